From an optimization exercise on the open Yosys and OpenROAD flow, aimed at small area and a short achievable clock period; shortcuts taken in it are not production practice.
Where RTL was checked, it was by simulation tests only, not by an equivalence proof against the original.
Runs are listed by start time; runs that overlapped did not see each other's results, and the first one shown may already differ from the original design.
Not every run is shown, and edits may drop behaviour that the tests do not exercise.
No functional check of the RTL was part of runs 2 to 4 and 16.
In runs 9, 10 and 12 to 18 the design's own scripts or RTL, not TritonCTS, make the clock network.
No driver is modelled on the clock port, so clock power and skew are understated where the tree is cut down; a real chip needs a root buffer or a tree.
Power is estimated from default activity; no workload was simulated.

==> flow/design.v <==
module Multiplier_Reg(
    input logic clk,
    input logic rst,  
    input logic [65:0]phase_result_in,
    input logic [31:0]multiplicand_in,
    input logic done_in,
    output logic [65:0]phase_result_out,
    output logic [31:0]multiplicand_out,
    output logic done_out
);
    always_ff @(posedge clk , negedge rst)
    begin
        if(~rst)
        begin
            phase_result_out <= 66'd0;
            multiplicand_out <= 32'd0;
            done_out <= 1'b0;
        end
        else
        begin
            phase_result_out <= phase_result_in;
            multiplicand_out <= multiplicand_in;
            done_out <= done_in;
        end
    end
endmodule
module Multiplier_32bit(
    input logic clk,
    input logic rst,
    input logic [31:0] in0,  
    input logic [31:0] in1,  
    output logic done,
    output logic [63:0] result
);
    genvar i;
    logic [32:0]Holder[31:0];
    logic [32:0]Holder_wire[31:0];
    logic [31:0]add_en;
    logic [31:0]sub_en;
    logic [32:0]Q[31:0];
    logic [65:0]phase_in[31:0];           
    logic [65:0]phase_result_wire[31:0];
    logic [65:0]phase_result[31:0];
    logic [32:0]mcand[31:0];              
    logic [65:0]phase_wire_1, phase_wire_2, phase_wire_3;
    logic [31:0]in0_1, in0_2, in0_3;
    logic done_1, done_2;
    generate
        for(i=0 ; i<32 ; i=i+1)
        begin : step
            if(i == 0) begin : first
                assign phase_in[i] = {33'd0, in1, 1'b0};
                assign mcand[i] = {in0[31], in0};
            end
            else if(i == 8) begin : r1
                assign phase_in[i] = phase_wire_1;
                assign mcand[i] = {in0_1[31], in0_1};
            end
            else if(i == 16) begin : r2
                assign phase_in[i] = phase_wire_2;
                assign mcand[i] = {in0_2[31], in0_2};
            end
            else if(i == 24) begin : r3
                assign phase_in[i] = phase_wire_3;
                assign mcand[i] = {in0_3[31], in0_3};
            end
            else begin : mid
                assign phase_in[i] = phase_result[i-1];
                assign mcand[i] = mcand[i-1];
            end
            always_comb begin
            Q[i] = phase_in[i][32:0];          
            Holder[i] = phase_in[i][65:33];    
            case({Q[i][1], Q[i][0]})
                2'b00: begin sub_en[i] = 0; add_en[i] = 0; end
                2'b01: begin sub_en[i] = 0; add_en[i]  = 1; end
                2'b10: begin sub_en[i] = 1; add_en[i]  = 0; end
                default: begin sub_en[i] = 0; add_en[i]  = 0; end
            endcase
            if(add_en[i]) begin
                Holder_wire[i] = Holder[i] + mcand[i];
            end
            else if(sub_en[i]) begin
                Holder_wire[i] = Holder[i] - mcand[i];
            end
            else begin
                Holder_wire[i] = Holder[i];
            end
            phase_result_wire[i] = {Holder_wire[i], Q[i]};
            phase_result[i] = {phase_result_wire[i][65] , phase_result_wire[i][65:1]};
            end
        end
    endgenerate
    Multiplier_Reg Reg_1(
                .clk(clk),
                .rst(rst),
                .phase_result_in(phase_result[7]),
                .multiplicand_in(in0),
                .done_in(1'b1),
                .phase_result_out(phase_wire_1),
                .multiplicand_out(in0_1),
                .done_out(done_1)
            );
    Multiplier_Reg Reg_2(
                .clk(clk),
                .rst(rst),
                .phase_result_in(phase_result[15]),
                .multiplicand_in(in0_1),
                .done_in(done_1),
                .phase_result_out(phase_wire_2),
                .multiplicand_out(in0_2),
                .done_out(done_2)
            );
    Multiplier_Reg Reg_3(
                .clk(clk),
                .rst(rst),
                .phase_result_in(phase_result[23]),
                .multiplicand_in(in0_2),
                .done_in(done_2),
                .phase_result_out(phase_wire_3),
                .multiplicand_out(in0_3),
                .done_out(done)
            );
    assign result = phase_result[31][64:1];  
endmodule
==> flow/run.sh <==
#!/bin/bash
# synth_recipe.tcl (not shown) runs the flow's synth.tcl, then flattens the netlist and writes it again
# the make line also repeats each setting of config.mk as NAME=value (left out here)
make -C /OpenROAD-flow-scripts/flow DESIGN_CONFIG=/design/flow/config.mk WORK_HOME=/design/flow/orfs CLKGATE_MAP_FILE= SYNTH_SCRIPT=/design/flow/synth_recipe.tcl finish
==> flow/config.mk <==
export PLATFORM = sky130hd
export DESIGN_NAME = Multiplier_32bit
export DESIGN_NICKNAME = Multiplier_32bit
export VERILOG_FILES = /design/flow/design.v
export SDC_FILE = /design/flow/constraint.sdc
export NUM_CORES = 4
export LEC_CHECK = 0
export CAP_MARGIN = 20
export CORE_MARGIN = 2
export CORE_UTILIZATION = 40
export PLACE_DENSITY = 0.6
export SLEW_MARGIN = 20
==> flow/constraint.sdc <==
create_clock -name core_clock -period 28.0 [get_ports {clk}]
set_input_delay 5.6000 -clock core_clock [delete_from_list [all_inputs] [get_ports {clk}]]
set_output_delay 5.6000 -clock core_clock [all_outputs]
set_load 0.01 [all_outputs]
==> results of run 1 <==
[final cells by class]
type	instances	share of cell area [%]
Antenna cell	33	0.0606
Clock buffer	48	0.857
Clock inverter	31	0.246
Inverter	1286	3.55
Multi-Input combinational cell	16466	82.6
Sequential cell	294	5.42
Tap cell	4305	3.96
Timing Repair Buffer	556	3.29
[per-layer routing]
layer	wire length, microns	part of all wire (%)
met1	253000	41
met2	257000	41
met3	64400	10
met4	46000	7.4
met5	138	0.022
[path summary, 6_finish.rpt]
kind | start | endpoint | slack (ns) | depth (start not counted)
setup / recovery | Reg_3.multiplicand_out[12] | result[63] | 1.04 | 75
hold / removal | Reg_2.done_out | Reg_3.done_out | 0.34 | 0
setup reg to reg | Reg_1.multiplicand_out[7] | Reg_2.phase_result_out[63] | 5.65 | 76
hold reg to reg | Reg_2.done_out | Reg_3.done_out | 0.34 | 0
max in group asynchronous | rst | Reg_1.phase_result_out[1] | 20.66 | 4
min in group asynchronous | rst | Reg_1.phase_result_out[27] | 4.83 | 1
[worst max-delay path: cells and delay by family, from the launching register on]
| kind | cells | cell delay [ns] |
|---|---|---|
| flops | 1 | 0.80 |
| compound gates | 49 | 12.43 |
| simple gates | 13 | 2.61 |
| fa+ha+maj | 8 | 3.19 |
| buf+inv | 5 | 1.54 |
[cells by family after synthesis]
family / Yosys count
AOI/OAI and AO/OA: 7910
xor gates and xnor gates: 422
adders and majority gates: 2046
buffers and inverters: 2392
DFF: 294
muxes: 115
other: 1
and+or+nand+nor: 5972
[through the flow]
stage / util (%) / std cells / TNS (ns) / hold WS (ns) / instance area [sq um]
final: 42.5 / 23019 / 0 / 0.344 / 136000
after floorplan: - / 19152 / 0 / 0.331 / 129000
after detailed placement: 41.9 / 22904 / 0 / 0.336 / 134000
after global routing: 42.5 / 23006 / -0.00418 / 0.344 / 136000
after global placement: 41.9 / 22903 / 0 / 0.332 / 134000
after CTS: 42.4 / 22983 / 0 / 0.348 / 136000
[flip-flops by register name, indices dropped and copies added, names as in the netlist]
signal,cells
Reg_1.phase_result_out,65
Reg_3.multiplicand_out,32
Reg_1.multiplicand_out,32
Reg_2.phase_result_out,65
Reg_3.phase_result_out,65
Reg_1.done_out,1
Reg_2.done_out,1
Reg_2.multiplicand_out,32
Reg_3.done_out,1
[layout by cell type (no fill, tap or decap), drive strengths merged, types with 233 or more instances in the layout]
cell type | Yosys | layout
buf | 132 | 435
a21o | 457 | 457
o22ai | 295 | 295
nand2 | 1292 | 1292
inv | 1276 | 1282
o211ai | 233 | 233
xnor2 | 334 | 334
a211oi | 263 | 263
a31oi | 249 | 249
o21bai | 430 | 430
nor2 | 2158 | 2158
dfrtp | 294 | 294
nor3 | 617 | 617
nand3 | 362 | 362
a21oi | 2151 | 2151
o21ai | 1333 | 1333
nand2b | 280 | 280
ha | 1983 | 1983
[what timing repair did]
action / CTS / global route
endpoints found under the setup margin: 4 / 8
setup buffers: 0 / 3
gates resized for setup: 4 / 27
==> metrics.cfg, run 1 <==
[status]
run_status=finished clean

[floorplan]
fp.dieW_microns=571
die-area_sq_um=326000
die_h_microns=571
row_count=208
initial_core_util_pct=40.2
core_area_sq_um=321000
ios=131

[global_route]
grt_pass1_wl_microns=907000
grtUsageMet3_pct=7.08
grtUsageMet2_pct=54.1
grt.met1_usage_pct=46.9
grt_max_degree=78
top_usage_layer=met2
grt_usage_pct=36.0
antenna_found_initial=33
grt_pass1_vias=139005
gr-total-overflow=0

[clock_network]
cts.path.max_buffers=3
cts.sinks=294
numCtsBuffers=43
root_buffer=clkbuf_16
cts_tree=built
htreeDepth=2
clock_latency_ns=0.72
cts_hold_buf=0
clkTransAtPathRegs_ns=0.06

[yosys]
yosysTopAreaCellShare_pct=19.3
yosysTopAreaCell=ha_1
synth_top_family_by_area=compound AO/OA/AOI/OAI gates
synth_commonest_cells=2,158 x nor2_1, 2,146 x a21oi_1, 1,983 x ha_1
postSynthCellCount=19152
syn_avg_cell_area_sq_um=6.72
synth_compound_area_share_pct=41.5
synth_cell_types=119
synth_nets=21263
syn_area_sq_um=129000
synthAdderAreaFrac_pct=20.2
synth-edff-count=0
ys_seq_area_share_pct=5.72
synth-async-reset-ratio_pct=100
ys_ff_latch=294
synth_xor_area_share_pct=2.87
yosysMostFrequentCell=nor2_1
synth-simple-area-share_pct=21.7
synthMuxAreaShare_pct=0.960
ys_top_cells_by_area=ha_1 19%, a21oi_1 8.3%, nor2_1 6.3%
yosys_most_used_dff=dfrtp_1
synth_warnings=16

[final_layout]
syn_to_final_growth_pct=5.78
n_fill_cell=33990
multiInputGateArea_sq_um=113000
drive_above_1_share_pct=5.04
nNetsFinal=20758
register_area_sq_um=7380

[critical_path]
slowest_stage=dfrtp_1
required_ns=22.40
end_kind=output port
cp.arrival_ns=21.36
crit_fanout=9
crit_top_cell=a21oi_1
slowest_delay_ns=0.80
start_kind=flip-flop
crit_type=reg -> out

[drt]
wl_per_cell_microns=27.0
viasPerCell=6.70
ant_nets=0
drcViolationCount=0
vias=154293
routed_wl_microns=621000
drt-pass1-iter-count=8
first_iter_violations=19947

[timing]
final-hold-violation-count=0
fin_crit_sh_pct=96.3
skew_ns=0.0478
final_max_slew_viol_count=0
setup_viol=0
fin_crit_ns=26.96
layout_setup_ws_ns=1.04
max_clock_freq_ghz=0.0371
worstMarginPinSlew_ns=1.23
slew_headroom_pct=17.8

[placed_design]
hpwl_microns=478000
routabilityCongestion=1.04
place_ws_ns=0.370
io_buffers=130

[worst_hold_path]
hold_class=reg -> reg

[job]
max_cap_violations=0

Power of run 1 is not shown: the default activity estimate is doubtful for this run.
==> run 2: changes to the inputs <==
==> flow/design.v (replaced) <==
module FullAdd(
    input  logic a,
    input  logic b,
    input  logic ci,
    output logic s,
    output logic co
);
    assign s  = a ^ b ^ ci;
    assign co = (a & b) | (a & ci) | (b & ci);
endmodule
module HalfAdd(
    input  logic a,
    input  logic b,
    output logic s,
    output logic co
);
    assign s  = a ^ b;
    assign co = a & b;
endmodule
module Multiplier_32bit(
    input  logic        clk,
    input  logic        rst,
    input  logic [31:0] in0,   
    input  logic [31:0] in1,   
    output logic        done,
    output logic [63:0] result
);
    logic [31:0] a_q, b_q;
    logic [2:0]  done_q;
    always_ff @(posedge clk) begin
        a_q <= in0;
        b_q <= in1;
    end
    always_ff @(posedge clk, negedge rst) begin
        if (~rst) done_q <= 3'b000;
        else      done_q <= {done_q[1:0], 1'b1};
    end
    assign done = done_q[2];
    logic [15:0] one, two, neg;
    logic [32:0] bx;
    assign bx = {b_q, 1'b0};
    genvar gi;
    generate
        for (gi = 0; gi < 16; gi = gi + 1) begin : enc
            assign one[gi] = bx[2*gi+1] ^ bx[2*gi];
            assign two[gi] = (bx[2*gi+2] ^ bx[2*gi+1]) & ~(bx[2*gi+1] ^ bx[2*gi]);
            assign neg[gi] = bx[2*gi+2];
        end
    endgenerate
    logic [33:0] ax;
    assign ax = {a_q[31], a_q, 1'b0};
    logic [32:0] pp0;
    assign pp0 = ((ax[33:1] & {33{one[0]}}) | (ax[32:0] & {33{two[0]}})) ^ {33{neg[0]}};
    logic [32:0] pp1;
    assign pp1 = ((ax[33:1] & {33{one[1]}}) | (ax[32:0] & {33{two[1]}})) ^ {33{neg[1]}};
    logic [32:0] pp2;
    assign pp2 = ((ax[33:1] & {33{one[2]}}) | (ax[32:0] & {33{two[2]}})) ^ {33{neg[2]}};
    logic [32:0] pp3;
    assign pp3 = ((ax[33:1] & {33{one[3]}}) | (ax[32:0] & {33{two[3]}})) ^ {33{neg[3]}};
    logic [32:0] pp4;
    assign pp4 = ((ax[33:1] & {33{one[4]}}) | (ax[32:0] & {33{two[4]}})) ^ {33{neg[4]}};
    logic [32:0] pp5;
    assign pp5 = ((ax[33:1] & {33{one[5]}}) | (ax[32:0] & {33{two[5]}})) ^ {33{neg[5]}};
    logic [32:0] pp6;
    assign pp6 = ((ax[33:1] & {33{one[6]}}) | (ax[32:0] & {33{two[6]}})) ^ {33{neg[6]}};
    logic [32:0] pp7;
    assign pp7 = ((ax[33:1] & {33{one[7]}}) | (ax[32:0] & {33{two[7]}})) ^ {33{neg[7]}};
    logic [32:0] pp8;
    assign pp8 = ((ax[33:1] & {33{one[8]}}) | (ax[32:0] & {33{two[8]}})) ^ {33{neg[8]}};
    logic [32:0] pp9;
    assign pp9 = ((ax[33:1] & {33{one[9]}}) | (ax[32:0] & {33{two[9]}})) ^ {33{neg[9]}};
    logic [32:0] pp10;
    assign pp10 = ((ax[33:1] & {33{one[10]}}) | (ax[32:0] & {33{two[10]}})) ^ {33{neg[10]}};
    logic [32:0] pp11;
    assign pp11 = ((ax[33:1] & {33{one[11]}}) | (ax[32:0] & {33{two[11]}})) ^ {33{neg[11]}};
    logic [32:0] pp12;
    assign pp12 = ((ax[33:1] & {33{one[12]}}) | (ax[32:0] & {33{two[12]}})) ^ {33{neg[12]}};
    logic [32:0] pp13;
    assign pp13 = ((ax[33:1] & {33{one[13]}}) | (ax[32:0] & {33{two[13]}})) ^ {33{neg[13]}};
    logic [32:0] pp14;
    assign pp14 = ((ax[33:1] & {33{one[14]}}) | (ax[32:0] & {33{two[14]}})) ^ {33{neg[14]}};
    logic [32:0] pp15;
    assign pp15 = ((ax[33:1] & {33{one[15]}}) | (ax[32:0] & {33{two[15]}})) ^ {33{neg[15]}};
    logic n1;
    logic n2;
    logic n3;
    logic n4;
    logic n5;
    logic n6;
    logic n7;
    logic n8;
    logic n9;
    logic n10;
    logic n11;
    logic n12;
    logic n13;
    logic n14;
    logic n15;
    logic n16;
    logic s17;
    logic c18;
    logic s19;
    logic c20;
    logic s21;
    logic c22;
    logic s23;
    logic c24;
    logic s25;
    logic c26;
    logic s27;
    logic c28;
    logic s29;
    logic c30;
    logic s31;
    logic c32;
    logic s33;
    logic c34;
    logic s35;
    logic c36;
    logic s37;
    logic c38;
    logic s39;
    logic c40;
    logic s41;
    logic c42;
    logic s43;
    logic c44;
    logic s45;
    logic c46;
    logic s47;
    logic c48;
    logic s49;
    logic c50;
    logic s51;
    logic c52;
    logic s53;
    logic c54;
    logic s55;
    logic c56;
    logic s57;
    logic c58;
    logic s59;
    logic c60;
    logic s61;
    logic c62;
    logic s63;
    logic c64;
    logic s65;
    logic c66;
    logic s67;
    logic c68;
    logic s69;
    logic c70;
    logic s71;
    logic c72;
    logic s73;
    logic c74;
    logic s75;
    logic c76;
    logic s77;
    logic c78;
    logic s79;
    logic c80;
    logic s81;
    logic c82;
    logic s83;
    logic c84;
    logic s85;
    logic c86;
    logic s87;
    logic c88;
    logic s89;
    logic c90;
    logic s91;
    logic c92;
    logic s93;
    logic c94;
    logic s95;
    logic c96;
    logic n97;
    logic s98;
    logic c99;
    logic s100;
    logic c101;
    logic s102;
    logic c103;
    logic s104;
    logic c105;
    logic s106;
    logic c107;
    logic s108;
    logic c109;
    logic s110;
    logic c111;
    logic s112;
    logic c113;
    logic s114;
    logic c115;
    logic s116;
    logic c117;
    logic s118;
    logic c119;
    logic s120;
    logic c121;
    logic s122;
    logic c123;
    logic s124;
    logic c125;
    logic s126;
    logic c127;
    logic s128;
    logic c129;
    logic s130;
    logic c131;
    logic s132;
    logic c133;
    logic s134;
    logic c135;
    logic s136;
    logic c137;
    logic s138;
    logic c139;
    logic s140;
    logic c141;
    logic s142;
    logic c143;
    logic s144;
    logic c145;
    logic s146;
    logic c147;
    logic s148;
    logic c149;
    logic s150;
    logic c151;
    logic s152;
    logic c153;
    logic s154;
    logic c155;
    logic s156;
    logic c157;
    logic s158;
    logic c159;
    logic s160;
    logic c161;
    logic s162;
    logic c163;
    logic s164;
    logic c165;
    logic s166;
    logic c167;
    logic s168;
    logic c169;
    logic s170;
    logic c171;
    logic s172;
    logic c173;
    logic s174;
    logic c175;
    logic s176;
    logic c177;
    logic s178;
    logic c179;
    logic s180;
    logic c181;
    logic s182;
    logic c183;
    logic s184;
    logic c185;
    logic s186;
    logic c187;
    logic s188;
    logic c189;
    logic s190;
    logic c191;
    logic s192;
    logic c193;
    logic s194;
    logic c195;
    logic s196;
    logic c197;
    logic s198;
    logic c199;
    logic s200;
    logic c201;
    logic s202;
    logic c203;
    logic s204;
    logic c205;
    logic s206;
    logic c207;
    logic s208;
    logic c209;
    logic s210;
    logic c211;
    logic s212;
    logic c213;
    logic s214;
    logic c215;
    logic s216;
    logic c217;
    logic s218;
    logic c219;
    logic s220;
    logic c221;
    logic s222;
    logic c223;
    logic s224;
    logic c225;
    logic s226;
    logic c227;
    logic s228;
    logic c229;
    logic s230;
    logic c231;
    logic s232;
    logic c233;
    logic s234;
    logic c235;
    logic s236;
    logic c237;
    logic s238;
    logic c239;
    logic s240;
    logic c241;
    logic s242;
    logic c243;
    logic s244;
    logic c245;
    logic s246;
    logic c247;
    logic s248;
    logic c249;
    logic s250;
    logic c251;
    logic s252;
    logic c253;
    logic s254;
    logic c255;
    logic s256;
    logic c257;
    logic s258;
    logic c259;
    logic s260;
    logic c261;
    logic s262;
    logic c263;
    logic s264;
    logic c265;
    logic s266;
    logic c267;
    logic s268;
    logic c269;
    logic s270;
    logic c271;
    logic s272;
    logic c273;
    logic s274;
    logic c275;
    logic s276;
    logic c277;
    logic s278;
    logic c279;
    logic s280;
    logic c281;
    logic s282;
    logic c283;
    logic s284;
    logic c285;
    logic s286;
    logic c287;
    logic s288;
    logic c289;
    logic s290;
    logic c291;
    logic s292;
    logic c293;
    logic s294;
    logic c295;
    logic s296;
    logic c297;
    logic s298;
    logic c299;
    logic s300;
    logic c301;
    logic s302;
    logic c303;
    logic n304;
    logic s305;
    logic c306;
    logic s307;
    logic c308;
    logic s309;
    logic c310;
    logic s311;
    logic c312;
    logic s313;
    logic c314;
    logic s315;
    logic c316;
    logic s317;
    logic c318;
    logic s319;
    logic c320;
    logic s321;
    logic c322;
    logic s323;
    logic c324;
    logic s325;
    logic c326;
    logic s327;
    logic c328;
    logic s329;
    logic c330;
    logic s331;
    logic c332;
    logic s333;
    logic c334;
    logic s335;
    logic c336;
    logic s337;
    logic c338;
    logic s339;
    logic c340;
    logic s341;
    logic c342;
    logic s343;
    logic c344;
    logic s345;
    logic c346;
    logic s347;
    logic c348;
    logic s349;
    logic c350;
    logic s351;
    logic c352;
    logic s353;
    logic c354;
    logic s355;
    logic c356;
    logic s357;
    logic c358;
    logic s359;
    logic c360;
    logic s361;
    logic c362;
    logic s363;
    logic c364;
    logic s365;
    logic c366;
    logic s367;
    logic c368;
    logic s369;
    logic c370;
    logic s371;
    logic c372;
    logic s373;
    logic c374;
    logic s375;
    logic c376;
    logic s377;
    logic c378;
    logic s379;
    logic c380;
    logic s381;
    logic c382;
    logic s383;
    logic c384;
    logic s385;
    logic c386;
    logic s387;
    logic c388;
    logic s389;
    logic c390;
    logic s391;
    logic c392;
    logic s393;
    logic c394;
    logic s395;
    logic c396;
    logic s397;
    logic c398;
    logic s399;
    logic c400;
    logic s401;
    logic c402;
    logic s403;
    logic c404;
    logic s405;
    logic c406;
    logic s407;
    logic c408;
    logic s409;
    logic c410;
    logic s411;
    logic c412;
    logic s413;
    logic c414;
    logic s415;
    logic c416;
    logic s417;
    logic c418;
    logic s419;
    logic c420;
    logic s421;
    logic c422;
    logic s423;
    logic c424;
    logic s425;
    logic c426;
    logic s427;
    logic c428;
    logic s429;
    logic c430;
    logic s431;
    logic c432;
    logic s433;
    logic c434;
    logic s435;
    logic c436;
    logic s437;
    logic c438;
    logic s439;
    logic c440;
    logic s441;
    logic c442;
    logic s443;
    logic c444;
    logic s445;
    logic c446;
    logic s447;
    logic c448;
    logic s449;
    logic c450;
    logic s451;
    logic c452;
    logic s453;
    logic c454;
    logic s455;
    logic c456;
    logic s457;
    logic c458;
    logic s459;
    logic c460;
    logic s461;
    logic c462;
    logic s463;
    logic c464;
    logic s465;
    logic c466;
    logic s467;
    logic c468;
    logic s469;
    logic c470;
    logic s471;
    logic c472;
    logic s473;
    logic c474;
    logic s475;
    logic c476;
    logic s477;
    logic c478;
    logic s479;
    logic c480;
    logic s481;
    logic c482;
    logic s483;
    logic c484;
    logic s485;
    logic c486;
    logic s487;
    logic c488;
    logic s489;
    logic c490;
    logic s491;
    logic c492;
    logic s493;
    logic c494;
    logic s495;
    logic c496;
    logic s497;
    logic c498;
    logic s499;
    logic c500;
    logic s501;
    logic c502;
    logic s503;
    logic c504;
    logic s505;
    logic c506;
    logic s507;
    logic c508;
    logic s509;
    logic c510;
    logic s511;
    logic c512;
    logic s513;
    logic c514;
    logic s515;
    logic c516;
    logic s517;
    logic c518;
    logic s519;
    logic c520;
    logic s521;
    logic c522;
    logic s523;
    logic c524;
    logic s525;
    logic c526;
    logic s527;
    logic c528;
    logic s529;
    logic c530;
    logic s531;
    logic c532;
    logic s533;
    logic c534;
    logic s535;
    logic c536;
    logic s537;
    logic c538;
    logic s539;
    logic c540;
    logic s541;
    logic c542;
    logic n543;
    logic s544;
    logic c545;
    logic s546;
    logic c547;
    logic s548;
    logic c549;
    logic s550;
    logic c551;
    logic s552;
    logic c553;
    logic s554;
    logic c555;
    logic s556;
    logic c557;
    logic s558;
    logic c559;
    logic s560;
    logic c561;
    logic s562;
    logic c563;
    logic s564;
    logic c565;
    logic s566;
    logic c567;
    logic s568;
    logic c569;
    logic s570;
    logic c571;
    logic s572;
    logic c573;
    logic s574;
    logic c575;
    logic s576;
    logic c577;
    logic s578;
    logic c579;
    logic s580;
    logic c581;
    logic s582;
    logic c583;
    logic s584;
    logic c585;
    logic s586;
    logic c587;
    logic s588;
    logic c589;
    logic s590;
    logic c591;
    logic s592;
    logic c593;
    logic s594;
    logic c595;
    logic s596;
    logic c597;
    logic s598;
    logic c599;
    logic s600;
    logic c601;
    logic s602;
    logic c603;
    logic s604;
    logic c605;
    logic s606;
    logic c607;
    logic s608;
    logic c609;
    logic s610;
    logic c611;
    logic s612;
    logic c613;
    logic s614;
    logic c615;
    logic s616;
    logic c617;
    logic s618;
    logic c619;
    logic s620;
    logic c621;
    logic s622;
    logic c623;
    logic s624;
    logic c625;
    logic s626;
    logic c627;
    logic s628;
    logic c629;
    logic s630;
    logic c631;
    logic s632;
    logic c633;
    logic s634;
    logic c635;
    logic s636;
    logic c637;
    logic s638;
    logic c639;
    logic s640;
    logic c641;
    logic s642;
    logic c643;
    logic s644;
    logic c645;
    logic s646;
    logic c647;
    logic s648;
    logic c649;
    logic s650;
    logic c651;
    logic s652;
    logic c653;
    logic s654;
    logic c655;
    logic s656;
    logic c657;
    logic s658;
    logic c659;
    logic s660;
    logic c661;
    logic s662;
    logic c663;
    logic s664;
    logic c665;
    logic s666;
    logic c667;
    logic s668;
    logic c669;
    logic s670;
    logic c671;
    logic s672;
    logic c673;
    logic s674;
    logic c675;
    logic s676;
    logic c677;
    logic s678;
    logic c679;
    logic s680;
    logic c681;
    logic s682;
    logic c683;
    logic s684;
    logic c685;
    logic s686;
    logic c687;
    logic s688;
    logic c689;
    logic s690;
    logic c691;
    logic s692;
    logic c693;
    logic s694;
    logic c695;
    logic s696;
    logic c697;
    logic s698;
    logic c699;
    logic s700;
    logic c701;
    logic s702;
    logic c703;
    logic s704;
    logic c705;
    logic s706;
    logic c707;
    logic s708;
    logic c709;
    logic s710;
    logic c711;
    logic s712;
    logic c713;
    logic s714;
    logic c715;
    logic s716;
    logic c717;
    logic s718;
    logic c719;
    logic s720;
    logic c721;
    logic s722;
    logic c723;
    logic s724;
    logic c725;
    logic s726;
    logic c727;
    logic s728;
    logic c729;
    logic s730;
    logic c731;
    logic s732;
    logic c733;
    logic s734;
    logic c735;
    logic s736;
    logic c737;
    logic s738;
    logic c739;
    logic s740;
    logic c741;
    logic n742;
    logic s743;
    logic c744;
    logic s745;
    logic c746;
    logic s747;
    logic c748;
    logic s749;
    logic c750;
    logic s751;
    logic c752;
    logic s753;
    logic c754;
    logic s755;
    logic c756;
    logic s757;
    logic c758;
    logic s759;
    logic c760;
    logic s761;
    logic c762;
    logic s763;
    logic c764;
    logic s765;
    logic c766;
    logic s767;
    logic c768;
    logic s769;
    logic c770;
    logic s771;
    logic c772;
    logic s773;
    logic c774;
    logic s775;
    logic c776;
    logic s777;
    logic c778;
    logic s779;
    logic c780;
    logic s781;
    logic c782;
    logic s783;
    logic c784;
    logic s785;
    logic c786;
    logic s787;
    logic c788;
    logic s789;
    logic c790;
    logic s791;
    logic c792;
    logic s793;
    logic c794;
    logic s795;
    logic c796;
    logic s797;
    logic c798;
    logic s799;
    logic c800;
    logic s801;
    logic c802;
    logic s803;
    logic c804;
    logic s805;
    logic c806;
    logic s807;
    logic c808;
    logic s809;
    logic c810;
    logic s811;
    logic c812;
    logic s813;
    logic c814;
    logic s815;
    logic c816;
    logic s817;
    logic c818;
    logic s819;
    logic c820;
    logic s821;
    logic c822;
    logic s823;
    logic c824;
    logic s825;
    logic c826;
    logic s827;
    logic c828;
    logic s829;
    logic c830;
    logic s831;
    logic c832;
    logic s833;
    logic c834;
    logic s835;
    logic c836;
    logic s837;
    logic c838;
    logic s839;
    logic c840;
    logic s841;
    logic c842;
    logic s843;
    logic c844;
    logic s845;
    logic c846;
    logic s847;
    logic c848;
    logic s849;
    logic c850;
    logic s851;
    logic c852;
    logic n853;
    logic s854;
    logic c855;
    logic s856;
    logic c857;
    logic s858;
    logic c859;
    logic s860;
    logic c861;
    logic s862;
    logic c863;
    logic s864;
    logic c865;
    logic s866;
    logic c867;
    logic s868;
    logic c869;
    logic s870;
    logic c871;
    logic s872;
    logic c873;
    logic s874;
    logic c875;
    logic s876;
    logic c877;
    logic s878;
    logic c879;
    logic s880;
    logic c881;
    logic s882;
    logic c883;
    logic s884;
    logic c885;
    logic s886;
    logic c887;
    logic s888;
    logic c889;
    logic s890;
    logic c891;
    logic s892;
    logic c893;
    logic s894;
    logic c895;
    logic s896;
    logic c897;
    logic s898;
    logic c899;
    logic s900;
    logic c901;
    logic s902;
    logic c903;
    logic s904;
    logic c905;
    logic s906;
    logic c907;
    logic s908;
    logic c909;
    logic s910;
    logic c911;
    logic s912;
    logic c913;
    logic s914;
    logic c915;
    logic s916;
    logic c917;
    logic s918;
    logic c919;
    logic s920;
    logic c921;
    logic s922;
    logic c923;
    logic s924;
    logic c925;
    logic s926;
    logic c927;
    logic s928;
    logic c929;
    logic s930;
    logic c931;
    logic s932;
    logic c933;
    logic s934;
    logic c935;
    logic s936;
    logic c937;
    logic s938;
    logic c939;
    logic s940;
    logic c941;
    logic s942;
    logic c943;
    logic s944;
    logic c945;
    logic s946;
    logic c947;
    logic s948;
    logic c949;
    logic s950;
    logic c951;
    logic s952;
    logic c953;
    logic s954;
    logic c955;
    logic s956;
    logic c957;
    logic s958;
    logic c959;
    logic s960;
    logic c961;
    logic s962;
    logic c963;
    logic s964;
    logic c965;
    logic s966;
    logic c967;
    logic s968;
    logic c969;
    logic s970;
    logic c971;
    logic n972;
    assign n1 = ~pp0[32];
    assign n2 = ~pp1[32];
    assign n3 = ~pp2[32];
    assign n4 = ~pp3[32];
    assign n5 = ~pp4[32];
    assign n6 = ~pp5[32];
    assign n7 = ~pp6[32];
    assign n8 = ~pp7[32];
    assign n9 = ~pp8[32];
    assign n10 = ~pp9[32];
    assign n11 = ~pp10[32];
    assign n12 = ~pp11[32];
    assign n13 = ~pp12[32];
    assign n14 = ~pp13[32];
    assign n15 = ~pp14[32];
    assign n16 = ~pp15[32];
    HalfAdd u_s17 (.a(pp0[24]), .b(pp1[22]), .s(s17), .co(c18));
    HalfAdd u_s19 (.a(pp0[25]), .b(pp1[23]), .s(s19), .co(c20));
    FullAdd u_s21 (.a(pp0[26]), .b(pp1[24]), .ci(pp2[22]), .s(s21), .co(c22));
    HalfAdd u_s23 (.a(pp3[20]), .b(pp4[18]), .s(s23), .co(c24));
    FullAdd u_s25 (.a(pp0[27]), .b(pp1[25]), .ci(pp2[23]), .s(s25), .co(c26));
    HalfAdd u_s27 (.a(pp3[21]), .b(pp4[19]), .s(s27), .co(c28));
    FullAdd u_s29 (.a(pp0[28]), .b(pp1[26]), .ci(pp2[24]), .s(s29), .co(c30));
    FullAdd u_s31 (.a(pp3[22]), .b(pp4[20]), .ci(pp5[18]), .s(s31), .co(c32));
    HalfAdd u_s33 (.a(pp6[16]), .b(pp7[14]), .s(s33), .co(c34));
    FullAdd u_s35 (.a(pp0[29]), .b(pp1[27]), .ci(pp2[25]), .s(s35), .co(c36));
    FullAdd u_s37 (.a(pp3[23]), .b(pp4[21]), .ci(pp5[19]), .s(s37), .co(c38));
    HalfAdd u_s39 (.a(pp6[17]), .b(pp7[15]), .s(s39), .co(c40));
    FullAdd u_s41 (.a(pp0[30]), .b(pp1[28]), .ci(pp2[26]), .s(s41), .co(c42));
    FullAdd u_s43 (.a(pp3[24]), .b(pp4[22]), .ci(pp5[20]), .s(s43), .co(c44));
    FullAdd u_s45 (.a(pp6[18]), .b(pp7[16]), .ci(pp8[14]), .s(s45), .co(c46));
    HalfAdd u_s47 (.a(pp9[12]), .b(pp10[10]), .s(s47), .co(c48));
    FullAdd u_s49 (.a(pp0[31]), .b(pp1[29]), .ci(pp2[27]), .s(s49), .co(c50));
    FullAdd u_s51 (.a(pp3[25]), .b(pp4[23]), .ci(pp5[21]), .s(s51), .co(c52));
    FullAdd u_s53 (.a(pp6[19]), .b(pp7[17]), .ci(pp8[15]), .s(s53), .co(c54));
    HalfAdd u_s55 (.a(pp9[13]), .b(pp10[11]), .s(s55), .co(c56));
    FullAdd u_s57 (.a(pp0[32]), .b(pp1[30]), .ci(pp2[28]), .s(s57), .co(c58));
    FullAdd u_s59 (.a(pp3[26]), .b(pp4[24]), .ci(pp5[22]), .s(s59), .co(c60));
    FullAdd u_s61 (.a(pp6[20]), .b(pp7[18]), .ci(pp8[16]), .s(s61), .co(c62));
    HalfAdd u_s63 (.a(pp9[14]), .b(pp10[12]), .s(s63), .co(c64));
    FullAdd u_s65 (.a(pp0[32]), .b(pp1[31]), .ci(pp2[29]), .s(s65), .co(c66));
    FullAdd u_s67 (.a(pp3[27]), .b(pp4[25]), .ci(pp5[23]), .s(s67), .co(c68));
    FullAdd u_s69 (.a(pp6[21]), .b(pp7[19]), .ci(pp8[17]), .s(s69), .co(c70));
    HalfAdd u_s71 (.a(pp9[15]), .b(pp10[13]), .s(s71), .co(c72));
    FullAdd u_s73 (.a(n1), .b(n2), .ci(pp2[30]), .s(s73), .co(c74));
    FullAdd u_s75 (.a(pp3[28]), .b(pp4[26]), .ci(pp5[24]), .s(s75), .co(c76));
    FullAdd u_s77 (.a(pp6[22]), .b(pp7[20]), .ci(pp8[18]), .s(s77), .co(c78));
    HalfAdd u_s79 (.a(pp9[16]), .b(pp10[14]), .s(s79), .co(c80));
    assign s81 = ~(pp2[31] ^ pp3[29]);
    assign c82 = pp2[31] | pp3[29];
    FullAdd u_s83 (.a(pp4[27]), .b(pp5[25]), .ci(pp6[23]), .s(s83), .co(c84));
    FullAdd u_s85 (.a(pp7[21]), .b(pp8[19]), .ci(pp9[17]), .s(s85), .co(c86));
    FullAdd u_s87 (.a(n3), .b(pp3[30]), .ci(pp4[28]), .s(s87), .co(c88));
    FullAdd u_s89 (.a(pp5[26]), .b(pp6[24]), .ci(pp7[22]), .s(s89), .co(c90));
    assign s91 = ~(pp3[31] ^ pp4[29]);
    assign c92 = pp3[31] | pp4[29];
    HalfAdd u_s93 (.a(pp5[27]), .b(pp6[25]), .s(s93), .co(c94));
    FullAdd u_s95 (.a(n4), .b(pp4[30]), .ci(pp5[28]), .s(s95), .co(c96));
    assign n97 = ~pp4[31];
    HalfAdd u_s98 (.a(pp0[16]), .b(pp1[14]), .s(s98), .co(c99));
    HalfAdd u_s100 (.a(pp0[17]), .b(pp1[15]), .s(s100), .co(c101));
    FullAdd u_s102 (.a(pp0[18]), .b(pp1[16]), .ci(pp2[14]), .s(s102), .co(c103));
    HalfAdd u_s104 (.a(pp3[12]), .b(pp4[10]), .s(s104), .co(c105));
    FullAdd u_s106 (.a(pp0[19]), .b(pp1[17]), .ci(pp2[15]), .s(s106), .co(c107));
    HalfAdd u_s108 (.a(pp3[13]), .b(pp4[11]), .s(s108), .co(c109));
    FullAdd u_s110 (.a(pp0[20]), .b(pp1[18]), .ci(pp2[16]), .s(s110), .co(c111));
    FullAdd u_s112 (.a(pp3[14]), .b(pp4[12]), .ci(pp5[10]), .s(s112), .co(c113));
    HalfAdd u_s114 (.a(pp6[8]), .b(pp7[6]), .s(s114), .co(c115));
    FullAdd u_s116 (.a(pp0[21]), .b(pp1[19]), .ci(pp2[17]), .s(s116), .co(c117));
    FullAdd u_s118 (.a(pp3[15]), .b(pp4[13]), .ci(pp5[11]), .s(s118), .co(c119));
    HalfAdd u_s120 (.a(pp6[9]), .b(pp7[7]), .s(s120), .co(c121));
    FullAdd u_s122 (.a(pp0[22]), .b(pp1[20]), .ci(pp2[18]), .s(s122), .co(c123));
    FullAdd u_s124 (.a(pp3[16]), .b(pp4[14]), .ci(pp5[12]), .s(s124), .co(c125));
    FullAdd u_s126 (.a(pp6[10]), .b(pp7[8]), .ci(pp8[6]), .s(s126), .co(c127));
    HalfAdd u_s128 (.a(pp9[4]), .b(pp10[2]), .s(s128), .co(c129));
    FullAdd u_s130 (.a(pp0[23]), .b(pp1[21]), .ci(pp2[19]), .s(s130), .co(c131));
    FullAdd u_s132 (.a(pp3[17]), .b(pp4[15]), .ci(pp5[13]), .s(s132), .co(c133));
    FullAdd u_s134 (.a(pp6[11]), .b(pp7[9]), .ci(pp8[7]), .s(s134), .co(c135));
    HalfAdd u_s136 (.a(pp9[5]), .b(pp10[3]), .s(s136), .co(c137));
    FullAdd u_s138 (.a(s17), .b(pp2[20]), .ci(pp3[18]), .s(s138), .co(c139));
    FullAdd u_s140 (.a(pp4[16]), .b(pp5[14]), .ci(pp6[12]), .s(s140), .co(c141));
    FullAdd u_s142 (.a(pp7[10]), .b(pp8[8]), .ci(pp9[6]), .s(s142), .co(c143));
    FullAdd u_s144 (.a(pp10[4]), .b(pp11[2]), .ci(pp12[0]), .s(s144), .co(c145));
    FullAdd u_s146 (.a(s19), .b(pp2[21]), .ci(pp3[19]), .s(s146), .co(c147));
    FullAdd u_s148 (.a(pp4[17]), .b(pp5[15]), .ci(pp6[13]), .s(s148), .co(c149));
    FullAdd u_s150 (.a(pp7[11]), .b(pp8[9]), .ci(pp9[7]), .s(s150), .co(c151));
    FullAdd u_s152 (.a(pp10[5]), .b(pp11[3]), .ci(pp12[1]), .s(s152), .co(c153));
    FullAdd u_s154 (.a(s21), .b(s23), .ci(pp5[16]), .s(s154), .co(c155));
    FullAdd u_s156 (.a(pp6[14]), .b(pp7[12]), .ci(pp8[10]), .s(s156), .co(c157));
    FullAdd u_s158 (.a(pp9[8]), .b(pp10[6]), .ci(pp11[4]), .s(s158), .co(c159));
    FullAdd u_s160 (.a(pp12[2]), .b(pp13[0]), .ci(neg[13]), .s(s160), .co(c161));
    FullAdd u_s162 (.a(s25), .b(s27), .ci(pp5[17]), .s(s162), .co(c163));
    FullAdd u_s164 (.a(pp6[15]), .b(pp7[13]), .ci(pp8[11]), .s(s164), .co(c165));
    FullAdd u_s166 (.a(pp9[9]), .b(pp10[7]), .ci(pp11[5]), .s(s166), .co(c167));
    FullAdd u_s168 (.a(pp12[3]), .b(pp13[1]), .ci(c22), .s(s168), .co(c169));
    FullAdd u_s170 (.a(s29), .b(s31), .ci(s33), .s(s170), .co(c171));
    FullAdd u_s172 (.a(pp8[12]), .b(pp9[10]), .ci(pp10[8]), .s(s172), .co(c173));
    FullAdd u_s174 (.a(pp11[6]), .b(pp12[4]), .ci(pp13[2]), .s(s174), .co(c175));
    FullAdd u_s176 (.a(pp14[0]), .b(neg[14]), .ci(c26), .s(s176), .co(c177));
    FullAdd u_s178 (.a(s35), .b(s37), .ci(s39), .s(s178), .co(c179));
    FullAdd u_s180 (.a(pp8[13]), .b(pp9[11]), .ci(pp10[9]), .s(s180), .co(c181));
    FullAdd u_s182 (.a(pp11[7]), .b(pp12[5]), .ci(pp13[3]), .s(s182), .co(c183));
    FullAdd u_s184 (.a(pp14[1]), .b(c30), .ci(c32), .s(s184), .co(c185));
    FullAdd u_s186 (.a(s41), .b(s43), .ci(s45), .s(s186), .co(c187));
    FullAdd u_s188 (.a(s47), .b(pp11[8]), .ci(pp12[6]), .s(s188), .co(c189));
    FullAdd u_s190 (.a(pp13[4]), .b(pp14[2]), .ci(pp15[0]), .s(s190), .co(c191));
    FullAdd u_s192 (.a(neg[15]), .b(c36), .ci(c38), .s(s192), .co(c193));
    FullAdd u_s194 (.a(s49), .b(s51), .ci(s53), .s(s194), .co(c195));
    FullAdd u_s196 (.a(s55), .b(pp11[9]), .ci(pp12[7]), .s(s196), .co(c197));
    FullAdd u_s198 (.a(pp13[5]), .b(pp14[3]), .ci(pp15[1]), .s(s198), .co(c199));
    FullAdd u_s200 (.a(c42), .b(c44), .ci(c46), .s(s200), .co(c201));
    FullAdd u_s202 (.a(s57), .b(s59), .ci(s61), .s(s202), .co(c203));
    FullAdd u_s204 (.a(s63), .b(pp11[10]), .ci(pp12[8]), .s(s204), .co(c205));
    FullAdd u_s206 (.a(pp13[6]), .b(pp14[4]), .ci(pp15[2]), .s(s206), .co(c207));
    FullAdd u_s208 (.a(c50), .b(c52), .ci(c54), .s(s208), .co(c209));
    FullAdd u_s210 (.a(s65), .b(s67), .ci(s69), .s(s210), .co(c211));
    FullAdd u_s212 (.a(s71), .b(pp11[11]), .ci(pp12[9]), .s(s212), .co(c213));
    FullAdd u_s214 (.a(pp13[7]), .b(pp14[5]), .ci(pp15[3]), .s(s214), .co(c215));
    FullAdd u_s216 (.a(c58), .b(c60), .ci(c62), .s(s216), .co(c217));
    FullAdd u_s218 (.a(s73), .b(s75), .ci(s77), .s(s218), .co(c219));
    FullAdd u_s220 (.a(s79), .b(pp11[12]), .ci(pp12[10]), .s(s220), .co(c221));
    FullAdd u_s222 (.a(pp13[8]), .b(pp14[6]), .ci(pp15[4]), .s(s222), .co(c223));
    FullAdd u_s224 (.a(c66), .b(c68), .ci(c70), .s(s224), .co(c225));
    FullAdd u_s226 (.a(s81), .b(s83), .ci(s85), .s(s226), .co(c227));
    FullAdd u_s228 (.a(pp10[15]), .b(pp11[13]), .ci(pp12[11]), .s(s228), .co(c229));
    FullAdd u_s230 (.a(pp13[9]), .b(pp14[7]), .ci(pp15[5]), .s(s230), .co(c231));
    FullAdd u_s232 (.a(c74), .b(c76), .ci(c78), .s(s232), .co(c233));
    FullAdd u_s234 (.a(s87), .b(s89), .ci(pp8[20]), .s(s234), .co(c235));
    FullAdd u_s236 (.a(pp9[18]), .b(pp10[16]), .ci(pp11[14]), .s(s236), .co(c237));
    FullAdd u_s238 (.a(pp12[12]), .b(pp13[10]), .ci(pp14[8]), .s(s238), .co(c239));
    FullAdd u_s240 (.a(pp15[6]), .b(c82), .ci(c84), .s(s240), .co(c241));
    FullAdd u_s242 (.a(s91), .b(s93), .ci(pp7[23]), .s(s242), .co(c243));
    FullAdd u_s244 (.a(pp8[21]), .b(pp9[19]), .ci(pp10[17]), .s(s244), .co(c245));
    FullAdd u_s246 (.a(pp11[15]), .b(pp12[13]), .ci(pp13[11]), .s(s246), .co(c247));
    FullAdd u_s248 (.a(pp14[9]), .b(pp15[7]), .ci(c88), .s(s248), .co(c249));
    FullAdd u_s250 (.a(s95), .b(pp6[26]), .ci(pp7[24]), .s(s250), .co(c251));
    FullAdd u_s252 (.a(pp8[22]), .b(pp9[20]), .ci(pp10[18]), .s(s252), .co(c253));
    FullAdd u_s254 (.a(pp11[16]), .b(pp12[14]), .ci(pp13[12]), .s(s254), .co(c255));
    FullAdd u_s256 (.a(pp14[10]), .b(pp15[8]), .ci(c92), .s(s256), .co(c257));
    FullAdd u_s258 (.a(n97), .b(pp5[29]), .ci(pp6[27]), .s(s258), .co(c259));
    FullAdd u_s260 (.a(pp7[25]), .b(pp8[23]), .ci(pp9[21]), .s(s260), .co(c261));
    FullAdd u_s262 (.a(pp10[19]), .b(pp11[17]), .ci(pp12[15]), .s(s262), .co(c263));
    FullAdd u_s264 (.a(pp13[13]), .b(pp14[11]), .ci(pp15[9]), .s(s264), .co(c265));
    FullAdd u_s266 (.a(n5), .b(pp5[30]), .ci(pp6[28]), .s(s266), .co(c267));
    FullAdd u_s268 (.a(pp7[26]), .b(pp8[24]), .ci(pp9[22]), .s(s268), .co(c269));
    FullAdd u_s270 (.a(pp10[20]), .b(pp11[18]), .ci(pp12[16]), .s(s270), .co(c271));
    FullAdd u_s272 (.a(pp13[14]), .b(pp14[12]), .ci(pp15[10]), .s(s272), .co(c273));
    assign s274 = ~(pp5[31] ^ pp6[29]);
    assign c275 = pp5[31] | pp6[29];
    FullAdd u_s276 (.a(pp7[27]), .b(pp8[25]), .ci(pp9[23]), .s(s276), .co(c277));
    FullAdd u_s278 (.a(pp10[21]), .b(pp11[19]), .ci(pp12[17]), .s(s278), .co(c279));
    HalfAdd u_s280 (.a(pp13[15]), .b(pp14[13]), .s(s280), .co(c281));
    FullAdd u_s282 (.a(n6), .b(pp6[30]), .ci(pp7[28]), .s(s282), .co(c283));
    FullAdd u_s284 (.a(pp8[26]), .b(pp9[24]), .ci(pp10[22]), .s(s284), .co(c285));
    FullAdd u_s286 (.a(pp11[20]), .b(pp12[18]), .ci(pp13[16]), .s(s286), .co(c287));
    assign s288 = ~(pp6[31] ^ pp7[29]);
    assign c289 = pp6[31] | pp7[29];
    FullAdd u_s290 (.a(pp8[27]), .b(pp9[25]), .ci(pp10[23]), .s(s290), .co(c291));
    HalfAdd u_s292 (.a(pp11[21]), .b(pp12[19]), .s(s292), .co(c293));
    FullAdd u_s294 (.a(n7), .b(pp7[30]), .ci(pp8[28]), .s(s294), .co(c295));
    FullAdd u_s296 (.a(pp9[26]), .b(pp10[24]), .ci(pp11[22]), .s(s296), .co(c297));
    assign s298 = ~(pp7[31] ^ pp8[29]);
    assign c299 = pp7[31] | pp8[29];
    HalfAdd u_s300 (.a(pp9[27]), .b(pp10[25]), .s(s300), .co(c301));
    FullAdd u_s302 (.a(n8), .b(pp8[30]), .ci(pp9[28]), .s(s302), .co(c303));
    assign n304 = ~pp8[31];
    HalfAdd u_s305 (.a(pp0[10]), .b(pp1[8]), .s(s305), .co(c306));
    HalfAdd u_s307 (.a(pp0[11]), .b(pp1[9]), .s(s307), .co(c308));
    FullAdd u_s309 (.a(pp0[12]), .b(pp1[10]), .ci(pp2[8]), .s(s309), .co(c310));
    HalfAdd u_s311 (.a(pp3[6]), .b(pp4[4]), .s(s311), .co(c312));
    FullAdd u_s313 (.a(pp0[13]), .b(pp1[11]), .ci(pp2[9]), .s(s313), .co(c314));
    HalfAdd u_s315 (.a(pp3[7]), .b(pp4[5]), .s(s315), .co(c316));
    FullAdd u_s317 (.a(pp0[14]), .b(pp1[12]), .ci(pp2[10]), .s(s317), .co(c318));
    FullAdd u_s319 (.a(pp3[8]), .b(pp4[6]), .ci(pp5[4]), .s(s319), .co(c320));
    HalfAdd u_s321 (.a(pp6[2]), .b(pp7[0]), .s(s321), .co(c322));
    FullAdd u_s323 (.a(pp0[15]), .b(pp1[13]), .ci(pp2[11]), .s(s323), .co(c324));
    FullAdd u_s325 (.a(pp3[9]), .b(pp4[7]), .ci(pp5[5]), .s(s325), .co(c326));
    HalfAdd u_s327 (.a(pp6[3]), .b(pp7[1]), .s(s327), .co(c328));
    FullAdd u_s329 (.a(s98), .b(pp2[12]), .ci(pp3[10]), .s(s329), .co(c330));
    FullAdd u_s331 (.a(pp4[8]), .b(pp5[6]), .ci(pp6[4]), .s(s331), .co(c332));
    FullAdd u_s333 (.a(pp7[2]), .b(pp8[0]), .ci(neg[8]), .s(s333), .co(c334));
    FullAdd u_s335 (.a(s100), .b(pp2[13]), .ci(pp3[11]), .s(s335), .co(c336));
    FullAdd u_s337 (.a(pp4[9]), .b(pp5[7]), .ci(pp6[5]), .s(s337), .co(c338));
    FullAdd u_s339 (.a(pp7[3]), .b(pp8[1]), .ci(c99), .s(s339), .co(c340));
    FullAdd u_s341 (.a(s102), .b(s104), .ci(pp5[8]), .s(s341), .co(c342));
    FullAdd u_s343 (.a(pp6[6]), .b(pp7[4]), .ci(pp8[2]), .s(s343), .co(c344));
    FullAdd u_s345 (.a(pp9[0]), .b(neg[9]), .ci(c101), .s(s345), .co(c346));
    FullAdd u_s347 (.a(s106), .b(s108), .ci(pp5[9]), .s(s347), .co(c348));
    FullAdd u_s349 (.a(pp6[7]), .b(pp7[5]), .ci(pp8[3]), .s(s349), .co(c350));
    FullAdd u_s351 (.a(pp9[1]), .b(c103), .ci(c105), .s(s351), .co(c352));
    FullAdd u_s353 (.a(s110), .b(s112), .ci(s114), .s(s353), .co(c354));
    FullAdd u_s355 (.a(pp8[4]), .b(pp9[2]), .ci(pp10[0]), .s(s355), .co(c356));
    FullAdd u_s357 (.a(neg[10]), .b(c107), .ci(c109), .s(s357), .co(c358));
    FullAdd u_s359 (.a(s116), .b(s118), .ci(s120), .s(s359), .co(c360));
    FullAdd u_s361 (.a(pp8[5]), .b(pp9[3]), .ci(pp10[1]), .s(s361), .co(c362));
    FullAdd u_s363 (.a(c111), .b(c113), .ci(c115), .s(s363), .co(c364));
    FullAdd u_s365 (.a(s122), .b(s124), .ci(s126), .s(s365), .co(c366));
    FullAdd u_s367 (.a(s128), .b(pp11[0]), .ci(neg[11]), .s(s367), .co(c368));
    FullAdd u_s369 (.a(c117), .b(c119), .ci(c121), .s(s369), .co(c370));
    FullAdd u_s371 (.a(s130), .b(s132), .ci(s134), .s(s371), .co(c372));
    FullAdd u_s373 (.a(s136), .b(pp11[1]), .ci(c123), .s(s373), .co(c374));
    FullAdd u_s375 (.a(c125), .b(c127), .ci(c129), .s(s375), .co(c376));
    FullAdd u_s377 (.a(s138), .b(s140), .ci(s142), .s(s377), .co(c378));
    FullAdd u_s379 (.a(s144), .b(neg[12]), .ci(c131), .s(s379), .co(c380));
    FullAdd u_s381 (.a(c133), .b(c135), .ci(c137), .s(s381), .co(c382));
    FullAdd u_s383 (.a(s146), .b(s148), .ci(s150), .s(s383), .co(c384));
    FullAdd u_s385 (.a(s152), .b(c18), .ci(c139), .s(s385), .co(c386));
    FullAdd u_s387 (.a(c141), .b(c143), .ci(c145), .s(s387), .co(c388));
    FullAdd u_s389 (.a(s154), .b(s156), .ci(s158), .s(s389), .co(c390));
    FullAdd u_s391 (.a(s160), .b(c20), .ci(c147), .s(s391), .co(c392));
    FullAdd u_s393 (.a(c149), .b(c151), .ci(c153), .s(s393), .co(c394));
    FullAdd u_s395 (.a(s162), .b(s164), .ci(s166), .s(s395), .co(c396));
    FullAdd u_s397 (.a(s168), .b(c24), .ci(c155), .s(s397), .co(c398));
    FullAdd u_s399 (.a(c157), .b(c159), .ci(c161), .s(s399), .co(c400));
    FullAdd u_s401 (.a(s170), .b(s172), .ci(s174), .s(s401), .co(c402));
    FullAdd u_s403 (.a(s176), .b(c28), .ci(c163), .s(s403), .co(c404));
    FullAdd u_s405 (.a(c165), .b(c167), .ci(c169), .s(s405), .co(c406));
    FullAdd u_s407 (.a(s178), .b(s180), .ci(s182), .s(s407), .co(c408));
    FullAdd u_s409 (.a(s184), .b(c34), .ci(c171), .s(s409), .co(c410));
    FullAdd u_s411 (.a(c173), .b(c175), .ci(c177), .s(s411), .co(c412));
    FullAdd u_s413 (.a(s186), .b(s188), .ci(s190), .s(s413), .co(c414));
    FullAdd u_s415 (.a(s192), .b(c40), .ci(c179), .s(s415), .co(c416));
    FullAdd u_s417 (.a(c181), .b(c183), .ci(c185), .s(s417), .co(c418));
    FullAdd u_s419 (.a(s194), .b(s196), .ci(s198), .s(s419), .co(c420));
    FullAdd u_s421 (.a(s200), .b(c48), .ci(c187), .s(s421), .co(c422));
    FullAdd u_s423 (.a(c189), .b(c191), .ci(c193), .s(s423), .co(c424));
    FullAdd u_s425 (.a(s202), .b(s204), .ci(s206), .s(s425), .co(c426));
    FullAdd u_s427 (.a(s208), .b(c56), .ci(c195), .s(s427), .co(c428));
    FullAdd u_s429 (.a(c197), .b(c199), .ci(c201), .s(s429), .co(c430));
    FullAdd u_s431 (.a(s210), .b(s212), .ci(s214), .s(s431), .co(c432));
    FullAdd u_s433 (.a(s216), .b(c64), .ci(c203), .s(s433), .co(c434));
    FullAdd u_s435 (.a(c205), .b(c207), .ci(c209), .s(s435), .co(c436));
    FullAdd u_s437 (.a(s218), .b(s220), .ci(s222), .s(s437), .co(c438));
    FullAdd u_s439 (.a(s224), .b(c72), .ci(c211), .s(s439), .co(c440));
    FullAdd u_s441 (.a(c213), .b(c215), .ci(c217), .s(s441), .co(c442));
    FullAdd u_s443 (.a(s226), .b(s228), .ci(s230), .s(s443), .co(c444));
    FullAdd u_s445 (.a(s232), .b(c80), .ci(c219), .s(s445), .co(c446));
    FullAdd u_s447 (.a(c221), .b(c223), .ci(c225), .s(s447), .co(c448));
    FullAdd u_s449 (.a(s234), .b(s236), .ci(s238), .s(s449), .co(c450));
    FullAdd u_s451 (.a(s240), .b(c86), .ci(c227), .s(s451), .co(c452));
    FullAdd u_s453 (.a(c229), .b(c231), .ci(c233), .s(s453), .co(c454));
    FullAdd u_s455 (.a(s242), .b(s244), .ci(s246), .s(s455), .co(c456));
    FullAdd u_s457 (.a(s248), .b(c90), .ci(c235), .s(s457), .co(c458));
    FullAdd u_s459 (.a(c237), .b(c239), .ci(c241), .s(s459), .co(c460));
    FullAdd u_s461 (.a(s250), .b(s252), .ci(s254), .s(s461), .co(c462));
    FullAdd u_s463 (.a(s256), .b(c94), .ci(c243), .s(s463), .co(c464));
    FullAdd u_s465 (.a(c245), .b(c247), .ci(c249), .s(s465), .co(c466));
    FullAdd u_s467 (.a(s258), .b(s260), .ci(s262), .s(s467), .co(c468));
    FullAdd u_s469 (.a(s264), .b(c96), .ci(c251), .s(s469), .co(c470));
    FullAdd u_s471 (.a(c253), .b(c255), .ci(c257), .s(s471), .co(c472));
    FullAdd u_s473 (.a(s266), .b(s268), .ci(s270), .s(s473), .co(c474));
    FullAdd u_s475 (.a(s272), .b(pp4[31]), .ci(c259), .s(s475), .co(c476));
    FullAdd u_s477 (.a(c261), .b(c263), .ci(c265), .s(s477), .co(c478));
    FullAdd u_s479 (.a(s274), .b(s276), .ci(s278), .s(s479), .co(c480));
    FullAdd u_s481 (.a(s280), .b(pp15[11]), .ci(c267), .s(s481), .co(c482));
    FullAdd u_s483 (.a(c269), .b(c271), .ci(c273), .s(s483), .co(c484));
    FullAdd u_s485 (.a(s282), .b(s284), .ci(s286), .s(s485), .co(c486));
    FullAdd u_s487 (.a(pp14[14]), .b(pp15[12]), .ci(c275), .s(s487), .co(c488));
    FullAdd u_s489 (.a(c277), .b(c279), .ci(c281), .s(s489), .co(c490));
    FullAdd u_s491 (.a(s288), .b(s290), .ci(s292), .s(s491), .co(c492));
    FullAdd u_s493 (.a(pp13[17]), .b(pp14[15]), .ci(pp15[13]), .s(s493), .co(c494));
    FullAdd u_s495 (.a(c283), .b(c285), .ci(c287), .s(s495), .co(c496));
    FullAdd u_s497 (.a(s294), .b(s296), .ci(pp12[20]), .s(s497), .co(c498));
    FullAdd u_s499 (.a(pp13[18]), .b(pp14[16]), .ci(pp15[14]), .s(s499), .co(c500));
    FullAdd u_s501 (.a(c289), .b(c291), .ci(c293), .s(s501), .co(c502));
    FullAdd u_s503 (.a(s298), .b(s300), .ci(pp11[23]), .s(s503), .co(c504));
    FullAdd u_s505 (.a(pp12[21]), .b(pp13[19]), .ci(pp14[17]), .s(s505), .co(c506));
    FullAdd u_s507 (.a(pp15[15]), .b(c295), .ci(c297), .s(s507), .co(c508));
    FullAdd u_s509 (.a(s302), .b(pp10[26]), .ci(pp11[24]), .s(s509), .co(c510));
    FullAdd u_s511 (.a(pp12[22]), .b(pp13[20]), .ci(pp14[18]), .s(s511), .co(c512));
    FullAdd u_s513 (.a(pp15[16]), .b(c299), .ci(c301), .s(s513), .co(c514));
    FullAdd u_s515 (.a(n304), .b(pp9[29]), .ci(pp10[27]), .s(s515), .co(c516));
    FullAdd u_s517 (.a(pp11[25]), .b(pp12[23]), .ci(pp13[21]), .s(s517), .co(c518));
    FullAdd u_s519 (.a(pp14[19]), .b(pp15[17]), .ci(c303), .s(s519), .co(c520));
    FullAdd u_s521 (.a(n9), .b(pp9[30]), .ci(pp10[28]), .s(s521), .co(c522));
    FullAdd u_s523 (.a(pp11[26]), .b(pp12[24]), .ci(pp13[22]), .s(s523), .co(c524));
    FullAdd u_s525 (.a(pp14[20]), .b(pp15[18]), .ci(pp8[31]), .s(s525), .co(c526));
    assign s527 = ~(pp9[31] ^ pp10[29]);
    assign c528 = pp9[31] | pp10[29];
    FullAdd u_s529 (.a(pp11[27]), .b(pp12[25]), .ci(pp13[23]), .s(s529), .co(c530));
    HalfAdd u_s531 (.a(pp14[21]), .b(pp15[19]), .s(s531), .co(c532));
    FullAdd u_s533 (.a(n10), .b(pp10[30]), .ci(pp11[28]), .s(s533), .co(c534));
    FullAdd u_s535 (.a(pp12[26]), .b(pp13[24]), .ci(pp14[22]), .s(s535), .co(c536));
    assign s537 = ~(pp10[31] ^ pp11[29]);
    assign c538 = pp10[31] | pp11[29];
    HalfAdd u_s539 (.a(pp12[27]), .b(pp13[25]), .s(s539), .co(c540));
    FullAdd u_s541 (.a(n11), .b(pp11[30]), .ci(pp12[28]), .s(s541), .co(c542));
    assign n543 = ~pp11[31];
    HalfAdd u_s544 (.a(pp0[6]), .b(pp1[4]), .s(s544), .co(c545));
    HalfAdd u_s546 (.a(pp0[7]), .b(pp1[5]), .s(s546), .co(c547));
    FullAdd u_s548 (.a(pp0[8]), .b(pp1[6]), .ci(pp2[4]), .s(s548), .co(c549));
    HalfAdd u_s550 (.a(pp3[2]), .b(pp4[0]), .s(s550), .co(c551));
    FullAdd u_s552 (.a(pp0[9]), .b(pp1[7]), .ci(pp2[5]), .s(s552), .co(c553));
    HalfAdd u_s554 (.a(pp3[3]), .b(pp4[1]), .s(s554), .co(c555));
    FullAdd u_s556 (.a(s305), .b(pp2[6]), .ci(pp3[4]), .s(s556), .co(c557));
    FullAdd u_s558 (.a(pp4[2]), .b(pp5[0]), .ci(neg[5]), .s(s558), .co(c559));
    FullAdd u_s560 (.a(s307), .b(pp2[7]), .ci(pp3[5]), .s(s560), .co(c561));
    FullAdd u_s562 (.a(pp4[3]), .b(pp5[1]), .ci(c306), .s(s562), .co(c563));
    FullAdd u_s564 (.a(s309), .b(s311), .ci(pp5[2]), .s(s564), .co(c565));
    FullAdd u_s566 (.a(pp6[0]), .b(neg[6]), .ci(c308), .s(s566), .co(c567));
    FullAdd u_s568 (.a(s313), .b(s315), .ci(pp5[3]), .s(s568), .co(c569));
    FullAdd u_s570 (.a(pp6[1]), .b(c310), .ci(c312), .s(s570), .co(c571));
    FullAdd u_s572 (.a(s317), .b(s319), .ci(s321), .s(s572), .co(c573));
    FullAdd u_s574 (.a(neg[7]), .b(c314), .ci(c316), .s(s574), .co(c575));
    FullAdd u_s576 (.a(s323), .b(s325), .ci(s327), .s(s576), .co(c577));
    FullAdd u_s578 (.a(c318), .b(c320), .ci(c322), .s(s578), .co(c579));
    FullAdd u_s580 (.a(s329), .b(s331), .ci(s333), .s(s580), .co(c581));
    FullAdd u_s582 (.a(c324), .b(c326), .ci(c328), .s(s582), .co(c583));
    FullAdd u_s584 (.a(s335), .b(s337), .ci(s339), .s(s584), .co(c585));
    FullAdd u_s586 (.a(c330), .b(c332), .ci(c334), .s(s586), .co(c587));
    FullAdd u_s588 (.a(s341), .b(s343), .ci(s345), .s(s588), .co(c589));
    FullAdd u_s590 (.a(c336), .b(c338), .ci(c340), .s(s590), .co(c591));
    FullAdd u_s592 (.a(s347), .b(s349), .ci(s351), .s(s592), .co(c593));
    FullAdd u_s594 (.a(c342), .b(c344), .ci(c346), .s(s594), .co(c595));
    FullAdd u_s596 (.a(s353), .b(s355), .ci(s357), .s(s596), .co(c597));
    FullAdd u_s598 (.a(c348), .b(c350), .ci(c352), .s(s598), .co(c599));
    FullAdd u_s600 (.a(s359), .b(s361), .ci(s363), .s(s600), .co(c601));
    FullAdd u_s602 (.a(c354), .b(c356), .ci(c358), .s(s602), .co(c603));
    FullAdd u_s604 (.a(s365), .b(s367), .ci(s369), .s(s604), .co(c605));
    FullAdd u_s606 (.a(c360), .b(c362), .ci(c364), .s(s606), .co(c607));
    FullAdd u_s608 (.a(s371), .b(s373), .ci(s375), .s(s608), .co(c609));
    FullAdd u_s610 (.a(c366), .b(c368), .ci(c370), .s(s610), .co(c611));
    FullAdd u_s612 (.a(s377), .b(s379), .ci(s381), .s(s612), .co(c613));
    FullAdd u_s614 (.a(c372), .b(c374), .ci(c376), .s(s614), .co(c615));
    FullAdd u_s616 (.a(s383), .b(s385), .ci(s387), .s(s616), .co(c617));
    FullAdd u_s618 (.a(c378), .b(c380), .ci(c382), .s(s618), .co(c619));
    FullAdd u_s620 (.a(s389), .b(s391), .ci(s393), .s(s620), .co(c621));
    FullAdd u_s622 (.a(c384), .b(c386), .ci(c388), .s(s622), .co(c623));
    FullAdd u_s624 (.a(s395), .b(s397), .ci(s399), .s(s624), .co(c625));
    FullAdd u_s626 (.a(c390), .b(c392), .ci(c394), .s(s626), .co(c627));
    FullAdd u_s628 (.a(s401), .b(s403), .ci(s405), .s(s628), .co(c629));
    FullAdd u_s630 (.a(c396), .b(c398), .ci(c400), .s(s630), .co(c631));
    FullAdd u_s632 (.a(s407), .b(s409), .ci(s411), .s(s632), .co(c633));
    FullAdd u_s634 (.a(c402), .b(c404), .ci(c406), .s(s634), .co(c635));
    FullAdd u_s636 (.a(s413), .b(s415), .ci(s417), .s(s636), .co(c637));
    FullAdd u_s638 (.a(c408), .b(c410), .ci(c412), .s(s638), .co(c639));
    FullAdd u_s640 (.a(s419), .b(s421), .ci(s423), .s(s640), .co(c641));
    FullAdd u_s642 (.a(c414), .b(c416), .ci(c418), .s(s642), .co(c643));
    FullAdd u_s644 (.a(s425), .b(s427), .ci(s429), .s(s644), .co(c645));
    FullAdd u_s646 (.a(c420), .b(c422), .ci(c424), .s(s646), .co(c647));
    FullAdd u_s648 (.a(s431), .b(s433), .ci(s435), .s(s648), .co(c649));
    FullAdd u_s650 (.a(c426), .b(c428), .ci(c430), .s(s650), .co(c651));
    FullAdd u_s652 (.a(s437), .b(s439), .ci(s441), .s(s652), .co(c653));
    FullAdd u_s654 (.a(c432), .b(c434), .ci(c436), .s(s654), .co(c655));
    FullAdd u_s656 (.a(s443), .b(s445), .ci(s447), .s(s656), .co(c657));
    FullAdd u_s658 (.a(c438), .b(c440), .ci(c442), .s(s658), .co(c659));
    FullAdd u_s660 (.a(s449), .b(s451), .ci(s453), .s(s660), .co(c661));
    FullAdd u_s662 (.a(c444), .b(c446), .ci(c448), .s(s662), .co(c663));
    FullAdd u_s664 (.a(s455), .b(s457), .ci(s459), .s(s664), .co(c665));
    FullAdd u_s666 (.a(c450), .b(c452), .ci(c454), .s(s666), .co(c667));
    FullAdd u_s668 (.a(s461), .b(s463), .ci(s465), .s(s668), .co(c669));
    FullAdd u_s670 (.a(c456), .b(c458), .ci(c460), .s(s670), .co(c671));
    FullAdd u_s672 (.a(s467), .b(s469), .ci(s471), .s(s672), .co(c673));
    FullAdd u_s674 (.a(c462), .b(c464), .ci(c466), .s(s674), .co(c675));
    FullAdd u_s676 (.a(s473), .b(s475), .ci(s477), .s(s676), .co(c677));
    FullAdd u_s678 (.a(c468), .b(c470), .ci(c472), .s(s678), .co(c679));
    FullAdd u_s680 (.a(s479), .b(s481), .ci(s483), .s(s680), .co(c681));
    FullAdd u_s682 (.a(c474), .b(c476), .ci(c478), .s(s682), .co(c683));
    FullAdd u_s684 (.a(s485), .b(s487), .ci(s489), .s(s684), .co(c685));
    FullAdd u_s686 (.a(c480), .b(c482), .ci(c484), .s(s686), .co(c687));
    FullAdd u_s688 (.a(s491), .b(s493), .ci(s495), .s(s688), .co(c689));
    FullAdd u_s690 (.a(c486), .b(c488), .ci(c490), .s(s690), .co(c691));
    FullAdd u_s692 (.a(s497), .b(s499), .ci(s501), .s(s692), .co(c693));
    FullAdd u_s694 (.a(c492), .b(c494), .ci(c496), .s(s694), .co(c695));
    FullAdd u_s696 (.a(s503), .b(s505), .ci(s507), .s(s696), .co(c697));
    FullAdd u_s698 (.a(c498), .b(c500), .ci(c502), .s(s698), .co(c699));
    FullAdd u_s700 (.a(s509), .b(s511), .ci(s513), .s(s700), .co(c701));
    FullAdd u_s702 (.a(c504), .b(c506), .ci(c508), .s(s702), .co(c703));
    FullAdd u_s704 (.a(s515), .b(s517), .ci(s519), .s(s704), .co(c705));
    FullAdd u_s706 (.a(c510), .b(c512), .ci(c514), .s(s706), .co(c707));
    FullAdd u_s708 (.a(s521), .b(s523), .ci(s525), .s(s708), .co(c709));
    FullAdd u_s710 (.a(c516), .b(c518), .ci(c520), .s(s710), .co(c711));
    FullAdd u_s712 (.a(s527), .b(s529), .ci(s531), .s(s712), .co(c713));
    FullAdd u_s714 (.a(c522), .b(c524), .ci(c526), .s(s714), .co(c715));
    FullAdd u_s716 (.a(s533), .b(s535), .ci(pp15[20]), .s(s716), .co(c717));
    FullAdd u_s718 (.a(c528), .b(c530), .ci(c532), .s(s718), .co(c719));
    FullAdd u_s720 (.a(s537), .b(s539), .ci(pp14[23]), .s(s720), .co(c721));
    FullAdd u_s722 (.a(pp15[21]), .b(c534), .ci(c536), .s(s722), .co(c723));
    FullAdd u_s724 (.a(s541), .b(pp13[26]), .ci(pp14[24]), .s(s724), .co(c725));
    FullAdd u_s726 (.a(pp15[22]), .b(c538), .ci(c540), .s(s726), .co(c727));
    FullAdd u_s728 (.a(n543), .b(pp12[29]), .ci(pp13[27]), .s(s728), .co(c729));
    FullAdd u_s730 (.a(pp14[25]), .b(pp15[23]), .ci(c542), .s(s730), .co(c731));
    FullAdd u_s732 (.a(n12), .b(pp12[30]), .ci(pp13[28]), .s(s732), .co(c733));
    FullAdd u_s734 (.a(pp14[26]), .b(pp15[24]), .ci(pp11[31]), .s(s734), .co(c735));
    assign s736 = ~(pp12[31] ^ pp13[29]);
    assign c737 = pp12[31] | pp13[29];
    HalfAdd u_s738 (.a(pp14[27]), .b(pp15[25]), .s(s738), .co(c739));
    FullAdd u_s740 (.a(n13), .b(pp13[30]), .ci(pp14[28]), .s(s740), .co(c741));
    assign n742 = ~pp13[31];
    HalfAdd u_s743 (.a(pp0[4]), .b(pp1[2]), .s(s743), .co(c744));
    HalfAdd u_s745 (.a(pp0[5]), .b(pp1[3]), .s(s745), .co(c746));
    FullAdd u_s747 (.a(s544), .b(pp2[2]), .ci(pp3[0]), .s(s747), .co(c748));
    FullAdd u_s749 (.a(s546), .b(pp2[3]), .ci(pp3[1]), .s(s749), .co(c750));
    FullAdd u_s751 (.a(s548), .b(s550), .ci(neg[4]), .s(s751), .co(c752));
    FullAdd u_s753 (.a(s552), .b(s554), .ci(c549), .s(s753), .co(c754));
    FullAdd u_s755 (.a(s556), .b(s558), .ci(c553), .s(s755), .co(c756));
    FullAdd u_s757 (.a(s560), .b(s562), .ci(c557), .s(s757), .co(c758));
    FullAdd u_s759 (.a(s564), .b(s566), .ci(c561), .s(s759), .co(c760));
    FullAdd u_s761 (.a(s568), .b(s570), .ci(c565), .s(s761), .co(c762));
    FullAdd u_s763 (.a(s572), .b(s574), .ci(c569), .s(s763), .co(c764));
    FullAdd u_s765 (.a(s576), .b(s578), .ci(c573), .s(s765), .co(c766));
    FullAdd u_s767 (.a(s580), .b(s582), .ci(c577), .s(s767), .co(c768));
    FullAdd u_s769 (.a(s584), .b(s586), .ci(c581), .s(s769), .co(c770));
    FullAdd u_s771 (.a(s588), .b(s590), .ci(c585), .s(s771), .co(c772));
    FullAdd u_s773 (.a(s592), .b(s594), .ci(c589), .s(s773), .co(c774));
    FullAdd u_s775 (.a(s596), .b(s598), .ci(c593), .s(s775), .co(c776));
    FullAdd u_s777 (.a(s600), .b(s602), .ci(c597), .s(s777), .co(c778));
    FullAdd u_s779 (.a(s604), .b(s606), .ci(c601), .s(s779), .co(c780));
    FullAdd u_s781 (.a(s608), .b(s610), .ci(c605), .s(s781), .co(c782));
    FullAdd u_s783 (.a(s612), .b(s614), .ci(c609), .s(s783), .co(c784));
    FullAdd u_s785 (.a(s616), .b(s618), .ci(c613), .s(s785), .co(c786));
    FullAdd u_s787 (.a(s620), .b(s622), .ci(c617), .s(s787), .co(c788));
    FullAdd u_s789 (.a(s624), .b(s626), .ci(c621), .s(s789), .co(c790));
    FullAdd u_s791 (.a(s628), .b(s630), .ci(c625), .s(s791), .co(c792));
    FullAdd u_s793 (.a(s632), .b(s634), .ci(c629), .s(s793), .co(c794));
    FullAdd u_s795 (.a(s636), .b(s638), .ci(c633), .s(s795), .co(c796));
    FullAdd u_s797 (.a(s640), .b(s642), .ci(c637), .s(s797), .co(c798));
    FullAdd u_s799 (.a(s644), .b(s646), .ci(c641), .s(s799), .co(c800));
    FullAdd u_s801 (.a(s648), .b(s650), .ci(c645), .s(s801), .co(c802));
    FullAdd u_s803 (.a(s652), .b(s654), .ci(c649), .s(s803), .co(c804));
    FullAdd u_s805 (.a(s656), .b(s658), .ci(c653), .s(s805), .co(c806));
    FullAdd u_s807 (.a(s660), .b(s662), .ci(c657), .s(s807), .co(c808));
    FullAdd u_s809 (.a(s664), .b(s666), .ci(c661), .s(s809), .co(c810));
    FullAdd u_s811 (.a(s668), .b(s670), .ci(c665), .s(s811), .co(c812));
    FullAdd u_s813 (.a(s672), .b(s674), .ci(c669), .s(s813), .co(c814));
    FullAdd u_s815 (.a(s676), .b(s678), .ci(c673), .s(s815), .co(c816));
    FullAdd u_s817 (.a(s680), .b(s682), .ci(c677), .s(s817), .co(c818));
    FullAdd u_s819 (.a(s684), .b(s686), .ci(c681), .s(s819), .co(c820));
    FullAdd u_s821 (.a(s688), .b(s690), .ci(c685), .s(s821), .co(c822));
    FullAdd u_s823 (.a(s692), .b(s694), .ci(c689), .s(s823), .co(c824));
    FullAdd u_s825 (.a(s696), .b(s698), .ci(c693), .s(s825), .co(c826));
    FullAdd u_s827 (.a(s700), .b(s702), .ci(c697), .s(s827), .co(c828));
    FullAdd u_s829 (.a(s704), .b(s706), .ci(c701), .s(s829), .co(c830));
    FullAdd u_s831 (.a(s708), .b(s710), .ci(c705), .s(s831), .co(c832));
    FullAdd u_s833 (.a(s712), .b(s714), .ci(c709), .s(s833), .co(c834));
    FullAdd u_s835 (.a(s716), .b(s718), .ci(c713), .s(s835), .co(c836));
    FullAdd u_s837 (.a(s720), .b(s722), .ci(c717), .s(s837), .co(c838));
    FullAdd u_s839 (.a(s724), .b(s726), .ci(c721), .s(s839), .co(c840));
    FullAdd u_s841 (.a(s728), .b(s730), .ci(c725), .s(s841), .co(c842));
    FullAdd u_s843 (.a(s732), .b(s734), .ci(c729), .s(s843), .co(c844));
    FullAdd u_s845 (.a(s736), .b(s738), .ci(c733), .s(s845), .co(c846));
    FullAdd u_s847 (.a(s740), .b(pp15[26]), .ci(c737), .s(s847), .co(c848));
    FullAdd u_s849 (.a(n742), .b(pp14[29]), .ci(pp15[27]), .s(s849), .co(c850));
    FullAdd u_s851 (.a(n14), .b(pp14[30]), .ci(pp15[28]), .s(s851), .co(c852));
    assign n853 = ~pp14[31];
    HalfAdd u_s854 (.a(pp0[2]), .b(pp1[0]), .s(s854), .co(c855));
    HalfAdd u_s856 (.a(pp0[3]), .b(pp1[1]), .s(s856), .co(c857));
    FullAdd u_s858 (.a(s743), .b(pp2[0]), .ci(neg[2]), .s(s858), .co(c859));
    FullAdd u_s860 (.a(s745), .b(pp2[1]), .ci(c744), .s(s860), .co(c861));
    FullAdd u_s862 (.a(s747), .b(neg[3]), .ci(c746), .s(s862), .co(c863));
    FullAdd u_s864 (.a(s749), .b(c545), .ci(c748), .s(s864), .co(c865));
    FullAdd u_s866 (.a(s751), .b(c547), .ci(c750), .s(s866), .co(c867));
    FullAdd u_s868 (.a(s753), .b(c551), .ci(c752), .s(s868), .co(c869));
    FullAdd u_s870 (.a(s755), .b(c555), .ci(c754), .s(s870), .co(c871));
    FullAdd u_s872 (.a(s757), .b(c559), .ci(c756), .s(s872), .co(c873));
    FullAdd u_s874 (.a(s759), .b(c563), .ci(c758), .s(s874), .co(c875));
    FullAdd u_s876 (.a(s761), .b(c567), .ci(c760), .s(s876), .co(c877));
    FullAdd u_s878 (.a(s763), .b(c571), .ci(c762), .s(s878), .co(c879));
    FullAdd u_s880 (.a(s765), .b(c575), .ci(c764), .s(s880), .co(c881));
    FullAdd u_s882 (.a(s767), .b(c579), .ci(c766), .s(s882), .co(c883));
    FullAdd u_s884 (.a(s769), .b(c583), .ci(c768), .s(s884), .co(c885));
    FullAdd u_s886 (.a(s771), .b(c587), .ci(c770), .s(s886), .co(c887));
    FullAdd u_s888 (.a(s773), .b(c591), .ci(c772), .s(s888), .co(c889));
    FullAdd u_s890 (.a(s775), .b(c595), .ci(c774), .s(s890), .co(c891));
    FullAdd u_s892 (.a(s777), .b(c599), .ci(c776), .s(s892), .co(c893));
    FullAdd u_s894 (.a(s779), .b(c603), .ci(c778), .s(s894), .co(c895));
    FullAdd u_s896 (.a(s781), .b(c607), .ci(c780), .s(s896), .co(c897));
    FullAdd u_s898 (.a(s783), .b(c611), .ci(c782), .s(s898), .co(c899));
    FullAdd u_s900 (.a(s785), .b(c615), .ci(c784), .s(s900), .co(c901));
    FullAdd u_s902 (.a(s787), .b(c619), .ci(c786), .s(s902), .co(c903));
    FullAdd u_s904 (.a(s789), .b(c623), .ci(c788), .s(s904), .co(c905));
    FullAdd u_s906 (.a(s791), .b(c627), .ci(c790), .s(s906), .co(c907));
    FullAdd u_s908 (.a(s793), .b(c631), .ci(c792), .s(s908), .co(c909));
    FullAdd u_s910 (.a(s795), .b(c635), .ci(c794), .s(s910), .co(c911));
    FullAdd u_s912 (.a(s797), .b(c639), .ci(c796), .s(s912), .co(c913));
    FullAdd u_s914 (.a(s799), .b(c643), .ci(c798), .s(s914), .co(c915));
    FullAdd u_s916 (.a(s801), .b(c647), .ci(c800), .s(s916), .co(c917));
    FullAdd u_s918 (.a(s803), .b(c651), .ci(c802), .s(s918), .co(c919));
    FullAdd u_s920 (.a(s805), .b(c655), .ci(c804), .s(s920), .co(c921));
    FullAdd u_s922 (.a(s807), .b(c659), .ci(c806), .s(s922), .co(c923));
    FullAdd u_s924 (.a(s809), .b(c663), .ci(c808), .s(s924), .co(c925));
    FullAdd u_s926 (.a(s811), .b(c667), .ci(c810), .s(s926), .co(c927));
    FullAdd u_s928 (.a(s813), .b(c671), .ci(c812), .s(s928), .co(c929));
    FullAdd u_s930 (.a(s815), .b(c675), .ci(c814), .s(s930), .co(c931));
    FullAdd u_s932 (.a(s817), .b(c679), .ci(c816), .s(s932), .co(c933));
    FullAdd u_s934 (.a(s819), .b(c683), .ci(c818), .s(s934), .co(c935));
    FullAdd u_s936 (.a(s821), .b(c687), .ci(c820), .s(s936), .co(c937));
    FullAdd u_s938 (.a(s823), .b(c691), .ci(c822), .s(s938), .co(c939));
    FullAdd u_s940 (.a(s825), .b(c695), .ci(c824), .s(s940), .co(c941));
    FullAdd u_s942 (.a(s827), .b(c699), .ci(c826), .s(s942), .co(c943));
    FullAdd u_s944 (.a(s829), .b(c703), .ci(c828), .s(s944), .co(c945));
    FullAdd u_s946 (.a(s831), .b(c707), .ci(c830), .s(s946), .co(c947));
    FullAdd u_s948 (.a(s833), .b(c711), .ci(c832), .s(s948), .co(c949));
    FullAdd u_s950 (.a(s835), .b(c715), .ci(c834), .s(s950), .co(c951));
    FullAdd u_s952 (.a(s837), .b(c719), .ci(c836), .s(s952), .co(c953));
    FullAdd u_s954 (.a(s839), .b(c723), .ci(c838), .s(s954), .co(c955));
    FullAdd u_s956 (.a(s841), .b(c727), .ci(c840), .s(s956), .co(c957));
    FullAdd u_s958 (.a(s843), .b(c731), .ci(c842), .s(s958), .co(c959));
    FullAdd u_s960 (.a(s845), .b(c735), .ci(c844), .s(s960), .co(c961));
    FullAdd u_s962 (.a(s847), .b(c739), .ci(c846), .s(s962), .co(c963));
    FullAdd u_s964 (.a(s849), .b(c741), .ci(c848), .s(s964), .co(c965));
    FullAdd u_s966 (.a(s851), .b(pp13[31]), .ci(c850), .s(s966), .co(c967));
    FullAdd u_s968 (.a(n853), .b(pp15[29]), .ci(c852), .s(s968), .co(c969));
    FullAdd u_s970 (.a(n15), .b(pp15[30]), .ci(pp14[31]), .s(s970), .co(c971));
    assign n972 = ~pp15[31];
    logic [63:0] ra_q, rb_q;
    always_ff @(posedge clk) begin
        ra_q[0] <= pp0[0];
        rb_q[0] <= neg[0];
        ra_q[1] <= pp0[1];
        ra_q[2] <= s854;
        rb_q[2] <= neg[1];
        ra_q[3] <= s856;
        rb_q[3] <= c855;
        ra_q[4] <= s858;
        rb_q[4] <= c857;
        ra_q[5] <= s860;
        rb_q[5] <= c859;
        ra_q[6] <= s862;
        rb_q[6] <= c861;
        ra_q[7] <= s864;
        rb_q[7] <= c863;
        ra_q[8] <= s866;
        rb_q[8] <= c865;
        ra_q[9] <= s868;
        rb_q[9] <= c867;
        ra_q[10] <= s870;
        rb_q[10] <= c869;
        ra_q[11] <= s872;
        rb_q[11] <= c871;
        ra_q[12] <= s874;
        rb_q[12] <= c873;
        ra_q[13] <= s876;
        rb_q[13] <= c875;
        ra_q[14] <= s878;
        rb_q[14] <= c877;
        ra_q[15] <= s880;
        rb_q[15] <= c879;
        ra_q[16] <= s882;
        rb_q[16] <= c881;
        ra_q[17] <= s884;
        rb_q[17] <= c883;
        ra_q[18] <= s886;
        rb_q[18] <= c885;
        ra_q[19] <= s888;
        rb_q[19] <= c887;
        ra_q[20] <= s890;
        rb_q[20] <= c889;
        ra_q[21] <= s892;
        rb_q[21] <= c891;
        ra_q[22] <= s894;
        rb_q[22] <= c893;
        ra_q[23] <= s896;
        rb_q[23] <= c895;
        ra_q[24] <= s898;
        rb_q[24] <= c897;
        ra_q[25] <= s900;
        rb_q[25] <= c899;
        ra_q[26] <= s902;
        rb_q[26] <= c901;
        ra_q[27] <= s904;
        rb_q[27] <= c903;
        ra_q[28] <= s906;
        rb_q[28] <= c905;
        ra_q[29] <= s908;
        rb_q[29] <= c907;
        ra_q[30] <= s910;
        rb_q[30] <= c909;
        ra_q[31] <= s912;
        rb_q[31] <= c911;
        ra_q[32] <= s914;
        rb_q[32] <= c913;
        ra_q[33] <= s916;
        rb_q[33] <= c915;
        ra_q[34] <= s918;
        rb_q[34] <= c917;
        ra_q[35] <= s920;
        rb_q[35] <= c919;
        ra_q[36] <= s922;
        rb_q[36] <= c921;
        ra_q[37] <= s924;
        rb_q[37] <= c923;
        ra_q[38] <= s926;
        rb_q[38] <= c925;
        ra_q[39] <= s928;
        rb_q[39] <= c927;
        ra_q[40] <= s930;
        rb_q[40] <= c929;
        ra_q[41] <= s932;
        rb_q[41] <= c931;
        ra_q[42] <= s934;
        rb_q[42] <= c933;
        ra_q[43] <= s936;
        rb_q[43] <= c935;
        ra_q[44] <= s938;
        rb_q[44] <= c937;
        ra_q[45] <= s940;
        rb_q[45] <= c939;
        ra_q[46] <= s942;
        rb_q[46] <= c941;
        ra_q[47] <= s944;
        rb_q[47] <= c943;
        ra_q[48] <= s946;
        rb_q[48] <= c945;
        ra_q[49] <= s948;
        rb_q[49] <= c947;
        ra_q[50] <= s950;
        rb_q[50] <= c949;
        ra_q[51] <= s952;
        rb_q[51] <= c951;
        ra_q[52] <= s954;
        rb_q[52] <= c953;
        ra_q[53] <= s956;
        rb_q[53] <= c955;
        ra_q[54] <= s958;
        rb_q[54] <= c957;
        ra_q[55] <= s960;
        rb_q[55] <= c959;
        ra_q[56] <= s962;
        rb_q[56] <= c961;
        ra_q[57] <= s964;
        rb_q[57] <= c963;
        ra_q[58] <= s966;
        rb_q[58] <= c965;
        ra_q[59] <= s968;
        rb_q[59] <= c967;
        ra_q[60] <= s970;
        rb_q[60] <= c969;
        ra_q[61] <= n972;
        rb_q[61] <= c971;
        ra_q[62] <= n16;
        rb_q[62] <= pp15[31];
    end
    logic [63:0] xa, xb;
    assign xa = {1'b1, ra_q[62], ra_q[61], ra_q[60], ra_q[59], ra_q[58], ra_q[57], ra_q[56], ra_q[55], ra_q[54], ra_q[53], ra_q[52], ra_q[51], ra_q[50], ra_q[49], ra_q[48], ra_q[47], ra_q[46], ra_q[45], ra_q[44], ra_q[43], ra_q[42], ra_q[41], ra_q[40], ra_q[39], ra_q[38], ra_q[37], ra_q[36], ra_q[35], ra_q[34], ra_q[33], ra_q[32], ra_q[31], ra_q[30], ra_q[29], ra_q[28], ra_q[27], ra_q[26], ra_q[25], ra_q[24], ra_q[23], ra_q[22], ra_q[21], ra_q[20], ra_q[19], ra_q[18], ra_q[17], ra_q[16], ra_q[15], ra_q[14], ra_q[13], ra_q[12], ra_q[11], ra_q[10], ra_q[9], ra_q[8], ra_q[7], ra_q[6], ra_q[5], ra_q[4], ra_q[3], ra_q[2], ra_q[1], ra_q[0]};
    assign xb = {1'b0, rb_q[62], rb_q[61], rb_q[60], rb_q[59], rb_q[58], rb_q[57], rb_q[56], rb_q[55], rb_q[54], rb_q[53], rb_q[52], rb_q[51], rb_q[50], rb_q[49], rb_q[48], rb_q[47], rb_q[46], rb_q[45], rb_q[44], rb_q[43], rb_q[42], rb_q[41], rb_q[40], rb_q[39], rb_q[38], rb_q[37], rb_q[36], rb_q[35], rb_q[34], rb_q[33], rb_q[32], rb_q[31], rb_q[30], rb_q[29], rb_q[28], rb_q[27], rb_q[26], rb_q[25], rb_q[24], rb_q[23], rb_q[22], rb_q[21], rb_q[20], rb_q[19], rb_q[18], rb_q[17], rb_q[16], rb_q[15], rb_q[14], rb_q[13], rb_q[12], rb_q[11], rb_q[10], rb_q[9], rb_q[8], rb_q[7], rb_q[6], rb_q[5], rb_q[4], rb_q[3], rb_q[2], 1'b0, rb_q[0]};
    logic [63:0] sum;
    assign sum = xa + xb;
    logic [63:0] p_q;
    always_ff @(posedge clk) p_q <= sum;
    assign result = p_q;
endmodule
--- a/flow/config.mk
+++ b/flow/config.mk
@@ -7,2 +7,3 @@
 export LEC_CHECK = 0
+export ABC_AREA = 1
 export CAP_MARGIN = 20
@@ -12 +13,2 @@
 export SLEW_MARGIN = 20
+export SYNTH_HIERARCHICAL = 1
==> run 2 against run 1 <==
Against the previous run:
- still clean on timing, DRC and antenna
- core utilization rose by 2.3 points
- worst setup slack improved by 20 ns
- count of clock-buffer cells in the layout fell by 7
- first-iteration DRC count fell by 86%
- register-to-register slack improved by 17 ns
- maximum frequency rose to 3.8 times the previous value
- routed wire length fell by 83%
- critical path depth fell by 74
- sequential cell count fell by 38
- critical endpoint is now result[32]
==> metrics.cfg, run 2 <==
[critical_path]
reg2reg_setup_slack_ns=22.29
crit_chain=clkdlybuf4s50_1
r2r-start=b_q[7]
r2r_cells=11
end_kind=output port
crit_fanout=1
cp.arrival_ns=1.40
start_kind=flip-flop
cp_num_buf_inv=1
worstReg2RegEnd=ra_q[33]
slowest_delay_ns=0.53
crit_type=reg -> out
slowest_stage=clkdlybuf4s50_1
path_delay_family=buffers and inverters
required_ns=22.40

[global_route]
grt_pass1_wl_microns=159000
grt_max_degree=47
gr-total-overflow=0
grt_usage_pct=27.2
antenna_found_initial=8
grt_pass1_vias=26093

[clock_network]
postCtsSetupBuffers=0
htreeDepth=2
cts_hold_buf=0
cts.sinks=256
clock_latency_ns=0.58
numCtsBuffers=34
cts_tree=built
cts-resized-gates=0
cts.path.max_buffers=3
clkTransAtPathRegs_ns=0.07
root_buffer=clkbuf_16

[yosys]
postSynthCellCount=3456
ys_top_cells_by_area=fa_1 29%, dfxtp_1 17%, xor2_1 16%
yosysTopAreaCellShare_pct=28.8
ys_seq_area_share_pct=17.3
yosysTopAreaCell=fa_1
yosysMostFrequentCell=nand2_1
synth_warnings=7
ys_ff_latch=256
synth_commonest_cells=627 x nand2_1, 542 x xor2_1, 495 x o22ai_1
synth_cell_types=34
syn_area_sq_um=29600
synth-async-reset-ratio_pct=1.17
syn_avg_cell_area_sq_um=8.57
synth_nets=4060
synth-edff-count=0
yosys_most_used_dff=dfxtp_1

[drt]
wl_per_cell_microns=23.8
ant_nets=0
drt-pass1-iter-count=6
vias=25522
viasPerCell=5.77
first_iter_violations=2737
drcViolationCount=0
routed_wl_microns=105000

[floorplan]
ios=131
die_h_microns=276
core_area_sq_um=73200
die-area_sq_um=76300
fp.dieW_microns=276
initial_core_util_pct=40.5
row_count=99

[final_layout]
syn_to_final_growth_pct=10.7
largest_register_ffs=64
top_register=p_q
final_common_cell=nand2_1
reg_top3=p_q: 64 flops, ra_q: 63 flops, rb_q: 62 flops
layout_common_cells=614 x nand2_1, 542 x xor2_1, 495 x o22ai_1
n_fill_cell=7173
drive_above_1_share_pct=6.67
post-route-util_pct=44.8
nNetsFinal=4041

[timing]
skew_ns=0.0402
setup_viol=0
slew_headroom_pct=24.4
tns_ns=0
final_max_slew_viol_count=0
worstMarginPinSlew_ns=1.13
max_clock_freq_ghz=0.143
final-hold-violation-count=0
layout_setup_ws_ns=21.00
rsz0062_at_grt=no
fin_crit_ns=7.00
fin_crit_sh_pct=25.0
whs_ns=0.354

[job]
max_cap_violations=0

[worst_hold_path]
worstHoldStart=done_q[1]
whs_path_depth=0
hold_class=reg -> reg
hold_end=done_q[2]

[status]
run_status=finished clean

[placed_design]
hpwl_microns=70000
routabilityCongestion=0.942
io_buffers=130
place_ws_ns=21.56

==> run 2: cell types whose count changed after synthesis, moves of 365 or more <==
cell      before  now
clkbuf_1     973  110
fa_1          62  427
inv_1       1272  375
nor2_1      2158  134
a21o_1       457    0
a21oi_1     2146   59
xor2_1        88  542
nand2_1     1292  627
nor3_1       615   10
o21ai_0     1296    7
o21bai_1     430    5
ha_1        1983  111
==> run 2: through the flow <==
| stage | area (sq um) | instances |
|---|---|---|
| floorplan | 29600 | 3456 |
| global placement | 31700 | 4360 |
| detailed placement | 31700 | 4360 |
| CTS | 32800 | 4420 |
| global route | 32800 | 4421 |
| finish | 32800 | 4422 |
==> run 2: cell type report <==
type                            instances  area (sq um)  share of cell area, %
Multi-Input combinational cell       2554         22100                   67.3
Inverter                              389          1460                   4.45
Clock buffer                           41           918                   2.80
Tap cell                              959          1200                   3.66
Sequential cell                       256          5160                   15.7
Antenna cell                            2          5.00                 0.0153
Timing Repair Buffer                  202          1840                   5.62
Clock inverter                         19           151                  0.462
==> run 2: kinds of logic (layout without fill, tap and decap cells) <==
logic type / Yosys count / count (layout) / share of synthesized area, %
other: 1 / 3 / 0.0127
adders and majority gates: 538 / 538 / 33.5
DFF: 256 / 256 / 17.3
and+or+nand+nor: 876 / 876 / 12.0
AOI/OAI and AO/OA: 597 / 597 / 12.4
buffers and inverters: 646 / 651 / 8.70
xor gates and xnor gates: 542 / 542 / 16.0
==> run 2: per-module statistics from Yosys (local to each module, per instance) <==
| module | cells | times used |
|---|---|---|
| Multiplier_32bit | 2989 | 1 |
| FullAdd | 1 | 427 |
| HalfAdd | 1 | 40 |
==> run 2: how the worst max path moves through the flow <==
stage	startpoint	endpoint	slack, ns	cells past startpoint
3_5_place_dp	done_q[2]	done	21.56	1
4_1_cts	p_q[21]	result[21]	20.96	1
5_1_grt	p_q[31]	result[31]	20.93	1
6_report	p_q[32]	result[32]	21.00	1
2_1_floorplan	done_q[2]	done	22.02	0
3_3_place_gp	done_q[2]	done	21.57	1
==> run 2: layer usage <==
metal  share of wire, %  vias to the layer above  wire length (microns)  track usage (%)
met1                 39                    12241                  40700             34.3
met2                 43                     1757                  44900             40.9
met3                 14                      394                  14500             10.7
li1                   -                    11120                      -                -
met4                4.9                       10                   5120             12.3
met5              0.098                        -                    103            0.500
Power of run 2 is not shown: the default activity estimate is doubtful for this run.
==> run 3: changes to the inputs <==
--- a/flow/design.v
+++ b/flow/design.v
@@ -1692,3 +1692,795 @@
     logic [63:0] sum;
-    assign sum = xa + xb;
+    logic fp1;
+    logic fg2;
+    logic fp3;
+    logic fg4;
+    logic fp5;
+    logic fg6;
+    logic fp7;
+    logic fg8;
+    logic fp9;
+    logic fg10;
+    logic fp11;
+    logic fg12;
+    logic fp13;
+    logic fg14;
+    logic fp15;
+    logic fg16;
+    logic fp17;
+    logic fg18;
+    logic fp19;
+    logic fg20;
+    logic fp21;
+    logic fg22;
+    logic fp23;
+    logic fg24;
+    logic fp25;
+    logic fg26;
+    logic fp27;
+    logic fg28;
+    logic fp29;
+    logic fg30;
+    logic fp31;
+    logic fg32;
+    logic fp33;
+    logic fg34;
+    logic fp35;
+    logic fg36;
+    logic fp37;
+    logic fg38;
+    logic fp39;
+    logic fg40;
+    logic fp41;
+    logic fg42;
+    logic fp43;
+    logic fg44;
+    logic fp45;
+    logic fg46;
+    logic fp47;
+    logic fg48;
+    logic fp49;
+    logic fg50;
+    logic fp51;
+    logic fg52;
+    logic fp53;
+    logic fg54;
+    logic fp55;
+    logic fg56;
+    logic fp57;
+    logic fg58;
+    logic fp59;
+    logic fg60;
+    logic fp61;
+    logic fg62;
+    logic fp63;
+    logic fg64;
+    logic fp65;
+    logic fg66;
+    logic fp67;
+    logic fg68;
+    logic fp69;
+    logic fg70;
+    logic fp71;
+    logic fg72;
+    logic fp73;
+    logic fg74;
+    logic fp75;
+    logic fg76;
+    logic fp77;
+    logic fg78;
+    logic fp79;
+    logic fg80;
+    logic fp81;
+    logic fg82;
+    logic fp83;
+    logic fg84;
+    logic fp85;
+    logic fg86;
+    logic fp87;
+    logic fg88;
+    logic fp89;
+    logic fg90;
+    logic fp91;
+    logic fg92;
+    logic fp93;
+    logic fg94;
+    logic fp95;
+    logic fg96;
+    logic fp97;
+    logic fg98;
+    logic fp99;
+    logic fg100;
+    logic fp101;
+    logic fg102;
+    logic fp103;
+    logic fg104;
+    logic fp105;
+    logic fg106;
+    logic fp107;
+    logic fg108;
+    logic fp109;
+    logic fg110;
+    logic fp111;
+    logic fg112;
+    logic fp113;
+    logic fg114;
+    logic fp115;
+    logic fg116;
+    logic fp117;
+    logic fg118;
+    logic fp119;
+    logic fg120;
+    logic fp121;
+    logic fg122;
+    logic fp123;
+    logic fg124;
+    logic fg125;
+    logic fq126;
+    logic fg127;
+    logic fq128;
+    logic fg129;
+    logic fq130;
+    logic fg131;
+    logic fq132;
+    logic fg133;
+    logic fq134;
+    logic fg135;
+    logic fq136;
+    logic fg137;
+    logic fq138;
+    logic fg139;
+    logic fq140;
+    logic fg141;
+    logic fq142;
+    logic fg143;
+    logic fq144;
+    logic fg145;
+    logic fq146;
+    logic fg147;
+    logic fq148;
+    logic fg149;
+    logic fq150;
+    logic fg151;
+    logic fq152;
+    logic fg153;
+    logic fq154;
+    logic fg155;
+    logic fq156;
+    logic fg157;
+    logic fq158;
+    logic fg159;
+    logic fq160;
+    logic fg161;
+    logic fq162;
+    logic fg163;
+    logic fq164;
+    logic fg165;
+    logic fq166;
+    logic fg167;
+    logic fq168;
+    logic fg169;
+    logic fq170;
+    logic fg171;
+    logic fq172;
+    logic fg173;
+    logic fq174;
+    logic fg175;
+    logic fq176;
+    logic fg177;
+    logic fq178;
+    logic fg179;
+    logic fq180;
+    logic fg181;
+    logic fq182;
+    logic fg183;
+    logic fq184;
+    logic fg185;
+    logic fq186;
+    logic fg187;
+    logic fq188;
+    logic fg189;
+    logic fq190;
+    logic fg191;
+    logic fq192;
+    logic fg193;
+    logic fq194;
+    logic fg195;
+    logic fq196;
+    logic fg197;
+    logic fq198;
+    logic fg199;
+    logic fq200;
+    logic fg201;
+    logic fq202;
+    logic fg203;
+    logic fq204;
+    logic fg205;
+    logic fq206;
+    logic fg207;
+    logic fq208;
+    logic fg209;
+    logic fq210;
+    logic fg211;
+    logic fq212;
+    logic fg213;
+    logic fq214;
+    logic fg215;
+    logic fq216;
+    logic fg217;
+    logic fq218;
+    logic fg219;
+    logic fq220;
+    logic fg221;
+    logic fq222;
+    logic fg223;
+    logic fq224;
+    logic fg225;
+    logic fq226;
+    logic fg227;
+    logic fq228;
+    logic fg229;
+    logic fq230;
+    logic fg231;
+    logic fq232;
+    logic fg233;
+    logic fq234;
+    logic fg235;
+    logic fq236;
+    logic fg237;
+    logic fq238;
+    logic fg239;
+    logic fq240;
+    logic fg241;
+    logic fq242;
+    logic fg243;
+    logic fq244;
+    logic fg245;
+    logic fq246;
+    logic fg247;
+    logic fq248;
+    logic fg249;
+    logic fq250;
+    logic fg251;
+    logic fq252;
+    logic fg253;
+    logic fq254;
+    logic fg255;
+    logic fq256;
+    logic fg257;
+    logic fq258;
+    logic fg259;
+    logic fq260;
+    logic fg261;
+    logic fq262;
+    logic fg263;
+    logic fq264;
+    logic fg265;
+    logic fq266;
+    logic fg267;
+    logic fq268;
+    logic fg269;
+    logic fq270;
+    logic fg271;
+    logic fq272;
+    logic fg273;
+    logic fq274;
+    logic fg275;
+    logic fq276;
+    logic fg277;
+    logic fq278;
+    logic fg279;
+    logic fq280;
+    logic fg281;
+    logic fq282;
+    logic fg283;
+    logic fq284;
+    logic fg285;
+    logic fq286;
+    logic fg287;
+    logic fq288;
+    logic fg289;
+    logic fq290;
+    logic fg291;
+    logic fq292;
+    logic fg293;
+    logic fq294;
+    logic fg295;
+    logic fq296;
+    logic fg297;
+    logic fq298;
+    logic fg299;
+    logic fq300;
+    logic fg301;
+    logic fq302;
+    logic fg303;
+    logic fq304;
+    logic fg305;
+    logic fq306;
+    logic fg307;
+    logic fq308;
+    logic fg309;
+    logic fq310;
+    logic fg311;
+    logic fq312;
+    logic fg313;
+    logic fq314;
+    logic fg315;
+    logic fq316;
+    logic fg317;
+    logic fq318;
+    logic fg319;
+    logic fq320;
+    logic fg321;
+    logic fq322;
+    logic fg323;
+    logic fq324;
+    logic fg325;
+    logic fq326;
+    logic fg327;
+    logic fq328;
+    logic fg329;
+    logic fq330;
+    logic fg331;
+    logic fq332;
+    logic fg333;
+    logic fq334;
+    logic fg335;
+    logic fq336;
+    logic fg337;
+    logic fq338;
+    logic fg339;
+    logic fq340;
+    logic fg341;
+    logic fq342;
+    logic fg343;
+    logic fq344;
+    logic fg345;
+    logic fq346;
+    logic fg347;
+    logic fq348;
+    logic fg349;
+    logic fq350;
+    logic fg351;
+    logic fq352;
+    logic fg353;
+    logic fq354;
+    logic fg355;
+    logic fq356;
+    logic fg357;
+    logic fq358;
+    logic fg359;
+    logic fq360;
+    logic fg361;
+    logic fq362;
+    logic fg363;
+    logic fq364;
+    logic fo365;
+    logic fo366;
+    logic fo367;
+    logic fo368;
+    logic fo369;
+    logic fo370;
+    logic fo371;
+    logic fo372;
+    logic fo373;
+    logic fo374;
+    logic fo375;
+    logic fo376;
+    logic fo377;
+    logic fo378;
+    logic fo379;
+    logic fo380;
+    logic fo381;
+    logic fo382;
+    logic fo383;
+    logic fo384;
+    logic fo385;
+    logic fo386;
+    logic fo387;
+    logic fo388;
+    logic fo389;
+    logic fo390;
+    logic fo391;
+    logic fo392;
+    logic fo393;
+    logic fo394;
+    logic fo395;
+    logic fo396;
+    logic fo397;
+    logic fo398;
+    logic fo399;
+    logic fo400;
+    logic fo401;
+    logic fo402;
+    logic fo403;
+    logic fo404;
+    logic fo405;
+    logic fo406;
+    logic fo407;
+    logic fo408;
+    logic fo409;
+    logic fo410;
+    logic fo411;
+    logic fo412;
+    logic fo413;
+    logic fo414;
+    logic fo415;
+    logic fo416;
+    logic fo417;
+    logic fo418;
+    logic fo419;
+    logic fo420;
+    logic fo421;
+    logic fo422;
+    logic fo423;
+    logic fo424;
+    logic fo425;
+    logic fo426;
+    logic fo427;
+    HalfAdd u_fp1 (.a(ra_q[0]), .b(rb_q[0]), .s(fp1), .co(fg2));
+    HalfAdd u_fp3 (.a(ra_q[2]), .b(rb_q[2]), .s(fp3), .co(fg4));
+    HalfAdd u_fp5 (.a(ra_q[3]), .b(rb_q[3]), .s(fp5), .co(fg6));
+    HalfAdd u_fp7 (.a(ra_q[4]), .b(rb_q[4]), .s(fp7), .co(fg8));
+    HalfAdd u_fp9 (.a(ra_q[5]), .b(rb_q[5]), .s(fp9), .co(fg10));
+    HalfAdd u_fp11 (.a(ra_q[6]), .b(rb_q[6]), .s(fp11), .co(fg12));
+    HalfAdd u_fp13 (.a(ra_q[7]), .b(rb_q[7]), .s(fp13), .co(fg14));
+    HalfAdd u_fp15 (.a(ra_q[8]), .b(rb_q[8]), .s(fp15), .co(fg16));
+    HalfAdd u_fp17 (.a(ra_q[9]), .b(rb_q[9]), .s(fp17), .co(fg18));
+    HalfAdd u_fp19 (.a(ra_q[10]), .b(rb_q[10]), .s(fp19), .co(fg20));
+    HalfAdd u_fp21 (.a(ra_q[11]), .b(rb_q[11]), .s(fp21), .co(fg22));
+    HalfAdd u_fp23 (.a(ra_q[12]), .b(rb_q[12]), .s(fp23), .co(fg24));
+    HalfAdd u_fp25 (.a(ra_q[13]), .b(rb_q[13]), .s(fp25), .co(fg26));
+    HalfAdd u_fp27 (.a(ra_q[14]), .b(rb_q[14]), .s(fp27), .co(fg28));
+    HalfAdd u_fp29 (.a(ra_q[15]), .b(rb_q[15]), .s(fp29), .co(fg30));
+    HalfAdd u_fp31 (.a(ra_q[16]), .b(rb_q[16]), .s(fp31), .co(fg32));
+    HalfAdd u_fp33 (.a(ra_q[17]), .b(rb_q[17]), .s(fp33), .co(fg34));
+    HalfAdd u_fp35 (.a(ra_q[18]), .b(rb_q[18]), .s(fp35), .co(fg36));
+    HalfAdd u_fp37 (.a(ra_q[19]), .b(rb_q[19]), .s(fp37), .co(fg38));
+    HalfAdd u_fp39 (.a(ra_q[20]), .b(rb_q[20]), .s(fp39), .co(fg40));
+    HalfAdd u_fp41 (.a(ra_q[21]), .b(rb_q[21]), .s(fp41), .co(fg42));
+    HalfAdd u_fp43 (.a(ra_q[22]), .b(rb_q[22]), .s(fp43), .co(fg44));
+    HalfAdd u_fp45 (.a(ra_q[23]), .b(rb_q[23]), .s(fp45), .co(fg46));
+    HalfAdd u_fp47 (.a(ra_q[24]), .b(rb_q[24]), .s(fp47), .co(fg48));
+    HalfAdd u_fp49 (.a(ra_q[25]), .b(rb_q[25]), .s(fp49), .co(fg50));
+    HalfAdd u_fp51 (.a(ra_q[26]), .b(rb_q[26]), .s(fp51), .co(fg52));
+    HalfAdd u_fp53 (.a(ra_q[27]), .b(rb_q[27]), .s(fp53), .co(fg54));
+    HalfAdd u_fp55 (.a(ra_q[28]), .b(rb_q[28]), .s(fp55), .co(fg56));
+    HalfAdd u_fp57 (.a(ra_q[29]), .b(rb_q[29]), .s(fp57), .co(fg58));
+    HalfAdd u_fp59 (.a(ra_q[30]), .b(rb_q[30]), .s(fp59), .co(fg60));
+    HalfAdd u_fp61 (.a(ra_q[31]), .b(rb_q[31]), .s(fp61), .co(fg62));
+    HalfAdd u_fp63 (.a(ra_q[32]), .b(rb_q[32]), .s(fp63), .co(fg64));
+    HalfAdd u_fp65 (.a(ra_q[33]), .b(rb_q[33]), .s(fp65), .co(fg66));
+    HalfAdd u_fp67 (.a(ra_q[34]), .b(rb_q[34]), .s(fp67), .co(fg68));
+    HalfAdd u_fp69 (.a(ra_q[35]), .b(rb_q[35]), .s(fp69), .co(fg70));
+    HalfAdd u_fp71 (.a(ra_q[36]), .b(rb_q[36]), .s(fp71), .co(fg72));
+    HalfAdd u_fp73 (.a(ra_q[37]), .b(rb_q[37]), .s(fp73), .co(fg74));
+    HalfAdd u_fp75 (.a(ra_q[38]), .b(rb_q[38]), .s(fp75), .co(fg76));
+    HalfAdd u_fp77 (.a(ra_q[39]), .b(rb_q[39]), .s(fp77), .co(fg78));
+    HalfAdd u_fp79 (.a(ra_q[40]), .b(rb_q[40]), .s(fp79), .co(fg80));
+    HalfAdd u_fp81 (.a(ra_q[41]), .b(rb_q[41]), .s(fp81), .co(fg82));
+    HalfAdd u_fp83 (.a(ra_q[42]), .b(rb_q[42]), .s(fp83), .co(fg84));
+    HalfAdd u_fp85 (.a(ra_q[43]), .b(rb_q[43]), .s(fp85), .co(fg86));
+    HalfAdd u_fp87 (.a(ra_q[44]), .b(rb_q[44]), .s(fp87), .co(fg88));
+    HalfAdd u_fp89 (.a(ra_q[45]), .b(rb_q[45]), .s(fp89), .co(fg90));
+    HalfAdd u_fp91 (.a(ra_q[46]), .b(rb_q[46]), .s(fp91), .co(fg92));
+    HalfAdd u_fp93 (.a(ra_q[47]), .b(rb_q[47]), .s(fp93), .co(fg94));
+    HalfAdd u_fp95 (.a(ra_q[48]), .b(rb_q[48]), .s(fp95), .co(fg96));
+    HalfAdd u_fp97 (.a(ra_q[49]), .b(rb_q[49]), .s(fp97), .co(fg98));
+    HalfAdd u_fp99 (.a(ra_q[50]), .b(rb_q[50]), .s(fp99), .co(fg100));
+    HalfAdd u_fp101 (.a(ra_q[51]), .b(rb_q[51]), .s(fp101), .co(fg102));
+    HalfAdd u_fp103 (.a(ra_q[52]), .b(rb_q[52]), .s(fp103), .co(fg104));
+    HalfAdd u_fp105 (.a(ra_q[53]), .b(rb_q[53]), .s(fp105), .co(fg106));
+    HalfAdd u_fp107 (.a(ra_q[54]), .b(rb_q[54]), .s(fp107), .co(fg108));
+    HalfAdd u_fp109 (.a(ra_q[55]), .b(rb_q[55]), .s(fp109), .co(fg110));
+    HalfAdd u_fp111 (.a(ra_q[56]), .b(rb_q[56]), .s(fp111), .co(fg112));
+    HalfAdd u_fp113 (.a(ra_q[57]), .b(rb_q[57]), .s(fp113), .co(fg114));
+    HalfAdd u_fp115 (.a(ra_q[58]), .b(rb_q[58]), .s(fp115), .co(fg116));
+    HalfAdd u_fp117 (.a(ra_q[59]), .b(rb_q[59]), .s(fp117), .co(fg118));
+    HalfAdd u_fp119 (.a(ra_q[60]), .b(rb_q[60]), .s(fp119), .co(fg120));
+    HalfAdd u_fp121 (.a(ra_q[61]), .b(rb_q[61]), .s(fp121), .co(fg122));
+    HalfAdd u_fp123 (.a(ra_q[62]), .b(rb_q[62]), .s(fp123), .co(fg124));
+    assign fg125 = ra_q[1] & fg2;
+    assign fq126 = ra_q[1] & fp1;
+    assign fg127 = fg6 | (fp5 & fg4);
+    assign fq128 = fp5 & fp3;
+    assign fg129 = fg10 | (fp9 & fg8);
+    assign fq130 = fp9 & fp7;
+    assign fg131 = fg14 | (fp13 & fg12);
+    assign fq132 = fp13 & fp11;
+    assign fg133 = fg18 | (fp17 & fg16);
+    assign fq134 = fp17 & fp15;
+    assign fg135 = fg22 | (fp21 & fg20);
+    assign fq136 = fp21 & fp19;
+    assign fg137 = fg26 | (fp25 & fg24);
+    assign fq138 = fp25 & fp23;
+    assign fg139 = fg30 | (fp29 & fg28);
+    assign fq140 = fp29 & fp27;
+    assign fg141 = fg34 | (fp33 & fg32);
+    assign fq142 = fp33 & fp31;
+    assign fg143 = fg38 | (fp37 & fg36);
+    assign fq144 = fp37 & fp35;
+    assign fg145 = fg42 | (fp41 & fg40);
+    assign fq146 = fp41 & fp39;
+    assign fg147 = fg46 | (fp45 & fg44);
+    assign fq148 = fp45 & fp43;
+    assign fg149 = fg50 | (fp49 & fg48);
+    assign fq150 = fp49 & fp47;
+    assign fg151 = fg54 | (fp53 & fg52);
+    assign fq152 = fp53 & fp51;
+    assign fg153 = fg58 | (fp57 & fg56);
+    assign fq154 = fp57 & fp55;
+    assign fg155 = fg62 | (fp61 & fg60);
+    assign fq156 = fp61 & fp59;
+    assign fg157 = fg66 | (fp65 & fg64);
+    assign fq158 = fp65 & fp63;
+    assign fg159 = fg70 | (fp69 & fg68);
+    assign fq160 = fp69 & fp67;
+    assign fg161 = fg74 | (fp73 & fg72);
+    assign fq162 = fp73 & fp71;
+    assign fg163 = fg78 | (fp77 & fg76);
+    assign fq164 = fp77 & fp75;
+    assign fg165 = fg82 | (fp81 & fg80);
+    assign fq166 = fp81 & fp79;
+    assign fg167 = fg86 | (fp85 & fg84);
+    assign fq168 = fp85 & fp83;
+    assign fg169 = fg90 | (fp89 & fg88);
+    assign fq170 = fp89 & fp87;
+    assign fg171 = fg94 | (fp93 & fg92);
+    assign fq172 = fp93 & fp91;
+    assign fg173 = fg98 | (fp97 & fg96);
+    assign fq174 = fp97 & fp95;
+    assign fg175 = fg102 | (fp101 & fg100);
+    assign fq176 = fp101 & fp99;
+    assign fg177 = fg106 | (fp105 & fg104);
+    assign fq178 = fp105 & fp103;
+    assign fg179 = fg110 | (fp109 & fg108);
+    assign fq180 = fp109 & fp107;
+    assign fg181 = fg114 | (fp113 & fg112);
+    assign fq182 = fp113 & fp111;
+    assign fg183 = fg118 | (fp117 & fg116);
+    assign fq184 = fp117 & fp115;
+    assign fg185 = fg122 | (fp121 & fg120);
+    assign fq186 = fp121 & fp119;
+    assign fg187 = 1'b1 & fg124;
+    assign fq188 = 1'b1 & fp123;
+    assign fg189 = fg127 | (fq128 & fg125);
+    assign fq190 = fq128 & fq126;
+    assign fg191 = fg131 | (fq132 & fg129);
+    assign fq192 = fq132 & fq130;
+    assign fg193 = fg135 | (fq136 & fg133);
+    assign fq194 = fq136 & fq134;
+    assign fg195 = fg139 | (fq140 & fg137);
+    assign fq196 = fq140 & fq138;
+    assign fg197 = fg143 | (fq144 & fg141);
+    assign fq198 = fq144 & fq142;
+    assign fg199 = fg147 | (fq148 & fg145);
+    assign fq200 = fq148 & fq146;
+    assign fg201 = fg151 | (fq152 & fg149);
+    assign fq202 = fq152 & fq150;
+    assign fg203 = fg155 | (fq156 & fg153);
+    assign fq204 = fq156 & fq154;
+    assign fg205 = fg159 | (fq160 & fg157);
+    assign fq206 = fq160 & fq158;
+    assign fg207 = fg163 | (fq164 & fg161);
+    assign fq208 = fq164 & fq162;
+    assign fg209 = fg167 | (fq168 & fg165);
+    assign fq210 = fq168 & fq166;
+    assign fg211 = fg171 | (fq172 & fg169);
+    assign fq212 = fq172 & fq170;
+    assign fg213 = fg175 | (fq176 & fg173);
+    assign fq214 = fq176 & fq174;
+    assign fg215 = fg179 | (fq180 & fg177);
+    assign fq216 = fq180 & fq178;
+    assign fg217 = fg183 | (fq184 & fg181);
+    assign fq218 = fq184 & fq182;
+    assign fg219 = fg187 | (fq188 & fg185);
+    assign fq220 = fq188 & fq186;
+    assign fg221 = fg191 | (fq192 & fg189);
+    assign fq222 = fq192 & fq190;
+    assign fg223 = fg195 | (fq196 & fg193);
+    assign fq224 = fq196 & fq194;
+    assign fg225 = fg199 | (fq200 & fg197);
+    assign fq226 = fq200 & fq198;
+    assign fg227 = fg203 | (fq204 & fg201);
+    assign fq228 = fq204 & fq202;
+    assign fg229 = fg207 | (fq208 & fg205);
+    assign fq230 = fq208 & fq206;
+    assign fg231 = fg211 | (fq212 & fg209);
+    assign fq232 = fq212 & fq210;
+    assign fg233 = fg215 | (fq216 & fg213);
+    assign fq234 = fq216 & fq214;
+    assign fg235 = fg219 | (fq220 & fg217);
+    assign fq236 = fq220 & fq218;
+    assign fg237 = fg223 | (fq224 & fg221);
+    assign fq238 = fq224 & fq222;
+    assign fg239 = fg227 | (fq228 & fg225);
+    assign fq240 = fq228 & fq226;
+    assign fg241 = fg231 | (fq232 & fg229);
+    assign fq242 = fq232 & fq230;
+    assign fg243 = fg235 | (fq236 & fg233);
+    assign fq244 = fq236 & fq234;
+    assign fg245 = fg239 | (fq240 & fg237);
+    assign fq246 = fq240 & fq238;
+    assign fg247 = fg243 | (fq244 & fg241);
+    assign fq248 = fq244 & fq242;
+    assign fg249 = fg247 | (fq248 & fg245);
+    assign fq250 = fq248 & fq246;
+    assign fg251 = fg241 | (fq242 & fg245);
+    assign fq252 = fq242 & fq246;
+    assign fg253 = fg225 | (fq226 & fg237);
+    assign fq254 = fq226 & fq238;
+    assign fg255 = fg229 | (fq230 & fg245);
+    assign fq256 = fq230 & fq246;
+    assign fg257 = fg233 | (fq234 & fg251);
+    assign fq258 = fq234 & fq252;
+    assign fg259 = fg193 | (fq194 & fg221);
+    assign fq260 = fq194 & fq222;
+    assign fg261 = fg197 | (fq198 & fg237);
+    assign fq262 = fq198 & fq238;
+    assign fg263 = fg201 | (fq202 & fg253);
+    assign fq264 = fq202 & fq254;
+    assign fg265 = fg205 | (fq206 & fg245);
+    assign fq266 = fq206 & fq246;
+    assign fg267 = fg209 | (fq210 & fg255);
+    assign fq268 = fq210 & fq256;
+    assign fg269 = fg213 | (fq214 & fg251);
+    assign fq270 = fq214 & fq252;
+    assign fg271 = fg217 | (fq218 & fg257);
+    assign fq272 = fq218 & fq258;
+    assign fg273 = fg129 | (fq130 & fg189);
+    assign fq274 = fq130 & fq190;
+    assign fg275 = fg133 | (fq134 & fg221);
+    assign fq276 = fq134 & fq222;
+    assign fg277 = fg137 | (fq138 & fg259);
+    assign fq278 = fq138 & fq260;
+    assign fg279 = fg141 | (fq142 & fg237);
+    assign fq280 = fq142 & fq238;
+    assign fg281 = fg145 | (fq146 & fg261);
+    assign fq282 = fq146 & fq262;
+    assign fg283 = fg149 | (fq150 & fg253);
+    assign fq284 = fq150 & fq254;
+    assign fg285 = fg153 | (fq154 & fg263);
+    assign fq286 = fq154 & fq264;
+    assign fg287 = fg157 | (fq158 & fg245);
+    assign fq288 = fq158 & fq246;
+    assign fg289 = fg161 | (fq162 & fg265);
+    assign fq290 = fq162 & fq266;
+    assign fg291 = fg165 | (fq166 & fg255);
+    assign fq292 = fq166 & fq256;
+    assign fg293 = fg169 | (fq170 & fg267);
+    assign fq294 = fq170 & fq268;
+    assign fg295 = fg173 | (fq174 & fg251);
+    assign fq296 = fq174 & fq252;
+    assign fg297 = fg177 | (fq178 & fg269);
+    assign fq298 = fq178 & fq270;
+    assign fg299 = fg181 | (fq182 & fg257);
+    assign fq300 = fq182 & fq258;
+    assign fg301 = fg185 | (fq186 & fg271);
+    assign fq302 = fq186 & fq272;
+    assign fg303 = fg4 | (fp3 & fg125);
+    assign fq304 = fp3 & fq126;
+    assign fg305 = fg8 | (fp7 & fg189);
+    assign fq306 = fp7 & fq190;
+    assign fg307 = fg12 | (fp11 & fg273);
+    assign fq308 = fp11 & fq274;
+    assign fg309 = fg16 | (fp15 & fg221);
+    assign fq310 = fp15 & fq222;
+    assign fg311 = fg20 | (fp19 & fg275);
+    assign fq312 = fp19 & fq276;
+    assign fg313 = fg24 | (fp23 & fg259);
+    assign fq314 = fp23 & fq260;
+    assign fg315 = fg28 | (fp27 & fg277);
+    assign fq316 = fp27 & fq278;
+    assign fg317 = fg32 | (fp31 & fg237);
+    assign fq318 = fp31 & fq238;
+    assign fg319 = fg36 | (fp35 & fg279);
+    assign fq320 = fp35 & fq280;
+    assign fg321 = fg40 | (fp39 & fg261);
+    assign fq322 = fp39 & fq262;
+    assign fg323 = fg44 | (fp43 & fg281);
+    assign fq324 = fp43 & fq282;
+    assign fg325 = fg48 | (fp47 & fg253);
+    assign fq326 = fp47 & fq254;
+    assign fg327 = fg52 | (fp51 & fg283);
+    assign fq328 = fp51 & fq284;
+    assign fg329 = fg56 | (fp55 & fg263);
+    assign fq330 = fp55 & fq264;
+    assign fg331 = fg60 | (fp59 & fg285);
+    assign fq332 = fp59 & fq286;
+    assign fg333 = fg64 | (fp63 & fg245);
+    assign fq334 = fp63 & fq246;
+    assign fg335 = fg68 | (fp67 & fg287);
+    assign fq336 = fp67 & fq288;
+    assign fg337 = fg72 | (fp71 & fg265);
+    assign fq338 = fp71 & fq266;
+    assign fg339 = fg76 | (fp75 & fg289);
+    assign fq340 = fp75 & fq290;
+    assign fg341 = fg80 | (fp79 & fg255);
+    assign fq342 = fp79 & fq256;
+    assign fg343 = fg84 | (fp83 & fg291);
+    assign fq344 = fp83 & fq292;
+    assign fg345 = fg88 | (fp87 & fg267);
+    assign fq346 = fp87 & fq268;
+    assign fg347 = fg92 | (fp91 & fg293);
+    assign fq348 = fp91 & fq294;
+    assign fg349 = fg96 | (fp95 & fg251);
+    assign fq350 = fp95 & fq252;
+    assign fg351 = fg100 | (fp99 & fg295);
+    assign fq352 = fp99 & fq296;
+    assign fg353 = fg104 | (fp103 & fg269);
+    assign fq354 = fp103 & fq270;
+    assign fg355 = fg108 | (fp107 & fg297);
+    assign fq356 = fp107 & fq298;
+    assign fg357 = fg112 | (fp111 & fg257);
+    assign fq358 = fp111 & fq258;
+    assign fg359 = fg116 | (fp115 & fg299);
+    assign fq360 = fp115 & fq300;
+    assign fg361 = fg120 | (fp119 & fg271);
+    assign fq362 = fp119 & fq272;
+    assign fg363 = fg124 | (fp123 & fg301);
+    assign fq364 = fp123 & fq302;
+    assign fo365 = ra_q[1] ^ fg2;
+    assign fo366 = fp3 ^ fg125;
+    assign fo367 = fp5 ^ fg303;
+    assign fo368 = fp7 ^ fg189;
+    assign fo369 = fp9 ^ fg305;
+    assign fo370 = fp11 ^ fg273;
+    assign fo371 = fp13 ^ fg307;
+    assign fo372 = fp15 ^ fg221;
+    assign fo373 = fp17 ^ fg309;
+    assign fo374 = fp19 ^ fg275;
+    assign fo375 = fp21 ^ fg311;
+    assign fo376 = fp23 ^ fg259;
+    assign fo377 = fp25 ^ fg313;
+    assign fo378 = fp27 ^ fg277;
+    assign fo379 = fp29 ^ fg315;
+    assign fo380 = fp31 ^ fg237;
+    assign fo381 = fp33 ^ fg317;
+    assign fo382 = fp35 ^ fg279;
+    assign fo383 = fp37 ^ fg319;
+    assign fo384 = fp39 ^ fg261;
+    assign fo385 = fp41 ^ fg321;
+    assign fo386 = fp43 ^ fg281;
+    assign fo387 = fp45 ^ fg323;
+    assign fo388 = fp47 ^ fg253;
+    assign fo389 = fp49 ^ fg325;
+    assign fo390 = fp51 ^ fg283;
+    assign fo391 = fp53 ^ fg327;
+    assign fo392 = fp55 ^ fg263;
+    assign fo393 = fp57 ^ fg329;
+    assign fo394 = fp59 ^ fg285;
+    assign fo395 = fp61 ^ fg331;
+    assign fo396 = fp63 ^ fg245;
+    assign fo397 = fp65 ^ fg333;
+    assign fo398 = fp67 ^ fg287;
+    assign fo399 = fp69 ^ fg335;
+    assign fo400 = fp71 ^ fg265;
+    assign fo401 = fp73 ^ fg337;
+    assign fo402 = fp75 ^ fg289;
+    assign fo403 = fp77 ^ fg339;
+    assign fo404 = fp79 ^ fg255;
+    assign fo405 = fp81 ^ fg341;
+    assign fo406 = fp83 ^ fg291;
+    assign fo407 = fp85 ^ fg343;
+    assign fo408 = fp87 ^ fg267;
+    assign fo409 = fp89 ^ fg345;
+    assign fo410 = fp91 ^ fg293;
+    assign fo411 = fp93 ^ fg347;
+    assign fo412 = fp95 ^ fg251;
+    assign fo413 = fp97 ^ fg349;
+    assign fo414 = fp99 ^ fg295;
+    assign fo415 = fp101 ^ fg351;
+    assign fo416 = fp103 ^ fg269;
+    assign fo417 = fp105 ^ fg353;
+    assign fo418 = fp107 ^ fg297;
+    assign fo419 = fp109 ^ fg355;
+    assign fo420 = fp111 ^ fg257;
+    assign fo421 = fp113 ^ fg357;
+    assign fo422 = fp115 ^ fg299;
+    assign fo423 = fp117 ^ fg359;
+    assign fo424 = fp119 ^ fg271;
+    assign fo425 = fp121 ^ fg361;
+    assign fo426 = fp123 ^ fg301;
+    assign fo427 = 1'b1 ^ fg363;
+    assign sum = {fo427, fo426, fo425, fo424, fo423, fo422, fo421, fo420, fo419, fo418, fo417, fo416, fo415, fo414, fo413, fo412, fo411, fo410, fo409, fo408, fo407, fo406, fo405, fo404, fo403, fo402, fo401, fo400, fo399, fo398, fo397, fo396, fo395, fo394, fo393, fo392, fo391, fo390, fo389, fo388, fo387, fo386, fo385, fo384, fo383, fo382, fo381, fo380, fo379, fo378, fo377, fo376, fo375, fo374, fo373, fo372, fo371, fo370, fo369, fo368, fo367, fo366, fo365, fp1};
     logic [63:0] p_q;
==> run 3 against run 2 <==
Against the previous run:
- still clean on timing, DRC and antenna
- global-route usage fell by 1.7 points
- sequential share of layout area is 1.7 points higher
- cell count fell by 21%
- synthesized cell count down 25%
- count of clock-buffer cells in the layout rose by 1
- maximum frequency down 1.3%
- final area is 9.9% lower
- register-to-register slack lost 0.16 ns
- clock skew down 0.0011 ns
==> metrics.cfg, run 3 <==
[critical_path]
crit_path_end=result[49]
r2r_cells=11
slowest_delay_ns=0.53
crit_start=p_q[49]
cp_num_buf_inv=1
cp.arrival_ns=1.50
path_delay_family=buffers and inverters
required_ns=22.40
crit_chain=clkdlybuf4s50_1
reg2reg_setup_slack_ns=22.13
crit_type=reg -> out
crit_fanout=1
worstReg2RegEnd=ra_q[34]
start_kind=flip-flop
end_kind=output port
slowest_stage=clkdlybuf4s50_1
r2r-start=b_q[11]
crit_cells=1

[global_route]
grt_pass1_wl_microns=133000
antenna_found_initial=0
grt_max_degree=64
grt_usage_pct=25.5
gr-total-overflow=0
grt_pass1_vias=22602

[pwr]
p_total_w=0.00384
ir_drop_v=0.0000896
leakagePower_nw=12.2
power_density_nw_per_um2=130

[yosys]
syn_avg_cell_area_sq_um=10.1
synth-edff-count=0
synth_compound_area_share_pct=14.3
synthAdderAreaFrac_pct=39.1
synthMuxAreaShare_pct=0
ys_ff_latch=256
postSynthCellCount=2609
yosysTopAreaCell=fa_1
synth_cell_types=36
synth_top_family_by_area=adder cells
synth_nets=3244
synth_warnings=7
synth_commonest_cells=482 x xor2_1, 465 x o22ai_1, 427 x fa_1
syn_area_sq_um=26400
ys_top_cells_by_area=fa_1 32%, dfxtp_1 19%, xor2_1 16%
synth_xor_area_share_pct=17.0
yosys_most_used_dff=dfxtp_1
synth-simple-area-share_pct=4.57
synth-async-reset-ratio_pct=1.17
yosysTopAreaCellShare_pct=32.4
ys_seq_area_share_pct=19.5
yosysMostFrequentCell=xor2_1

[floorplan]
core_area_sq_um=65500
die-area_sq_um=68000
row_count=94
die_h_microns=261
ios=131
initial_core_util_pct=40.3
fp.dieW_microns=261

[placed_design]
placed_cell_area_sq_um=28500
io_buffers=130
hpwl_microns=58000
dp_cells=3424
routabilityCongestion=0.885

[clock_network]
cts_tree=built
postCtsSetupBuffers=0
cts_hold_buf=0
cts-resized-gates=0
numCtsBuffers=31
clkTransAtPathRegs_ns=0.06
cts.path.max_buffers=3
root_buffer=clkbuf_16
cts.sinks=256
htreeDepth=1
clock_latency_ns=0.65

[final_layout]
final_common_cell=xor2_1
finalInstanceArea_sq_um=29500
diodes=0
drive_above_1_share_pct=7.60
top_register=p_q
syn_to_final_growth_pct=11.9
layout_common_cells=482 x xor2_1, 465 x o22ai_1, 427 x fa_1
reg_top3=p_q: 64 flops, ra_q: 63 flops, rb_q: 62 flops
fin_cells=3482
nNetsFinal=3228
largest_register_ffs=64

[drt]
drcViolationCount=0
ant_nets=0
vias=21032
first_iter_violations=2353
drt-pass1-iter-count=9
routed_wl_microns=86200
wl_per_cell_microns=24.8
viasPerCell=6.04

[timing]
whs_ns=0.360
final-hold-violation-count=0
fin_crit_sh_pct=25.3
tns_ns=0
fin_crit_ns=7.10
worstMarginPinSlew_ns=1.18
setup_viol=0
rsz0062_at_grt=no
final_max_slew_viol_count=0
slew_headroom_pct=21.2
max_clock_freq_ghz=0.141
skew_ns=0.0390

[worst_hold_path]
hold_class=reg -> reg

[status]
run_status=finished clean

[job]
max_cap_violations=0

==> run 3: cell count changes in the layout (fill, tap and decap cells not counted), sizes merged, moves of 14 or more <==
cell and delta:
xor2 -60, nand3 -37, xnor2 +29, ha +31, inv -270, nor2 -46, nand2 -486, o22ai -30
nor3 -14, o21ai +26
==> run 3: where the power goes <==
group          total, W  leakage [nW]  internal, W  switching [W]
clock          0.000410         0.519     0.000233       0.000177
sequential     0.000639          2.17     0.000595      0.0000444
combinational   0.00279          9.54      0.00128        0.00151
==> run 3: logic make-up (layout without fill, tap and decap cells) <==
group / count (synthesis) / count (layout)
other: 1 / 1
adders and majority gates: 569 / 569
DFF: 256 / 256
buffers and inverters: 371 / 380
and+or+nand+nor: 285 / 285
AOI/OAI and AO/OA: 616 / 616
xor gates and xnor gates: 511 / 511
==> run 3: how the worst min path moves through the flow <==
stage / from / to / slack [ns] / cells after the start
after floorplan: done_q[0] / done_q[1] / 0.33 / 0
after detailed placement: done_q[0] / done_q[1] / 0.34 / 0
after global placement: done_q[0] / done_q[1] / 0.34 / 0
final: done_q[0] / done_q[1] / 0.36 / 0
after global routing: done_q[1] / done_q[2] / 0.38 / 0
after CTS: done_q[0] / done_q[1] / 0.37 / 0
==> run 3: cell type report <==
type	instances	area, sq um
well taps	864	1080
multi-input cells	1982	19900
inverters	111	417
repair buffers	211	1910
clock inverters	16	150
flip-flops and latches	256	5160
fillers	6074	36000
clock buffers	42	887
==> run 3: per-module statistics from Yosys (local to each module, per instance) <==
module            flip-flops and latches  area (sq um)  times used  cells
HalfAdd                                0          12.5         102      1
FullAdd                                0          20.0         427      1
Multiplier_32bit                     256         16600           1   2080
==> run 3: per-stage QoR <==
| step | util [%] | setup WS, ns |
|---|---|---|
| 6_report | 45.1 | 20.90 |
| 5_1_grt | 45.1 | 20.82 |
| 4_1_cts | 45.1 | 20.87 |
| 3_5_place_dp | 43.5 | 21.57 |
| 3_3_place_gp | 43.5 | 21.57 |
| 2_1_floorplan | - | 22.02 |
==> run 3: layer usage <==
layer  GRT usage (%)  routed length, microns
met4            12.5                    4460
met5               0                       0
met2            41.1                   39900
met3            6.18                    9430
met1            31.9                   32400
==> run 4: changes to the inputs <==
==> flow/flow/run.sh (new file) <==
#!/bin/bash
set -euo pipefail
export BUFFER_PORTS_ARGS="-buffer_cell sky130_fd_sc_hd__buf_2"
bash standard.sh > standard_flow.log 2>&1
==> flow/standard.sh (new file) <==
#!/bin/bash
# synth_recipe.tcl (not shown) runs the flow's synth.tcl, then flattens the netlist and writes it again
# the make line also repeats each setting of config.mk as NAME=value (left out here)
make -C /OpenROAD-flow-scripts/flow DESIGN_CONFIG=/design/flow/config.mk WORK_HOME=/design/flow/orfs CLKGATE_MAP_FILE= SYNTH_SCRIPT=/design/flow/synth_recipe.tcl "${@:-finish}"
removed: flow/run.sh
==> run 4 against run 3 <==
Against the previous run:
- first-iteration DRC count is 1.9% higher
- critical path type unchanged
- clock skew shrank 0.014 ns
- register-to-register slack gained 0.07 ns
- synthesized area is the same
- via count shrank 0.72%
- worst hold slack worse by 0.0080 ns
- worst setup slack improved by 0.44 ns
- sequential share of layout area up 0.43 points
- sequential cell count unchanged
- routed wire length fell by 2.2%
- synthesized cell count unchanged
- still clean on timing, DRC and antenna
==> metrics.cfg, run 4 <==
[status]
run_status=finished clean

[clock_network]
clock_latency_ns=0.60
root_buffer=clkbuf_16
cts-resized-gates=0
cts.path.max_buffers=3
numCtsBuffers=29
postCtsSetupBuffers=0
htreeDepth=1
cts_hold_buf=0
cts.sinks=256
clkTransAtPathRegs_ns=0.06
cts_tree=built

[critical_path]
end_kind=output port
crit_type=reg -> out
cp.arrival_ns=1.06
required_ns=22.40
reg2reg_setup_slack_ns=22.20
worstReg2RegEnd=ra_q[38]
crit_chain=buf_2
r2r_cells=11
crit_fanout=1
path_delay_family=flip-flops
cp_num_buf_inv=1
start_kind=flip-flop
slowest_delay_ns=0.35
r2r-start=b_q[11]
slowest_stage=dfrtp_1

[yosys]
syn_area_sq_um=26400
synth_nets=3244
ys_seq_area_share_pct=19.5
yosysMostFrequentCell=xor2_1
synth_commonest_cells=482 x xor2_1, 465 x o22ai_1, 427 x fa_1
synth_cell_types=36
yosys_most_used_dff=dfxtp_1
postSynthCellCount=2609
synth-async-reset-ratio_pct=1.17
yosysTopAreaCell=fa_1
synth-edff-count=0
syn_avg_cell_area_sq_um=10.1
yosysTopAreaCellShare_pct=32.4
ys_ff_latch=256
synth_warnings=7
ys_top_cells_by_area=fa_1 32%, dfxtp_1 19%, xor2_1 16%

[final_layout]
reg_top3=p_q: 64 flops, ra_q: 63 flops, rb_q: 62 flops
largest_register_ffs=64
post-route-util_pct=44.0
drive_above_1_share_pct=12.4
syn_to_final_growth_pct=9.22
layout_common_cells=482 x xor2_1, 465 x o22ai_1, 427 x fa_1
fin_cells=3475
top_register=p_q
nNetsFinal=3224
final_common_cell=xor2_1
diodes=0
n_fill_cell=6179

[timing]
skew_ns=0.0251
fin_crit_ns=6.66
whs_ns=0.352
max_clock_freq_ghz=0.150
fin_crit_sh_pct=23.8
setup_viol=0
final_max_slew_viol_count=0
worstMarginPinSlew_ns=1.13
rsz0062_at_grt=no
final-hold-violation-count=0
layout_setup_ws_ns=21.34
tns_ns=0
slew_headroom_pct=24.2

[global_route]
grt_pass1_wl_microns=130000
gr-total-overflow=0
grt_pass1_vias=22053
grt_max_degree=64
antenna_found_initial=0
grt_usage_pct=24.8

[floorplan]
die_h_microns=261
initial_core_util_pct=40.3
fp.dieW_microns=261
die-area_sq_um=68000
core_area_sq_um=65500
row_count=94
ios=131

[drt]
drt-pass1-iter-count=8
wl_per_cell_microns=24.3
vias=20881
routed_wl_microns=84300
ant_nets=0
viasPerCell=6.01
first_iter_violations=2397
drcViolationCount=0

[pwr]
ir_drop_v=0.000106
power_density_nw_per_um2=129
leakagePower_nw=12.2

[placed_design]
routabilityCongestion=0.903
dp_cells=3422
hpwl_microns=57200
place_ws_ns=21.94
io_buffers=130

[worst_hold_path]
hold_class=reg -> reg
hold_end=done_q[2]
whs_path_depth=0
worstHoldStart=done_q[1]

[job]
max_cap_violations=0

run 4: worst reg2reg max path: stages, from the launching register on:
cell and delay (ns):
dfxtp_2 0.32, buf_4 0.56, inv_1 0.26, o21ai_4 0.89, o22ai_1 0.21, xor2_1 0.28
fa_1 0.48, fa_1 0.56, fa_1 0.58, fa_1 0.53, fa_1 0.52, fa_1 0.48
run 4: logic make-up after synthesis:
kind of cell / count (synthesis) / share of synthesized area (%)
other cells: 1 / 0.0142
simple gates: 285 / 4.57
fa+ha+maj: 569 / 39.1
xor+xnor: 511 / 17.0
compound gates: 616 / 14.3
buf+inv: 371 / 5.54
flops: 256 / 19.5
run 4: metrics by stage:
| stage | total power [W] | cell area, sq um |
|---|---|---|
| after detailed placement | 0.00341 | 27800 |
| after floorplan | 0.00260 | 26400 |
| after CTS | 0.00383 | 28800 |
| final | 0.00372 | 28800 |
| after global routing | 0.00421 | 28800 |
| after global placement | 0.00337 | 27800 |
run 4: worst max path at each step:
stage | start | to | slack, ns | depth (start not counted)
after floorplan | done_q[2] | done | 22.02 | 0
after global placement | done_q[2] | done | 21.93 | 1
after detailed placement | done_q[2] | done | 21.94 | 1
after CTS | done_q[2] | done | 21.28 | 1
after global routing | done_q[2] | done | 21.28 | 1
final | done_q[2] | done | 21.34 | 1
run 4: modules after synthesis, one instance, submodules excluded:
| module | flops+latches | area (sq um) | cells inside |
|---|---|---|---|
| HalfAdd | 0 | 12.5 | 1 |
| FullAdd | 0 | 20.0 | 1 |
| Multiplier_32bit | 256 | 16600 | 2080 |
run 4: area by class of cell:
type	instances	area (sq um)	area share, %
timing repair buffer	209	1240	4.31
tap	864	1080	3.75
clock inverter	17	203	0.703
inverter	111	417	1.45
sequential	256	5160	17.9
multi-input combinational	1982	19900	69.1
clock buffer	36	792	2.75
run 4: where the power goes:
| part | leakage [nW] | total (W) | switching [W] | internal [W] |
|---|---|---|---|---|
| Sequential | 2.17 | 0.000639 | 0.0000444 | 0.000594 |
| Combinational | 9.53 | 0.00269 | 0.00148 | 0.00121 |
| Clock | 0.476 | 0.000392 | 0.000162 | 0.000230 |
| Total | 12.2 | 0.00372 | 0.00169 | 0.00204 |
run 4: per-layer routing:
| layer | vias to the layer above | global-route usage (%) | part of all wire (%) |
|---|---|---|---|
| met4 | 0 | 13.7 | 6.3 |
| met3 | 375 | 6.42 | 11 |
| li1 | 8788 | - | - |
| met2 | 1363 | 39.2 | 45 |
| met5 | - | 0 | 0 |
| met1 | 10355 | 31.0 | 38 |
## Run 5: large edit since run 4, in outline
flow/design.v: 2489 -> 2327 lines; modules unchanged: 2
  Multiplier_32bit: edited, 2470 -> 2308 lines, shown in part
==> module Multiplier_32bit, changes in run 5, first 101 of 3140 lines <==
@@ -9,3 +9,2 @@
     logic [31:0] a_q, b_q;
-    logic [2:0]  done_q;
     always_ff @(posedge clk) begin
@@ -14,2 +13,3 @@
     end
+    logic [2:0] done_q;
     always_ff @(posedge clk, negedge rst) begin
@@ -64,20 +64,20 @@
     assign pp15 = ((ax[33:1] & {33{one[15]}}) | (ax[32:0] & {33{two[15]}})) ^ {33{neg[15]}};
-    logic n1;
-    logic n2;
-    logic n3;
-    logic n4;
-    logic n5;
-    logic n6;
-    logic n7;
-    logic n8;
-    logic n9;
-    logic n10;
-    logic n11;
-    logic n12;
-    logic n13;
-    logic n14;
-    logic n15;
-    logic n16;
-    logic s17;
-    logic c18;
+    logic h1;
+    logic k2;
+    logic h3;
+    logic k4;
+    logic s5;
+    logic c6;
+    logic h7;
+    logic k8;
+    logic s9;
+    logic c10;
+    logic h11;
+    logic k12;
+    logic s13;
+    logic c14;
+    logic s15;
+    logic c16;
+    logic h17;
+    logic k18;
     logic s19;
@@ -86,4 +86,4 @@
     logic c22;
-    logic s23;
-    logic c24;
+    logic h23;
+    logic k24;
     logic s25;
@@ -94,4 +94,4 @@
     logic c30;
-    logic s31;
-    logic c32;
+    logic h31;
+    logic k32;
     logic s33;
@@ -102,6 +102,6 @@
     logic c38;
-    logic s39;
-    logic c40;
-    logic s41;
-    logic c42;
+    logic h39;
+    logic k40;
+    logic x41;
+    logic o42;
     logic s43;
@@ -112,4 +112,4 @@
     logic c48;
-    logic s49;
-    logic c50;
+    logic x49;
+    logic o50;
     logic s51;
@@ -118,4 +118,4 @@
     logic c54;
-    logic s55;
-    logic c56;
+    logic h55;
+    logic k56;
     logic s57;
@@ -126,8 +126,8 @@
     logic c62;
-    logic s63;
-    logic c64;
+    logic x63;
+    logic o64;
     logic s65;
     logic c66;
-    logic s67;
-    logic c68;
+    logic h67;
+    logic k68;
     logic s69;
@@ -136,27 +136,27 @@
     logic c72;
--- a/flow/config.mk
+++ b/flow/config.mk
@@ -8,7 +8,8 @@
 export ABC_AREA = 1
-export CAP_MARGIN = 20
+export CAP_MARGIN = 0
 export CORE_MARGIN = 2
 export CORE_UTILIZATION = 40
+export GPL_TIMING_DRIVEN = 0
 export PLACE_DENSITY = 0.6
-export SLEW_MARGIN = 20
+export SLEW_MARGIN = 0
 export SYNTH_HIERARCHICAL = 1
==> run 5 against run 4 <==
Against the previous run:
- synthesized area is essentially flat
- combinational power grew 2%
- core utilization grew 0.43 points
- non-clock buffer count grew 181
- die area is essentially flat
- critical path depth is the same
==> metrics.cfg, run 5 <==
[worst_hold_path]
hold_class=reg -> reg
hold_end=done_q[1]
worstHoldStart=done_q[0]
whs_path_depth=0

[timing]
whs_ns=0.350
worstMarginPinSlew_ns=1.31
rsz0062_at_grt=no
skew_ns=0.0422
fin_crit_sh_pct=23.8
fin_crit_ns=6.67
final-hold-violation-count=0
max_clock_freq_ghz=0.150
setup_viol=0
final_max_slew_viol_count=0
tns_ns=0
slew_headroom_pct=11.9

[final_layout]
layout_common_cells=482 x xor2_1, 465 x o22ai_1, 425 x fa_1
reg_top3=p_q: 64 flops, ra_q: 63 flops, rb_q: 62 flops
nNetsFinal=3408
final_common_cell=xor2_1
drive_above_1_share_pct=9.48
largest_register_ffs=64
top_register=p_q
syn_to_final_growth_pct=10.3

[yosys]
synth_cell_types=36
synth_top_family_by_area=adder cells
postSynthCellCount=2615
synth_nets=3249
ys_top_cells_by_area=fa_1 32%, dfxtp_1 19%, xor2_1 16%
synth-edff-count=0
synthMuxAreaShare_pct=0
synth-simple-area-share_pct=4.62
synth_compound_area_share_pct=14.3
syn_avg_cell_area_sq_um=10.1
synth_warnings=7
ys_seq_area_share_pct=19.5
syn_area_sq_um=26400
yosys_most_used_dff=dfxtp_1
synth-async-reset-ratio_pct=1.17
yosysMostFrequentCell=xor2_1
synth_commonest_cells=482 x xor2_1, 465 x o22ai_1, 425 x fa_1
yosysTopAreaCell=fa_1
synth_xor_area_share_pct=17.0
synthAdderAreaFrac_pct=39.0
yosysTopAreaCellShare_pct=32.2
ys_ff_latch=256

[pwr]
power_density_nw_per_um2=129
p_int_w=0.00205
clock_power_share_pct=10.5
p_sw_w=0.00172
p_seq_share_pct=16.9
switching_share_pct=45.5
ir_drop_v=0.000108
leakagePower_nw=12.2
pwr-share-comb_pct=72.6

[placed_design]
io_buffers=130
hpwl_microns=88900
routabilityCongestion=1.03

[drt]
viasPerCell=5.96
drcViolationCount=0
first_iter_violations=2399
wl_per_cell_microns=30.4
drt-pass1-iter-count=8
ant_nets=0
routed_wl_microns=111000
vias=21814

[global_route]
grt_pass1_wl_microns=159000
antenna_found_initial=3
grt_usage_pct=33.0
gr-total-overflow=0
grt_pass1_vias=22724
grt_max_degree=15

[clock_network]
root_buffer=clkbuf_16
cts.sinks=256
postCtsSetupBuffers=0
clkTransAtPathRegs_ns=0.06
clock_latency_ns=0.61
cts-resized-gates=0
cts.path.max_buffers=3
cts_hold_buf=0
htreeDepth=1
numCtsBuffers=27
cts_tree=built

[critical_path]
end_kind=output port
cp_num_buf_inv=1
worstReg2RegEnd=ra_q[36]
path_delay_family=flip-flops
crit_fanout=1
required_ns=22.40
slowest_stage=dfxtp_1
r2r_cells=12
start_kind=flip-flop
crit_type=reg -> out
reg2reg_setup_slack_ns=21.83
crit_chain=buf_2
cp.arrival_ns=1.07
r2r-start=b_q[11]
slowest_delay_ns=0.31

[job]
max_cap_violations=0

[floorplan]
fp.dieW_microns=261
die_h_microns=261
ios=131
die-area_sq_um=68000
core_area_sq_um=65500
row_count=94
initial_core_util_pct=40.3

[status]
run_status=finished clean

==> run 5: cell count changes after synthesis, moves of 2 or more <==
cell / before / now
buf_1: 37 / 33
inv_1: 109 / 115
nand2_1: 140 / 144
o21ai_0: 47 / 49
buf_2: 56 / 59
nand2_2: 6 / 4
fa_1: 427 / 425
==> run 5: worst max-delay path by stage <==
| stage | cells past startpoint | start | endpoint |
|---|---|---|---|
| after floorplan | 0 | done_q[2] | done |
| after detailed placement | 12 | b_q[15] | rb_q[32] |
| after global routing | 1 | p_q[60] | result[60] |
| after global placement | 1 | done_q[2] | done |
| after CTS | 1 | p_q[60] | result[60] |
| final | 1 | p_q[58] | result[58] |
==> run 5: cell type report <==
cell class / count / area [sq um]
timing repair buffer: 130 / 651
clock inverter: 16 / 241
tap: 864 / 1080
sequential: 256 / 5140
clock buffer: 34 / 742
buffer: 260 / 1050
antenna: 1 / 2.50
inverter: 117 / 439
fill: 6339 / 36400
multi-input combinational: 1982 / 19800
==> run 5: power groups by stage <==
| stage | clock network [W] | logic (W) | registers (W) |
|---|---|---|---|
| 6_report | 0.000394 | 0.00274 | 0.000638 |
| 5_1_grt | 0.000420 | 0.00319 | 0.000654 |
| 4_1_cts | 0.000407 | 0.00285 | 0.000641 |
| 3_5_place_dp | 0 | 0.00283 | 0.000646 |
| 3_3_place_gp | 0 | 0.00279 | 0.000644 |
| 2_1_floorplan | 0 | 0.00193 | 0.000661 |
==> run 5: modules after synthesis (local to each module, per instance) <==
module / flip-flops and latches / times used / cell area, sq um
Multiplier_32bit: 256 / 1 / 16600
FullAdd: 0 / 425 / 20.0
HalfAdd: 0 / 101 / 12.5
==> run 5: logic make-up (layout without fill, tap and decap cells) <==
family	count (synthesis)	count (layout)
AO/OA/AOI/OAI	615	615
XOR/XNOR	511	511
adder cells (fa/ha/maj)	568	568
buffers and inverters	377	557
flip-flops	256	256
other	1	2
AND/OR/NAND/NOR	287	287
==> run 5: per-stage QoR <==
stage	power (W)	setup slack (ns)	util (%)	std cells	cell area [sq um]
global route	0.00426	21.29	44.4	3659	29100
floorplan	0.00259	22.02	-	2615	26400
finish	0.00377	21.33	44.4	3660	29100
CTS	0.00389	21.29	44.4	3659	29100
detailed placement	0.00347	21.90	42.9	3609	28100
global placement	0.00343	21.93	42.9	3609	28100
==> run 5: layer usage <==
metal | GRT usage [%] | vias to the layer above | wire (microns)
met5 | 0 | - | 0
met4 | 16.2 | 0 | 6610
met3 | 7.49 | 307 | 9910
met2 | 52.0 | 1335 | 50000
met1 | 42.7 | 11002 | 44800
li1 | - | 9170 | -
==> run 6: changes to the inputs <==
--- a/flow/config.mk
+++ b/flow/config.mk
@@ -8,8 +8,9 @@
 export ABC_AREA = 1
-export CAP_MARGIN = 0
+export CAP_MARGIN = 20
 export CORE_MARGIN = 2
-export CORE_UTILIZATION = 40
-export GPL_TIMING_DRIVEN = 0
-export PLACE_DENSITY = 0.6
-export SLEW_MARGIN = 0
+export CORE_UTILIZATION = 60
+export CTS_CLUSTER_DIAMETER = 60
+export CTS_CLUSTER_SIZE = 30
+export PLACE_DENSITY = 0.75
+export SLEW_MARGIN = 20
 export SYNTH_HIERARCHICAL = 1
==> run 6 against run 5 <==
Against the previous run:
- via count decreased by 1.9%
- clock power decreased by 9.6%
- combinational power about the same
- cell count decreased by 13%
- largest power group unchanged
- synthesized area unchanged
- synthesized cell count unchanged
- count of clock-buffer cells in the layout decreased by 12
- first-iteration DRC count increased by 19%
- sequential power about the same
- routed wire length decreased by 29%
==> metrics.cfg, run 6 <==
[status]
run_status=finished clean

[critical_path]
path_delay_family=flip-flops
slowest_delay_ns=0.34
r2r-start=b_q[15]
crit_type=reg -> out
crit_fanout=1
required_ns=22.40
start_kind=flip-flop
slowest_stage=dfxtp_1
crit_chain=buf_2
crit_start=p_q[63]
end_kind=output port
cp_num_buf_inv=1
cp.arrival_ns=1.05

[final_layout]
syn_to_final_growth_pct=7.42
largest_register_ffs=64
fin_cells=3183
diodes=0
drive_above_1_share_pct=11.7
final_common_cell=xor2_1
layout_common_cells=482 x xor2_1, 465 x o22ai_1, 425 x fa_1
top_register=p_q
nNetsFinal=3216
reg_top3=p_q: 64 flops, ra_q: 63 flops, rb_q: 62 flops
n_fill_cell=3336
post-route-util_pct=65.5

[floorplan]
fp.dieW_microns=214
ios=131
die-area_sq_um=45700
core_area_sq_um=43300
initial_core_util_pct=61.0
row_count=76
die_h_microns=214

[timing]
setup_viol=0
slew_headroom_pct=21.2
rsz0062_at_grt=no
fin_crit_ns=6.65
final-hold-violation-count=0
skew_ns=0.0480
worstMarginPinSlew_ns=1.18
max_clock_freq_ghz=0.150
whs_ns=0.355
final_max_slew_viol_count=0
fin_crit_sh_pct=23.8
tns_ns=0

[yosys]
synth_warnings=7
yosysTopAreaCell=fa_1
synth_cell_types=36
synth_compound_area_share_pct=14.3
synth-simple-area-share_pct=4.62
yosysMostFrequentCell=xor2_1
syn_area_sq_um=26400
yosys_most_used_dff=dfxtp_1
ys_seq_area_share_pct=19.5
postSynthCellCount=2615
synth_xor_area_share_pct=17.0
synth-async-reset-ratio_pct=1.17
synthMuxAreaShare_pct=0
syn_avg_cell_area_sq_um=10.1
yosysTopAreaCellShare_pct=32.2
ys_ff_latch=256
synth_commonest_cells=482 x xor2_1, 465 x o22ai_1, 425 x fa_1
ys_top_cells_by_area=fa_1 32%, dfxtp_1 19%, xor2_1 16%
synth_top_family_by_area=adder cells
synth-edff-count=0
synth_nets=3249
synthAdderAreaFrac_pct=39.0

[clock_network]
numCtsBuffers=22
clkTransAtPathRegs_ns=0.10
cts.path.max_buffers=3
cts-resized-gates=0
postCtsSetupBuffers=0
root_buffer=clkbuf_16
cts_tree=built
htreeDepth=1
clock_latency_ns=0.59
cts_hold_buf=0
cts.sinks=256

[placed_design]
routabilityCongestion=0.984
hpwl_microns=53200
dp_cells=3143
io_buffers=130

[drt]
drcViolationCount=0
first_iter_violations=2863
routed_wl_microns=79100
drt-pass1-iter-count=6
vias=21408
ant_nets=0
viasPerCell=6.73
wl_per_cell_microns=24.9

[pwr]
power_density_nw_per_um2=131
leakagePower_nw=12.1
ir_drop_v=0.0000948

[global_route]
grt_pass1_vias=22680
grt_usage_pct=35.7
grt_max_degree=65
gr-total-overflow=0
antenna_found_initial=1
grt_pass1_wl_microns=124000

[worst_hold_path]
hold_class=reg -> reg
worstHoldStart=done_q[1]

[job]
max_cap_violations=0

==> run 6: logic make-up (layout without fill, tap and decap cells) <==
family,count (synthesis),count (layout)
AO/OA/AOI/OAI,615,615
XOR/XNOR,511,511
adder cells (fa/ha/maj),568,568
buffers and inverters,377,360
flip-flops,256,256
other,1,1
AND/OR/NAND/NOR,287,287
==> run 6: per-stage QoR <==
step	cell area (sq um)	power, W	worst slack, ns
floorplan	26400	0.00259	22.02
global placement	27400	0.00324	21.94
detailed placement	27400	0.00337	21.94
CTS	28300	0.00375	21.33
global route	28300	0.00414	21.31
finish	28300	0.00370	21.35
==> run 6: worst register-to-register path: cells and delay by family, from the launching register on <==
| kind | cells | cell delay, ns |
|---|---|---|
| XOR/XNOR | 1 | 0.22 |
| flip-flops | 1 | 0.32 |
| adder cells (fa/ha/maj) | 6 | 3.13 |
| AO/OA/AOI/OAI | 2 | 1.12 |
| buffers and inverters | 2 | 0.90 |
==> run 6: layer usage <==
| layer | up-vias | wire (microns) | track usage (%) |
|---|---|---|---|
| li1 | 8762 | - | - |
| met1 | 10198 | 27700 | 44.8 |
| met2 | 1921 | 34400 | 53.8 |
| met3 | 527 | 12000 | 12.6 |
| met4 | 0 | 5080 | 20.6 |
| met5 | - | 0 | 0 |
==> run 6: layout make-up <==
cell class	count	area (sq um)	share of cell area (%)
Multi-Input combinational cell	1982	19900	70.1
Inverter	117	439	1.55
Clock buffer	22	551	1.94
Timing Repair Buffer	203	1220	4.30
Sequential cell	256	5160	18.2
Tap cell	585	732	2.58
Clock inverter	18	367	1.29
==> run 6: worst paths after layout <==
kind | to | slack [ns] | cells after the start
setup / recovery | result[63] | 21.35 | 1
hold / removal | done_q[2] | 0.35 | 0
setup reg to reg | ra_q[34] | 22.17 | 11
hold reg to reg | done_q[2] | 0.35 | 0
max in group asynchronous | done_q[1] | 23.06 | 1
min in group asynchronous | done_q[0] | 4.82 | 1
==> run 6: modules after synthesis (local to each module, per instance) <==
module            cells inside  area [sq um]  times used
FullAdd                      1          20.0         425
HalfAdd                      1          12.5         101
Multiplier_32bit          2089         16600           1
==> run 6: where the power goes <==
group	internal, W	total [W]	switching, W
Clock	0.000170	0.000356	0.000187
Combinational	0.00122	0.00271	0.00149
Sequential	0.000593	0.000638	0.0000448
Total	0.00198	0.00370	0.00172
==> run 7: changes to the inputs <==
--- a/flow/config.mk
+++ b/flow/config.mk
@@ -11,4 +11,4 @@
 export CORE_UTILIZATION = 60
-export CTS_CLUSTER_DIAMETER = 60
-export CTS_CLUSTER_SIZE = 30
+export CTS_CLUSTER_DIAMETER = 80
+export CTS_CLUSTER_SIZE = 25
 export PLACE_DENSITY = 0.75
==> run 7 against run 6 <==
Against the previous run:
- still clean
- count of clock-buffer cells in the layout fell by 4
- register-to-register slack got worse by 0.02 ns
- via count barely moved
- largest power group unchanged
==> metrics.cfg, run 7 <==
[yosys]
synth_xor_area_share_pct=17.0
synth_commonest_cells=482 x xor2_1, 465 x o22ai_1, 425 x fa_1
synthMuxAreaShare_pct=0
syn_avg_cell_area_sq_um=10.1
yosysTopAreaCell=fa_1
synth_warnings=7
synth_compound_area_share_pct=14.3
synth_top_family_by_area=adder cells
postSynthCellCount=2615
ys_seq_area_share_pct=19.5
yosys_most_used_dff=dfxtp_1
synth-async-reset-ratio_pct=1.17
synth-edff-count=0
synth_nets=3249
ys_ff_latch=256
synth_cell_types=36
yosysTopAreaCellShare_pct=32.2
synth-simple-area-share_pct=4.62
syn_area_sq_um=26400
synthAdderAreaFrac_pct=39.0
ys_top_cells_by_area=fa_1 32%, dfxtp_1 19%, xor2_1 16%
yosysMostFrequentCell=xor2_1

[timing]
slew_headroom_pct=21.6
final_max_slew_viol_count=0
rsz0062_at_grt=no
fin_crit_sh_pct=23.7
worstMarginPinSlew_ns=1.17
setup_viol=0
tns_ns=0
max_clock_freq_ghz=0.151
skew_ns=0.0421
fin_crit_ns=6.64
final-hold-violation-count=0

[global_route]
grt_usage_pct=35.9
grt_max_degree=65
grtUsageMet3_pct=11.7
antenna_found_initial=1
grt.met1_usage_pct=45.2
grtUsageMet2_pct=54.0
grt_pass1_wl_microns=125000
top_usage_layer=met2
grt_pass1_vias=22800
gr-total-overflow=0

[final_layout]
largest_register_ffs=64
multiInputGateArea_sq_um=19900
top_register=p_q
diodes=0
layout_common_cells=482 x xor2_1, 465 x o22ai_1, 425 x fa_1
n_fill_cell=3360
drive_above_1_share_pct=11.4
final_common_cell=xor2_1
syn_to_final_growth_pct=6.43
finalInstanceArea_sq_um=28100
reg_top3=p_q: 64 flops, ra_q: 63 flops, rb_q: 62 flops
register_area_sq_um=5160
nNetsFinal=3212

[clock_network]
root_buffer=clkbuf_16
clkTransAtPathRegs_ns=0.09
clock_latency_ns=0.58
postCtsSetupBuffers=0
cts-resized-gates=0
htreeDepth=1
numCtsBuffers=18
cts_hold_buf=0
cts_tree=built
cts.path.max_buffers=3
cts.sinks=256

[critical_path]
path_delay_family=flip-flops
worstReg2RegEnd=ra_q[34]
start_kind=flip-flop
cp.arrival_ns=1.04
crit_path_end=result[63]
crit_cells=1
crit_type=reg -> out
r2r_cells=11
crit_fanout=1
required_ns=22.40
cp_num_buf_inv=1
slowest_delay_ns=0.34
r2r-start=b_q[15]
end_kind=output port
reg2reg_setup_slack_ns=22.15
crit_chain=buf_2
slowest_stage=dfxtp_1
crit_start=p_q[63]

[floorplan]
ios=131
initial_core_util_pct=61.0
die_h_microns=214
row_count=76
fp.dieW_microns=214
core_area_sq_um=43300
die-area_sq_um=45700

[placed_design]
io_buffers=130
placed_cell_area_sq_um=27400
hpwl_microns=53200
routabilityCongestion=0.984

[job]
max_cap_violations=0

[pwr]
switching_share_pct=46.4
pwr-share-comb_pct=74.5
p_total_w=0.00364
power_density_nw_per_um2=130
leakagePower_nw=12.0
p_int_w=0.00195
p_sw_w=0.00169
p_seq_share_pct=17.5
clock_power_share_pct=8.0
ir_drop_v=0.0000869

[drt]
viasPerCell=6.75
wl_per_cell_microns=25.1
routed_wl_microns=79600
drt-pass1-iter-count=8
ant_nets=0
first_iter_violations=2942
vias=21425
drcViolationCount=0

[status]
run_status=finished clean

[worst_hold_path]
hold_class=reg -> reg

## run 7: cell counts after synthesis
No cell type changed its count.
## run 7: power groups by stage
stage | clock network, W | registers (W) | logic (W)
3_5_place_dp | 0 | 0.000646 | 0.00272
6_report | 0.000292 | 0.000638 | 0.00271
4_1_cts | 0.000300 | 0.000639 | 0.00274
2_1_floorplan | 0 | 0.000661 | 0.00193
3_3_place_gp | 0 | 0.000642 | 0.00259
5_1_grt | 0.000312 | 0.000653 | 0.00311
## run 7: final cells by class
type	instances	area share, %
inverters	117	1.56
flip-flops and latches	256	18.4
repair buffers	203	4.34
clock buffers	18	1.60
well taps	585	2.61
multi-input cells	1982	70.8
clock inverters	11	0.735
## run 7: logic make-up (layout without fill, tap and decap cells)
kind of cell               after synthesis  in the layout
buffers and inverters                  377            349
DFF                                    256            256
and+or+nand+nor                        287            287
xor gates and xnor gates               511            511
other                                    1              1
adders and majority gates              568            568
AOI/OAI and AO/OA                      615            615
## run 7: modules after synthesis, one instance, submodules excluded
module,cells,flops+latches
Multiplier_32bit,2089,256
FullAdd,1,0
HalfAdd,1,0
## run 7: worst min path at each step
stage	from	endpoint	slack, ns	cells past startpoint
floorplan	b_q[3]	rb_q[2]	0.33	0
global placement	done_q[0]	done_q[1]	0.34	0
detailed placement	done_q[0]	done_q[1]	0.34	0
CTS	done_q[0]	done_q[1]	0.36	0
global route	done_q[0]	done_q[1]	0.36	0
finish	done_q[0]	done_q[1]	0.35	0
## run 7: per-stage QoR
stage / hold WS, ns / setup slack, ns / util (%) / cells
6_report: 0.352 / 21.36 / 64.9 / 3172
5_1_grt: 0.363 / 21.33 / 64.9 / 3172
4_1_cts: 0.356 / 21.34 / 64.9 / 3172
3_5_place_dp: 0.336 / 21.94 / 63.4 / 3143
3_3_place_gp: 0.339 / 21.94 / 63.3 / 3142
2_1_floorplan: 0.326 / 22.02 / - / 2615
## run 7: per-layer routing
layer	up-vias	share of wire, %
met5	-	0.074
met4	4	6.4
met3	521	15
met2	1917	44
met1	10233	35
li1	8750	-
==> run 8: changes to the inputs <==
--- a/flow/config.mk
+++ b/flow/config.mk
@@ -10,6 +10,6 @@
 export CORE_MARGIN = 2
-export CORE_UTILIZATION = 60
+export CORE_UTILIZATION = 55
 export CTS_CLUSTER_DIAMETER = 80
-export CTS_CLUSTER_SIZE = 25
-export PLACE_DENSITY = 0.75
+export CTS_CLUSTER_SIZE = 30
+export PLACE_DENSITY = 0.65
 export SLEW_MARGIN = 20
==> run 8 against run 7 <==
Against the previous run:
- clock power increased by 2%
- worst hold slack is essentially flat
- maximum frequency down 0.12%
- global-route usage fell by 2.6 points
- total power shrank 0.85%
- largest power group unchanged
- highest routed layer unchanged
==> metrics.cfg, run 8 <==
[critical_path]
crit_fanout=1
crit_type=reg -> out
cp.arrival_ns=1.05
start_kind=flip-flop
end_kind=output port
cp_num_buf_inv=1
required_ns=22.40
slowest_delay_ns=0.36
slowest_stage=dfrtp_1
crit_chain=buf_2
path_delay_family=flip-flops

[pwr]
pwr-share-comb_pct=74.0
leakagePower_nw=12.0
p_int_w=0.00194
ir_drop_v=0.0000768
switching_share_pct=46.4
p_seq_share_pct=17.7
p_sw_w=0.00167
power_density_nw_per_um2=128
clock_power_share_pct=8.3

[placed_design]
routabilityCongestion=0.943
place_ws_ns=21.93
placed_cell_area_sq_um=27500
io_buffers=130
hpwl_microns=54300

[final_layout]
n_fill_cell=3949
final_common_cell=xor2_1
drive_above_1_share_pct=11.4
largest_register_ffs=64
top_register=p_q
finalInstanceArea_sq_um=28200
reg_top3=p_q: 64 flops, ra_q: 63 flops, rb_q: 62 flops
register_area_sq_um=5160
layout_common_cells=482 x xor2_1, 465 x o22ai_1, 425 x fa_1
multiInputGateArea_sq_um=19900
syn_to_final_growth_pct=6.80
nNetsFinal=3212

[clock_network]
clkTransAtPathRegs_ns=0.08
cts_tree=built
htreeDepth=1
cts.path.max_buffers=3
cts-resized-gates=0
clock_latency_ns=0.58
root_buffer=clkbuf_16
cts.sinks=256
numCtsBuffers=18
postCtsSetupBuffers=0
cts_hold_buf=0

[drt]
drcViolationCount=0
wl_per_cell_microns=25.4
first_iter_violations=2682
vias=20976
viasPerCell=6.54
drt-pass1-iter-count=6
routed_wl_microns=81400
ant_nets=0

[timing]
final-hold-violation-count=0
setup_viol=0
worstMarginPinSlew_ns=1.12
fin_crit_ns=6.65
whs_ns=0.352
tns_ns=0
max_clock_freq_ghz=0.150
slew_headroom_pct=24.9
rsz0062_at_grt=no
fin_crit_sh_pct=23.7
skew_ns=0.0343
layout_setup_ws_ns=21.35
final_max_slew_viol_count=0

[yosys]
synth-async-reset-ratio_pct=1.17
yosys_most_used_dff=dfxtp_1
synth_warnings=7
synth_cell_types=36
syn_area_sq_um=26400
yosysTopAreaCellShare_pct=32.2
ys_top_cells_by_area=fa_1 32%, dfxtp_1 19%, xor2_1 16%
ys_ff_latch=256
ys_seq_area_share_pct=19.5
syn_avg_cell_area_sq_um=10.1
yosysMostFrequentCell=xor2_1
synth_nets=3249
synth_commonest_cells=482 x xor2_1, 465 x o22ai_1, 425 x fa_1
yosysTopAreaCell=fa_1
synth-edff-count=0
postSynthCellCount=2615

[floorplan]
die-area_sq_um=49700
initial_core_util_pct=55.5
die_h_microns=223
fp.dieW_microns=223
ios=131
core_area_sq_um=47500
row_count=80

[global_route]
gr-total-overflow=0
grt_pass1_vias=22485
grt_pass1_wl_microns=128000
grt_usage_pct=33.2
grt_max_degree=65
antenna_found_initial=2

[job]
max_cap_violations=0

[status]
run_status=finished clean

[worst_hold_path]
hold_class=reg -> reg

[run 8: cell counts after synthesis]
No cell type changed its count.
[run 8: final timing paths]
kind	startpoint	end	slack (ns)	depth (start not counted)
worst max-delay path	done_q[2]	done	21.35	1
worst min-delay path	done_q[0]	done_q[1]	0.35	0
worst max register to register	b_q[9]	ra_q[36]	21.97	12
worst min register to register	done_q[0]	done_q[1]	0.35	0
max in group asynchronous	rst	done_q[1]	23.07	1
min in group asynchronous	rst	done_q[2]	4.82	1
[run 8: layout make-up]
class | instances | share of cell area, %
multi-input combinational | 1982 | 70.6
sequential | 256 | 18.3
timing repair buffer | 203 | 4.32
tap | 615 | 2.73
clock buffer | 18 | 1.60
inverter | 117 | 1.56
clock inverter | 14 | 0.861
antenna | 1 | 0.00888
[run 8: Yosys stat by module (local to each module, per instance)]
module            copies in the design  flip-flops and latches  cells inside  area, sq um
HalfAdd                            101                       0             1         12.5
FullAdd                            425                       0             1         20.0
Multiplier_32bit                     1                     256          2089        16600
[run 8: kinds of logic (layout without fill, tap and decap cells)]
kind of cell    Yosys count  after routing  synth area share (%)
flops                   256            256                  19.5
simple gates            287            287                  4.62
other cells               1              2                0.0142
xor+xnor                511            511                  17.0
buf+inv                 377            352                  5.64
compound gates          615            615                  14.3
fa+ha+maj               568            568                  39.0
[run 8: per-stage QoR]
step	utilization (%)	power [W]	instances
after floorplan	-	0.00259	2615
after global placement	57.8	0.00327	3172
after detailed placement	57.8	0.00335	3172
after CTS	59.2	0.00368	3204
after global routing	59.3	0.00411	3205
final	59.3	0.00361	3206
[run 8: power groups by stage]
| stage | Clock [W] | Sequential [W] | Combinational, W |
|---|---|---|---|
| CTS | 0.000309 | 0.000640 | 0.00273 |
| global placement | 0 | 0.000643 | 0.00263 |
| detailed placement | 0 | 0.000646 | 0.00270 |
| global route | 0.000324 | 0.000652 | 0.00314 |
| finish | 0.000299 | 0.000639 | 0.00267 |
| floorplan | 0 | 0.000661 | 0.00193 |
[run 8: worst reg2reg max path, delay by kind of cell, from the launching register on]
kind                     cells  cell delay, ns
buffers and inverters        3            1.25
adder cells (fa/ha/maj)      6            3.13
flip-flops                   1            0.33
XOR/XNOR                     1            0.20
AO/OA/AOI/OAI                2            1.00
[run 8: routing by layer]
metal  GRT usage [%]  part of all wire (%)
met4            16.8                   5.5
met1            42.4                    38
met2            51.3                    44
met3            10.2                    12
met5               0                 0.016
==> run 9: changes to the inputs <==
==> flow/flow/run.sh (replaced) <==
#!/bin/bash
# The standard layout with two changes:
#  - the port buffers are plain buf_2 cells (BUFFER_PORTS_ARGS);
#  - after CTS, flow/clock_tree.tcl (ORFS's POST_CTS_TCL hook) replaces the
#    clock tree with a shallow two-level tree of clkbuf_16 cells.
# ORFS writes each step's log under orfs/logs; make's own output goes to
# standard_flow.log here.
set -euo pipefail
export BUFFER_PORTS_ARGS="-buffer_cell sky130_fd_sc_hd__buf_2"
export POST_CTS_TCL="$PWD/flow/clock_tree.tcl"
bash standard.sh > standard_flow.log 2>&1
==> flow/flow/clock_tree.tcl (new file) <==

proc ct_cluster {pts NX NY} {
  set n [llength $pts]
  set byx [lsort -real -index 1 $pts]
  set groups {}
  for {set cx 0} {$cx < $NX} {incr cx} {
    set a [expr {int(round(double($cx)*$n/$NX))}]
    set b [expr {int(round(double($cx+1)*$n/$NX))-1}]
    set col [lsort -real -index 2 [lrange $byx $a $b]]
    set m [llength $col]
    for {set cy 0} {$cy < $NY} {incr cy} {
      set a2 [expr {int(round(double($cy)*$m/$NY))}]
      set b2 [expr {int(round(double($cy+1)*$m/$NY))-1}]
      set g [lrange $col $a2 $b2]
      if {[llength $g]} { lappend groups $g }
    }
  }
  return $groups
}

proc ct_centroid {g} {
  set sx 0.0; set sy 0.0
  foreach p $g { set sx [expr {$sx + [lindex $p 1]}]; set sy [expr {$sy + [lindex $p 2]}] }
  return [list [expr {$sx/[llength $g]}] [expr {$sy/[llength $g]}]]
}

proc ct_rebuild {NX NY MX MY leafcell rootcell} {
  set block [ord::get_db_block]
  set db [ord::get_db]
  set dbu [$block getDbUnitsPerMicron]
  set clknet [$block findNet clk]

  # collect the clock tree cells and the flip-flop clock pins below the port
  set tree_insts {}
  set tree_nets {}
  set sinks {}
  set todo [list $clknet]
  while {[llength $todo]} {
    set net [lindex $todo 0]
    set todo [lrange $todo 1 end]
    foreach it [$net getITerms] {
      if {![$it isInputSignal]} continue
      set inst [$it getInst]
      set master [$inst getMaster]
      if {[$master isSequential]} {
        lappend sinks $it
      } else {
        lappend tree_insts $inst
        foreach ot [$inst getITerms] {
          if {[$ot isOutputSignal] && [$ot getNet] ne "NULL"} {
            lappend tree_nets [$ot getNet]
            lappend todo [$ot getNet]
          }
        }
      }
    }
  }
  puts "clock tree: removing [llength $tree_insts] cells, [llength $tree_nets] nets; [llength $sinks] flip-flops"
  foreach it $sinks { $it disconnect }
  foreach inst $tree_insts { odb::dbInst_destroy $inst }
  foreach net $tree_nets { odb::dbNet_destroy $net }

  set pts {}
  foreach it $sinks {
    set b [[$it getInst] getBBox]
    lappend pts [list $it [expr {([$b xMin]+[$b xMax])/2.0/$dbu}] [expr {([$b yMin]+[$b yMax])/2.0/$dbu}]]
  }
  set leaves {}
  set i 0
  foreach g [ct_cluster $pts $NX $NY] {
    lassign [ct_centroid $g] cx cy
    set inst [odb::dbInst_create $block [$db findMaster $leafcell] "clktree_leaf_$i"]
    set net [odb::dbNet_create $block "clktree_leaf_net_$i"]
    $net setSigType CLOCK
    [$inst findITerm X] connect $net
    foreach p $g { [lindex $p 0] connect $net }
    $inst setLocation [expr {int($cx*$dbu)}] [expr {int($cy*$dbu)}]
    $inst setPlacementStatus PLACED
    lappend leaves [list $inst $cx $cy]
    puts "clock leaf $i: [llength $g] flip-flops at [format %.1f $cx] [format %.1f $cy]"
    incr i
  }
  set j 0
  foreach g [ct_cluster $leaves $MX $MY] {
    lassign [ct_centroid $g] cx cy
    set inst [odb::dbInst_create $block [$db findMaster $rootcell] "clktree_root_$j"]
    set net [odb::dbNet_create $block "clktree_root_net_$j"]
    $net setSigType CLOCK
    [$inst findITerm A] connect $clknet
    [$inst findITerm X] connect $net
    foreach p $g { [[lindex $p 0] findITerm A] connect $net }
    $inst setLocation [expr {int($cx*$dbu)}] [expr {int($cy*$dbu)}]
    $inst setPlacementStatus PLACED
    puts "clock root $j: [llength $g] leaves at [format %.1f $cx] [format %.1f $cy]"
    incr j
  }
}

ct_rebuild 4 4 2 2 sky130_fd_sc_hd__clkbuf_16 sky130_fd_sc_hd__clkbuf_16
detailed_placement
check_placement -verbose
estimate_parasitics -placement
report_clock_latency
--- a/flow/config.mk
+++ b/flow/config.mk
@@ -10,6 +10,6 @@
 export CORE_MARGIN = 2
-export CORE_UTILIZATION = 55
+export CORE_UTILIZATION = 60
 export CTS_CLUSTER_DIAMETER = 80
-export CTS_CLUSTER_SIZE = 30
-export PLACE_DENSITY = 0.65
+export CTS_CLUSTER_SIZE = 25
+export PLACE_DENSITY = 0.75
 export SLEW_MARGIN = 20
==> run 9 against run 8 <==
Against the previous run:
- critical path depth did not move
- total power fell by 0.25%
- sequential power barely moved
- clock power fell by 17%
- final area fell by 0.91%
- die area fell by 8.2%
- via count rose by 2.8%
- sequential cell count did not move
- core utilization rose by 5.3 points
- global-route usage rose by 2.9 points
- largest cell class unchanged
==> metrics.cfg, run 9 <==
[status]
run_status=finished clean

[floorplan]
core_area_sq_um=43300
row_count=76
die_h_microns=214
die-area_sq_um=45700
ios=131
initial_core_util_pct=61.0
fp.dieW_microns=214

[critical_path]
slowest_delay_ns=0.35
slowest_stage=dfrtp_1
crit_start=done_q[2]
crit_chain=buf_2
cp_num_buf_inv=1
crit_type=reg -> out
crit_fanout=1
reg2reg_setup_slack_ns=22.14
worstReg2RegEnd=ra_q[30]
crit_path_end=done
start_kind=flip-flop
crit_cells=1
cp.arrival_ns=0.80
path_delay_family=flip-flops
required_ns=22.40
r2r-start=b_q[13]
r2r_cells=11
end_kind=output port

[clock_network]
clkTransAtPathRegs_ns=0.07
cts.sinks=256
clock_latency_ns=0.35

[timing]
fin_crit_sh_pct=22.8
final_max_slew_viol_count=0
rsz0062_at_grt=no
layout_setup_ws_ns=21.60
fin_crit_ns=6.40
slew_headroom_pct=21.4
final-hold-violation-count=0
skew_ns=0.0590
max_clock_freq_ghz=0.156
setup_viol=0
worstMarginPinSlew_ns=1.17
tns_ns=0

[yosys]
ys_seq_area_share_pct=19.5
ys_ff_latch=256
synth_nets=3249
synth_cell_types=36
synth_commonest_cells=482 x xor2_1, 465 x o22ai_1, 425 x fa_1
synth-async-reset-ratio_pct=1.17
ys_top_cells_by_area=fa_1 32%, dfxtp_1 19%, xor2_1 16%
syn_avg_cell_area_sq_um=10.1
postSynthCellCount=2615
yosys_most_used_dff=dfxtp_1
syn_area_sq_um=26400
synth-edff-count=0
yosysTopAreaCellShare_pct=32.2
yosysMostFrequentCell=xor2_1
synth_warnings=7
yosysTopAreaCell=fa_1

[placed_design]
routabilityCongestion=0.984
io_buffers=130
place_ws_ns=21.94
hpwl_microns=53200

[global_route]
grt_usage_pct=36.2
grt_max_degree=65
grtUsageMet3_pct=12.6
grt_pass1_wl_microns=125000
top_usage_layer=met2
gr-total-overflow=0
grt.met1_usage_pct=44.9
grt_pass1_vias=22910
antenna_found_initial=1
grtUsageMet2_pct=54.3

[final_layout]
register_area_sq_um=5160
multiInputGateArea_sq_um=19900
nNetsFinal=3214
diodes=0
largest_register_ffs=64
final_common_cell=xor2_1
reg_top3=p_q: 64 flops, ra_q: 63 flops, rb_q: 62 flops
drive_above_1_share_pct=11.1
layout_common_cells=482 x xor2_1, 465 x o22ai_1, 425 x fa_1
syn_to_final_growth_pct=5.84
n_fill_cell=3361
top_register=p_q

[drt]
viasPerCell=6.82
first_iter_violations=3036
drcViolationCount=0
wl_per_cell_microns=25.3
drt-pass1-iter-count=9
vias=21560
routed_wl_microns=79900
ant_nets=0

[pwr]
power_density_nw_per_um2=129
leakagePower_nw=11.9
ir_drop_v=0.0000849

[worst_hold_path]
hold_class=reg -> reg

[job]
max_cap_violations=0

run 9: cell counts after synthesis:
Identical to the previous run, type by type.
run 9: cells by family after synthesis:
logic type,share of synthesized area (%)
AND/OR/NAND/NOR,4.62
adder cells (fa/ha/maj),39.0
XOR/XNOR,17.0
buffers and inverters,5.64
flip-flops,19.5
other,0.0142
AO/OA/AOI/OAI,14.3
run 9: per-layer routing:
metal,wire [microns],vias up
li1,-,8748
met1,28000,10289
met2,34800,1975
met3,11600,548
met4,5480,0
met5,0,-
run 9: how the worst min path moves through the flow:
stage                   start         to  depth (start not counted)
floorplan              b_q[3]    rb_q[2]                          0
global placement    done_q[0]  done_q[1]                          0
detailed placement  done_q[0]  done_q[1]                          0
global route        done_q[0]  done_q[1]                          0
finish              done_q[0]  done_q[1]                          0
run 9: per-stage QoR:
stage          cell area [sq um]  utilization [%]  cells  hold slack, ns  power [W]
2_1_floorplan              26400                -   2615           0.326    0.00259
3_3_place_gp               27400             63.3   3142           0.339    0.00324
3_5_place_dp               27400             63.4   3143           0.336    0.00337
5_1_grt                    27900             64.5   3163           0.360    0.00403
6_report                   27900             64.5   3163           0.349    0.00360
run 9: power breakdown:
part           internal [W]  total, W  switching (W)  leakage, nW
combinational       0.00122   0.00271        0.00149         9.52
sequential         0.000593  0.000638      0.0000450         2.17
clock              0.000127  0.000249       0.000121        0.246
run 9: per-module statistics from Yosys (local to each module, per instance):
module	copies in the design	cells	flip-flops and latches	cell area, sq um
Multiplier_32bit	1	2089	256	16600
FullAdd	425	1	0	20.0
HalfAdd	101	1	0	12.5
run 9: final cells by class:
type / count / area share (%)
Sequential cell: 256 / 18.5
Buffer: 20 / 1.79
Inverter: 117 / 1.57
Tap cell: 585 / 2.62
Timing Repair Buffer: 203 / 4.36
Multi-Input combinational cell: 1982 / 71.2
==> run 10: changes to the inputs <==
--- a/flow/flow/run.sh
+++ b/flow/flow/run.sh
@@ -4,3 +4,3 @@
 #  - after CTS, flow/clock_tree.tcl (ORFS's POST_CTS_TCL hook) replaces the
-#    clock tree with a shallow two-level tree of clkbuf_16 cells.
+#    clock tree with a shallow two-level tree of inv_16 cells.
 # ORFS writes each step's log under orfs/logs; make's own output goes to
--- a/flow/flow/clock_tree.tcl
+++ b/flow/flow/clock_tree.tcl
@@ -24,2 +24,9 @@
   return [list [expr {$sx/[llength $g]}] [expr {$sy/[llength $g]}]]
+}
+
+proc ct_out {inst} {
+  set m [$inst getMaster]
+  foreach mt [$m getMTerms] {
+    if {[$mt getIoType] eq "OUTPUT"} { return [$mt getName] }
+  }
 }
@@ -74,3 +81,3 @@
     $net setSigType CLOCK
-    [$inst findITerm X] connect $net
+    [$inst findITerm [ct_out $inst]] connect $net
     foreach p $g { [lindex $p 0] connect $net }
@@ -89,3 +96,3 @@
     [$inst findITerm A] connect $clknet
-    [$inst findITerm X] connect $net
+    [$inst findITerm [ct_out $inst]] connect $net
     foreach p $g { [[lindex $p 0] findITerm A] connect $net }
@@ -98,3 +105,3 @@
 
-ct_rebuild 4 4 2 2 sky130_fd_sc_hd__clkbuf_16 sky130_fd_sc_hd__clkbuf_16
+ct_rebuild 3 4 2 2 sky130_fd_sc_hd__inv_16 sky130_fd_sc_hd__inv_16
 detailed_placement
==> run 10 against run 9 <==
Against the previous run:
- sequential cell count unchanged
- still clean on timing, DRC and antenna
- clock power down 25%
- critical endpoint unchanged
- synthesized cell count unchanged
- worst setup slack better by 0.18 ns
- sequential share of layout area up 0.12 points
- die area unchanged
==> metrics.cfg, run 10 <==
[status]
run_status=finished clean

[drt]
wl_per_cell_microns=25.2
ant_nets=0
viasPerCell=6.79
vias=21452
drt-pass1-iter-count=6
dr.max_layer_used=met5
wl_met1_microns=27900
met3_length_microns=11700
routed_wl_microns=79500
drcViolationCount=0
dr_wl_met2_microns=34900
first_iter_violations=3120

[critical_path]
end_kind=output port
crit_type=reg -> out
slowest_delay_ns=0.35
path_delay_family=flip-flops
slowest_stage=dfrtp_1
crit_fanout=1
cp_num_buf_inv=1
start_kind=flip-flop
crit_chain=buf_2
required_ns=22.40
cp.arrival_ns=0.62

[timing]
final_max_slew_viol_count=0
fin_crit_sh_pct=22.2
skew_ns=0.0260
rsz0062_at_grt=no
layout_setup_ws_ns=21.78
fin_crit_ns=6.22
setup_viol=0
tns_ns=0
final-hold-violation-count=0
max_clock_freq_ghz=0.161
slew_headroom_pct=21.7
worstMarginPinSlew_ns=1.17

[yosys]
postSynthCellCount=2615
yosys_most_used_dff=dfxtp_1
synth_commonest_cells=482 x xor2_1, 465 x o22ai_1, 425 x fa_1
synth_warnings=7
syn_avg_cell_area_sq_um=10.1
syn_area_sq_um=26400
synth_cell_types=36
ys_seq_area_share_pct=19.5
yosysMostFrequentCell=xor2_1
synth-async-reset-ratio_pct=1.17
synth-edff-count=0
ys_ff_latch=256
ys_top_cells_by_area=fa_1 32%, dfxtp_1 19%, xor2_1 16%
yosysTopAreaCellShare_pct=32.2
synth_nets=3249
yosysTopAreaCell=fa_1

[final_layout]
finalInstanceArea_sq_um=27700
nNetsFinal=3210
top_register=p_q
syn_to_final_growth_pct=5.15
drive_above_1_share_pct=10.9
reg_top3=p_q: 64 flops, ra_q: 63 flops, rb_q: 62 flops
n_fill_cell=3392
diodes=0
largest_register_ffs=64
final_common_cell=xor2_1
post-route-util_pct=64.1
layout_common_cells=482 x xor2_1, 465 x o22ai_1, 425 x fa_1

[clock_network]
clock_latency_ns=0.15
cts.sinks=256
clkTransAtPathRegs_ns=0.07

[placed_design]
place_ws_ns=21.94
placed_cell_area_sq_um=27400
hpwl_microns=53200
io_buffers=130
routabilityCongestion=0.984

[floorplan]
core_area_sq_um=43300
ios=131
die-area_sq_um=45700
fp.dieW_microns=214
die_h_microns=214
initial_core_util_pct=61.0
row_count=76

[global_route]
grt_pass1_vias=22783
grt_pass1_wl_microns=125000
grt_usage_pct=36.0
antenna_found_initial=1
grt_max_degree=65
gr-total-overflow=0

[pwr]
power_density_nw_per_um2=128
p_total_w=0.00354
leakagePower_nw=11.8
ir_drop_v=0.0000806

[worst_hold_path]
hold_class=reg -> reg

[job]
max_cap_violations=0

==> run 10: cell count changes in the layout (fill, tap and decap cells not counted), sizes merged <==
cell | previous run | this run
clkbuf | 20 | 0
inv | 116 | 132
==> run 10: logic make-up after synthesis <==
group	Yosys count	synth area share, %
compound gates	615	14.3
fa+ha+maj	568	39.0
xor+xnor	511	17.0
buf+inv	377	5.64
simple gates	287	4.62
flops	256	19.5
other cells	1	0.0142
==> run 10: where the power goes <==
group	total (W)	internal [W]	switching [W]
sequential	0.000639	0.000594	0.0000454
combinational	0.00272	0.00122	0.00149
clock	0.000186	0.0000398	0.000146
total	0.00354	0.00186	0.00168
==> run 10: worst paths after layout <==
kind                        endpoint      start  cells past startpoint  slack, ns
max                             done  done_q[2]                      1      21.78
min                        done_q[1]  done_q[0]                      0       0.35
max reg2reg                 ra_q[30]    b_q[15]                     11      22.15
min reg2reg                done_q[1]  done_q[0]                      0       0.35
max in group asynchronous  done_q[0]        rst                      1      22.65
min in group asynchronous  done_q[1]        rst                      1       5.24
==> run 10: per-layer routing <==
layer | global-route usage, % | vias up
met2 | 54.0 | 1929
met3 | 12.4 | 489
met5 | 0.862 | -
li1 | - | 8750
met1 | 44.9 | 10282
met4 | 22.1 | 2
==> run 10: layout make-up <==
cell class                      count  area [sq um]  area share [%]
Inverter                          133           759            2.74
Multi-Input combinational cell   1982         19900            71.6
Sequential cell                   256          5160            18.6
Tap cell                          585           732            2.64
Timing Repair Buffer              203          1220            4.39
==> run 10: stage by stage <==
step / instances / hold WS, ns
detailed placement: 3143 / 0.336
global placement: 3142 / 0.339
finish: 3159 / 0.349
floorplan: 2615 / 0.326
global route: 3159 / 0.361
==> run 10: modules after synthesis (local to each module, per instance) <==
module	copies in the design	cells	area, sq um
FullAdd	425	1	20.0
HalfAdd	101	1	12.5
Multiplier_32bit	1	2089	16600
==> run 11: changes to the inputs <==
--- a/flow/design.v
+++ b/flow/design.v
@@ -19,2 +19,13 @@
 endmodule
+module Sel3(
+    input  logic s1,
+    input  logic s2,
+    input  logic s3,
+    input  logic x1,
+    input  logic x2,
+    input  logic x3,
+    output logic yn
+);
+    assign yn = ~((s1 & x1) | (s2 & x2) | (s3 & x3));
+endmodule
 module Multiplier_32bit(
@@ -1037,2 +1048,20 @@
     logic i954;
+    logic h955;
+    logic k956;
+    logic h957;
+    logic k958;
+    logic s959;
+    logic c960;
+    logic s961;
+    logic c962;
+    logic s963;
+    logic c964;
+    logic s965;
+    logic c966;
+    logic s967;
+    logic c968;
+    logic s969;
+    logic c970;
+    logic s971;
+    logic c972;
     HalfAdd u_h1 (.a(pp0[24]), .b(pp1[22]), .s(h1), .co(k2));
@@ -1527,21 +1556,15 @@
     assign i954 = ~pp15[31];
+    HalfAdd u_h955 (.a(pp0[0]), .b(neg[0]), .s(h955), .co(k956));
+    HalfAdd u_h957 (.a(pp0[1]), .b(k956), .s(h957), .co(k958));
+    FullAdd u_s959 (.a(h836), .b(neg[1]), .ci(k958), .s(s959), .co(c960));
+    FullAdd u_s961 (.a(h838), .b(k837), .ci(c960), .s(s961), .co(c962));
+    FullAdd u_s963 (.a(s840), .b(k839), .ci(c962), .s(s963), .co(c964));
+    FullAdd u_s965 (.a(s842), .b(c841), .ci(c964), .s(s965), .co(c966));
+    FullAdd u_s967 (.a(s844), .b(c843), .ci(c966), .s(s967), .co(c968));
+    FullAdd u_s969 (.a(s846), .b(c845), .ci(c968), .s(s969), .co(c970));
+    FullAdd u_s971 (.a(s848), .b(c847), .ci(c970), .s(s971), .co(c972));
     logic [63:0] ra_q, rb_q;
+    logic [8:0] rl_q;
+    logic [0:0] rc_q;
     always_ff @(posedge clk) begin
-        ra_q[0] <= pp0[0];
-        rb_q[0] <= neg[0];
-        ra_q[1] <= pp0[1];
-        ra_q[2] <= h836;
-        rb_q[2] <= neg[1];
-        ra_q[3] <= h838;
-        rb_q[3] <= k837;
-        ra_q[4] <= s840;
-        rb_q[4] <= k839;
-        ra_q[5] <= s842;
-        rb_q[5] <= c841;
-        ra_q[6] <= s844;
-        rb_q[6] <= c843;
-        ra_q[7] <= s846;
-        rb_q[7] <= c845;
-        ra_q[8] <= s848;
-        rb_q[8] <= c847;
         ra_q[9] <= s850;
@@ -1654,21 +1677,13 @@
         rb_q[62] <= pp15[31];
+        rl_q[0] <= h955;
+        rl_q[1] <= h957;
+        rl_q[2] <= s959;
+        rl_q[3] <= s961;
+        rl_q[4] <= s963;
+        rl_q[5] <= s965;
+        rl_q[6] <= s967;
+        rl_q[7] <= s969;
+        rl_q[8] <= s971;
+        rc_q[0] <= c972;
     end
-    logic fp955;
-    logic fg956;
-    logic fp957;
-    logic fg958;
-    logic fp959;
-    logic fg960;
-    logic fp961;
-    logic fg962;
-    logic fp963;
-    logic fg964;
-    logic fp965;
-    logic fg966;
-    logic fp967;
-    logic fg968;
-    logic fp969;
-    logic fg970;
-    logic fp971;
-    logic fg972;
     logic fp973;
@@ -1779,60 +1794,60 @@
     logic fg1078;
-    logic fg1079;
-    logic fq1080;
+    logic fp1079;
+    logic fg1080;
     logic fg1081;
-    logic fq1082;
-    logic fg1083;
-    logic fq1084;
-    logic fg1085;
-    logic fq1086;
-    logic fg1087;
-    logic fq1088;
-    logic fg1089;
-    logic fq1090;
-    logic fg1091;
-    logic fq1092;
-    logic fg1093;
-    logic fq1094;
-    logic fg1095;
-    logic fq1096;
-    logic fg1097;
-    logic fq1098;
-    logic fg1099;
-    logic fq1100;
-    logic fg1101;
-    logic fq1102;
-    logic fg1103;
-    logic fq1104;
-    logic fg1105;
-    logic fq1106;
-    logic fg1107;
-    logic fq1108;
-    logic fg1109;
-    logic fq1110;
-    logic fg1111;
-    logic fq1112;
-    logic fg1113;
-    logic fq1114;
-    logic fg1115;
-    logic fq1116;
-    logic fg1117;
-    logic fq1118;
-    logic fg1119;
-    logic fq1120;
-    logic fg1121;
-    logic fq1122;
-    logic fg1123;
-    logic fq1124;
-    logic fg1125;
-    logic fq1126;
-    logic fg1127;
-    logic fq1128;
-    logic fg1129;
-    logic fq1130;
-    logic fg1131;
-    logic fq1132;
-    logic fg1133;
-    logic fq1134;
-    logic fg1135;
-    logic fq1136;
+    logic fg1082;
+    logic fq1083;
+    logic fg1084;
+    logic fq1085;
+    logic fg1086;
+    logic fq1087;
+    logic fg1088;
+    logic fq1089;
+    logic fg1090;
+    logic fq1091;
+    logic fg1092;
+    logic fq1093;
+    logic fg1094;
+    logic fq1095;
+    logic fg1096;
+    logic fq1097;
+    logic fg1098;
+    logic fq1099;
+    logic fg1100;
+    logic fq1101;
+    logic fg1102;
+    logic fq1103;
+    logic fg1104;
+    logic fq1105;
+    logic fg1106;
+    logic fq1107;
+    logic fg1108;
+    logic fq1109;
+    logic fg1110;
+    logic fq1111;
+    logic fg1112;
+    logic fq1113;
+    logic fg1114;
+    logic fq1115;
+    logic fg1116;
+    logic fq1117;
+    logic fg1118;
+    logic fq1119;
+    logic fg1120;
+    logic fq1121;
+    logic fg1122;
+    logic fq1123;
+    logic fg1124;
+    logic fq1125;
+    logic fg1126;
+    logic fq1127;
+    logic fg1128;
+    logic fq1129;
+    logic fg1130;
+    logic fq1131;
+    logic fg1132;
+    logic fq1133;
+    logic fg1134;
+    logic fq1135;
+    logic fg1136;
     logic fg1137;
@@ -1864,15 +1879,15 @@
     logic fg1163;
-    logic fq1164;
-    logic fg1165;
-    logic fq1166;
-    logic fg1167;
-    logic fq1168;
-    logic fg1169;
-    logic fq1170;
-    logic fg1171;
-    logic fq1172;
-    logic fg1173;
-    logic fq1174;
-    logic fg1175;
-    logic fq1176;
+    logic fg1164;
+    logic fq1165;
+    logic fg1166;
+    logic fq1167;
+    logic fg1168;
+    logic fq1169;
+    logic fg1170;
+    logic fq1171;
+    logic fg1172;
+    logic fq1173;
+    logic fg1174;
+    logic fq1175;
+    logic fg1176;
     logic fg1177;
@@ -1882,443 +1897,259 @@
     logic fg1181;
-    logic fq1182;
+    logic fg1182;
     logic fg1183;
-    logic fq1184;
+    logic fg1184;
     logic fg1185;
-    logic fq1186;
+    logic fg1186;
     logic fg1187;
-    logic fq1188;
+    logic fg1188;
     logic fg1189;
-    logic fq1190;
+    logic fg1190;
     logic fg1191;
-    logic fq1192;
+    logic fg1192;
     logic fg1193;
-    logic fq1194;
+    logic fg1194;
     logic fg1195;
-    logic fq1196;
+    logic fg1196;
     logic fg1197;
-    logic fq1198;
+    logic fg1198;
     logic fg1199;
-    logic fq1200;
+    logic fg1200;
     logic fg1201;
-    logic fq1202;
+    logic fg1202;
     logic fg1203;
-    logic fq1204;
+    logic fg1204;
     logic fg1205;
-    logic fq1206;
+    logic fg1206;
     logic fg1207;
-    logic fq1208;
+    logic fg1208;
     logic fg1209;
-    logic fq1210;
+    logic fg1210;
     logic fg1211;
-    logic fq1212;
+    logic fg1212;
     logic fg1213;
-    logic fq1214;
+    logic fg1214;
     logic fg1215;
-    logic fq1216;
+    logic fg1216;
     logic fg1217;
-    logic fq1218;
+    logic fg1218;
     logic fg1219;
-    logic fq1220;
+    logic fg1220;
     logic fg1221;
-    logic fq1222;
+    logic fg1222;
     logic fg1223;
-    logic fq1224;
+    logic fg1224;
     logic fg1225;
-    logic fq1226;
+    logic fg1226;
     logic fg1227;
-    logic fq1228;
+    logic fg1228;
     logic fg1229;
-    logic fq1230;
+    logic fg1230;
     logic fg1231;
-    logic fq1232;
-    logic fg1233;
-    logic fq1234;
-    logic fg1235;
-    logic fq1236;
-    logic fg1237;
-    logic fq1238;
-    logic fg1239;
-    logic fq1240;
-    logic fg1241;
-    logic fq1242;
-    logic fg1243;
-    logic fq1244;
-    logic fg1245;
-    logic fq1246;
-    logic fg1247;
-    logic fq1248;
-    logic fg1249;
-    logic fq1250;
-    logic fg1251;
-    logic fq1252;
-    logic fg1253;
-    logic fq1254;
-    logic fg1255;
-    logic fq1256;
-    logic fg1257;
-    logic fq1258;
-    logic fg1259;
-    logic fq1260;
-    logic fg1261;
-    logic fq1262;
-    logic fg1263;
-    logic fq1264;
-    logic fg1265;
-    logic fq1266;
-    logic fg1267;
-    logic fq1268;
-    logic fg1269;
-    logic fq1270;
-    logic fg1271;
-    logic fq1272;
-    logic fg1273;
-    logic fq1274;
-    logic fg1275;
-    logic fq1276;
-    logic fg1277;
-    logic fq1278;
-    logic fg1279;
-    logic fq1280;
-    logic fg1281;
-    logic fq1282;
-    logic fg1283;
-    logic fq1284;
-    logic fg1285;
-    logic fq1286;
-    logic fg1287;
-    logic fq1288;
-    logic fg1289;
-    logic fq1290;
-    logic fg1291;
-    logic fq1292;
-    logic fg1293;
-    logic fq1294;
-    logic fg1295;
-    logic fq1296;
-    logic fg1297;
-    logic fq1298;
-    logic fg1299;
-    logic fq1300;
-    logic fg1301;
-    logic fq1302;
-    logic fg1303;
-    logic fq1304;
-    logic fg1305;
-    logic fq1306;
-    logic fg1307;
-    logic fq1308;
-    logic fg1309;
-    logic fq1310;
-    logic fg1311;
-    logic fq1312;
-    logic fg1313;
-    logic fq1314;
-    logic fg1315;
-    logic fq1316;
-    logic fg1317;
-    logic fq1318;
-    HalfAdd u_fp955 (.a(ra_q[0]), .b(rb_q[0]), .s(fp955), .co(fg956));
-    HalfAdd u_fp957 (.a(ra_q[2]), .b(rb_q[2]), .s(fp957), .co(fg958));
-    HalfAdd u_fp959 (.a(ra_q[3]), .b(rb_q[3]), .s(fp959), .co(fg960));
-    HalfAdd u_fp961 (.a(ra_q[4]), .b(rb_q[4]), .s(fp961), .co(fg962));
-    HalfAdd u_fp963 (.a(ra_q[5]), .b(rb_q[5]), .s(fp963), .co(fg964));
-    HalfAdd u_fp965 (.a(ra_q[6]), .b(rb_q[6]), .s(fp965), .co(fg966));
-    HalfAdd u_fp967 (.a(ra_q[7]), .b(rb_q[7]), .s(fp967), .co(fg968));
-    HalfAdd u_fp969 (.a(ra_q[8]), .b(rb_q[8]), .s(fp969), .co(fg970));
-    HalfAdd u_fp971 (.a(ra_q[9]), .b(rb_q[9]), .s(fp971), .co(fg972));
-    HalfAdd u_fp973 (.a(ra_q[10]), .b(rb_q[10]), .s(fp973), .co(fg974));
-    HalfAdd u_fp975 (.a(ra_q[11]), .b(rb_q[11]), .s(fp975), .co(fg976));
-    HalfAdd u_fp977 (.a(ra_q[12]), .b(rb_q[12]), .s(fp977), .co(fg978));
-    HalfAdd u_fp979 (.a(ra_q[13]), .b(rb_q[13]), .s(fp979), .co(fg980));
-    HalfAdd u_fp981 (.a(ra_q[14]), .b(rb_q[14]), .s(fp981), .co(fg982));
-    HalfAdd u_fp983 (.a(ra_q[15]), .b(rb_q[15]), .s(fp983), .co(fg984));
-    HalfAdd u_fp985 (.a(ra_q[16]), .b(rb_q[16]), .s(fp985), .co(fg986));
-    HalfAdd u_fp987 (.a(ra_q[17]), .b(rb_q[17]), .s(fp987), .co(fg988));
-    HalfAdd u_fp989 (.a(ra_q[18]), .b(rb_q[18]), .s(fp989), .co(fg990));
-    HalfAdd u_fp991 (.a(ra_q[19]), .b(rb_q[19]), .s(fp991), .co(fg992));
-    HalfAdd u_fp993 (.a(ra_q[20]), .b(rb_q[20]), .s(fp993), .co(fg994));
-    HalfAdd u_fp995 (.a(ra_q[21]), .b(rb_q[21]), .s(fp995), .co(fg996));
-    HalfAdd u_fp997 (.a(ra_q[22]), .b(rb_q[22]), .s(fp997), .co(fg998));
-    HalfAdd u_fp999 (.a(ra_q[23]), .b(rb_q[23]), .s(fp999), .co(fg1000));
-    HalfAdd u_fp1001 (.a(ra_q[24]), .b(rb_q[24]), .s(fp1001), .co(fg1002));
-    HalfAdd u_fp1003 (.a(ra_q[25]), .b(rb_q[25]), .s(fp1003), .co(fg1004));
-    HalfAdd u_fp1005 (.a(ra_q[26]), .b(rb_q[26]), .s(fp1005), .co(fg1006));
-    HalfAdd u_fp1007 (.a(ra_q[27]), .b(rb_q[27]), .s(fp1007), .co(fg1008));
-    HalfAdd u_fp1009 (.a(ra_q[28]), .b(rb_q[28]), .s(fp1009), .co(fg1010));
-    HalfAdd u_fp1011 (.a(ra_q[29]), .b(rb_q[29]), .s(fp1011), .co(fg1012));
-    HalfAdd u_fp1013 (.a(ra_q[30]), .b(rb_q[30]), .s(fp1013), .co(fg1014));
-    HalfAdd u_fp1015 (.a(ra_q[31]), .b(rb_q[31]), .s(fp1015), .co(fg1016));
-    HalfAdd u_fp1017 (.a(ra_q[32]), .b(rb_q[32]), .s(fp1017), .co(fg1018));
-    HalfAdd u_fp1019 (.a(ra_q[33]), .b(rb_q[33]), .s(fp1019), .co(fg1020));
-    HalfAdd u_fp1021 (.a(ra_q[34]), .b(rb_q[34]), .s(fp1021), .co(fg1022));
-    HalfAdd u_fp1023 (.a(ra_q[35]), .b(rb_q[35]), .s(fp1023), .co(fg1024));
-    HalfAdd u_fp1025 (.a(ra_q[36]), .b(rb_q[36]), .s(fp1025), .co(fg1026));
-    HalfAdd u_fp1027 (.a(ra_q[37]), .b(rb_q[37]), .s(fp1027), .co(fg1028));
-    HalfAdd u_fp1029 (.a(ra_q[38]), .b(rb_q[38]), .s(fp1029), .co(fg1030));
-    HalfAdd u_fp1031 (.a(ra_q[39]), .b(rb_q[39]), .s(fp1031), .co(fg1032));
-    HalfAdd u_fp1033 (.a(ra_q[40]), .b(rb_q[40]), .s(fp1033), .co(fg1034));
-    HalfAdd u_fp1035 (.a(ra_q[41]), .b(rb_q[41]), .s(fp1035), .co(fg1036));
-    HalfAdd u_fp1037 (.a(ra_q[42]), .b(rb_q[42]), .s(fp1037), .co(fg1038));
-    HalfAdd u_fp1039 (.a(ra_q[43]), .b(rb_q[43]), .s(fp1039), .co(fg1040));
-    HalfAdd u_fp1041 (.a(ra_q[44]), .b(rb_q[44]), .s(fp1041), .co(fg1042));
-    HalfAdd u_fp1043 (.a(ra_q[45]), .b(rb_q[45]), .s(fp1043), .co(fg1044));
-    HalfAdd u_fp1045 (.a(ra_q[46]), .b(rb_q[46]), .s(fp1045), .co(fg1046));
-    HalfAdd u_fp1047 (.a(ra_q[47]), .b(rb_q[47]), .s(fp1047), .co(fg1048));
-    HalfAdd u_fp1049 (.a(ra_q[48]), .b(rb_q[48]), .s(fp1049), .co(fg1050));
-    HalfAdd u_fp1051 (.a(ra_q[49]), .b(rb_q[49]), .s(fp1051), .co(fg1052));
-    HalfAdd u_fp1053 (.a(ra_q[50]), .b(rb_q[50]), .s(fp1053), .co(fg1054));
-    HalfAdd u_fp1055 (.a(ra_q[51]), .b(rb_q[51]), .s(fp1055), .co(fg1056));
-    HalfAdd u_fp1057 (.a(ra_q[52]), .b(rb_q[52]), .s(fp1057), .co(fg1058));
-    HalfAdd u_fp1059 (.a(ra_q[53]), .b(rb_q[53]), .s(fp1059), .co(fg1060));
-    HalfAdd u_fp1061 (.a(ra_q[54]), .b(rb_q[54]), .s(fp1061), .co(fg1062));
-    HalfAdd u_fp1063 (.a(ra_q[55]), .b(rb_q[55]), .s(fp1063), .co(fg1064));
-    HalfAdd u_fp1065 (.a(ra_q[56]), .b(rb_q[56]), .s(fp1065), .co(fg1066));
-    HalfAdd u_fp1067 (.a(ra_q[57]), .b(rb_q[57]), .s(fp1067), .co(fg1068));
-    HalfAdd u_fp1069 (.a(ra_q[58]), .b(rb_q[58]), .s(fp1069), .co(fg1070));
-    HalfAdd u_fp1071 (.a(ra_q[59]), .b(rb_q[59]), .s(fp1071), .co(fg1072));
-    HalfAdd u_fp1073 (.a(ra_q[60]), .b(rb_q[60]), .s(fp1073), .co(fg1074));
-    HalfAdd u_fp1075 (.a(ra_q[61]), .b(rb_q[61]), .s(fp1075), .co(fg1076));
-    HalfAdd u_fp1077 (.a(ra_q[62]), .b(rb_q[62]), .s(fp1077), .co(fg1078));
-    assign fg1079 = ra_q[1] & fg956;
-    assign fq1080 = ra_q[1] & fp955;
-    assign fg1081 = fg960 | (fp959 & fg958);
-    assign fq1082 = fp959 & fp957;
-    assign fg1083 = fg964 | (fp963 & fg962);
-    assign fq1084 = fp963 & fp961;
-    assign fg1085 = fg968 | (fp967 & fg966);
-    assign fq1086 = fp967 & fp965;
-    assign fg1087 = fg972 | (fp971 & fg970);
-    assign fq1088 = fp971 & fp969;
-    assign fg1089 = fg976 | (fp975 & fg974);
-    assign fq1090 = fp975 & fp973;
-    assign fg1091 = fg980 | (fp979 & fg978);
-    assign fq1092 = fp979 & fp977;
-    assign fg1093 = fg984 | (fp983 & fg982);
-    assign fq1094 = fp983 & fp981;
-    assign fg1095 = fg988 | (fp987 & fg986);
-    assign fq1096 = fp987 & fp985;
-    assign fg1097 = fg992 | (fp991 & fg990);
-    assign fq1098 = fp991 & fp989;
-    assign fg1099 = fg996 | (fp995 & fg994);
-    assign fq1100 = fp995 & fp993;
-    assign fg1101 = fg1000 | (fp999 & fg998);
-    assign fq1102 = fp999 & fp997;
-    assign fg1103 = fg1004 | (fp1003 & fg1002);
-    assign fq1104 = fp1003 & fp1001;
-    assign fg1105 = fg1008 | (fp1007 & fg1006);
-    assign fq1106 = fp1007 & fp1005;
-    assign fg1107 = fg1012 | (fp1011 & fg1010);
-    assign fq1108 = fp1011 & fp1009;
-    assign fg1109 = fg1016 | (fp1015 & fg1014);
-    assign fq1110 = fp1015 & fp1013;
-    assign fg1111 = fg1020 | (fp1019 & fg1018);
-    assign fq1112 = fp1019 & fp1017;
-    assign fg1113 = fg1024 | (fp1023 & fg1022);
-    assign fq1114 = fp1023 & fp1021;
-    assign fg1115 = fg1028 | (fp1027 & fg1026);
-    assign fq1116 = fp1027 & fp1025;
-    assign fg1117 = fg1032 | (fp1031 & fg1030);
-    assign fq1118 = fp1031 & fp1029;
-    assign fg1119 = fg1036 | (fp1035 & fg1034);
-    assign fq1120 = fp1035 & fp1033;
-    assign fg1121 = fg1040 | (fp1039 & fg1038);
-    assign fq1122 = fp1039 & fp1037;
-    assign fg1123 = fg1044 | (fp1043 & fg1042);
-    assign fq1124 = fp1043 & fp1041;
-    assign fg1125 = fg1048 | (fp1047 & fg1046);
-    assign fq1126 = fp1047 & fp1045;
-    assign fg1127 = fg1052 | (fp1051 & fg1050);
-    assign fq1128 = fp1051 & fp1049;
-    assign fg1129 = fg1056 | (fp1055 & fg1054);
-    assign fq1130 = fp1055 & fp1053;
-    assign fg1131 = fg1060 | (fp1059 & fg1058);
-    assign fq1132 = fp1059 & fp1057;
-    assign fg1133 = fg1064 | (fp1063 & fg1062);
-    assign fq1134 = fp1063 & fp1061;
-    assign fg1135 = fg1068 | (fp1067 & fg1066);
-    assign fq1136 = fp1067 & fp1065;
-    assign fg1137 = fg1072 | (fp1071 & fg1070);
-    assign fq1138 = fp1071 & fp1069;
-    assign fg1139 = fg1076 | (fp1075 & fg1074);
-    assign fq1140 = fp1075 & fp1073;
-    assign fg1141 = 1'b1 & fg1078;
-    assign fq1142 = 1'b1 & fp1077;
-    assign fg1143 = fg1081 | (fq1082 & fg1079);
-    assign fq1144 = fq1082 & fq1080;
-    assign fg1145 = fg1085 | (fq1086 & fg1083);
-    assign fq1146 = fq1086 & fq1084;
-    assign fg1147 = fg1089 | (fq1090 & fg1087);
-    assign fq1148 = fq1090 & fq1088;
-    assign fg1149 = fg1093 | (fq1094 & fg1091);
-    assign fq1150 = fq1094 & fq1092;
-    assign fg1151 = fg1097 | (fq1098 & fg1095);
-    assign fq1152 = fq1098 & fq1096;
-    assign fg1153 = fg1101 | (fq1102 & fg1099);
-    assign fq1154 = fq1102 & fq1100;
-    assign fg1155 = fg1105 | (fq1106 & fg1103);
-    assign fq1156 = fq1106 & fq1104;
-    assign fg1157 = fg1109 | (fq1110 & fg1107);
-    assign fq1158 = fq1110 & fq1108;
-    assign fg1159 = fg1113 | (fq1114 & fg1111);
-    assign fq1160 = fq1114 & fq1112;
-    assign fg1161 = fg1117 | (fq1118 & fg1115);
-    assign fq1162 = fq1118 & fq1116;
-    assign fg1163 = fg1121 | (fq1122 & fg1119);
-    assign fq1164 = fq1122 & fq1120;
-    assign fg1165 = fg1125 | (fq1126 & fg1123);
-    assign fq1166 = fq1126 & fq1124;
-    assign fg1167 = fg1129 | (fq1130 & fg1127);
-    assign fq1168 = fq1130 & fq1128;
-    assign fg1169 = fg1133 | (fq1134 & fg1131);
-    assign fq1170 = fq1134 & fq1132;
-    assign fg1171 = fg1137 | (fq1138 & fg1135);
-    assign fq1172 = fq1138 & fq1136;
-    assign fg1173 = fg1141 | (fq1142 & fg1139);
-    assign fq1174 = fq1142 & fq1140;
-    assign fg1175 = fg1145 | (fq1146 & fg1143);
-    assign fq1176 = fq1146 & fq1144;
-    assign fg1177 = fg1149 | (fq1150 & fg1147);
-    assign fq1178 = fq1150 & fq1148;
-    assign fg1179 = fg1153 | (fq1154 & fg1151);
-    assign fq1180 = fq1154 & fq1152;
-    assign fg1181 = fg1157 | (fq1158 & fg1155);
-    assign fq1182 = fq1158 & fq1156;
-    assign fg1183 = fg1161 | (fq1162 & fg1159);
-    assign fq1184 = fq1162 & fq1160;
-    assign fg1185 = fg1165 | (fq1166 & fg1163);
-    assign fq1186 = fq1166 & fq1164;
-    assign fg1187 = fg1169 | (fq1170 & fg1167);
-    assign fq1188 = fq1170 & fq1168;
-    assign fg1189 = fg1173 | (fq1174 & fg1171);
-    assign fq1190 = fq1174 & fq1172;
-    assign fg1191 = fg1177 | (fq1178 & fg1175);
-    assign fq1192 = fq1178 & fq1176;
-    assign fg1193 = fg1181 | (fq1182 & fg1179);
-    assign fq1194 = fq1182 & fq1180;
-    assign fg1195 = fg1185 | (fq1186 & fg1183);
-    assign fq1196 = fq1186 & fq1184;
-    assign fg1197 = fg1189 | (fq1190 & fg1187);
-    assign fq1198 = fq1190 & fq1188;
-    assign fg1199 = fg1193 | (fq1194 & fg1191);
-    assign fq1200 = fq1194 & fq1192;
-    assign fg1201 = fg1197 | (fq1198 & fg1195);
-    assign fq1202 = fq1198 & fq1196;
-    assign fg1203 = fg1201 | (fq1202 & fg1199);
-    assign fq1204 = fq1202 & fq1200;
-    assign fg1205 = fg1195 | (fq1196 & fg1199);
-    assign fq1206 = fq1196 & fq1200;
-    assign fg1207 = fg1179 | (fq1180 & fg1191);
-    assign fq1208 = fq1180 & fq1192;
-    assign fg1209 = fg1183 | (fq1184 & fg1199);
-    assign fq1210 = fq1184 & fq1200;
-    assign fg1211 = fg1187 | (fq1188 & fg1205);
-    assign fq1212 = fq1188 & fq1206;
-    assign fg1213 = fg1147 | (fq1148 & fg1175);
-    assign fq1214 = fq1148 & fq1176;
-    assign fg1215 = fg1151 | (fq1152 & fg1191);
-    assign fq1216 = fq1152 & fq1192;
-    assign fg1217 = fg1155 | (fq1156 & fg1207);
-    assign fq1218 = fq1156 & fq1208;
-    assign fg1219 = fg1159 | (fq1160 & fg1199);
-    assign fq1220 = fq1160 & fq1200;
-    assign fg1221 = fg1163 | (fq1164 & fg1209);
-    assign fq1222 = fq1164 & fq1210;
-    assign fg1223 = fg1167 | (fq1168 & fg1205);
-    assign fq1224 = fq1168 & fq1206;
-    assign fg1225 = fg1171 | (fq1172 & fg1211);
-    assign fq1226 = fq1172 & fq1212;
-    assign fg1227 = fg1083 | (fq1084 & fg1143);
-    assign fq1228 = fq1084 & fq1144;
-    assign fg1229 = fg1087 | (fq1088 & fg1175);
-    assign fq1230 = fq1088 & fq1176;
-    assign fg1231 = fg1091 | (fq1092 & fg1213);
-    assign fq1232 = fq1092 & fq1214;
-    assign fg1233 = fg1095 | (fq1096 & fg1191);
-    assign fq1234 = fq1096 & fq1192;
-    assign fg1235 = fg1099 | (fq1100 & fg1215);
-    assign fq1236 = fq1100 & fq1216;
-    assign fg1237 = fg1103 | (fq1104 & fg1207);
-    assign fq1238 = fq1104 & fq1208;
-    assign fg1239 = fg1107 | (fq1108 & fg1217);
-    assign fq1240 = fq1108 & fq1218;
-    assign fg1241 = fg1111 | (fq1112 & fg1199);
-    assign fq1242 = fq1112 & fq1200;
-    assign fg1243 = fg1115 | (fq1116 & fg1219);
-    assign fq1244 = fq1116 & fq1220;
-    assign fg1245 = fg1119 | (fq1120 & fg1209);
-    assign fq1246 = fq1120 & fq1210;
-    assign fg1247 = fg1123 | (fq1124 & fg1221);
-    assign fq1248 = fq1124 & fq1222;
-    assign fg1249 = fg1127 | (fq1128 & fg1205);
-    assign fq1250 = fq1128 & fq1206;
-    assign fg1251 = fg1131 | (fq1132 & fg1223);
-    assign fq1252 = fq1132 & fq1224;
-    assign fg1253 = fg1135 | (fq1136 & fg1211);
-    assign fq1254 = fq1136 & fq1212;
-    assign fg1255 = fg1139 | (fq1140 & fg1225);
-    assign fq1256 = fq1140 & fq1226;
-    assign fg1257 = fg958 | (fp957 & fg1079);
-    assign fq1258 = fp957 & fq1080;
-    assign fg1259 = fg962 | (fp961 & fg1143);
-    assign fq1260 = fp961 & fq1144;
-    assign fg1261 = fg966 | (fp965 & fg1227);
-    assign fq1262 = fp965 & fq1228;
-    assign fg1263 = fg970 | (fp969 & fg1175);
-    assign fq1264 = fp969 & fq1176;
-    assign fg1265 = fg974 | (fp973 & fg1229);
-    assign fq1266 = fp973 & fq1230;
-    assign fg1267 = fg978 | (fp977 & fg1213);
-    assign fq1268 = fp977 & fq1214;
-    assign fg1269 = fg982 | (fp981 & fg1231);
-    assign fq1270 = fp981 & fq1232;
-    assign fg1271 = fg986 | (fp985 & fg1191);
-    assign fq1272 = fp985 & fq1192;
-    assign fg1273 = fg990 | (fp989 & fg1233);
-    assign fq1274 = fp989 & fq1234;
-    assign fg1275 = fg994 | (fp993 & fg1215);
-    assign fq1276 = fp993 & fq1216;
-    assign fg1277 = fg998 | (fp997 & fg1235);
-    assign fq1278 = fp997 & fq1236;
-    assign fg1279 = fg1002 | (fp1001 & fg1207);
-    assign fq1280 = fp1001 & fq1208;
-    assign fg1281 = fg1006 | (fp1005 & fg1237);
-    assign fq1282 = fp1005 & fq1238;
-    assign fg1283 = fg1010 | (fp1009 & fg1217);
-    assign fq1284 = fp1009 & fq1218;
-    assign fg1285 = fg1014 | (fp1013 & fg1239);
-    assign fq1286 = fp1013 & fq1240;
-    assign fg1287 = fg1018 | (fp1017 & fg1199);
-    assign fq1288 = fp1017 & fq1200;
-    assign fg1289 = fg1022 | (fp1021 & fg1241);
-    assign fq1290 = fp1021 & fq1242;
-    assign fg1291 = fg1026 | (fp1025 & fg1219);
-    assign fq1292 = fp1025 & fq1220;
-    assign fg1293 = fg1030 | (fp1029 & fg1243);
-    assign fq1294 = fp1029 & fq1244;
-    assign fg1295 = fg1034 | (fp1033 & fg1209);
-    assign fq1296 = fp1033 & fq1210;
-    assign fg1297 = fg1038 | (fp1037 & fg1245);
-    assign fq1298 = fp1037 & fq1246;
-    assign fg1299 = fg1042 | (fp1041 & fg1221);
-    assign fq1300 = fp1041 & fq1222;
-    assign fg1301 = fg1046 | (fp1045 & fg1247);
-    assign fq1302 = fp1045 & fq1248;
-    assign fg1303 = fg1050 | (fp1049 & fg1205);
-    assign fq1304 = fp1049 & fq1206;
-    assign fg1305 = fg1054 | (fp1053 & fg1249);
-    assign fq1306 = fp1053 & fq1250;
-    assign fg1307 = fg1058 | (fp1057 & fg1223);
-    assign fq1308 = fp1057 & fq1224;
-    assign fg1309 = fg1062 | (fp1061 & fg1251);
-    assign fq1310 = fp1061 & fq1252;
-    assign fg1311 = fg1066 | (fp1065 & fg1211);
-    assign fq1312 = fp1065 & fq1212;
-    assign fg1313 = fg1070 | (fp1069 & fg1253);
-    assign fq1314 = fp1069 & fq1254;
-    assign fg1315 = fg1074 | (fp1073 & fg1225);
-    assign fq1316 = fp1073 & fq1226;
-    assign fg1317 = fg1078 | (fp1077 & fg1255);
-    assign fq1318 = fp1077 & fq1256;
+    HalfAdd u_fp973 (.a(ra_q[9]), .b(rb_q[9]), .s(fp973), .co(fg974));
+    HalfAdd u_fp975 (.a(ra_q[10]), .b(rb_q[10]), .s(fp975), .co(fg976));
+    HalfAdd u_fp977 (.a(ra_q[11]), .b(rb_q[11]), .s(fp977), .co(fg978));
+    HalfAdd u_fp979 (.a(ra_q[12]), .b(rb_q[12]), .s(fp979), .co(fg980));
+    HalfAdd u_fp981 (.a(ra_q[13]), .b(rb_q[13]), .s(fp981), .co(fg982));
+    HalfAdd u_fp983 (.a(ra_q[14]), .b(rb_q[14]), .s(fp983), .co(fg984));
+    HalfAdd u_fp985 (.a(ra_q[15]), .b(rb_q[15]), .s(fp985), .co(fg986));
+    HalfAdd u_fp987 (.a(ra_q[16]), .b(rb_q[16]), .s(fp987), .co(fg988));
+    HalfAdd u_fp989 (.a(ra_q[17]), .b(rb_q[17]), .s(fp989), .co(fg990));
+    HalfAdd u_fp991 (.a(ra_q[18]), .b(rb_q[18]), .s(fp991), .co(fg992));
+    HalfAdd u_fp993 (.a(ra_q[19]), .b(rb_q[19]), .s(fp993), .co(fg994));
+    HalfAdd u_fp995 (.a(ra_q[20]), .b(rb_q[20]), .s(fp995), .co(fg996));
+    HalfAdd u_fp997 (.a(ra_q[21]), .b(rb_q[21]), .s(fp997), .co(fg998));
+    HalfAdd u_fp999 (.a(ra_q[22]), .b(rb_q[22]), .s(fp999), .co(fg1000));
+    HalfAdd u_fp1001 (.a(ra_q[23]), .b(rb_q[23]), .s(fp1001), .co(fg1002));
+    HalfAdd u_fp1003 (.a(ra_q[24]), .b(rb_q[24]), .s(fp1003), .co(fg1004));
+    HalfAdd u_fp1005 (.a(ra_q[25]), .b(rb_q[25]), .s(fp1005), .co(fg1006));
+    HalfAdd u_fp1007 (.a(ra_q[26]), .b(rb_q[26]), .s(fp1007), .co(fg1008));
+    HalfAdd u_fp1009 (.a(ra_q[27]), .b(rb_q[27]), .s(fp1009), .co(fg1010));
+    HalfAdd u_fp1011 (.a(ra_q[28]), .b(rb_q[28]), .s(fp1011), .co(fg1012));
+    HalfAdd u_fp1013 (.a(ra_q[29]), .b(rb_q[29]), .s(fp1013), .co(fg1014));
+    HalfAdd u_fp1015 (.a(ra_q[30]), .b(rb_q[30]), .s(fp1015), .co(fg1016));
+    HalfAdd u_fp1017 (.a(ra_q[31]), .b(rb_q[31]), .s(fp1017), .co(fg1018));
+    HalfAdd u_fp1019 (.a(ra_q[32]), .b(rb_q[32]), .s(fp1019), .co(fg1020));
+    HalfAdd u_fp1021 (.a(ra_q[33]), .b(rb_q[33]), .s(fp1021), .co(fg1022));
+    HalfAdd u_fp1023 (.a(ra_q[34]), .b(rb_q[34]), .s(fp1023), .co(fg1024));
+    HalfAdd u_fp1025 (.a(ra_q[35]), .b(rb_q[35]), .s(fp1025), .co(fg1026));
+    HalfAdd u_fp1027 (.a(ra_q[36]), .b(rb_q[36]), .s(fp1027), .co(fg1028));
+    HalfAdd u_fp1029 (.a(ra_q[37]), .b(rb_q[37]), .s(fp1029), .co(fg1030));
+    HalfAdd u_fp1031 (.a(ra_q[38]), .b(rb_q[38]), .s(fp1031), .co(fg1032));
+    HalfAdd u_fp1033 (.a(ra_q[39]), .b(rb_q[39]), .s(fp1033), .co(fg1034));
+    HalfAdd u_fp1035 (.a(ra_q[40]), .b(rb_q[40]), .s(fp1035), .co(fg1036));
+    HalfAdd u_fp1037 (.a(ra_q[41]), .b(rb_q[41]), .s(fp1037), .co(fg1038));
+    HalfAdd u_fp1039 (.a(ra_q[42]), .b(rb_q[42]), .s(fp1039), .co(fg1040));
+    HalfAdd u_fp1041 (.a(ra_q[43]), .b(rb_q[43]), .s(fp1041), .co(fg1042));
+    HalfAdd u_fp1043 (.a(ra_q[44]), .b(rb_q[44]), .s(fp1043), .co(fg1044));
+    HalfAdd u_fp1045 (.a(ra_q[45]), .b(rb_q[45]), .s(fp1045), .co(fg1046));
+    HalfAdd u_fp1047 (.a(ra_q[46]), .b(rb_q[46]), .s(fp1047), .co(fg1048));
+    HalfAdd u_fp1049 (.a(ra_q[47]), .b(rb_q[47]), .s(fp1049), .co(fg1050));
+    HalfAdd u_fp1051 (.a(ra_q[48]), .b(rb_q[48]), .s(fp1051), .co(fg1052));
+    HalfAdd u_fp1053 (.a(ra_q[49]), .b(rb_q[49]), .s(fp1053), .co(fg1054));
+    HalfAdd u_fp1055 (.a(ra_q[50]), .b(rb_q[50]), .s(fp1055), .co(fg1056));
+    HalfAdd u_fp1057 (.a(ra_q[51]), .b(rb_q[51]), .s(fp1057), .co(fg1058));
+    HalfAdd u_fp1059 (.a(ra_q[52]), .b(rb_q[52]), .s(fp1059), .co(fg1060));
+    HalfAdd u_fp1061 (.a(ra_q[53]), .b(rb_q[53]), .s(fp1061), .co(fg1062));
+    HalfAdd u_fp1063 (.a(ra_q[54]), .b(rb_q[54]), .s(fp1063), .co(fg1064));
+    HalfAdd u_fp1065 (.a(ra_q[55]), .b(rb_q[55]), .s(fp1065), .co(fg1066));
+    HalfAdd u_fp1067 (.a(ra_q[56]), .b(rb_q[56]), .s(fp1067), .co(fg1068));
+    HalfAdd u_fp1069 (.a(ra_q[57]), .b(rb_q[57]), .s(fp1069), .co(fg1070));
+    HalfAdd u_fp1071 (.a(ra_q[58]), .b(rb_q[58]), .s(fp1071), .co(fg1072));
+    HalfAdd u_fp1073 (.a(ra_q[59]), .b(rb_q[59]), .s(fp1073), .co(fg1074));
+    HalfAdd u_fp1075 (.a(ra_q[60]), .b(rb_q[60]), .s(fp1075), .co(fg1076));
+    HalfAdd u_fp1077 (.a(ra_q[61]), .b(rb_q[61]), .s(fp1077), .co(fg1078));
+    HalfAdd u_fp1079 (.a(ra_q[62]), .b(rb_q[62]), .s(fp1079), .co(fg1080));
+    assign fg1081 = fg974 | (fp973 & rc_q[0]);
+    assign fg1082 = fg978 | (fp977 & fg976);
+    assign fq1083 = fp977 & fp975;
+    assign fg1084 = fg982 | (fp981 & fg980);
+    assign fq1085 = fp981 & fp979;
+    assign fg1086 = fg986 | (fp985 & fg984);
+    assign fq1087 = fp985 & fp983;
+    assign fg1088 = fg990 | (fp989 & fg988);
+    assign fq1089 = fp989 & fp987;
+    assign fg1090 = fg994 | (fp993 & fg992);
+    assign fq1091 = fp993 & fp991;
+    assign fg1092 = fg998 | (fp997 & fg996);
+    assign fq1093 = fp997 & fp995;
+    assign fg1094 = fg1002 | (fp1001 & fg1000);
+    assign fq1095 = fp1001 & fp999;
+    assign fg1096 = fg1006 | (fp1005 & fg1004);
+    assign fq1097 = fp1005 & fp1003;
+    assign fg1098 = fg1010 | (fp1009 & fg1008);
+    assign fq1099 = fp1009 & fp1007;
+    assign fg1100 = fg1014 | (fp1013 & fg1012);
+    assign fq1101 = fp1013 & fp1011;
+    assign fg1102 = fg1018 | (fp1017 & fg1016);
+    assign fq1103 = fp1017 & fp1015;
+    assign fg1104 = fg1022 | (fp1021 & fg1020);
+    assign fq1105 = fp1021 & fp1019;
+    assign fg1106 = fg1026 | (fp1025 & fg1024);
+    assign fq1107 = fp1025 & fp1023;
+    assign fg1108 = fg1030 | (fp1029 & fg1028);
+    assign fq1109 = fp1029 & fp1027;
+    assign fg1110 = fg1034 | (fp1033 & fg1032);
+    assign fq1111 = fp1033 & fp1031;
+    assign fg1112 = fg1038 | (fp1037 & fg1036);
+    assign fq1113 = fp1037 & fp1035;
+    assign fg1114 = fg1042 | (fp1041 & fg1040);
+    assign fq1115 = fp1041 & fp1039;
+    assign fg1116 = fg1046 | (fp1045 & fg1044);
+    assign fq1117 = fp1045 & fp1043;
+    assign fg1118 = fg1050 | (fp1049 & fg1048);
+    assign fq1119 = fp1049 & fp1047;
+    assign fg1120 = fg1054 | (fp1053 & fg1052);
+    assign fq1121 = fp1053 & fp1051;
+    assign fg1122 = fg1058 | (fp1057 & fg1056);
+    assign fq1123 = fp1057 & fp1055;
+    assign fg1124 = fg1062 | (fp1061 & fg1060);
+    assign fq1125 = fp1061 & fp1059;
+    assign fg1126 = fg1066 | (fp1065 & fg1064);
+    assign fq1127 = fp1065 & fp1063;
+    assign fg1128 = fg1070 | (fp1069 & fg1068);
+    assign fq1129 = fp1069 & fp1067;
+    assign fg1130 = fg1074 | (fp1073 & fg1072);
+    assign fq1131 = fp1073 & fp1071;
+    assign fg1132 = fg1078 | (fp1077 & fg1076);
+    assign fq1133 = fp1077 & fp1075;
+    assign fg1134 = 1'b1 & fg1080;
+    assign fq1135 = 1'b1 & fp1079;
+    assign fg1136 = fg1082 | (fq1083 & fg1081);
+    assign fg1137 = fg1086 | (fq1087 & fg1084);
+    assign fq1138 = fq1087 & fq1085;
+    assign fg1139 = fg1090 | (fq1091 & fg1088);
+    assign fq1140 = fq1091 & fq1089;
+    assign fg1141 = fg1094 | (fq1095 & fg1092);
+    assign fq1142 = fq1095 & fq1093;
+    assign fg1143 = fg1098 | (fq1099 & fg1096);
+    assign fq1144 = fq1099 & fq1097;
+    assign fg1145 = fg1102 | (fq1103 & fg1100);
+    assign fq1146 = fq1103 & fq1101;
+    assign fg1147 = fg1106 | (fq1107 & fg1104);
+    assign fq1148 = fq1107 & fq1105;
+    assign fg1149 = fg1110 | (fq1111 & fg1108);
+    assign fq1150 = fq1111 & fq1109;
+    assign fg1151 = fg1114 | (fq1115 & fg1112);
+    assign fq1152 = fq1115 & fq1113;
+    assign fg1153 = fg1118 | (fq1119 & fg1116);
+    assign fq1154 = fq1119 & fq1117;
+    assign fg1155 = fg1122 | (fq1123 & fg1120);
+    assign fq1156 = fq1123 & fq1121;
+    assign fg1157 = fg1126 | (fq1127 & fg1124);
+    assign fq1158 = fq1127 & fq1125;
+    assign fg1159 = fg1130 | (fq1131 & fg1128);
+    assign fq1160 = fq1131 & fq1129;
+    assign fg1161 = fg1134 | (fq1135 & fg1132);
+    assign fq1162 = fq1135 & fq1133;
+    assign fg1163 = fg1137 | (fq1138 & fg1136);
+    assign fg1164 = fg1141 | (fq1142 & fg1139);
+    assign fq1165 = fq1142 & fq1140;
+    assign fg1166 = fg1145 | (fq1146 & fg1143);
+    assign fq1167 = fq1146 & fq1144;
+    assign fg1168 = fg1149 | (fq1150 & fg1147);
+    assign fq1169 = fq1150 & fq1148;
+    assign fg1170 = fg1153 | (fq1154 & fg1151);
+    assign fq1171 = fq1154 & fq1152;
+    assign fg1172 = fg1157 | (fq1158 & fg1155);
+    assign fq1173 = fq1158 & fq1156;
+    assign fg1174 = fg1161 | (fq1162 & fg1159);
+    assign fq1175 = fq1162 & fq1160;
+    assign fg1176 = fg1164 | (fq1165 & fg1163);
+    assign fg1177 = fg1168 | (fq1169 & fg1166);
+    assign fq1178 = fq1169 & fq1167;
+    assign fg1179 = fg1172 | (fq1173 & fg1170);
+    assign fq1180 = fq1173 & fq1171;
+    assign fg1181 = fg1177 | (fq1178 & fg1176);
+    assign fg1182 = fg1179 | (fq1180 & fg1181);
+    assign fg1183 = fg1166 | (fq1167 & fg1176);
+    assign fg1184 = fg1170 | (fq1171 & fg1181);
+    assign fg1185 = fg1174 | (fq1175 & fg1182);
+    assign fg1186 = fg1139 | (fq1140 & fg1163);
+    assign fg1187 = fg1143 | (fq1144 & fg1176);
+    assign fg1188 = fg1147 | (fq1148 & fg1183);
+    assign fg1189 = fg1151 | (fq1152 & fg1181);
+    assign fg1190 = fg1155 | (fq1156 & fg1184);
+    assign fg1191 = fg1159 | (fq1160 & fg1182);
+    assign fg1192 = fg1084 | (fq1085 & fg1136);
+    assign fg1193 = fg1088 | (fq1089 & fg1163);
+    assign fg1194 = fg1092 | (fq1093 & fg1186);
+    assign fg1195 = fg1096 | (fq1097 & fg1176);
+    assign fg1196 = fg1100 | (fq1101 & fg1187);
+    assign fg1197 = fg1104 | (fq1105 & fg1183);
+    assign fg1198 = fg1108 | (fq1109 & fg1188);
+    assign fg1199 = fg1112 | (fq1113 & fg1181);
+    assign fg1200 = fg1116 | (fq1117 & fg1189);
+    assign fg1201 = fg1120 | (fq1121 & fg1184);
+    assign fg1202 = fg1124 | (fq1125 & fg1190);
+    assign fg1203 = fg1128 | (fq1129 & fg1182);
+    assign fg1204 = fg1132 | (fq1133 & fg1191);
+    assign fg1205 = fg976 | (fp975 & fg1081);
+    assign fg1206 = fg980 | (fp979 & fg1136);
+    assign fg1207 = fg984 | (fp983 & fg1192);
+    assign fg1208 = fg988 | (fp987 & fg1163);
+    assign fg1209 = fg992 | (fp991 & fg1193);
+    assign fg1210 = fg996 | (fp995 & fg1186);
+    assign fg1211 = fg1000 | (fp999 & fg1194);
+    assign fg1212 = fg1004 | (fp1003 & fg1176);
+    assign fg1213 = fg1008 | (fp1007 & fg1195);
+    assign fg1214 = fg1012 | (fp1011 & fg1187);
+    assign fg1215 = fg1016 | (fp1015 & fg1196);
+    assign fg1216 = fg1020 | (fp1019 & fg1183);
+    assign fg1217 = fg1024 | (fp1023 & fg1197);
+    assign fg1218 = fg1028 | (fp1027 & fg1188);
+    assign fg1219 = fg1032 | (fp1031 & fg1198);
+    assign fg1220 = fg1036 | (fp1035 & fg1181);
+    assign fg1221 = fg1040 | (fp1039 & fg1199);
+    assign fg1222 = fg1044 | (fp1043 & fg1189);
+    assign fg1223 = fg1048 | (fp1047 & fg1200);
+    assign fg1224 = fg1052 | (fp1051 & fg1184);
+    assign fg1225 = fg1056 | (fp1055 & fg1201);
+    assign fg1226 = fg1060 | (fp1059 & fg1190);
+    assign fg1227 = fg1064 | (fp1063 & fg1202);
+    assign fg1228 = fg1068 | (fp1067 & fg1182);
+    assign fg1229 = fg1072 | (fp1071 & fg1203);
+    assign fg1230 = fg1076 | (fp1075 & fg1191);
+    assign fg1231 = fg1080 | (fp1079 & fg1204);
     logic [63:0] sum;
-    assign sum = {(1'b1 ^ fg1317), (fp1077 ^ fg1255), (fp1075 ^ fg1315), (fp1073 ^ fg1225), (fp1071 ^ fg1313), (fp1069 ^ fg1253), (fp1067 ^ fg1311), (fp1065 ^ fg1211), (fp1063 ^ fg1309), (fp1061 ^ fg1251), (fp1059 ^ fg1307), (fp1057 ^ fg1223), (fp1055 ^ fg1305), (fp1053 ^ fg1249), (fp1051 ^ fg1303), (fp1049 ^ fg1205), (fp1047 ^ fg1301), (fp1045 ^ fg1247), (fp1043 ^ fg1299), (fp1041 ^ fg1221), (fp1039 ^ fg1297), (fp1037 ^ fg1245), (fp1035 ^ fg1295), (fp1033 ^ fg1209), (fp1031 ^ fg1293), (fp1029 ^ fg1243), (fp1027 ^ fg1291), (fp1025 ^ fg1219), (fp1023 ^ fg1289), (fp1021 ^ fg1241), (fp1019 ^ fg1287), (fp1017 ^ fg1199), (fp1015 ^ fg1285), (fp1013 ^ fg1239), (fp1011 ^ fg1283), (fp1009 ^ fg1217), (fp1007 ^ fg1281), (fp1005 ^ fg1237), (fp1003 ^ fg1279), (fp1001 ^ fg1207), (fp999 ^ fg1277), (fp997 ^ fg1235), (fp995 ^ fg1275), (fp993 ^ fg1215), (fp991 ^ fg1273), (fp989 ^ fg1233), (fp987 ^ fg1271), (fp985 ^ fg1191), (fp983 ^ fg1269), (fp981 ^ fg1231), (fp979 ^ fg1267), (fp977 ^ fg1213), (fp975 ^ fg1265), (fp973 ^ fg1229), (fp971 ^ fg1263), (fp969 ^ fg1175), (fp967 ^ fg1261), (fp965 ^ fg1227), (fp963 ^ fg1259), (fp961 ^ fg1143), (fp959 ^ fg1257), (fp957 ^ fg1079), (ra_q[1] ^ fg956), fp955};
+    assign sum = {(1'b1 ^ fg1231), (fp1079 ^ fg1204), (fp1077 ^ fg1230), (fp1075 ^ fg1191), (fp1073 ^ fg1229), (fp1071 ^ fg1203), (fp1069 ^ fg1228), (fp1067 ^ fg1182), (fp1065 ^ fg1227), (fp1063 ^ fg1202), (fp1061 ^ fg1226), (fp1059 ^ fg1190), (fp1057 ^ fg1225), (fp1055 ^ fg1201), (fp1053 ^ fg1224), (fp1051 ^ fg1184), (fp1049 ^ fg1223), (fp1047 ^ fg1200), (fp1045 ^ fg1222), (fp1043 ^ fg1189), (fp1041 ^ fg1221), (fp1039 ^ fg1199), (fp1037 ^ fg1220), (fp1035 ^ fg1181), (fp1033 ^ fg1219), (fp1031 ^ fg1198), (fp1029 ^ fg1218), (fp1027 ^ fg1188), (fp1025 ^ fg1217), (fp1023 ^ fg1197), (fp1021 ^ fg1216), (fp1019 ^ fg1183), (fp1017 ^ fg1215), (fp1015 ^ fg1196), (fp1013 ^ fg1214), (fp1011 ^ fg1187), (fp1009 ^ fg1213), (fp1007 ^ fg1195), (fp1005 ^ fg1212), (fp1003 ^ fg1176), (fp1001 ^ fg1211), (fp999 ^ fg1194), (fp997 ^ fg1210), (fp995 ^ fg1186), (fp993 ^ fg1209), (fp991 ^ fg1193), (fp989 ^ fg1208), (fp987 ^ fg1163), (fp985 ^ fg1207), (fp983 ^ fg1192), (fp981 ^ fg1206), (fp979 ^ fg1136), (fp977 ^ fg1205), (fp975 ^ fg1081), (fp973 ^ rc_q[0]), rl_q[8], rl_q[7], rl_q[6], rl_q[5], rl_q[4], rl_q[3], rl_q[2], rl_q[1], rl_q[0]};
     logic [63:0] p_q;
--- a/flow/flow/run.sh
+++ b/flow/flow/run.sh
@@ -4,3 +4,4 @@
 #  - after CTS, flow/clock_tree.tcl (ORFS's POST_CTS_TCL hook) replaces the
-#    clock tree with a shallow two-level tree of inv_16 cells.
+#    clock tree with a shallow two-level tree of inv_16 cells, and makes
+#    the input ports' buffers buf_1.
 # ORFS writes each step's log under orfs/logs; make's own output goes to
--- a/flow/flow/clock_tree.tcl
+++ b/flow/flow/clock_tree.tcl
@@ -106,2 +106,17 @@
 ct_rebuild 3 4 2 2 sky130_fd_sc_hd__inv_16 sky130_fd_sc_hd__inv_16
+
+# The input ports' buffers only feed flip-flops here, so the smallest buffer does.
+set n_in 0
+foreach port [get_ports -filter "direction==input"] {
+  set pname [get_full_name $port]
+  if {$pname eq "clk"} continue
+  foreach pin [get_pins -of_objects [get_nets -of_objects $port] -filter "direction==input"] {
+    set inst [get_cells -of_objects $pin]
+    if {[get_property $inst ref_name] eq "sky130_fd_sc_hd__buf_2"} {
+      replace_cell $inst sky130_fd_sc_hd__buf_1
+      incr n_in
+    }
+  }
+}
+puts "input port buffers made buf_1: $n_in"
 detailed_placement
==> run 11 against run 10 <==
Against the previous run:
- the run now fails in 4_1_cts
- synthesized cell count decreased by 0.99%
- synthesized area down 0.85%
==> metrics.cfg, run 11 <==
[yosys]
synthAdderAreaFrac_pct=39.4
synth-edff-count=0
synth_commonest_cells=482 x xor2_1, 465 x o22ai_1, 432 x fa_1
yosysMostFrequentCell=xor2_1
synth_nets=3220
synth_warnings=7
synth_compound_area_share_pct=14.2
yosysTopAreaCellShare_pct=33.1
ys_ff_latch=249
synth-async-reset-ratio_pct=1.20
yosysTopAreaCell=fa_1
synth_cell_types=36
synthMuxAreaShare_pct=0
synth_xor_area_share_pct=17.0
ys_top_cells_by_area=fa_1 33%, dfxtp_1 19%, xor2_1 16%
synth-simple-area-share_pct=4.27
synth_top_family_by_area=adder cells
ys_seq_area_share_pct=19.1
postSynthCellCount=2589
syn_area_sq_um=26200
yosys_most_used_dff=dfxtp_1
syn_avg_cell_area_sq_um=10.1

[placed_design]
placed_cell_area_sq_um=27100
place_ws_ns=21.92
io_buffers=130
routabilityCongestion=0.971
hpwl_microns=52400

[floorplan]
ios=131
initial_core_util_pct=60.7
die_h_microns=213
fp.dieW_microns=213
row_count=76

[status]
stop_stage=4_1_cts
toolErrorMsg=[ERROR STA-0100] unsupported object type Port.
run_status=stopped before the end

[clock_network]
cts.sinks=249

## run 11: cell types whose count changed after synthesis, sizes merged, moves of 7 or more
cell    before  now
fa         425  432
ha         143  133
inv        116  124
clkbuf     168  122
nor2       103   95
buf         92  138
dfxtp      253  246
## run 11: worst max path at each step
stage / end / cells past startpoint
3_3_place_gp: done / 1
3_5_place_dp: done / 1
2_1_floorplan: done / 0
## run 11: cells by family after synthesis
family	after synthesis
compound gates	607
xor+xnor	507
fa+ha+maj	565
buf+inv	385
flops	249
other cells	1
simple gates	275
## run 11: modules after synthesis (local to each module, per instance)
module	copies in the design	cell area, sq um	flip-flops and latches	cells inside
HalfAdd	95	12.5	0	1
Multiplier_32bit	1	16300	249	2062
FullAdd	432	20.0	0	1
## run 11: per-stage QoR
step | hold WS [ns] | std cells
floorplan | 0.310 | 2589
global placement | 0.313 | 3120
detailed placement | 0.312 | 3120
==> run 12: changes to the inputs <==
--- a/flow/flow/clock_tree.tcl
+++ b/flow/flow/clock_tree.tcl
@@ -109,9 +109,8 @@
 set n_in 0
-foreach port [get_ports -filter "direction==input"] {
-  set pname [get_full_name $port]
-  if {$pname eq "clk"} continue
-  foreach pin [get_pins -of_objects [get_nets -of_objects $port] -filter "direction==input"] {
-    set inst [get_cells -of_objects $pin]
-    if {[get_property $inst ref_name] eq "sky130_fd_sc_hd__buf_2"} {
-      replace_cell $inst sky130_fd_sc_hd__buf_1
+foreach bt [[ord::get_db_block] getBTerms] {
+  if {[$bt getIoType] ne "INPUT" || [$bt getName] eq "clk"} continue
+  foreach it [[$bt getNet] getITerms] {
+    set inst [$it getInst]
+    if {[[$inst getMaster] getName] eq "sky130_fd_sc_hd__buf_2"} {
+      replace_cell [get_cells [$inst getName]] sky130_fd_sc_hd__buf_1
       incr n_in
==> run 12 against run 11 <==
Against the previous run:
- the run now finishes clean
- synthesized area stayed put
- synthesized cell count stayed put
==> metrics.cfg, run 12 <==
[placed_design]
io_buffers=130
hpwl_microns=52400
placed_cell_area_sq_um=27100
routabilityCongestion=0.971
place_ws_ns=21.92

[floorplan]
die-area_sq_um=45300
fp.dieW_microns=213
ios=131
die_h_microns=213
row_count=76
initial_core_util_pct=60.7
core_area_sq_um=43100

[final_layout]
largest_register_ffs=64
nNetsFinal=3184
finalInstanceArea_sq_um=27400
post-route-util_pct=63.6
diodes=0
syn_to_final_growth_pct=4.69
reg_top3=p_q: 64 flops, ra_q: 54 flops, rb_q: 54 flops
final_common_cell=xor2_1
drive_above_1_share_pct=8.35
layout_common_cells=482 x xor2_1, 465 x o22ai_1, 432 x fa_1
top_register=p_q

[timing]
rsz0062_at_grt=no
worstMarginPinSlew_ns=1.15
skew_ns=0.0273
setup_viol=0
final_max_slew_viol_count=0
slew_headroom_pct=23.0
max_clock_freq_ghz=0.160
layout_setup_ws_ns=21.75
fin_crit_sh_pct=22.3
fin_crit_ns=6.25
tns_ns=0
final-hold-violation-count=0

[critical_path]
required_ns=22.40
path_delay_family=flip-flops
crit_fanout=1
cp_num_buf_inv=1
end_kind=output port
slowest_delay_ns=0.36
start_kind=flip-flop
crit_type=reg -> out
slowest_stage=dfrtp_1
crit_chain=buf_2
cp.arrival_ns=0.65

[status]
run_status=finished clean

[clock_network]
clkTransAtPathRegs_ns=0.07
clock_latency_ns=0.16
cts.sinks=249

[drt]
vias=21114
routed_wl_microns=78300
ant_nets=0
viasPerCell=6.73
drcViolationCount=0
drt-pass1-iter-count=8
first_iter_violations=3261
wl_per_cell_microns=25.0

[yosys]
synth-edff-count=0
ys_top_cells_by_area=fa_1 33%, dfxtp_1 19%, xor2_1 16%
ys_ff_latch=249
yosys_most_used_dff=dfxtp_1
syn_avg_cell_area_sq_um=10.1
yosysMostFrequentCell=xor2_1
synth_commonest_cells=482 x xor2_1, 465 x o22ai_1, 432 x fa_1
ys_seq_area_share_pct=19.1
synth-async-reset-ratio_pct=1.20
synth_cell_types=36
yosysTopAreaCell=fa_1
syn_area_sq_um=26200
synth_nets=3220
synth_warnings=7
yosysTopAreaCellShare_pct=33.1
postSynthCellCount=2589

[pwr]
p_int_w=0.00183
p_sw_w=0.00166
clock_power_share_pct=5.3
p_seq_share_pct=18.1
ir_drop_v=0.0000901
pwr-share-comb_pct=76.6
switching_share_pct=47.5
power_density_nw_per_um2=127
leakagePower_nw=11.6

[global_route]
grt_pass1_vias=22134
gr-total-overflow=0
grt_usage_pct=35.5
grt_pass1_wl_microns=123000
grt_max_degree=65
antenna_found_initial=0

[job]
max_cap_violations=0

[worst_hold_path]
hold_class=reg -> reg

-- run 12: cell counts after synthesis --
Identical to the previous run, type by type.
-- run 12: cell type report --
type	count	area [sq um]
multi-input cells	1955	19700
fillers	3475	15700
repair buffers	206	1140
well taps	585	732
flip-flops and latches	249	5020
inverters	141	790
-- run 12: routing by layer --
layer / global-route usage (%) / up-vias / part of all wire [%]
li1: - / 8633 / -
met1: 45.0 / 10213 / 36
met2: 53.1 / 1805 / 43
met3: 13.3 / 463 / 15
met4: 18.8 / 0 / 5.9
met5: 0 / - / 0
-- run 12: worst paths after layout --
| kind | startpoint | end | slack, ns | cells past startpoint |
|---|---|---|---|---|
| setup reg to reg | b_q[7] | ra_q[30] | 22.12 | 12 |
| setup / recovery | done_q[2] | done | 21.75 | 1 |
| min in group asynchronous | rst | done_q[0] | 5.24 | 1 |
| hold reg to reg | rl_q[8] | p_q[8] | 0.33 | 0 |
| max in group asynchronous | rst | done_q[2] | 22.60 | 1 |
| hold / removal | rl_q[8] | p_q[8] | 0.33 | 0 |
-- run 12: cell families after synthesis --
group,after synthesis,share of synthesized area (%)
compound gates,607,14.2
other cells,1,0.0143
fa+ha+maj,565,39.4
xor+xnor,507,17.0
buf+inv,385,6.01
flops,249,19.1
simple gates,275,4.27
-- run 12: modules after synthesis, one instance, submodules excluded --
| module | flip-flops and latches | cells inside | area (sq um) |
|---|---|---|---|
| FullAdd | 0 | 1 | 20.0 |
| Multiplier_32bit | 249 | 2062 | 16300 |
| HalfAdd | 0 | 1 | 12.5 |
-- run 12: through the flow --
stage / power [W] / std cells / hold slack (ns)
6_report: 0.00348 / 3136 / 0.327
2_1_floorplan: 0.00257 / 2589 / 0.310
3_5_place_dp: 0.00330 / 3120 / 0.312
3_3_place_gp: 0.00321 / 3120 / 0.313
5_1_grt: 0.00392 / 3136 / 0.334
-- run 12: power by group through the flow --
stage	logic (W)	registers (W)	clock network [W]
global placement	0.00258	0.000632	0
detailed placement	0.00267	0.000635	0
global route	0.00307	0.000641	0.000205
floorplan	0.00192	0.000649	0
finish	0.00267	0.000629	0.000186
==> run 13: changes to the inputs <==
--- a/flow/config.mk
+++ b/flow/config.mk
@@ -8,3 +8,3 @@
 export ABC_AREA = 1
-export CAP_MARGIN = 20
+export CAP_MARGIN = 0
 export CORE_MARGIN = 2
@@ -14,3 +14,3 @@
 export PLACE_DENSITY = 0.75
-export SLEW_MARGIN = 20
+export SLEW_MARGIN = 0
 export SYNTH_HIERARCHICAL = 1
==> run 13 against run 12 <==
Against the previous run:
- worst hold slack stayed put
- first-iteration DRC count is 0.71% higher
- register-to-register slack hardly changed
- final area hardly changed
- worst setup slack hardly changed
- still clean on timing, DRC and antenna
- routed wire length hardly changed
- cell count stayed put
- synthesized cell count stayed put
- combinational power hardly changed
- clock skew hardly changed
- largest cell class unchanged
==> metrics.cfg, run 13 <==
[timing]
fin_crit_ns=6.25
final-hold-violation-count=0
skew_ns=0.0273
fin_crit_sh_pct=22.3
whs_ns=0.327
slew_headroom_pct=22.8
worstMarginPinSlew_ns=1.15
setup_viol=0
final_max_slew_viol_count=0
max_clock_freq_ghz=0.160
layout_setup_ws_ns=21.75
tns_ns=0
rsz0062_at_grt=no

[final_layout]
n_fill_cell=3476
largest_register_ffs=64
nNetsFinal=3184
final_common_cell=xor2_1
diodes=0
drive_above_1_share_pct=8.35
top_register=p_q
syn_to_final_growth_pct=4.68
layout_common_cells=482 x xor2_1, 465 x o22ai_1, 432 x fa_1
reg_top3=p_q: 64 flops, ra_q: 54 flops, rb_q: 54 flops

[clock_network]
cts.sinks=249
clock_latency_ns=0.16
clkTransAtPathRegs_ns=0.07

[yosys]
synthMuxAreaShare_pct=0
syn_area_sq_um=26200
synth_commonest_cells=482 x xor2_1, 465 x o22ai_1, 432 x fa_1
ys_ff_latch=249
synth-simple-area-share_pct=4.27
synth_nets=3220
synth_xor_area_share_pct=17.0
yosysTopAreaCellShare_pct=33.1
yosysMostFrequentCell=xor2_1
synth-edff-count=0
yosysTopAreaCell=fa_1
synth_cell_types=36
syn_avg_cell_area_sq_um=10.1
synth-async-reset-ratio_pct=1.20
synth_compound_area_share_pct=14.2
synthAdderAreaFrac_pct=39.4
ys_top_cells_by_area=fa_1 33%, dfxtp_1 19%, xor2_1 16%
synth_warnings=7
postSynthCellCount=2589
synth_top_family_by_area=adder cells
ys_seq_area_share_pct=19.1
yosys_most_used_dff=dfxtp_1

[drt]
viasPerCell=6.74
routed_wl_microns=78400
ant_nets=0
first_iter_violations=3284
drt-pass1-iter-count=8
drcViolationCount=0
vias=21145
wl_per_cell_microns=25.0

[global_route]
antenna_found_initial=0
grt_usage_pct=35.5
grt_pass1_vias=22134
gr-total-overflow=0
grt_max_degree=65
grt_pass1_wl_microns=123000

[worst_hold_path]
hold_class=reg -> reg

[floorplan]
fp.dieW_microns=213
row_count=76
ios=131
die-area_sq_um=45300
die_h_microns=213
initial_core_util_pct=60.7
core_area_sq_um=43100

[critical_path]
crit_chain=buf_2
cp.arrival_ns=0.65
crit_type=reg -> out
slowest_delay_ns=0.36
slowest_stage=dfrtp_1
end_kind=output port
path_delay_family=flip-flops
start_kind=flip-flop
cp_num_buf_inv=1
required_ns=22.40
crit_fanout=1

[pwr]
p_total_w=0.00348
power_density_nw_per_um2=127
leakagePower_nw=11.6
ir_drop_v=0.0000902

[placed_design]
hpwl_microns=52400
place_ws_ns=21.92
routabilityCongestion=0.971
io_buffers=130

[job]
max_cap_violations=0

[status]
run_status=finished clean

==> run 13: cell count changes in the layout (fill, tap and decap cells not counted) <==
| cell | change |
|---|---|
| dfxtp_4 | -1 |
| dfxtp_2 | +1 |
==> run 13: final timing paths <==
kind                                start        end  slack [ns]  depth (start not counted)
worst max register to register     b_q[7]   ra_q[30]       22.13                         12
worst min register to register    rl_q[8]     p_q[8]        0.33                          0
max in group asynchronous             rst  done_q[2]       22.60                          1
worst min-delay path              rl_q[8]     p_q[8]        0.33                          0
worst max-delay path            done_q[2]       done       21.75                          1
min in group asynchronous             rst  done_q[0]        5.24                          1
==> run 13: per-module statistics from Yosys (local to each module, per instance) <==
| module | flip-flops and latches | cells |
|---|---|---|
| Multiplier_32bit | 249 | 2062 |
| HalfAdd | 0 | 1 |
| FullAdd | 0 | 1 |
==> run 13: per-stage QoR <==
| step | instances | instance area [sq um] | utilization, % |
|---|---|---|---|
| after floorplan | 2589 | 26200 | - |
| after global placement | 3120 | 27100 | 63.0 |
| after detailed placement | 3120 | 27100 | 63.0 |
| after global routing | 3136 | 27400 | 63.6 |
| final | 3136 | 27400 | 63.6 |
==> run 13: cell families after synthesis <==
kind of cell,Yosys count
xor+xnor,507
simple gates,275
flops,249
other cells,1
buf+inv,385
fa+ha+maj,565
compound gates,607
==> run 13: area by class of cell <==
| class | instances | area (sq um) | share of cell area, % |
|---|---|---|---|
| inverters | 141 | 790 | 2.88 |
| flip-flops and latches | 249 | 5020 | 18.3 |
| multi-input cells | 1955 | 19700 | 72.0 |
| repair buffers | 206 | 1140 | 4.16 |
| well taps | 585 | 732 | 2.67 |
==> run 13: metal layers <==
metal  GRT usage [%]  routed length [microns]
met3            13.3                    12000
met1            45.0                    28100
met4            18.8                     4650
met5               0                        0
met2            53.1                    33700
==> run 13: report_power, final <==
group	internal, W	switching, W	leakage, nW
registers	0.000583	0.0000461	2.11
clock network	0.0000392	0.000146	0.157
logic	0.00121	0.00146	9.29
==> run 14: changes to the inputs <==
--- a/flow/config.mk
+++ b/flow/config.mk
@@ -8,9 +8,9 @@
 export ABC_AREA = 1
-export CAP_MARGIN = 0
+export CAP_MARGIN = 20
 export CORE_MARGIN = 2
-export CORE_UTILIZATION = 60
+export CORE_UTILIZATION = 50
 export CTS_CLUSTER_DIAMETER = 80
 export CTS_CLUSTER_SIZE = 25
-export PLACE_DENSITY = 0.75
-export SLEW_MARGIN = 0
+export PLACE_DENSITY = 0.65
+export SLEW_MARGIN = 20
 export SYNTH_HIERARCHICAL = 1
==> run 14 against run 13 <==
Against the previous run:
- still clean on timing, DRC and antenna
- clock skew shrank 0.0070 ns
- total power grew 0.19%
- global-route usage shrank 5.4 points
- synthesized cell count is the same
- sequential share of layout area shrank 0.079 points
- cell count grew 3.1%
- first-iteration DRC count shrank 25%
- register-to-register slack is essentially flat
- routed wire length grew 2.5%
- sequential cell count is the same
- clock power is essentially flat
- sequential power is essentially flat
- critical path type unchanged
==> metrics.cfg, run 14 <==
[placed_design]
io_buffers=130
placed_cell_area_sq_um=27300
routabilityCongestion=0.930
place_ws_ns=21.94
hpwl_microns=54500

[floorplan]
ios=131
row_count=83
fp.dieW_microns=233
core_area_sq_um=51500
initial_core_util_pct=50.8
die_h_microns=233
die-area_sq_um=54200

[yosys]
synth-simple-area-share_pct=4.27
syn_avg_cell_area_sq_um=10.1
ys_top_cells_by_area=fa_1 33%, dfxtp_1 19%, xor2_1 16%
synth_compound_area_share_pct=14.2
synth-edff-count=0
ys_ff_latch=249
synth_cell_types=36
syn_area_sq_um=26200
synthMuxAreaShare_pct=0
ys_seq_area_share_pct=19.1
yosysMostFrequentCell=xor2_1
yosys_most_used_dff=dfxtp_1
synth_warnings=7
yosysTopAreaCellShare_pct=33.1
synth-async-reset-ratio_pct=1.20
synth_xor_area_share_pct=17.0
synthAdderAreaFrac_pct=39.4
synth_nets=3220
postSynthCellCount=2589
synth_top_family_by_area=adder cells
synth_commonest_cells=482 x xor2_1, 465 x o22ai_1, 432 x fa_1
yosysTopAreaCell=fa_1

[global_route]
grt_pass1_vias=21495
gr-total-overflow=0
grt_usage_pct=30.1
grt_max_degree=65
grt_pass1_wl_microns=125000
antenna_found_initial=0

[critical_path]
r2r-start=b_q[7]
r2r_cells=12
crit_cells=1
crit_start=done_q[2]
crit_path_end=done
worstReg2RegEnd=ra_q[30]
cp_num_buf_inv=1
slowest_stage=dfrtp_1
end_kind=output port
cp.arrival_ns=0.63
slowest_delay_ns=0.35
crit_type=reg -> out
crit_fanout=1
crit_chain=buf_2
start_kind=flip-flop
reg2reg_setup_slack_ns=22.14
path_delay_family=flip-flops
required_ns=22.40

[timing]
layout_setup_ws_ns=21.77
tns_ns=0
skew_ns=0.0203
rsz0062_at_grt=no
final_max_slew_viol_count=0
slew_headroom_pct=25.1
fin_crit_sh_pct=22.2
worstMarginPinSlew_ns=1.12
final-hold-violation-count=0
setup_viol=0
fin_crit_ns=6.23
max_clock_freq_ghz=0.161
whs_ns=0.322

[drt]
ant_nets=0
wl_per_cell_microns=24.9
drcViolationCount=0
first_iter_violations=2477
vias=20689
viasPerCell=6.40
routed_wl_microns=80300
drt-pass1-iter-count=9

[pwr]
ir_drop_v=0.0000650
p_total_w=0.00349
power_density_nw_per_um2=127
leakagePower_nw=11.6

[job]
max_cap_violations=0

[final_layout]
final_common_cell=xor2_1
layout_common_cells=482 x xor2_1, 465 x o22ai_1, 432 x fa_1
nNetsFinal=3185
diodes=0
finalInstanceArea_sq_um=27500
syn_to_final_growth_pct=5.14
top_register=p_q
largest_register_ffs=64
n_fill_cell=4648
reg_top3=p_q: 64 flops, ra_q: 54 flops, rb_q: 54 flops
drive_above_1_share_pct=8.39

[worst_hold_path]
whs_path_depth=0
hold_class=reg -> reg

[clock_network]
cts.sinks=249
clkTransAtPathRegs_ns=0.07
clock_latency_ns=0.14

[status]
run_status=finished clean

[run 14: cell types whose count changed in the layout (fill, tap and decap cells not counted)]
| cell | change |
|---|---|
| o21ai_4 | -1 |
| buf_4 | +1 |
| o21ai_2 | +1 |
[run 14: layout make-up]
class	instances	area (sq um)	area share, %
multi-input cells	1955	19700	71.6
flip-flops and latches	249	5020	18.2
repair buffers	207	1150	4.17
well taps	680	851	3.09
inverters	141	790	2.87
[run 14: where the power goes]
part / switching (W) / leakage, nW / total, W / internal (W)
combinational: 0.00147 / 9.29 / 0.00268 / 0.00121
clock: 0.000146 / 0.157 / 0.000186 / 0.0000396
sequential: 0.0000458 / 2.11 / 0.000629 / 0.000583
[run 14: cells by family after synthesis]
| group | after synthesis |
|---|---|
| flip-flops | 249 |
| other | 1 |
| buffers and inverters | 385 |
| adder cells (fa/ha/maj) | 565 |
| AO/OA/AOI/OAI | 607 |
| AND/OR/NAND/NOR | 275 |
| XOR/XNOR | 507 |
[run 14: worst min-delay path by stage]
| stage | end | slack (ns) | start |
|---|---|---|---|
| finish | p_q[8] | 0.32 | rl_q[8] |
| global route | p_q[8] | 0.33 | rl_q[8] |
| detailed placement | p_q[6] | 0.31 | rl_q[6] |
| global placement | p_q[7] | 0.32 | rl_q[7] |
| floorplan | p_q[0] | 0.31 | rl_q[0] |
[run 14: per-stage QoR]
step	instances	util (%)
after floorplan	2589	-
after global placement	3216	52.9
after detailed placement	3216	52.9
after global routing	3232	53.4
final	3232	53.4
[run 14: per-module statistics from Yosys (local to each module, per instance)]
module	flops+latches	copies in the design	cell area, sq um
FullAdd	0	432	20.0
HalfAdd	0	95	12.5
Multiplier_32bit	249	1	16300
[run 14: per-layer routing]
layer	GRT usage [%]	wire, microns	up-vias
li1	-	-	8642
met1	39.8	30600	10203
met2	46.4	35700	1569
met3	8.48	10500	275
met4	12.9	3540	0
met5	0	0	-
==> run 15: changes to the inputs <==
--- a/flow/config.mk
+++ b/flow/config.mk
@@ -10,6 +10,6 @@
 export CORE_MARGIN = 2
-export CORE_UTILIZATION = 50
+export CORE_UTILIZATION = 70
 export CTS_CLUSTER_DIAMETER = 80
 export CTS_CLUSTER_SIZE = 25
-export PLACE_DENSITY = 0.65
+export PLACE_DENSITY = 0.85
 export SLEW_MARGIN = 20
==> run 15 against run 14 <==
Against the previous run:
- routed wire length is 0.45% higher
- clock skew grew 0.0071 ns
- critical path type unchanged
- combinational power is 2% higher
- worst setup slack did not move
- cell count shrank 6.7%
- die area is 28% lower
- total power increased by 2.0%
- critical endpoint unchanged
==> metrics.cfg, run 15 <==
[status]
run_status=finished clean

[final_layout]
syn_to_final_growth_pct=4.05
fin_cells=3017
n_fill_cell=2464
largest_register_ffs=64
nNetsFinal=3182
multiInputGateArea_sq_um=19700
reg_top3=p_q: 64 flops, ra_q: 54 flops, rb_q: 54 flops
drive_above_1_share_pct=8.28
register_area_sq_um=5020
top_register=p_q
diodes=0
layout_common_cells=482 x xor2_1, 465 x o22ai_1, 432 x fa_1
final_common_cell=xor2_1

[critical_path]
path_delay_family=flip-flops
r2r-start=b_q[9]
cp_num_buf_inv=1
crit_cells=1
crit_fanout=1
crit_start=done_q[2]
slowest_delay_ns=0.36
crit_type=reg -> out
cp.arrival_ns=0.63
required_ns=22.40
slowest_stage=dfrtp_1
start_kind=flip-flop
r2r_cells=12
end_kind=output port
crit_chain=buf_2

[timing]
worstMarginPinSlew_ns=1.15
setup_viol=0
skew_ns=0.0275
fin_crit_sh_pct=22.2
final_max_slew_viol_count=0
final-hold-violation-count=0
fin_crit_ns=6.23
slew_headroom_pct=23.2
whs_ns=0.332
tns_ns=0
rsz0062_at_grt=no
max_clock_freq_ghz=0.161

[yosys]
synth-simple-area-share_pct=4.27
postSynthCellCount=2589
ys_ff_latch=249
yosysMostFrequentCell=xor2_1
synthAdderAreaFrac_pct=39.4
synth_warnings=7
yosys_most_used_dff=dfxtp_1
synth_top_family_by_area=adder cells
synth_xor_area_share_pct=17.0
ys_seq_area_share_pct=19.1
synthMuxAreaShare_pct=0
synth_nets=3220
syn_area_sq_um=26200
syn_avg_cell_area_sq_um=10.1
synth_compound_area_share_pct=14.2
synth-async-reset-ratio_pct=1.20
yosysTopAreaCellShare_pct=33.1
synth_cell_types=36
yosysTopAreaCell=fa_1
synth_commonest_cells=482 x xor2_1, 465 x o22ai_1, 432 x fa_1
ys_top_cells_by_area=fa_1 33%, dfxtp_1 19%, xor2_1 16%
synth-edff-count=0

[drt]
first_iter_violations=3875
routed_wl_microns=80700
drcViolationCount=0
wl_per_cell_microns=26.7
drt-pass1-iter-count=9
vias=22142
ant_nets=0
viasPerCell=7.34

[worst_hold_path]
whs_path_depth=0
worstHoldStart=rl_q[8]
hold_class=reg -> reg

[placed_design]
dp_cells=3001
io_buffers=130
routabilityCongestion=1.03
hpwl_microns=53100

[pwr]
p_int_w=0.00185
switching_share_pct=48.0
power_density_nw_per_um2=131
p_sw_w=0.00171
p_total_w=0.00356
leakagePower_nw=11.5
clock_power_share_pct=5.2
pwr-share-comb_pct=76.9
ir_drop_v=0.0000932
p_seq_share_pct=17.8

[job]
max_cap_violations=0

[floorplan]
die_h_microns=197
row_count=70
fp.dieW_microns=197
core_area_sq_um=36700
ios=131
initial_core_util_pct=71.3
die-area_sq_um=38900

[clock_network]
cts.sinks=249
clkTransAtPathRegs_ns=0.07
clock_latency_ns=0.15

[global_route]
gr-total-overflow=0
antenna_found_initial=0
grt_pass1_vias=23313
grt_pass1_wl_microns=125000
grt_max_degree=65
grt_usage_pct=42.1

run 15: final timing paths:
check                       endpoint  slack (ns)
setup / recovery                done       21.77
hold / removal                p_q[8]        0.33
setup reg to reg            ra_q[34]       22.15
hold reg to reg               p_q[8]        0.33
max in group asynchronous  done_q[0]       22.61
min in group asynchronous  done_q[2]        5.25
run 15: power groups by stage:
stage | Clock [W] | Combinational (W) | Sequential [W]
2_1_floorplan | 0 | 0.00192 | 0.000649
3_3_place_gp | 0 | 0.00254 | 0.000633
3_5_place_dp | 0 | 0.00270 | 0.000638
5_1_grt | 0.000207 | 0.00311 | 0.000645
6_report | 0.000187 | 0.00274 | 0.000634
run 15: worst register-to-register path: stages, from the launching register on:
cell and delay [ns]:
dfxtp_2 0.32, buf_4 0.53, inv_1 0.26, o21ai_2 0.73, buf_4 0.40, o22ai_1 0.15
xor2_1 0.22, fa_1 0.60, fa_1 0.47, fa_1 0.52, fa_1 0.52, fa_1 0.52
fa_1 0.48
run 15: routing by layer:
metal  share of wire (%)  routed length (microns)  up-vias  track usage, %
met2                  42                    34200     2314            62.5
met3                  17                    13800      725            16.7
met4                 7.4                     5990        2            25.3
met1                  33                    26600    10465            52.0
li1                    -                        -     8636               -
met5               0.062                       50        -            1.02
run 15: cell families (layout without fill, tap and decap cells):
group           after synthesis  in the layout
buf+inv                     385            345
xor+xnor                    507            507
simple gates                275            275
flops                       249            249
compound gates              607            607
other cells                   1              1
fa+ha+maj                   565            565
run 15: cell type report:
type,instances,area share [%]
tap,468,2.15
timing repair buffer,204,4.13
multi-input combinational,1955,72.4
inverter,141,2.90
sequential,249,18.4
run 15: Yosys stat by module (local to each module, per instance):
module	cell area, sq um	flip-flops and latches	cells
Multiplier_32bit	16300	249	2062
HalfAdd	12.5	0	1
FullAdd	20.0	0	1
run 15: through the flow:
stage	worst slack, ns	util, %	instance area [sq um]
after global routing	21.74	74.2	27200
after floorplan	22.02	-	26200
after global placement	21.94	73.5	27000
after detailed placement	21.94	73.5	27000
final	21.77	74.2	27200
==> run 16: changes to the inputs <==
--- a/flow/design.v
+++ b/flow/design.v
@@ -1066,2 +1066,111 @@
     logic c972;
+    logic h973;
+    logic k974;
+    logic s975;
+    logic c976;
+    logic s977;
+    logic c978;
+    logic h979;
+    logic k980;
+    logic s981;
+    logic c982;
+    logic h983;
+    logic k984;
+    logic s985;
+    logic c986;
+    logic h987;
+    logic k988;
+    logic s989;
+    logic c990;
+    logic h991;
+    logic k992;
+    logic s993;
+    logic c994;
+    logic s995;
+    logic c996;
+    logic h997;
+    logic k998;
+    logic s999;
+    logic c1000;
+    logic s1001;
+    logic c1002;
+    logic h1003;
+    logic k1004;
+    logic s1005;
+    logic c1006;
+    logic s1007;
+    logic c1008;
+    logic h1009;
+    logic k1010;
+    logic s1011;
+    logic c1012;
+    logic s1013;
+    logic c1014;
+    logic h1015;
+    logic k1016;
+    logic s1017;
+    logic c1018;
+    logic h1019;
+    logic k1020;
+    logic s1021;
+    logic c1022;
+    logic h1023;
+    logic k1024;
+    logic s1025;
+    logic c1026;
+    logic h1027;
+    logic k1028;
+    logic s1029;
+    logic c1030;
+    logic h1031;
+    logic k1032;
+    logic s1033;
+    logic c1034;
+    logic h1035;
+    logic k1036;
+    logic s1037;
+    logic c1038;
+    logic h1039;
+    logic k1040;
+    logic s1041;
+    logic c1042;
+    logic s1043;
+    logic c1044;
+    logic h1045;
+    logic k1046;
+    logic s1047;
+    logic c1048;
+    logic s1049;
+    logic c1050;
+    logic h1051;
+    logic k1052;
+    logic s1053;
+    logic c1054;
+    logic h1055;
+    logic k1056;
+    logic s1057;
+    logic c1058;
+    logic h1059;
+    logic k1060;
+    logic s1061;
+    logic c1062;
+    logic h1063;
+    logic k1064;
+    logic s1065;
+    logic c1066;
+    logic h1067;
+    logic k1068;
+    logic s1069;
+    logic c1070;
+    logic s1071;
+    logic c1072;
+    logic h1073;
+    logic k1074;
+    logic s1075;
+    logic c1076;
+    logic s1077;
+    logic c1078;
+    logic h1079;
+    logic k1080;
+    logic i1081;
     HalfAdd u_h1 (.a(pp0[24]), .b(pp1[22]), .s(h1), .co(k2));
@@ -1565,2 +1674,57 @@
     FullAdd u_s971 (.a(s848), .b(c847), .ci(c970), .s(s971), .co(c972));
+    HalfAdd u_h973 (.a(s850), .b(c849), .s(h973), .co(k974));
+    FullAdd u_s975 (.a(s852), .b(c851), .ci(k974), .s(s975), .co(c976));
+    FullAdd u_s977 (.a(s854), .b(c853), .ci(c976), .s(s977), .co(c978));
+    HalfAdd u_h979 (.a(s856), .b(c855), .s(h979), .co(k980));
+    FullAdd u_s981 (.a(s858), .b(c857), .ci(k980), .s(s981), .co(c982));
+    HalfAdd u_h983 (.a(s860), .b(c859), .s(h983), .co(k984));
+    FullAdd u_s985 (.a(s862), .b(c861), .ci(k984), .s(s985), .co(c986));
+    HalfAdd u_h987 (.a(s864), .b(c863), .s(h987), .co(k988));
+    FullAdd u_s989 (.a(s866), .b(c865), .ci(k988), .s(s989), .co(c990));
+    HalfAdd u_h991 (.a(s868), .b(c867), .s(h991), .co(k992));
+    FullAdd u_s993 (.a(s870), .b(c869), .ci(k992), .s(s993), .co(c994));
+    FullAdd u_s995 (.a(s872), .b(c871), .ci(c994), .s(s995), .co(c996));
+    HalfAdd u_h997 (.a(s874), .b(c873), .s(h997), .co(k998));
+    FullAdd u_s999 (.a(s876), .b(c875), .ci(k998), .s(s999), .co(c1000));
+    FullAdd u_s1001 (.a(s878), .b(c877), .ci(c1000), .s(s1001), .co(c1002));
+    HalfAdd u_h1003 (.a(s880), .b(c879), .s(h1003), .co(k1004));
+    FullAdd u_s1005 (.a(s882), .b(c881), .ci(k1004), .s(s1005), .co(c1006));
+    FullAdd u_s1007 (.a(s884), .b(c883), .ci(c1006), .s(s1007), .co(c1008));
+    HalfAdd u_h1009 (.a(s886), .b(c885), .s(h1009), .co(k1010));
+    FullAdd u_s1011 (.a(s888), .b(c887), .ci(k1010), .s(s1011), .co(c1012));
+    FullAdd u_s1013 (.a(s890), .b(c889), .ci(c1012), .s(s1013), .co(c1014));
+    HalfAdd u_h1015 (.a(s892), .b(c891), .s(h1015), .co(k1016));
+    FullAdd u_s1017 (.a(s894), .b(c893), .ci(k1016), .s(s1017), .co(c1018));
+    HalfAdd u_h1019 (.a(s896), .b(c895), .s(h1019), .co(k1020));
+    FullAdd u_s1021 (.a(s898), .b(c897), .ci(k1020), .s(s1021), .co(c1022));
+    HalfAdd u_h1023 (.a(s900), .b(c899), .s(h1023), .co(k1024));
+    FullAdd u_s1025 (.a(s902), .b(c901), .ci(k1024), .s(s1025), .co(c1026));
+    HalfAdd u_h1027 (.a(s904), .b(c903), .s(h1027), .co(k1028));
+    FullAdd u_s1029 (.a(s906), .b(c905), .ci(k1028), .s(s1029), .co(c1030));
+    HalfAdd u_h1031 (.a(s908), .b(c907), .s(h1031), .co(k1032));
+    FullAdd u_s1033 (.a(s910), .b(c909), .ci(k1032), .s(s1033), .co(c1034));
+    HalfAdd u_h1035 (.a(s912), .b(c911), .s(h1035), .co(k1036));
+    FullAdd u_s1037 (.a(s914), .b(c913), .ci(k1036), .s(s1037), .co(c1038));
+    HalfAdd u_h1039 (.a(s916), .b(c915), .s(h1039), .co(k1040));
+    FullAdd u_s1041 (.a(s918), .b(c917), .ci(k1040), .s(s1041), .co(c1042));
+    FullAdd u_s1043 (.a(s920), .b(c919), .ci(c1042), .s(s1043), .co(c1044));
+    HalfAdd u_h1045 (.a(s922), .b(c921), .s(h1045), .co(k1046));
+    FullAdd u_s1047 (.a(s924), .b(c923), .ci(k1046), .s(s1047), .co(c1048));
+    FullAdd u_s1049 (.a(s926), .b(c925), .ci(c1048), .s(s1049), .co(c1050));
+    HalfAdd u_h1051 (.a(s928), .b(c927), .s(h1051), .co(k1052));
+    FullAdd u_s1053 (.a(s930), .b(c929), .ci(k1052), .s(s1053), .co(c1054));
+    HalfAdd u_h1055 (.a(s932), .b(c931), .s(h1055), .co(k1056));
+    FullAdd u_s1057 (.a(s934), .b(c933), .ci(k1056), .s(s1057), .co(c1058));
+    HalfAdd u_h1059 (.a(s936), .b(c935), .s(h1059), .co(k1060));
+    FullAdd u_s1061 (.a(s938), .b(c937), .ci(k1060), .s(s1061), .co(c1062));
+    HalfAdd u_h1063 (.a(s940), .b(c939), .s(h1063), .co(k1064));
+    FullAdd u_s1065 (.a(s942), .b(c941), .ci(k1064), .s(s1065), .co(c1066));
+    HalfAdd u_h1067 (.a(s944), .b(c943), .s(h1067), .co(k1068));
+    FullAdd u_s1069 (.a(s946), .b(c945), .ci(k1068), .s(s1069), .co(c1070));
+    FullAdd u_s1071 (.a(s948), .b(c947), .ci(c1070), .s(s1071), .co(c1072));
+    HalfAdd u_h1073 (.a(s950), .b(c949), .s(h1073), .co(k1074));
+    FullAdd u_s1075 (.a(s952), .b(c951), .ci(k1074), .s(s1075), .co(c1076));
+    FullAdd u_s1077 (.a(i954), .b(c953), .ci(c1076), .s(s1077), .co(c1078));
+    HalfAdd u_h1079 (.a(~pp15[32]), .b(pp15[31]), .s(h1079), .co(k1080));
+    assign i1081 = ~k1080;
     logic [63:0] ra_q, rb_q;
@@ -1568,111 +1732,81 @@
     logic [0:0] rc_q;
+    logic [63:0] rs_q, rk_q, rm_q, rn_q;
     always_ff @(posedge clk) begin
-        ra_q[9] <= s850;
-        rb_q[9] <= c849;
-        ra_q[10] <= s852;
-        rb_q[10] <= c851;
-        ra_q[11] <= s854;
-        rb_q[11] <= c853;
-        ra_q[12] <= s856;
-        rb_q[12] <= c855;
-        ra_q[13] <= s858;
-        rb_q[13] <= c857;
-        ra_q[14] <= s860;
-        rb_q[14] <= c859;
-        ra_q[15] <= s862;
-        rb_q[15] <= c861;
-        ra_q[16] <= s864;
-        rb_q[16] <= c863;
-        ra_q[17] <= s866;
-        rb_q[17] <= c865;
-        ra_q[18] <= s868;
-        rb_q[18] <= c867;
-        ra_q[19] <= s870;
-        rb_q[19] <= c869;
-        ra_q[20] <= s872;
-        rb_q[20] <= c871;
-        ra_q[21] <= s874;
-        rb_q[21] <= c873;
-        ra_q[22] <= s876;
-        rb_q[22] <= c875;
-        ra_q[23] <= s878;
-        rb_q[23] <= c877;
-        ra_q[24] <= s880;
-        rb_q[24] <= c879;
-        ra_q[25] <= s882;
-        rb_q[25] <= c881;
-        ra_q[26] <= s884;
-        rb_q[26] <= c883;
-        ra_q[27] <= s886;
-        rb_q[27] <= c885;
-        ra_q[28] <= s888;
-        rb_q[28] <= c887;
-        ra_q[29] <= s890;
-        rb_q[29] <= c889;
-        ra_q[30] <= s892;
-        rb_q[30] <= c891;
-        ra_q[31] <= s894;
-        rb_q[31] <= c893;
-        ra_q[32] <= s896;
-        rb_q[32] <= c895;
-        ra_q[33] <= s898;
-        rb_q[33] <= c897;
-        ra_q[34] <= s900;
-        rb_q[34] <= c899;
-        ra_q[35] <= s902;
-        rb_q[35] <= c901;
-        ra_q[36] <= s904;
-        rb_q[36] <= c903;
-        ra_q[37] <= s906;
-        rb_q[37] <= c905;
-        ra_q[38] <= s908;
-        rb_q[38] <= c907;
-        ra_q[39] <= s910;
-        rb_q[39] <= c909;
-        ra_q[40] <= s912;
-        rb_q[40] <= c911;
-        ra_q[41] <= s914;
-        rb_q[41] <= c913;
-        ra_q[42] <= s916;
-        rb_q[42] <= c915;
-        ra_q[43] <= s918;
-        rb_q[43] <= c917;
-        ra_q[44] <= s920;
-        rb_q[44] <= c919;
-        ra_q[45] <= s922;
-        rb_q[45] <= c921;
-        ra_q[46] <= s924;
-        rb_q[46] <= c923;
-        ra_q[47] <= s926;
-        rb_q[47] <= c925;
-        ra_q[48] <= s928;
-        rb_q[48] <= c927;
-        ra_q[49] <= s930;
-        rb_q[49] <= c929;
-        ra_q[50] <= s932;
-        rb_q[50] <= c931;
-        ra_q[51] <= s934;
-        rb_q[51] <= c933;
-        ra_q[52] <= s936;
-        rb_q[52] <= c935;
-        ra_q[53] <= s938;
-        rb_q[53] <= c937;
-        ra_q[54] <= s940;
-        rb_q[54] <= c939;
-        ra_q[55] <= s942;
-        rb_q[55] <= c941;
-        ra_q[56] <= s944;
-        rb_q[56] <= c943;
-        ra_q[57] <= s946;
-        rb_q[57] <= c945;
-        ra_q[58] <= s948;
-        rb_q[58] <= c947;
-        ra_q[59] <= s950;
-        rb_q[59] <= c949;
-        ra_q[60] <= s952;
-        rb_q[60] <= c951;
-        ra_q[61] <= i954;
-        rb_q[61] <= c953;
-        ra_q[62] <= ~pp15[32];
-        rb_q[62] <= pp15[31];
+        rs_q[9] <= h973;
+        rs_q[10] <= s975;
+        rs_q[11] <= s977;
+        rk_q[12] <= c978;
+        rs_q[12] <= h979;
+        rs_q[13] <= s981;
+        rk_q[14] <= c982;
+        rs_q[14] <= h983;
+        rs_q[15] <= s985;
+        rk_q[16] <= c986;
+        rs_q[16] <= h987;
+        rs_q[17] <= s989;
+        rk_q[18] <= c990;
+        rm_q[18] <= h991;
+        rm_q[19] <= s993;
+        rm_q[20] <= s995;
+        rn_q[21] <= c996;
+        rm_q[21] <= h997;
+        rm_q[22] <= s999;
+        rm_q[23] <= s1001;
+        rn_q[24] <= c1002;
+        rm_q[24] <= h1003;
+        rm_q[25] <= s1005;
+        rm_q[26] <= s1007;
+        rn_q[27] <= c1008;
+        rm_q[27] <= h1009;
+        rm_q[28] <= s1011;
+        rm_q[29] <= s1013;
+        rn_q[30] <= c1014;
+        rm_q[30] <= h1015;
+        rm_q[31] <= s1017;
+        rn_q[32] <= c1018;
+        rm_q[32] <= h1019;
+        rm_q[33] <= s1021;
+        rn_q[34] <= c1022;
+        rm_q[34] <= h1023;
+        rm_q[35] <= s1025;
+        rn_q[36] <= c1026;
+        rm_q[36] <= h1027;
+        rm_q[37] <= s1029;
+        rn_q[38] <= c1030;
+        rm_q[38] <= h1031;
+        rm_q[39] <= s1033;
+        rn_q[40] <= c1034;
+        rm_q[40] <= h1035;
+        rm_q[41] <= s1037;
+        rn_q[42] <= c1038;
+        rm_q[42] <= h1039;
+        rm_q[43] <= s1041;
+        rm_q[44] <= s1043;
+        rn_q[45] <= c1044;
+        rm_q[45] <= h1045;
+        rm_q[46] <= s1047;
+        rm_q[47] <= s1049;
+        rn_q[48] <= c1050;
+        rs_q[48] <= h1051;
+        rs_q[49] <= s1053;
+        rk_q[50] <= c1054;
+        rs_q[50] <= h1055;
+        rs_q[51] <= s1057;
+        rk_q[52] <= c1058;
+        rs_q[52] <= h1059;
+        rs_q[53] <= s1061;
+        rk_q[54] <= c1062;
+        rs_q[54] <= h1063;
+        rs_q[55] <= s1065;
+        rk_q[56] <= c1066;
+        rs_q[56] <= h1067;
+        rs_q[57] <= s1069;
+        rs_q[58] <= s1071;
+        rk_q[59] <= c1072;
+        rs_q[59] <= h1073;
+        rs_q[60] <= s1075;
+        rs_q[61] <= s1077;
+        rk_q[62] <= c1078;
+        rs_q[62] <= h1079;
+        rs_q[63] <= i1081;
         rl_q[0] <= h955;
@@ -1688,135 +1822,26 @@
     end
-    logic fp973;
-    logic fg974;
-    logic fp975;
-    logic fg976;
-    logic fp977;
-    logic fg978;
-    logic fp979;
-    logic fg980;
-    logic fp981;
-    logic fg982;
-    logic fp983;
-    logic fg984;
-    logic fp985;
-    logic fg986;
-    logic fp987;
-    logic fg988;
-    logic fp989;
-    logic fg990;
-    logic fp991;
-    logic fg992;
-    logic fp993;
-    logic fg994;
-    logic fp995;
-    logic fg996;
-    logic fp997;
-    logic fg998;
-    logic fp999;
-    logic fg1000;
-    logic fp1001;
-    logic fg1002;
-    logic fp1003;
-    logic fg1004;
-    logic fp1005;
-    logic fg1006;
-    logic fp1007;
-    logic fg1008;
-    logic fp1009;
-    logic fg1010;
-    logic fp1011;
-    logic fg1012;
-    logic fp1013;
-    logic fg1014;
-    logic fp1015;
-    logic fg1016;
-    logic fp1017;
-    logic fg1018;
-    logic fp1019;
-    logic fg1020;
-    logic fp1021;
-    logic fg1022;
-    logic fp1023;
-    logic fg1024;
-    logic fp1025;
-    logic fg1026;
-    logic fp1027;
-    logic fg1028;
-    logic fp1029;
-    logic fg1030;
-    logic fp1031;
-    logic fg1032;
-    logic fp1033;
-    logic fg1034;
-    logic fp1035;
-    logic fg1036;
-    logic fp1037;
-    logic fg1038;
-    logic fp1039;
-    logic fg1040;
-    logic fp1041;
-    logic fg1042;
-    logic fp1043;
-    logic fg1044;
-    logic fp1045;
-    logic fg1046;
-    logic fp1047;
-    logic fg1048;
-    logic fp1049;
-    logic fg1050;
-    logic fp1051;
-    logic fg1052;
-    logic fp1053;
-    logic fg1054;
-    logic fp1055;
-    logic fg1056;
-    logic fp1057;
-    logic fg1058;
-    logic fp1059;
-    logic fg1060;
-    logic fp1061;
-    logic fg1062;
-    logic fp1063;
-    logic fg1064;
-    logic fp1065;
-    logic fg1066;
-    logic fp1067;
-    logic fg1068;
-    logic fp1069;
-    logic fg1070;
-    logic fp1071;
-    logic fg1072;
-    logic fp1073;
-    logic fg1074;
-    logic fp1075;
-    logic fg1076;
-    logic fp1077;
-    logic fg1078;
-    logic fp1079;
-    logic fg1080;
-    logic fg1081;
-    logic fg1082;
-    logic fq1083;
-    logic fg1084;
-    logic fq1085;
-    logic fg1086;
-    logic fq1087;
-    logic fg1088;
-    logic fq1089;
-    logic fg1090;
-    logic fq1091;
-    logic fg1092;
-    logic fq1093;
-    logic fg1094;
-    logic fq1095;
-    logic fg1096;
-    logic fq1097;
-    logic fg1098;
-    logic fq1099;
-    logic fg1100;
-    logic fq1101;
-    logic fg1102;
-    logic fq1103;
-    logic fg1104;
-    logic fq1105;
+    logic fa1082;
+    logic fa1083;
+    logic fa1084;
+    logic fa1085;
+    logic fa1086;
+    logic fa1087;
+    logic fa1088;
+    logic fa1089;
+    logic fa1090;
+    logic fa1091;
+    logic fa1092;
+    logic fa1093;
+    logic fa1094;
+    logic fa1095;
+    logic fa1096;
+    logic fa1097;
+    logic fa1098;
+    logic fa1099;
+    logic fa1100;
+    logic fa1101;
+    logic fa1102;
+    logic fa1103;
+    logic fa1104;
+    logic fg1105;
     logic fg1106;
@@ -1844,10 +1869,10 @@
     logic fg1128;
-    logic fq1129;
-    logic fg1130;
-    logic fq1131;
-    logic fg1132;
-    logic fq1133;
-    logic fg1134;
-    logic fq1135;
-    logic fg1136;
+    logic fg1129;
+    logic fq1130;
+    logic fg1131;
+    logic fq1132;
+    logic fg1133;
+    logic fq1134;
+    logic fg1135;
+    logic fq1136;
     logic fg1137;
@@ -1855,301 +1880,174 @@
     logic fg1139;
-    logic fq1140;
-    logic fg1141;
-    logic fq1142;
-    logic fg1143;
-    logic fq1144;
+    logic fg1140;
+    logic fq1141;
+    logic fg1142;
+    logic fq1143;
+    logic fg1144;
     logic fg1145;
-    logic fq1146;
+    logic fg1146;
     logic fg1147;
-    logic fq1148;
+    logic fg1148;
     logic fg1149;
-    logic fq1150;
+    logic fg1150;
     logic fg1151;
-    logic fq1152;
+    logic fg1152;
     logic fg1153;
-    logic fq1154;
+    logic fg1154;
     logic fg1155;
-    logic fq1156;
+    logic fg1156;
     logic fg1157;
-    logic fq1158;
+    logic fg1158;
     logic fg1159;
-    logic fq1160;
+    logic fg1160;
     logic fg1161;
-    logic fq1162;
+    logic fg1162;
     logic fg1163;
-    logic fg1164;
-    logic fq1165;
-    logic fg1166;
-    logic fq1167;
-    logic fg1168;
-    logic fq1169;
-    logic fg1170;
-    logic fq1171;
-    logic fg1172;
-    logic fq1173;
-    logic fg1174;
-    logic fq1175;
-    logic fg1176;
-    logic fg1177;
-    logic fq1178;
-    logic fg1179;
-    logic fq1180;
-    logic fg1181;
-    logic fg1182;
-    logic fg1183;
-    logic fg1184;
-    logic fg1185;
-    logic fg1186;
-    logic fg1187;
-    logic fg1188;
-    logic fg1189;
-    logic fg1190;
-    logic fg1191;
-    logic fg1192;
-    logic fg1193;
-    logic fg1194;
-    logic fg1195;
-    logic fg1196;
-    logic fg1197;
-    logic fg1198;
-    logic fg1199;
-    logic fg1200;
-    logic fg1201;
-    logic fg1202;
-    logic fg1203;
-    logic fg1204;
-    logic fg1205;
-    logic fg1206;
-    logic fg1207;
-    logic fg1208;
-    logic fg1209;
-    logic fg1210;
-    logic fg1211;
-    logic fg1212;
-    logic fg1213;
-    logic fg1214;
-    logic fg1215;
-    logic fg1216;
-    logic fg1217;
-    logic fg1218;
-    logic fg1219;
-    logic fg1220;
-    logic fg1221;
-    logic fg1222;
-    logic fg1223;
-    logic fg1224;
-    logic fg1225;
-    logic fg1226;
-    logic fg1227;
-    logic fg1228;
-    logic fg1229;
-    logic fg1230;
-    logic fg1231;
-    HalfAdd u_fp973 (.a(ra_q[9]), .b(rb_q[9]), .s(fp973), .co(fg974));
-    HalfAdd u_fp975 (.a(ra_q[10]), .b(rb_q[10]), .s(fp975), .co(fg976));
-    HalfAdd u_fp977 (.a(ra_q[11]), .b(rb_q[11]), .s(fp977), .co(fg978));
-    HalfAdd u_fp979 (.a(ra_q[12]), .b(rb_q[12]), .s(fp979), .co(fg980));
-    HalfAdd u_fp981 (.a(ra_q[13]), .b(rb_q[13]), .s(fp981), .co(fg982));
-    HalfAdd u_fp983 (.a(ra_q[14]), .b(rb_q[14]), .s(fp983), .co(fg984));
-    HalfAdd u_fp985 (.a(ra_q[15]), .b(rb_q[15]), .s(fp985), .co(fg986));
-    HalfAdd u_fp987 (.a(ra_q[16]), .b(rb_q[16]), .s(fp987), .co(fg988));
-    HalfAdd u_fp989 (.a(ra_q[17]), .b(rb_q[17]), .s(fp989), .co(fg990));
-    HalfAdd u_fp991 (.a(ra_q[18]), .b(rb_q[18]), .s(fp991), .co(fg992));
-    HalfAdd u_fp993 (.a(ra_q[19]), .b(rb_q[19]), .s(fp993), .co(fg994));
-    HalfAdd u_fp995 (.a(ra_q[20]), .b(rb_q[20]), .s(fp995), .co(fg996));
-    HalfAdd u_fp997 (.a(ra_q[21]), .b(rb_q[21]), .s(fp997), .co(fg998));
-    HalfAdd u_fp999 (.a(ra_q[22]), .b(rb_q[22]), .s(fp999), .co(fg1000));
-    HalfAdd u_fp1001 (.a(ra_q[23]), .b(rb_q[23]), .s(fp1001), .co(fg1002));
-    HalfAdd u_fp1003 (.a(ra_q[24]), .b(rb_q[24]), .s(fp1003), .co(fg1004));
-    HalfAdd u_fp1005 (.a(ra_q[25]), .b(rb_q[25]), .s(fp1005), .co(fg1006));
-    HalfAdd u_fp1007 (.a(ra_q[26]), .b(rb_q[26]), .s(fp1007), .co(fg1008));
-    HalfAdd u_fp1009 (.a(ra_q[27]), .b(rb_q[27]), .s(fp1009), .co(fg1010));
-    HalfAdd u_fp1011 (.a(ra_q[28]), .b(rb_q[28]), .s(fp1011), .co(fg1012));
-    HalfAdd u_fp1013 (.a(ra_q[29]), .b(rb_q[29]), .s(fp1013), .co(fg1014));
-    HalfAdd u_fp1015 (.a(ra_q[30]), .b(rb_q[30]), .s(fp1015), .co(fg1016));
-    HalfAdd u_fp1017 (.a(ra_q[31]), .b(rb_q[31]), .s(fp1017), .co(fg1018));
-    HalfAdd u_fp1019 (.a(ra_q[32]), .b(rb_q[32]), .s(fp1019), .co(fg1020));
-    HalfAdd u_fp1021 (.a(ra_q[33]), .b(rb_q[33]), .s(fp1021), .co(fg1022));
-    HalfAdd u_fp1023 (.a(ra_q[34]), .b(rb_q[34]), .s(fp1023), .co(fg1024));
-    HalfAdd u_fp1025 (.a(ra_q[35]), .b(rb_q[35]), .s(fp1025), .co(fg1026));
-    HalfAdd u_fp1027 (.a(ra_q[36]), .b(rb_q[36]), .s(fp1027), .co(fg1028));
-    HalfAdd u_fp1029 (.a(ra_q[37]), .b(rb_q[37]), .s(fp1029), .co(fg1030));
-    HalfAdd u_fp1031 (.a(ra_q[38]), .b(rb_q[38]), .s(fp1031), .co(fg1032));
-    HalfAdd u_fp1033 (.a(ra_q[39]), .b(rb_q[39]), .s(fp1033), .co(fg1034));
-    HalfAdd u_fp1035 (.a(ra_q[40]), .b(rb_q[40]), .s(fp1035), .co(fg1036));
-    HalfAdd u_fp1037 (.a(ra_q[41]), .b(rb_q[41]), .s(fp1037), .co(fg1038));
-    HalfAdd u_fp1039 (.a(ra_q[42]), .b(rb_q[42]), .s(fp1039), .co(fg1040));
-    HalfAdd u_fp1041 (.a(ra_q[43]), .b(rb_q[43]), .s(fp1041), .co(fg1042));
-    HalfAdd u_fp1043 (.a(ra_q[44]), .b(rb_q[44]), .s(fp1043), .co(fg1044));
-    HalfAdd u_fp1045 (.a(ra_q[45]), .b(rb_q[45]), .s(fp1045), .co(fg1046));
-    HalfAdd u_fp1047 (.a(ra_q[46]), .b(rb_q[46]), .s(fp1047), .co(fg1048));
-    HalfAdd u_fp1049 (.a(ra_q[47]), .b(rb_q[47]), .s(fp1049), .co(fg1050));
-    HalfAdd u_fp1051 (.a(ra_q[48]), .b(rb_q[48]), .s(fp1051), .co(fg1052));
-    HalfAdd u_fp1053 (.a(ra_q[49]), .b(rb_q[49]), .s(fp1053), .co(fg1054));
-    HalfAdd u_fp1055 (.a(ra_q[50]), .b(rb_q[50]), .s(fp1055), .co(fg1056));
-    HalfAdd u_fp1057 (.a(ra_q[51]), .b(rb_q[51]), .s(fp1057), .co(fg1058));
-    HalfAdd u_fp1059 (.a(ra_q[52]), .b(rb_q[52]), .s(fp1059), .co(fg1060));
-    HalfAdd u_fp1061 (.a(ra_q[53]), .b(rb_q[53]), .s(fp1061), .co(fg1062));
-    HalfAdd u_fp1063 (.a(ra_q[54]), .b(rb_q[54]), .s(fp1063), .co(fg1064));
-    HalfAdd u_fp1065 (.a(ra_q[55]), .b(rb_q[55]), .s(fp1065), .co(fg1066));
-    HalfAdd u_fp1067 (.a(ra_q[56]), .b(rb_q[56]), .s(fp1067), .co(fg1068));
-    HalfAdd u_fp1069 (.a(ra_q[57]), .b(rb_q[57]), .s(fp1069), .co(fg1070));
-    HalfAdd u_fp1071 (.a(ra_q[58]), .b(rb_q[58]), .s(fp1071), .co(fg1072));
-    HalfAdd u_fp1073 (.a(ra_q[59]), .b(rb_q[59]), .s(fp1073), .co(fg1074));
-    HalfAdd u_fp1075 (.a(ra_q[60]), .b(rb_q[60]), .s(fp1075), .co(fg1076));
-    HalfAdd u_fp1077 (.a(ra_q[61]), .b(rb_q[61]), .s(fp1077), .co(fg1078));
-    HalfAdd u_fp1079 (.a(ra_q[62]), .b(rb_q[62]), .s(fp1079), .co(fg1080));
-    assign fg1081 = fg974 | (fp973 & rc_q[0]);
-    assign fg1082 = fg978 | (fp977 & fg976);
-    assign fq1083 = fp977 & fp975;
-    assign fg1084 = fg982 | (fp981 & fg980);
-    assign fq1085 = fp981 & fp979;
-    assign fg1086 = fg986 | (fp985 & fg984);
-    assign fq1087 = fp985 & fp983;
-    assign fg1088 = fg990 | (fp989 & fg988);
-    assign fq1089 = fp989 & fp987;
-    assign fg1090 = fg994 | (fp993 & fg992);
-    assign fq1091 = fp993 & fp991;
-    assign fg1092 = fg998 | (fp997 & fg996);
-    assign fq1093 = fp997 & fp995;
-    assign fg1094 = fg1002 | (fp1001 & fg1000);
-    assign fq1095 = fp1001 & fp999;
-    assign fg1096 = fg1006 | (fp1005 & fg1004);
-    assign fq1097 = fp1005 & fp1003;
-    assign fg1098 = fg1010 | (fp1009 & fg1008);
-    assign fq1099 = fp1009 & fp1007;
-    assign fg1100 = fg1014 | (fp1013 & fg1012);
-    assign fq1101 = fp1013 & fp1011;
-    assign fg1102 = fg1018 | (fp1017 & fg1016);
-    assign fq1103 = fp1017 & fp1015;
-    assign fg1104 = fg1022 | (fp1021 & fg1020);
-    assign fq1105 = fp1021 & fp1019;
-    assign fg1106 = fg1026 | (fp1025 & fg1024);
-    assign fq1107 = fp1025 & fp1023;
-    assign fg1108 = fg1030 | (fp1029 & fg1028);
-    assign fq1109 = fp1029 & fp1027;
-    assign fg1110 = fg1034 | (fp1033 & fg1032);
-    assign fq1111 = fp1033 & fp1031;
-    assign fg1112 = fg1038 | (fp1037 & fg1036);
-    assign fq1113 = fp1037 & fp1035;
-    assign fg1114 = fg1042 | (fp1041 & fg1040);
-    assign fq1115 = fp1041 & fp1039;
-    assign fg1116 = fg1046 | (fp1045 & fg1044);
-    assign fq1117 = fp1045 & fp1043;
-    assign fg1118 = fg1050 | (fp1049 & fg1048);
-    assign fq1119 = fp1049 & fp1047;
-    assign fg1120 = fg1054 | (fp1053 & fg1052);
-    assign fq1121 = fp1053 & fp1051;
-    assign fg1122 = fg1058 | (fp1057 & fg1056);
-    assign fq1123 = fp1057 & fp1055;
-    assign fg1124 = fg1062 | (fp1061 & fg1060);
-    assign fq1125 = fp1061 & fp1059;
-    assign fg1126 = fg1066 | (fp1065 & fg1064);
-    assign fq1127 = fp1065 & fp1063;
-    assign fg1128 = fg1070 | (fp1069 & fg1068);
-    assign fq1129 = fp1069 & fp1067;
-    assign fg1130 = fg1074 | (fp1073 & fg1072);
-    assign fq1131 = fp1073 & fp1071;
-    assign fg1132 = fg1078 | (fp1077 & fg1076);
-    assign fq1133 = fp1077 & fp1075;
-    assign fg1134 = 1'b1 & fg1080;
-    assign fq1135 = 1'b1 & fp1079;
-    assign fg1136 = fg1082 | (fq1083 & fg1081);
-    assign fg1137 = fg1086 | (fq1087 & fg1084);
-    assign fq1138 = fq1087 & fq1085;
-    assign fg1139 = fg1090 | (fq1091 & fg1088);
-    assign fq1140 = fq1091 & fq1089;
-    assign fg1141 = fg1094 | (fq1095 & fg1092);
-    assign fq1142 = fq1095 & fq1093;
-    assign fg1143 = fg1098 | (fq1099 & fg1096);
-    assign fq1144 = fq1099 & fq1097;
-    assign fg1145 = fg1102 | (fq1103 & fg1100);
-    assign fq1146 = fq1103 & fq1101;
-    assign fg1147 = fg1106 | (fq1107 & fg1104);
-    assign fq1148 = fq1107 & fq1105;
-    assign fg1149 = fg1110 | (fq1111 & fg1108);
-    assign fq1150 = fq1111 & fq1109;
-    assign fg1151 = fg1114 | (fq1115 & fg1112);
-    assign fq1152 = fq1115 & fq1113;
-    assign fg1153 = fg1118 | (fq1119 & fg1116);
-    assign fq1154 = fq1119 & fq1117;
-    assign fg1155 = fg1122 | (fq1123 & fg1120);
-    assign fq1156 = fq1123 & fq1121;
-    assign fg1157 = fg1126 | (fq1127 & fg1124);
-    assign fq1158 = fq1127 & fq1125;
-    assign fg1159 = fg1130 | (fq1131 & fg1128);
-    assign fq1160 = fq1131 & fq1129;
-    assign fg1161 = fg1134 | (fq1135 & fg1132);
-    assign fq1162 = fq1135 & fq1133;
-    assign fg1163 = fg1137 | (fq1138 & fg1136);
-    assign fg1164 = fg1141 | (fq1142 & fg1139);
-    assign fq1165 = fq1142 & fq1140;
-    assign fg1166 = fg1145 | (fq1146 & fg1143);
-    assign fq1167 = fq1146 & fq1144;
-    assign fg1168 = fg1149 | (fq1150 & fg1147);
-    assign fq1169 = fq1150 & fq1148;
-    assign fg1170 = fg1153 | (fq1154 & fg1151);
-    assign fq1171 = fq1154 & fq1152;
-    assign fg1172 = fg1157 | (fq1158 & fg1155);
-    assign fq1173 = fq1158 & fq1156;
-    assign fg1174 = fg1161 | (fq1162 & fg1159);
-    assign fq1175 = fq1162 & fq1160;
-    assign fg1176 = fg1164 | (fq1165 & fg1163);
-    assign fg1177 = fg1168 | (fq1169 & fg1166);
-    assign fq1178 = fq1169 & fq1167;
-    assign fg1179 = fg1172 | (fq1173 & fg1170);
-    assign fq1180 = fq1173 & fq1171;
-    assign fg1181 = fg1177 | (fq1178 & fg1176);
-    assign fg1182 = fg1179 | (fq1180 & fg1181);
-    assign fg1183 = fg1166 | (fq1167 & fg1176);
-    assign fg1184 = fg1170 | (fq1171 & fg1181);
-    assign fg1185 = fg1174 | (fq1175 & fg1182);
-    assign fg1186 = fg1139 | (fq1140 & fg1163);
-    assign fg1187 = fg1143 | (fq1144 & fg1176);
-    assign fg1188 = fg1147 | (fq1148 & fg1183);
-    assign fg1189 = fg1151 | (fq1152 & fg1181);
-    assign fg1190 = fg1155 | (fq1156 & fg1184);
-    assign fg1191 = fg1159 | (fq1160 & fg1182);
-    assign fg1192 = fg1084 | (fq1085 & fg1136);
-    assign fg1193 = fg1088 | (fq1089 & fg1163);
-    assign fg1194 = fg1092 | (fq1093 & fg1186);
-    assign fg1195 = fg1096 | (fq1097 & fg1176);
-    assign fg1196 = fg1100 | (fq1101 & fg1187);
-    assign fg1197 = fg1104 | (fq1105 & fg1183);
-    assign fg1198 = fg1108 | (fq1109 & fg1188);
-    assign fg1199 = fg1112 | (fq1113 & fg1181);
-    assign fg1200 = fg1116 | (fq1117 & fg1189);
-    assign fg1201 = fg1120 | (fq1121 & fg1184);
-    assign fg1202 = fg1124 | (fq1125 & fg1190);
-    assign fg1203 = fg1128 | (fq1129 & fg1182);
-    assign fg1204 = fg1132 | (fq1133 & fg1191);
-    assign fg1205 = fg976 | (fp975 & fg1081);
-    assign fg1206 = fg980 | (fp979 & fg1136);
-    assign fg1207 = fg984 | (fp983 & fg1192);
-    assign fg1208 = fg988 | (fp987 & fg1163);
-    assign fg1209 = fg992 | (fp991 & fg1193);
-    assign fg1210 = fg996 | (fp995 & fg1186);
-    assign fg1211 = fg1000 | (fp999 & fg1194);
-    assign fg1212 = fg1004 | (fp1003 & fg1176);
-    assign fg1213 = fg1008 | (fp1007 & fg1195);
-    assign fg1214 = fg1012 | (fp1011 & fg1187);
-    assign fg1215 = fg1016 | (fp1015 & fg1196);
-    assign fg1216 = fg1020 | (fp1019 & fg1183);
-    assign fg1217 = fg1024 | (fp1023 & fg1197);
-    assign fg1218 = fg1028 | (fp1027 & fg1188);
-    assign fg1219 = fg1032 | (fp1031 & fg1198);
-    assign fg1220 = fg1036 | (fp1035 & fg1181);
-    assign fg1221 = fg1040 | (fp1039 & fg1199);
-    assign fg1222 = fg1044 | (fp1043 & fg1189);
-    assign fg1223 = fg1048 | (fp1047 & fg1200);
-    assign fg1224 = fg1052 | (fp1051 & fg1184);
-    assign fg1225 = fg1056 | (fp1055 & fg1201);
-    assign fg1226 = fg1060 | (fp1059 & fg1190);
-    assign fg1227 = fg1064 | (fp1063 & fg1202);
-    assign fg1228 = fg1068 | (fp1067 & fg1182);
-    assign fg1229 = fg1072 | (fp1071 & fg1203);
-    assign fg1230 = fg1076 | (fp1075 & fg1191);
-    assign fg1231 = fg1080 | (fp1079 & fg1204);
+    logic ft1164;
+    logic ft1165;
+    logic ft1166;
+    logic ft1167;
+    logic ft1168;
+    logic ft1169;
+    logic ft1170;
+    logic ft1171;
+    logic ft1172;
+    logic ft1173;
+    logic ft1174;
+    logic ft1175;
+    logic ft1176;
+    logic ft1177;
+    logic ft1178;
+    logic ft1179;
+    logic ft1180;
+    logic ft1181;
+    logic ft1182;
+    logic ft1183;
+    logic ft1184;
+    logic ft1185;
+    logic ft1186;
+    logic ft1187;
+    logic ft1188;
+    logic ft1189;
+    logic ft1190;
+    logic ft1191;
+    logic ft1192;
+    logic ft1193;
+    logic ft1194;
+    logic ft1195;
+    assign fa1082 = rs_q[9] & rs_q[10] & rs_q[11];
+    assign fa1083 = rs_q[12] & rs_q[13];
+    assign fa1084 = rs_q[14] & rs_q[15];
+    assign fa1085 = rs_q[16] & rs_q[17];
+    assign fa1086 = rm_q[18] & rm_q[19] & rm_q[20];
+    assign fa1087 = rm_q[21] & rm_q[22] & rm_q[23];
+    assign fa1088 = rm_q[24] & rm_q[25] & rm_q[26];
+    assign fa1089 = rm_q[27] & rm_q[28] & rm_q[29];
+    assign fa1090 = rm_q[30] & rm_q[31];
+    assign fa1091 = rm_q[32] & rm_q[33];
+    assign fa1092 = rm_q[34] & rm_q[35];
+    assign fa1093 = rm_q[36] & rm_q[37];
+    assign fa1094 = rm_q[38] & rm_q[39];
+    assign fa1095 = rm_q[40] & rm_q[41];
+    assign fa1096 = rm_q[42] & rm_q[43] & rm_q[44];
+    assign fa1097 = rm_q[45] & rm_q[46] & rm_q[47];
+    assign fa1098 = rs_q[48] & rs_q[49];
+    assign fa1099 = rs_q[50] & rs_q[51];
+    assign fa1100 = rs_q[52] & rs_q[53];
+    assign fa1101 = rs_q[54] & rs_q[55];
+    assign fa1102 = rs_q[56] & rs_q[57] & rs_q[58];
+    assign fa1103 = rs_q[59] & rs_q[60] & rs_q[61];
+    assign fa1104 = rs_q[62] & rs_q[63];
+    assign fg1105 = rk_q[12] | (fa1082 & rc_q[0]);
+    assign fg1106 = rk_q[16] | (fa1084 & rk_q[14]);
+    assign fq1107 = fa1084 & fa1083;
+    assign fg1108 = rn_q[21] | (fa1086 & rk_q[18]);
+    assign fq1109 = fa1086 & fa1085;
+    assign fg1110 = rn_q[27] | (fa1088 & rn_q[24]);
+    assign fq1111 = fa1088 & fa1087;
+    assign fg1112 = rn_q[32] | (fa1090 & rn_q[30]);
+    assign fq1113 = fa1090 & fa1089;
+    assign fg1114 = rn_q[36] | (fa1092 & rn_q[34]);
+    assign fq1115 = fa1092 & fa1091;
+    assign fg1116 = rn_q[40] | (fa1094 & rn_q[38]);
+    assign fq1117 = fa1094 & fa1093;
+    assign fg1118 = rn_q[45] | (fa1096 & rn_q[42]);
+    assign fq1119 = fa1096 & fa1095;
+    assign fg1120 = rk_q[50] | (fa1098 & rn_q[48]);
+    assign fq1121 = fa1098 & fa1097;
+    assign fg1122 = rk_q[54] | (fa1100 & rk_q[52]);
+    assign fq1123 = fa1100 & fa1099;
+    assign fg1124 = rk_q[59] | (fa1102 & rk_q[56]);
+    assign fq1125 = fa1102 & fa1101;
+    assign fg1126 = fa1104 & rk_q[62];
+    assign fq1127 = fa1104 & fa1103;
+    assign fg1128 = fg1106 | (fq1107 & fg1105);
+    assign fg1129 = fg1110 | (fq1111 & fg1108);
+    assign fq1130 = fq1111 & fq1109;
+    assign fg1131 = fg1114 | (fq1115 & fg1112);
+    assign fq1132 = fq1115 & fq1113;
+    assign fg1133 = fg1118 | (fq1119 & fg1116);
+    assign fq1134 = fq1119 & fq1117;
+    assign fg1135 = fg1122 | (fq1123 & fg1120);
+    assign fq1136 = fq1123 & fq1121;
+    assign fg1137 = fg1126 | (fq1127 & fg1124);
+    assign fq1138 = fq1127 & fq1125;
+    assign fg1139 = fg1129 | (fq1130 & fg1128);
+    assign fg1140 = fg1133 | (fq1134 & fg1131);
+    assign fq1141 = fq1134 & fq1132;
+    assign fg1142 = fg1137 | (fq1138 & fg1135);
+    assign fq1143 = fq1138 & fq1136;
+    assign fg1144 = fg1140 | (fq1141 & fg1139);
+    assign fg1145 = fg1142 | (fq1143 & fg1144);
+    assign fg1146 = fg1131 | (fq1132 & fg1139);
+    assign fg1147 = fg1135 | (fq1136 & fg1144);
+    assign fg1148 = fg1108 | (fq1109 & fg1128);
+    assign fg1149 = fg1112 | (fq1113 & fg1139);
+    assign fg1150 = fg1116 | (fq1117 & fg1146);
+    assign fg1151 = fg1120 | (fq1121 & fg1144);
+    assign fg1152 = fg1124 | (fq1125 & fg1147);
+    assign fg1153 = rk_q[14] | (fa1083 & fg1105);
+    assign fg1154 = rk_q[18] | (fa1085 & fg1128);
+    assign fg1155 = rn_q[24] | (fa1087 & fg1148);
+    assign fg1156 = rn_q[30] | (fa1089 & fg1139);
+    assign fg1157 = rn_q[34] | (fa1091 & fg1149);
+    assign fg1158 = rn_q[38] | (fa1093 & fg1146);
+    assign fg1159 = rn_q[42] | (fa1095 & fg1150);
+    assign fg1160 = rn_q[48] | (fa1097 & fg1144);
+    assign fg1161 = rk_q[52] | (fa1099 & fg1151);
+    assign fg1162 = rk_q[56] | (fa1101 & fg1147);
+    assign fg1163 = rk_q[62] | (fa1103 & fg1152);
+    assign ft1164 = rc_q[0] & rs_q[9];
+    assign ft1165 = ft1164 & rs_q[10];
+    assign ft1166 = fg1105 & rs_q[12];
+    assign ft1167 = fg1153 & rs_q[14];
+    assign ft1168 = fg1128 & rs_q[16];
+    assign ft1169 = fg1154 & rm_q[18];
+    assign ft1170 = ft1169 & rm_q[19];
+    assign ft1171 = fg1148 & rm_q[21];
+    assign ft1172 = ft1171 & rm_q[22];
+    assign ft1173 = fg1155 & rm_q[24];
+    assign ft1174 = ft1173 & rm_q[25];
+    assign ft1175 = fg1139 & rm_q[27];
+    assign ft1176 = ft1175 & rm_q[28];
+    assign ft1177 = fg1156 & rm_q[30];
+    assign ft1178 = fg1149 & rm_q[32];
+    assign ft1179 = fg1157 & rm_q[34];
+    assign ft1180 = fg1146 & rm_q[36];
+    assign ft1181 = fg1158 & rm_q[38];
+    assign ft1182 = fg1150 & rm_q[40];
+    assign ft1183 = fg1159 & rm_q[42];
+    assign ft1184 = ft1183 & rm_q[43];
+    assign ft1185 = fg1144 & rm_q[45];
+    assign ft1186 = ft1185 & rm_q[46];
+    assign ft1187 = fg1160 & rs_q[48];
+    assign ft1188 = fg1151 & rs_q[50];
+    assign ft1189 = fg1161 & rs_q[52];
+    assign ft1190 = fg1147 & rs_q[54];
+    assign ft1191 = fg1162 & rs_q[56];
+    assign ft1192 = ft1191 & rs_q[57];
+    assign ft1193 = fg1152 & rs_q[59];
+    assign ft1194 = ft1193 & rs_q[60];
+    assign ft1195 = fg1163 & rs_q[62];
     logic [63:0] sum;
-    assign sum = {(1'b1 ^ fg1231), (fp1079 ^ fg1204), (fp1077 ^ fg1230), (fp1075 ^ fg1191), (fp1073 ^ fg1229), (fp1071 ^ fg1203), (fp1069 ^ fg1228), (fp1067 ^ fg1182), (fp1065 ^ fg1227), (fp1063 ^ fg1202), (fp1061 ^ fg1226), (fp1059 ^ fg1190), (fp1057 ^ fg1225), (fp1055 ^ fg1201), (fp1053 ^ fg1224), (fp1051 ^ fg1184), (fp1049 ^ fg1223), (fp1047 ^ fg1200), (fp1045 ^ fg1222), (fp1043 ^ fg1189), (fp1041 ^ fg1221), (fp1039 ^ fg1199), (fp1037 ^ fg1220), (fp1035 ^ fg1181), (fp1033 ^ fg1219), (fp1031 ^ fg1198), (fp1029 ^ fg1218), (fp1027 ^ fg1188), (fp1025 ^ fg1217), (fp1023 ^ fg1197), (fp1021 ^ fg1216), (fp1019 ^ fg1183), (fp1017 ^ fg1215), (fp1015 ^ fg1196), (fp1013 ^ fg1214), (fp1011 ^ fg1187), (fp1009 ^ fg1213), (fp1007 ^ fg1195), (fp1005 ^ fg1212), (fp1003 ^ fg1176), (fp1001 ^ fg1211), (fp999 ^ fg1194), (fp997 ^ fg1210), (fp995 ^ fg1186), (fp993 ^ fg1209), (fp991 ^ fg1193), (fp989 ^ fg1208), (fp987 ^ fg1163), (fp985 ^ fg1207), (fp983 ^ fg1192), (fp981 ^ fg1206), (fp979 ^ fg1136), (fp977 ^ fg1205), (fp975 ^ fg1081), (fp973 ^ rc_q[0]), rl_q[8], rl_q[7], rl_q[6], rl_q[5], rl_q[4], rl_q[3], rl_q[2], rl_q[1], rl_q[0]};
+    assign sum = {(rs_q[63] ^ ft1195), (rs_q[62] ^ fg1163), (rs_q[61] ^ ft1194), (rs_q[60] ^ ft1193), (rs_q[59] ^ fg1152), (rs_q[58] ^ ft1192), (rs_q[57] ^ ft1191), (rs_q[56] ^ fg1162), (rs_q[55] ^ ft1190), (rs_q[54] ^ fg1147), (rs_q[53] ^ ft1189), (rs_q[52] ^ fg1161), (rs_q[51] ^ ft1188), (rs_q[50] ^ fg1151), (rs_q[49] ^ ft1187), (rs_q[48] ^ fg1160), (rm_q[47] ^ ft1186), (rm_q[46] ^ ft1185), (rm_q[45] ^ fg1144), (rm_q[44] ^ ft1184), (rm_q[43] ^ ft1183), (rm_q[42] ^ fg1159), (rm_q[41] ^ ft1182), (rm_q[40] ^ fg1150), (rm_q[39] ^ ft1181), (rm_q[38] ^ fg1158), (rm_q[37] ^ ft1180), (rm_q[36] ^ fg1146), (rm_q[35] ^ ft1179), (rm_q[34] ^ fg1157), (rm_q[33] ^ ft1178), (rm_q[32] ^ fg1149), (rm_q[31] ^ ft1177), (rm_q[30] ^ fg1156), (rm_q[29] ^ ft1176), (rm_q[28] ^ ft1175), (rm_q[27] ^ fg1139), (rm_q[26] ^ ft1174), (rm_q[25] ^ ft1173), (rm_q[24] ^ fg1155), (rm_q[23] ^ ft1172), (rm_q[22] ^ ft1171), (rm_q[21] ^ fg1148), (rm_q[20] ^ ft1170), (rm_q[19] ^ ft1169), (rm_q[18] ^ fg1154), (rs_q[17] ^ ft1168), (rs_q[16] ^ fg1128), (rs_q[15] ^ ft1167), (rs_q[14] ^ fg1153), (rs_q[13] ^ ft1166), (rs_q[12] ^ fg1105), (rs_q[11] ^ ft1165), (rs_q[10] ^ ft1164), (rs_q[9] ^ rc_q[0]), rl_q[8], rl_q[7], rl_q[6], rl_q[5], rl_q[4], rl_q[3], rl_q[2], rl_q[1], rl_q[0]};
     logic [63:0] p_q;
--- a/flow/flow/run.sh
+++ b/flow/flow/run.sh
@@ -4,3 +4,4 @@
 #  - after CTS, flow/clock_tree.tcl (ORFS's POST_CTS_TCL hook) replaces the
-#    clock tree with a shallow two-level tree of inv_16 cells, and makes
+#    clock tree with a shallow two-level tree of inv_16 cells (the rm_q/rn_q
+#    registers get a later clock through a delay chain), and makes
 #    the input ports' buffers buf_1.
--- a/flow/flow/clock_tree.tcl
+++ b/flow/flow/clock_tree.tcl
@@ -27,4 +27,3 @@
 proc ct_out {inst} {
-  set m [$inst getMaster]
-  foreach mt [$m getMTerms] {
+  foreach mt [[$inst getMaster] getMTerms] {
     if {[$mt getIoType] eq "OUTPUT"} { return [$mt getName] }
@@ -33,3 +32,36 @@
 
-proc ct_rebuild {NX NY MX MY leafcell rootcell} {
+proc ct_in {inst} {
+  foreach mt [[$inst getMaster] getMTerms] {
+    if {[$mt getIoType] eq "INPUT"} { return [$mt getName] }
+  }
+}
+
+proc ct_place {inst x y} {
+  set dbu [[ord::get_db_block] getDbUnitsPerMicron]
+  $inst setLocation [expr {int($x*$dbu)}] [expr {int($y*$dbu)}]
+  $inst setPlacementStatus PLACED
+}
+
+# make leaf inverters for the clusters of pts; returns {inst x y} per leaf
+proc ct_leaves {pts NX NY leafcell prefix} {
+  set block [ord::get_db_block]
+  set db [ord::get_db]
+  set leaves {}
+  set i 0
+  foreach g [ct_cluster $pts $NX $NY] {
+    lassign [ct_centroid $g] cx cy
+    set inst [odb::dbInst_create $block [$db findMaster $leafcell] "${prefix}_$i"]
+    set net [odb::dbNet_create $block "${prefix}_net_$i"]
+    $net setSigType CLOCK
+    [$inst findITerm [ct_out $inst]] connect $net
+    foreach p $g { [lindex $p 0] connect $net }
+    ct_place $inst $cx $cy
+    lappend leaves [list $inst $cx $cy]
+    puts "clock $prefix $i: [llength $g] flip-flops at [format %.1f $cx] [format %.1f $cy]"
+    incr i
+  }
+  return $leaves
+}
+
+proc ct_rebuild {NX NY MX MY LNX LNY leafcell rootcell dlycells} {
   set block [ord::get_db_block]
@@ -50,4 +82,3 @@
       set inst [$it getInst]
-      set master [$inst getMaster]
-      if {[$master isSequential]} {
+      if {[[$inst getMaster] isSequential]} {
         lappend sinks $it
@@ -70,21 +101,19 @@
   set pts {}
+  set late {}
   foreach it $sinks {
-    set b [[$it getInst] getBBox]
-    lappend pts [list $it [expr {([$b xMin]+[$b xMax])/2.0/$dbu}] [expr {([$b yMin]+[$b yMax])/2.0/$dbu}]]
+    set inst [$it getInst]
+    set b [$inst getBBox]
+    set p [list $it [expr {([$b xMin]+[$b xMax])/2.0/$dbu}] [expr {([$b yMin]+[$b yMax])/2.0/$dbu}]]
+    if {[string match {rm_q*} [$inst getName]] || [string match {rn_q*} [$inst getName]]} {
+      lappend late $p
+    } else {
+      lappend pts $p
+    }
   }
-  set leaves {}
-  set i 0
-  foreach g [ct_cluster $pts $NX $NY] {
-    lassign [ct_centroid $g] cx cy
-    set inst [odb::dbInst_create $block [$db findMaster $leafcell] "clktree_leaf_$i"]
-    set net [odb::dbNet_create $block "clktree_leaf_net_$i"]
-    $net setSigType CLOCK
-    [$inst findITerm [ct_out $inst]] connect $net
-    foreach p $g { [lindex $p 0] connect $net }
-    $inst setLocation [expr {int($cx*$dbu)}] [expr {int($cy*$dbu)}]
-    $inst setPlacementStatus PLACED
-    lappend leaves [list $inst $cx $cy]
-    puts "clock leaf $i: [llength $g] flip-flops at [format %.1f $cx] [format %.1f $cy]"
-    incr i
-  }
+  puts "clock tree: [llength $pts] flip-flops on time, [llength $late] late"
+  set leaves [ct_leaves $pts $NX $NY $leafcell clktree_leaf]
+  set lleaves {}
+  if {[llength $late]} { set lleaves [ct_leaves $late $LNX $LNY $leafcell clktree_late] }
+
+  set roots {}
   set j 0
@@ -95,7 +124,7 @@
     $net setSigType CLOCK
-    [$inst findITerm A] connect $clknet
+    [$inst findITerm [ct_in $inst]] connect $clknet
     [$inst findITerm [ct_out $inst]] connect $net
-    foreach p $g { [[lindex $p 0] findITerm A] connect $net }
-    $inst setLocation [expr {int($cx*$dbu)}] [expr {int($cy*$dbu)}]
-    $inst setPlacementStatus PLACED
+    foreach p $g { [[lindex $p 0] findITerm [ct_in [lindex $p 0]]] connect $net }
+    ct_place $inst $cx $cy
+    lappend roots [list $net $cx $cy]
     puts "clock root $j: [llength $g] leaves at [format %.1f $cx] [format %.1f $cy]"
@@ -103,5 +132,32 @@
   }
+
+  # late leaves: nearest root -> delay chain -> leaf
+  set k 0
+  foreach lf $lleaves {
+    lassign $lf linst lx ly
+    set best ""; set bd 1e18
+    foreach r $roots {
+      lassign $r rnet rx ry
+      set d [expr {abs($rx-$lx) + abs($ry-$ly)}]
+      if {$d < $bd} { set bd $d; set best $r }
+    }
+    lassign $best rnet rx ry
+    set prev $rnet
+    set m 0
+    foreach dc $dlycells {
+      set dinst [odb::dbInst_create $block [$db findMaster $dc] "clktree_dly_${k}_$m"]
+      set dnet [odb::dbNet_create $block "clktree_dly_net_${k}_$m"]
+      $dnet setSigType CLOCK
+      [$dinst findITerm [ct_in $dinst]] connect $prev
+      [$dinst findITerm [ct_out $dinst]] connect $dnet
+      ct_place $dinst $lx $ly
+      set prev $dnet
+      incr m
+    }
+    [$linst findITerm [ct_in $linst]] connect $prev
+    incr k
+  }
 }
 
-ct_rebuild 3 4 2 2 sky130_fd_sc_hd__inv_16 sky130_fd_sc_hd__inv_16
+ct_rebuild 3 4 2 2 2 2 sky130_fd_sc_hd__inv_16 sky130_fd_sc_hd__inv_16 {sky130_fd_sc_hd__clkdlybuf4s50_1 sky130_fd_sc_hd__clkdlybuf4s50_1}
 
--- a/flow/config.mk
+++ b/flow/config.mk
@@ -10,6 +10,6 @@
 export CORE_MARGIN = 2
-export CORE_UTILIZATION = 70
+export CORE_UTILIZATION = 60
 export CTS_CLUSTER_DIAMETER = 80
 export CTS_CLUSTER_SIZE = 25
-export PLACE_DENSITY = 0.85
+export PLACE_DENSITY = 0.75
 export SLEW_MARGIN = 20
==> run 16 against run 15 <==
Against the previous run:
- first-iteration DRC count is 30% lower
- sequential cell count is 31 lower
- die area is 13% higher
- worst hold slack worse by 0.042 ns
- sequential share of layout area is 2.0 points lower
- critical path depth stayed put
- cell count is 1.1% lower
- final area is 1.8% lower
- register-to-register slack better by 0.24 ns
- synthesized area is 2.8% lower
- maximum frequency is 0.32% lower
- routed wire length is 1.9% lower
==> metrics.cfg, run 16 <==
[yosys]
synth_nets=3106
ys_ff_latch=218
synth-simple-area-share_pct=3.58
synth_commonest_cells=504 x xor2_1, 465 x o22ai_1, 463 x fa_1
yosys_most_used_dff=dfxtp_1
synthMuxAreaShare_pct=0
ys_top_cells_by_area=fa_1 36%, xor2_1 17%, dfxtp_1 17%
synth_xor_area_share_pct=17.4
synth_top_family_by_area=adder cells
syn_avg_cell_area_sq_um=10.3
synthAdderAreaFrac_pct=41.7
synth_warnings=7
syn_area_sq_um=25400
yosysTopAreaCellShare_pct=36.5
postSynthCellCount=2471
ys_seq_area_share_pct=17.2
synth_compound_area_share_pct=14.1
yosysTopAreaCell=fa_1
yosysMostFrequentCell=xor2_1
synth-async-reset-ratio_pct=1.38
synth-edff-count=0
synth_cell_types=33

[global_route]
grt_pass1_wl_microns=123000
grt_usage_pct=36.5
grt_max_degree=64
antenna_found_initial=1
grt_pass1_vias=21372
gr-total-overflow=0

[timing]
max_clock_freq_ghz=0.160
worstMarginPinSlew_ns=1.09
slew_headroom_pct=27.1
fin_crit_sh_pct=22.3
rsz0062_at_grt=no
skew_ns=1.17
setup_viol=0
final-hold-violation-count=0
tns_ns=0
final_max_slew_viol_count=0
fin_crit_ns=6.25

[drt]
vias=20421
routed_wl_microns=79100
first_iter_violations=2718
drt-pass1-iter-count=8
wl_per_cell_microns=26.5
ant_nets=0
drcViolationCount=0
viasPerCell=6.85

[critical_path]
required_ns=22.40
crit_chain=buf_2
slowest_stage=dfrtp_1
end_kind=output port
crit_fanout=1
cp_num_buf_inv=1
path_delay_family=flip-flops
crit_type=reg -> out
cp.arrival_ns=0.65
slowest_delay_ns=0.36
start_kind=flip-flop

[final_layout]
diodes=0
largest_register_ffs=64
layout_common_cells=504 x xor2_1, 465 x o22ai_1, 463 x fa_1
syn_to_final_growth_pct=5.14
nNetsFinal=3081
top_register=p_q
reg_top3=p_q: 64 flops, a_q: 32 flops, b_q: 32 flops
drive_above_1_share_pct=8.59
n_fill_cell=3349
final_common_cell=xor2_1

[job]
max_cap_violations=0

[clock_network]
cts.sinks=218
clkTransAtPathRegs_ns=0.06
clock_latency_ns=1.29

[floorplan]
fp.dieW_microns=210
initial_core_util_pct=60.7
row_count=75
ios=131
die-area_sq_um=44000
die_h_microns=210
core_area_sq_um=41900

[placed_design]
routabilityCongestion=1.02
io_buffers=130
hpwl_microns=55000

[status]
run_status=finished clean

[worst_hold_path]
hold_class=reg -> reg

[run 16: cell types whose count changed after synthesis, moves of 14 or more]
cell     previous run  this run
dfxtp_1           246       215
fa_1              432       463
nand2_1           144       115
ha_1              133       106
xnor2_1            25         0
nor2_1             94        72
xor2_1            482       504
inv_1             123       108
a21oi_1            61        47
[run 16: final timing paths]
check | slack [ns] | endpoint | start | depth (start not counted)
min in group asynchronous | 5.23 | done_q[0] | rst | 1
max in group asynchronous | 22.62 | done_q[2] | rst | 1
min reg2reg | 0.29 | p_q[1] | rl_q[1] | 0
max | 21.75 | done | done_q[2] | 1
max reg2reg | 22.39 | rs_q[49] | b_q[19] | 13
min | 0.29 | p_q[1] | rl_q[1] | 0
[run 16: routing by layer]
metal	share of wire, %	vias up	routed length, microns	track usage, %
met5	0	-	0	0
met1	36	10063	28200	47.0
met2	45	1707	35300	55.9
li1	-	8253	-	-
met4	6.3	0	4950	20.8
met3	13	398	10600	9.91
[run 16: cells by family (layout without fill, tap and decap cells)]
kind of cell	after synthesis	after routing
buf+inv	372	345
fa+ha+maj	569	569
other cells	1	1
simple gates	219	219
flops	218	218
xor+xnor	504	504
compound gates	588	588
[run 16: cell type report]
cell class | instances | area, sq um | share of cell area, %
well taps | 539 | 674 | 2.52
repair buffers | 205 | 1130 | 4.24
plain buffers | 8 | 80.1 | 0.300
inverters | 132 | 821 | 3.07
flip-flops and latches | 218 | 4400 | 16.5
multi-input cells | 1881 | 19600 | 73.4
[run 16: per-module statistics from Yosys, one instance, submodules excluded]
module,flops+latches,area [sq um]
HalfAdd,0,12.5
Multiplier_32bit,218,15400
FullAdd,0,20.0
[run 16: through the flow]
step                area [sq um]  setup WS, ns  hold slack (ns)  util [%]  instances
floorplan                  25400         22.02            0.310         -       2471
global placement           26300         21.63            0.312      62.9       2955
detailed placement         26300         21.48            0.312      62.9       2955
global route               26700         21.73            0.308      63.9       2983
finish                     26700         21.75            0.291      63.9       2983
[run 16: worst reg2reg max path: stages, from the launching register on]
cell     delay, ns
dfxtp_2       0.50
buf_4         0.51
inv_1         0.25
o21ai_4       0.46
buf_4         0.34
o22ai_1       0.13
xor2_1        0.17
fa_1          0.48
fa_1          0.50
fa_1          0.59
fa_1          0.46
fa_1          0.43
ha_1          0.20
fa_1          0.44
Power of run 16 is not shown: the default activity estimate is doubtful for this run.
==> run 17: changes to the inputs <==
--- a/flow/design.v
+++ b/flow/design.v
@@ -1088,8 +1088,8 @@
     logic c994;
-    logic s995;
-    logic c996;
-    logic h997;
-    logic k998;
-    logic s999;
-    logic c1000;
+    logic h995;
+    logic k996;
+    logic s997;
+    logic c998;
+    logic h999;
+    logic k1000;
     logic s1001;
@@ -1100,12 +1100,12 @@
     logic c1006;
-    logic s1007;
-    logic c1008;
-    logic h1009;
-    logic k1010;
+    logic h1007;
+    logic k1008;
+    logic s1009;
+    logic c1010;
     logic s1011;
     logic c1012;
-    logic s1013;
-    logic c1014;
-    logic h1015;
-    logic k1016;
+    logic h1013;
+    logic k1014;
+    logic s1015;
+    logic c1016;
     logic s1017;
@@ -1116,61 +1116,3 @@
     logic c1022;
-    logic h1023;
-    logic k1024;
-    logic s1025;
-    logic c1026;
-    logic h1027;
-    logic k1028;
-    logic s1029;
-    logic c1030;
-    logic h1031;
-    logic k1032;
-    logic s1033;
-    logic c1034;
-    logic h1035;
-    logic k1036;
-    logic s1037;
-    logic c1038;
-    logic h1039;
-    logic k1040;
-    logic s1041;
-    logic c1042;
-    logic s1043;
-    logic c1044;
-    logic h1045;
-    logic k1046;
-    logic s1047;
-    logic c1048;
-    logic s1049;
-    logic c1050;
-    logic h1051;
-    logic k1052;
-    logic s1053;
-    logic c1054;
-    logic h1055;
-    logic k1056;
-    logic s1057;
-    logic c1058;
-    logic h1059;
-    logic k1060;
-    logic s1061;
-    logic c1062;
-    logic h1063;
-    logic k1064;
-    logic s1065;
-    logic c1066;
-    logic h1067;
-    logic k1068;
-    logic s1069;
-    logic c1070;
-    logic s1071;
-    logic c1072;
-    logic h1073;
-    logic k1074;
-    logic s1075;
-    logic c1076;
-    logic s1077;
-    logic c1078;
-    logic h1079;
-    logic k1080;
-    logic i1081;
+    logic i1023;
     HalfAdd u_h1 (.a(pp0[24]), .b(pp1[22]), .s(h1), .co(k2));
@@ -1683,48 +1625,19 @@
     FullAdd u_s989 (.a(s866), .b(c865), .ci(k988), .s(s989), .co(c990));
-    HalfAdd u_h991 (.a(s868), .b(c867), .s(h991), .co(k992));
-    FullAdd u_s993 (.a(s870), .b(c869), .ci(k992), .s(s993), .co(c994));
-    FullAdd u_s995 (.a(s872), .b(c871), .ci(c994), .s(s995), .co(c996));
-    HalfAdd u_h997 (.a(s874), .b(c873), .s(h997), .co(k998));
-    FullAdd u_s999 (.a(s876), .b(c875), .ci(k998), .s(s999), .co(c1000));
-    FullAdd u_s1001 (.a(s878), .b(c877), .ci(c1000), .s(s1001), .co(c1002));
-    HalfAdd u_h1003 (.a(s880), .b(c879), .s(h1003), .co(k1004));
-    FullAdd u_s1005 (.a(s882), .b(c881), .ci(k1004), .s(s1005), .co(c1006));
-    FullAdd u_s1007 (.a(s884), .b(c883), .ci(c1006), .s(s1007), .co(c1008));
-    HalfAdd u_h1009 (.a(s886), .b(c885), .s(h1009), .co(k1010));
-    FullAdd u_s1011 (.a(s888), .b(c887), .ci(k1010), .s(s1011), .co(c1012));
-    FullAdd u_s1013 (.a(s890), .b(c889), .ci(c1012), .s(s1013), .co(c1014));
-    HalfAdd u_h1015 (.a(s892), .b(c891), .s(h1015), .co(k1016));
-    FullAdd u_s1017 (.a(s894), .b(c893), .ci(k1016), .s(s1017), .co(c1018));
-    HalfAdd u_h1019 (.a(s896), .b(c895), .s(h1019), .co(k1020));
-    FullAdd u_s1021 (.a(s898), .b(c897), .ci(k1020), .s(s1021), .co(c1022));
-    HalfAdd u_h1023 (.a(s900), .b(c899), .s(h1023), .co(k1024));
-    FullAdd u_s1025 (.a(s902), .b(c901), .ci(k1024), .s(s1025), .co(c1026));
-    HalfAdd u_h1027 (.a(s904), .b(c903), .s(h1027), .co(k1028));
-    FullAdd u_s1029 (.a(s906), .b(c905), .ci(k1028), .s(s1029), .co(c1030));
-    HalfAdd u_h1031 (.a(s908), .b(c907), .s(h1031), .co(k1032));
-    FullAdd u_s1033 (.a(s910), .b(c909), .ci(k1032), .s(s1033), .co(c1034));
-    HalfAdd u_h1035 (.a(s912), .b(c911), .s(h1035), .co(k1036));
-    FullAdd u_s1037 (.a(s914), .b(c913), .ci(k1036), .s(s1037), .co(c1038));
-    HalfAdd u_h1039 (.a(s916), .b(c915), .s(h1039), .co(k1040));
-    FullAdd u_s1041 (.a(s918), .b(c917), .ci(k1040), .s(s1041), .co(c1042));
-    FullAdd u_s1043 (.a(s920), .b(c919), .ci(c1042), .s(s1043), .co(c1044));
-    HalfAdd u_h1045 (.a(s922), .b(c921), .s(h1045), .co(k1046));
-    FullAdd u_s1047 (.a(s924), .b(c923), .ci(k1046), .s(s1047), .co(c1048));
-    FullAdd u_s1049 (.a(s926), .b(c925), .ci(c1048), .s(s1049), .co(c1050));
-    HalfAdd u_h1051 (.a(s928), .b(c927), .s(h1051), .co(k1052));
-    FullAdd u_s1053 (.a(s930), .b(c929), .ci(k1052), .s(s1053), .co(c1054));
-    HalfAdd u_h1055 (.a(s932), .b(c931), .s(h1055), .co(k1056));
-    FullAdd u_s1057 (.a(s934), .b(c933), .ci(k1056), .s(s1057), .co(c1058));
-    HalfAdd u_h1059 (.a(s936), .b(c935), .s(h1059), .co(k1060));
-    FullAdd u_s1061 (.a(s938), .b(c937), .ci(k1060), .s(s1061), .co(c1062));
-    HalfAdd u_h1063 (.a(s940), .b(c939), .s(h1063), .co(k1064));
-    FullAdd u_s1065 (.a(s942), .b(c941), .ci(k1064), .s(s1065), .co(c1066));
-    HalfAdd u_h1067 (.a(s944), .b(c943), .s(h1067), .co(k1068));
-    FullAdd u_s1069 (.a(s946), .b(c945), .ci(k1068), .s(s1069), .co(c1070));
-    FullAdd u_s1071 (.a(s948), .b(c947), .ci(c1070), .s(s1071), .co(c1072));
-    HalfAdd u_h1073 (.a(s950), .b(c949), .s(h1073), .co(k1074));
-    FullAdd u_s1075 (.a(s952), .b(c951), .ci(k1074), .s(s1075), .co(c1076));
-    FullAdd u_s1077 (.a(i954), .b(c953), .ci(c1076), .s(s1077), .co(c1078));
-    HalfAdd u_h1079 (.a(~pp15[32]), .b(pp15[31]), .s(h1079), .co(k1080));
-    assign i1081 = ~k1080;
+    HalfAdd u_h991 (.a(s926), .b(c925), .s(h991), .co(k992));
+    FullAdd u_s993 (.a(s928), .b(c927), .ci(k992), .s(s993), .co(c994));
+    HalfAdd u_h995 (.a(s930), .b(c929), .s(h995), .co(k996));
+    FullAdd u_s997 (.a(s932), .b(c931), .ci(k996), .s(s997), .co(c998));
+    HalfAdd u_h999 (.a(s934), .b(c933), .s(h999), .co(k1000));
+    FullAdd u_s1001 (.a(s936), .b(c935), .ci(k1000), .s(s1001), .co(c1002));
+    HalfAdd u_h1003 (.a(s938), .b(c937), .s(h1003), .co(k1004));
+    FullAdd u_s1005 (.a(s940), .b(c939), .ci(k1004), .s(s1005), .co(c1006));
+    HalfAdd u_h1007 (.a(s942), .b(c941), .s(h1007), .co(k1008));
+    FullAdd u_s1009 (.a(s944), .b(c943), .ci(k1008), .s(s1009), .co(c1010));
+    FullAdd u_s1011 (.a(s946), .b(c945), .ci(c1010), .s(s1011), .co(c1012));
+    HalfAdd u_h1013 (.a(s948), .b(c947), .s(h1013), .co(k1014));
+    FullAdd u_s1015 (.a(s950), .b(c949), .ci(k1014), .s(s1015), .co(c1016));
+    FullAdd u_s1017 (.a(s952), .b(c951), .ci(c1016), .s(s1017), .co(c1018));
+    HalfAdd u_h1019 (.a(i954), .b(c953), .s(h1019), .co(k1020));
+    FullAdd u_s1021 (.a(~pp15[32]), .b(pp15[31]), .ci(k1020), .s(s1021), .co(c1022));
+    assign i1023 = ~c1022;
     logic [63:0] ra_q, rb_q;
@@ -1732,3 +1645,3 @@
     logic [0:0] rc_q;
-    logic [63:0] rs_q, rk_q, rm_q, rn_q;
+    logic [63:0] rs_q, rk_q;
     always_ff @(posedge clk) begin
@@ -1747,66 +1660,83 @@
         rk_q[18] <= c990;
-        rm_q[18] <= h991;
-        rm_q[19] <= s993;
-        rm_q[20] <= s995;
-        rn_q[21] <= c996;
-        rm_q[21] <= h997;
-        rm_q[22] <= s999;
-        rm_q[23] <= s1001;
-        rn_q[24] <= c1002;
-        rm_q[24] <= h1003;
-        rm_q[25] <= s1005;
-        rm_q[26] <= s1007;
-        rn_q[27] <= c1008;
-        rm_q[27] <= h1009;
-        rm_q[28] <= s1011;
-        rm_q[29] <= s1013;
-        rn_q[30] <= c1014;
-        rm_q[30] <= h1015;
-        rm_q[31] <= s1017;
-        rn_q[32] <= c1018;
-        rm_q[32] <= h1019;
-        rm_q[33] <= s1021;
-        rn_q[34] <= c1022;
-        rm_q[34] <= h1023;
-        rm_q[35] <= s1025;
-        rn_q[36] <= c1026;
-        rm_q[36] <= h1027;
-        rm_q[37] <= s1029;
-        rn_q[38] <= c1030;
-        rm_q[38] <= h1031;
-        rm_q[39] <= s1033;
-        rn_q[40] <= c1034;
-        rm_q[40] <= h1035;
-        rm_q[41] <= s1037;
-        rn_q[42] <= c1038;
-        rm_q[42] <= h1039;
-        rm_q[43] <= s1041;
-        rm_q[44] <= s1043;
-        rn_q[45] <= c1044;
-        rm_q[45] <= h1045;
-        rm_q[46] <= s1047;
-        rm_q[47] <= s1049;
-        rn_q[48] <= c1050;
-        rs_q[48] <= h1051;
-        rs_q[49] <= s1053;
-        rk_q[50] <= c1054;
-        rs_q[50] <= h1055;
-        rs_q[51] <= s1057;
-        rk_q[52] <= c1058;
-        rs_q[52] <= h1059;
-        rs_q[53] <= s1061;
-        rk_q[54] <= c1062;
-        rs_q[54] <= h1063;
-        rs_q[55] <= s1065;
-        rk_q[56] <= c1066;
-        rs_q[56] <= h1067;
-        rs_q[57] <= s1069;
-        rs_q[58] <= s1071;
-        rk_q[59] <= c1072;
-        rs_q[59] <= h1073;
-        rs_q[60] <= s1075;
-        rs_q[61] <= s1077;
-        rk_q[62] <= c1078;
-        rs_q[62] <= h1079;
-        rs_q[63] <= i1081;
+        ra_q[18] <= s868;
+        rb_q[18] <= c867;
+        ra_q[19] <= s870;
+        rb_q[19] <= c869;
+        ra_q[20] <= s872;
+        rb_q[20] <= c871;
+        ra_q[21] <= s874;
+        rb_q[21] <= c873;
+        ra_q[22] <= s876;
+        rb_q[22] <= c875;
+        ra_q[23] <= s878;
+        rb_q[23] <= c877;
+        ra_q[24] <= s880;
+        rb_q[24] <= c879;
+        ra_q[25] <= s882;
+        rb_q[25] <= c881;
+        ra_q[26] <= s884;
+        rb_q[26] <= c883;
+        ra_q[27] <= s886;
+        rb_q[27] <= c885;
+        ra_q[28] <= s888;
+        rb_q[28] <= c887;
+        ra_q[29] <= s890;
+        rb_q[29] <= c889;
+        ra_q[30] <= s892;
+        rb_q[30] <= c891;
+        ra_q[31] <= s894;
+        rb_q[31] <= c893;
+        ra_q[32] <= s896;
+        rb_q[32] <= c895;
+        ra_q[33] <= s898;
+        rb_q[33] <= c897;
+        ra_q[34] <= s900;
+        rb_q[34] <= c899;
+        ra_q[35] <= s902;
+        rb_q[35] <= c901;
+        ra_q[36] <= s904;
+        rb_q[36] <= c903;
+        ra_q[37] <= s906;
+        rb_q[37] <= c905;
+        ra_q[38] <= s908;
+        rb_q[38] <= c907;
+        ra_q[39] <= s910;
+        rb_q[39] <= c909;
+        ra_q[40] <= s912;
+        rb_q[40] <= c911;
+        ra_q[41] <= s914;
+        rb_q[41] <= c913;
+        ra_q[42] <= s916;
+        rb_q[42] <= c915;
+        ra_q[43] <= s918;
+        rb_q[43] <= c917;
+        ra_q[44] <= s920;
+        rb_q[44] <= c919;
+        ra_q[45] <= s922;
+        rb_q[45] <= c921;
+        ra_q[46] <= s924;
+        rb_q[46] <= c923;
+        rs_q[47] <= h991;
+        rs_q[48] <= s993;
+        rk_q[49] <= c994;
+        rs_q[49] <= h995;
+        rs_q[50] <= s997;
+        rk_q[51] <= c998;
+        rs_q[51] <= h999;
+        rs_q[52] <= s1001;
+        rk_q[53] <= c1002;
+        rs_q[53] <= h1003;
+        rs_q[54] <= s1005;
+        rk_q[55] <= c1006;
+        rs_q[55] <= h1007;
+        rs_q[56] <= s1009;
+        rs_q[57] <= s1011;
+        rk_q[58] <= c1012;
+        rs_q[58] <= h1013;
+        rs_q[59] <= s1015;
+        rs_q[60] <= s1017;
+        rk_q[61] <= c1018;
+        rs_q[61] <= h1019;
+        rs_q[62] <= s1021;
+        rs_q[63] <= i1023;
         rl_q[0] <= h955;
@@ -1822,6 +1752,64 @@
     end
-    logic fa1082;
-    logic fa1083;
-    logic fa1084;
-    logic fa1085;
+    logic fa1024;
+    logic fa1025;
+    logic fa1026;
+    logic fa1027;
+    logic fp1028;
+    logic fg1029;
+    logic fp1030;
+    logic fg1031;
+    logic fp1032;
+    logic fg1033;
+    logic fp1034;
+    logic fg1035;
+    logic fp1036;
+    logic fg1037;
+    logic fp1038;
+    logic fg1039;
+    logic fp1040;
+    logic fg1041;
+    logic fp1042;
+    logic fg1043;
+    logic fp1044;
+    logic fg1045;
+    logic fp1046;
+    logic fg1047;
+    logic fp1048;
+    logic fg1049;
+    logic fp1050;
+    logic fg1051;
+    logic fp1052;
+    logic fg1053;
+    logic fp1054;
+    logic fg1055;
+    logic fp1056;
+    logic fg1057;
+    logic fp1058;
+    logic fg1059;
+    logic fp1060;
+    logic fg1061;
+    logic fp1062;
+    logic fg1063;
+    logic fp1064;
+    logic fg1065;
+    logic fp1066;
+    logic fg1067;
+    logic fp1068;
+    logic fg1069;
+    logic fp1070;
+    logic fg1071;
+    logic fp1072;
+    logic fg1073;
+    logic fp1074;
+    logic fg1075;
+    logic fp1076;
+    logic fg1077;
+    logic fp1078;
+    logic fg1079;
+    logic fp1080;
+    logic fg1081;
+    logic fp1082;
+    logic fg1083;
+    logic fp1084;
+    logic fg1085;
     logic fa1086;
@@ -1833,15 +1821,15 @@
     logic fa1092;
-    logic fa1093;
-    logic fa1094;
-    logic fa1095;
-    logic fa1096;
-    logic fa1097;
-    logic fa1098;
-    logic fa1099;
-    logic fa1100;
-    logic fa1101;
-    logic fa1102;
-    logic fa1103;
-    logic fa1104;
-    logic fg1105;
+    logic fg1093;
+    logic fg1094;
+    logic fq1095;
+    logic fg1096;
+    logic fq1097;
+    logic fg1098;
+    logic fq1099;
+    logic fg1100;
+    logic fq1101;
+    logic fg1102;
+    logic fq1103;
+    logic fg1104;
+    logic fq1105;
     logic fg1106;
@@ -1869,6 +1857,6 @@
     logic fg1128;
-    logic fg1129;
-    logic fq1130;
-    logic fg1131;
-    logic fq1132;
+    logic fq1129;
+    logic fg1130;
+    logic fq1131;
+    logic fg1132;
     logic fg1133;
@@ -1880,174 +1868,239 @@
     logic fg1139;
-    logic fg1140;
-    logic fq1141;
-    logic fg1142;
-    logic fq1143;
-    logic fg1144;
+    logic fq1140;
+    logic fg1141;
+    logic fq1142;
+    logic fg1143;
+    logic fq1144;
     logic fg1145;
-    logic fg1146;
+    logic fq1146;
     logic fg1147;
-    logic fg1148;
+    logic fq1148;
     logic fg1149;
-    logic fg1150;
+    logic fq1150;
     logic fg1151;
     logic fg1152;
-    logic fg1153;
+    logic fq1153;
     logic fg1154;
-    logic fg1155;
+    logic fq1155;
     logic fg1156;
-    logic fg1157;
+    logic fq1157;
     logic fg1158;
-    logic fg1159;
+    logic fq1159;
     logic fg1160;
     logic fg1161;
-    logic fg1162;
+    logic fq1162;
     logic fg1163;
-    logic ft1164;
-    logic ft1165;
-    logic ft1166;
-    logic ft1167;
-    logic ft1168;
-    logic ft1169;
-    logic ft1170;
-    logic ft1171;
-    logic ft1172;
-    logic ft1173;
-    logic ft1174;
-    logic ft1175;
-    logic ft1176;
-    logic ft1177;
-    logic ft1178;
-    logic ft1179;
-    logic ft1180;
-    logic ft1181;
-    logic ft1182;
-    logic ft1183;
-    logic ft1184;
-    logic ft1185;
-    logic ft1186;
-    logic ft1187;
-    logic ft1188;
-    logic ft1189;
-    logic ft1190;
-    logic ft1191;
-    logic ft1192;
-    logic ft1193;
-    logic ft1194;
-    logic ft1195;
-    assign fa1082 = rs_q[9] & rs_q[10] & rs_q[11];
-    assign fa1083 = rs_q[12] & rs_q[13];
-    assign fa1084 = rs_q[14] & rs_q[15];
-    assign fa1085 = rs_q[16] & rs_q[17];
-    assign fa1086 = rm_q[18] & rm_q[19] & rm_q[20];
-    assign fa1087 = rm_q[21] & rm_q[22] & rm_q[23];
-    assign fa1088 = rm_q[24] & rm_q[25] & rm_q[26];
-    assign fa1089 = rm_q[27] & rm_q[28] & rm_q[29];
-    assign fa1090 = rm_q[30] & rm_q[31];
-    assign fa1091 = rm_q[32] & rm_q[33];
-    assign fa1092 = rm_q[34] & rm_q[35];
-    assign fa1093 = rm_q[36] & rm_q[37];
-    assign fa1094 = rm_q[38] & rm_q[39];
-    assign fa1095 = rm_q[40] & rm_q[41];
-    assign fa1096 = rm_q[42] & rm_q[43] & rm_q[44];
-    assign fa1097 = rm_q[45] & rm_q[46] & rm_q[47];
-    assign fa1098 = rs_q[48] & rs_q[49];
-    assign fa1099 = rs_q[50] & rs_q[51];
-    assign fa1100 = rs_q[52] & rs_q[53];
-    assign fa1101 = rs_q[54] & rs_q[55];
-    assign fa1102 = rs_q[56] & rs_q[57] & rs_q[58];
-    assign fa1103 = rs_q[59] & rs_q[60] & rs_q[61];
-    assign fa1104 = rs_q[62] & rs_q[63];
-    assign fg1105 = rk_q[12] | (fa1082 & rc_q[0]);
-    assign fg1106 = rk_q[16] | (fa1084 & rk_q[14]);
-    assign fq1107 = fa1084 & fa1083;
-    assign fg1108 = rn_q[21] | (fa1086 & rk_q[18]);
-    assign fq1109 = fa1086 & fa1085;
-    assign fg1110 = rn_q[27] | (fa1088 & rn_q[24]);
-    assign fq1111 = fa1088 & fa1087;
-    assign fg1112 = rn_q[32] | (fa1090 & rn_q[30]);
-    assign fq1113 = fa1090 & fa1089;
-    assign fg1114 = rn_q[36] | (fa1092 & rn_q[34]);
-    assign fq1115 = fa1092 & fa1091;
-    assign fg1116 = rn_q[40] | (fa1094 & rn_q[38]);
-    assign fq1117 = fa1094 & fa1093;
-    assign fg1118 = rn_q[45] | (fa1096 & rn_q[42]);
-    assign fq1119 = fa1096 & fa1095;
-    assign fg1120 = rk_q[50] | (fa1098 & rn_q[48]);
-    assign fq1121 = fa1098 & fa1097;
-    assign fg1122 = rk_q[54] | (fa1100 & rk_q[52]);
-    assign fq1123 = fa1100 & fa1099;
-    assign fg1124 = rk_q[59] | (fa1102 & rk_q[56]);
-    assign fq1125 = fa1102 & fa1101;
-    assign fg1126 = fa1104 & rk_q[62];
-    assign fq1127 = fa1104 & fa1103;
-    assign fg1128 = fg1106 | (fq1107 & fg1105);
-    assign fg1129 = fg1110 | (fq1111 & fg1108);
-    assign fq1130 = fq1111 & fq1109;
-    assign fg1131 = fg1114 | (fq1115 & fg1112);
-    assign fq1132 = fq1115 & fq1113;
-    assign fg1133 = fg1118 | (fq1119 & fg1116);
-    assign fq1134 = fq1119 & fq1117;
-    assign fg1135 = fg1122 | (fq1123 & fg1120);
-    assign fq1136 = fq1123 & fq1121;
-    assign fg1137 = fg1126 | (fq1127 & fg1124);
-    assign fq1138 = fq1127 & fq1125;
-    assign fg1139 = fg1129 | (fq1130 & fg1128);
-    assign fg1140 = fg1133 | (fq1134 & fg1131);
-    assign fq1141 = fq1134 & fq1132;
-    assign fg1142 = fg1137 | (fq1138 & fg1135);
-    assign fq1143 = fq1138 & fq1136;
-    assign fg1144 = fg1140 | (fq1141 & fg1139);
-    assign fg1145 = fg1142 | (fq1143 & fg1144);
-    assign fg1146 = fg1131 | (fq1132 & fg1139);
-    assign fg1147 = fg1135 | (fq1136 & fg1144);
-    assign fg1148 = fg1108 | (fq1109 & fg1128);
-    assign fg1149 = fg1112 | (fq1113 & fg1139);
-    assign fg1150 = fg1116 | (fq1117 & fg1146);
-    assign fg1151 = fg1120 | (fq1121 & fg1144);
-    assign fg1152 = fg1124 | (fq1125 & fg1147);
-    assign fg1153 = rk_q[14] | (fa1083 & fg1105);
-    assign fg1154 = rk_q[18] | (fa1085 & fg1128);
-    assign fg1155 = rn_q[24] | (fa1087 & fg1148);
-    assign fg1156 = rn_q[30] | (fa1089 & fg1139);
-    assign fg1157 = rn_q[34] | (fa1091 & fg1149);
-    assign fg1158 = rn_q[38] | (fa1093 & fg1146);
-    assign fg1159 = rn_q[42] | (fa1095 & fg1150);
-    assign fg1160 = rn_q[48] | (fa1097 & fg1144);
-    assign fg1161 = rk_q[52] | (fa1099 & fg1151);
-    assign fg1162 = rk_q[56] | (fa1101 & fg1147);
-    assign fg1163 = rk_q[62] | (fa1103 & fg1152);
-    assign ft1164 = rc_q[0] & rs_q[9];
-    assign ft1165 = ft1164 & rs_q[10];
-    assign ft1166 = fg1105 & rs_q[12];
-    assign ft1167 = fg1153 & rs_q[14];
-    assign ft1168 = fg1128 & rs_q[16];
-    assign ft1169 = fg1154 & rm_q[18];
-    assign ft1170 = ft1169 & rm_q[19];
-    assign ft1171 = fg1148 & rm_q[21];
-    assign ft1172 = ft1171 & rm_q[22];
-    assign ft1173 = fg1155 & rm_q[24];
-    assign ft1174 = ft1173 & rm_q[25];
-    assign ft1175 = fg1139 & rm_q[27];
-    assign ft1176 = ft1175 & rm_q[28];
-    assign ft1177 = fg1156 & rm_q[30];
-    assign ft1178 = fg1149 & rm_q[32];
-    assign ft1179 = fg1157 & rm_q[34];
-    assign ft1180 = fg1146 & rm_q[36];
-    assign ft1181 = fg1158 & rm_q[38];
-    assign ft1182 = fg1150 & rm_q[40];
-    assign ft1183 = fg1159 & rm_q[42];
-    assign ft1184 = ft1183 & rm_q[43];
-    assign ft1185 = fg1144 & rm_q[45];
-    assign ft1186 = ft1185 & rm_q[46];
-    assign ft1187 = fg1160 & rs_q[48];
-    assign ft1188 = fg1151 & rs_q[50];
-    assign ft1189 = fg1161 & rs_q[52];
-    assign ft1190 = fg1147 & rs_q[54];
-    assign ft1191 = fg1162 & rs_q[56];
-    assign ft1192 = ft1191 & rs_q[57];
-    assign ft1193 = fg1152 & rs_q[59];
-    assign ft1194 = ft1193 & rs_q[60];
-    assign ft1195 = fg1163 & rs_q[62];
+    logic fg1164;
+    logic fg1165;
+    logic fg1166;
+    logic fg1167;
+    logic fg1168;
+    logic fg1169;
+    logic fg1170;
+    logic fg1171;
+    logic fg1172;
+    logic fg1173;
+    logic fg1174;
+    logic fg1175;
+    logic fg1176;
+    logic fg1177;
+    logic fg1178;
+    logic fg1179;
+    logic fg1180;
+    logic fg1181;
+    logic fg1182;
+    logic fg1183;
+    logic fg1184;
+    logic fg1185;
+    logic fg1186;
+    logic fg1187;
+    logic fg1188;
+    logic fg1189;
+    logic fg1190;
+    logic fg1191;
+    logic fg1192;
+    logic fg1193;
+    logic fg1194;
+    logic fg1195;
+    logic fg1196;
+    logic fg1197;
+    logic fg1198;
+    logic ft1199;
+    logic ft1200;
+    logic ft1201;
+    logic ft1202;
+    logic ft1203;
+    logic ft1204;
+    logic ft1205;
+    logic ft1206;
+    logic ft1207;
+    logic ft1208;
+    logic ft1209;
+    logic ft1210;
+    logic ft1211;
+    logic ft1212;
+    logic ft1213;
+    assign fa1024 = rs_q[9] & rs_q[10] & rs_q[11];
+    assign fa1025 = rs_q[12] & rs_q[13];
+    assign fa1026 = rs_q[14] & rs_q[15];
+    assign fa1027 = rs_q[16] & rs_q[17];
+    HalfAdd u_fp1028 (.a(ra_q[18]), .b(rb_q[18]), .s(fp1028), .co(fg1029));
+    HalfAdd u_fp1030 (.a(ra_q[19]), .b(rb_q[19]), .s(fp1030), .co(fg1031));
+    HalfAdd u_fp1032 (.a(ra_q[20]), .b(rb_q[20]), .s(fp1032), .co(fg1033));
+    HalfAdd u_fp1034 (.a(ra_q[21]), .b(rb_q[21]), .s(fp1034), .co(fg1035));
+    HalfAdd u_fp1036 (.a(ra_q[22]), .b(rb_q[22]), .s(fp1036), .co(fg1037));
+    HalfAdd u_fp1038 (.a(ra_q[23]), .b(rb_q[23]), .s(fp1038), .co(fg1039));
+    HalfAdd u_fp1040 (.a(ra_q[24]), .b(rb_q[24]), .s(fp1040), .co(fg1041));
+    HalfAdd u_fp1042 (.a(ra_q[25]), .b(rb_q[25]), .s(fp1042), .co(fg1043));
+    HalfAdd u_fp1044 (.a(ra_q[26]), .b(rb_q[26]), .s(fp1044), .co(fg1045));
+    HalfAdd u_fp1046 (.a(ra_q[27]), .b(rb_q[27]), .s(fp1046), .co(fg1047));
+    HalfAdd u_fp1048 (.a(ra_q[28]), .b(rb_q[28]), .s(fp1048), .co(fg1049));
+    HalfAdd u_fp1050 (.a(ra_q[29]), .b(rb_q[29]), .s(fp1050), .co(fg1051));
+    HalfAdd u_fp1052 (.a(ra_q[30]), .b(rb_q[30]), .s(fp1052), .co(fg1053));
+    HalfAdd u_fp1054 (.a(ra_q[31]), .b(rb_q[31]), .s(fp1054), .co(fg1055));
+    HalfAdd u_fp1056 (.a(ra_q[32]), .b(rb_q[32]), .s(fp1056), .co(fg1057));
+    HalfAdd u_fp1058 (.a(ra_q[33]), .b(rb_q[33]), .s(fp1058), .co(fg1059));
+    HalfAdd u_fp1060 (.a(ra_q[34]), .b(rb_q[34]), .s(fp1060), .co(fg1061));
+    HalfAdd u_fp1062 (.a(ra_q[35]), .b(rb_q[35]), .s(fp1062), .co(fg1063));
+    HalfAdd u_fp1064 (.a(ra_q[36]), .b(rb_q[36]), .s(fp1064), .co(fg1065));
+    HalfAdd u_fp1066 (.a(ra_q[37]), .b(rb_q[37]), .s(fp1066), .co(fg1067));
+    HalfAdd u_fp1068 (.a(ra_q[38]), .b(rb_q[38]), .s(fp1068), .co(fg1069));
+    HalfAdd u_fp1070 (.a(ra_q[39]), .b(rb_q[39]), .s(fp1070), .co(fg1071));
+    HalfAdd u_fp1072 (.a(ra_q[40]), .b(rb_q[40]), .s(fp1072), .co(fg1073));
+    HalfAdd u_fp1074 (.a(ra_q[41]), .b(rb_q[41]), .s(fp1074), .co(fg1075));
+    HalfAdd u_fp1076 (.a(ra_q[42]), .b(rb_q[42]), .s(fp1076), .co(fg1077));
+    HalfAdd u_fp1078 (.a(ra_q[43]), .b(rb_q[43]), .s(fp1078), .co(fg1079));
+    HalfAdd u_fp1080 (.a(ra_q[44]), .b(rb_q[44]), .s(fp1080), .co(fg1081));
+    HalfAdd u_fp1082 (.a(ra_q[45]), .b(rb_q[45]), .s(fp1082), .co(fg1083));
+    HalfAdd u_fp1084 (.a(ra_q[46]), .b(rb_q[46]), .s(fp1084), .co(fg1085));
+    assign fa1086 = rs_q[47] & rs_q[48];
+    assign fa1087 = rs_q[49] & rs_q[50];
+    assign fa1088 = rs_q[51] & rs_q[52];
+    assign fa1089 = rs_q[53] & rs_q[54];
+    assign fa1090 = rs_q[55] & rs_q[56] & rs_q[57];
+    assign fa1091 = rs_q[58] & rs_q[59] & rs_q[60];
+    assign fa1092 = rs_q[61] & rs_q[62] & rs_q[63];
+    assign fg1093 = rk_q[12] | (fa1024 & rc_q[0]);
+    assign fg1094 = rk_q[16] | (fa1026 & rk_q[14]);
+    assign fq1095 = fa1026 & fa1025;
+    assign fg1096 = fg1029 | (fp1028 & rk_q[18]);
+    assign fq1097 = fp1028 & fa1027;
+    assign fg1098 = fg1033 | (fp1032 & fg1031);
+    assign fq1099 = fp1032 & fp1030;
+    assign fg1100 = fg1037 | (fp1036 & fg1035);
+    assign fq1101 = fp1036 & fp1034;
+    assign fg1102 = fg1041 | (fp1040 & fg1039);
+    assign fq1103 = fp1040 & fp1038;
+    assign fg1104 = fg1045 | (fp1044 & fg1043);
+    assign fq1105 = fp1044 & fp1042;
+    assign fg1106 = fg1049 | (fp1048 & fg1047);
+    assign fq1107 = fp1048 & fp1046;
+    assign fg1108 = fg1053 | (fp1052 & fg1051);
+    assign fq1109 = fp1052 & fp1050;
+    assign fg1110 = fg1057 | (fp1056 & fg1055);
+    assign fq1111 = fp1056 & fp1054;
+    assign fg1112 = fg1061 | (fp1060 & fg1059);
+    assign fq1113 = fp1060 & fp1058;
+    assign fg1114 = fg1065 | (fp1064 & fg1063);
+    assign fq1115 = fp1064 & fp1062;
+    assign fg1116 = fg1069 | (fp1068 & fg1067);
+    assign fq1117 = fp1068 & fp1066;
+    assign fg1118 = fg1073 | (fp1072 & fg1071);
+    assign fq1119 = fp1072 & fp1070;
+    assign fg1120 = fg1077 | (fp1076 & fg1075);
+    assign fq1121 = fp1076 & fp1074;
+    assign fg1122 = fg1081 | (fp1080 & fg1079);
+    assign fq1123 = fp1080 & fp1078;
+    assign fg1124 = fg1085 | (fp1084 & fg1083);
+    assign fq1125 = fp1084 & fp1082;
+    assign fg1126 = rk_q[51] | (fa1087 & rk_q[49]);
+    assign fq1127 = fa1087 & fa1086;
+    assign fg1128 = rk_q[55] | (fa1089 & rk_q[53]);
+    assign fq1129 = fa1089 & fa1088;
+    assign fg1130 = rk_q[61] | (fa1091 & rk_q[58]);
+    assign fq1131 = fa1091 & fa1090;
+    assign fg1132 = fg1094 | (fq1095 & fg1093);
+    assign fg1133 = fg1098 | (fq1099 & fg1096);
+    assign fq1134 = fq1099 & fq1097;
+    assign fg1135 = fg1102 | (fq1103 & fg1100);
+    assign fq1136 = fq1103 & fq1101;
+    assign fg1137 = fg1106 | (fq1107 & fg1104);
+    assign fq1138 = fq1107 & fq1105;
+    assign fg1139 = fg1110 | (fq1111 & fg1108);
+    assign fq1140 = fq1111 & fq1109;
+    assign fg1141 = fg1114 | (fq1115 & fg1112);
+    assign fq1142 = fq1115 & fq1113;
+    assign fg1143 = fg1118 | (fq1119 & fg1116);
+    assign fq1144 = fq1119 & fq1117;
+    assign fg1145 = fg1122 | (fq1123 & fg1120);
+    assign fq1146 = fq1123 & fq1121;
+    assign fg1147 = fg1126 | (fq1127 & fg1124);
+    assign fq1148 = fq1127 & fq1125;
+    assign fg1149 = fg1130 | (fq1131 & fg1128);
+    assign fq1150 = fq1131 & fq1129;
+    assign fg1151 = fg1133 | (fq1134 & fg1132);
+    assign fg1152 = fg1137 | (fq1138 & fg1135);
+    assign fq1153 = fq1138 & fq1136;
+    assign fg1154 = fg1141 | (fq1142 & fg1139);
+    assign fq1155 = fq1142 & fq1140;
+    assign fg1156 = fg1145 | (fq1146 & fg1143);
+    assign fq1157 = fq1146 & fq1144;
+    assign fg1158 = fg1149 | (fq1150 & fg1147);
+    assign fq1159 = fq1150 & fq1148;
+    assign fg1160 = fg1152 | (fq1153 & fg1151);
+    assign fg1161 = fg1156 | (fq1157 & fg1154);
+    assign fq1162 = fq1157 & fq1155;
+    assign fg1163 = fg1161 | (fq1162 & fg1160);
+    assign fg1164 = fg1154 | (fq1155 & fg1160);
+    assign fg1165 = fg1158 | (fq1159 & fg1163);
+    assign fg1166 = fg1135 | (fq1136 & fg1151);
+    assign fg1167 = fg1139 | (fq1140 & fg1160);
+    assign fg1168 = fg1143 | (fq1144 & fg1164);
+    assign fg1169 = fg1147 | (fq1148 & fg1163);
+    assign fg1170 = fg1096 | (fq1097 & fg1132);
+    assign fg1171 = fg1100 | (fq1101 & fg1151);
+    assign fg1172 = fg1104 | (fq1105 & fg1166);
+    assign fg1173 = fg1108 | (fq1109 & fg1160);
+    assign fg1174 = fg1112 | (fq1113 & fg1167);
+    assign fg1175 = fg1116 | (fq1117 & fg1164);
+    assign fg1176 = fg1120 | (fq1121 & fg1168);
+    assign fg1177 = fg1124 | (fq1125 & fg1163);
+    assign fg1178 = fg1128 | (fq1129 & fg1169);
+    assign fg1179 = rk_q[14] | (fa1025 & fg1093);
+    assign fg1180 = rk_q[18] | (fa1027 & fg1132);
+    assign fg1181 = fg1031 | (fp1030 & fg1170);
+    assign fg1182 = fg1035 | (fp1034 & fg1151);
+    assign fg1183 = fg1039 | (fp1038 & fg1171);
+    assign fg1184 = fg1043 | (fp1042 & fg1166);
+    assign fg1185 = fg1047 | (fp1046 & fg1172);
+    assign fg1186 = fg1051 | (fp1050 & fg1160);
+    assign fg1187 = fg1055 | (fp1054 & fg1173);
+    assign fg1188 = fg1059 | (fp1058 & fg1167);
+    assign fg1189 = fg1063 | (fp1062 & fg1174);
+    assign fg1190 = fg1067 | (fp1066 & fg1164);
+    assign fg1191 = fg1071 | (fp1070 & fg1175);
+    assign fg1192 = fg1075 | (fp1074 & fg1168);
+    assign fg1193 = fg1079 | (fp1078 & fg1176);
+    assign fg1194 = fg1083 | (fp1082 & fg1163);
+    assign fg1195 = rk_q[49] | (fa1086 & fg1177);
+    assign fg1196 = rk_q[53] | (fa1088 & fg1169);
+    assign fg1197 = rk_q[58] | (fa1090 & fg1178);
+    assign fg1198 = fa1092 & fg1165;
+    assign ft1199 = rc_q[0] & rs_q[9];
+    assign ft1200 = ft1199 & rs_q[10];
+    assign ft1201 = fg1093 & rs_q[12];
+    assign ft1202 = fg1179 & rs_q[14];
+    assign ft1203 = fg1132 & rs_q[16];
+    assign ft1204 = fg1177 & rs_q[47];
+    assign ft1205 = fg1195 & rs_q[49];
+    assign ft1206 = fg1169 & rs_q[51];
+    assign ft1207 = fg1196 & rs_q[53];
+    assign ft1208 = fg1178 & rs_q[55];
+    assign ft1209 = ft1208 & rs_q[56];
+    assign ft1210 = fg1197 & rs_q[58];
+    assign ft1211 = ft1210 & rs_q[59];
+    assign ft1212 = fg1165 & rs_q[61];
+    assign ft1213 = ft1212 & rs_q[62];
     logic [63:0] sum;
-    assign sum = {(rs_q[63] ^ ft1195), (rs_q[62] ^ fg1163), (rs_q[61] ^ ft1194), (rs_q[60] ^ ft1193), (rs_q[59] ^ fg1152), (rs_q[58] ^ ft1192), (rs_q[57] ^ ft1191), (rs_q[56] ^ fg1162), (rs_q[55] ^ ft1190), (rs_q[54] ^ fg1147), (rs_q[53] ^ ft1189), (rs_q[52] ^ fg1161), (rs_q[51] ^ ft1188), (rs_q[50] ^ fg1151), (rs_q[49] ^ ft1187), (rs_q[48] ^ fg1160), (rm_q[47] ^ ft1186), (rm_q[46] ^ ft1185), (rm_q[45] ^ fg1144), (rm_q[44] ^ ft1184), (rm_q[43] ^ ft1183), (rm_q[42] ^ fg1159), (rm_q[41] ^ ft1182), (rm_q[40] ^ fg1150), (rm_q[39] ^ ft1181), (rm_q[38] ^ fg1158), (rm_q[37] ^ ft1180), (rm_q[36] ^ fg1146), (rm_q[35] ^ ft1179), (rm_q[34] ^ fg1157), (rm_q[33] ^ ft1178), (rm_q[32] ^ fg1149), (rm_q[31] ^ ft1177), (rm_q[30] ^ fg1156), (rm_q[29] ^ ft1176), (rm_q[28] ^ ft1175), (rm_q[27] ^ fg1139), (rm_q[26] ^ ft1174), (rm_q[25] ^ ft1173), (rm_q[24] ^ fg1155), (rm_q[23] ^ ft1172), (rm_q[22] ^ ft1171), (rm_q[21] ^ fg1148), (rm_q[20] ^ ft1170), (rm_q[19] ^ ft1169), (rm_q[18] ^ fg1154), (rs_q[17] ^ ft1168), (rs_q[16] ^ fg1128), (rs_q[15] ^ ft1167), (rs_q[14] ^ fg1153), (rs_q[13] ^ ft1166), (rs_q[12] ^ fg1105), (rs_q[11] ^ ft1165), (rs_q[10] ^ ft1164), (rs_q[9] ^ rc_q[0]), rl_q[8], rl_q[7], rl_q[6], rl_q[5], rl_q[4], rl_q[3], rl_q[2], rl_q[1], rl_q[0]};
+    assign sum = {(rs_q[63] ^ ft1213), (rs_q[62] ^ ft1212), (rs_q[61] ^ fg1165), (rs_q[60] ^ ft1211), (rs_q[59] ^ ft1210), (rs_q[58] ^ fg1197), (rs_q[57] ^ ft1209), (rs_q[56] ^ ft1208), (rs_q[55] ^ fg1178), (rs_q[54] ^ ft1207), (rs_q[53] ^ fg1196), (rs_q[52] ^ ft1206), (rs_q[51] ^ fg1169), (rs_q[50] ^ ft1205), (rs_q[49] ^ fg1195), (rs_q[48] ^ ft1204), (rs_q[47] ^ fg1177), (fp1084 ^ fg1194), (fp1082 ^ fg1163), (fp1080 ^ fg1193), (fp1078 ^ fg1176), (fp1076 ^ fg1192), (fp1074 ^ fg1168), (fp1072 ^ fg1191), (fp1070 ^ fg1175), (fp1068 ^ fg1190), (fp1066 ^ fg1164), (fp1064 ^ fg1189), (fp1062 ^ fg1174), (fp1060 ^ fg1188), (fp1058 ^ fg1167), (fp1056 ^ fg1187), (fp1054 ^ fg1173), (fp1052 ^ fg1186), (fp1050 ^ fg1160), (fp1048 ^ fg1185), (fp1046 ^ fg1172), (fp1044 ^ fg1184), (fp1042 ^ fg1166), (fp1040 ^ fg1183), (fp1038 ^ fg1171), (fp1036 ^ fg1182), (fp1034 ^ fg1151), (fp1032 ^ fg1181), (fp1030 ^ fg1170), (fp1028 ^ fg1180), (rs_q[17] ^ ft1203), (rs_q[16] ^ fg1132), (rs_q[15] ^ ft1202), (rs_q[14] ^ fg1179), (rs_q[13] ^ ft1201), (rs_q[12] ^ fg1093), (rs_q[11] ^ ft1200), (rs_q[10] ^ ft1199), (rs_q[9] ^ rc_q[0]), rl_q[8], rl_q[7], rl_q[6], rl_q[5], rl_q[4], rl_q[3], rl_q[2], rl_q[1], rl_q[0]};
     logic [63:0] p_q;
--- a/flow/flow/run.sh
+++ b/flow/flow/run.sh
@@ -4,4 +4,3 @@
 #  - after CTS, flow/clock_tree.tcl (ORFS's POST_CTS_TCL hook) replaces the
-#    clock tree with a shallow two-level tree of inv_16 cells (the rm_q/rn_q
-#    registers get a later clock through a delay chain), and makes
+#    clock tree with a shallow two-level tree of inv_16 cells, and makes
 #    the input ports' buffers buf_1.
==> flow/flow/clock_tree.tcl: back to that of run 12 <==
==> run 17 against run 16 <==
Against the previous run:
- synthesized cell count increased by 1.5%
- die area increased by 1.0%
- critical path type unchanged
- routed wire length decreased by 1.5%
- still clean
- first-iteration DRC count increased by 10%
==> metrics.cfg, run 17 <==
[status]
run_status=finished clean

[timing]
tns_ns=0
skew_ns=0.0328
rsz0062_at_grt=no
final-hold-violation-count=0
layout_setup_ws_ns=21.78
fin_crit_sh_pct=22.2
worstMarginPinSlew_ns=1.20
final_max_slew_viol_count=0
fin_crit_ns=6.22
setup_viol=0
max_clock_freq_ghz=0.161
slew_headroom_pct=19.9

[yosys]
yosysTopAreaCell=fa_1
synth_cell_types=37
synth-edff-count=0
yosysTopAreaCellShare_pct=34.8
syn_area_sq_um=25700
ys_seq_area_share_pct=18.4
yosysMostFrequentCell=xor2_1
yosys_most_used_dff=dfxtp_1
synth_nets=3140
synth-async-reset-ratio_pct=1.28
synth_warnings=7
syn_avg_cell_area_sq_um=10.2
synth_commonest_cells=494 x xor2_1, 465 x o22ai_1, 446 x fa_1
ys_ff_latch=235
postSynthCellCount=2508
ys_top_cells_by_area=fa_1 35%, dfxtp_1 18%, xor2_1 17%

[final_layout]
multiInputGateArea_sq_um=19700
register_area_sq_um=4740
nNetsFinal=3101
n_fill_cell=3331
final_common_cell=xor2_1
layout_common_cells=494 x xor2_1, 465 x o22ai_1, 446 x fa_1
finalInstanceArea_sq_um=26900
largest_register_ffs=64
syn_to_final_growth_pct=4.89
drive_above_1_share_pct=8.47
top_register=p_q
reg_top3=p_q: 64 flops, a_q: 32 flops, b_q: 32 flops

[critical_path]
cp.arrival_ns=0.62
start_kind=flip-flop
crit_chain=buf_2
end_kind=output port
crit_type=reg -> out
cp_num_buf_inv=1
crit_fanout=1
slowest_delay_ns=0.35
required_ns=22.40
reg2reg_setup_slack_ns=22.17
path_delay_family=flip-flops
slowest_stage=dfrtp_1

[floorplan]
die_h_microns=211
fp.dieW_microns=211
row_count=75
core_area_sq_um=42100
ios=131
die-area_sq_um=44500
initial_core_util_pct=61.0

[worst_hold_path]
hold_class=reg -> reg

[drt]
drt-pass1-iter-count=9
wl_per_cell_microns=25.9
vias=20793
viasPerCell=6.91
drcViolationCount=0
ant_nets=0
routed_wl_microns=78000
first_iter_violations=2996

[global_route]
grt_max_degree=65
grt_usage_pct=35.8
antenna_found_initial=0
grt_pass1_wl_microns=122000
gr-total-overflow=0
grt_pass1_vias=22057

[placed_design]
placed_cell_area_sq_um=26700
io_buffers=130
routabilityCongestion=0.964
place_ws_ns=21.94
hpwl_microns=51700

[pwr]
ir_drop_v=0.0000907
leakagePower_nw=11.3
power_density_nw_per_um2=131

[clock_network]
clkTransAtPathRegs_ns=0.06
clock_latency_ns=0.15
cts.sinks=235

[job]
max_cap_violations=0

run 17: cell type report:
cell class	count	share of cell area (%)
diodes	1	0.00929
inverters	122	2.67
multi-input cells	1907	73.1
flip-flops and latches	235	17.6
well taps	539	2.50
repair buffers	203	4.15
run 17: kinds of logic after synthesis:
group | after synthesis | synth area share, %
buffers and inverters | 366 | 5.42
flip-flops | 235 | 18.4
AO/OA/AOI/OAI | 608 | 14.5
XOR/XNOR | 507 | 17.3
other | 1 | 0.0146
adder cells (fa/ha/maj) | 566 | 40.6
AND/OR/NAND/NOR | 225 | 3.74
run 17: path summary, 6_finish.rpt:
path	startpoint	endpoint	depth (start not counted)
min reg2reg	rl_q[8]	p_q[8]	0
min	rl_q[8]	p_q[8]	0
max reg2reg	b_q[3]	ra_q[26]	12
min in group asynchronous	rst	done_q[2]	1
max in group asynchronous	rst	done_q[1]	1
max	done_q[2]	done	1
run 17: per-stage QoR:
step / utilization, % / total power, W / hold slack, ns / std cells
final: 63.9 / 0.00352 / 0.325 / 3007
after global routing: 63.9 / 0.00400 / 0.331 / 3006
after detailed placement: 63.4 / 0.00335 / 0.312 / 2990
after global placement: 63.4 / 0.00324 / 0.316 / 2990
after floorplan: - / 0.00258 / 0.310 / 2508
run 17: metal layers:
metal / part of all wire, % / routed length (microns) / track usage [%] / up-vias
met1: 35 / 27600 / 45.7 / 10029
li1: - / - / - / 8379
met3: 15 / 12000 / 12.5 / 482
met4: 6.2 / 4840 / 19.5 / 0
met2: 43 / 33500 / 53.6 / 1903
met5: 0 / 0 / 0.334 / -
run 17: Yosys stat by module, one instance, submodules excluded:
module / cells / copies in the design / area (sq um) / flops+latches
Multiplier_32bit: 1981 / 1 / 15700 / 235
FullAdd: 1 / 446 / 20.0 / 0
HalfAdd: 1 / 81 / 12.5 / 0
run 17: power by group:
group / internal, W / switching, W
sequential: 0.000561 / 0.0000491
clock: 0.0000395 / 0.000143
combinational: 0.00124 / 0.00148
total: 0.00184 / 0.00168
## Run 18: large edit since run 17, in outline
flow/design.v: 2109 -> 2086 lines; modules unchanged: 3
  Multiplier_32bit: edited, 2079 -> 2056 lines, shown in part
==> module Multiplier_32bit, changes in run 18, first 73 of 1536 lines <==
@@ -1046,12 +1046,12 @@
     logic c982;
-    logic h983;
-    logic k984;
-    logic s985;
-    logic c986;
-    logic h987;
-    logic k988;
-    logic s989;
-    logic c990;
-    logic h991;
-    logic k992;
+    logic s983;
+    logic c984;
+    logic h985;
+    logic k986;
+    logic s987;
+    logic c988;
+    logic h989;
+    logic k990;
+    logic s991;
+    logic c992;
     logic s993;
@@ -1074,8 +1074,8 @@
     logic c1010;
-    logic s1011;
-    logic c1012;
-    logic h1013;
-    logic k1014;
-    logic s1015;
-    logic c1016;
+    logic h1011;
+    logic k1012;
+    logic s1013;
+    logic c1014;
+    logic h1015;
+    logic k1016;
     logic s1017;
@@ -1086,12 +1086,34 @@
     logic c1022;
-    logic i1023;
-    HalfAdd u_h1 (.a(pp0[24]), .b(pp1[22]), .s(h1), .co(k2));
+    logic h1023;
+    logic k1024;
+    logic s1025;
+    logic c1026;
+    logic s1027;
+    logic c1028;
+    logic h1029;
+    logic k1030;
+    logic s1031;
+    logic c1032;
+    logic s1033;
+    logic c1034;
+    logic h1035;
+    logic k1036;
+    logic s1037;
+    logic c1038;
+    logic s1039;
+    logic c1040;
+    logic h1041;
+    logic k1042;
+    logic s1043;
+    logic c1044;
+    logic i1045;
+    HalfAdd u_h1 (.a(neg[12]), .b(pp0[24]), .s(h1), .co(k2));
     HalfAdd u_h3 (.a(pp0[25]), .b(pp1[23]), .s(h3), .co(k4));
-    FullAdd u_s5 (.a(pp0[26]), .b(pp1[24]), .ci(pp2[22]), .s(s5), .co(c6));
-    HalfAdd u_h7 (.a(pp3[20]), .b(pp4[18]), .s(h7), .co(k8));
+    FullAdd u_s5 (.a(neg[13]), .b(pp0[26]), .ci(pp1[24]), .s(s5), .co(c6));
+    HalfAdd u_h7 (.a(pp2[22]), .b(pp3[20]), .s(h7), .co(k8));
     FullAdd u_s9 (.a(pp0[27]), .b(pp1[25]), .ci(pp2[23]), .s(s9), .co(c10));
     HalfAdd u_h11 (.a(pp3[21]), .b(pp4[19]), .s(h11), .co(k12));
--- a/flow/flow/run.sh
+++ b/flow/flow/run.sh
@@ -4,3 +4,3 @@
 #  - after CTS, flow/clock_tree.tcl (ORFS's POST_CTS_TCL hook) replaces the
-#    clock tree with a shallow two-level tree of inv_16 cells, and makes
+#    clock tree with a shallow two-level tree of inv_12 cells, and makes
 #    the input ports' buffers buf_1.
--- a/flow/flow/clock_tree.tcl
+++ b/flow/flow/clock_tree.tcl
@@ -105,3 +105,3 @@
 
-ct_rebuild 3 4 2 2 sky130_fd_sc_hd__inv_16 sky130_fd_sc_hd__inv_16
+ct_rebuild 3 4 2 2 sky130_fd_sc_hd__inv_12 sky130_fd_sc_hd__inv_12
 
==> run 18 against run 17 <==
Against the previous run:
- still clean on timing, DRC and antenna
- sequential share of layout area is 0.36 points lower
- final area is 0.96% lower
- combinational power is 5% lower
- worst setup slack worse by 0.016 ns
- worst hold slack worse by 0.011 ns
- clock skew is 0.0050 ns higher
- total power is 4.8% lower
- core utilization is 0.33 points lower
- cell count is 0.76% lower
- routed wire length is 1.5% lower
- synthesized area is 0.71% lower
- synthesized cell count is 0.72% lower
- highest routed layer is now met5
==> metrics.cfg, run 18 <==
[pwr]
power_density_nw_per_um2=126
leakagePower_nw=11.1
p_total_w=0.00335
ir_drop_v=0.0000777

[yosys]
synth_cell_types=34
yosysTopAreaCellShare_pct=35.6
postSynthCellCount=2490
yosysMostFrequentCell=xor2_1
ys_ff_latch=228
ys_top_cells_by_area=fa_1 36%, dfxtp_1 18%, xor2_1 17%
synth-edff-count=0
syn_area_sq_um=25500
synth_commonest_cells=497 x xor2_1, 465 x o22ai_1, 453 x fa_1
yosysTopAreaCell=fa_1
ys_seq_area_share_pct=18.0
syn_avg_cell_area_sq_um=10.2
synth-async-reset-ratio_pct=1.32
synth_nets=3124
yosys_most_used_dff=dfxtp_1
synth_warnings=7

[critical_path]
cp.arrival_ns=0.64
slowest_delay_ns=0.35
start_kind=flip-flop
slowest_stage=dfxtp_1
required_ns=22.40
end_kind=output port
cp_num_buf_inv=1
r2r_cells=13
crit_fanout=1
crit_type=reg -> out
crit_cells=1
path_delay_family=flip-flops
crit_chain=buf_2

[final_layout]
multiInputGateArea_sq_um=19600
n_fill_cell=3322
final_common_cell=xor2_1
reg_top3=p_q: 64 flops, rs_q: 37 flops
fin_cells=2984
layout_common_cells=497 x xor2_1, 465 x o22ai_1, 453 x fa_1
top_register=p_q
nNetsFinal=3081
register_area_sq_um=4600
diodes=0
largest_register_ffs=64
syn_to_final_growth_pct=4.63
drive_above_1_share_pct=8.34

[global_route]
grtUsageMet3_pct=12.5
grt_pass1_wl_microns=120000
grt_usage_pct=35.4
grt_max_degree=65
grtUsageMet2_pct=53.7
grt_pass1_vias=21915
grt.met1_usage_pct=44.3
gr-total-overflow=0
top_usage_layer=met2
antenna_found_initial=1

[placed_design]
routabilityCongestion=0.941
dp_cells=2968
hpwl_microns=51500
io_buffers=130

[clock_network]
clock_latency_ns=0.16
cts.sinks=228
clkTransAtPathRegs_ns=0.11

[status]
run_status=finished clean

[drt]
viasPerCell=6.93
drcViolationCount=0
routed_wl_microns=76800
drt-pass1-iter-count=8
wl_per_cell_microns=25.7
ant_nets=0
first_iter_violations=3126
vias=20678

[timing]
max_clock_freq_ghz=0.160
skew_ns=0.0378
fin_crit_sh_pct=22.3
worstMarginPinSlew_ns=1.23
setup_viol=0
fin_crit_ns=6.23
tns_ns=0
final_max_slew_viol_count=0
final-hold-violation-count=0
rsz0062_at_grt=no
slew_headroom_pct=17.8

[floorplan]
row_count=75
die_h_microns=210
fp.dieW_microns=210
die-area_sq_um=44200
initial_core_util_pct=60.8
core_area_sq_um=41900
ios=131

[worst_hold_path]
whs_path_depth=0
hold_class=reg -> reg

[job]
max_cap_violations=0

[run 18: changes by cell type after synthesis, moves of 4 or more]
cell / previous run / this run
buf_1: 32 / 39
clkbuf_1: 213 / 206
a21oi_1: 58 / 52
nor2_1: 81 / 77
ha_1: 120 / 115
dfxtp_1: 232 / 225
fa_1: 446 / 453
xnor2_1: 13 / 8
inv_1: 103 / 109
nand2_2: 5 / 9
[run 18: layout make-up]
class                   count  share of cell area (%)
flip-flops and latches    228                    17.2
inverters                 129                    2.57
multi-input cells        1889                    73.6
well taps                 539                    2.53
repair buffers            199                    4.08
[run 18: cell families after synthesis]
group                    after synthesis  share of synthesized area (%)
AO/OA/AOI/OAI                        600                           14.4
buffers and inverters                373                           5.56
AND/OR/NAND/NOR                      215                           3.54
adder cells (fa/ha/maj)              568                           41.2
flip-flops                           228                           18.0
XOR/XNOR                             505                           17.3
other                                  1                         0.0147
[run 18: stage by stage]
| step | hold slack, ns | setup WS [ns] | cell area [sq um] | utilization [%] |
|---|---|---|---|---|
| after floorplan | 0.310 | 22.02 | 25500 | - |
| after global placement | 0.313 | 21.93 | 26500 | 63.2 |
| after detailed placement | 0.312 | 21.94 | 26500 | 63.2 |
| after global routing | 0.328 | 21.74 | 26700 | 63.6 |
| final | 0.315 | 21.77 | 26700 | 63.6 |
[run 18: path summary, 6_finish.rpt]
| check | startpoint | endpoint | slack (ns) |
|---|---|---|---|
| hold / removal | rl_q[0] | p_q[0] | 0.31 |
| min in group asynchronous | rst | done_q[2] | 5.25 |
| hold reg to reg | rl_q[0] | p_q[0] | 0.31 |
| max in group asynchronous | rst | done_q[1] | 22.60 |
| setup / recovery | p_q[11] | result[11] | 21.77 |
| setup reg to reg | b_q[19] | rs_q[27] | 22.16 |
[run 18: per-layer routing]
metal,vias up,share of wire (%)
met4,2,6.5
met1,10006,34
met2,1875,44
met3,507,15
li1,8288,-
met5,-,0.017
[run 18: modules after synthesis, one instance, submodules excluded]
module	copies in the design	flops+latches	cell area, sq um
FullAdd	453	0	20.0
Multiplier_32bit	1	228	15500
HalfAdd	74	0	12.5
[run 18: power breakdown]
group	internal [W]	total (W)	switching (W)
Sequential	0.000544	0.000591	0.0000470
Combinational	0.00118	0.00260	0.00141
Clock	0.0000323	0.000163	0.000131
Total	0.00176	0.00335	0.00159
[run 18: worst register-to-register path: cells and delay by family, from the launching register on]
kind                     cells  cell delay [ns]
adder cells (fa/ha/maj)      7             3.01
XOR/XNOR                     1             0.19
AND/OR/NAND/NOR              2             0.94
buffers and inverters        2             1.04
AO/OA/AOI/OAI                1             0.13
flip-flops                   1             0.42

[separate check: timing with driven ports]
No port has a modelled driver above. Below, the same layouts with a new extraction and two added sets of constraints.
Step 1 (the two cells are an assumption about what drives the block):
set clk [get_ports {clk}]
set_driving_cell -lib_cell sky130_fd_sc_hd__clkbuf_16 $clk
set_driving_cell -lib_cell sky130_fd_sc_hd__buf_2 [delete_from_list [all_inputs] $clk]
Step 2, shift: input delay + t, output delay - t, t = (earliest + latest rising clock arrival at the registers) / 2. This alone moves slack from input paths to output paths.
Three values: ideal, step 1, step 2; two values: the first two.
| run | t, ns | setup slack, ns | worst setup path at the end | clock arrival spread, ns | worst data-port slew with drivers (ns) | pins driven straight from the clock port |
|---|---|---|---|---|---|---|
| run 1 | 0.812 | 1.045 / 0.929 / 1.741 | register to output | 0.050 / 0.049 | 0.12 | 1 |
| run 2 | 0.619 | 20.997 / 20.936 / 21.555 | register to output | 0.042 / 0.042 | 0.04 | 1 |
| run 3 | 0.695 | 20.904 / 20.839 / 21.534 | register to output | 0.039 / 0.039 | 0.05 | 1 |
| run 4 | 0.649 | 21.342 / 21.278 / 21.927 | register to output | 0.028 / 0.027 | 0.04 | 1 |
| run 5 | 0.655 | 21.327 / 21.263 / 21.829 | register to register | 0.042 / 0.042 | 0.07 | 1 |
| run 6 | 0.624 | 21.347 / 21.286 / 21.910 | register to output | 0.048 / 0.048 | 0.03 | 1 |
| run 7 | 0.611 | 21.360 / 21.302 / 21.913 | register to output | 0.043 / 0.043 | 0.03 | 1 |
| run 8 | 0.625 | 21.352 / 21.294 / 21.918 | register to output | 0.035 / 0.035 | 0.03 | 1 |
| run 9 | 0.449 | 21.603 / 21.470 / 21.918 | register to output | 0.059 / 0.059 | 0.03 | 4 |
| run 10 | 0.356 | 21.782 / 21.557 / 21.913 | register to output | 0.026 / 0.025 | 0.03 | 4 |
| run 12 | 0.366 | 21.750 / 21.525 / 21.891 | register to output | 0.028 / 0.028 | 0.04 | 4 |
| run 13 | 0.366 | 21.750 / 21.525 / 21.891 | register to output | 0.028 / 0.027 | 0.04 | 4 |
| run 14 | 0.369 | 21.773 / 21.536 / 21.905 | register to output | 0.022 / 0.024 | 0.03 | 4 |
| run 15 | 0.362 | 21.773 / 21.545 / 21.907 | register to output | 0.028 / 0.030 | 0.04 | 4 |
| run 16 | 0.923 | 21.753 / 21.529 / 21.558 | input to register | 1.172 / 1.174 | 0.06 | 4 |
| run 17 | 0.372 | 21.781 / 21.546 / 21.918 | register to output | 0.033 / 0.034 | 0.05 | 4 |
| run 18 | 0.347 | 21.765 / 21.558 / 21.905 | register to output | 0.038 / 0.040 | 0.05 | 4 |
In run 16 the clock reaches the registers at very different times; t lies between them, and the last value is a rough guide only. For run 16, which loses most, drivers alone change the setup slack by -0.224 ns; drivers and shift together by -0.195 ns.
